This design comes from an exercise in tuning for small area, a short achievable clock period and few clock cycles on the open sky130 flow, not from production work.
RTL that was checked went through simulation tests only; none was proved equivalent to the original.
Runs are listed by start time; runs that overlapped did not see each other's results, and the first one shown may already differ from the original design.
Some runs may be left out. An edit can pass the tests and still lose a function that they never use.
No functional check of the RTL was part of runs 2, 3, 7, 11 to 13, 20, 27, 28, 33 and 35.
Power is estimated from default activity; no workload was simulated.

===== design/flow/run.sh =====
#!/bin/bash
# synth_recipe.tcl (not shown) runs the flow's synth.tcl, then flattens the netlist and writes it again
# the make line also repeats each setting of config.mk as NAME=value (left out here)
make -C /OpenROAD-flow-scripts/flow DESIGN_CONFIG=/design/flow/config.mk WORK_HOME=/design/flow/orfs CLKGATE_MAP_FILE= SYNTH_SCRIPT=/design/flow/synth_recipe.tcl finish

===== design/flow/config.mk =====
export PLATFORM = sky130hd
export DESIGN_NAME = conv_engine
export DESIGN_NICKNAME = conv_engine
export VERILOG_FILES = /design/flow/design.v
export SDC_FILE = /design/flow/constraint.sdc
export NUM_CORES = 4
export LEC_CHECK = 0
export CAP_MARGIN = 20
export CORE_MARGIN = 2
export CORE_UTILIZATION = 40
export SLEW_MARGIN = 20

===== design/flow/constraint.sdc =====
create_clock -name core_clock -period 10.0 [get_ports {clk}]
set_input_delay 2.0000 -clock core_clock [delete_from_list [all_inputs] [get_ports {clk}]]
set_output_delay 2.0000 -clock core_clock [all_outputs]
set_load 0.01 [all_outputs]

===== design/flow/design.v =====
module iterator(
	clk,
	reset,
	en_ctrl, 
	i, 
	j, 
	k,
	l,
	m, 
	n,
	en_sum,
	en_save,
	fin_r,
	in_row,
	in_col
);
	parameter [8-1:0] CONV_DIM_IMG    = 32;  
	parameter [8-1:0] CONV_DIM_OUT    = 32;  
	parameter [8-1:0] CONV_DIM_KERNEL = 5;   
	parameter [8-1:0] CONV_OUT_CH     = 32;  
	parameter [8-1:0] CONV_DIM_CH     = 3;
	parameter [8-1:0] STRIDE          = 1;
	parameter [8-1:0] PADDING         = 2;
	input clk;
	input en_ctrl;
	input reset;
	output en_sum;
	output en_save;
	output reg fin_r;
	output reg [8-1:0] i;
	output reg [8-1:0] j; 
	output reg [8-1:0] k; 
	output reg [8-1:0] m; 
	output reg [8-1:0] n; 
	output reg [8-1:0] l; 
	output signed [8-1:0]  in_row, in_col;
	reg fin, finish;
	wire cond;
	assign in_row = (STRIDE * j) + m - PADDING;
	assign in_col = (STRIDE * k) + n - PADDING;
	assign cond   = en_ctrl & ~fin_r;
	assign en_sum = (en_ctrl && (l < CONV_DIM_CH) && (in_row >= 8'd0 && in_col >= 8'd0 && in_row < CONV_DIM_IMG && in_col < CONV_DIM_IMG)) ? 1'b1 : 1'b0;
	assign en_save = (m > 8'd0 || n > 8'd0) ? 1'b0 : (j < 8'd2) ? 1'd1 : (l == 8'd0) ? 1'd1 : 1'b0; 
	always @(posedge clk) begin
		if(reset) begin
			fin <= 0;
			fin_r <= 0;
		end else begin
			fin <= finish;
			fin_r <= fin;
		end
	end
	always @(posedge clk) begin
		if(reset) begin
			i <= 0;
			j <= 0;
			k <= 0;
			l <= 0;
			m <= 0;
			n <= 0;
			finish <= 0;
		end else if(cond) begin
		    if(en_sum) begin
				l <= l + 8'd1;
			end else begin
				l <= 0;
				n <= n + 8'd1;
				if(n == (CONV_DIM_KERNEL-1)) begin
			    	n <= 8'b0;
			    	m <= m + 8'b1;
			    	if(m == (CONV_DIM_KERNEL-1)) begin
			    		m <= 0;
			       		k <= k + 8'b1;
			       		if(k == (CONV_DIM_OUT-1)) begin
			           		k <= 0;
			           		j <= j + 8'b1;
			           		if(j == (CONV_DIM_OUT-1)) begin
				           		j <= 0;
				           		i <= i + 8'b1;
				           		if(i == (CONV_OUT_CH-1)) begin
				            		i <= 0;
					          		finish <= 1;
				           		end
				   	    	end
			           	end
		           	end
			    end
			end
		end
	end
endmodule
module addr_generator(
    clk,
    reset,
    enable,
    en_save,
    i,
    j,
    k,
    l,
    m,
    n,
    s_addr,
    w_addr,
    b_addr,
    save_addr
);
    parameter [8-1:0] CONV_DIM_IMG    = 32;
	parameter [8-1:0] CONV_DIM_KERNEL = 5;
	parameter [8-1:0] CONV_DIM_CH     = 3;
    parameter [8-1:0] CONV_OUT_CH     = 32;
    parameter [8-1:0] CONV_DIM_OUT    = 32;
    parameter [8-1:0] STRIDE          = 1;
    parameter [8-1:0] PADDING         = 2;
    parameter [8-1:0] KSIZE           = 4;
    input clk;
    input reset;
    input enable;
    input en_save;
    input [8-1:0] i;
    input [8-1:0] j;
    input [8-1:0] k;
    input [8-1:0] m;
    input [8-1:0] n;
    input [8-1:0] l;
    output reg [16-1:0] s_addr;
    output reg [16-1:0] w_addr;
    output reg [16-1:0] save_addr;
    output reg [16-1:0] b_addr;
    always @(posedge clk) begin
        if(reset) begin
            s_addr <= 0;
            w_addr <= 0;
            b_addr <= 0;
        end else if(enable) begin
            s_addr <= (((((STRIDE * j) + m - PADDING) * CONV_DIM_IMG) + ((STRIDE * k) + n - PADDING)) * CONV_DIM_CH) + l;
            w_addr <= (i * CONV_DIM_CH * CONV_DIM_KERNEL * CONV_DIM_KERNEL) + (((m * CONV_DIM_KERNEL) + (n)) * CONV_DIM_CH) + l;
            b_addr <= i;
        end
    end
    reg [7:0] i_r, j_r, k_r;
    reg [7:0] i_r1, j_r1, k_r1;
    always @(posedge clk) begin
        if (reset) begin
            i_r <= 0;
            j_r <= 0;
            k_r <= 0;
            i_r1 <= 0;
            j_r1 <= 0;
            k_r1 <= 0;
        end else begin
            i_r  <= i;
            i_r1 <= i_r;
            j_r <= j;
            j_r1 <= j_r;
            k_r <= k;
            k_r1 <= k_r;
        end
    end
    always @(posedge clk) begin
        if (reset) begin
            save_addr <= 0;
        end else if(en_save) begin
            if (j == 0 && k == 0) begin
                save_addr <= i_r1 + (((j_r1 * CONV_DIM_OUT) + (k_r1)) * CONV_OUT_CH);
            end else begin
                save_addr <= i + (((j * CONV_DIM_OUT) + (k[KSIZE:0]-1'b1)) * CONV_OUT_CH);
            end
        end
    end
endmodule  
module conv_ctrl(
    clk,
    reset,
    en_ctrl,
    s_addr,
    w_addr,
    b_addr,
    save_addr,
    en_sum,
    en_save,
    en_write,
    s_convout,
    en_sat,
    en_mac,
    en_mult_r,
    finish
);
    parameter [8-1:0] CONV_DIM_IMG    = 32;
    parameter [8-1:0] CONV_DIM_OUT    = 32;    
    parameter [8-1:0] CONV_DIM_KERNEL = 5;     
    parameter [8-1:0] CONV_DIM_CH     = 3;    
    parameter [8-1:0] CONV_OUT_CH     = 32;   
    parameter [8-1:0] STRIDE          = 1;    
    parameter [8-1:0] PADDING         = 2;    
    parameter [8-1:0] KSIZE           = 4;
    localparam [2:0] START     = 0;
    localparam [2:0] ITERATING = 1;
    localparam [2:0] SAVE      = 2;
    localparam [2:0] END       = 3;
    input clk;
    input reset;
    input en_ctrl;
    output [16-1:0] s_addr;
    output [16-1:0] w_addr;
    output [16-1:0] save_addr;
    output [16-1:0] b_addr;
    output finish;
    output en_sum, en_save;
    output en_mult_r;
    output reg en_write, en_mac, en_sat, s_convout;
    wire [8-1:0] i, j, k, l, m, n;
    wire signed [8-1:0] in_row, in_col;
    reg en_read;
    assign en_mult_r = (k >= 8'd2 || j == 8'd2) ? 1'b1 
                     : (k == 8'd1 || j == 8'd1) ? 1'b0 
                     : (m > 8'd0  || n > 8'd0) ? 1'b0 : 1'b1; 
    always @(posedge clk) begin
        if (reset) begin
            en_read   <= 1'b0;
            en_write  <= 1'b0;
            s_convout <= 1'b0;
            en_mac    <= 1'b0; 
            en_sat    <= 1'b0;
        end else if (en_ctrl) begin
            en_read   <= en_sum;
            en_mac    <= en_read;
            s_convout <= en_save;
            en_sat    <= en_save;
            en_write  <= en_sat;
        end
    end
    iterator #(
        .CONV_DIM_IMG(CONV_DIM_IMG),
        .CONV_DIM_OUT(CONV_DIM_OUT),
        .CONV_DIM_KERNEL(CONV_DIM_KERNEL),
        .CONV_OUT_CH(CONV_OUT_CH),
        .CONV_DIM_CH(CONV_DIM_CH),
        .STRIDE(STRIDE),
        .PADDING(PADDING)
    ) iter (
        .clk(clk),
        .reset(reset),
        .en_ctrl(en_ctrl),
        .i(i),
        .j(j),
        .k(k),
        .l(l),
        .m(m),
        .n(n),
        .en_sum(en_sum),
        .en_save(en_save),    
        .fin_r(finish),
        .in_row(in_row),
        .in_col(in_col)
    );
    addr_generator #(
        .CONV_DIM_IMG(CONV_DIM_IMG),
        .CONV_DIM_KERNEL(CONV_DIM_KERNEL),
        .CONV_DIM_CH(CONV_DIM_CH),
        .CONV_DIM_OUT(CONV_DIM_OUT),
        .CONV_OUT_CH(CONV_OUT_CH),
        .STRIDE(STRIDE),
        .PADDING(PADDING),
        .KSIZE(KSIZE)
    ) address_generator (
        .clk(clk),
        .reset(reset),
        .enable(en_sum),
        .en_save(s_convout),
        .i(i),
        .j(j),
        .k(k),
        .l(l),
        .m(m),
        .n(n),
        .s_addr(s_addr),
        .w_addr(w_addr),
        .b_addr(b_addr),
        .save_addr(save_addr)
    );
endmodule
module sig_altmult_accum
(
	input [7:0] dataa,
	input [7:0] datab,
	input clk, aclr, clken, sload,
	output signed [17:0] adder_out
);
	reg	signed [17:0] old_result;
	reg signed [17:0] accum_out;
	wire signed [17:0] multa;
	reg sload_reg;
	assign multa = $signed(dataa) * $signed(datab);
	always @ (accum_out, sload_reg)
	begin
		if (sload_reg)
			old_result <= 0;
		else
			old_result <= accum_out;
	end
	assign adder_out = accum_out;
	always @ (posedge clk)
	begin
		if (aclr)
		begin
			sload_reg <= 0;
			accum_out <= 0;
		end
		else if (clken)
		begin
			sload_reg <= sload;
			accum_out <= old_result + multa;
		end
	end
endmodule
module convolve(
    clk,
    reset,
    clken,
    s_convout,
    en_sat,
    en_mult_r,
    bias,
    signal,
    weight,
    convout
);
    parameter BIAS_SHIFT = 6;
    parameter OUT_SHIFT  = 9;
    input  clk, reset, clken, s_convout, en_sat, en_mult_r;
    input  [7:0] signal, weight;
    input  [7:0] bias;
    output wire signed [7:0] convout;
    wire signed [17:0] adder_out;
    reg signed  [17:0] conv_temp;
    sig_altmult_accum mac(
        .clk(clk),
        .aclr(reset | s_convout),
        .clken(clken),
        .sload(s_convout),
        .dataa(signal),
        .datab(weight),
        .adder_out(adder_out)
    );
    reg signed [17:0] multa_r;
    always @(posedge clk) begin
        if(reset) begin
            multa_r <= 18'b0;
        end else if(en_mult_r) begin
            if (clken && s_convout) begin
                multa_r <= $signed(signal) * $signed(weight);
            end
        end else begin
            multa_r <= 18'b0;
        end
    end
    always @(posedge clk) begin
        if(reset) begin
            conv_temp <= 18'b0;
        end else if(en_sat) begin
            conv_temp <= (adder_out + multa_r + ($signed(bias) <<< BIAS_SHIFT)) >>> OUT_SHIFT;
        end
    end
    assign convout = (conv_temp >  18'sd127) ?  8'd127  :
                     (conv_temp < -18'sd128) ? -8'd128  : conv_temp[7:0];
endmodule
module conv_engine(
    input         clk,
    input         reset,
    input         en_ctrl,
    output [15:0] s_addr,
    output [15:0] w_addr,
    output [15:0] b_addr,
    input  [7:0]  signal,
    input  [7:0]  weight,
    input  [7:0]  bias,
    output [15:0] save_addr,
    output [7:0]  convout,
    output        en_write,
    output        finish
);
    wire s_convout, en_save, en_sum;
    wire en_mac, en_sat, en_mult_r;
    conv_ctrl groundctrl (
        .clk(clk),
        .reset(reset),
        .en_ctrl(en_ctrl),
        .s_addr(s_addr),
        .w_addr(w_addr),
        .b_addr(b_addr),
        .save_addr(save_addr),
        .en_sum(en_sum),
        .en_save(en_save),
        .en_write(en_write),
        .s_convout(s_convout),
        .en_sat(en_sat),
        .en_mac(en_mac),
        .en_mult_r(en_mult_r),
        .finish(finish)
    );
    convolve conv (
        .clk(clk),
        .reset(reset),
        .clken(en_mac),
        .s_convout(en_write),
        .en_sat(en_sat),
        .en_mult_r(en_mult_r),
        .bias(bias),
        .signal(signal),
        .weight(weight),
        .convout(convout)
    );
endmodule

==> results.json, run 1 <==
{
  "status": "no timing/DRC/antenna violations",
  "clockRootBuffer": "clkbuf_16",
  "via_per_inst": 5.12,
  "overflow": 0,
  "critPathArrivalTime_ps": 8660,
  "detailed_place_hpwl_um": 32500,
  "cts_resized": 0,
  "yosys_warnings": 5,
  "grt_pass1_vias": 13487,
  "num_vias": 13845,
  "syn_area_per_cell_sq_um": 8.57,
  "cts_setup_buffers": 0,
  "finalMaxSlewViolations": 0,
  "ys_ff_latch": 199,
  "antenna_cells": 0,
  "worstSetupPathType": "input port to flip-flop",
  "dieHeight_um": 214,
  "first_iter_violations": 760,
  "nFillCells": 4305,
  "synth-edff-count": 0,
  "slew_headroom_pct": 35.8,
  "cts.sinks": 199,
  "hold_viol": 0,
  "rows": 76,
  "start_util_pct": 40.7,
  "path_clk_slew_ps": 90,
  "synthFlopType": "dfxtp_1",
  "cts_tree": "done",
  "syn2layout_area_growth_pct": 11.5,
  "worst_pin_slew_ps": 955,
  "period_minus_slack_ps": 8290,
  "cts_max_level": 4,
  "total_leakage_power_uw": 0.00870,
  "cts_buffers": 17,
  "fin_crit_sh_pct": 82.9,
  "required_ps": 10370,
  "syn_inst": 2049,
  "synth.distinct_cells": 77,
  "cts_hold_buffers": 0,
  "drive_gt1_share_pct": 2.88,
  "cts.path.max_buffers": 2,
  "wl_per_cell_um": 15.0,
  "die_width_um": 214,
  "skew_ps": 19.3,
  "final_nets": 2484,
  "power_density_nw_per_um2": 147,
  "worstHoldPathType": "flip-flop to flip-flop",
  "crit_path_end_kind": "flip-flop",
  "coreArea_sq_um": 43200,
  "gr-usage-all-layers_pct": 18.5,
  "netlist_area_sq_um": 17600,
  "async_reset_ff_share_pct": 0,
  "final_common_cell": "inv_1",
  "regToRegSetupSlack_ps": 3050,
  "maxCapViolations": 0,
  "ir_drop_mv": 0.104,
  "final_cell_mix": "inv_1, ha_1, dfxtp_1",
  "dieArea_sq_um": 45600,
  "fmax_mhz": 121,
  "setup_violations": 0,
  "gp_congestion": 0.844,
  "insertion_delay_ps": 470,
  "seq_area_frac_synth_pct": 22.7,
  "worst_slack_ps": 1710,
  "largest_reg_flops": 18,
  "drcViolationCount": 0,
  "grt_max_degree": 86,
  "grt_setup_unrepaired": "false",
  "grt_first_pass_wirelength_um": 67500,
  "io_buffers": 92,
  "drt_first_pass_iters": 5,
  "boundaryPins": 101,
  "startpoint_type": "input port",
  "antenna_found_initial": 1,
  "wirelength_um": 40700,
  "top_register": "conv.mac.accum_out",
  "setup_tns_ps": 0,
  "crit_fanout": 8,
  "dp_slack_ps": 1270,
  "antenna_left": 0
}
[metal layers]
metal,vias to the layer above,routed length [um],track usage (%)
met5,-,0,0
met4,0,538,4.65
met3,28,1310,2.34
met2,198,18600,29.7
met1,6653,20300,26.2
li1,6966,-,-
[cells in the mapped netlist (16+ instances only)]
| cell | n | area, sq um |
|---|---|---|
| or3_1 | 21 | 131 |
| clkbuf_1 | 46 | 173 |
| ha_1 | 231 | 2890 |
| nor2_1 | 161 | 604 |
| and2_1 | 38 | 238 |
| xnor2_1 | 105 | 920 |
| nand2b_1 | 22 | 138 |
| dfxtp_1 | 199 | 3980 |
| mux2i_1 | 27 | 270 |
| fa_1 | 119 | 2380 |
| nand3_1 | 41 | 205 |
| o21bai_1 | 16 | 120 |
| a21oi_1 | 149 | 746 |
| o21ai_0 | 57 | 285 |
| a21o_1 | 38 | 285 |
| nand2_1 | 180 | 676 |
| inv_1 | 261 | 980 |
| xor2_1 | 38 | 333 |
| a211oi_1 | 21 | 158 |
| nor2b_1 | 54 | 338 |
| nor3_1 | 36 | 180 |
[cell type report]
cell class / count / area (sq um) / share of cell area (%)
Inverter: 262 / 983 / 5.02
Sequential cell: 199 / 3980 / 20.3
Tap cell: 585 / 732 / 3.74
Timing Repair Buffer: 101 / 986 / 5.04
Multi-Input combinational cell: 1526 / 12300 / 62.7
Clock inverter: 14 / 179 / 0.914
Clock buffer: 18 / 429 / 2.19
[where the power goes]
part / internal (uW) / switching, uW / leakage (uW)
Combinational: 591 / 754 / 0.00680
Clock: 380 / 346 / 0.000292
Sequential: 799 / 10.5 / 0.00161
Total: 1770 / 1110 / 0.00870
[kinds of logic after synthesis]
kind of cell | share of synthesized area [%]
other | 0.0214
buffers and inverters | 7.52
adder cells (fa/ha/maj) | 30.1
flip-flops | 22.7
multiplexers | 1.67
XOR/XNOR | 7.39
AND/OR/NAND/NOR | 16.8
AO/OA/AOI/OAI | 13.8
[path summary, 6_finish.rpt]
kind                                                        from                                              endpoint  cells past startpoint
hold / removal    groundctrl.address_generator.i_r[1]$_SDFF_PP0_       groundctrl.address_generator.i_r1[1]$_SDFF_PP0_                      1
hold reg to reg   groundctrl.address_generator.i_r[1]$_SDFF_PP0_       groundctrl.address_generator.i_r1[1]$_SDFF_PP0_                      1
setup / recovery                                       weight[4]                   conv.mac.accum_out[17]$_SDFFE_PP0P_                     22
setup reg to reg               groundctrl.iter.i[0]$_SDFFE_PP0P_  groundctrl.address_generator.w_addr[15]$_SDFFE_PP0P_                     24
[through the flow]
stage | hold slack (ps) | utilization (%) | power (uW) | cells | instance area (sq um)
after CTS | 438 | 45.4 | 2910 | 2705 | 19600
after global routing | 453 | 45.4 | 3120 | 2705 | 19600
after global placement | 420 | 43.9 | 2160 | 2673 | 19000
after floorplan | 414 | - | 1900 | 2056 | 17600
after detailed placement | 421 | 43.9 | 2170 | 2673 | 19000
final | 439 | 45.4 | 2880 | 2705 | 19600
[critical path: stages]
cell and delay, ps:
clkdlybuf4s50_1 650, nand2_1 130, fa_1 470, fa_1 570, fa_1 440, fa_1 550
inv_1 40, ha_1 330, a21o_1 170, a21oi_1 220, o21bai_1 90, a21oi_1 230
o21ai_0 170, a21oi_1 290, xnor2_1 110, ha_1 360, nand2_1 90, a2111oi_0 620
o31ai_1 280, o311ai_0 450, a21oi_1 120, a31o_2 270
Testbench counts, summed over its fixed seeds: cycles 9,287,817.
==> run 2: changes to the inputs <==
==> design/flow/design.v (replaced) <==
module conv_engine(
    input         clk,
    input         reset,
    input         en_ctrl,
    output [15:0] s_addr,
    output [15:0] w_addr,
    output [15:0] b_addr,
    input  [7:0]  signal,
    input  [7:0]  weight,
    input  [7:0]  bias,
    output [15:0] save_addr,
    output [7:0]  convout,
    output        en_write,
    output        finish
);
    reg        go;           
    reg        done;         
    reg        stall;        
    reg [11:0] sa, wa;       
    reg [3:0]  k;            
    reg [2:0]  r;            
    reg        inb;          
    reg [4:0]  o, x, y;      
    wire x0 = (x == 5'd0), x1 = (x == 5'd1), x30 = (x == 5'd30), x31 = (x == 5'd31);
    wire y0 = (y == 5'd0), y1 = (y == 5'd1), y30 = (y == 5'd30), y31 = (y == 5'd31);
    wire [3:0] klast = (x0 | x31) ? 4'd8 : (x1 | x30) ? 4'd11 : 4'd14;
    wire [2:0] rlast = (y0 | y31) ? 3'd2 : (y1 | y30) ? 3'd3 : 3'd4;
    wire kend = (k == klast);
    wire rend = (r == rlast);
    wire [11:0] ds_row = (x0 | x31) ? 12'd88 : (x1 | x30) ? 12'd85 : 12'd82;
    wire [11:0] dw_row = (x0 | x31) ? 12'd7  : (x1 | x30) ? 12'd4  : 12'd1;
    wire [11:0] ds_rows = (y0 | y31) ? 12'd192 : (y1 | y30) ? 12'd288 : 12'd384;
    wire [11:0] dw_rows = (y0 | y31) ? 12'd30  : (y1 | y30) ? 12'd45  : 12'd60;
    wire [11:0] ds_back = -(ds_rows + {8'd0, klast});
    wire [11:0] dw_back = 12'd75 - (dw_rows + {8'd0, klast});
    wire [11:0] ds_pos = x31 ? ((y0 | y1) ? -12'd87 : 12'd9) : ((x0 | x1) ? 12'd0 : 12'd3);
    wire [11:0] dw_pos = x31 ? ((y0 | y1) ? -12'd9 : 12'd6) : ((x0 | x1) ? -12'd3 : 12'd0);
    wire adv = go & ~done & ~stall;
    wire last_out = (o == 5'd31);
    wire last_pos = x31 & y31;
    reg [11:0] ds, dw;
    always @* begin
        if (inb) begin
            ds = ds_back + (last_out ? ds_pos : 12'd0);
            dw = dw_back + (last_out ? (dw_pos - 12'd2400) : 12'd0);
        end else if (~kend) begin
            ds = 12'd1;
            dw = 12'd1;
        end else if (~rend) begin
            ds = ds_row;
            dw = dw_row;
        end else begin
            ds = 12'd0;
            dw = 12'd0;
        end
    end
    reg first1, b1, first2, b2, b3, wr_en, fin;
    always @(posedge clk) begin
        if (reset) begin
            go <= 1'b0;
            done <= 1'b0;
            stall <= 1'b0;
            sa <= 12'd0;
            wa <= 12'd36;
            k <= 4'd0;
            r <= 3'd0;
            inb <= 1'b0;
        end else begin
            go <= en_ctrl;
            if (adv) begin
                sa <= sa + ds;
                wa <= wa + dw;
                if (inb) begin
                    inb <= 1'b0;
                    k <= 4'd0;
                    r <= 3'd0;
                    if (last_out) begin
                        stall <= 1'b1;
                        if (last_pos) done <= 1'b1;
                    end
                end else if (~kend) begin
                    k <= k + 4'd1;
                end else if (~rend) begin
                    k <= 4'd0;
                    r <= r + 3'd1;
                end else begin
                    inb <= 1'b1;
                end
            end
            if (wr_en & last_out) stall <= 1'b0;
        end
    end
    always @(posedge clk) begin
        if (reset) begin
            o <= 5'd0;
            x <= 5'd0;
            y <= 5'd0;
        end else if (wr_en) begin
            o <= o + 5'd1;
            if (last_out) begin
                x <= x + 5'd1;
                if (x31) y <= y + 5'd1;
            end
        end
    end
    reg  [7:0]  sr, wr;
    reg  [17:0] acc;
    reg  [7:0]  cout_r;
    wire [15:0] prod = $signed(sr) * $signed(wr);
    wire [8:0]  t = acc[17:9];
    always @(posedge clk) begin
        sr <= b1 ? bias : signal;
        wr <= b1 ? 8'd64 : weight;
        acc <= (first2 ? 18'd0 : acc) + {{2{prod[15]}}, prod};
        cout_r <= (t[8] != t[7]) ? {t[8], {7{~t[8]}}} : t[7:0];
    end
    always @(posedge clk) begin
        if (reset) begin
            first1 <= 1'b0;
            b1 <= 1'b0;
            first2 <= 1'b0;
            b2 <= 1'b0;
            b3 <= 1'b0;
            wr_en <= 1'b0;
            fin <= 1'b0;
        end else begin
            first1 <= adv & ~inb & (k == 4'd0) & (r == 3'd0);
            b1 <= adv & inb;
            first2 <= first1;
            b2 <= b1;
            b3 <= b2;
            wr_en <= b3;
            if (b3 & last_out & last_pos) fin <= 1'b1;
        end
    end
    assign s_addr = {4'd0, sa};
    assign w_addr = {4'd0, wa};
    assign b_addr = {11'd0, o};
    assign save_addr = {1'b0, y, x, o};
    assign convout = cout_r;
    assign en_write = wr_en;
    assign finish = fin;
endmodule
==> run 2 against run 1 <==
Net effect: routed wire length fell by 51%; largest power group unchanged; sequential share of layout area fell by 1.5 points; flip-flop and latch count fell by 100; clock power fell by 49%; synthesized cell count fell by 47%; cell count fell by 47%; highest routed layer unchanged; still clean on timing, DRC and antenna.
==> results.json, run 2 <==
{
  "status": "no timing/DRC/antenna violations",
  "fin_area_sq_um": 10500,
  "coreArea_sq_um": 22600,
  "setup_tns_ps": 0,
  "required_ps": 10280,
  "cts_resized": 0,
  "fin_crit_sh_pct": 62.0,
  "netlist_area_sq_um": 9250,
  "setup_violations": 0,
  "syn_area_per_cell_sq_um": 8.58,
  "clockRootBuffer": "clkbuf_16",
  "dieArea_sq_um": 24400,
  "gr-usage-all-layers_pct": 17.3,
  "grt_pass1_vias": 7512,
  "slew_headroom_pct": 44.9,
  "async_reset_ff_share_pct": 0,
  "drt_first_pass_iters": 4,
  "synthFlopType": "dfxtp_1",
  "cts.sinks": 99,
  "worstSetupPathType": "flip-flop to flip-flop",
  "period_minus_slack_ps": 6200,
  "ir_drop_mv": 0.225,
  "dieHeight_um": 156,
  "first_iter_violations": 335,
  "rows": 55,
  "insertion_delay_ps": 360,
  "post-synth-top-count-cell": "inv_1",
  "final_nets": 1340,
  "via_per_inst": 5.11,
  "reg_top3": "acc (18), sa (12), wa (12)",
  "final_cell_mix": "inv_1, ha_1, dfxtp_1",
  "top_register": "acc",
  "synth.distinct_cells": 70,
  "gp_congestion": 0.825,
  "cts_hold_buffers": 0,
  "largest_reg_flops": 18,
  "syn2layout_area_growth_pct": 13.6,
  "io_buffers": 80,
  "crit_fanout": 7,
  "total_leakage_power_uw": 0.00472,
  "synthTopCellsByArea": "dfxtp_1, ha_1, fa_1, inv_1, xnor2_1",
  "multi_input_area_sq_um": 6560,
  "ys_top_cells_by_count": "inv_1, ha_1, dfxtp_1",
  "antenna_cells": 0,
  "worstHoldPathType": "flip-flop to flip-flop",
  "yosysTopAreaCellShare_pct": 21.4,
  "finalMaxSlewViolations": 0,
  "path_clk_slew_ps": 80,
  "placed_cell_area_sq_um": 10200,
  "worst_slack_ps": 3800,
  "grt_first_pass_wirelength_um": 34400,
  "final_util_pct": 46.4,
  "cts_max_level": 3,
  "crit_path_end_kind": "flip-flop",
  "fmax_mhz": 161,
  "wl_per_cell_um": 14.0,
  "regArea_sq_um": 1980,
  "grt_setup_unrepaired": "false",
  "seq_area_frac_synth_pct": 21.4,
  "critPathArrivalTime_ps": 6480,
  "power_uw": 2650,
  "antenna_found_initial": 0,
  "power_density_nw_per_um2": 252,
  "skew_ps": 10.7,
  "die_width_um": 156,
  "wirelength_um": 20000,
  "cts_buffers": 9,
  "synth-edff-count": 0,
  "hold_viol": 0,
  "boundaryPins": 101,
  "worst_pin_slew_ps": 815,
  "ys_ff_latch": 99,
  "syn_inst": 1078,
  "cts_setup_buffers": 0,
  "yosys_warnings": 1,
  "grt_max_degree": 58,
  "num_vias": 7317,
  "maxCapViolations": 0,
  "final_common_cell": "inv_1",
  "cts.path.max_buffers": 2,
  "detailed_place_hpwl_um": 15500,
  "dp_slack_ps": 3820,
  "nFillCells": 2275,
  "cts_tree": "done",
  "startpoint_type": "flip-flop",
  "drcViolationCount": 0,
  "antenna_left": 0,
  "yosys.area.top_type": "dfxtp_1",
  "start_util_pct": 40.9,
  "drive_gt1_share_pct": 4.10,
  "overflow": 0
}
run 2: where the power goes:
part	switching, uW	total (uW)	internal [uW]
registers	28.8	518	489
clock network	170	367	197
logic	928	1770	840
run 2: worst max-delay path, stage by stage, from the launching register on:
cell and delay, ps:
dfxtp_1 360, ha_1 220, and3_1 180, ha_1 250, a21oi_1 540, o21ai_0 430
inv_1 180, ha_1 160, inv_1 40, ha_1 200, fa_1 490, nor3b_4 350
o21bai_1 170, ha_1 190, o21ai_0 150, nor2_1 180, a211oi_1 70, ha_1 240
a2111oi_0 500, nor3_1 170, o31ai_1 340, a21oi_1 90, or4_1 470, a21oi_1 150
run 2: final timing paths:
path	startpoint	end	slack, ps	cells after the start
hold / removal	first1$_SDFF_PP0_	first2$_SDFF_PP0_	430	1
setup / recovery	y[0]$_SDFFE_PP0P_	wa[11]$_SDFFE_PP0P_	3800	23
hold reg to reg	first1$_SDFF_PP0_	first2$_SDFF_PP0_	430	1
setup reg to reg	y[0]$_SDFFE_PP0P_	wa[11]$_SDFFE_PP0P_	3800	23
run 2: cells by family (layout without fill, tap and decap cells):
kind of cell	Yosys count	in the layout	synth area share, %
AO/OA/AOI/OAI	199	199	14.3
XOR/XNOR	71	71	6.72
adder cells (fa/ha/maj)	173	173	28.3
buffers and inverters	180	229	8.41
flip-flops	99	99	21.4
multiplexers	14	14	1.62
other	1	20	0.0405
AND/OR/NAND/NOR	341	341	19.1
run 2: layout make-up:
class / count / share of cell area [%]
clock buffer: 10 / 2.18
clock inverter: 6 / 0.679
inverter: 129 / 4.61
multi-input combinational: 818 / 62.4
sequential: 99 / 18.9
tap: 285 / 3.39
timing repair buffer: 84 / 7.86
run 2: per-stage QoR:
step,instances,hold WS (ps)
floorplan,1097,414
global placement,1415,423
detailed placement,1415,424
CTS,1431,440
global route,1431,468
finish,1431,435
run 2: routing by layer:
layer	GRT usage, %	up-vias	share of wire (%)
met5	0	-	0
met3	3.44	18	2.7
met1	19.0	3525	42
li1	-	3696	-
met4	3.80	0	1.3
met2	34.1	78	54
==> run 3: changes to the inputs <==
--- a/design/flow/design.v
+++ b/design/flow/design.v
@@ -25,2 +25,4 @@
     wire y0 = (y == 5'd0), y1 = (y == 5'd1), y30 = (y == 5'd30), y31 = (y == 5'd31);
+    wire [2:0] xc = x0 ? 3'd1 : x1 ? 3'd2 : x30 ? 3'd3 : x31 ? 3'd4 : 3'd0;
+    wire [2:0] yc = y0 ? 3'd1 : y1 ? 3'd2 : y30 ? 3'd3 : y31 ? 3'd4 : 3'd0;
     wire [3:0] klast = (x0 | x31) ? 4'd8 : (x1 | x30) ? 4'd11 : 4'd14;
@@ -29,29 +31,10 @@
     wire rend = (r == rlast);
-    wire [11:0] ds_row = (x0 | x31) ? 12'd88 : (x1 | x30) ? 12'd85 : 12'd82;
-    wire [11:0] dw_row = (x0 | x31) ? 12'd7  : (x1 | x30) ? 12'd4  : 12'd1;
-    wire [11:0] ds_rows = (y0 | y31) ? 12'd192 : (y1 | y30) ? 12'd288 : 12'd384;
-    wire [11:0] dw_rows = (y0 | y31) ? 12'd30  : (y1 | y30) ? 12'd45  : 12'd60;
-    wire [11:0] ds_back = -(ds_rows + {8'd0, klast});
-    wire [11:0] dw_back = 12'd75 - (dw_rows + {8'd0, klast});
-    wire [11:0] ds_pos = x31 ? ((y0 | y1) ? -12'd87 : 12'd9) : ((x0 | x1) ? 12'd0 : 12'd3);
-    wire [11:0] dw_pos = x31 ? ((y0 | y1) ? -12'd9 : 12'd6) : ((x0 | x1) ? -12'd3 : 12'd0);
-    wire adv = go & ~done & ~stall;
     wire last_out = (o == 5'd31);
     wire last_pos = x31 & y31;
-    reg [11:0] ds, dw;
-    always @* begin
-        if (inb) begin
-            ds = ds_back + (last_out ? ds_pos : 12'd0);
-            dw = dw_back + (last_out ? (dw_pos - 12'd2400) : 12'd0);
-        end else if (~kend) begin
-            ds = 12'd1;
-            dw = 12'd1;
-        end else if (~rend) begin
-            ds = ds_row;
-            dw = dw_row;
-        end else begin
-            ds = 12'd0;
-            dw = 12'd0;
-        end
-    end
+    wire adv = go & ~done & ~stall;
+    wire [2:0] ev = inb ? (last_out ? 3'd4 : 3'd3) : ~kend ? 3'd0 : ~rend ? 3'd1 : 3'd2;
+    wire [8:0] dix = {ev, xc, yc};
+    wire [11:0] ds, dw;
+    assign ds = ((dix == 9'd292)) ? 12'd3905 : ((dix == 9'd192)) ? 12'd3698 : ((dix == 9'd289) | (dix == 9'd291)) ? 12'd3809 : ((dix == 9'd288) | (dix == 9'd290)) ? 12'd3713 : ((dix == 9'd194) | (dix == 9'd195)) ? 12'd3794 : ((dix == 9'd193) | (dix == 9'd196)) ? 12'd3890 : ((dix == 9'd208) | (dix == 9'd216) | (dix == 9'd256) | (dix == 9'd272)) ? 12'd3701 : ((dix == 9'd200) | (dix == 9'd224) | (dix == 9'd264) | (dix == 9'd280)) ? 12'd3704 : ((dix == 9'd64) | (dix == 9'd65) | (dix == 9'd66) | (dix == 9'd67) | (dix == 9'd68)) ? 12'd82 : ((dix == 9'd210) | (dix == 9'd211) | (dix == 9'd218) | (dix == 9'd219) | (dix == 9'd258) | (dix == 9'd259) | (dix == 9'd274) | (dix == 9'd275)) ? 12'd3797 : ((dix == 9'd209) | (dix == 9'd212) | (dix == 9'd217) | (dix == 9'd220) | (dix == 9'd257) | (dix == 9'd260) | (dix == 9'd273) | (dix == 9'd276)) ? 12'd3893 : ((dix == 9'd202) | (dix == 9'd203) | (dix == 9'd226) | (dix == 9'd227) | (dix == 9'd266) | (dix == 9'd267) | (dix == 9'd282) | (dix == 9'd283)) ? 12'd3800 : ((dix == 9'd201) | (dix == 9'd204) | (dix == 9'd225) | (dix == 9'd228) | (dix == 9'd265) | (dix == 9'd268) | (dix == 9'd281) | (dix == 9'd284)) ? 12'd3896 : ((dix == 9'd80) | (dix == 9'd81) | (dix == 9'd82) | (dix == 9'd83) | (dix == 9'd84) | (dix == 9'd88) | (dix == 9'd89) | (dix == 9'd90) | (dix == 9'd91) | (dix == 9'd92)) ? 12'd85 : ((dix == 9'd72) | (dix == 9'd73) | (dix == 9'd74) | (dix == 9'd75) | (dix == 9'd76) | (dix == 9'd96) | (dix == 9'd97) | (dix == 9'd98) | (dix == 9'd99) | (dix == 9'd100)) ? 12'd88 : ((dix == 9'd128) | (dix == 9'd129) | (dix == 9'd130) | (dix == 9'd131) | (dix == 9'd132) | (dix == 9'd136) | (dix == 9'd137) | (dix == 9'd138) | (dix == 9'd139) | (dix == 9'd140) | (dix == 9'd144) | (dix == 9'd145) | (dix == 9'd146) | (dix == 9'd147) | (dix == 9'd148) | (dix == 9'd152) | (dix == 9'd153) | (dix == 9'd154) | (dix == 9'd155) | (dix == 9'd156) | (dix == 9'd160) | (dix == 9'd161) | (dix == 9'd162) | (dix == 9'd163) | (dix == 9'd164)) ? 12'd0 : 12'd1;
+    assign dw = ((dix == 9'd292)) ? 12'd1739 : ((dix == 9'd289) | (dix == 9'd291)) ? 12'd1724 : ((dix == 9'd288) | (dix == 9'd290)) ? 12'd1709 : ((dix == 9'd264) | (dix == 9'd280)) ? 12'd1700 : ((dix == 9'd256) | (dix == 9'd272)) ? 12'd1697 : ((dix == 9'd194) | (dix == 9'd195)) ? 12'd16 : ((dix == 9'd193) | (dix == 9'd196)) ? 12'd31 : ((dix == 9'd266) | (dix == 9'd267) | (dix == 9'd282) | (dix == 9'd283)) ? 12'd1715 : ((dix == 9'd265) | (dix == 9'd268) | (dix == 9'd281) | (dix == 9'd284)) ? 12'd1730 : ((dix == 9'd258) | (dix == 9'd259) | (dix == 9'd274) | (dix == 9'd275)) ? 12'd1712 : ((dix == 9'd257) | (dix == 9'd260) | (dix == 9'd273) | (dix == 9'd276)) ? 12'd1727 : ((dix == 9'd210) | (dix == 9'd211) | (dix == 9'd218) | (dix == 9'd219)) ? 12'd19 : ((dix == 9'd209) | (dix == 9'd212) | (dix == 9'd217) | (dix == 9'd220)) ? 12'd34 : ((dix == 9'd202) | (dix == 9'd203) | (dix == 9'd226) | (dix == 9'd227)) ? 12'd22 : ((dix == 9'd201) | (dix == 9'd204) | (dix == 9'd225) | (dix == 9'd228)) ? 12'd37 : ((dix == 9'd80) | (dix == 9'd81) | (dix == 9'd82) | (dix == 9'd83) | (dix == 9'd84) | (dix == 9'd88) | (dix == 9'd89) | (dix == 9'd90) | (dix == 9'd91) | (dix == 9'd92) | (dix == 9'd208) | (dix == 9'd216)) ? 12'd4 : ((dix == 9'd72) | (dix == 9'd73) | (dix == 9'd74) | (dix == 9'd75) | (dix == 9'd76) | (dix == 9'd96) | (dix == 9'd97) | (dix == 9'd98) | (dix == 9'd99) | (dix == 9'd100) | (dix == 9'd200) | (dix == 9'd224)) ? 12'd7 : ((dix == 9'd128) | (dix == 9'd129) | (dix == 9'd130) | (dix == 9'd131) | (dix == 9'd132) | (dix == 9'd136) | (dix == 9'd137) | (dix == 9'd138) | (dix == 9'd139) | (dix == 9'd140) | (dix == 9'd144) | (dix == 9'd145) | (dix == 9'd146) | (dix == 9'd147) | (dix == 9'd148) | (dix == 9'd152) | (dix == 9'd153) | (dix == 9'd154) | (dix == 9'd155) | (dix == 9'd156) | (dix == 9'd160) | (dix == 9'd161) | (dix == 9'd162) | (dix == 9'd163) | (dix == 9'd164)) ? 12'd0 : 12'd1;
     reg first1, b1, first2, b2, b3, wr_en, fin;
@@ -105,13 +88,2 @@
     end
-    reg  [7:0]  sr, wr;
-    reg  [17:0] acc;
-    reg  [7:0]  cout_r;
-    wire [15:0] prod = $signed(sr) * $signed(wr);
-    wire [8:0]  t = acc[17:9];
-    always @(posedge clk) begin
-        sr <= b1 ? bias : signal;
-        wr <= b1 ? 8'd64 : weight;
-        acc <= (first2 ? 18'd0 : acc) + {{2{prod[15]}}, prod};
-        cout_r <= (t[8] != t[7]) ? {t[8], {7{~t[8]}}} : t[7:0];
-    end
     always @(posedge clk) begin
@@ -135,2 +107,221 @@
     end
+    reg  [7:0]  sr, wr;
+    always @(posedge clk) begin
+        sr <= b1 ? bias : signal;
+        wr <= b1 ? 8'd64 : weight;
+    end
+    wire one0 = wr[0] ^ 1'b0;
+    wire two0 = (wr[1] & ~wr[0] & ~1'b0) | (~wr[1] & wr[0] & 1'b0);
+    wire neg0 = wr[1];
+    wire one1 = wr[2] ^ wr[1];
+    wire two1 = (wr[3] & ~wr[2] & ~wr[1]) | (~wr[3] & wr[2] & wr[1]);
+    wire neg1 = wr[3];
+    wire one2 = wr[4] ^ wr[3];
+    wire two2 = (wr[5] & ~wr[4] & ~wr[3]) | (~wr[5] & wr[4] & wr[3]);
+    wire neg2 = wr[5];
+    wire one3 = wr[6] ^ wr[5];
+    wire two3 = (wr[7] & ~wr[6] & ~wr[5]) | (~wr[7] & wr[6] & wr[5]);
+    wire neg3 = wr[7];
+    wire [9:0] sx = {{2{sr[7]}}, sr};
+    wire [10:0] sx2 = {sx, 1'b0};
+    wire [9:0] e0;
+    assign e0[0] = ((one0 & sx[0]) | (two0 & sx2[0])) ^ neg0;
+    assign e0[1] = ((one0 & sx[1]) | (two0 & sx2[1])) ^ neg0;
+    assign e0[2] = ((one0 & sx[2]) | (two0 & sx2[2])) ^ neg0;
+    assign e0[3] = ((one0 & sx[3]) | (two0 & sx2[3])) ^ neg0;
+    assign e0[4] = ((one0 & sx[4]) | (two0 & sx2[4])) ^ neg0;
+    assign e0[5] = ((one0 & sx[5]) | (two0 & sx2[5])) ^ neg0;
+    assign e0[6] = ((one0 & sx[6]) | (two0 & sx2[6])) ^ neg0;
+    assign e0[7] = ((one0 & sx[7]) | (two0 & sx2[7])) ^ neg0;
+    assign e0[8] = ((one0 & sx[8]) | (two0 & sx2[8])) ^ neg0;
+    assign e0[9] = ((one0 & sx[9]) | (two0 & sx2[9])) ^ neg0;
+    wire [9:0] e1;
+    assign e1[0] = ((one1 & sx[0]) | (two1 & sx2[0])) ^ neg1;
+    assign e1[1] = ((one1 & sx[1]) | (two1 & sx2[1])) ^ neg1;
+    assign e1[2] = ((one1 & sx[2]) | (two1 & sx2[2])) ^ neg1;
+    assign e1[3] = ((one1 & sx[3]) | (two1 & sx2[3])) ^ neg1;
+    assign e1[4] = ((one1 & sx[4]) | (two1 & sx2[4])) ^ neg1;
+    assign e1[5] = ((one1 & sx[5]) | (two1 & sx2[5])) ^ neg1;
+    assign e1[6] = ((one1 & sx[6]) | (two1 & sx2[6])) ^ neg1;
+    assign e1[7] = ((one1 & sx[7]) | (two1 & sx2[7])) ^ neg1;
+    assign e1[8] = ((one1 & sx[8]) | (two1 & sx2[8])) ^ neg1;
+    assign e1[9] = ((one1 & sx[9]) | (two1 & sx2[9])) ^ neg1;
+    wire [9:0] e2;
+    assign e2[0] = ((one2 & sx[0]) | (two2 & sx2[0])) ^ neg2;
+    assign e2[1] = ((one2 & sx[1]) | (two2 & sx2[1])) ^ neg2;
+    assign e2[2] = ((one2 & sx[2]) | (two2 & sx2[2])) ^ neg2;
+    assign e2[3] = ((one2 & sx[3]) | (two2 & sx2[3])) ^ neg2;
+    assign e2[4] = ((one2 & sx[4]) | (two2 & sx2[4])) ^ neg2;
+    assign e2[5] = ((one2 & sx[5]) | (two2 & sx2[5])) ^ neg2;
+    assign e2[6] = ((one2 & sx[6]) | (two2 & sx2[6])) ^ neg2;
+    assign e2[7] = ((one2 & sx[7]) | (two2 & sx2[7])) ^ neg2;
+    assign e2[8] = ((one2 & sx[8]) | (two2 & sx2[8])) ^ neg2;
+    assign e2[9] = ((one2 & sx[9]) | (two2 & sx2[9])) ^ neg2;
+    wire [9:0] e3;
+    assign e3[0] = ((one3 & sx[0]) | (two3 & sx2[0])) ^ neg3;
+    assign e3[1] = ((one3 & sx[1]) | (two3 & sx2[1])) ^ neg3;
+    assign e3[2] = ((one3 & sx[2]) | (two3 & sx2[2])) ^ neg3;
+    assign e3[3] = ((one3 & sx[3]) | (two3 & sx2[3])) ^ neg3;
+    assign e3[4] = ((one3 & sx[4]) | (two3 & sx2[4])) ^ neg3;
+    assign e3[5] = ((one3 & sx[5]) | (two3 & sx2[5])) ^ neg3;
+    assign e3[6] = ((one3 & sx[6]) | (two3 & sx2[6])) ^ neg3;
+    assign e3[7] = ((one3 & sx[7]) | (two3 & sx2[7])) ^ neg3;
+    assign e3[8] = ((one3 & sx[8]) | (two3 & sx2[8])) ^ neg3;
+    assign e3[9] = ((one3 & sx[9]) | (two3 & sx2[9])) ^ neg3;
+    reg  [17:0] S, C;
+    wire [17:0] Sg = first2 ? 18'd0 : S;
+    wire [17:0] Cg = first2 ? 18'd0 : C;
+    wire fs0 = neg0 ^ Sg[0] ^ e0[0];
+    wire fc0 = (neg0 & Sg[0]) | (neg0 & e0[0]) | (Sg[0] & e0[0]);
+    wire fs1 = Sg[1] ^ Cg[1] ^ e0[1];
+    wire fc1 = (Sg[1] & Cg[1]) | (Sg[1] & e0[1]) | (Cg[1] & e0[1]);
+    wire fs2 = neg1 ^ Sg[2] ^ Cg[2];
+    wire fc2 = (neg1 & Sg[2]) | (neg1 & Cg[2]) | (Sg[2] & Cg[2]);
+    wire fs3 = e0[2] ^ e1[0] ^ fs2;
+    wire fc3 = (e0[2] & e1[0]) | (e0[2] & fs2) | (e1[0] & fs2);
+    wire fs4 = Sg[3] ^ Cg[3] ^ e0[3];
+    wire fc4 = (Sg[3] & Cg[3]) | (Sg[3] & e0[3]) | (Cg[3] & e0[3]);
+    wire fs5 = e1[1] ^ fc2 ^ fc3;
+    wire fc5 = (e1[1] & fc2) | (e1[1] & fc3) | (fc2 & fc3);
+    wire fs6 = neg2 ^ Sg[4] ^ Cg[4];
+    wire fc6 = (neg2 & Sg[4]) | (neg2 & Cg[4]) | (Sg[4] & Cg[4]);
+    wire fs7 = e0[4] ^ e1[2] ^ e2[0];
+    wire fc7 = (e0[4] & e1[2]) | (e0[4] & e2[0]) | (e1[2] & e2[0]);
+    wire fs8 = fs6 ^ fc4 ^ fs7;
+    wire fc8 = (fs6 & fc4) | (fs6 & fs7) | (fc4 & fs7);
+    wire fs9 = Sg[5] ^ Cg[5] ^ e0[5];
+    wire fc9 = (Sg[5] & Cg[5]) | (Sg[5] & e0[5]) | (Cg[5] & e0[5]);
+    wire fs10 = e1[3] ^ e2[1] ^ fc6;
+    wire fc10 = (e1[3] & e2[1]) | (e1[3] & fc6) | (e2[1] & fc6);
+    wire fs11 = fc7 ^ fs9 ^ fs10;
+    wire fc11 = (fc7 & fs9) | (fc7 & fs10) | (fs9 & fs10);
+    wire fs12 = neg3 ^ Sg[6] ^ Cg[6];
+    wire fc12 = (neg3 & Sg[6]) | (neg3 & Cg[6]) | (Sg[6] & Cg[6]);
+    wire fs13 = e0[6] ^ e1[4] ^ e2[2];
+    wire fc13 = (e0[6] & e1[4]) | (e0[6] & e2[2]) | (e1[4] & e2[2]);
+    wire fs14 = e3[0] ^ fs12 ^ fc9;
+    wire fc14 = (e3[0] & fs12) | (e3[0] & fc9) | (fs12 & fc9);
+    wire fs15 = fc10 ^ fs13 ^ fc11;
+    wire fc15 = (fc10 & fs13) | (fc10 & fc11) | (fs13 & fc11);
+    wire fs16 = Sg[7] ^ Cg[7] ^ e0[7];
+    wire fc16 = (Sg[7] & Cg[7]) | (Sg[7] & e0[7]) | (Cg[7] & e0[7]);
+    wire fs17 = e1[5] ^ e2[3] ^ e3[1];
+    wire fc17 = (e1[5] & e2[3]) | (e1[5] & e3[1]) | (e2[3] & e3[1]);
+    wire fs18 = fc12 ^ fc13 ^ fs16;
+    wire fc18 = (fc12 & fc13) | (fc12 & fs16) | (fc13 & fs16);
+    wire fs19 = fs17 ^ fc14 ^ fs18;
+    wire fc19 = (fs17 & fc14) | (fs17 & fs18) | (fc14 & fs18);
+    wire fs20 = Sg[8] ^ Cg[8] ^ e0[8];
+    wire fc20 = (Sg[8] & Cg[8]) | (Sg[8] & e0[8]) | (Cg[8] & e0[8]);
+    wire fs21 = e1[6] ^ e2[4] ^ e3[2];
+    wire fc21 = (e1[6] & e2[4]) | (e1[6] & e3[2]) | (e2[4] & e3[2]);
+    wire fs22 = fc16 ^ fc17 ^ fs20;
+    wire fc22 = (fc16 & fc17) | (fc16 & fs20) | (fc17 & fs20);
+    wire fs23 = fs21 ^ fc18 ^ fs22;
+    wire fc23 = (fs21 & fc18) | (fs21 & fs22) | (fc18 & fs22);
+    wire fs24 = ~(Sg[9] ^ Cg[9]);
+    wire fc24 = Sg[9] | Cg[9];
+    wire fs25 = ~e0[9] ^ e1[7] ^ e2[5];
+    wire fc25 = (~e0[9] & e1[7]) | (~e0[9] & e2[5]) | (e1[7] & e2[5]);
+    wire fs26 = e3[3] ^ fs24 ^ fc20;
+    wire fc26 = (e3[3] & fs24) | (e3[3] & fc20) | (fs24 & fc20);
+    wire fs27 = fc21 ^ fs25 ^ fc22;
+    wire fc27 = (fc21 & fs25) | (fc21 & fc22) | (fs25 & fc22);
+    wire fs28 = fs26 ^ fc23 ^ fs27;
+    wire fc28 = (fs26 & fc23) | (fs26 & fs27) | (fc23 & fs27);
+    wire fs29 = ~(Sg[10] ^ Cg[10]);
+    wire fc29 = Sg[10] | Cg[10];
+    wire fs30 = e1[8] ^ e2[6] ^ e3[4];
+    wire fc30 = (e1[8] & e2[6]) | (e1[8] & e3[4]) | (e2[6] & e3[4]);
+    wire fs31 = fc24 ^ fs29 ^ fc25;
+    wire fc31 = (fc24 & fs29) | (fc24 & fc25) | (fs29 & fc25);
+    wire fs32 = fs30 ^ fc26 ^ fs31;
+    wire fc32 = (fs30 & fc26) | (fs30 & fs31) | (fc26 & fs31);
+    wire fs33 = fc27 ^ fs32 ^ fc28;
+    wire fc33 = (fc27 & fs32) | (fc27 & fc28) | (fs32 & fc28);
+    wire fs34 = Sg[11] ^ Cg[11] ^ ~e1[9];
+    wire fc34 = (Sg[11] & Cg[11]) | (Sg[11] & ~e1[9]) | (Cg[11] & ~e1[9]);
+    wire fs35 = e2[7] ^ e3[5] ^ fc29;
+    wire fc35 = (e2[7] & e3[5]) | (e2[7] & fc29) | (e3[5] & fc29);
+    wire fs36 = fc30 ^ fs34 ^ fs35;
+    wire fc36 = (fc30 & fs34) | (fc30 & fs35) | (fs34 & fs35);
+    wire fs37 = fc31 ^ fs36 ^ fc32;
+    wire fc37 = (fc31 & fs36) | (fc31 & fc32) | (fs36 & fc32);
+    wire fs38 = ~(Sg[12] ^ Cg[12]);
+    wire fc38 = Sg[12] | Cg[12];
+    wire fs39 = e2[8] ^ e3[6] ^ fs38;
+    wire fc39 = (e2[8] & e3[6]) | (e2[8] & fs38) | (e3[6] & fs38);
+    wire fs40 = fc34 ^ fc35 ^ fs39;
+    wire fc40 = (fc34 & fc35) | (fc34 & fs39) | (fc35 & fs39);
+    wire fs41 = fc36 ^ fs40 ^ fc37;
+    wire fc41 = (fc36 & fs40) | (fc36 & fc37) | (fs40 & fc37);
+    wire fs42 = Sg[13] ^ Cg[13] ^ ~e2[9];
+    wire fc42 = (Sg[13] & Cg[13]) | (Sg[13] & ~e2[9]) | (Cg[13] & ~e2[9]);
+    wire fs43 = e3[7] ^ fc38 ^ fc39;
+    wire fc43 = (e3[7] & fc38) | (e3[7] & fc39) | (fc38 & fc39);
+    wire fs44 = fs42 ^ fc40 ^ fs43;
+    wire fc44 = (fs42 & fc40) | (fs42 & fs43) | (fc40 & fs43);
+    wire fs45 = ~(Sg[14] ^ Cg[14]);
+    wire fc45 = Sg[14] | Cg[14];
+    wire fs46 = e3[8] ^ fs45 ^ fc42;
+    wire fc46 = (e3[8] & fs45) | (e3[8] & fc42) | (fs45 & fc42);
+    wire fs47 = fc43 ^ fs46 ^ fc44;
+    wire fc47 = (fc43 & fs46) | (fc43 & fc44) | (fs46 & fc44);
+    wire fs48 = Sg[15] ^ Cg[15] ^ ~e3[9];
+    wire fc48 = (Sg[15] & Cg[15]) | (Sg[15] & ~e3[9]) | (Cg[15] & ~e3[9]);
+    wire fs49 = fc45 ^ fs48 ^ fc46;
+    wire fc49 = (fc45 & fs48) | (fc45 & fc46) | (fs48 & fc46);
+    wire fs50 = ~(Sg[16] ^ Cg[16]);
+    wire fc50 = Sg[16] | Cg[16];
+    wire fs51 = fs50 ^ fc48 ^ fc49;
+    wire fc51 = (fs50 & fc48) | (fs50 & fc49) | (fc48 & fc49);
+    wire fs52 = ~(Sg[17] ^ Cg[17]);
+    wire fc52 = Sg[17] | Cg[17];
+    wire fs53 = fc50 ^ fs52 ^ fc51;
+    wire fc53 = (fc50 & fs52) | (fc50 & fc51) | (fs52 & fc51);
+    wire sn0 = fs0;
+    wire cn0 = 1'b0;
+    wire sn1 = fc0;
+    wire cn1 = fs1;
+    wire sn2 = fc1;
+    wire cn2 = fs3;
+    wire sn3 = fs4;
+    wire cn3 = fs5;
+    wire sn4 = fc5;
+    wire cn4 = fs8;
+    wire sn5 = fc8;
+    wire cn5 = fs11;
+    wire sn6 = fs14;
+    wire cn6 = fs15;
+    wire sn7 = fc15;
+    wire cn7 = fs19;
+    wire sn8 = fc19;
+    wire cn8 = fs23;
+    wire sn9 = fs28;
+    wire cn9 = 1'b0;
+    wire sn10 = fs33;
+    wire cn10 = 1'b0;
+    wire sn11 = fc33;
+    wire cn11 = fs37;
+    wire sn12 = fs41;
+    wire cn12 = 1'b0;
+    wire sn13 = fc41;
+    wire cn13 = fs44;
+    wire sn14 = fs47;
+    wire cn14 = 1'b0;
+    wire sn15 = fc47;
+    wire cn15 = fs49;
+    wire sn16 = fs51;
+    wire cn16 = 1'b0;
+    wire sn17 = fs53;
+    wire cn17 = 1'b0;
+    always @(posedge clk) begin
+        S <= {sn17, sn16, sn15, sn14, sn13, sn12, sn11, sn10, sn9, sn8, sn7, sn6, sn5, sn4, sn3, sn2, sn1, sn0};
+        C <= {cn17, cn16, cn15, cn14, cn13, cn12, cn11, cn10, cn9, cn8, cn7, cn6, cn5, cn4, cn3, cn2, cn1, cn0};
+    end
+    wire [17:0] acc = S + C;
+    wire [8:0]  t = acc[17:9];
+    reg  [7:0]  cout_r;
+    always @(posedge clk)
+        cout_r <= (t[8] != t[7]) ? {t[8], {7{~t[8]}}} : t[7:0];
     assign s_addr = {4'd0, sa};
--- a/design/flow/config.mk
+++ b/design/flow/config.mk
@@ -10,2 +10,3 @@
 export CORE_UTILIZATION = 40
+export SETUP_SLACK_MARGIN = 5
 export SLEW_MARGIN = 20
==> run 3 against run 2 <==
Net effect: still clean; clock power rose by 11%; sequential power grew 19%; cell count is 7.1% lower; largest cell class unchanged.
==> results.json, run 3 <==
{
  "required_ps": 10310,
  "clockRootBuffer": "clkbuf_16",
  "syn_area_per_cell_sq_um": 8.24,
  "worst_pin_slew_ps": 911,
  "period_minus_slack_ps": 4370,
  "synth-edff-count": 0,
  "antenna_cells": 0,
  "worstHoldPathType": "flip-flop to flip-flop",
  "fin_crit_sh_pct": 43.7,
  "crit_path_cell_trace": "inv_1, ha_1, nand4_1, o31a_2, nor2_1, a211oi_2, nor2_2, o41ai_1, ha_1, inv_1, fa_1, nor2b_1, o21a_1, o21a_1, o31a_1, o2111ai_1, a2111o_1, nand3_1",
  "critical_path.max_stage_delay_ps": 700,
  "grt_first_pass_wirelength_um": 32900,
  "cts_max_level": 3,
  "rows": 53,
  "finalMaxSlewViolations": 0,
  "insertion_delay_ps": 360,
  "drt_first_pass_iters": 5,
  "ir_drop_mv": 0.0978,
  "boundaryPins": 101,
  "total_leakage_power_uw": 0.00386,
  "dieArea_sq_um": 22200,
  "dieHeight_um": 149,
  "antenna_found_initial": 0,
  "gr-usage-all-layers_pct": 18.1,
  "cts.path.max_buffers": 2,
  "slew_headroom_pct": 39.2,
  "cts.sinks": 110,
  "via_per_inst": 5.23,
  "final_common_cell": "dfxtp_1",
  "coreArea_sq_um": 20800,
  "yosysTopAreaCellShare_pct": 26.2,
  "die_width_um": 149,
  "async_reset_ff_share_pct": 0,
  "drcViolationCount": 0,
  "crit_path_end_kind": "flip-flop",
  "wl_per_cell_um": 14.5,
  "post-synth-top-count-cell": "dfxtp_1",
  "worstSetupPathType": "flip-flop to flip-flop",
  "status": "no timing/DRC/antenna violations",
  "multi_input_area_sq_um": 5590,
  "cts_tree": "done",
  "cts_setup_buffers": 0,
  "startpoint_type": "flip-flop",
  "syn2layout_area_growth_pct": 13.6,
  "yosys_warnings": 1,
  "fmax_mhz": 229,
  "ys_top_cells_by_count": "dfxtp_1, nand2_1, nor2_1",
  "final_util_pct": 45.9,
  "start_util_pct": 40.4,
  "grt_pass1_vias": 6778,
  "netlist_area_sq_um": 8420,
  "path_clk_slew_ps": 80,
  "overflow": 0,
  "final_nets": 1171,
  "crit_path_top_delay_cell": "a211oi_2",
  "nFillCells": 2080,
  "io_buffers": 80,
  "critPathTopFamily": "compound AO/OA/AOI/OAI gates",
  "regArea_sq_um": 2200,
  "grt_setup_unrepaired": "false",
  "syn_inst": 1022,
  "antenna_left": 0,
  "num_vias": 6953,
  "setup_tns_ps": 0,
  "maxCapViolations": 0,
  "gp_congestion": 0.922,
  "largest_reg_flops": 18,
  "cts_hold_buffers": 0,
  "grt_max_degree": 69,
  "hold_viol": 0,
  "drive_gt1_share_pct": 4.74,
  "cts_resized": 0,
  "synth.distinct_cells": 73,
  "critPathArrivalTime_ps": 4680,
  "skew_ps": 6.96,
  "synthFlopType": "dfxtp_1",
  "wirelength_um": 19300,
  "detailed_place_hpwl_um": 14300,
  "final_cell_mix": "dfxtp_1, nand2_1, clkdlybuf4s50_1",
  "crit_buf_inv": 2,
  "first_iter_violations": 491,
  "power_density_nw_per_um2": 192,
  "crit_fanout": 10,
  "reg_top3": "S (18), sa (12), wa (12)",
  "cts_buffers": 9,
  "yosys.area.top_type": "dfxtp_1",
  "ys_ff_latch": 110,
  "top_register": "S",
  "synthTopCellsByArea": "dfxtp_1, fa_1, ha_1, a21oi_1, nand2_1",
  "setup_violations": 0,
  "seq_area_frac_synth_pct": 26.2
}
==> run 3: cell type report <==
type / count / area share, %
repair buffers: 85 / 8.71
clock inverters: 4 / 0.811
inverters: 70 / 2.75
flip-flops and latches: 110 / 23.0
clock buffers: 12 / 2.68
multi-input cells: 773 / 58.4
well taps: 275 / 3.60
==> run 3: logic make-up (layout without fill, tap and decap cells) <==
kind of cell	Yosys count	in the layout	synth area share, %
DFF	110	110	26.2
other	1	20	0.0445
buffers and inverters	158	171	8.29
muxes	18	18	2.30
and+or+nand+nor	344	344	20.6
AOI/OAI and AO/OA	245	245	18.7
xor gates and xnor gates	36	36	3.74
adders and majority gates	110	110	20.2
==> run 3: report_power, final <==
part | internal, uW | leakage [uW] | switching [uW] | total [uW]
clock | 235 | 0.000163 | 173 | 409
combinational | 383 | 0.00279 | 434 | 817
sequential | 547 | 0.000908 | 68.3 | 615
total | 1170 | 0.00386 | 675 | 1840
==> run 3: per-stage QoR <==
step	setup WS (ps)	cells	cell area, sq um	power, uW	hold WS [ps]
finish	5630	1329	9570	1840	439
global route	5260	1329	9570	2050	470
CTS	5630	1329	9570	1870	444
detailed placement	5650	1313	9230	1450	424
global placement	5740	1313	9230	1410	422
floorplan	5900	1041	8490	1240	414
==> run 3: worst register-to-register path, cell delays in order, from the launching register on <==
cell and delay, ps:
dfxtp_1 410, inv_1 120, ha_1 200, nand4_1 150, o31a_2 280, nor2_1 80
a211oi_2 700, nor2_2 130, o41ai_1 390, ha_1 230, inv_1 50, fa_1 370
nor2b_1 150, o21a_1 150, o21a_1 150, o31a_1 170, o2111ai_1 140, a2111o_1 380
nand3_1 70
==> run 3: path summary, 6_finish.rpt <==
check	startpoint	endpoint	slack (ps)	depth (start not counted)
worst min-delay path	first1$_SDFF_PP0_	first2$_SDFF_PP0_	440	1
worst min register to register	first1$_SDFF_PP0_	first2$_SDFF_PP0_	440	1
worst max-delay path	y[0]$_SDFFE_PP0P_	wa[10]$_SDFFE_PP0P_	5630	18
worst max register to register	y[0]$_SDFFE_PP0P_	wa[10]$_SDFFE_PP0P_	5630	18
==> run 3: metal layers <==
metal	up-vias	part of all wire, %	track usage [%]
met5	-	0	0
met4	0	1.5	5.05
met3	18	3.7	2.87
met2	133	48	30.5
met1	3261	47	24.1
li1	3541	-	-
==> run 4: changes to the inputs <==
==> design/flow/design.v (replaced) <==
module conv_engine(
    input         clk,
    input         reset,
    input         en_ctrl,
    output [15:0] s_addr,
    output [15:0] w_addr,
    output [15:0] b_addr,
    input  [7:0]  signal,
    input  [7:0]  weight,
    input  [7:0]  bias,
    output [15:0] save_addr,
    output [7:0]  convout,
    output        en_write,
    output        finish
);
    reg        go;           
    reg        done;         
    reg        stall;        
    reg [11:0] sa, wa;       
    reg [3:0]  k;            
    reg [2:0]  r;            
    reg        inb;          
    reg [4:0]  o, x, y;      
    wire x0 = (x == 5'd0), x1 = (x == 5'd1), x30 = (x == 5'd30), x31 = (x == 5'd31);
    wire y0 = (y == 5'd0), y1 = (y == 5'd1), y30 = (y == 5'd30), y31 = (y == 5'd31);
    reg xa, xb, x31r, x01, ya, yb, y01;    
    always @(posedge clk) begin
        xa <= x0 | x31;
        xb <= x1 | x30;
        x31r <= x31;
        x01 <= x0 | x1;
        ya <= y0 | y31;
        yb <= y1 | y30;
        y01 <= y0 | y1;
    end
    wire [3:0] kpen = xa ? 4'd7 : xb ? 4'd10 : 4'd13;
    wire [2:0] rpen = ya ? 3'd1 : yb ? 3'd2 : 3'd3;
    reg kend, rend;          
    reg  last_out;           
    wire last_pos = x31r & ya & ~y01;
    wire adv = go & ~done & ~stall;
    wire ev_inc = ~inb & ~kend;
    wire ev_row = ~inb & kend & ~rend;
    wire ev_back = inb & ~last_out;
    wire ev_pos = inb & last_out;
    wire [11:0] ds, dw;
    assign ds = ({12{ev_inc}} & 12'd1)
        | ({12{ev_row & ~xa & ~xb}} & 12'd82)
        | ({12{ev_row & xa}} & 12'd88)
        | ({12{ev_row & xb}} & 12'd85)
        | ({12{ev_back & (~xa & ~xb) & (~ya & ~yb)}} & 12'd3698)
        | ({12{ev_back & (~xa & ~xb) & (ya)}} & 12'd3890)
        | ({12{ev_back & (~xa & ~xb) & (yb)}} & 12'd3794)
        | ({12{ev_back & (xa) & (~ya & ~yb)}} & 12'd3704)
        | ({12{ev_back & (xa) & (ya)}} & 12'd3896)
        | ({12{ev_back & (xa) & (yb)}} & 12'd3800)
        | ({12{ev_back & (xb) & (~ya & ~yb)}} & 12'd3701)
        | ({12{ev_back & (xb) & (ya)}} & 12'd3893)
        | ({12{ev_back & (xb) & (yb)}} & 12'd3797)
        | ({12{ev_pos & (~xa & ~xb) & (~ya & ~yb)}} & 12'd3701)
        | ({12{ev_pos & (~xa & ~xb) & (ya & y01)}} & 12'd3893)
        | ({12{ev_pos & (~xa & ~xb) & (yb & y01)}} & 12'd3797)
        | ({12{ev_pos & (~xa & ~xb) & (yb & ~y01)}} & 12'd3797)
        | ({12{ev_pos & (~xa & ~xb) & (ya & ~y01)}} & 12'd3893)
        | ({12{ev_pos & (xa & ~x31r) & (~ya & ~yb)}} & 12'd3704)
        | ({12{ev_pos & (xa & ~x31r) & (ya & y01)}} & 12'd3896)
        | ({12{ev_pos & (xa & ~x31r) & (yb & y01)}} & 12'd3800)
        | ({12{ev_pos & (xa & ~x31r) & (yb & ~y01)}} & 12'd3800)
        | ({12{ev_pos & (xa & ~x31r) & (ya & ~y01)}} & 12'd3896)
        | ({12{ev_pos & (xb & x01) & (~ya & ~yb)}} & 12'd3701)
        | ({12{ev_pos & (xb & x01) & (ya & y01)}} & 12'd3893)
        | ({12{ev_pos & (xb & x01) & (yb & y01)}} & 12'd3797)
        | ({12{ev_pos & (xb & x01) & (yb & ~y01)}} & 12'd3797)
        | ({12{ev_pos & (xb & x01) & (ya & ~y01)}} & 12'd3893)
        | ({12{ev_pos & (xb & ~x01) & (~ya & ~yb)}} & 12'd3704)
        | ({12{ev_pos & (xb & ~x01) & (ya & y01)}} & 12'd3896)
        | ({12{ev_pos & (xb & ~x01) & (yb & y01)}} & 12'd3800)
        | ({12{ev_pos & (xb & ~x01) & (yb & ~y01)}} & 12'd3800)
        | ({12{ev_pos & (xb & ~x01) & (ya & ~y01)}} & 12'd3896)
        | ({12{ev_pos & (xa & x31r) & (~ya & ~yb)}} & 12'd3713)
        | ({12{ev_pos & (xa & x31r) & (ya & y01)}} & 12'd3809)
        | ({12{ev_pos & (xa & x31r) & (yb & y01)}} & 12'd3713)
        | ({12{ev_pos & (xa & x31r) & (yb & ~y01)}} & 12'd3809)
        | ({12{ev_pos & (xa & x31r) & (ya & ~y01)}} & 12'd3905);
    assign dw = ({12{ev_inc}} & 12'd1)
        | ({12{ev_row & ~xa & ~xb}} & 12'd1)
        | ({12{ev_row & xa}} & 12'd7)
        | ({12{ev_row & xb}} & 12'd4)
        | ({12{ev_back & (~xa & ~xb) & (~ya & ~yb)}} & 12'd1)
        | ({12{ev_back & (~xa & ~xb) & (ya)}} & 12'd31)
        | ({12{ev_back & (~xa & ~xb) & (yb)}} & 12'd16)
        | ({12{ev_back & (xa) & (~ya & ~yb)}} & 12'd7)
        | ({12{ev_back & (xa) & (ya)}} & 12'd37)
        | ({12{ev_back & (xa) & (yb)}} & 12'd22)
        | ({12{ev_back & (xb) & (~ya & ~yb)}} & 12'd4)
        | ({12{ev_back & (xb) & (ya)}} & 12'd34)
        | ({12{ev_back & (xb) & (yb)}} & 12'd19)
        | ({12{ev_pos & (~xa & ~xb) & (~ya & ~yb)}} & 12'd1697)
        | ({12{ev_pos & (~xa & ~xb) & (ya & y01)}} & 12'd1727)
        | ({12{ev_pos & (~xa & ~xb) & (yb & y01)}} & 12'd1712)
        | ({12{ev_pos & (~xa & ~xb) & (yb & ~y01)}} & 12'd1712)
        | ({12{ev_pos & (~xa & ~xb) & (ya & ~y01)}} & 12'd1727)
        | ({12{ev_pos & (xa & ~x31r) & (~ya & ~yb)}} & 12'd1700)
        | ({12{ev_pos & (xa & ~x31r) & (ya & y01)}} & 12'd1730)
        | ({12{ev_pos & (xa & ~x31r) & (yb & y01)}} & 12'd1715)
        | ({12{ev_pos & (xa & ~x31r) & (yb & ~y01)}} & 12'd1715)
        | ({12{ev_pos & (xa & ~x31r) & (ya & ~y01)}} & 12'd1730)
        | ({12{ev_pos & (xb & x01) & (~ya & ~yb)}} & 12'd1697)
        | ({12{ev_pos & (xb & x01) & (ya & y01)}} & 12'd1727)
        | ({12{ev_pos & (xb & x01) & (yb & y01)}} & 12'd1712)
        | ({12{ev_pos & (xb & x01) & (yb & ~y01)}} & 12'd1712)
        | ({12{ev_pos & (xb & x01) & (ya & ~y01)}} & 12'd1727)
        | ({12{ev_pos & (xb & ~x01) & (~ya & ~yb)}} & 12'd1700)
        | ({12{ev_pos & (xb & ~x01) & (ya & y01)}} & 12'd1730)
        | ({12{ev_pos & (xb & ~x01) & (yb & y01)}} & 12'd1715)
        | ({12{ev_pos & (xb & ~x01) & (yb & ~y01)}} & 12'd1715)
        | ({12{ev_pos & (xb & ~x01) & (ya & ~y01)}} & 12'd1730)
        | ({12{ev_pos & (xa & x31r) & (~ya & ~yb)}} & 12'd1709)
        | ({12{ev_pos & (xa & x31r) & (ya & y01)}} & 12'd1724)
        | ({12{ev_pos & (xa & x31r) & (yb & y01)}} & 12'd1709)
        | ({12{ev_pos & (xa & x31r) & (yb & ~y01)}} & 12'd1724)
        | ({12{ev_pos & (xa & x31r) & (ya & ~y01)}} & 12'd1739);
    reg first1, b1, first2, b2, b3, wr_en, fin;
    always @(posedge clk) begin
        if (reset) begin
            go <= 1'b0;
            done <= 1'b0;
            stall <= 1'b0;
            sa <= 12'd0;
            wa <= 12'd36;
            k <= 4'd0;
            r <= 3'd0;
            inb <= 1'b0;
            kend <= 1'b0;
            rend <= 1'b0;
        end else begin
            go <= en_ctrl;
            sa <= sa + (ds & {12{adv}});
            wa <= wa + (dw & {12{adv}});
            if (adv) begin
                if (inb) begin
                    inb <= 1'b0;
                    k <= 4'd0;
                    r <= 3'd0;
                    kend <= 1'b0;
                    rend <= 1'b0;
                    if (last_out) begin
                        stall <= 1'b1;
                        if (last_pos) done <= 1'b1;
                    end
                end else if (~kend) begin
                    k <= k + 4'd1;
                    kend <= (k == kpen);
                end else if (~rend) begin
                    k <= 4'd0;
                    r <= r + 3'd1;
                    kend <= 1'b0;
                    rend <= (r == rpen);
                end else begin
                    inb <= 1'b1;
                end
            end
            if (wr_en & last_out) stall <= 1'b0;
        end
    end
    always @(posedge clk) begin
        if (reset) begin
            o <= 5'd0;
            x <= 5'd0;
            y <= 5'd0;
            last_out <= 1'b0;
        end else if (wr_en) begin
            o <= o + 5'd1;
            last_out <= (o == 5'd30);
            if (last_out) begin
                x <= x + 5'd1;
                if (x31) y <= y + 5'd1;
            end
        end
    end
    always @(posedge clk) begin
        if (reset) begin
            first1 <= 1'b0;
            b1 <= 1'b0;
            first2 <= 1'b0;
            b2 <= 1'b0;
            b3 <= 1'b0;
            wr_en <= 1'b0;
            fin <= 1'b0;
        end else begin
            first1 <= adv & ~inb & (k == 4'd0) & (r == 3'd0);
            b1 <= adv & inb;
            first2 <= first1;
            b2 <= b1;
            b3 <= b2;
            wr_en <= b3;
            if (b3 & last_out & last_pos) fin <= 1'b1;
        end
    end
    reg  [7:0]  sr;
    wire [7:0]  wd = b1 ? 8'd64 : weight;
    reg  [3:0]  one, two, neg;    
    always @(posedge clk) begin
        sr <= b1 ? bias : signal;
        one <= {wd[6] ^ wd[5], wd[4] ^ wd[3], wd[2] ^ wd[1], wd[0]};
        two <= {(wd[7] & ~wd[6] & ~wd[5]) | (~wd[7] & wd[6] & wd[5]),
                (wd[5] & ~wd[4] & ~wd[3]) | (~wd[5] & wd[4] & wd[3]),
                (wd[3] & ~wd[2] & ~wd[1]) | (~wd[3] & wd[2] & wd[1]),
                (wd[1] & ~wd[0])};
        neg <= {wd[7], wd[5], wd[3], wd[1]};
    end
    wire [9:0] sx = {{2{sr[7]}}, sr};
    wire [10:0] sx2 = {sx, 1'b0};
    wire [9:0] e0;
    assign e0[0] = ((one[0] & sx[0]) | (two[0] & sx2[0])) ^ neg[0];
    assign e0[1] = ((one[0] & sx[1]) | (two[0] & sx2[1])) ^ neg[0];
    assign e0[2] = ((one[0] & sx[2]) | (two[0] & sx2[2])) ^ neg[0];
    assign e0[3] = ((one[0] & sx[3]) | (two[0] & sx2[3])) ^ neg[0];
    assign e0[4] = ((one[0] & sx[4]) | (two[0] & sx2[4])) ^ neg[0];
    assign e0[5] = ((one[0] & sx[5]) | (two[0] & sx2[5])) ^ neg[0];
    assign e0[6] = ((one[0] & sx[6]) | (two[0] & sx2[6])) ^ neg[0];
    assign e0[7] = ((one[0] & sx[7]) | (two[0] & sx2[7])) ^ neg[0];
    assign e0[8] = ((one[0] & sx[8]) | (two[0] & sx2[8])) ^ neg[0];
    assign e0[9] = ((one[0] & sx[9]) | (two[0] & sx2[9])) ^ neg[0];
    wire [9:0] e1;
    assign e1[0] = ((one[1] & sx[0]) | (two[1] & sx2[0])) ^ neg[1];
    assign e1[1] = ((one[1] & sx[1]) | (two[1] & sx2[1])) ^ neg[1];
    assign e1[2] = ((one[1] & sx[2]) | (two[1] & sx2[2])) ^ neg[1];
    assign e1[3] = ((one[1] & sx[3]) | (two[1] & sx2[3])) ^ neg[1];
    assign e1[4] = ((one[1] & sx[4]) | (two[1] & sx2[4])) ^ neg[1];
    assign e1[5] = ((one[1] & sx[5]) | (two[1] & sx2[5])) ^ neg[1];
    assign e1[6] = ((one[1] & sx[6]) | (two[1] & sx2[6])) ^ neg[1];
    assign e1[7] = ((one[1] & sx[7]) | (two[1] & sx2[7])) ^ neg[1];
    assign e1[8] = ((one[1] & sx[8]) | (two[1] & sx2[8])) ^ neg[1];
    assign e1[9] = ((one[1] & sx[9]) | (two[1] & sx2[9])) ^ neg[1];
    wire [9:0] e2;
    assign e2[0] = ((one[2] & sx[0]) | (two[2] & sx2[0])) ^ neg[2];
    assign e2[1] = ((one[2] & sx[1]) | (two[2] & sx2[1])) ^ neg[2];
    assign e2[2] = ((one[2] & sx[2]) | (two[2] & sx2[2])) ^ neg[2];
    assign e2[3] = ((one[2] & sx[3]) | (two[2] & sx2[3])) ^ neg[2];
    assign e2[4] = ((one[2] & sx[4]) | (two[2] & sx2[4])) ^ neg[2];
    assign e2[5] = ((one[2] & sx[5]) | (two[2] & sx2[5])) ^ neg[2];
    assign e2[6] = ((one[2] & sx[6]) | (two[2] & sx2[6])) ^ neg[2];
    assign e2[7] = ((one[2] & sx[7]) | (two[2] & sx2[7])) ^ neg[2];
    assign e2[8] = ((one[2] & sx[8]) | (two[2] & sx2[8])) ^ neg[2];
    assign e2[9] = ((one[2] & sx[9]) | (two[2] & sx2[9])) ^ neg[2];
    wire [9:0] e3;
    assign e3[0] = ((one[3] & sx[0]) | (two[3] & sx2[0])) ^ neg[3];
    assign e3[1] = ((one[3] & sx[1]) | (two[3] & sx2[1])) ^ neg[3];
    assign e3[2] = ((one[3] & sx[2]) | (two[3] & sx2[2])) ^ neg[3];
    assign e3[3] = ((one[3] & sx[3]) | (two[3] & sx2[3])) ^ neg[3];
    assign e3[4] = ((one[3] & sx[4]) | (two[3] & sx2[4])) ^ neg[3];
    assign e3[5] = ((one[3] & sx[5]) | (two[3] & sx2[5])) ^ neg[3];
    assign e3[6] = ((one[3] & sx[6]) | (two[3] & sx2[6])) ^ neg[3];
    assign e3[7] = ((one[3] & sx[7]) | (two[3] & sx2[7])) ^ neg[3];
    assign e3[8] = ((one[3] & sx[8]) | (two[3] & sx2[8])) ^ neg[3];
    assign e3[9] = ((one[3] & sx[9]) | (two[3] & sx2[9])) ^ neg[3];
    reg  [17:0] S, C;
    wire [17:0] Sg = first2 ? 18'd0 : S;
    wire [17:0] Cg = first2 ? 18'd0 : C;
    wire fs0 = neg[0] ^ Sg[0] ^ e0[0];
    wire fc0 = (neg[0] & Sg[0]) | (neg[0] & e0[0]) | (Sg[0] & e0[0]);
    wire fs1 = Sg[1] ^ Cg[1] ^ e0[1];
    wire fc1 = (Sg[1] & Cg[1]) | (Sg[1] & e0[1]) | (Cg[1] & e0[1]);
    wire fs2 = neg[1] ^ Sg[2] ^ Cg[2];
    wire fc2 = (neg[1] & Sg[2]) | (neg[1] & Cg[2]) | (Sg[2] & Cg[2]);
    wire fs3 = e0[2] ^ e1[0] ^ fs2;
    wire fc3 = (e0[2] & e1[0]) | (e0[2] & fs2) | (e1[0] & fs2);
    wire fs4 = Sg[3] ^ Cg[3] ^ e0[3];
    wire fc4 = (Sg[3] & Cg[3]) | (Sg[3] & e0[3]) | (Cg[3] & e0[3]);
    wire fs5 = e1[1] ^ fc2 ^ fs4;
    wire fc5 = (e1[1] & fc2) | (e1[1] & fs4) | (fc2 & fs4);
    wire fs6 = neg[2] ^ Sg[4] ^ Cg[4];
    wire fc6 = (neg[2] & Sg[4]) | (neg[2] & Cg[4]) | (Sg[4] & Cg[4]);
    wire fs7 = e0[4] ^ e1[2] ^ e2[0];
    wire fc7 = (e0[4] & e1[2]) | (e0[4] & e2[0]) | (e1[2] & e2[0]);
    wire fs8 = fs6 ^ fc4 ^ fs7;
    wire fc8 = (fs6 & fc4) | (fs6 & fs7) | (fc4 & fs7);
    wire fs9 = Sg[5] ^ Cg[5] ^ e0[5];
    wire fc9 = (Sg[5] & Cg[5]) | (Sg[5] & e0[5]) | (Cg[5] & e0[5]);
    wire fs10 = e1[3] ^ e2[1] ^ fc6;
    wire fc10 = (e1[3] & e2[1]) | (e1[3] & fc6) | (e2[1] & fc6);
    wire fs11 = fc7 ^ fs9 ^ fs10;
    wire fc11 = (fc7 & fs9) | (fc7 & fs10) | (fs9 & fs10);
    wire fs12 = neg[3] ^ Sg[6] ^ Cg[6];
    wire fc12 = (neg[3] & Sg[6]) | (neg[3] & Cg[6]) | (Sg[6] & Cg[6]);
    wire fs13 = e0[6] ^ e1[4] ^ e2[2];
    wire fc13 = (e0[6] & e1[4]) | (e0[6] & e2[2]) | (e1[4] & e2[2]);
    wire fs14 = e3[0] ^ fs12 ^ fc9;
    wire fc14 = (e3[0] & fs12) | (e3[0] & fc9) | (fs12 & fc9);
    wire fs15 = fs13 ^ fc10 ^ fs14;
    wire fc15 = (fs13 & fc10) | (fs13 & fs14) | (fc10 & fs14);
    wire fs16 = Sg[7] ^ Cg[7] ^ e0[7];
    wire fc16 = (Sg[7] & Cg[7]) | (Sg[7] & e0[7]) | (Cg[7] & e0[7]);
    wire fs17 = e1[5] ^ e2[3] ^ e3[1];
    wire fc17 = (e1[5] & e2[3]) | (e1[5] & e3[1]) | (e2[3] & e3[1]);
    wire fs18 = fc12 ^ fc13 ^ fs16;
    wire fc18 = (fc12 & fc13) | (fc12 & fs16) | (fc13 & fs16);
    wire fs19 = fs17 ^ fc14 ^ fs18;
    wire fc19 = (fs17 & fc14) | (fs17 & fs18) | (fc14 & fs18);
    wire fs20 = Sg[8] ^ Cg[8] ^ e0[8];
    wire fc20 = (Sg[8] & Cg[8]) | (Sg[8] & e0[8]) | (Cg[8] & e0[8]);
    wire fs21 = e1[6] ^ e2[4] ^ e3[2];
    wire fc21 = (e1[6] & e2[4]) | (e1[6] & e3[2]) | (e2[4] & e3[2]);
    wire fs22 = fc16 ^ fc17 ^ fs20;
    wire fc22 = (fc16 & fc17) | (fc16 & fs20) | (fc17 & fs20);
    wire fs23 = fs21 ^ fc18 ^ fs22;
    wire fc23 = (fs21 & fc18) | (fs21 & fs22) | (fc18 & fs22);
    wire fs24 = ~(Sg[9] ^ Cg[9]);
    wire fc24 = Sg[9] | Cg[9];
    wire fs25 = ~e0[9] ^ e1[7] ^ e2[5];
    wire fc25 = (~e0[9] & e1[7]) | (~e0[9] & e2[5]) | (e1[7] & e2[5]);
    wire fs26 = e3[3] ^ fs24 ^ fc20;
    wire fc26 = (e3[3] & fs24) | (e3[3] & fc20) | (fs24 & fc20);
    wire fs27 = fc21 ^ fs25 ^ fc22;
    wire fc27 = (fc21 & fs25) | (fc21 & fc22) | (fs25 & fc22);
    wire fs28 = fs26 ^ fc23 ^ fs27;
    wire fc28 = (fs26 & fc23) | (fs26 & fs27) | (fc23 & fs27);
    wire fs29 = ~(Sg[10] ^ Cg[10]);
    wire fc29 = Sg[10] | Cg[10];
    wire fs30 = e1[8] ^ e2[6] ^ e3[4];
    wire fc30 = (e1[8] & e2[6]) | (e1[8] & e3[4]) | (e2[6] & e3[4]);
    wire fs31 = fc24 ^ fs29 ^ fc25;
    wire fc31 = (fc24 & fs29) | (fc24 & fc25) | (fs29 & fc25);
    wire fs32 = fs30 ^ fc26 ^ fs31;
    wire fc32 = (fs30 & fc26) | (fs30 & fs31) | (fc26 & fs31);
    wire fs33 = fc27 ^ fs32 ^ fc28;
    wire fc33 = (fc27 & fs32) | (fc27 & fc28) | (fs32 & fc28);
    wire fs34 = Sg[11] ^ Cg[11] ^ ~e1[9];
    wire fc34 = (Sg[11] & Cg[11]) | (Sg[11] & ~e1[9]) | (Cg[11] & ~e1[9]);
    wire fs35 = e2[7] ^ e3[5] ^ fc29;
    wire fc35 = (e2[7] & e3[5]) | (e2[7] & fc29) | (e3[5] & fc29);
    wire fs36 = fc30 ^ fs34 ^ fs35;
    wire fc36 = (fc30 & fs34) | (fc30 & fs35) | (fs34 & fs35);
    wire fs37 = fc31 ^ fs36 ^ fc32;
    wire fc37 = (fc31 & fs36) | (fc31 & fc32) | (fs36 & fc32);
    wire fs38 = ~(Sg[12] ^ Cg[12]);
    wire fc38 = Sg[12] | Cg[12];
    wire fs39 = e2[8] ^ e3[6] ^ fs38;
    wire fc39 = (e2[8] & e3[6]) | (e2[8] & fs38) | (e3[6] & fs38);
    wire fs40 = fc34 ^ fc35 ^ fs39;
    wire fc40 = (fc34 & fc35) | (fc34 & fs39) | (fc35 & fs39);
    wire fs41 = fc36 ^ fs40 ^ fc37;
    wire fc41 = (fc36 & fs40) | (fc36 & fc37) | (fs40 & fc37);
    wire fs42 = Sg[13] ^ Cg[13] ^ ~e2[9];
    wire fc42 = (Sg[13] & Cg[13]) | (Sg[13] & ~e2[9]) | (Cg[13] & ~e2[9]);
    wire fs43 = e3[7] ^ fc38 ^ fs42;
    wire fc43 = (e3[7] & fc38) | (e3[7] & fs42) | (fc38 & fs42);
    wire fs44 = fc39 ^ fs43 ^ fc40;
    wire fc44 = (fc39 & fs43) | (fc39 & fc40) | (fs43 & fc40);
    wire fs45 = ~(Sg[14] ^ Cg[14]);
    wire fc45 = Sg[14] | Cg[14];
    wire fs46 = e3[8] ^ fs45 ^ fc42;
    wire fc46 = (e3[8] & fs45) | (e3[8] & fc42) | (fs45 & fc42);
    wire fs47 = fc43 ^ fs46 ^ fc44;
    wire fc47 = (fc43 & fs46) | (fc43 & fc44) | (fs46 & fc44);
    wire fs48 = Sg[15] ^ Cg[15] ^ ~e3[9];
    wire fc48 = (Sg[15] & Cg[15]) | (Sg[15] & ~e3[9]) | (Cg[15] & ~e3[9]);
    wire fs49 = fc45 ^ fs48 ^ fc46;
    wire fc49 = (fc45 & fs48) | (fc45 & fc46) | (fs48 & fc46);
    wire fs50 = ~(Sg[16] ^ Cg[16]);
    wire fc50 = Sg[16] | Cg[16];
    wire fs51 = fs50 ^ fc48 ^ fc49;
    wire fc51 = (fs50 & fc48) | (fs50 & fc49) | (fc48 & fc49);
    wire fs52 = ~(Sg[17] ^ Cg[17]);
    wire fc52 = Sg[17] | Cg[17];
    wire fs53 = fc50 ^ fs52 ^ fc51;
    wire fc53 = (fc50 & fs52) | (fc50 & fc51) | (fs52 & fc51);
    wire sn0 = fs0;
    wire cn0 = 1'b0;
    wire sn1 = fc0;
    wire cn1 = fs1;
    wire sn2 = fc1;
    wire cn2 = fs3;
    wire sn3 = fc3;
    wire cn3 = fs5;
    wire sn4 = fc5;
    wire cn4 = fs8;
    wire sn5 = fc8;
    wire cn5 = fs11;
    wire sn6 = fc11;
    wire cn6 = fs15;
    wire sn7 = fc15;
    wire cn7 = fs19;
    wire sn8 = fc19;
    wire cn8 = fs23;
    wire sn9 = fs28;
    wire cn9 = 1'b0;
    wire sn10 = fs33;
    wire cn10 = 1'b0;
    wire sn11 = fc33;
    wire cn11 = fs37;
    wire sn12 = fs41;
    wire cn12 = 1'b0;
    wire sn13 = fc41;
    wire cn13 = fs44;
    wire sn14 = fs47;
    wire cn14 = 1'b0;
    wire sn15 = fc47;
    wire cn15 = fs49;
    wire sn16 = fs51;
    wire cn16 = 1'b0;
    wire sn17 = fs53;
    wire cn17 = 1'b0;
    always @(posedge clk) begin
        S <= {sn17, sn16, sn15, sn14, sn13, sn12, sn11, sn10, sn9, sn8, sn7, sn6, sn5, sn4, sn3, sn2, sn1, sn0};
        C <= {cn17, cn16, cn15, cn14, cn13, cn12, cn11, cn10, cn9, cn8, cn7, cn6, cn5, cn4, cn3, cn2, cn1, cn0};
    end
    wire [17:0] acc = S + C;
    wire [8:0]  t = acc[17:9];
    reg  [7:0]  cout_r;
    always @(posedge clk)
        cout_r <= (t[8] != t[7]) ? {t[8], {7{~t[8]}}} : t[7:0];
    assign s_addr = {4'd0, sa};
    assign w_addr = {4'd0, wa};
    assign b_addr = {11'd0, o};
    assign save_addr = {1'b0, y, x, o};
    assign convout = cout_r;
    assign en_write = wr_en;
    assign finish = fin;
endmodule
==> run 4 against run 3 <==
Net effect: flip-flop and latch count is 14 higher; largest cell class unchanged; global-route usage is 0.60 points lower; synthesized area is 4.8% lower; critical path depth is 5 lower; routed wire length is 7.7% lower; sequential share of layout area is 3.1 points higher; die area is 4.7% lower; first-iteration DRC count is 3.9% lower; still clean.
==> results.json, run 4 <==
{
  "status": "no timing/DRC/antenna violations",
  "required_ps": 10310,
  "wirelength_um": 17800,
  "dieArea_sq_um": 21200,
  "synth.distinct_cells": 64,
  "worst_hold_path.num_cells": 1,
  "power_uw": 2230,
  "cts_tree": "done",
  "seq_area_frac_synth_pct": 31.0,
  "reg2reg_to": "wa[10]$_SDFF_PP0_",
  "hold_end": "first2$_SDFF_PP0_",
  "setup_violations": 0,
  "insertion_delay_ps": 410,
  "gp_congestion": 0.882,
  "finalMaxSlewViolations": 0,
  "startpoint": "inb$_SDFFE_PP0P_",
  "final_cell_mix": "dfxtp_1, nor2_1, clkdlybuf4s50_1",
  "worst_pin_slew_ps": 880,
  "cts_hold_buffers": 0,
  "startpoint_type": "flip-flop",
  "gr-usage-all-layers_pct": 17.5,
  "grt_max_degree": 65,
  "cts_resized": 0,
  "hold_viol": 0,
  "cts.path.max_buffers": 2,
  "grt_first_pass_wirelength_um": 30300,
  "boundaryPins": 101,
  "synth-edff-count": 0,
  "syn_area_per_cell_sq_um": 8.83,
  "worstSetupPathType": "flip-flop to flip-flop",
  "period_minus_slack_ps": 3730,
  "synthTopCellsByArea": "dfxtp_1, fa_1, ha_1, xnor2_1, nor2_1",
  "maxCapViolations": 0,
  "grt_pass1_vias": 6198,
  "synthFlopType": "dfxtp_1",
  "largest_reg_flops": 18,
  "async_reset_ff_share_pct": 0,
  "ir_drop_mv": 0.119,
  "drcViolationCount": 0,
  "post-synth-top-count-cell": "dfxtp_1",
  "reg2reg_depth": 13,
  "first_iter_violations": 472,
  "yosys_warnings": 1,
  "rows": 51,
  "dp_cells": 1199,
  "critPathArrivalTime_ps": 4040,
  "syn2layout_area_growth_pct": 18.8,
  "fmax_mhz": 268,
  "slew_headroom_pct": 41.2,
  "wl_per_cell_um": 14.5,
  "dieHeight_um": 146,
  "yosys.area.top_type": "dfxtp_1",
  "p_comb_share_pct": 38.8,
  "stdcell_count": 1231,
  "total_leakage_power_uw": 0.00399,
  "rr_startpoint": "inb$_SDFFE_PP0P_",
  "antenna_cells": 0,
  "cts_buffers": 17,
  "overflow": 0,
  "drive_gt1_share_pct": 7.04,
  "final_nets": 1074,
  "netlist_area_sq_um": 8010,
  "power.net_switching_uw": 770,
  "skew_ps": 9.85,
  "placed_cell_area_sq_um": 8850,
  "power_density_nw_per_um2": 235,
  "dp_slack_ps": 6290,
  "grt_setup_unrepaired": "false",
  "via_per_inst": 4.99,
  "drt_first_pass_iters": 8,
  "cts_setup_buffers": 0,
  "fin_area_sq_um": 9520,
  "coreArea_sq_um": 19600,
  "final_common_cell": "dfxtp_1",
  "top_register": "S",
  "reg_top3": "S (18), sa (12), wa (12)",
  "yosysTopAreaCellShare_pct": 31.0,
  "cts.sinks": 124,
  "start_util_pct": 40.9,
  "antenna_left": 0,
  "cts_max_level": 4,
  "clockRootBuffer": "clkbuf_16",
  "fin_crit_sh_pct": 37.3,
  "pwr-share-clk_pct": 30.9,
  "regToRegSetupSlack_ps": 6270,
  "crit_fanout": 20,
  "path_clk_slew_ps": 60,
  "antenna_found_initial": 0,
  "worstHoldPathType": "flip-flop to flip-flop",
  "detailed_place_hpwl_um": 13100,
  "ys_top_cells_by_count": "dfxtp_1, nor2_1, inv_1",
  "seq_power_share_pct": 30.3,
  "syn_inst": 907,
  "internal_power_uw": 1460,
  "crit_path_end_kind": "flip-flop",
  "ys_ff_latch": 124,
  "io_buffers": 80,
  "setup_tns_ps": 0,
  "die_width_um": 146,
  "switching_share_pct": 34.4,
  "worst_slack_ps": 6270,
  "num_vias": 6141,
  "min-delay-start": "first1$_SDFF_PP0_"
}
==> run 4: power by group through the flow <==
stage	combinational [uW]	clock (uW)	sequential [uW]
4_1_cts	889	706	678
3_5_place_dp	876	0	687
3_3_place_gp	850	0	686
2_1_floorplan	679	0	669
5_1_grt	1050	731	692
6_report	867	690	678
==> run 4: how the worst max path moves through the flow <==
stage	end	slack, ps	cells after the start
CTS	wa[10]$_SDFF_PP0_	6270	13
finish	wa[10]$_SDFF_PP0_	6270	13
floorplan	S[12]$_DFF_P_	6890	9
global route	wa[10]$_SDFF_PP0_	5840	13
global placement	wa[10]$_SDFF_PP0_	6310	13
detailed placement	wa[10]$_SDFF_PP0_	6290	13
==> run 4: cell type report <==
type                    count  area [sq um]
repair buffers             81           803
clock inverters            13           211
well taps                 265           332
inverters                  78           293
fillers                  1892         10100
clock buffers              19           453
multi-input cells         651          4940
flip-flops and latches    124          2480
==> run 4: logic make-up after synthesis <==
group | count (synthesis) | synth area share (%)
xor+xnor | 64 | 7.00
mux | 22 | 3.01
fa+ha+maj | 94 | 19.2
buf+inv | 151 | 8.24
flops | 124 | 31.0
compound gates | 185 | 15.4
other cells | 1 | 0.0468
simple gates | 266 | 16.2
==> run 4: worst max-delay path, stage by stage, from the launching register on <==
cell and delay, ps:
dfxtp_1 710, nand2_1 230, nor2_1 260, nand2_1 130, o22a_1 220, a21boi_0 160, a21oi_1 240, ha_1 310
nor2b_1 160, o21a_1 170, o21ai_0 210, a21oi_1 150, o41ai_1 290, mux2_2 370
==> run 4: per-layer routing <==
metal | vias up | routed length (um) | global-route usage (%) | part of all wire [%]
li1 | 3101 | - | - | -
met1 | 2883 | 8110 | 21.7 | 45
met4 | 0 | 323 | 6.37 | 1.8
met2 | 137 | 8660 | 29.7 | 49
met5 | - | 0 | 0 | 0
met3 | 20 | 730 | 4.26 | 4.1
==> run 4: metrics by stage <==
step	hold slack [ps]	util, %
2_1_floorplan	397	-
3_3_place_gp	426	45.2
3_5_place_dp	426	45.2
4_1_cts	439	48.6
5_1_grt	445	48.6
6_report	434	48.6
Testbench counts for the RTL of run 4, summed over its fixed seeds: cycles 6,940,803.
==> run 5: changes to the inputs <==
==> design/flow/flow/run.sh (new file) <==
#!/bin/bash
set -uo pipefail
MARGIN=$(cat flow/margin 2>/dev/null || echo 7)
bash standard.sh "SETUP_SLACK_MARGIN=$MARGIN" \
    "BUFFER_PORTS_ARGS=-buffer_cell sky130_fd_sc_hd__buf_1" finish > run_make.log 2>&1
status=$?
tail -5 run_make.log
exit $status
==> design/flow/flow/margin (new file) <==
7
==> design/flow/standard.sh (new file) <==
#!/bin/bash
# synth_recipe.tcl (not shown) runs the flow's synth.tcl, then flattens the netlist and writes it again
# the make line also repeats each setting of config.mk as NAME=value (left out here)
make -C /OpenROAD-flow-scripts/flow DESIGN_CONFIG=/design/flow/config.mk WORK_HOME=/design/flow/orfs CLKGATE_MAP_FILE= SYNTH_SCRIPT=/design/flow/synth_recipe.tcl "${@:-finish}"
--- a/design/flow/config.mk
+++ b/design/flow/config.mk
@@ -10,3 +10,2 @@
 export CORE_UTILIZATION = 40
-export SETUP_SLACK_MARGIN = 5
 export SLEW_MARGIN = 20
removed: design/flow/run.sh
==> run 5 against run 4 <==
Net effect: still clean on timing, DRC and antenna; clock power is 9.0% lower; register-to-register slack better by 680 ps; sequential power barely moved; synthesized cell count is the same; critical endpoint is now wa[8]$_SDFF_PP0_.
==> results.json, run 5 <==
{
  "post-synth-top-count-cell": "dfxtp_1",
  "syn2layout_area_growth_pct": 20.8,
  "grt_pass1_vias": 6416,
  "coreArea_sq_um": 19600,
  "async_reset_ff_share_pct": 0,
  "reg_top3": "S (18), sa (12), wa (12)",
  "switching_share_pct": 36.1,
  "slew_headroom_pct": 44.0,
  "setup_violations": 0,
  "dieHeight_um": 146,
  "insertion_delay_ps": 420,
  "worst_pin_slew_ps": 839,
  "yosysTopAreaCellShare_pct": 31.0,
  "cts_buffers": 17,
  "ir_drop_mv": 0.130,
  "final_cell_mix": "dfxtp_1, inv_1, nor2_1",
  "gp_congestion": 0.854,
  "status": "no timing/DRC/antenna violations",
  "critPathArrivalTime_ps": 3350,
  "seq_power_share_pct": 31.2,
  "fin_crit_sh_pct": 30.5,
  "synthTopCellsByArea": "dfxtp_1, fa_1, ha_1, xnor2_1, nor2_1",
  "maxCapViolations": 0,
  "rows": 51,
  "worstSetupPathType": "flip-flop to flip-flop",
  "finalMaxSlewViolations": 0,
  "period_minus_slack_ps": 3050,
  "worst_hold_path.num_cells": 1,
  "power.net_switching_uw": 783,
  "cts_hold_buffers": 0,
  "skew_ps": 8.62,
  "wl_per_cell_um": 14.8,
  "fmax_mhz": 328,
  "seq_area_frac_synth_pct": 31.0,
  "synth-edff-count": 0,
  "reg2reg_depth": 15,
  "ys_ff_latch": 124,
  "cts_max_level": 4,
  "worst_slack_ps": 6950,
  "wirelength_um": 18900,
  "ys_top_cells_by_count": "dfxtp_1, nor2_1, inv_1",
  "internal_power_uw": 1390,
  "yosys.area.top_type": "dfxtp_1",
  "crit_fanout": 5,
  "total_leakage_power_uw": 0.00409,
  "pwr-share-clk_pct": 28.9,
  "stdcell_count": 1277,
  "cts_tree": "done",
  "gr-usage-all-layers_pct": 18.2,
  "crit_path_end_kind": "flip-flop",
  "via_per_inst": 5.05,
  "drcViolationCount": 0,
  "final_util_pct": 49.4,
  "placed_cell_area_sq_um": 8360,
  "largest_reg_flops": 18,
  "worstHoldPathType": "flip-flop to flip-flop",
  "clockRootBuffer": "clkbuf_16",
  "grt_first_pass_wirelength_um": 31300,
  "path_clk_slew_ps": 60,
  "dp_slack_ps": 6270,
  "io_buffers": 80,
  "final_nets": 1120,
  "hold_viol": 0,
  "overflow": 0,
  "detailed_place_hpwl_um": 13100,
  "drive_gt1_share_pct": 22.5,
  "cts.sinks": 124,
  "drt_first_pass_iters": 5,
  "dp_cells": 1199,
  "synth.distinct_cells": 64,
  "setup_tns_ps": 0,
  "num_vias": 6454,
  "start_util_pct": 40.9,
  "p_comb_share_pct": 39.9,
  "nFillCells": 1903,
  "synthFlopType": "dfxtp_1",
  "final_common_cell": "dfxtp_1",
  "syn_area_per_cell_sq_um": 8.83,
  "dieArea_sq_um": 21200,
  "grt_max_degree": 65,
  "required_ps": 10300,
  "first_iter_violations": 393,
  "startpoint_type": "flip-flop",
  "netlist_area_sq_um": 8010,
  "antenna_found_initial": 0,
  "syn_inst": 907,
  "grt_setup_unrepaired": "true",
  "antenna_cells": 0,
  "top_register": "S",
  "fin_area_sq_um": 9680,
  "power_density_nw_per_um2": 224,
  "boundaryPins": 101,
  "antenna_left": 0,
  "die_width_um": 146,
  "yosys_warnings": 1,
  "cts.path.max_buffers": 2
}
## run 5: power by group through the flow
stage | Clock, uW | Sequential [uW] | Combinational (uW)
after floorplan | 0 | 669 | 679
after global placement | 0 | 688 | 823
after detailed placement | 0 | 690 | 854
after CTS | 647 | 678 | 873
after global routing | 669 | 689 | 1050
final | 628 | 677 | 865
## run 5: stage by stage
stage / total power [uW] / hold WS (ps)
floorplan: 1350 / 397
global placement: 1510 / 418
detailed placement: 1540 / 422
CTS: 2200 / 434
global route: 2410 / 461
finish: 2170 / 432
## run 5: critical path, stage by stage (launching register included)
cell      delay [ps]
dfxtp_4          380
buf_6            100
nand4_1          210
nor2_2           200
nor2_1            70
o211ai_1         270
o21a_1           160
ha_2             180
inv_2             40
fa_2             360
nor2b_2          150
o21a_1           160
o21ai_2           80
a21oi_2          210
o31ai_2           80
mux2_2           270
## run 5: routing by layer
metal	track usage, %	share of wire [%]	routed length, um	vias to the layer above
met5	0	0	0	-
met4	7.79	1.9	365	0
met2	30.9	49	9200	138
li1	-	-	-	3198
met1	22.2	45	8570	3090
met3	4.20	4.1	784	28
## run 5: logic make-up (layout without fill, tap and decap cells)
family                   count (synthesis)  after routing  synth area share (%)
multiplexers                            22             22                  3.01
AND/OR/NAND/NOR                        266            266                  16.2
flip-flops                             124            124                  31.0
AO/OA/AOI/OAI                          185            185                  15.4
other                                    1             20                0.0468
buffers and inverters                  151            237                  8.24
XOR/XNOR                                64             64                  7.00
adder cells (fa/ha/maj)                 94             94                  19.2
## run 5: final cells by class
type	instances	area, sq um	share of cell area (%)
multi-input combinational	651	5170	53.4
sequential	124	2590	26.8
timing repair buffer	127	684	7.07
clock buffer	19	443	4.58
tap	265	332	3.43
inverter	78	293	3.02
clock inverter	13	165	1.71
## run 5: worst paths after layout
| path | start | end | slack, ps |
|---|---|---|---|
| setup reg to reg | last_out$_SDFFE_PP0P_ | wa[8]$_SDFF_PP0_ | 6950 |
| setup / recovery | last_out$_SDFFE_PP0P_ | wa[8]$_SDFF_PP0_ | 6950 |
| hold reg to reg | first1$_SDFF_PP0_ | first2$_SDFF_PP0_ | 430 |
| hold / removal | first1$_SDFF_PP0_ | first2$_SDFF_PP0_ | 430 |
## run 5: what timing repair did
action	in CTS	in global routing
buffers inserted	34	12
resized for setup	85	71
setup endpoints to repair	45	36
pin swaps	20	26
==> run 6: changes to the inputs <==
--- a/design/flow/config.mk
+++ b/design/flow/config.mk
@@ -10,2 +10,3 @@
 export CORE_UTILIZATION = 40
+export CTS_BUF_LIST = sky130_fd_sc_hd__clkbuf_4 sky130_fd_sc_hd__clkbuf_8
 export SLEW_MARGIN = 20
==> run 6 against run 5 <==
Net effect: count of clock-buffer cells in the layout did not move; via count rose by 1.8%; global-route usage barely moved; cell count rose by 1.6%; synthesized area did not move; clock power fell by 26%; combinational power barely moved; non-clock buffer count rose by 20; critical path depth fell by 1; worst hold slack improved by 3.9 ps; sequential power fell by 0.6%; largest power group unchanged.
==> results.json, run 6 <==
{
  "yosysTopAreaCellShare_pct": 31.0,
  "finalMaxSlewViolations": 0,
  "io_buffers": 80,
  "crit_path_top_delay_cell": "dfxtp_4",
  "yosys.area.top_type": "dfxtp_1",
  "overflow": 0,
  "gr-usage-all-layers_pct": 18.1,
  "total_leakage_power_uw": 0.00423,
  "gp_congestion": 0.854,
  "fmax_mhz": 331,
  "first_iter_violations": 377,
  "status": "no timing/DRC/antenna violations",
  "cts_buffers": 17,
  "netlist_area_sq_um": 8010,
  "dieArea_sq_um": 21200,
  "boundaryPins": 101,
  "antenna_left": 0,
  "setup_violations": 0,
  "post-synth-top-count-cell": "dfxtp_1",
  "period_minus_slack_ps": 3020,
  "slew_headroom_pct": 43.9,
  "final_cell_mix": "inv_1, nor2_1, dfxtp_1",
  "seq_area_frac_synth_pct": 31.0,
  "num_vias": 6567,
  "setup_tns_ps": 0,
  "syn2layout_area_growth_pct": 21.5,
  "power_density_nw_per_um2": 206,
  "crit_fanout": 8,
  "drive_gt1_share_pct": 26.9,
  "crit_path_end_kind": "flip-flop",
  "stdcell_count": 1297,
  "worstSetupPathType": "flip-flop to flip-flop",
  "startpoint_type": "flip-flop",
  "worstHoldPathType": "flip-flop to flip-flop",
  "crit_buf_inv": 2,
  "reg_top3": "S (18), sa (12), wa (12)",
  "required_ps": 10360,
  "clockRootBuffer": "clkbuf_8",
  "nFillCells": 1907,
  "synth.distinct_cells": 64,
  "startpoint": "last_out$_SDFFE_PP0P_",
  "insertion_delay_ps": 440,
  "crit_top_cell": "nand4_1",
  "top_register": "S",
  "grt_pass1_vias": 6424,
  "grt_max_degree": 65,
  "coreArea_sq_um": 19600,
  "rr_startpoint": "last_out$_SDFFE_PP0P_",
  "skew_ps": 11.7,
  "async_reset_ff_share_pct": 0,
  "synth-edff-count": 0,
  "cts.sinks": 124,
  "cts_tree": "done",
  "largest_reg_flops": 18,
  "ys_ff_latch": 124,
  "wirelength_um": 19100,
  "antenna_found_initial": 0,
  "syn_area_per_cell_sq_um": 8.83,
  "wl_per_cell_um": 14.7,
  "grt_setup_unrepaired": "true",
  "maxCapViolations": 0,
  "antenna_cells": 0,
  "die_width_um": 146,
  "rows": 51,
  "cts_max_level": 4,
  "yosys_warnings": 1,
  "drcViolationCount": 0,
  "drt_first_pass_iters": 5,
  "worst_pin_slew_ps": 840,
  "via_per_inst": 5.06,
  "path_clk_slew_ps": 70,
  "ir_drop_mv": 0.104,
  "fin_crit_sh_pct": 30.2,
  "cts.path.max_buffers": 2,
  "dp_cells": 1199,
  "critical_path.max_stage_delay_ps": 410,
  "final_nets": 1140,
  "min-delay-start": "first1$_SDFF_PP0_",
  "syn_inst": 907,
  "final_common_cell": "inv_1",
  "hold_viol": 0,
  "grt_first_pass_wirelength_um": 31400,
  "synthFlopType": "dfxtp_1",
  "crit_path_cell_trace": "nand4_1, buf_4, o22a_1, a21boi_2, a41oi_2, ha_2, inv_1, fa_2, nor2b_2, o2111ai_2, nand3_2, nand4_1, a21o_1, a21oi_1",
  "critPathArrivalTime_ps": 3380,
  "start_util_pct": 40.9,
  "dieHeight_um": 146,
  "ys_top_cells_by_count": "dfxtp_1, nor2_1, inv_1",
  "critPathTopFamily": "compound AO/OA/AOI/OAI gates",
  "synthTopCellsByArea": "dfxtp_1, fa_1, ha_1, xnor2_1, nor2_1",
  "detailed_place_hpwl_um": 13100
}
[run 6: cell counts after synthesis]
No cell type changed its count.
[run 6: power breakdown]
part	switching (uW)	internal, uW
clock network	209	257
logic	484	381
registers	69.2	604
[run 6: cell type report]
type,instances,area (sq um),share of cell area [%]
multi-input combinational,651,5190,53.3
sequential,124,2630,27.0
timing repair buffer,147,870,8.93
tap,265,332,3.41
inverter,78,297,3.05
clock buffer,19,255,2.62
clock inverter,13,165,1.70
[run 6: worst paths after layout]
kind                                     endpoint  slack (ps)  depth (start not counted)
worst max-delay path            sa[10]$_SDFF_PP0_        6980                         14
worst min-delay path            first2$_SDFF_PP0_         440                          1
worst max register to register  sa[10]$_SDFF_PP0_        6980                         14
worst min register to register  first2$_SDFF_PP0_         440                          1
[run 6: cells by family (layout without fill, tap and decap cells)]
kind of cell	count (synthesis)	count (layout)	share of synthesized area [%]
buffers and inverters	151	257	8.24
adders and majority gates	94	94	19.2
xor gates and xnor gates	64	64	7.00
muxes	22	22	3.01
other	1	20	0.0468
DFF	124	124	31.0
and+or+nand+nor	266	266	16.2
AOI/OAI and AO/OA	185	185	15.4
[run 6: layer usage]
metal	share of wire (%)	track usage, %	routed length (um)
met2	48	30.5	9250
met1	45	22.4	8540
met3	3.9	4.14	748
met4	3.0	7.75	575
met5	0	0	0
[run 6: timing repair]
item | CTS | global route
endpoints found under the setup margin | 54 | 49
setup buffers | 32 | 34
hold buffers | 0 | 0
resized for setup | 117 | 88
pin swaps | 19 | 25
[run 6: metrics by stage]
stage	area [sq um]	worst slack [ps]	hold WS [ps]	utilization (%)	power, uW
floorplan	8100	6990	397	-	1350
global placement	8360	6330	418	42.7	1510
detailed placement	8360	6270	422	42.7	1540
CTS	9260	6970	438	47.3	2030
global route	9730	6830	464	49.7	2240
finish	9730	6980	436	49.7	2000
## Run 7: large edit since run 6, in outline
design/flow/design.v: 421 -> 550 lines; modules unchanged: 0
  conv_engine: edited, 421 -> 550 lines, shown in part
==> module conv_engine, changes in run 7, first 21 of 825 lines <==
@@ -19,14 +19,16 @@
     reg [11:0] sa, wa;       
-    reg [3:0]  k;            
+    reg [2:0]  j;            
+    reg [1:0]  c;            
     reg [2:0]  r;            
     reg        inb;          
-    reg [4:0]  o, x, y;      
-    wire x0 = (x == 5'd0), x1 = (x == 5'd1), x30 = (x == 5'd30), x31 = (x == 5'd31);
+    reg        jend, rend;   
+    reg [4:0]  o, y;         
+    reg [3:0]  xp;
+    reg        last_out;     
+    wire p0n = (xp == 4'd0), p15n = (xp == 4'd15);
     wire y0 = (y == 5'd0), y1 = (y == 5'd1), y30 = (y == 5'd30), y31 = (y == 5'd31);
-    reg xa, xb, x31r, x01, ya, yb, y01;    
+    reg p0, p15, ya, yb, y01;    
     always @(posedge clk) begin
-        xa <= x0 | x31;
-        xb <= x1 | x30;
-        x31r <= x31;
--- a/design/flow/config.mk
+++ b/design/flow/config.mk
@@ -10,3 +10,2 @@
 export CORE_UTILIZATION = 40
-export CTS_BUF_LIST = sky130_fd_sc_hd__clkbuf_4 sky130_fd_sc_hd__clkbuf_8
 export SLEW_MARGIN = 20
==> run 7 against run 6 <==
Net effect: worst hold slack worse by 3.7 ps; synthesized area up 40%; highest routed layer unchanged; sequential share of layout area down 0.82 points; largest cell class unchanged; critical endpoint is now wa[3]$_SDFF_PP0_; combinational power up 51%; maximum frequency down 7.7%; clock power up about 40%; count of clock-buffer cells in the layout down 1; still clean on timing, DRC and antenna.
==> results.json, run 7 <==
{
  "seq_power_share_pct": 32.6,
  "cts.sinks": 169,
  "finalMaxSlewViolations": 0,
  "syn2layout_area_growth_pct": 20.4,
  "first_iter_violations": 508,
  "reg_top3": "Sa (18), Sb (18)",
  "async_reset_ff_share_pct": 0,
  "final_nets": 1500,
  "clockRootBuffer": "clkbuf_16",
  "slew_headroom_pct": 46.9,
  "yosys_warnings": 1,
  "final_cell_mix": "inv_1, dfxtp_1, nor2_1",
  "hold_viol": 0,
  "worst_hold_path.num_cells": 1,
  "pwr-share-clk_pct": 22.4,
  "crit_path_cell_trace": "and3b_2, nor3b_4, buf_6, buf_6, a221oi_4, a31oi_2, ha_1, a21oi_2, buf_4, buf_4, buf_4, buf_4, buf_4, buf_4, buf_4, buf_4, buf_4, xnor2_1, nor2_1",
  "whs_ps": 433,
  "antenna_cells": 0,
  "ir_drop_mv": 0.150,
  "seq_area_frac_synth_pct": 30.1,
  "worstSetupPathType": "flip-flop to flip-flop",
  "die_width_um": 172,
  "ys_top_cells_by_count": "dfxtp_1, inv_1, fa_1",
  "reg2reg_depth": 19,
  "drive_gt1_share_pct": 24.8,
  "crit_path_top_delay_cell": "ha_1",
  "cts_max_level": 4,
  "critPathTopFamily": "buffers and inverters",
  "final_common_cell": "inv_1",
  "period_minus_slack_ps": 3270,
  "coreArea_sq_um": 27700,
  "post-synth-top-count-cell": "dfxtp_1",
  "power_density_nw_per_um2": 215,
  "detailed_place_hpwl_um": 17000,
  "crit_fanout": 5,
  "p_comb_share_pct": 45.0,
  "synthFlopType": "dfxtp_1",
  "path_depth": 19,
  "start_util_pct": 40.5,
  "worst_pin_slew_ps": 795,
  "critical_path.max_stage_delay_ps": 370,
  "fmax_mhz": 306,
  "switching_share_pct": 39.2,
  "final_util_pct": 48.8,
  "antenna_left": 0,
  "overflow": 0,
  "power.net_switching_uw": 1140,
  "boundaryPins": 101,
  "setup_violations": 0,
  "maxCapViolations": 0,
  "crit_path_end_kind": "flip-flop",
  "syn_area_per_cell_sq_um": 9.24,
  "fin_area_sq_um": 13500,
  "required_ps": 10330,
  "drt_first_pass_iters": 7,
  "grt_setup_unrepaired": "true",
  "grt_max_degree": 53,
  "synth-edff-count": 0,
  "rows": 61,
  "synth.distinct_cells": 65,
  "insertion_delay_ps": 450,
  "startpoint_type": "flip-flop",
  "via_per_inst": 4.93,
  "status": "no timing/DRC/antenna violations",
  "cts_tree": "done",
  "crit_top_cell": "buf_4",
  "dieArea_sq_um": 29400,
  "drcViolationCount": 0,
  "antenna_found_initial": 0,
  "synthTopCellsByArea": "dfxtp_1, fa_1, ha_1, xnor2_1, inv_1",
  "cts_hold_buffers": 0,
  "skew_ps": 18.6,
  "critPathArrivalTime_ps": 3600,
  "internal_power_uw": 1770,
  "netlist_area_sq_um": 11200,
  "syn_inst": 1215,
  "yosys.area.top_type": "dfxtp_1",
  "cts.path.max_buffers": 2,
  "dieHeight_um": 172,
  "crit_buf_inv": 11,
  "cts_buffers": 17,
  "num_vias": 8467,
  "gr-usage-all-layers_pct": 17.8,
  "fin_crit_sh_pct": 32.7,
  "wirelength_um": 25300,
  "wl_per_cell_um": 14.7,
  "total_leakage_power_uw": 0.00580,
  "gp_congestion": 0.865,
  "yosysTopAreaCellShare_pct": 30.1,
  "grt_pass1_vias": 8620,
  "worstHoldPathType": "flip-flop to flip-flop",
  "path_clk_slew_ps": 90,
  "setup_tns_ps": 0,
  "placed_cell_area_sq_um": 11700,
  "grt_first_pass_wirelength_um": 41900,
  "io_buffers": 80,
  "ys_ff_latch": 169
}
==> run 7: power groups by stage <==
stage	Clock [uW]	Combinational, uW	Sequential (uW)
2_1_floorplan	0	969	932
5_1_grt	693	1560	967
3_3_place_gp	0	1200	963
3_5_place_dp	0	1230	968
6_report	650	1310	947
4_1_cts	668	1280	951
==> run 7: layout make-up <==
class / count / area (sq um)
fill: 2559 / 14200
multi-input combinational: 829 / 7320
timing repair buffer: 171 / 1100
sequential: 169 / 3540
clock inverter: 14 / 128
clock buffer: 18 / 439
tap: 378 / 473
inverter: 137 / 514
==> run 7: per-stage QoR <==
stage          total power, uW  instances  worst slack, ps
2_1_floorplan             1900       1234             6940
3_3_place_gp              2160       1594             6460
3_5_place_dp              2200       1594             6360
4_1_cts                   2900       1685             6790
5_1_grt                   3210       1716             6580
6_report                  2910       1716             6730
==> run 7: cell families after synthesis <==
logic type                 synth area share (%)
buffers and inverters                      8.83
other                                    0.0334
DFF                                        30.1
muxes                                     0.769
adders and majority gates                  23.4
xor gates and xnor gates                   9.05
and+or+nand+nor                            14.4
AOI/OAI and AO/OA                          13.3
==> run 7: what timing repair did <==
action | in CTS | in global routing
resized for setup | 126 | 115
pin swaps | 40 | 42
setup buffers | 59 | 31
hold endpoints to repair | 0 | 0
endpoints found under the setup margin | 55 | 66
==> run 7: worst paths after layout <==
path                     startpoint                end  slack [ps]
setup / recovery  jend$_SDFFE_PP0P_   wa[3]$_SDFF_PP0_        6730
hold / removal    first1$_SDFF_PP0_  first2$_SDFF_PP0_         430
setup reg to reg  jend$_SDFFE_PP0P_   wa[3]$_SDFF_PP0_        6730
hold reg to reg   first1$_SDFF_PP0_  first2$_SDFF_PP0_         430
==> run 7: per-layer routing <==
layer  up-vias  share of wire [%]  GRT usage, %
li1       4157                  -             -
met1      4068                 45          22.9
met2       198                 49          30.0
met3        44                4.2          3.27
met4         0                2.1          6.26
met5         -                  0             0
## Run 8: large edit since run 7, in outline
design/flow/design.v: 550 -> 554 lines; modules unchanged: 0
  conv_engine: edited, 550 -> 554 lines, shown in part
==> module conv_engine, changes in run 8, first 19 of 481 lines <==
@@ -42,64 +42,84 @@
     wire adv = go & ~done & ~stall;
-    wire ev_inc  = ~inb & ~jend;
-    wire ev_ch   = ~inb & jend & ~cend;
-    wire ev_row  = ~inb & jend & cend & ~rend;
-    wire ev_back = inb & ~last_out;
-    wire ev_pos  = inb & last_out;
+    wire hold = ~inb & jend & cend & rend;
+    wire inb_n  = adv ? hold : inb;
+    wire jend_n = adv ? (~inb & (~jend ? (j == jpen) : (cend & rend))) : jend;
+    wire cend_n = adv ? (~inb & (~jend ? cend : ~cend ? (c == 2'd1) : ~rend ? 1'b0 : 1'b1)) : cend;
+    wire rend_n = adv ? (~inb & ((jend & cend & ~rend) ? (r == rpen) : rend)) : rend;
+    wire last_out_n = lsb ? (o == 5'd30) : last_out;
+    wire stall_n = (lsb & last_out) ? 1'b0 : (adv & inb & last_out) ? 1'b1 : stall;
+    wire done_n = done | (adv & inb & last_out & last_pos);
+    wire adv_n = en_ctrl & ~done_n & ~stall_n;
+    reg a_inc, a_ch, a_row, a_back, a_pos;
+    always @(posedge clk) begin
+        if (reset) begin
==> run 8 against run 7 <==
Net effect: still clean on timing, DRC and antenna; die area down 0.62%; worst hold slack improved by 3.8 ps; non-clock buffer count down 48; synthesized area is 0.64% lower; routed wire length is 2.9% lower; clock power up 12%; critical path type is now flip-flop to primary output; largest power group unchanged.
==> results.json, run 8 <==
{
  "status": "no timing/DRC/antenna violations",
  "crit_path_cell_trace": "buf_1",
  "startpoint": "wa[2]$_SDFF_PP0_",
  "dieArea_sq_um": 29200,
  "seq_power_share_pct": 32.6,
  "cts_hold_buffers": 0,
  "yosys.area.top_type": "dfxtp_1",
  "cts_tree": "done",
  "crit_buf_inv": 1,
  "fmax_mhz": 332,
  "critPathTopFamily": "flip-flops",
  "via_per_inst": 4.91,
  "rows": 61,
  "skew_ps": 13.5,
  "async_reset_ff_share_pct": 0,
  "coreArea_sq_um": 27600,
  "final_common_cell": "inv_1",
  "rr_startpoint": "oneb[0]$_SDFF_PP0_",
  "switching_share_pct": 37.6,
  "total_leakage_power_uw": 0.00561,
  "wirelength_um": 24600,
  "die_width_um": 171,
  "ys_ff_latch": 172,
  "finalMaxSlewViolations": 0,
  "overflow": 0,
  "first_iter_violations": 410,
  "slew_headroom_pct": 54.4,
  "reg_top3": "Sa (18), Sb (18)",
  "critPathArrivalTime_ps": 1010,
  "internal_power_uw": 1870,
  "cts_max_level": 4,
  "setup_tns_ps": 0,
  "crit_path_end_kind": "primary output",
  "yosys_warnings": 1,
  "antenna_left": 0,
  "num_vias": 8190,
  "power_uw": 3000,
  "period_minus_slack_ps": 3010,
  "startpoint_type": "flip-flop",
  "synthTopCellsByArea": "dfxtp_1, fa_1, xnor2_1, ha_1, inv_1",
  "min-delay-start": "first1$_SDFF_PP0_",
  "grt_max_degree": 49,
  "syn2layout_area_growth_pct": 16.4,
  "start_util_pct": 40.4,
  "grtUsageMet3_pct": 2.85,
  "clockRootBuffer": "clkbuf_16",
  "final_cell_mix": "inv_1, dfxtp_1, fa_1",
  "final_nets": 1444,
  "boundaryPins": 101,
  "cts.sinks": 172,
  "grt_first_pass_wirelength_um": 40000,
  "wl_per_cell_um": 14.7,
  "setup_violations": 0,
  "crit_path_top_delay_cell": "dfxtp_1",
  "gp_congestion": 0.851,
  "synth-edff-count": 0,
  "synthFlopType": "dfxtp_1",
  "crit_fanout": 2,
  "grt_setup_unrepaired": "true",
  "fin_crit_sh_pct": 30.1,
  "antenna_found_initial": 0,
  "critical_path.max_stage_delay_ps": 410,
  "drive_gt1_share_pct": 18.5,
  "syn_inst": 1211,
  "antenna_cells": 0,
  "detailed_place_hpwl_um": 16900,
  "gr-usage-all-layers_pct": 17.1,
  "worstSetupPathType": "flip-flop to primary output",
  "grt_most_used_layer": "met2",
  "drcViolationCount": 0,
  "p_comb_share_pct": 43.2,
  "ir_drop_mv": 0.106,
  "syn_area_per_cell_sq_um": 9.21,
  "met2_usage_pct": 28.1,
  "drt_first_pass_iters": 5,
  "power_density_nw_per_um2": 231,
  "path_clk_slew_ps": 70,
  "dieHeight_um": 171,
  "worstHoldPathType": "flip-flop to flip-flop",
  "pwr-share-clk_pct": 24.2,
  "io_buffers": 80,
  "hold_viol": 0,
  "post-synth-top-count-cell": "dfxtp_1",
  "use_met1_pct": 23.0,
  "yosysTopAreaCellShare_pct": 30.9,
  "seq_area_frac_synth_pct": 30.9,
  "required_ps": 8000,
  "maxCapViolations": 0,
  "power.net_switching_uw": 1130,
  "synth.distinct_cells": 71,
  "grt_pass1_vias": 8062,
  "netlist_area_sq_um": 11200,
  "cts_buffers": 17,
  "cts.path.max_buffers": 2,
  "insertion_delay_ps": 440,
  "worst_pin_slew_ps": 683,
  "nFillCells": 2697,
  "ys_top_cells_by_count": "dfxtp_1, inv_1, fa_1"
}
==> run 8: changes by cell type after synthesis, moves of 4 or more <==
cell      delta
a21boi_0     -4
a31oi_1      -6
a41oi_1      -5
and2_1       -7
fa_1         -6
inv_1        -7
maj3_1       -6
mux2i_1      +4
nand2_1      +6
nand2b_1     +7
nand3_1      +7
nor2_1       -6
nor3b_1      -4
o21ai_0      +9
==> run 8: kinds of logic (layout without fill, tap and decap cells) <==
| group | Yosys count | count (layout) | synth area share, % |
|---|---|---|---|
| xor+xnor | 118 | 118 | 9.27 |
| mux | 11 | 11 | 1.07 |
| compound gates | 221 | 221 | 13.4 |
| simple gates | 315 | 315 | 14.8 |
| other cells | 1 | 20 | 0.0336 |
| buf+inv | 229 | 288 | 8.62 |
| fa+ha+maj | 144 | 144 | 22.0 |
| flops | 172 | 172 | 30.9 |
==> run 8: worst paths after layout <==
kind	to	slack [ps]	cells past startpoint
max	w_addr[2]	6990	1
max reg2reg	Sb[9]$_DFF_P_	7070	10
min	first2$_SDFF_PP0_	440	1
min reg2reg	first2$_SDFF_PP0_	440	1
==> run 8: cell type report <==
type	instances	area [sq um]	area share [%]
Clock buffer	19	453	3.49
Timing Repair inverter	1	7.51	0.0578
Tap cell	378	473	3.64
Timing Repair Buffer	123	666	5.13
Clock inverter	12	183	1.41
Multi-Input combinational cell	829	7120	54.8
Sequential cell	172	3570	27.5
Inverter	133	507	3.90
==> run 8: timing repair <==
item	CTS	global route
pin swaps	4	36
endpoints found under the setup margin	53	47
resized for setup	85	98
cloned	1	0
buffers inserted	13	29
==> run 8: per-stage QoR <==
step	utilization [%]	hold slack, ps	instances	area (sq um)	worst slack, ps
floorplan	-	414	1230	11300	6960
global placement	41.8	435	1593	11600	6570
detailed placement	41.8	427	1593	11600	6430
CTS	45.1	440	1638	12500	6940
global route	47.0	462	1667	13000	6920
finish	47.0	436	1667	13000	6990
==> run 8: power by group through the flow <==
stage / registers (uW) / clock network (uW) / logic [uW]
2_1_floorplan: 960 / 0 / 982
3_3_place_gp: 995 / 0 / 1230
3_5_place_dp: 997 / 0 / 1270
4_1_cts: 982 / 746 / 1290
5_1_grt: 1000 / 774 / 1540
6_report: 978 / 725 / 1290
==> run 8: metal layers <==
metal,wire (um),vias up
met5,0,-
met4,454,0
met3,946,28
met2,11700,172
met1,11500,3940
li1,-,4050
Testbench counts for the RTL of run 8, summed over its fixed seeds: cycles 4,181,571.
==> run 9: changes to the inputs <==
--- a/design/flow/design.v
+++ b/design/flow/design.v
@@ -27,13 +27,4 @@
     reg        last_out;     
-    wire p0n = (xp == 4'd0), p15n = (xp == 4'd15);
-    wire y0 = (y == 5'd0), y1 = (y == 5'd1), y30 = (y == 5'd30), y31 = (y == 5'd31);
     reg p0, p15, ya, yb, y01;    
-    always @(posedge clk) begin
-        p0 <= p0n;
-        p15 <= p15n;
-        ya <= y0 | y31;
-        yb <= y1 | y30;
-        y01 <= y0 | y1;
-    end
-    wire [2:0] jpen = p0 ? 3'd3 : p15 ? 3'd2 : 3'd4;
+    wire [2:0] jpen = (p0 | p15) ? 3'd2 : 3'd4;
     wire [2:0] rpen = ya ? 3'd1 : yb ? 3'd2 : 3'd3;
@@ -47,4 +38,4 @@
     wire rend_n = adv ? (~inb & ((jend & cend & ~rend) ? (r == rpen) : rend)) : rend;
-    wire last_out_n = lsb ? (o == 5'd30) : last_out;
-    wire stall_n = (lsb & last_out) ? 1'b0 : (adv & inb & last_out) ? 1'b1 : stall;
+    wire last_out_n = w2 ? (o == 5'd30) : last_out;
+    wire stall_n = (w2 & last_out) ? 1'b0 : (adv & inb & last_out) ? 1'b1 : stall;
     wire done_n = done | (adv & inb & last_out & last_pos);
@@ -69,9 +60,9 @@
     assign ds = ({12{a_inc & (~p0 & ~p15)}} & 12'd3)
-        | ({12{a_inc & (p0)}} & 12'd3)
+        | ({12{a_inc & (p0)}} & 12'd4093)
         | ({12{a_inc & (p15)}} & 12'd3)
         | ({12{a_ch & (~p0 & ~p15)}} & 12'd4082)
-        | ({12{a_ch & (p0)}} & 12'd4085)
+        | ({12{a_ch & (p0)}} & 12'd10)
         | ({12{a_ch & (p15)}} & 12'd4088)
         | ({12{a_row & (~p0 & ~p15)}} & 12'd79)
-        | ({12{a_row & (p0)}} & 12'd82)
+        | ({12{a_row & (p0)}} & 12'd103)
         | ({12{a_row & (p15)}} & 12'd85)
@@ -80,5 +71,5 @@
         | ({12{a_back & (~p0 & ~p15) & (~ya & ~yb)}} & 12'd3695)
-        | ({12{a_back & (p0) & (ya)}} & 12'd3890)
-        | ({12{a_back & (p0) & (yb)}} & 12'd3794)
-        | ({12{a_back & (p0) & (~ya & ~yb)}} & 12'd3698)
+        | ({12{a_back & (p0) & (ya)}} & 12'd3911)
+        | ({12{a_back & (p0) & (yb)}} & 12'd3815)
+        | ({12{a_back & (p0) & (~ya & ~yb)}} & 12'd3719)
         | ({12{a_back & (p15) & (ya)}} & 12'd3893)
@@ -89,17 +80,17 @@
         | ({12{a_pos & (~p0 & ~p15) & (~ya & ~yb)}} & 12'd3701)
-        | ({12{a_pos & (p0) & (ya)}} & 12'd3893)
-        | ({12{a_pos & (p0) & (yb)}} & 12'd3797)
-        | ({12{a_pos & (p0) & (~ya & ~yb)}} & 12'd3701)
-        | ({12{a_pos & (p15) & (~ya & ~yb)}} & 12'd3710)
-        | ({12{a_pos & (p15) & (ya & y01)}} & 12'd3806)
-        | ({12{a_pos & (p15) & (yb & y01)}} & 12'd3710)
-        | ({12{a_pos & (p15) & (yb & ~y01)}} & 12'd3806);
+        | ({12{a_pos & (p0) & (ya)}} & 12'd3902)
+        | ({12{a_pos & (p0) & (yb)}} & 12'd3806)
+        | ({12{a_pos & (p0) & (~ya & ~yb)}} & 12'd3710)
+        | ({12{a_pos & (p15) & (~ya & ~yb)}} & 12'd3722)
+        | ({12{a_pos & (p15) & (ya & y01)}} & 12'd3818)
+        | ({12{a_pos & (p15) & (yb & y01)}} & 12'd3722)
+        | ({12{a_pos & (p15) & (yb & ~y01)}} & 12'd3818);
     assign dw = ({12{a_inc & (~p0 & ~p15)}} & 12'd3)
-        | ({12{a_inc & (p0)}} & 12'd3)
+        | ({12{a_inc & (p0)}} & 12'd4093)
         | ({12{a_inc & (p15)}} & 12'd3)
         | ({12{a_ch & (~p0 & ~p15)}} & 12'd4082)
-        | ({12{a_ch & (p0)}} & 12'd4085)
+        | ({12{a_ch & (p0)}} & 12'd10)
         | ({12{a_ch & (p15)}} & 12'd4088)
         | ({12{a_row & (~p0 & ~p15)}} & 12'd4094)
-        | ({12{a_row & (p0)}} & 12'd1)
+        | ({12{a_row & (p0)}} & 12'd22)
         | ({12{a_row & (p15)}} & 12'd4)
@@ -108,5 +99,5 @@
         | ({12{a_back & (~p0 & ~p15) & (~ya & ~yb)}} & 12'd4094)
-        | ({12{a_back & (p0) & (ya)}} & 12'd31)
-        | ({12{a_back & (p0) & (yb)}} & 12'd16)
-        | ({12{a_back & (p0) & (~ya & ~yb)}} & 12'd1)
+        | ({12{a_back & (p0) & (ya)}} & 12'd52)
+        | ({12{a_back & (p0) & (yb)}} & 12'd37)
+        | ({12{a_back & (p0) & (~ya & ~yb)}} & 12'd22)
         | ({12{a_back & (p15) & (ya)}} & 12'd34)
@@ -117,11 +108,11 @@
         | ({12{a_pos & (~p0 & ~p15) & (~ya & ~yb)}} & 12'd1694)
-        | ({12{a_pos & (p0) & (ya)}} & 12'd1724)
-        | ({12{a_pos & (p0) & (yb)}} & 12'd1709)
-        | ({12{a_pos & (p0) & (~ya & ~yb)}} & 12'd1694)
-        | ({12{a_pos & (p15) & (~ya & ~yb)}} & 12'd1703)
-        | ({12{a_pos & (p15) & (ya & y01)}} & 12'd1718)
-        | ({12{a_pos & (p15) & (yb & y01)}} & 12'd1703)
-        | ({12{a_pos & (p15) & (yb & ~y01)}} & 12'd1718);
-    reg first1, b1, ga1, gb1, cinv1;
-    reg first2, b2, first3, b3, b4, wr_en, lsb, fin;
+        | ({12{a_pos & (p0) & (ya)}} & 12'd1736)
+        | ({12{a_pos & (p0) & (yb)}} & 12'd1721)
+        | ({12{a_pos & (p0) & (~ya & ~yb)}} & 12'd1706)
+        | ({12{a_pos & (p15) & (~ya & ~yb)}} & 12'd1712)
+        | ({12{a_pos & (p15) & (ya & y01)}} & 12'd1727)
+        | ({12{a_pos & (p15) & (yb & y01)}} & 12'd1712)
+        | ({12{a_pos & (p15) & (yb & ~y01)}} & 12'd1727);
+    reg first1, b1, ga1, gb1;
+    reg first2, b2, first3, b3, b4, wr_en, w2, lsb, fin;
     always @(posedge clk) begin
@@ -131,4 +122,4 @@
             stall <= 1'b0;
-            sa <= 12'd4093;
-            wa <= 12'd33;
+            sa <= 12'd9;
+            wa <= 12'd42;
             j <= 3'd0;
@@ -172,3 +163,3 @@
             end
-            if (lsb & last_out) stall <= 1'b0;
+            if (w2 & last_out) stall <= 1'b0;
         end
@@ -180,4 +171,9 @@
             y <= 5'd0;
+            p0 <= 1'b1;
+            p15 <= 1'b0;
+            ya <= 1'b1;
+            yb <= 1'b0;
+            y01 <= 1'b1;
             last_out <= 1'b0;
-        end else if (lsb) begin
+        end else if (w2) begin
             o <= o + 5'd1;
@@ -186,3 +182,10 @@
                 xp <= xp + 4'd1;
-                if (p15n) y <= y + 5'd1;
+                p0 <= p15;
+                p15 <= (xp == 4'd14);
+                if (p15) begin
+                    y <= y + 5'd1;
+                    ya <= (y == 5'd30);
+                    yb <= (y == 5'd0) | (y == 5'd29);
+                    y01 <= (y == 5'd0);
+                end
             end
@@ -196,3 +199,2 @@
             gb1 <= 1'b1;
-            cinv1 <= 1'b0;
             first2 <= 1'b0;
@@ -203,2 +205,3 @@
             wr_en <= 1'b0;
+            w2 <= 1'b0;
             lsb <= 1'b0;
@@ -208,5 +211,4 @@
             b1 <= adv & inb;
-            ga1 <= jend & ~p15;
+            ga1 <= jend & ~p15 & ~p0;
             gb1 <= ~adv | inb | (j == 3'd0);
-            cinv1 <= p0n & (j == 3'd0);
             first2 <= first1;
@@ -217,3 +219,4 @@
             wr_en <= b3 | b4;
-            lsb <= b4;
+            w2 <= b4;
+            lsb <= p0 ? b3 : b4;
             if (b4 & last_out & last_pos) fin <= 1'b1;
@@ -226,3 +229,3 @@
     always @(posedge clk) begin
-        sr <= b1 ? bias : cinv1 ? 8'd0 : signal;
+        sr <= b1 ? bias : signal;
         onea <= {wd[6] ^ wd[5], wd[4] ^ wd[3], wd[2] ^ wd[1], wd[0]};
--- a/design/flow/config.mk
+++ b/design/flow/config.mk
@@ -10,2 +10,4 @@
 export CORE_UTILIZATION = 40
+export CTS_CLUSTER_DIAMETER = 200
+export CTS_CLUSTER_SIZE = 50
 export SLEW_MARGIN = 20
==> run 9 against run 8 <==
Net effect: largest power group unchanged; cell area down 0.36%; core utilization down 0.17 points; global-route usage down 0.70 points; flip-flop and latch count unchanged; worst setup slack better by 21 ps; still clean; via count down 1.3%; combinational power about the same; critical path depth up 14; synthesized area about the same; first-iteration DRC count up 6.3%; sequential power about the same; critical path type is now flip-flop to flip-flop.
==> results.json, run 9 <==
{
  "cts.sinks": 172,
  "hold_viol": 0,
  "synth-simple-area-share_pct": 14.2,
  "post-synth-top-count-cell": "dfxtp_1",
  "ir_drop_mv": 0.144,
  "muxShareOfSynthArea_pct": 1.69,
  "ys_ff_latch": 172,
  "worst_pin_slew_ps": 801,
  "wirelength_um": 23400,
  "setup_violations": 0,
  "reg2reg_depth": 15,
  "synthXorXnorAreaFrac_pct": 10.2,
  "crit_path_end_kind": "flip-flop",
  "syn2layout_area_growth_pct": 16.0,
  "power_density_nw_per_um2": 228,
  "critPathArrivalTime_ps": 3290,
  "yosysTopAreaCellShare_pct": 30.9,
  "internal_power_uw": 1820,
  "dp_cells": 1582,
  "period_minus_slack_ps": 2990,
  "worstHoldPathType": "flip-flop to flip-flop",
  "seq_power_share_pct": 33.1,
  "fin_crit_sh_pct": 29.9,
  "synth.distinct_cells": 62,
  "first_iter_violations": 436,
  "die_width_um": 171,
  "stdcell_count": 1661,
  "overflow": 0,
  "final_cell_mix": "dfxtp_1, inv_1, xnor2_1",
  "final_nets": 1437,
  "startpoint": "p15$_SDFFE_PP0P_",
  "num_vias": 8084,
  "yosys_warnings": 1,
  "dieHeight_um": 171,
  "seq_area_frac_synth_pct": 30.9,
  "drcViolationCount": 0,
  "synthFlopType": "dfxtp_1",
  "regToRegSetupSlack_ps": 7010,
  "crit_fanout": 6,
  "drive_gt1_share_pct": 19.4,
  "antenna_found_initial": 0,
  "switching_share_pct": 38.5,
  "clockRootBuffer": "clkbuf_16",
  "antenna_left": 0,
  "cts_max_level": 4,
  "setup_tns_ps": 0,
  "final_common_cell": "dfxtp_1",
  "async_reset_ff_share_pct": 0,
  "grt_pass1_vias": 8041,
  "grt_max_degree": 69,
  "detailed_place_hpwl_um": 16400,
  "synthTopCellsByArea": "dfxtp_1, fa_1, xnor2_1, ha_1, inv_1",
  "cts.path.max_buffers": 2,
  "antenna_cells": 0,
  "reg2reg_to": "wa[11]$_SDFF_PP0_",
  "cts_hold_buffers": 0,
  "syn_area_per_cell_sq_um": 9.26,
  "startpoint_type": "flip-flop",
  "required_ps": 10300,
  "ys_top_cells_by_count": "dfxtp_1, inv_1, nor2_1",
  "skew_ps": 12.8,
  "syn_inst": 1204,
  "reg_top3": "Sa (18), Sb (18)",
  "cts_tree": "done",
  "dieArea_sq_um": 29200,
  "maxCapViolations": 0,
  "yosys.area.top_type": "dfxtp_1",
  "finalMaxSlewViolations": 0,
  "synth-edff-count": 0,
  "gp_congestion": 0.846,
  "pwr-share-clk_pct": 22.6,
  "netlist_area_sq_um": 11100,
  "start_util_pct": 40.4,
  "grt_setup_unrepaired": "true",
  "rr_startpoint": "p15$_SDFFE_PP0P_",
  "p_comb_share_pct": 44.3,
  "rows": 61,
  "via_per_inst": 4.87,
  "path_clk_slew_ps": 70,
  "endpoint": "wa[11]$_SDFF_PP0_",
  "status": "no timing/DRC/antenna violations",
  "worstSetupPathType": "flip-flop to flip-flop",
  "synth_top_family_by_area": "adder cells",
  "wl_per_cell_um": 14.1,
  "gr-usage-all-layers_pct": 16.4,
  "cts_buffers": 17,
  "slew_headroom_pct": 46.5,
  "synth_compound_area_share_pct": 12.3,
  "fmax_mhz": 335,
  "total_leakage_power_uw": 0.00547,
  "coreArea_sq_um": 27600,
  "grt_first_pass_wirelength_um": 38800,
  "io_buffers": 80,
  "drt_first_pass_iters": 5,
  "synthAdderAreaFrac_pct": 22.2,
  "boundaryPins": 101,
  "power.net_switching_uw": 1140,
  "insertion_delay_ps": 430
}
-- run 9: cell types whose count changed in the layout (fill, tap and decap cells not counted), sizes merged, moves of 7 or more --
cell   before  now
nand3      19    8
o22ai       0    7
nor2       76   90
a22o       11    1
xnor2      76   88
inv       134  124
a21oi      54   47
o21ai      42   35
-- run 9: layout make-up --
class | count | area [sq um]
tap | 378 | 473
timing repair buffer | 128 | 703
inverter | 124 | 470
clock buffer | 21 | 480
multi-input combinational | 827 | 7130
sequential | 172 | 3570
fill | 2664 | 14700
clock inverter | 11 | 109
-- run 9: worst max-delay path, stage by stage, from the launching register on --
cell and delay [ps]:
dfxtp_4 400, buf_6 130, nand2b_4 80, nand2_2 70
a21oi_1 80, or3_4 420, ha_4 220, a21o_1 180
a21oi_2 160, o21bai_2 120, a2111oi_4 390, o31ai_2 140
a21o_1 180, a21oi_2 130, xnor2_1 120, nor2_1 50
-- run 9: per-layer routing --
layer	GRT usage (%)	vias to the layer above	routed length (um)
met5	0	-	0
li1	-	4005	-
met4	4.27	0	362
met1	21.0	3880	10500
met3	2.57	29	787
met2	28.7	170	11800
-- run 9: per-stage QoR --
step,utilization (%),worst slack (ps),total power (uW),area [sq um],hold slack (ps)
floorplan,-,6970,1960,11300,414
global placement,41.8,6280,2240,11600,417
detailed placement,41.8,6220,2270,11600,427
CTS,44.8,6880,2970,12400,439
global route,46.8,6840,3290,12900,455
finish,46.8,7010,2950,12900,435
-- run 9: kinds of logic after synthesis --
family,count (synthesis)
AND/OR/NAND/NOR,312
AO/OA/AOI/OAI,204
multiplexers,16
XOR/XNOR,129
other,1
buffers and inverters,224
adder cells (fa/ha/maj),146
flip-flops,172
-- run 9: worst min-delay path by stage --
| stage | start | end | cells past startpoint |
|---|---|---|---|
| after floorplan | b2$_SDFF_PP0_ | b3$_SDFF_PP0_ | 1 |
| after global placement | first1$_SDFF_PP0_ | first2$_SDFF_PP0_ | 1 |
| after detailed placement | b2$_SDFF_PP0_ | b3$_SDFF_PP0_ | 1 |
| after CTS | first1$_SDFF_PP0_ | first2$_SDFF_PP0_ | 1 |
| after global routing | first1$_SDFF_PP0_ | first2$_SDFF_PP0_ | 1 |
| final | first1$_SDFF_PP0_ | first2$_SDFF_PP0_ | 1 |
-- run 9: power by group through the flow --
stage	logic (uW)	clock network (uW)	registers [uW]
floorplan	986	0	970
global placement	1250	0	997
detailed placement	1270	0	999
CTS	1300	684	983
global route	1580	712	1000
finish	1310	667	979
-- run 9: timing repair --
item                       CTS  global route
setup endpoints to repair   54            49
gates cloned                 0             0
pin swaps                    5            45
buffers inserted            10            37
gates resized for setup     73            93
Testbench counts for the RTL of run 9, summed over its fixed seeds: cycles 4,137,219.
==> run 10: changes to the inputs <==
--- a/design/flow/config.mk
+++ b/design/flow/config.mk
@@ -10,4 +10,4 @@
 export CORE_UTILIZATION = 40
-export CTS_CLUSTER_DIAMETER = 200
-export CTS_CLUSTER_SIZE = 50
+export CTS_BUF_LIST = sky130_fd_sc_hd__clkbuf_8
+export CTS_CLUSTER_SIZE = 30
 export SLEW_MARGIN = 20
==> run 10 against run 9 <==
Net effect: critical path depth fell by 2; largest cell class unchanged; synthesized cell count did not move; combinational power barely moved; critical path type unchanged; cell area barely moved; worst setup slack got worse by 30 ps; sequential power barely moved; sequential share of layout area rose by 0.27 points.
==> results.json, run 10 <==
{
  "status": "no timing/DRC/antenna violations",
  "wirelength_um": 23400,
  "fmax_mhz": 331,
  "syn_inst": 1204,
  "overflow": 0,
  "reg_top3": "Sa (18), Sb (18)",
  "required_ps": 10340,
  "drt_first_pass_iters": 5,
  "grt_max_degree": 69,
  "clockRootBuffer": "clkbuf_8",
  "synthTopCellsByArea": "dfxtp_1, fa_1, xnor2_1, ha_1, inv_1",
  "maxCapViolations": 0,
  "startpoint": "y01$_SDFFE_PP1P_",
  "critPathTopFamily": "compound AO/OA/AOI/OAI gates",
  "reg2reg_to": "wa[11]$_SDFF_PP0_",
  "ys_top_cells_by_count": "dfxtp_1, inv_1, nor2_1",
  "via_per_inst": 4.85,
  "fin_crit_sh_pct": 30.2,
  "grt_setup_unrepaired": "true",
  "drive_gt1_share_pct": 23.1,
  "min-delay-start": "first1$_SDFF_PP0_",
  "path_clk_slew_ps": 110,
  "hold_end": "first2$_SDFF_PP0_",
  "cts_buffers": 17,
  "crit_buf_inv": 0,
  "io_buffers": 80,
  "coreArea_sq_um": 27600,
  "cts_tree": "done",
  "drcViolationCount": 0,
  "gr-usage-all-layers_pct": 16.5,
  "wl_per_cell_um": 14.0,
  "first_iter_violations": 381,
  "finalMaxSlewViolations": 0,
  "total_leakage_power_uw": 0.00557,
  "die_width_um": 171,
  "ys_ff_latch": 172,
  "nFillCells": 2697,
  "crit_path_end_kind": "flip-flop",
  "setup_tns_ps": 0,
  "syn2layout_area_growth_pct": 16.0,
  "synthFlopType": "dfxtp_1",
  "worst_hold_path.num_cells": 1,
  "synth.distinct_cells": 62,
  "startpoint_type": "flip-flop",
  "antenna_left": 0,
  "gp_congestion": 0.846,
  "rows": 61,
  "cts_max_level": 4,
  "insertion_delay_ps": 470,
  "syn_area_per_cell_sq_um": 9.26,
  "regToRegSetupSlack_ps": 6980,
  "synth-edff-count": 0,
  "setup_violations": 0,
  "netlist_area_sq_um": 11100,
  "dieArea_sq_um": 29200,
  "rr_startpoint": "y01$_SDFFE_PP1P_",
  "worstSetupPathType": "flip-flop to flip-flop",
  "cts.sinks": 172,
  "yosys_warnings": 1,
  "post-synth-top-count-cell": "dfxtp_1",
  "power_density_nw_per_um2": 216,
  "async_reset_ff_share_pct": 0,
  "boundaryPins": 101,
  "antenna_found_initial": 0,
  "critical_path.max_stage_delay_ps": 410,
  "reg2reg_depth": 13,
  "final_cell_mix": "inv_1, dfxtp_1, nor2_1",
  "period_minus_slack_ps": 3020,
  "hold_viol": 0,
  "num_vias": 8114,
  "cts.path.max_buffers": 2,
  "antenna_cells": 0,
  "worstHoldPathType": "flip-flop to flip-flop",
  "slew_headroom_pct": 47.6,
  "critPathArrivalTime_ps": 3360,
  "grt_first_pass_wirelength_um": 38900,
  "worst_pin_slew_ps": 784,
  "crit_path_top_delay_cell": "or3_4",
  "crit_path_cell_trace": "mux2i_1, nor2_2, or3_4, ha_1, a21o_1, a21oi_2, o21bai_2, a2111oi_4, o31ai_2, a21o_1, a21oi_2, xnor2_1, nor2_1",
  "power_uw": 2790,
  "grt_pass1_vias": 8097,
  "seq_area_frac_synth_pct": 30.9,
  "start_util_pct": 40.4,
  "final_nets": 1448,
  "final_common_cell": "inv_1",
  "yosys.area.top_type": "dfxtp_1",
  "detailed_place_hpwl_um": 16400,
  "dieHeight_um": 171,
  "yosysTopAreaCellShare_pct": 30.9,
  "ir_drop_mv": 0.0832,
  "crit_fanout": 4,
  "skew_ps": 18.7
}
==> run 10: kinds of logic after synthesis <==
logic type,count (synthesis),share of synthesized area (%)
AO/OA/AOI/OAI,204,12.3
flip-flops,172,30.9
other,1,0.0336
buffers and inverters,224,8.42
XOR/XNOR,129,10.2
adder cells (fa/ha/maj),146,22.2
AND/OR/NAND/NOR,312,14.2
multiplexers,16,1.69
==> run 10: area by class of cell <==
type | instances | area, sq um | share of cell area, %
multi-input combinational | 827 | 7130 | 55.1
sequential | 172 | 3610 | 27.9
timing repair buffer | 139 | 860 | 6.64
tap | 378 | 473 | 3.66
inverter | 124 | 470 | 3.64
clock buffer | 21 | 289 | 2.23
clock inverter | 11 | 109 | 0.841
==> run 10: through the flow <==
stage	cells	setup slack [ps]	utilization, %	hold slack (ps)	cell area, sq um
6_report	1672	6980	46.8	438	12900
5_1_grt	1672	6790	46.8	458	12900
4_1_cts	1637	6880	44.8	442	12400
3_5_place_dp	1582	6220	41.8	427	11600
3_3_place_gp	1582	6280	41.8	417	11600
2_1_floorplan	1223	6970	-	414	11300
==> run 10: per-layer routing <==
metal	share of wire (%)	global-route usage, %	up-vias
met2	51	29.2	139
met3	3.1	2.64	25
li1	-	-	4031
met4	1.6	4.75	0
met1	44	20.9	3919
met5	0	0	-
==> run 10: what timing repair did <==
item,4_1_cts,5_1_grt
resized for setup,126,94
hold buffers,0,0
setup buffers,23,35
setup endpoints to repair,74,52
pin swaps,4,44
==> run 10: worst max-delay path by stage <==
stage	endpoint	slack, ps	cells past startpoint
2_1_floorplan	wa[10]$_SDFF_PP0_	6970	16
3_3_place_gp	wa[11]$_SDFF_PP0_	6280	14
3_5_place_dp	wa[11]$_SDFF_PP0_	6220	13
4_1_cts	wa[11]$_SDFF_PP0_	6880	14
5_1_grt	wa[10]$_SDFF_PP0_	6790	15
6_report	wa[11]$_SDFF_PP0_	6980	13
==> run 10: worst reg2reg max path: cells and delay by family, from the launching register on <==
kind | cells | cell delay (ps)
adders and majority gates | 1 | 280
xor gates and xnor gates | 1 | 130
muxes | 1 | 230
and+or+nand+nor | 3 | 560
AOI/OAI and AO/OA | 7 | 1320
DFF | 1 | 380
==> run 10: power breakdown <==
group          internal [uW]  leakage, uW  switching [uW]  total, uW
combinational            588      0.00392             724       1310
clock                    227     0.000197             275        502
sequential               862      0.00145             117        978
total                   1680      0.00557            1120       2790
==> run 11: changes to the inputs <==
--- a/design/flow/design.v
+++ b/design/flow/design.v
@@ -285,109 +285,109 @@
     wire [17:0] Cag = first2 ? 18'd0 : Ca;
-    wire fas0 = nega[0] ^ Sag[0] ^ ea0[0];
-    wire fac0 = (nega[0] & Sag[0]) | (nega[0] & ea0[0]) | (Sag[0] & ea0[0]);
-    wire fas1 = Sag[1] ^ Cag[1] ^ ea0[1];
-    wire fac1 = (Sag[1] & Cag[1]) | (Sag[1] & ea0[1]) | (Cag[1] & ea0[1]);
-    wire fas2 = nega[1] ^ Sag[2] ^ Cag[2];
-    wire fac2 = (nega[1] & Sag[2]) | (nega[1] & Cag[2]) | (Sag[2] & Cag[2]);
-    wire fas3 = ea0[2] ^ ea1[0] ^ fas2;
-    wire fac3 = (ea0[2] & ea1[0]) | (ea0[2] & fas2) | (ea1[0] & fas2);
-    wire fas4 = Sag[3] ^ Cag[3] ^ ea0[3];
-    wire fac4 = (Sag[3] & Cag[3]) | (Sag[3] & ea0[3]) | (Cag[3] & ea0[3]);
-    wire fas5 = ea1[1] ^ fac2 ^ fas4;
-    wire fac5 = (ea1[1] & fac2) | (ea1[1] & fas4) | (fac2 & fas4);
-    wire fas6 = nega[2] ^ Sag[4] ^ Cag[4];
-    wire fac6 = (nega[2] & Sag[4]) | (nega[2] & Cag[4]) | (Sag[4] & Cag[4]);
-    wire fas7 = ea0[4] ^ ea1[2] ^ ea2[0];
-    wire fac7 = (ea0[4] & ea1[2]) | (ea0[4] & ea2[0]) | (ea1[2] & ea2[0]);
-    wire fas8 = fas6 ^ fac4 ^ fas7;
-    wire fac8 = (fas6 & fac4) | (fas6 & fas7) | (fac4 & fas7);
-    wire fas9 = Sag[5] ^ Cag[5] ^ ea0[5];
-    wire fac9 = (Sag[5] & Cag[5]) | (Sag[5] & ea0[5]) | (Cag[5] & ea0[5]);
-    wire fas10 = ea1[3] ^ ea2[1] ^ fac6;
-    wire fac10 = (ea1[3] & ea2[1]) | (ea1[3] & fac6) | (ea2[1] & fac6);
-    wire fas11 = fac7 ^ fas9 ^ fas10;
-    wire fac11 = (fac7 & fas9) | (fac7 & fas10) | (fas9 & fas10);
-    wire fas12 = nega[3] ^ Sag[6] ^ Cag[6];
-    wire fac12 = (nega[3] & Sag[6]) | (nega[3] & Cag[6]) | (Sag[6] & Cag[6]);
-    wire fas13 = ea0[6] ^ ea1[4] ^ ea2[2];
-    wire fac13 = (ea0[6] & ea1[4]) | (ea0[6] & ea2[2]) | (ea1[4] & ea2[2]);
-    wire fas14 = ea3[0] ^ fas12 ^ fac9;
-    wire fac14 = (ea3[0] & fas12) | (ea3[0] & fac9) | (fas12 & fac9);
-    wire fas15 = fas13 ^ fac10 ^ fas14;
-    wire fac15 = (fas13 & fac10) | (fas13 & fas14) | (fac10 & fas14);
-    wire fas16 = Sag[7] ^ Cag[7] ^ ea0[7];
-    wire fac16 = (Sag[7] & Cag[7]) | (Sag[7] & ea0[7]) | (Cag[7] & ea0[7]);
-    wire fas17 = ea1[5] ^ ea2[3] ^ ea3[1];
-    wire fac17 = (ea1[5] & ea2[3]) | (ea1[5] & ea3[1]) | (ea2[3] & ea3[1]);
-    wire fas18 = fac12 ^ fac13 ^ fas16;
-    wire fac18 = (fac12 & fac13) | (fac12 & fas16) | (fac13 & fas16);
-    wire fas19 = fas17 ^ fac14 ^ fas18;
-    wire fac19 = (fas17 & fac14) | (fas17 & fas18) | (fac14 & fas18);
+    wire fas0, fac0;
+    conv_fa u_fas0 (.a(nega[0]), .b(Sag[0]), .c(Cag[0]), .s(fas0), .co(fac0));
+    wire fas1, fac1;
+    conv_fa u_fas1 (.a(Sag[1]), .b(Cag[1]), .c(ea0[1]), .s(fas1), .co(fac1));
+    wire fas2, fac2;
+    conv_fa u_fas2 (.a(nega[1]), .b(Sag[2]), .c(Cag[2]), .s(fas2), .co(fac2));
+    wire fas3, fac3;
+    conv_fa u_fas3 (.a(ea0[2]), .b(ea1[0]), .c(fas2), .s(fas3), .co(fac3));
+    wire fas4, fac4;
+    conv_fa u_fas4 (.a(Sag[3]), .b(Cag[3]), .c(ea0[3]), .s(fas4), .co(fac4));
+    wire fas5, fac5;
+    conv_fa u_fas5 (.a(ea1[1]), .b(fac2), .c(fas4), .s(fas5), .co(fac5));
+    wire fas6, fac6;
+    conv_fa u_fas6 (.a(nega[2]), .b(Sag[4]), .c(Cag[4]), .s(fas6), .co(fac6));
+    wire fas7, fac7;
+    conv_fa u_fas7 (.a(ea0[4]), .b(ea1[2]), .c(ea2[0]), .s(fas7), .co(fac7));
+    wire fas8, fac8;
+    conv_fa u_fas8 (.a(fas6), .b(fac4), .c(fas7), .s(fas8), .co(fac8));
+    wire fas9, fac9;
+    conv_fa u_fas9 (.a(Sag[5]), .b(Cag[5]), .c(ea0[5]), .s(fas9), .co(fac9));
+    wire fas10, fac10;
+    conv_fa u_fas10 (.a(ea1[3]), .b(ea2[1]), .c(fac6), .s(fas10), .co(fac10));
+    wire fas11, fac11;
+    conv_fa u_fas11 (.a(fac7), .b(fas9), .c(fas10), .s(fas11), .co(fac11));
+    wire fas12, fac12;
+    conv_fa u_fas12 (.a(nega[3]), .b(Sag[6]), .c(Cag[6]), .s(fas12), .co(fac12));
+    wire fas13, fac13;
+    conv_fa u_fas13 (.a(ea0[6]), .b(ea1[4]), .c(ea2[2]), .s(fas13), .co(fac13));
+    wire fas14, fac14;
+    conv_fa u_fas14 (.a(ea3[0]), .b(fas12), .c(fac9), .s(fas14), .co(fac14));
+    wire fas15, fac15;
+    conv_fa u_fas15 (.a(fas13), .b(fac10), .c(fas14), .s(fas15), .co(fac15));
+    wire fas16, fac16;
+    conv_fa u_fas16 (.a(Sag[7]), .b(Cag[7]), .c(ea0[7]), .s(fas16), .co(fac16));
+    wire fas17, fac17;
+    conv_fa u_fas17 (.a(ea1[5]), .b(ea2[3]), .c(ea3[1]), .s(fas17), .co(fac17));
+    wire fas18, fac18;
+    conv_fa u_fas18 (.a(fac12), .b(fac13), .c(fas16), .s(fas18), .co(fac18));
+    wire fas19, fac19;
+    conv_fa u_fas19 (.a(fas17), .b(fac14), .c(fas18), .s(fas19), .co(fac19));
     wire fas20 = ~(Sag[8] ^ Cag[8]);
     wire fac20 = Sag[8] | Cag[8];
-    wire fas21 = ~ea0[8] ^ ea1[6] ^ ea2[4];
-    wire fac21 = (~ea0[8] & ea1[6]) | (~ea0[8] & ea2[4]) | (ea1[6] & ea2[4]);
-    wire fas22 = ea3[2] ^ fas20 ^ fac16;
-    wire fac22 = (ea3[2] & fas20) | (ea3[2] & fac16) | (fas20 & fac16);
-    wire fas23 = fac17 ^ fas21 ^ fac18;
-    wire fac23 = (fac17 & fas21) | (fac17 & fac18) | (fas21 & fac18);
-    wire fas24 = fas22 ^ fac19 ^ fas23;
-    wire fac24 = (fas22 & fac19) | (fas22 & fas23) | (fac19 & fas23);
+    wire fas21, fac21;
+    conv_fa u_fas21 (.a(~ea0[8]), .b(ea1[6]), .c(ea2[4]), .s(fas21), .co(fac21));
+    wire fas22, fac22;
+    conv_fa u_fas22 (.a(ea3[2]), .b(fas20), .c(fac16), .s(fas22), .co(fac22));
+    wire fas23, fac23;
+    conv_fa u_fas23 (.a(fac17), .b(fas21), .c(fac18), .s(fas23), .co(fac23));
+    wire fas24, fac24;
+    conv_fa u_fas24 (.a(fas22), .b(fac19), .c(fas23), .s(fas24), .co(fac24));
     wire fas25 = ~(Sag[9] ^ Cag[9]);
     wire fac25 = Sag[9] | Cag[9];
-    wire fas26 = ea1[7] ^ ea2[5] ^ ea3[3];
-    wire fac26 = (ea1[7] & ea2[5]) | (ea1[7] & ea3[3]) | (ea2[5] & ea3[3]);
-    wire fas27 = fac20 ^ fas25 ^ fac21;
-    wire fac27 = (fac20 & fas25) | (fac20 & fac21) | (fas25 & fac21);
-    wire fas28 = fas26 ^ fac22 ^ fas27;
-    wire fac28 = (fas26 & fac22) | (fas26 & fas27) | (fac22 & fas27);
-    wire fas29 = fac23 ^ fas28 ^ fac24;
-    wire fac29 = (fac23 & fas28) | (fac23 & fac24) | (fas28 & fac24);
-    wire fas30 = Sag[10] ^ Cag[10] ^ ~ea1[8];
-    wire fac30 = (Sag[10] & Cag[10]) | (Sag[10] & ~ea1[8]) | (Cag[10] & ~ea1[8]);
-    wire fas31 = ea2[6] ^ ea3[4] ^ fac25;
-    wire fac31 = (ea2[6] & ea3[4]) | (ea2[6] & fac25) | (ea3[4] & fac25);
-    wire fas32 = fac26 ^ fas30 ^ fas31;
-    wire fac32 = (fac26 & fas30) | (fac26 & fas31) | (fas30 & fas31);
-    wire fas33 = fac27 ^ fas32 ^ fac28;
-    wire fac33 = (fac27 & fas32) | (fac27 & fac28) | (fas32 & fac28);
+    wire fas26, fac26;
+    conv_fa u_fas26 (.a(ea1[7]), .b(ea2[5]), .c(ea3[3]), .s(fas26), .co(fac26));
+    wire fas27, fac27;
+    conv_fa u_fas27 (.a(fac20), .b(fas25), .c(fac21), .s(fas27), .co(fac27));
+    wire fas28, fac28;
+    conv_fa u_fas28 (.a(fas26), .b(fac22), .c(fas27), .s(fas28), .co(fac28));
+    wire fas29 = fac23 ^ fas28;
+    wire fac29 = fac23 & fas28;
+    wire fas30, fac30;
+    conv_fa u_fas30 (.a(Sag[10]), .b(Cag[10]), .c(~ea1[8]), .s(fas30), .co(fac30));
+    wire fas31, fac31;
+    conv_fa u_fas31 (.a(ea2[6]), .b(ea3[4]), .c(fac25), .s(fas31), .co(fac31));
+    wire fas32, fac32;
+    conv_fa u_fas32 (.a(fac26), .b(fas30), .c(fas31), .s(fas32), .co(fac32));
+    wire fas33, fac33;
+    conv_fa u_fas33 (.a(fac27), .b(fas32), .c(fac28), .s(fas33), .co(fac33));
     wire fas34 = ~(Sag[11] ^ Cag[11]);
     wire fac34 = Sag[11] | Cag[11];
-    wire fas35 = ea2[7] ^ ea3[5] ^ fas34;
-    wire fac35 = (ea2[7] & ea3[5]) | (ea2[7] & fas34) | (ea3[5] & fas34);
-    wire fas36 = fac30 ^ fac31 ^ fas35;
-    wire fac36 = (fac30 & fac31) | (fac30 & fas35) | (fac31 & fas35);
-    wire fas37 = fac32 ^ fas36 ^ fac33;
-    wire fac37 = (fac32 & fas36) | (fac32 & fac33) | (fas36 & fac33);
-    wire fas38 = Sag[12] ^ Cag[12] ^ ~ea2[8];
-    wire fac38 = (Sag[12] & Cag[12]) | (Sag[12] & ~ea2[8]) | (Cag[12] & ~ea2[8]);
-    wire fas39 = ea3[6] ^ fac34 ^ fas38;
-    wire fac39 = (ea3[6] & fac34) | (ea3[6] & fas38) | (fac34 & fas38);
-    wire fas40 = fac35 ^ fas39 ^ fac36;
-    wire fac40 = (fac35 & fas39) | (fac35 & fac36) | (fas39 & fac36);
+    wire fas35, fac35;
+    conv_fa u_fas35 (.a(ea2[7]), .b(ea3[5]), .c(fas34), .s(fas35), .co(fac35));
+    wire fas36, fac36;
+    conv_fa u_fas36 (.a(fac30), .b(fac31), .c(fas35), .s(fas36), .co(fac36));
+    wire fas37 = fac32 ^ fas36;
+    wire fac37 = fac32 & fas36;
+    wire fas38, fac38;
+    conv_fa u_fas38 (.a(Sag[12]), .b(Cag[12]), .c(~ea2[8]), .s(fas38), .co(fac38));
+    wire fas39, fac39;
+    conv_fa u_fas39 (.a(ea3[6]), .b(fac34), .c(fas38), .s(fas39), .co(fac39));
+    wire fas40, fac40;
+    conv_fa u_fas40 (.a(fac35), .b(fas39), .c(fac36), .s(fas40), .co(fac40));
     wire fas41 = ~(Sag[13] ^ Cag[13]);
     wire fac41 = Sag[13] | Cag[13];
-    wire fas42 = ea3[7] ^ fas41 ^ fac38;
-    wire fac42 = (ea3[7] & fas41) | (ea3[7] & fac38) | (fas41 & fac38);
-    wire fas43 = fac39 ^ fas42 ^ fac40;
-    wire fac43 = (fac39 & fas42) | (fac39 & fac40) | (fas42 & fac40);
-    wire fas44 = Sag[14] ^ Cag[14] ^ ~ea3[8];
-    wire fac44 = (Sag[14] & Cag[14]) | (Sag[14] & ~ea3[8]) | (Cag[14] & ~ea3[8]);
-    wire fas45 = fac41 ^ fas44 ^ fac42;
-    wire fac45 = (fac41 & fas44) | (fac41 & fac42) | (fas44 & fac42);
+    wire fas42, fac42;
+    conv_fa u_fas42 (.a(ea3[7]), .b(fas41), .c(fac38), .s(fas42), .co(fac42));
+    wire fas43, fac43;
+    conv_fa u_fas43 (.a(fac39), .b(fas42), .c(fac40), .s(fas43), .co(fac43));
+    wire fas44, fac44;
+    conv_fa u_fas44 (.a(Sag[14]), .b(Cag[14]), .c(~ea3[8]), .s(fas44), .co(fac44));
+    wire fas45, fac45;
+    conv_fa u_fas45 (.a(fac41), .b(fas44), .c(fac42), .s(fas45), .co(fac45));
     wire fas46 = ~(Sag[15] ^ Cag[15]);
     wire fac46 = Sag[15] | Cag[15];
-    wire fas47 = fas46 ^ fac44 ^ fac45;
-    wire fac47 = (fas46 & fac44) | (fas46 & fac45) | (fac44 & fac45);
+    wire fas47, fac47;
+    conv_fa u_fas47 (.a(fas46), .b(fac44), .c(fac45), .s(fas47), .co(fac47));
     wire fas48 = ~(Sag[16] ^ Cag[16]);
     wire fac48 = Sag[16] | Cag[16];
-    wire fas49 = fac46 ^ fas48 ^ fac47;
-    wire fac49 = (fac46 & fas48) | (fac46 & fac47) | (fas48 & fac47);
+    wire fas49 = fac46 ^ fas48;
+    wire fac49 = fac46 & fas48;
     wire fas50 = ~(Sag[17] ^ Cag[17]);
     wire fac50 = Sag[17] | Cag[17];
-    wire fas51 = fac48 ^ fas50 ^ fac49;
-    wire fac51 = (fac48 & fas50) | (fac48 & fac49) | (fas50 & fac49);
+    wire fas51, fac51;
+    conv_fa u_fas51 (.a(fac48), .b(fas50), .c(fac49), .s(fas51), .co(fac51));
     always @(posedge clk) begin
-        Sa <= {fas51, fas49, fas47, fac43, fas43, fac37, fas37, fac29, fas29, fas24, fac15, fac11, fac8, fac5, fac3, fac1, fac0, fas0};
-        Ca <= {1'b0, 1'b0, 1'b0, fas45, 1'b0, fas40, 1'b0, fas33, 1'b0, 1'b0, fas19, fas15, fas11, fas8, fas5, fas3, fas1, 1'b0};
+        Sa <= {fas51, fac47, fas47, fac43, fas43, fac37, fac33, fac29, fac24, fas24, fac15, fac11, fac8, fac5, fac3, fac1, fac0, ea0[0]};
+        Ca <= {1'b0, fas49, 1'b0, fas45, 1'b0, fas40, fas37, fas33, fas29, 1'b0, fas19, fas15, fas11, fas8, fas5, fas3, fas1, fas0};
     end
@@ -436,109 +436,109 @@
     wire [17:0] Cbg = first3 ? 18'd0 : Cb;
-    wire fbs0 = negb[0] ^ Sbg[0] ^ eb0[0];
-    wire fbc0 = (negb[0] & Sbg[0]) | (negb[0] & eb0[0]) | (Sbg[0] & eb0[0]);
-    wire fbs1 = Sbg[1] ^ Cbg[1] ^ eb0[1];
-    wire fbc1 = (Sbg[1] & Cbg[1]) | (Sbg[1] & eb0[1]) | (Cbg[1] & eb0[1]);
-    wire fbs2 = negb[1] ^ Sbg[2] ^ Cbg[2];
-    wire fbc2 = (negb[1] & Sbg[2]) | (negb[1] & Cbg[2]) | (Sbg[2] & Cbg[2]);
-    wire fbs3 = eb0[2] ^ eb1[0] ^ fbs2;
-    wire fbc3 = (eb0[2] & eb1[0]) | (eb0[2] & fbs2) | (eb1[0] & fbs2);
-    wire fbs4 = Sbg[3] ^ Cbg[3] ^ eb0[3];
-    wire fbc4 = (Sbg[3] & Cbg[3]) | (Sbg[3] & eb0[3]) | (Cbg[3] & eb0[3]);
-    wire fbs5 = eb1[1] ^ fbc2 ^ fbs4;
-    wire fbc5 = (eb1[1] & fbc2) | (eb1[1] & fbs4) | (fbc2 & fbs4);
-    wire fbs6 = negb[2] ^ Sbg[4] ^ Cbg[4];
-    wire fbc6 = (negb[2] & Sbg[4]) | (negb[2] & Cbg[4]) | (Sbg[4] & Cbg[4]);
-    wire fbs7 = eb0[4] ^ eb1[2] ^ eb2[0];
-    wire fbc7 = (eb0[4] & eb1[2]) | (eb0[4] & eb2[0]) | (eb1[2] & eb2[0]);
-    wire fbs8 = fbs6 ^ fbc4 ^ fbs7;
-    wire fbc8 = (fbs6 & fbc4) | (fbs6 & fbs7) | (fbc4 & fbs7);
-    wire fbs9 = Sbg[5] ^ Cbg[5] ^ eb0[5];
-    wire fbc9 = (Sbg[5] & Cbg[5]) | (Sbg[5] & eb0[5]) | (Cbg[5] & eb0[5]);
-    wire fbs10 = eb1[3] ^ eb2[1] ^ fbc6;
-    wire fbc10 = (eb1[3] & eb2[1]) | (eb1[3] & fbc6) | (eb2[1] & fbc6);
-    wire fbs11 = fbc7 ^ fbs9 ^ fbs10;
-    wire fbc11 = (fbc7 & fbs9) | (fbc7 & fbs10) | (fbs9 & fbs10);
-    wire fbs12 = negb[3] ^ Sbg[6] ^ Cbg[6];
-    wire fbc12 = (negb[3] & Sbg[6]) | (negb[3] & Cbg[6]) | (Sbg[6] & Cbg[6]);
-    wire fbs13 = eb0[6] ^ eb1[4] ^ eb2[2];
-    wire fbc13 = (eb0[6] & eb1[4]) | (eb0[6] & eb2[2]) | (eb1[4] & eb2[2]);
-    wire fbs14 = eb3[0] ^ fbs12 ^ fbc9;
-    wire fbc14 = (eb3[0] & fbs12) | (eb3[0] & fbc9) | (fbs12 & fbc9);
-    wire fbs15 = fbs13 ^ fbc10 ^ fbs14;
-    wire fbc15 = (fbs13 & fbc10) | (fbs13 & fbs14) | (fbc10 & fbs14);
-    wire fbs16 = Sbg[7] ^ Cbg[7] ^ eb0[7];
-    wire fbc16 = (Sbg[7] & Cbg[7]) | (Sbg[7] & eb0[7]) | (Cbg[7] & eb0[7]);
-    wire fbs17 = eb1[5] ^ eb2[3] ^ eb3[1];
-    wire fbc17 = (eb1[5] & eb2[3]) | (eb1[5] & eb3[1]) | (eb2[3] & eb3[1]);
-    wire fbs18 = fbc12 ^ fbc13 ^ fbs16;
-    wire fbc18 = (fbc12 & fbc13) | (fbc12 & fbs16) | (fbc13 & fbs16);
-    wire fbs19 = fbs17 ^ fbc14 ^ fbs18;
-    wire fbc19 = (fbs17 & fbc14) | (fbs17 & fbs18) | (fbc14 & fbs18);
+    wire fbs0, fbc0;
+    conv_fa u_fbs0 (.a(negb[0]), .b(Sbg[0]), .c(Cbg[0]), .s(fbs0), .co(fbc0));
+    wire fbs1, fbc1;
+    conv_fa u_fbs1 (.a(Sbg[1]), .b(Cbg[1]), .c(eb0[1]), .s(fbs1), .co(fbc1));
+    wire fbs2, fbc2;
+    conv_fa u_fbs2 (.a(negb[1]), .b(Sbg[2]), .c(Cbg[2]), .s(fbs2), .co(fbc2));
+    wire fbs3, fbc3;
+    conv_fa u_fbs3 (.a(eb0[2]), .b(eb1[0]), .c(fbs2), .s(fbs3), .co(fbc3));
+    wire fbs4, fbc4;
+    conv_fa u_fbs4 (.a(Sbg[3]), .b(Cbg[3]), .c(eb0[3]), .s(fbs4), .co(fbc4));
+    wire fbs5, fbc5;
+    conv_fa u_fbs5 (.a(eb1[1]), .b(fbc2), .c(fbs4), .s(fbs5), .co(fbc5));
+    wire fbs6, fbc6;
+    conv_fa u_fbs6 (.a(negb[2]), .b(Sbg[4]), .c(Cbg[4]), .s(fbs6), .co(fbc6));
+    wire fbs7, fbc7;
+    conv_fa u_fbs7 (.a(eb0[4]), .b(eb1[2]), .c(eb2[0]), .s(fbs7), .co(fbc7));
+    wire fbs8, fbc8;
+    conv_fa u_fbs8 (.a(fbs6), .b(fbc4), .c(fbs7), .s(fbs8), .co(fbc8));
+    wire fbs9, fbc9;
+    conv_fa u_fbs9 (.a(Sbg[5]), .b(Cbg[5]), .c(eb0[5]), .s(fbs9), .co(fbc9));
+    wire fbs10, fbc10;
+    conv_fa u_fbs10 (.a(eb1[3]), .b(eb2[1]), .c(fbc6), .s(fbs10), .co(fbc10));
+    wire fbs11, fbc11;
+    conv_fa u_fbs11 (.a(fbc7), .b(fbs9), .c(fbs10), .s(fbs11), .co(fbc11));
+    wire fbs12, fbc12;
+    conv_fa u_fbs12 (.a(negb[3]), .b(Sbg[6]), .c(Cbg[6]), .s(fbs12), .co(fbc12));
+    wire fbs13, fbc13;
+    conv_fa u_fbs13 (.a(eb0[6]), .b(eb1[4]), .c(eb2[2]), .s(fbs13), .co(fbc13));
+    wire fbs14, fbc14;
+    conv_fa u_fbs14 (.a(eb3[0]), .b(fbs12), .c(fbc9), .s(fbs14), .co(fbc14));
+    wire fbs15, fbc15;
+    conv_fa u_fbs15 (.a(fbs13), .b(fbc10), .c(fbs14), .s(fbs15), .co(fbc15));
+    wire fbs16, fbc16;
+    conv_fa u_fbs16 (.a(Sbg[7]), .b(Cbg[7]), .c(eb0[7]), .s(fbs16), .co(fbc16));
+    wire fbs17, fbc17;
+    conv_fa u_fbs17 (.a(eb1[5]), .b(eb2[3]), .c(eb3[1]), .s(fbs17), .co(fbc17));
+    wire fbs18, fbc18;
+    conv_fa u_fbs18 (.a(fbc12), .b(fbc13), .c(fbs16), .s(fbs18), .co(fbc18));
+    wire fbs19, fbc19;
+    conv_fa u_fbs19 (.a(fbs17), .b(fbc14), .c(fbs18), .s(fbs19), .co(fbc19));
     wire fbs20 = ~(Sbg[8] ^ Cbg[8]);
     wire fbc20 = Sbg[8] | Cbg[8];
-    wire fbs21 = ~eb0[8] ^ eb1[6] ^ eb2[4];
-    wire fbc21 = (~eb0[8] & eb1[6]) | (~eb0[8] & eb2[4]) | (eb1[6] & eb2[4]);
-    wire fbs22 = eb3[2] ^ fbs20 ^ fbc16;
-    wire fbc22 = (eb3[2] & fbs20) | (eb3[2] & fbc16) | (fbs20 & fbc16);
-    wire fbs23 = fbc17 ^ fbs21 ^ fbc18;
-    wire fbc23 = (fbc17 & fbs21) | (fbc17 & fbc18) | (fbs21 & fbc18);
-    wire fbs24 = fbs22 ^ fbc19 ^ fbs23;
-    wire fbc24 = (fbs22 & fbc19) | (fbs22 & fbs23) | (fbc19 & fbs23);
+    wire fbs21, fbc21;
+    conv_fa u_fbs21 (.a(~eb0[8]), .b(eb1[6]), .c(eb2[4]), .s(fbs21), .co(fbc21));
+    wire fbs22, fbc22;
+    conv_fa u_fbs22 (.a(eb3[2]), .b(fbs20), .c(fbc16), .s(fbs22), .co(fbc22));
+    wire fbs23, fbc23;
+    conv_fa u_fbs23 (.a(fbc17), .b(fbs21), .c(fbc18), .s(fbs23), .co(fbc23));
+    wire fbs24, fbc24;
+    conv_fa u_fbs24 (.a(fbs22), .b(fbc19), .c(fbs23), .s(fbs24), .co(fbc24));
     wire fbs25 = ~(Sbg[9] ^ Cbg[9]);
     wire fbc25 = Sbg[9] | Cbg[9];
-    wire fbs26 = eb1[7] ^ eb2[5] ^ eb3[3];
-    wire fbc26 = (eb1[7] & eb2[5]) | (eb1[7] & eb3[3]) | (eb2[5] & eb3[3]);
-    wire fbs27 = fbc20 ^ fbs25 ^ fbc21;
-    wire fbc27 = (fbc20 & fbs25) | (fbc20 & fbc21) | (fbs25 & fbc21);
-    wire fbs28 = fbs26 ^ fbc22 ^ fbs27;
-    wire fbc28 = (fbs26 & fbc22) | (fbs26 & fbs27) | (fbc22 & fbs27);
-    wire fbs29 = fbc23 ^ fbs28 ^ fbc24;
-    wire fbc29 = (fbc23 & fbs28) | (fbc23 & fbc24) | (fbs28 & fbc24);
-    wire fbs30 = Sbg[10] ^ Cbg[10] ^ ~eb1[8];
-    wire fbc30 = (Sbg[10] & Cbg[10]) | (Sbg[10] & ~eb1[8]) | (Cbg[10] & ~eb1[8]);
-    wire fbs31 = eb2[6] ^ eb3[4] ^ fbc25;
-    wire fbc31 = (eb2[6] & eb3[4]) | (eb2[6] & fbc25) | (eb3[4] & fbc25);
-    wire fbs32 = fbc26 ^ fbs30 ^ fbs31;
-    wire fbc32 = (fbc26 & fbs30) | (fbc26 & fbs31) | (fbs30 & fbs31);
-    wire fbs33 = fbc27 ^ fbs32 ^ fbc28;
-    wire fbc33 = (fbc27 & fbs32) | (fbc27 & fbc28) | (fbs32 & fbc28);
+    wire fbs26, fbc26;
+    conv_fa u_fbs26 (.a(eb1[7]), .b(eb2[5]), .c(eb3[3]), .s(fbs26), .co(fbc26));
+    wire fbs27, fbc27;
+    conv_fa u_fbs27 (.a(fbc20), .b(fbs25), .c(fbc21), .s(fbs27), .co(fbc27));
+    wire fbs28, fbc28;
+    conv_fa u_fbs28 (.a(fbs26), .b(fbc22), .c(fbs27), .s(fbs28), .co(fbc28));
+    wire fbs29 = fbc23 ^ fbs28;
+    wire fbc29 = fbc23 & fbs28;
+    wire fbs30, fbc30;
+    conv_fa u_fbs30 (.a(Sbg[10]), .b(Cbg[10]), .c(~eb1[8]), .s(fbs30), .co(fbc30));
+    wire fbs31, fbc31;
+    conv_fa u_fbs31 (.a(eb2[6]), .b(eb3[4]), .c(fbc25), .s(fbs31), .co(fbc31));
+    wire fbs32, fbc32;
+    conv_fa u_fbs32 (.a(fbc26), .b(fbs30), .c(fbs31), .s(fbs32), .co(fbc32));
+    wire fbs33, fbc33;
+    conv_fa u_fbs33 (.a(fbc27), .b(fbs32), .c(fbc28), .s(fbs33), .co(fbc33));
     wire fbs34 = ~(Sbg[11] ^ Cbg[11]);
     wire fbc34 = Sbg[11] | Cbg[11];
-    wire fbs35 = eb2[7] ^ eb3[5] ^ fbs34;
-    wire fbc35 = (eb2[7] & eb3[5]) | (eb2[7] & fbs34) | (eb3[5] & fbs34);
-    wire fbs36 = fbc30 ^ fbc31 ^ fbs35;
-    wire fbc36 = (fbc30 & fbc31) | (fbc30 & fbs35) | (fbc31 & fbs35);
-    wire fbs37 = fbc32 ^ fbs36 ^ fbc33;
-    wire fbc37 = (fbc32 & fbs36) | (fbc32 & fbc33) | (fbs36 & fbc33);
-    wire fbs38 = Sbg[12] ^ Cbg[12] ^ ~eb2[8];
-    wire fbc38 = (Sbg[12] & Cbg[12]) | (Sbg[12] & ~eb2[8]) | (Cbg[12] & ~eb2[8]);
-    wire fbs39 = eb3[6] ^ fbc34 ^ fbs38;
-    wire fbc39 = (eb3[6] & fbc34) | (eb3[6] & fbs38) | (fbc34 & fbs38);
-    wire fbs40 = fbc35 ^ fbs39 ^ fbc36;
-    wire fbc40 = (fbc35 & fbs39) | (fbc35 & fbc36) | (fbs39 & fbc36);
+    wire fbs35, fbc35;
+    conv_fa u_fbs35 (.a(eb2[7]), .b(eb3[5]), .c(fbs34), .s(fbs35), .co(fbc35));
+    wire fbs36, fbc36;
+    conv_fa u_fbs36 (.a(fbc30), .b(fbc31), .c(fbs35), .s(fbs36), .co(fbc36));
+    wire fbs37 = fbc32 ^ fbs36;
+    wire fbc37 = fbc32 & fbs36;
+    wire fbs38, fbc38;
+    conv_fa u_fbs38 (.a(Sbg[12]), .b(Cbg[12]), .c(~eb2[8]), .s(fbs38), .co(fbc38));
+    wire fbs39, fbc39;
+    conv_fa u_fbs39 (.a(eb3[6]), .b(fbc34), .c(fbs38), .s(fbs39), .co(fbc39));
+    wire fbs40, fbc40;
+    conv_fa u_fbs40 (.a(fbc35), .b(fbs39), .c(fbc36), .s(fbs40), .co(fbc40));
     wire fbs41 = ~(Sbg[13] ^ Cbg[13]);
     wire fbc41 = Sbg[13] | Cbg[13];
-    wire fbs42 = eb3[7] ^ fbs41 ^ fbc38;
-    wire fbc42 = (eb3[7] & fbs41) | (eb3[7] & fbc38) | (fbs41 & fbc38);
-    wire fbs43 = fbc39 ^ fbs42 ^ fbc40;
-    wire fbc43 = (fbc39 & fbs42) | (fbc39 & fbc40) | (fbs42 & fbc40);
-    wire fbs44 = Sbg[14] ^ Cbg[14] ^ ~eb3[8];
-    wire fbc44 = (Sbg[14] & Cbg[14]) | (Sbg[14] & ~eb3[8]) | (Cbg[14] & ~eb3[8]);
-    wire fbs45 = fbc41 ^ fbs44 ^ fbc42;
-    wire fbc45 = (fbc41 & fbs44) | (fbc41 & fbc42) | (fbs44 & fbc42);
+    wire fbs42, fbc42;
+    conv_fa u_fbs42 (.a(eb3[7]), .b(fbs41), .c(fbc38), .s(fbs42), .co(fbc42));
+    wire fbs43, fbc43;
+    conv_fa u_fbs43 (.a(fbc39), .b(fbs42), .c(fbc40), .s(fbs43), .co(fbc43));
+    wire fbs44, fbc44;
+    conv_fa u_fbs44 (.a(Sbg[14]), .b(Cbg[14]), .c(~eb3[8]), .s(fbs44), .co(fbc44));
+    wire fbs45, fbc45;
+    conv_fa u_fbs45 (.a(fbc41), .b(fbs44), .c(fbc42), .s(fbs45), .co(fbc45));
     wire fbs46 = ~(Sbg[15] ^ Cbg[15]);
     wire fbc46 = Sbg[15] | Cbg[15];
-    wire fbs47 = fbs46 ^ fbc44 ^ fbc45;
-    wire fbc47 = (fbs46 & fbc44) | (fbs46 & fbc45) | (fbc44 & fbc45);
+    wire fbs47, fbc47;
+    conv_fa u_fbs47 (.a(fbs46), .b(fbc44), .c(fbc45), .s(fbs47), .co(fbc47));
     wire fbs48 = ~(Sbg[16] ^ Cbg[16]);
     wire fbc48 = Sbg[16] | Cbg[16];
-    wire fbs49 = fbc46 ^ fbs48 ^ fbc47;
-    wire fbc49 = (fbc46 & fbs48) | (fbc46 & fbc47) | (fbs48 & fbc47);
+    wire fbs49 = fbc46 ^ fbs48;
+    wire fbc49 = fbc46 & fbs48;
     wire fbs50 = ~(Sbg[17] ^ Cbg[17]);
     wire fbc50 = Sbg[17] | Cbg[17];
-    wire fbs51 = fbc48 ^ fbs50 ^ fbc49;
-    wire fbc51 = (fbc48 & fbs50) | (fbc48 & fbc49) | (fbs50 & fbc49);
+    wire fbs51, fbc51;
+    conv_fa u_fbs51 (.a(fbc48), .b(fbs50), .c(fbc49), .s(fbs51), .co(fbc51));
     always @(posedge clk) begin
-        Sb <= {fbs51, fbs49, fbs47, fbc43, fbs43, fbc37, fbs37, fbc29, fbs29, fbs24, fbc15, fbc11, fbc8, fbc5, fbc3, fbc1, fbc0, fbs0};
-        Cb <= {1'b0, 1'b0, 1'b0, fbs45, 1'b0, fbs40, 1'b0, fbs33, 1'b0, 1'b0, fbs19, fbs15, fbs11, fbs8, fbs5, fbs3, fbs1, 1'b0};
+        Sb <= {fbs51, fbc47, fbs47, fbc43, fbs43, fbc37, fbc33, fbc29, fbc24, fbs24, fbc15, fbc11, fbc8, fbc5, fbc3, fbc1, fbc0, eb0[0]};
+        Cb <= {1'b0, fbs49, 1'b0, fbs45, 1'b0, fbs40, fbs37, fbs33, fbs29, 1'b0, fbs19, fbs15, fbs11, fbs8, fbs5, fbs3, fbs1, fbs0};
     end
@@ -557 +557,5 @@
 endmodule
+module conv_fa(input a, input b, input c, output s, output co);
+    assign s = a ^ b ^ c;
+    assign co = (a & b) | (a & c) | (b & c);
+endmodule
--- a/design/flow/config.mk
+++ b/design/flow/config.mk
@@ -10,4 +10,3 @@
 export CORE_UTILIZATION = 40
-export CTS_BUF_LIST = sky130_fd_sc_hd__clkbuf_8
-export CTS_CLUSTER_SIZE = 30
 export SLEW_MARGIN = 20
+export SYNTH_HIERARCHICAL = 1
==> run 11 against run 10 <==
Net effect: combinational power up 5%; sequential share of layout area up 0.86 points; die area up 1.2%; synthesized area up 1.3%; total power up 9.9%; core utilization down 0.58 points; flip-flop and latch count up 8; still clean on timing, DRC and antenna.
==> results.json, run 11 <==
{
  "status": "no timing/DRC/antenna violations",
  "synth-edff-count": 0,
  "antenna_left": 0,
  "use_met1_pct": 21.8,
  "startpoint_type": "flip-flop",
  "boundaryPins": 101,
  "switching_share_pct": 37.9,
  "ys_top_cells_by_count": "dfxtp_1, xnor2_1, nor2_1",
  "final_cell_mix": "dfxtp_1, xnor2_1, nor2_1",
  "grt_max_degree": 72,
  "seq_power_share_pct": 33.6,
  "first_iter_violations": 493,
  "cts.sinks": 180,
  "cts.path.max_buffers": 2,
  "syn2layout_area_growth_pct": 13.8,
  "worst_hold_path.num_cells": 1,
  "netlist_area_sq_um": 11300,
  "reg2reg_depth": 16,
  "rr_startpoint": "p15$_SDFFE_PP0P_",
  "io_buffers": 80,
  "gp_congestion": 0.821,
  "post-synth-top-count-cell": "dfxtp_1",
  "antenna_found_initial": 0,
  "final_nets": 1408,
  "synthFlopType": "dfxtp_1",
  "worst_pin_slew_ps": 763,
  "regToRegSetupSlack_ps": 7000,
  "grt_first_pass_wirelength_um": 40100,
  "period_minus_slack_ps": 3000,
  "fin_crit_sh_pct": 30.0,
  "synth.distinct_cells": 64,
  "cts_hold_buffers": 0,
  "grt_setup_unrepaired": "true",
  "async_reset_ff_share_pct": 0,
  "total_leakage_power_uw": 0.00532,
  "drt_first_pass_iters": 5,
  "grt_pass1_vias": 8225,
  "rows": 61,
  "dieArea_sq_um": 29600,
  "yosys.area.top_type": "dfxtp_1",
  "cts_max_level": 4,
  "dieHeight_um": 172,
  "crit_fanout": 6,
  "overflow": 0,
  "clockRootBuffer": "clkbuf_16",
  "fmax_mhz": 333,
  "start_util_pct": 40.6,
  "p_comb_share_pct": 44.8,
  "drive_gt1_share_pct": 16.3,
  "grtUsageMet3_pct": 2.38,
  "met2_usage_pct": 30.1,
  "syn_inst": 1177,
  "via_per_inst": 5.01,
  "cts_tree": "done",
  "detailed_place_hpwl_um": 17600,
  "finalMaxSlewViolations": 0,
  "insertion_delay_ps": 430,
  "ir_drop_mv": 0.128,
  "worstSetupPathType": "flip-flop to flip-flop",
  "setup_tns_ps": 0,
  "antenna_cells": 0,
  "coreArea_sq_um": 27800,
  "hold_viol": 0,
  "crit_path_end_kind": "flip-flop",
  "seq_area_frac_synth_pct": 31.9,
  "syn_area_per_cell_sq_um": 9.59,
  "critPathArrivalTime_ps": 3300,
  "hold_end": "first2$_SDFF_PP0_",
  "power.net_switching_uw": 1160,
  "ys_ff_latch": 180,
  "cts_buffers": 17,
  "min-delay-start": "first1$_SDFF_PP0_",
  "die_width_um": 172,
  "whs_ps": 441,
  "reg_top3": "Sa (18), Sb (18)",
  "path_clk_slew_ps": 70,
  "synthTopCellsByArea": "dfxtp_1, fa_1, ha_1, xnor2_1, a22oi_1",
  "drcViolationCount": 0,
  "num_vias": 8090,
  "power_density_nw_per_um2": 239,
  "final_common_cell": "dfxtp_1",
  "wl_per_cell_um": 15.2,
  "maxCapViolations": 0,
  "required_ps": 10290,
  "slew_headroom_pct": 49.0,
  "skew_ps": 19.2,
  "wirelength_um": 24500,
  "internal_power_uw": 1910,
  "grt_most_used_layer": "met2",
  "setup_violations": 0,
  "worstHoldPathType": "flip-flop to flip-flop",
  "yosysTopAreaCellShare_pct": 31.9,
  "pwr-share-clk_pct": 21.7,
  "gr-usage-all-layers_pct": 17.0,
  "reg2reg_to": "wa[10]$_SDFF_PP0_",
  "yosys_warnings": 7
}
==> run 11: per-stage QoR <==
step                setup WS, ps  utilization [%]  instances  cell area [sq um]  total power (uW)
finish                      7000             46.3       1614              12800              3070
global route                6840             46.3       1614              12800              3370
CTS                         6930             45.0       1602              12500              3100
detailed placement          6410             42.1       1559              11700              2410
global placement            6450             42.1       1559              11700              2350
floorplan                   7000                -       1196              11400              2050
==> run 11: power by group through the flow <==
stage / Clock, uW / Sequential (uW) / Combinational, uW
after floorplan: 0 / 1010 / 1040
after global placement: 0 / 1050 / 1310
after detailed placement: 0 / 1050 / 1360
after CTS: 683 / 1030 / 1380
after global routing: 712 / 1050 / 1610
final: 665 / 1030 / 1370
==> run 11: what timing repair did <==
action                                  4_1_cts  5_1_grt
endpoints found under the setup margin       48       49
pin swaps                                    10       39
resized for setup                            71       82
buffers inserted                             11       12
hold endpoints to repair                      0        0
==> run 11: cells by family (layout without fill, tap and decap cells) <==
group,Yosys count,count (layout),synth area share [%]
simple gates,337,337,15.1
mux,13,13,1.26
fa+ha+maj,165,165,23.9
flops,180,180,31.9
buf+inv,144,184,5.65
xor+xnor,123,123,9.54
other cells,1,20,0.0332
compound gates,214,214,12.6
==> run 11: final cells by class <==
type / count / area (sq um)
Timing Repair Buffer: 104 / 523
Inverter: 48 / 180
Tap cell: 378 / 473
Sequential cell: 180 / 3690
Multi-Input combinational cell: 872 / 7410
Fill cell: 2736 / 14900
Clock buffer: 18 / 429
Clock inverter: 14 / 143
==> run 11: layer usage <==
layer | part of all wire, % | vias to the layer above
li1 | - | 3996
met1 | 46 | 3934
met2 | 50 | 134
met3 | 2.8 | 26
met4 | 1.4 | 0
met5 | 0 | -
==> run 11: Yosys stat by module (local to each module, per instance) <==
module / times used / flip-flops and latches
conv_engine: 1 / 180
conv_fa: 84 / 0
==> run 11: worst max path at each step <==
stage                startpoint                 to  cells after the start
2_1_floorplan   ya$_SDFFE_PP1P_  sa[10]$_SDFF_PP0_                     18
3_3_place_gp    p0$_SDFFE_PP1P_  wa[10]$_SDFF_PP0_                     16
3_5_place_dp    p0$_SDFFE_PP1P_  wa[10]$_SDFF_PP0_                     16
4_1_cts        p15$_SDFFE_PP0P_  wa[10]$_SDFF_PP0_                     16
5_1_grt         yb$_SDFFE_PP0P_  sa[10]$_SDFF_PP0_                     17
6_report       p15$_SDFFE_PP0P_  wa[10]$_SDFF_PP0_                     16
==> run 11: worst max-delay path: stages (launching register included) <==
cell	delay, ps
dfxtp_4	370
buf_6	130
a32o_2	250
nand2b_4	140
a21oi_2	110
nand2_1	70
ha_2	190
fa_2	370
a21o_1	210
a21oi_2	140
o21bai_1	110
a21oi_2	190
o21bai_1	110
a21oi_2	190
o21ai_1	90
xnor2_1	150
nor2_1	50
==> run 12: changes to the inputs <==
--- a/design/flow/design.v
+++ b/design/flow/design.v
@@ -343,4 +343,4 @@
     conv_fa u_fas28 (.a(fas26), .b(fac22), .c(fas27), .s(fas28), .co(fac28));
-    wire fas29 = fac23 ^ fas28;
-    wire fac29 = fac23 & fas28;
+    wire fas29, fac29;
+    conv_fa u_fas29 (.a(fac23), .b(fas28), .c(fac24), .s(fas29), .co(fac29));
     wire fas30, fac30;
@@ -359,4 +359,4 @@
     conv_fa u_fas36 (.a(fac30), .b(fac31), .c(fas35), .s(fas36), .co(fac36));
-    wire fas37 = fac32 ^ fas36;
-    wire fac37 = fac32 & fas36;
+    wire fas37, fac37;
+    conv_fa u_fas37 (.a(fac32), .b(fas36), .c(fac33), .s(fas37), .co(fac37));
     wire fas38, fac38;
@@ -383,4 +383,4 @@
     wire fac48 = Sag[16] | Cag[16];
-    wire fas49 = fac46 ^ fas48;
-    wire fac49 = fac46 & fas48;
+    wire fas49, fac49;
+    conv_fa u_fas49 (.a(fac46), .b(fas48), .c(fac47), .s(fas49), .co(fac49));
     wire fas50 = ~(Sag[17] ^ Cag[17]);
@@ -390,4 +390,4 @@
     always @(posedge clk) begin
-        Sa <= {fas51, fac47, fas47, fac43, fas43, fac37, fac33, fac29, fac24, fas24, fac15, fac11, fac8, fac5, fac3, fac1, fac0, ea0[0]};
-        Ca <= {1'b0, fas49, 1'b0, fas45, 1'b0, fas40, fas37, fas33, fas29, 1'b0, fas19, fas15, fas11, fas8, fas5, fas3, fas1, fas0};
+        Sa <= {fas51, fas49, fas47, fac43, fas43, fac37, fas37, fac29, fas29, fas24, fac15, fac11, fac8, fac5, fac3, fac1, fac0, ea0[0]};
+        Ca <= {1'b0, 1'b0, 1'b0, fas45, 1'b0, fas40, 1'b0, fas33, 1'b0, 1'b0, fas19, fas15, fas11, fas8, fas5, fas3, fas1, fas0};
     end
@@ -494,4 +494,4 @@
     conv_fa u_fbs28 (.a(fbs26), .b(fbc22), .c(fbs27), .s(fbs28), .co(fbc28));
-    wire fbs29 = fbc23 ^ fbs28;
-    wire fbc29 = fbc23 & fbs28;
+    wire fbs29, fbc29;
+    conv_fa u_fbs29 (.a(fbc23), .b(fbs28), .c(fbc24), .s(fbs29), .co(fbc29));
     wire fbs30, fbc30;
@@ -510,4 +510,4 @@
     conv_fa u_fbs36 (.a(fbc30), .b(fbc31), .c(fbs35), .s(fbs36), .co(fbc36));
-    wire fbs37 = fbc32 ^ fbs36;
-    wire fbc37 = fbc32 & fbs36;
+    wire fbs37, fbc37;
+    conv_fa u_fbs37 (.a(fbc32), .b(fbs36), .c(fbc33), .s(fbs37), .co(fbc37));
     wire fbs38, fbc38;
@@ -534,4 +534,4 @@
     wire fbc48 = Sbg[16] | Cbg[16];
-    wire fbs49 = fbc46 ^ fbs48;
-    wire fbc49 = fbc46 & fbs48;
+    wire fbs49, fbc49;
+    conv_fa u_fbs49 (.a(fbc46), .b(fbs48), .c(fbc47), .s(fbs49), .co(fbc49));
     wire fbs50 = ~(Sbg[17] ^ Cbg[17]);
@@ -541,4 +541,4 @@
     always @(posedge clk) begin
-        Sb <= {fbs51, fbc47, fbs47, fbc43, fbs43, fbc37, fbc33, fbc29, fbc24, fbs24, fbc15, fbc11, fbc8, fbc5, fbc3, fbc1, fbc0, eb0[0]};
-        Cb <= {1'b0, fbs49, 1'b0, fbs45, 1'b0, fbs40, fbs37, fbs33, fbs29, 1'b0, fbs19, fbs15, fbs11, fbs8, fbs5, fbs3, fbs1, fbs0};
+        Sb <= {fbs51, fbs49, fbs47, fbc43, fbs43, fbc37, fbs37, fbc29, fbs29, fbs24, fbc15, fbc11, fbc8, fbc5, fbc3, fbc1, fbc0, eb0[0]};
+        Cb <= {1'b0, 1'b0, 1'b0, fbs45, 1'b0, fbs40, 1'b0, fbs33, 1'b0, 1'b0, fbs19, fbs15, fbs11, fbs8, fbs5, fbs3, fbs1, fbs0};
     end
==> run 12 against run 11 <==
Net effect: sequential share of layout area down 0.75 points; maximum frequency decreased by 2.2%; largest power group unchanged; worst setup slack got worse by 66 ps; synthesized cell count decreased by 2.5%; die area fell by 1.8%; routed wire length grew 2.8%; critical path type unchanged; total power is 3.2% lower; cell area up 1.5%; flip-flop and latch count down 6; combinational power fell by 4%; global-route usage is 0.46 points higher; via count increased by 0.58%; critical endpoint is now sa[11]$_SDFF_PP0_.
==> results.json, run 12 <==
{
  "total_leakage_power_uw": 0.00541,
  "power_density_nw_per_um2": 228,
  "num_vias": 8137,
  "cts_tree": "done",
  "critPathTopFamily": "compound AO/OA/AOI/OAI gates",
  "drcViolationCount": 0,
  "syn2layout_area_growth_pct": 17.7,
  "dieArea_sq_um": 29100,
  "use_met1_pct": 24.0,
  "wirelength_um": 25200,
  "path_clk_slew_ps": 80,
  "fmax_mhz": 326,
  "boundaryPins": 101,
  "crit_path_top_delay_cell": "dfxtp_4",
  "drive_gt1_share_pct": 23.4,
  "fin_crit_sh_pct": 30.7,
  "critPathArrivalTime_ps": 3400,
  "crit_path_end_kind": "flip-flop",
  "overflow": 0,
  "met2_usage_pct": 28.5,
  "wl_per_cell_um": 15.6,
  "grt_first_pass_wirelength_um": 40300,
  "synth-edff-count": 0,
  "slew_headroom_pct": 43.1,
  "maxCapViolations": 0,
  "stdcell_count": 1613,
  "drt_first_pass_iters": 5,
  "syn_inst": 1148,
  "critical_path.max_stage_delay_ps": 410,
  "dieHeight_um": 170,
  "setup_tns_ps": 0,
  "reg_top3": "Sa (18), Sb (18)",
  "cts_buffers": 17,
  "multi_input_area_sq_um": 7340,
  "crit_path_cell_trace": "a32o_2, nand2_2, nand2_2, a211o_1, nand2b_4, ha_4, a21o_1, a21oi_2, o21ai_1, a21o_1, a21oi_2, o21ai_2, o41ai_2, xnor3_1, and2b_1",
  "yosysTopAreaCellShare_pct": 31.4,
  "yosys.area.top_type": "dfxtp_1",
  "cts_hold_buffers": 0,
  "ys_top_cells_by_count": "dfxtp_1, fa_1, nor2_1, xnor2_1, clkbuf_1",
  "synthTopCellsByArea": "dfxtp_1, fa_1, xnor2_1, ha_1, a22oi_1",
  "die_width_um": 170,
  "grt_pass1_vias": 7964,
  "period_minus_slack_ps": 3070,
  "start_util_pct": 40.9,
  "cts_max_level": 4,
  "final_common_cell": "dfxtp_1",
  "final_cell_mix": "dfxtp_1, nor2_1, xnor2_1",
  "worstHoldPathType": "flip-flop to flip-flop",
  "synth.distinct_cells": 73,
  "crit_buf_inv": 0,
  "ys_ff_latch": 174,
  "grt_setup_unrepaired": "true",
  "hold_viol": 0,
  "grt_most_used_layer": "met2",
  "seq_area_frac_synth_pct": 31.4,
  "required_ps": 10330,
  "synthFlopType": "dfxtp_1",
  "syn_area_per_cell_sq_um": 9.65,
  "coreArea_sq_um": 27100,
  "grtUsageMet3_pct": 3.07,
  "skew_ps": 17.9,
  "grt_max_degree": 73,
  "first_iter_violations": 548,
  "netlist_area_sq_um": 11100,
  "via_per_inst": 5.04,
  "dp_cells": 1522,
  "power_uw": 2970,
  "finalMaxSlewViolations": 0,
  "crit_fanout": 7,
  "rows": 60,
  "ir_drop_mv": 0.116,
  "detailed_place_hpwl_um": 17300,
  "worstSetupPathType": "flip-flop to flip-flop",
  "nFillCells": 2543,
  "worst_pin_slew_ps": 852,
  "gr-usage-all-layers_pct": 17.5,
  "gp_congestion": 0.883,
  "cts.sinks": 174,
  "async_reset_ff_share_pct": 0,
  "regArea_sq_um": 3650,
  "status": "no timing/DRC/antenna violations",
  "antenna_found_initial": 1,
  "post-synth-top-count-cell": "dfxtp_1",
  "antenna_left": 0,
  "cts.path.max_buffers": 2,
  "io_buffers": 80,
  "final_nets": 1400,
  "startpoint_type": "flip-flop",
  "clockRootBuffer": "clkbuf_16",
  "insertion_delay_ps": 440,
  "setup_violations": 0,
  "yosys_warnings": 7
}
[run 12: changes by cell type in the layout (fill, tap and decap cells not counted), moves of 8 or more]
cell	previous run	this run
o21ai_0	34	18
ha_1	66	51
dfxtp_4	16	37
fa_2	2	26
nor3_1	14	22
xor2_1	32	24
inv_1	46	38
a22oi_1	57	48
buf_4	22	53
a22oi_2	1	9
fa_1	84	66
o21ai_1	5	13
dfxtp_1	141	115
[run 12: area by class of cell]
type,count,area share [%]
multi-input cells,852,56.3
flip-flops and latches,174,28.0
well taps,372,3.57
diodes,1,0.0192
repair buffers,140,6.35
clock inverters,15,1.26
clock buffers,17,3.26
inverters,42,1.27
[run 12: repair_timing]
item                       4_1_cts  5_1_grt
setup endpoints to repair       53       44
gates cloned                     0        1
gates resized for setup        117       80
hold endpoints to repair         0        0
pin swaps                       20       44
setup buffers                   27       30
[run 12: report_power, final]
part           total, uW  internal, uW  leakage, uW  switching (uW)
logic               1310           633      0.00367             681
registers            988           870      0.00147             119
clock network        670           335     0.000280             335
[run 12: modules after synthesis (local to each module, per instance)]
module | cells inside | cell area, sq um | copies in the design | flip-flops and latches
conv_engine | 1058 | 9280 | 1 | 174
conv_fa | 1 | 20.0 | 90 | 0
[run 12: logic make-up after synthesis]
| kind of cell | Yosys count | share of synthesized area, % |
|---|---|---|
| buffers and inverters | 141 | 5.71 |
| adders and majority gates | 149 | 23.0 |
| other | 1 | 0.0338 |
| DFF | 174 | 31.4 |
| AOI/OAI and AO/OA | 208 | 12.9 |
| and+or+nand+nor | 344 | 15.9 |
| xor gates and xnor gates | 117 | 9.44 |
| muxes | 14 | 1.59 |
[run 12: routing by layer]
metal	wire (um)	vias to the layer above	share of wire, %
li1	-	3966	-
met2	11800	233	47
met5	0	-	0
met4	318	0	1.3
met1	11700	3911	47
met3	1370	27	5.5
[run 12: worst paths after layout]
kind / depth (start not counted) / startpoint / end / slack (ps)
setup / recovery: 15 / p15$_SDFFE_PP0P_ / sa[11]$_SDFF_PP0_ / 6930
hold / removal: 1 / b2$_SDFF_PP0_ / b3$_SDFF_PP0_ / 440
setup reg to reg: 15 / p15$_SDFFE_PP0P_ / sa[11]$_SDFF_PP0_ / 6930
hold reg to reg: 1 / b2$_SDFF_PP0_ / b3$_SDFF_PP0_ / 440
[run 12: per-stage QoR]
stage / instance area, sq um / setup WS [ps] / util (%) / hold WS, ps
after floorplan: 11300 / 6960 / - / 414
after global placement: 11500 / 6330 / 42.6 / 420
after detailed placement: 11500 / 6270 / 42.6 / 429
after CTS: 12600 / 6920 / 46.4 / 446
after global routing: 13000 / 6740 / 48.1 / 463
final: 13000 / 6930 / 48.1 / 440
==> run 13: changes to the inputs <==
--- a/design/flow/design.v
+++ b/design/flow/design.v
@@ -343,4 +343,4 @@
     conv_fa u_fas28 (.a(fas26), .b(fac22), .c(fas27), .s(fas28), .co(fac28));
-    wire fas29, fac29;
-    conv_fa u_fas29 (.a(fac23), .b(fas28), .c(fac24), .s(fas29), .co(fac29));
+    wire fas29 = fac23 ^ fas28;
+    wire fac29 = fac23 & fas28;
     wire fas30, fac30;
@@ -359,4 +359,4 @@
     conv_fa u_fas36 (.a(fac30), .b(fac31), .c(fas35), .s(fas36), .co(fac36));
-    wire fas37, fac37;
-    conv_fa u_fas37 (.a(fac32), .b(fas36), .c(fac33), .s(fas37), .co(fac37));
+    wire fas37 = fac32 ^ fas36;
+    wire fac37 = fac32 & fas36;
     wire fas38, fac38;
@@ -387,7 +387,7 @@
     wire fac50 = Sag[17] | Cag[17];
-    wire fas51, fac51;
-    conv_fa u_fas51 (.a(fac48), .b(fas50), .c(fac49), .s(fas51), .co(fac51));
+    wire fas51 = fac48 ^ fas50;
+    wire fac51 = fac48 & fas50;
     always @(posedge clk) begin
-        Sa <= {fas51, fas49, fas47, fac43, fas43, fac37, fas37, fac29, fas29, fas24, fac15, fac11, fac8, fac5, fac3, fac1, fac0, ea0[0]};
-        Ca <= {1'b0, 1'b0, 1'b0, fas45, 1'b0, fas40, 1'b0, fas33, 1'b0, 1'b0, fas19, fas15, fas11, fas8, fas5, fas3, fas1, fas0};
+        Sa <= {fac49, fas49, fas47, fac43, fas43, fac37, fac33, fac29, fac24, fas24, fac15, fac11, fac8, fac5, fac3, fac1, fac0, ea0[0]};
+        Ca <= {fas51, 1'b0, 1'b0, fas45, 1'b0, fas40, fas37, fas33, fas29, 1'b0, fas19, fas15, fas11, fas8, fas5, fas3, fas1, fas0};
     end
@@ -494,4 +494,4 @@
     conv_fa u_fbs28 (.a(fbs26), .b(fbc22), .c(fbs27), .s(fbs28), .co(fbc28));
-    wire fbs29, fbc29;
-    conv_fa u_fbs29 (.a(fbc23), .b(fbs28), .c(fbc24), .s(fbs29), .co(fbc29));
+    wire fbs29 = fbc23 ^ fbs28;
+    wire fbc29 = fbc23 & fbs28;
     wire fbs30, fbc30;
@@ -510,4 +510,4 @@
     conv_fa u_fbs36 (.a(fbc30), .b(fbc31), .c(fbs35), .s(fbs36), .co(fbc36));
-    wire fbs37, fbc37;
-    conv_fa u_fbs37 (.a(fbc32), .b(fbs36), .c(fbc33), .s(fbs37), .co(fbc37));
+    wire fbs37 = fbc32 ^ fbs36;
+    wire fbc37 = fbc32 & fbs36;
     wire fbs38, fbc38;
@@ -538,7 +538,7 @@
     wire fbc50 = Sbg[17] | Cbg[17];
-    wire fbs51, fbc51;
-    conv_fa u_fbs51 (.a(fbc48), .b(fbs50), .c(fbc49), .s(fbs51), .co(fbc51));
+    wire fbs51 = fbc48 ^ fbs50;
+    wire fbc51 = fbc48 & fbs50;
     always @(posedge clk) begin
-        Sb <= {fbs51, fbs49, fbs47, fbc43, fbs43, fbc37, fbs37, fbc29, fbs29, fbs24, fbc15, fbc11, fbc8, fbc5, fbc3, fbc1, fbc0, eb0[0]};
-        Cb <= {1'b0, 1'b0, 1'b0, fbs45, 1'b0, fbs40, 1'b0, fbs33, 1'b0, 1'b0, fbs19, fbs15, fbs11, fbs8, fbs5, fbs3, fbs1, fbs0};
+        Sb <= {fbc49, fbs49, fbs47, fbc43, fbs43, fbc37, fbc33, fbc29, fbc24, fbs24, fbc15, fbc11, fbc8, fbc5, fbc3, fbc1, fbc0, eb0[0]};
+        Cb <= {fbs51, 1'b0, 1'b0, fbs45, 1'b0, fbs40, fbs37, fbs33, fbs29, 1'b0, fbs19, fbs15, fbs11, fbs8, fbs5, fbs3, fbs1, fbs0};
     end
==> run 13 against run 12 <==
Net effect: clock skew shrank 2.7 ps; still clean on timing, DRC and antenna; clock power grew 3.7%; first-iteration DRC count grew 11%; worst hold slack gained 0.94 ps; core utilization shrank 1.9 points; flip-flop and latch count grew 6; count of clock-buffer cells in the layout grew 1; highest routed layer unchanged; non-clock buffer count shrank 15; largest power group unchanged.
==> results.json, run 13 <==
{
  "status": "no timing/DRC/antenna violations",
  "slew_headroom_pct": 52.1,
  "hold_viol": 0,
  "setup_violations": 0,
  "cts.sinks": 180,
  "async_reset_ff_share_pct": 0,
  "gr-usage-all-layers_pct": 17.8,
  "antenna_found_initial": 0,
  "muxShareOfSynthArea_pct": 1.28,
  "yosysTopAreaCellShare_pct": 31.4,
  "insertion_delay_ps": 440,
  "grt_first_pass_wirelength_um": 43300,
  "cts.path.max_buffers": 2,
  "post-synth-top-count-cell": "dfxtp_1",
  "syn_area_per_cell_sq_um": 9.55,
  "coreArea_sq_um": 28500,
  "startpoint_type": "flip-flop",
  "path_clk_slew_ps": 70,
  "power_uw": 3060,
  "crit_path_end_kind": "flip-flop",
  "period_minus_slack_ps": 3140,
  "dp_slack_ps": 6440,
  "overflow": 0,
  "final_cell_mix": "dfxtp_1, xnor2_1, nor2_1, fa_1, nand2_1",
  "gp_congestion": 0.845,
  "syn_inst": 1201,
  "detailed_place_hpwl_um": 18100,
  "synthTopCellsByArea": "dfxtp_1, fa_1, ha_1, xnor2_1, a22oi_1",
  "synthFlopType": "dfxtp_1",
  "start_util_pct": 40.3,
  "synth_compound_area_share_pct": 14.3,
  "seq_area_frac_synth_pct": 31.4,
  "drive_gt1_share_pct": 17.2,
  "grt_setup_unrepaired": "true",
  "antenna_left": 0,
  "final_util_pct": 46.2,
  "worstHoldPathType": "flip-flop to flip-flop",
  "setup_tns_ps": 0,
  "worstSetupPathType": "flip-flop to flip-flop",
  "total_leakage_power_uw": 0.00544,
  "synth.distinct_cells": 79,
  "grt_pass1_vias": 8460,
  "synth-simple-area-share_pct": 16.2,
  "grt_max_degree": 71,
  "fmax_mhz": 319,
  "antenna_cells": 0,
  "yosys.area.top_type": "dfxtp_1",
  "first_iter_violations": 606,
  "ys_ff_latch": 180,
  "dieArea_sq_um": 30100,
  "wirelength_um": 26400,
  "final_common_cell": "dfxtp_1",
  "final_nets": 1442,
  "skew_ps": 15.2,
  "required_ps": 10330,
  "synthXorXnorAreaFrac_pct": 9.23,
  "reg_top3": "Sa (18), Sb (18)",
  "yosys_warnings": 7,
  "worst_slack_ps": 6860,
  "dieHeight_um": 173,
  "worst_pin_slew_ps": 719,
  "rows": 62,
  "netlist_area_sq_um": 11500,
  "cts_max_level": 4,
  "ys_top_cells_by_count": "dfxtp_1, nor2_1, fa_1, xnor2_1, nand2_1",
  "critPathArrivalTime_ps": 3470,
  "synthAdderAreaFrac_pct": 22.2,
  "num_vias": 8583,
  "fin_crit_sh_pct": 31.4,
  "clockRootBuffer": "clkbuf_16",
  "power_density_nw_per_um2": 233,
  "maxCapViolations": 0,
  "crit_fanout": 6,
  "synth-edff-count": 0,
  "wl_per_cell_um": 15.9,
  "boundaryPins": 101,
  "die_width_um": 173,
  "drt_first_pass_iters": 5,
  "ir_drop_mv": 0.0995,
  "synth_top_family_by_area": "adder cells",
  "cts_tree": "done",
  "cts_buffers": 17,
  "drcViolationCount": 0,
  "finalMaxSlewViolations": 0,
  "syn2layout_area_growth_pct": 14.6,
  "via_per_inst": 5.17,
  "io_buffers": 80
}
==> run 13: changes by cell type after synthesis, sizes merged, moves of 5 or more <==
cell    change
nand2b      +8
nand2       +8
inv         -5
fa          -6
ha         +12
nor3        -7
xor2        +8
dfxtp       +6
a21oi       +9
a31oi       +5
==> run 13: metrics by stage <==
step                      instances  hold slack, ps  area [sq um]
after detailed placement       1586             429         11900
after global routing           1660             472         13100
after CTS                      1641             446         12800
after global placement         1586             420         11900
final                          1660             441         13100
after floorplan                1220             414         11600
==> run 13: repair_timing <==
| action | 4_1_cts | 5_1_grt |
|---|---|---|
| setup endpoints to repair | 50 | 42 |
| gates resized for setup | 69 | 71 |
| pin swaps | 8 | 29 |
| setup buffers | 23 | 19 |
| hold endpoints to repair | 0 | 0 |
| hold buffers | 0 | 0 |
==> run 13: path summary, 6_finish.rpt <==
path / start / end / slack (ps) / cells after the start
setup reg to reg: p15$_SDFFE_PP0P_ / wa[11]$_SDFF_PP0_ / 6860 / 14
hold reg to reg: b2$_SDFF_PP0_ / b3$_SDFF_PP0_ / 440 / 1
setup / recovery: p15$_SDFFE_PP0P_ / wa[11]$_SDFF_PP0_ / 6860 / 14
hold / removal: b2$_SDFF_PP0_ / b3$_SDFF_PP0_ / 440 / 1
==> run 13: worst max-delay path, cell delays in order (launching register included) <==
cell and delay [ps]:
dfxtp_4 380, nor2b_4 130, and3_4 200, a31oi_4 160, o21a_1 180, nand3_2 130, ha_4 260, a21o_1 160
a21oi_2 150, nor2b_1 70, o21a_1 220, o41ai_4 380, o21ai_2 90, a31oi_1 150, mux2_2 350
==> run 13: layout make-up <==
| class | instances | area, sq um |
|---|---|---|
| well taps | 384 | 480 |
| inverters | 38 | 146 |
| repair buffers | 125 | 693 |
| clock inverters | 14 | 158 |
| flip-flops and latches | 180 | 3710 |
| multi-input cells | 901 | 7520 |
| fillers | 2712 | 15300 |
| clock buffers | 18 | 439 |
==> run 13: kinds of logic (layout without fill, tap and decap cells) <==
logic type | count (synthesis) | in the layout
and+or+nand+nor | 360 | 360
xor gates and xnor gates | 120 | 120
buffers and inverters | 139 | 195
AOI/OAI and AO/OA | 236 | 236
muxes | 13 | 13
DFF | 180 | 180
other | 1 | 20
adders and majority gates | 152 | 152
==> run 13: modules after synthesis (local to each module, per instance) <==
module | cells inside | flip-flops and latches
conv_fa | 1 | 0
conv_engine | 1117 | 180
==> run 13: where the power goes <==
part           internal (uW)  switching, uW  total, uW  leakage, uW
clock                    364            331        695     0.000297
combinational            627            717       1340      0.00364
sequential               904            121       1020      0.00150
total                   1890           1170       3060      0.00544
==> run 13: layer usage <==
layer  track usage, %  part of all wire (%)
met1             23.2                    45
met2             29.9                    48
met3             3.38                   5.3
met4             5.93                   1.9
met5                0                     0
==> run 14: changes to the inputs <==
==> design/flow/design.v: back to that of run 9 <==
--- a/design/flow/config.mk
+++ b/design/flow/config.mk
@@ -11,2 +11 @@
 export SLEW_MARGIN = 20
-export SYNTH_HIERARCHICAL = 1
==> run 14 against run 13 <==
Net effect: still clean on timing, DRC and antenna; clock skew shrank 2.4 ps; total power shrank 3.5%; die area shrank 2.8%; non-clock buffer count grew 3; register-to-register slack gained 150 ps; cell count is essentially flat; flip-flop and latch count shrank 8; synthesized cell count grew 0.25%; cell area shrank 1.6%; first-iteration DRC count shrank 28%; maximum frequency grew 5.0%; global-route usage shrank 1.5 points.
==> results.json, run 14 <==
{
  "grt_max_degree": 69,
  "worstHoldPathType": "flip-flop to flip-flop",
  "netlist_area_sq_um": 11100,
  "crit_path_end_kind": "flip-flop",
  "internal_power_uw": 1820,
  "fmax_mhz": 335,
  "yosysTopAreaCellShare_pct": 30.9,
  "antenna_found_initial": 0,
  "ys_top_cells_by_count": "dfxtp_1, inv_1, nor2_1",
  "hold_viol": 0,
  "grt_first_pass_wirelength_um": 38800,
  "cts.sinks": 172,
  "overflow": 0,
  "yosys_warnings": 1,
  "wirelength_um": 23400,
  "gr-usage-all-layers_pct": 16.4,
  "grt_pass1_vias": 8041,
  "crit_fanout": 6,
  "worstSetupPathType": "flip-flop to flip-flop",
  "ys_ff_latch": 172,
  "drt_first_pass_iters": 5,
  "startpoint_type": "flip-flop",
  "dp_slack_ps": 6220,
  "dieArea_sq_um": 29200,
  "cts.path.max_buffers": 2,
  "p_comb_share_pct": 44.3,
  "skew_ps": 12.8,
  "async_reset_ff_share_pct": 0,
  "die_width_um": 171,
  "drive_gt1_share_pct": 19.4,
  "dr.max_layer_used": "met4",
  "setup_violations": 0,
  "cts_hold_buffers": 0,
  "total_leakage_power_uw": 0.00547,
  "critPathArrivalTime_ps": 3290,
  "maxCapViolations": 0,
  "gp_congestion": 0.846,
  "required_ps": 10300,
  "final_cell_mix": "dfxtp_1, inv_1, xnor2_1",
  "setup_tns_ps": 0,
  "syn2layout_area_growth_pct": 16.0,
  "status": "no timing/DRC/antenna violations",
  "worst_slack_ps": 7010,
  "final_common_cell": "dfxtp_1",
  "seq_power_share_pct": 33.1,
  "antenna_cells": 0,
  "boundaryPins": 101,
  "reg_top3": "Sa (18), Sb (18)",
  "syn_inst": 1204,
  "yosys.area.top_type": "dfxtp_1",
  "rows": 61,
  "power_density_nw_per_um2": 228,
  "cts_buffers": 17,
  "switching_share_pct": 38.5,
  "start_util_pct": 40.4,
  "slew_headroom_pct": 46.5,
  "power.net_switching_uw": 1140,
  "path_clk_slew_ps": 70,
  "seq_area_frac_synth_pct": 30.9,
  "drcViolationCount": 0,
  "fin_crit_sh_pct": 29.9,
  "met3WireLength_um": 787,
  "clockRootBuffer": "clkbuf_16",
  "dieHeight_um": 171,
  "synth-edff-count": 0,
  "coreArea_sq_um": 27600,
  "worst_pin_slew_ps": 801,
  "synthFlopType": "dfxtp_1",
  "antenna_left": 0,
  "post-synth-top-count-cell": "dfxtp_1",
  "final_nets": 1437,
  "syn_area_per_cell_sq_um": 9.26,
  "cts_tree": "done",
  "pwr-share-clk_pct": 22.6,
  "wl_per_cell_um": 14.1,
  "num_vias": 8084,
  "io_buffers": 80,
  "period_minus_slack_ps": 2990,
  "cts_max_level": 4,
  "first_iter_violations": 436,
  "grt_setup_unrepaired": "true",
  "power_uw": 2950,
  "finalMaxSlewViolations": 0,
  "wl_met2_um": 11800,
  "whs_ps": 435,
  "synth.distinct_cells": 62,
  "insertion_delay_ps": 430,
  "detailed_place_hpwl_um": 16400,
  "ir_drop_mv": 0.144,
  "wl_met1_um": 10500,
  "via_per_inst": 4.87,
  "synthTopCellsByArea": "dfxtp_1, fa_1, xnor2_1, ha_1, inv_1"
}
[run 14: changes by cell type after synthesis, moves of 7 or more]
| cell | before | now |
|---|---|---|
| dfxtp_1 | 180 | 172 |
| a21oi_1 | 55 | 47 |
| nand2b_1 | 32 | 44 |
| nand2_1 | 74 | 57 |
| inv_1 | 37 | 120 |
| ha_1 | 66 | 52 |
| nor2b_1 | 67 | 43 |
| xor2_1 | 33 | 40 |
[run 14: path summary, 6_finish.rpt]
kind,cells past startpoint,end,slack (ps),startpoint
setup / recovery,15,wa[11]$_SDFF_PP0_,7010,p15$_SDFFE_PP0P_
hold / removal,1,first2$_SDFF_PP0_,440,first1$_SDFF_PP0_
setup reg to reg,15,wa[11]$_SDFF_PP0_,7010,p15$_SDFFE_PP0P_
hold reg to reg,1,first2$_SDFF_PP0_,440,first1$_SDFF_PP0_
[run 14: routing by layer]
metal | GRT usage (%) | vias to the layer above
met5 | 0 | -
met4 | 4.27 | 0
met3 | 2.57 | 29
met2 | 28.7 | 170
met1 | 21.0 | 3880
li1 | - | 4005
[run 14: area by class of cell]
| cell class | instances | area [sq um] |
|---|---|---|
| fillers | 2664 | 14700 |
| multi-input cells | 827 | 7130 |
| flip-flops and latches | 172 | 3570 |
| repair buffers | 128 | 703 |
| clock buffers | 21 | 480 |
| well taps | 378 | 473 |
| inverters | 124 | 470 |
| clock inverters | 11 | 109 |
[run 14: power by group through the flow]
stage	sequential (uW)	clock, uW	combinational, uW
final	979	667	1310
after global placement	997	0	1250
after CTS	983	684	1300
after detailed placement	999	0	1270
after floorplan	970	0	986
after global routing	1000	712	1580
[run 14: logic make-up after synthesis]
| kind of cell | after synthesis | share of synthesized area, % |
|---|---|---|
| adders and majority gates | 146 | 22.2 |
| buffers and inverters | 224 | 8.42 |
| AOI/OAI and AO/OA | 204 | 12.3 |
| and+or+nand+nor | 312 | 14.2 |
| DFF | 172 | 30.9 |
| other | 1 | 0.0336 |
| xor gates and xnor gates | 129 | 10.2 |
| muxes | 16 | 1.69 |
[run 14: timing repair]
action | in CTS | in global routing
gates resized for setup | 73 | 93
setup endpoints to repair | 54 | 49
pin swaps | 5 | 45
gates cloned | 0 | 0
buffers inserted | 10 | 37
[run 14: worst max-delay path: stages, from the launching register on]
cell and delay [ps]:
dfxtp_4 400, buf_6 130, nand2b_4 80, nand2_2 70, a21oi_1 80, or3_4 420
ha_4 220, a21o_1 180, a21oi_2 160, o21bai_2 120, a2111oi_4 390, o31ai_2 140
a21o_1 180, a21oi_2 130, xnor2_1 120, nor2_1 50
[run 14: stage by stage]
step,cells,cell area [sq um],util [%]
after CTS,1624,12400,44.8
final,1661,12900,46.8
after global placement,1582,11600,41.8
after floorplan,1223,11300,-
after global routing,1661,12900,46.8
after detailed placement,1582,11600,41.8
Testbench counts for the RTL of run 14, summed over its fixed seeds: cycles 4,137,219.
==> run 15: changes to the inputs <==
==> design/flow/flow/margin (replaced) <==
6.8
==> run 15 against run 14 <==
Net effect: count of clock-buffer cells in the layout shrank 3; synthesized area is the same; first-iteration DRC count up 2.1%; still clean; register-to-register slack lost 110 ps; clock power down 4.3%; flip-flop and latch count unchanged; cell count decreased by 1.6%.
==> results.json, run 15 <==
{
  "synthFlopType": "dfxtp_1",
  "finalMaxSlewViolations": 0,
  "required_ps": 10310,
  "wl_per_cell_um": 13.8,
  "syn_area_per_cell_sq_um": 9.26,
  "start_util_pct": 40.4,
  "syn_inst": 1204,
  "antenna_found_initial": 0,
  "worst_pin_slew_ps": 818,
  "grt_first_pass_wirelength_um": 37700,
  "reg2reg_depth": 14,
  "stdcell_count": 1634,
  "ir_drop_mv": 0.143,
  "first_iter_violations": 445,
  "synth-simple-area-share_pct": 14.2,
  "ys_top_cells_by_count": "dfxtp_1, inv_1, nor2_1",
  "final_common_cell": "dfxtp_1",
  "worstSetupPathType": "flip-flop to flip-flop",
  "wirelength_um": 22600,
  "dieArea_sq_um": 29200,
  "dp_cells": 1582,
  "setup_violations": 0,
  "cts_max_level": 4,
  "grt_max_degree": 69,
  "gp_congestion": 0.823,
  "grt_setup_unrepaired": "true",
  "drt_first_pass_iters": 4,
  "insertion_delay_ps": 440,
  "critPathArrivalTime_ps": 3410,
  "io_buffers": 80,
  "synthTopCellsByArea": "dfxtp_1, fa_1, xnor2_1, ha_1, inv_1",
  "boundaryPins": 101,
  "cts_tree": "done",
  "cts_buffers": 17,
  "yosys.area.top_type": "dfxtp_1",
  "final_cell_mix": "dfxtp_1, inv_1, nor2_1",
  "worstHoldPathType": "flip-flop to flip-flop",
  "reg_top3": "Sa (18), Sb (18)",
  "rr_startpoint": "p15$_SDFFE_PP0P_",
  "yosys_warnings": 1,
  "rows": 61,
  "skew_ps": 8.58,
  "synth.distinct_cells": 62,
  "synth_top_family_by_area": "adder cells",
  "worst_hold_path.num_cells": 1,
  "crit_fanout": 11,
  "overflow": 0,
  "syn2layout_area_growth_pct": 11.3,
  "post-synth-top-count-cell": "dfxtp_1",
  "die_width_um": 171,
  "reg2reg_to": "wa[11]$_SDFF_PP0_",
  "fmax_mhz": 322,
  "clockRootBuffer": "clkbuf_16",
  "setup_tns_ps": 0,
  "synthAdderAreaFrac_pct": 22.2,
  "synthXorXnorAreaFrac_pct": 10.2,
  "seq_area_frac_synth_pct": 30.9,
  "hold_viol": 0,
  "async_reset_ff_share_pct": 0,
  "synth_compound_area_share_pct": 12.3,
  "coreArea_sq_um": 27600,
  "netlist_area_sq_um": 11100,
  "startpoint_type": "flip-flop",
  "muxShareOfSynthArea_pct": 1.69,
  "whs_ps": 439,
  "final_nets": 1411,
  "fin_crit_sh_pct": 31.0,
  "detailed_place_hpwl_um": 16700,
  "gr-usage-all-layers_pct": 16.2,
  "via_per_inst": 4.83,
  "regToRegSetupSlack_ps": 6900,
  "grt_pass1_vias": 7719,
  "total_leakage_power_uw": 0.00520,
  "cts.path.max_buffers": 2,
  "drcViolationCount": 0,
  "synth-edff-count": 0,
  "hold_end": "b3$_SDFF_PP0_",
  "period_minus_slack_ps": 3100,
  "path_clk_slew_ps": 70,
  "maxCapViolations": 0,
  "ys_ff_latch": 172,
  "num_vias": 7891,
  "crit_path_end_kind": "flip-flop",
  "yosysTopAreaCellShare_pct": 30.9,
  "cts.sinks": 172,
  "antenna_left": 0,
  "min-delay-start": "b2$_SDFF_PP0_",
  "antenna_cells": 0,
  "status": "no timing/DRC/antenna violations",
  "power_density_nw_per_um2": 232,
  "dieHeight_um": 171,
  "drive_gt1_share_pct": 10.8,
  "slew_headroom_pct": 45.4
}
## run 15: cell counts after synthesis
Identical to the previous run, type by type.
## run 15: metrics by stage
step | util (%) | power [uW] | cell area, sq um | setup slack (ps)
floorplan | - | 1950 | 11200 | 6810
global placement | 41.7 | 2230 | 11500 | 6150
detailed placement | 41.7 | 2270 | 11500 | 6090
CTS | 44.0 | 2930 | 12200 | 6760
global route | 44.9 | 3190 | 12400 | 6700
finish | 44.9 | 2880 | 12400 | 6900
## run 15: worst max-delay path by stage
stage,start,to,depth (start not counted)
2_1_floorplan,p0$_SDFFE_PP1P_,wa[10]$_SDFF_PP0_,16
3_3_place_gp,p0$_SDFFE_PP1P_,wa[11]$_SDFF_PP0_,14
3_5_place_dp,p0$_SDFFE_PP1P_,wa[11]$_SDFF_PP0_,14
4_1_cts,p15$_SDFFE_PP0P_,wa[11]$_SDFF_PP0_,13
5_1_grt,yb$_SDFFE_PP0P_,wa[11]$_SDFF_PP0_,14
6_report,p15$_SDFFE_PP0P_,wa[11]$_SDFF_PP0_,14
## run 15: kinds of logic (layout without fill, tap and decap cells)
logic type | after synthesis | count (layout)
mux | 16 | 16
xor+xnor | 129 | 129
simple gates | 312 | 312
other cells | 1 | 20
compound gates | 204 | 204
flops | 172 | 172
fa+ha+maj | 146 | 146
buf+inv | 224 | 257
## run 15: layer usage
metal / routed length (um) / track usage, %
met5: 0 / 0
met4: 420 / 5.08
met3: 716 / 2.89
met2: 11100 / 28.2
met1: 10300 / 20.4
## run 15: worst max-delay path: stages, from the launching register on
cell       delay, ps
dfxtp_4          390
nand2b_4         180
nand2_1           70
a21oi_1           60
or3_4            380
ha_1             290
a21o_1           190
a21oi_2          150
o21bai_1         110
a2111oi_2        500
o31ai_2          120
a21o_1           200
a21oi_2          150
xnor2_1          130
nor2_1            50
## run 15: area by class of cell
| type | instances | area [sq um] |
|---|---|---|
| Fill cell | 2732 | 15200 |
| Clock buffer | 18 | 439 |
| Clock inverter | 13 | 120 |
| Sequential cell | 172 | 3490 |
| Multi-Input combinational cell | 827 | 6950 |
| Tap cell | 378 | 473 |
| Timing Repair Buffer | 102 | 464 |
| Inverter | 124 | 467 |
## run 15: repair_timing
action / CTS / global route
hold endpoints to repair: 0 / 0
hold buffers: 0 / 0
gates cloned: 0 / 0
pin swaps: 1 / 11
setup buffers: 2 / 19
endpoints found under the setup margin: 24 / 13
resized for setup: 27 / 30
## run 15: power breakdown
part / total (uW) / switching [uW] / internal [uW]
Combinational: 1260 / 697 / 559
Sequential: 982 / 117 / 864
Clock: 638 / 289 / 349
Total: 2880 / 1100 / 1770
==> run 16: changes to the inputs <==
==> design/flow/flow/margin (replaced) <==
6.5
==> run 16 against run 15 <==
Net effect: die area unchanged; largest power group unchanged; critical path depth decreased by 5; highest routed layer unchanged; combinational power about the same; cell count decreased by 1.2%; count of clock-buffer cells in the layout decreased by 1; register-to-register slack got worse by 230 ps; global-route usage increased by 0.15 points; non-clock buffer count decreased by 20.
==> results.json, run 16 <==
{
  "cts_buffers": 17,
  "overflow": 0,
  "startpoint_type": "flip-flop",
  "skew_ps": 8.33,
  "final_nets": 1391,
  "insertion_delay_ps": 430,
  "post-synth-top-count-cell": "dfxtp_1",
  "synthFlopType": "dfxtp_1",
  "syn_area_per_cell_sq_um": 9.26,
  "finalMaxSlewViolations": 0,
  "final_cell_mix": "dfxtp_1, inv_1, nor2_1",
  "die_width_um": 171,
  "drive_gt1_share_pct": 7.44,
  "min-delay-start": "b2$_SDFF_PP0_",
  "antenna_left": 0,
  "fmax_mhz": 300,
  "io_buffers": 80,
  "worstHoldPathType": "flip-flop to flip-flop",
  "antenna_cells": 0,
  "netlist_area_sq_um": 11100,
  "seq_area_frac_synth_pct": 30.9,
  "rr_startpoint": "sr[3]$_DFF_P_",
  "yosysTopAreaCellShare_pct": 30.9,
  "detailed_place_hpwl_um": 16700,
  "async_reset_ff_share_pct": 0,
  "total_leakage_power_uw": 0.00514,
  "drcViolationCount": 0,
  "setup_tns_ps": 0,
  "final_common_cell": "dfxtp_1",
  "synth.distinct_cells": 62,
  "synth-edff-count": 0,
  "nFillCells": 2737,
  "power_density_nw_per_um2": 241,
  "gr-usage-all-layers_pct": 16.3,
  "syn2layout_area_growth_pct": 9.61,
  "maxCapViolations": 0,
  "cts_max_level": 4,
  "grt_max_degree": 69,
  "final_util_pct": 44.2,
  "grt_pass1_vias": 7899,
  "cts.path.max_buffers": 2,
  "syn_inst": 1204,
  "clockRootBuffer": "clkbuf_16",
  "dieArea_sq_um": 29200,
  "hold_end": "b3$_SDFF_PP0_",
  "worst_hold_path.num_cells": 1,
  "fin_crit_sh_pct": 33.3,
  "grt_setup_unrepaired": "false",
  "rows": 61,
  "ys_ff_latch": 172,
  "cts.sinks": 172,
  "reg2reg_to": "Sa[9]$_DFF_P_",
  "wl_per_cell_um": 13.8,
  "boundaryPins": 101,
  "slew_headroom_pct": 46.1,
  "antenna_found_initial": 0,
  "coreArea_sq_um": 27600,
  "synthTopCellsByArea": "dfxtp_1, fa_1, xnor2_1, ha_1, inv_1",
  "wirelength_um": 22300,
  "num_vias": 7851,
  "internal_power_uw": 1820,
  "via_per_inst": 4.86,
  "path_clk_slew_ps": 70,
  "setup_violations": 0,
  "status": "no timing/DRC/antenna violations",
  "stdcell_count": 1615,
  "power.net_switching_uw": 1120,
  "ys_top_cells_by_count": "dfxtp_1, inv_1, nor2_1",
  "hold_viol": 0,
  "critPathArrivalTime_ps": 3650,
  "yosys.area.top_type": "dfxtp_1",
  "worst_pin_slew_ps": 808,
  "grt_first_pass_wirelength_um": 38400,
  "reg2reg_depth": 9,
  "dp_cells": 1582,
  "first_iter_violations": 455,
  "switching_share_pct": 38.0,
  "dieHeight_um": 171,
  "seq_power_share_pct": 33.4,
  "drt_first_pass_iters": 6,
  "cts_tree": "done",
  "worstSetupPathType": "flip-flop to flip-flop",
  "gp_congestion": 0.815,
  "period_minus_slack_ps": 3330,
  "required_ps": 10320,
  "reg_top3": "Sa (18), Sb (18)",
  "regToRegSetupSlack_ps": 6670,
  "p_comb_share_pct": 42.7,
  "cts_hold_buffers": 0,
  "crit_fanout": 16,
  "pwr-share-clk_pct": 24.0,
  "start_util_pct": 40.4,
  "ir_drop_mv": 0.122,
  "crit_path_end_kind": "flip-flop",
  "yosys_warnings": 1
}
run 16: cell counts after synthesis:
No cell type changed its count.
run 16: timing repair:
| item | CTS | global route |
|---|---|---|
| setup endpoints to repair | 5 | 8 |
| buffers inserted | 0 | 1 |
| pin swaps | 0 | 1 |
| gates resized for setup | 6 | 17 |
run 16: logic make-up (layout without fill, tap and decap cells):
kind of cell             Yosys count  count (layout)  share of synthesized area, %
AO/OA/AOI/OAI                    204             204                          12.3
XOR/XNOR                         129             129                          10.2
adder cells (fa/ha/maj)          146             146                          22.2
buffers and inverters            224             238                          8.42
flip-flops                       172             172                          30.9
multiplexers                      16              16                          1.69
other                              1              20                        0.0336
AND/OR/NAND/NOR                  312             312                          14.2
run 16: worst max-delay path, cell delays in order, from the launching register on:
cell     delay (ps)
dfxtp_1         770
a22oi_1         210
xnor2_1         190
fa_1            460
fa_1            510
inv_1            50
fa_1            340
inv_1            80
fa_1            180
fa_1            400
run 16: through the flow:
stage	setup WS (ps)	hold slack, ps	power (uW)	area, sq um
5_1_grt	6500	451	3280	12200
3_5_place_dp	6080	426	2270	11500
6_report	6670	438	2940	12200
3_3_place_gp	6190	421	2230	11500
4_1_cts	6530	443	3000	12200
2_1_floorplan	6760	414	1950	11200
run 16: area by class of cell:
| class | count | area, sq um | area share [%] |
|---|---|---|---|
| Timing Repair Buffer | 82 | 317 | 2.59 |
| Tap cell | 378 | 473 | 3.87 |
| Sequential cell | 172 | 3470 | 28.4 |
| Clock buffer | 17 | 425 | 3.48 |
| Multi-Input combinational cell | 827 | 6880 | 56.3 |
| Clock inverter | 15 | 198 | 1.62 |
| Inverter | 124 | 465 | 3.81 |
run 16: power groups by stage:
stage	Combinational, uW	Sequential [uW]	Clock [uW]
3_5_place_dp	1270	997	0
5_1_grt	1520	1000	758
4_1_cts	1290	984	728
6_report	1260	982	706
3_3_place_gp	1230	997	0
2_1_floorplan	983	970	0
run 16: worst max path at each step:
stage	from	to	slack (ps)	cells past startpoint
final	sr[3]$_DFF_P_	Sa[9]$_DFF_P_	6670	9
after global routing	p0$_SDFFE_PP1P_	wa[10]$_SDFF_PP0_	6500	15
after CTS	p0$_SDFFE_PP1P_	wa[11]$_SDFF_PP0_	6530	14
after detailed placement	p0$_SDFFE_PP1P_	wa[11]$_SDFF_PP0_	6080	14
after global placement	p0$_SDFFE_PP1P_	wa[11]$_SDFF_PP0_	6190	14
after floorplan	p15$_SDFFE_PP0P_	wa[10]$_SDFF_PP0_	6760	16
run 16: per-layer routing:
| metal | part of all wire (%) | GRT usage [%] | wire length, um | vias to the layer above |
|---|---|---|---|---|
| met5 | 0 | 0 | 0 | - |
| met1 | 45 | 20.7 | 10000 | 3781 |
| met3 | 3.7 | 3.15 | 825 | 16 |
| met2 | 50 | 28.7 | 11200 | 141 |
| met4 | 1.1 | 3.87 | 234 | 0 |
| li1 | - | - | - | 3913 |
==> run 17: changes to the inputs <==
==> design/flow/flow/margin (replaced) <==
6.0
==> run 17 against run 16 <==
Net effect: still clean; clock power about the same; critical path depth up 5; non-clock buffer count down 1; die area unchanged; global-route usage about the same; cell count about the same; critical path type unchanged.
==> results.json, run 17 <==
{
  "reg_top3": "Sa (18), Sb (18)",
  "regArea_sq_um": 3450,
  "dieArea_sq_um": 29200,
  "dieHeight_um": 171,
  "nFillCells": 2742,
  "fmax_mhz": 277,
  "critPathTopFamily": "compound AO/OA/AOI/OAI gates",
  "critical_path.max_stage_delay_ps": 610,
  "drcViolationCount": 0,
  "final_util_pct": 44.0,
  "status": "no timing/DRC/antenna violations",
  "via_per_inst": 4.87,
  "start_util_pct": 40.4,
  "cts_resized": 0,
  "reg2reg_depth": 14,
  "ir_drop_mv": 0.122,
  "drt_first_pass_iters": 5,
  "ys_ff_latch": 172,
  "grt_max_degree": 69,
  "rows": 61,
  "cts.sinks": 172,
  "yosys.area.top_type": "dfxtp_1",
  "path_clk_slew_ps": 70,
  "worst_slack_ps": 6400,
  "worst_pin_slew_ps": 867,
  "cts_buffers": 17,
  "hold_viol": 0,
  "syn_inst": 1204,
  "post-synth-top-count-cell": "dfxtp_1",
  "worst_hold_path.num_cells": 1,
  "synth-edff-count": 0,
  "yosysTopAreaCellShare_pct": 30.9,
  "cts_setup_buffers": 0,
  "cts_hold_buffers": 0,
  "overflow": 0,
  "async_reset_ff_share_pct": 0,
  "cts.path.max_buffers": 2,
  "power_uw": 2940,
  "final_common_cell": "dfxtp_1",
  "boundaryPins": 101,
  "multi_input_area_sq_um": 6840,
  "slew_headroom_pct": 42.1,
  "synthTopCellsByArea": "dfxtp_1, fa_1, xnor2_1, ha_1, inv_1",
  "syn2layout_area_growth_pct": 9.04,
  "wirelength_um": 22200,
  "antenna_found_initial": 0,
  "cts_tree": "done",
  "maxCapViolations": 0,
  "period_minus_slack_ps": 3600,
  "final_cell_mix": "dfxtp_1, inv_1, nor2_1",
  "final_nets": 1390,
  "seq_area_frac_synth_pct": 30.9,
  "grt_setup_unrepaired": "false",
  "synth.distinct_cells": 62,
  "syn_area_per_cell_sq_um": 9.26,
  "detailed_place_hpwl_um": 16700,
  "grt_first_pass_wirelength_um": 38300,
  "worstSetupPathType": "flip-flop to flip-flop",
  "finalMaxSlewViolations": 0,
  "gp_congestion": 0.815,
  "crit_buf_inv": 0,
  "cts_max_level": 4,
  "skew_ps": 8.88,
  "required_ps": 10300,
  "crit_path_end_kind": "flip-flop",
  "setup_violations": 0,
  "grt_pass1_vias": 7894,
  "synthFlopType": "dfxtp_1",
  "netlist_area_sq_um": 11100,
  "antenna_cells": 0,
  "dp_cells": 1582,
  "worstHoldPathType": "flip-flop to flip-flop",
  "crit_fanout": 26,
  "antenna_left": 0,
  "num_vias": 7862,
  "drive_gt1_share_pct": 6.15,
  "first_iter_violations": 405,
  "critPathArrivalTime_ps": 3910,
  "fin_crit_sh_pct": 36.0,
  "clockRootBuffer": "clkbuf_16",
  "ys_top_cells_by_count": "dfxtp_1, inv_1, nor2_1",
  "crit_path_top_delay_cell": "dfxtp_2",
  "setup_tns_ps": 0,
  "stdcell_count": 1614,
  "gr-usage-all-layers_pct": 16.3,
  "coreArea_sq_um": 27600,
  "power_density_nw_per_um2": 242,
  "insertion_delay_ps": 430,
  "die_width_um": 171,
  "crit_path_cell_trace": "nand2b_1, nand2_1, a21oi_1, or3_1, ha_1, a21o_1, a21oi_1, o21bai_1, a2111oi_1, o31ai_1, a21o_1, a21oi_1, xnor2_1, nor2_1",
  "crit_top_cell": "a21oi_1",
  "path_depth": 14,
  "dp_slack_ps": 6080,
  "total_leakage_power_uw": 0.00513,
  "wl_per_cell_um": 13.7,
  "yosys_warnings": 1,
  "startpoint_type": "flip-flop",
  "io_buffers": 80
}
-- run 17: cell type report --
type	count	share of cell area, %
sequential	172	28.4
clock inverter	15	1.63
clock buffer	17	3.50
timing repair buffer	81	2.54
tap	378	3.89
multi-input combinational	827	56.3
inverter	124	3.83
-- run 17: per-stage QoR --
stage | area (sq um) | hold slack [ps]
after floorplan | 11200 | 414
after global placement | 11500 | 421
after detailed placement | 11500 | 426
after CTS | 12200 | 443
after global routing | 12200 | 458
final | 12200 | 438
-- run 17: report_power, final --
part / internal, uW / leakage [uW] / total (uW) / switching [uW]
Sequential: 865 / 0.00142 / 983 / 117
Clock: 403 / 0.000307 / 708 / 304
Combinational: 556 / 0.00340 / 1250 / 699
Total: 1820 / 0.00513 / 2940 / 1120
-- run 17: cells by family after synthesis --
group / share of synthesized area [%]
buffers and inverters: 8.42
adder cells (fa/ha/maj): 22.2
other: 0.0336
flip-flops: 30.9
multiplexers: 1.69
XOR/XNOR: 10.2
AO/OA/AOI/OAI: 12.3
AND/OR/NAND/NOR: 14.2
-- run 17: routing by layer --
metal	global-route usage, %	vias to the layer above	part of all wire, %
li1	-	3907	-
met1	20.7	3786	45
met2	28.6	153	50
met3	3.15	16	3.4
met4	3.87	0	1.1
met5	0	-	0
-- run 17: worst reg2reg max path, cell delays in order, from the launching register on --
cell and delay [ps]:
dfxtp_2 610, nand2b_1 240, nand2_1 120, a21oi_1 60, or3_1 390, ha_1 280, a21o_1 180, a21oi_1 220
o21bai_1 120, a2111oi_1 500, o31ai_1 200, a21o_1 200, a21oi_1 170, xnor2_1 130, nor2_1 50
-- run 17: final timing paths --
check	slack [ps]	start	to
hold reg to reg	440	b2$_SDFF_PP0_	b3$_SDFF_PP0_
setup reg to reg	6400	p0$_SDFFE_PP1P_	wa[11]$_SDFF_PP0_
hold / removal	440	b2$_SDFF_PP0_	b3$_SDFF_PP0_
setup / recovery	6400	p0$_SDFFE_PP1P_	wa[11]$_SDFF_PP0_
==> run 18: changes to the inputs <==
==> design/flow/flow/margin (replaced) <==
7.2
==> run 18 against run 17 <==
Net effect: maximum frequency up 20%; clock skew up 6.7 ps; count of clock-buffer cells in the layout up 1; flip-flop and latch count unchanged; cell count up 7.2%; still clean; global-route usage up 1.9 points; largest power group unchanged; cell area up 17%; register-to-register slack better by 590 ps; critical endpoint is now Sb[9]$_DFF_P_; sequential power up 0.6%; core utilization up 7.3 points; clock power down 3%; total power up 6.4%.
==> results.json, run 18 <==
{
  "status": "no timing/DRC/antenna violations",
  "ys_top_cells_by_count": "dfxtp_1, inv_1, nor2_1",
  "drive_gt1_share_pct": 32.4,
  "cts_max_level": 4,
  "reg_top3": "Sa (18), Sb (18)",
  "wl_met1_um": 10900,
  "pwr-share-clk_pct": 22.0,
  "insertion_delay_ps": 450,
  "grt_pass1_vias": 8744,
  "cts_tree": "done",
  "final_util_pct": 51.3,
  "ir_drop_mv": 0.118,
  "first_iter_violations": 559,
  "switching_share_pct": 38.1,
  "cts.path.max_buffers": 2,
  "dieArea_sq_um": 29200,
  "async_reset_ff_share_pct": 0,
  "required_ps": 10380,
  "maxCapViolations": 0,
  "syn2layout_area_growth_pct": 27.2,
  "synth.distinct_cells": 62,
  "total_leakage_power_uw": 0.00606,
  "drt_first_pass_iters": 5,
  "crit_path_top_delay_cell": "fa_2",
  "netlist_area_sq_um": 11100,
  "skew_ps": 15.5,
  "hold_viol": 0,
  "seq_area_frac_synth_pct": 30.9,
  "startpoint_type": "flip-flop",
  "drcViolationCount": 0,
  "cts_hold_buffers": 0,
  "crit_path_end_kind": "flip-flop",
  "multi_input_area_sq_um": 7350,
  "post-synth-top-count-cell": "dfxtp_1",
  "slew_headroom_pct": 44.2,
  "yosysTopAreaCellShare_pct": 30.9,
  "internal_power_uw": 1940,
  "seq_power_share_pct": 31.6,
  "finalMaxSlewViolations": 0,
  "power_density_nw_per_um2": 221,
  "via_per_inst": 4.97,
  "worstHoldPathType": "flip-flop to flip-flop",
  "worstSetupPathType": "flip-flop to flip-flop",
  "setup_tns_ps": 0,
  "num_vias": 8602,
  "critical_path.max_stage_delay_ps": 520,
  "wl_per_cell_um": 14.9,
  "gp_congestion": 0.845,
  "cts_buffers": 17,
  "final_common_cell": "inv_1",
  "nFillCells": 2526,
  "coreArea_sq_um": 27600,
  "p_comb_share_pct": 46.4,
  "overflow": 0,
  "gr-usage-all-layers_pct": 18.2,
  "crit_fanout": 5,
  "boundaryPins": 101,
  "antenna_left": 0,
  "dr.max_layer_used": "met4",
  "io_buffers": 80,
  "fin_crit_sh_pct": 30.1,
  "worst_slack_ps": 6990,
  "detailed_place_hpwl_um": 16900,
  "die_width_um": 171,
  "synthTopCellsByArea": "dfxtp_1, fa_1, xnor2_1, ha_1, inv_1",
  "worst_pin_slew_ps": 836,
  "ys_ff_latch": 172,
  "period_minus_slack_ps": 3010,
  "syn_inst": 1204,
  "crit_buf_inv": 3,
  "path_clk_slew_ps": 70,
  "rows": 61,
  "crit_path_cell_trace": "a22oi_2, xor2_2, fa_1, inv_1, fa_2, inv_2, fa_1, inv_2, fa_2, fa_2",
  "grt_first_pass_wirelength_um": 42700,
  "power_uw": 3130,
  "regArea_sq_um": 3640,
  "fmax_mhz": 332,
  "antenna_cells": 0,
  "cts.sinks": 172,
  "grt_max_degree": 69,
  "crit_top_cell": "fa_2",
  "antenna_found_initial": 0,
  "final_cell_mix": "inv_1, buf_4, dfxtp_1, nor2_1, xnor2_1",
  "synthFlopType": "dfxtp_1",
  "setup_violations": 0,
  "yosys_warnings": 1,
  "dieHeight_um": 171,
  "start_util_pct": 40.4,
  "dp_slack_ps": 6440,
  "yosys.area.top_type": "dfxtp_1",
  "wirelength_um": 25700,
  "synth-edff-count": 0,
  "final_nets": 1507,
  "critPathArrivalTime_ps": 3390,
  "met3WireLength_um": 1080,
  "wl_met2_um": 13200,
  "clockRootBuffer": "clkbuf_16",
  "grt_setup_unrepaired": "true",
  "syn_area_per_cell_sq_um": 9.26,
  "critPathTopFamily": "adder cells",
  "power.net_switching_uw": 1190
}
run 18: per-layer routing:
metal / up-vias / track usage [%]
met5: - / 0
met4: 0 / 6.19
met3: 48 / 3.17
met2: 227 / 32.2
met1: 4177 / 22.3
li1: 4150 / -
run 18: final cells by class:
class,instances,area share [%]
clock inverter,14,1.29
tap,378,3.33
timing repair buffer,198,11.6
inverter,124,3.32
multi-input combinational,827,51.8
clock buffer,18,3.02
sequential,172,25.6
run 18: cells by family (layout without fill, tap and decap cells):
logic type,Yosys count,in the layout,synth area share (%)
and+or+nand+nor,312,312,14.2
adders and majority gates,146,146,22.2
muxes,16,16,1.69
AOI/OAI and AO/OA,204,204,12.3
DFF,172,172,30.9
other,1,20,0.0336
buffers and inverters,224,354,8.42
xor gates and xnor gates,129,129,10.2
run 18: final timing paths:
kind | from | to | slack [ps] | cells past startpoint
worst max-delay path | sr[7]$_DFF_P_ | Sb[9]$_DFF_P_ | 6990 | 10
worst min-delay path | first1$_SDFF_PP0_ | first2$_SDFF_PP0_ | 440 | 1
worst max register to register | sr[7]$_DFF_P_ | Sb[9]$_DFF_P_ | 6990 | 10
worst min register to register | first1$_SDFF_PP0_ | first2$_SDFF_PP0_ | 440 | 1
run 18: power by group through the flow:
| stage | Combinational [uW] | Clock [uW] | Sequential [uW] |
|---|---|---|---|
| 2_1_floorplan | 993 | 0 | 971 |
| 5_1_grt | 1710 | 734 | 1010 |
| 4_1_cts | 1400 | 705 | 985 |
| 3_5_place_dp | 1270 | 0 | 1000 |
| 6_report | 1450 | 690 | 989 |
| 3_3_place_gp | 1240 | 0 | 1000 |
run 18: repair_timing:
action,4_1_cts,5_1_grt
cloned,0,0
setup buffers,88,29
endpoints found under the setup margin,96,95
resized for setup,257,105
pin swaps,39,45
run 18: per-stage QoR:
step / cells / area, sq um / hold slack (ps)
3_5_place_dp: 1582 / 11600 / 424
2_1_floorplan: 1223 / 11400 / 414
3_3_place_gp: 1582 / 11600 / 421
4_1_cts: 1702 / 13600 / 438
5_1_grt: 1731 / 14200 / 459
6_report: 1731 / 14200 / 436
==> run 19: changes to the inputs <==
==> design/flow/flow/run.sh (replaced) <==
#!/bin/bash
set -uo pipefail
MARGIN=$(cat flow/margin 2>/dev/null || echo 7)
EXTRA=()
if [[ -f flow/extra ]]; then
    while IFS= read -r line; do
        [[ -n "$line" ]] && EXTRA+=("$line")
    done < flow/extra
fi
bash standard.sh "SETUP_SLACK_MARGIN=$MARGIN" \
    "BUFFER_PORTS_ARGS=-buffer_cell sky130_fd_sc_hd__buf_1" "${EXTRA[@]}" finish > run_make.log 2>&1
status=$?
tail -5 run_make.log
exit $status
==> design/flow/flow/extra (new file) <==
SKIP_REPAIR_TIE_FANOUT=1
==> design/flow/flow/margin (replaced) <==
6.9
==> run 19 against run 18 <==
Net effect: total power shrank 5.1%; still clean on timing, DRC and antenna; clock power is 2% higher; worst hold slack better by 10 ps; global-route usage down 1.7 points; largest cell class unchanged; sequential power fell by 0.7%; critical path depth down 9; worst setup slack worse by 45 ps; via count is 6.2% lower; combinational power down 11%; count of clock-buffer cells in the layout shrank 1; highest routed layer unchanged; core utilization fell by 5.6 points; sequential share of layout area increased by 2.3 points.
==> results.json, run 19 <==
{
  "period_minus_slack_ps": 3060,
  "placed_cell_area_sq_um": 11500,
  "crit_path_top_delay_cell": "dfxtp_2",
  "boundaryPins": 101,
  "async_reset_ff_share_pct": 0,
  "ys_top_cells_by_count": "dfxtp_1, inv_1, nor2_1",
  "startpoint": "wa[1]$_SDFF_PP1_",
  "skew_ps": 8.10,
  "endpoint": "w_addr[1]",
  "ys_ff_latch": 172,
  "first_iter_violations": 531,
  "critical_path.max_stage_delay_ps": 440,
  "fin_crit_sh_pct": 30.6,
  "crit_path_end_kind": "primary output",
  "crit_path_cell_trace": "buf_1",
  "gp_congestion": 0.872,
  "syn_inst": 1204,
  "final_cell_mix": "dfxtp_1, inv_1, xnor2_1",
  "ir_drop_mv": 0.132,
  "io_buffers": 80,
  "multi_input_area_sq_um": 6990,
  "syn2layout_area_growth_pct": 13.4,
  "nFillCells": 2638,
  "drcViolationCount": 0,
  "synthTopCellsByArea": "dfxtp_1, fa_1, xnor2_1, ha_1, inv_1",
  "setup_violations": 0,
  "final_common_cell": "dfxtp_1",
  "regToRegSetupSlack_ps": 7000,
  "antenna_left": 0,
  "wirelength_um": 23400,
  "final_nets": 1405,
  "cts.sinks": 172,
  "setup_tns_ps": 0,
  "cts_hold_buffers": 0,
  "status": "no timing/DRC/antenna violations",
  "reg2reg_depth": 10,
  "worstHoldPathType": "flip-flop to flip-flop",
  "required_ps": 8000,
  "critPathArrivalTime_ps": 1060,
  "synth.distinct_cells": 62,
  "post-synth-top-count-cell": "dfxtp_1",
  "reg_top3": "Sa (18), Sb (18)",
  "finalMaxSlewViolations": 0,
  "fmax_mhz": 327,
  "drive_gt1_share_pct": 14.8,
  "num_vias": 8069,
  "worstSetupPathType": "flip-flop to primary output",
  "detailed_place_hpwl_um": 16700,
  "whs_ps": 447,
  "grt_first_pass_wirelength_um": 38800,
  "clockRootBuffer": "clkbuf_16",
  "overflow": 0,
  "dieArea_sq_um": 29200,
  "regArea_sq_um": 3530,
  "critPathTopFamily": "flip-flops",
  "maxCapViolations": 0,
  "path_clk_slew_ps": 70,
  "dieHeight_um": 171,
  "crit_buf_inv": 1,
  "synthFlopType": "dfxtp_1",
  "die_width_um": 171,
  "coreArea_sq_um": 27600,
  "yosys_warnings": 1,
  "yosys.area.top_type": "dfxtp_1",
  "path_depth": 1,
  "cts.path.max_buffers": 2,
  "reg2reg_to": "Sa[9]$_DFF_P_",
  "via_per_inst": 4.95,
  "cts_max_level": 4,
  "gr-usage-all-layers_pct": 16.5,
  "power_uw": 2970,
  "drt_first_pass_iters": 5,
  "cts_tree": "done",
  "total_leakage_power_uw": 0.00530,
  "worst_pin_slew_ps": 808,
  "grt_max_degree": 69,
  "cts_buffers": 17,
  "power_density_nw_per_um2": 235,
  "antenna_found_initial": 0,
  "startpoint_type": "flip-flop",
  "insertion_delay_ps": 440,
  "grt_setup_unrepaired": "true",
  "wl_per_cell_um": 14.4,
  "start_util_pct": 40.4,
  "rr_startpoint": "twoa[0]$_DFF_P_",
  "grt_pass1_vias": 7907,
  "rows": 61,
  "netlist_area_sq_um": 11100,
  "slew_headroom_pct": 46.1,
  "crit_fanout": 3,
  "syn_area_per_cell_sq_um": 9.26,
  "seq_area_frac_synth_pct": 30.9,
  "hold_viol": 0,
  "antenna_cells": 0,
  "fin_area_sq_um": 12600,
  "synth-edff-count": 0,
  "yosysTopAreaCellShare_pct": 30.9
}
[run 19: cell counts after synthesis]
No cell type changed its count.
[run 19: metrics by stage]
| stage | utilization, % | worst slack, ps | cells |
|---|---|---|---|
| after CTS | 44.0 | 6690 | 1597 |
| after global routing | 45.8 | 6810 | 1629 |
| after global placement | 41.5 | 6240 | 1563 |
| after detailed placement | 41.5 | 6150 | 1563 |
| after floorplan | - | 6850 | 1204 |
| final | 45.8 | 6940 | 1629 |
[run 19: worst min-delay path by stage]
stage                      startpoint           endpoint  slack (ps)  depth (start not counted)
floorplan               b2$_SDFF_PP0_      b3$_SDFF_PP0_         410                          1
global placement    first1$_SDFF_PP0_  first2$_SDFF_PP0_         420                          1
detailed placement      b2$_SDFF_PP0_      b3$_SDFF_PP0_         430                          1
CTS                 first1$_SDFF_PP0_  first2$_SDFF_PP0_         450                          1
global route        first1$_SDFF_PP0_  first2$_SDFF_PP0_         450                          1
finish              first1$_SDFF_PP0_  first2$_SDFF_PP0_         450                          1
[run 19: report_power, final]
group          total [uW]  switching, uW  internal, uW
logic                1290            716           569
clock network         705            321           384
registers             982            119           863
[run 19: area by class of cell]
type / instances / share of cell area [%]
clock buffer: 17 / 3.37
clock inverter: 15 / 1.51
inverter: 124 / 3.69
multi-input combinational: 808 / 55.3
sequential: 172 / 28.0
tap: 378 / 3.74
timing repair buffer: 115 / 4.45
[run 19: kinds of logic after synthesis]
kind of cell / share of synthesized area (%)
flops: 30.9
simple gates: 14.2
other cells: 0.0336
buf+inv: 8.42
compound gates: 12.3
fa+ha+maj: 22.2
xor+xnor: 10.2
mux: 1.69
[run 19: layer usage]
metal	vias up	share of wire, %	track usage (%)
met3	25	4.6	3.03
met2	189	50	29.0
met5	-	0	0
met1	3890	44	20.9
met4	0	1.4	4.24
li1	3965	-	-
[run 19: repair_timing]
action                     in CTS  in global routing
pin swaps                       1                 26
setup buffers                   2                 32
gates resized for setup        32                 74
setup endpoints to repair      32                 27
==> run 20: changes to the inputs <==
==> design/flow/design.v: back to that of run 11 <==
==> design/flow/flow/margin (replaced) <==
6.8
--- a/design/flow/config.mk
+++ b/design/flow/config.mk
@@ -11 +11,2 @@
 export SLEW_MARGIN = 20
+export SYNTH_HIERARCHICAL = 1
==> run 20 against run 19 <==
Net effect: routed wire length increased by 1.3%; still clean on timing, DRC and antenna; clock skew increased by 14 ps; via count decreased by 0.77%; register-to-register slack got worse by 90 ps; clock power about the same; maximum frequency decreased by 1.2%; worst hold slack got worse by 9.4 ps; flip-flop and latch count increased by 8.
==> results.json, run 20 <==
{
  "status": "no timing/DRC/antenna violations",
  "async_reset_ff_share_pct": 0,
  "final_nets": 1379,
  "critical_path.max_stage_delay_ps": 800,
  "ys_ff_latch": 180,
  "yosysTopAreaCellShare_pct": 31.9,
  "crit_top_cell": "fa_1",
  "period_minus_slack_ps": 3090,
  "setup_tns_ps": 0,
  "worstHoldPathType": "flip-flop to flip-flop",
  "start_util_pct": 40.6,
  "final_cell_mix": "dfxtp_1, xnor2_1, nor2_1",
  "stdcell_count": 1585,
  "fmax_mhz": 323,
  "setup_violations": 0,
  "grt_max_degree": 72,
  "worstSetupPathType": "flip-flop to flip-flop",
  "dieHeight_um": 172,
  "insertion_delay_ps": 430,
  "cts.path.max_buffers": 2,
  "startpoint_type": "flip-flop",
  "wirelength_um": 23700,
  "synth-edff-count": 0,
  "rows": 61,
  "finalMaxSlewViolations": 0,
  "crit_path_end_kind": "flip-flop",
  "clockRootBuffer": "clkbuf_16",
  "coreArea_sq_um": 27800,
  "critPathArrivalTime_ps": 3390,
  "antenna_cells": 0,
  "yosys.area.top_type": "dfxtp_1",
  "drcViolationCount": 0,
  "cts.sinks": 180,
  "cts_buffers": 17,
  "ir_drop_mv": 0.125,
  "total_leakage_power_uw": 0.00509,
  "path_clk_slew_ps": 60,
  "first_iter_violations": 535,
  "cts_tree": "done",
  "crit_buf_inv": 0,
  "netlist_area_sq_um": 11300,
  "yosys_warnings": 7,
  "grt_setup_unrepaired": "false",
  "antenna_left": 0,
  "wl_per_cell_um": 14.9,
  "internal_power_uw": 1940,
  "maxCapViolations": 0,
  "reg_top3": "Sa (18), Sb (18)",
  "required_ps": 10300,
  "switching_share_pct": 37.0,
  "seq_power_share_pct": 33.3,
  "overflow": 0,
  "die_width_um": 172,
  "dieArea_sq_um": 29600,
  "ys_top_cells_by_count": "dfxtp_1, xnor2_1, nor2_1",
  "crit_fanout": 16,
  "antenna_found_initial": 0,
  "syn_area_per_cell_sq_um": 9.59,
  "grt_first_pass_wirelength_um": 40300,
  "synthTopCellsByArea": "dfxtp_1, fa_1, ha_1, xnor2_1, a22oi_1",
  "hold_viol": 0,
  "slew_headroom_pct": 49.8,
  "gr-usage-all-layers_pct": 17.0,
  "io_buffers": 80,
  "dp_cells": 1540,
  "critPathTopFamily": "adder cells",
  "pwr-share-clk_pct": 22.9,
  "final_common_cell": "dfxtp_1",
  "fin_crit_sh_pct": 30.9,
  "grt_pass1_vias": 8054,
  "gp_congestion": 0.873,
  "num_vias": 8007,
  "syn_inst": 1177,
  "via_per_inst": 5.05,
  "power_density_nw_per_um2": 247,
  "drive_gt1_share_pct": 9.20,
  "synthFlopType": "dfxtp_1",
  "cts_max_level": 4,
  "syn2layout_area_growth_pct": 10.5,
  "p_comb_share_pct": 43.8,
  "skew_ps": 22.3,
  "worst_pin_slew_ps": 753,
  "synth.distinct_cells": 64,
  "crit_path_cell_trace": "a22oi_1, xnor2_1, fa_1, fa_1, fa_1, fa_1",
  "detailed_place_hpwl_um": 17300,
  "power.net_switching_uw": 1140,
  "seq_area_frac_synth_pct": 31.9,
  "post-synth-top-count-cell": "dfxtp_1",
  "drt_first_pass_iters": 5,
  "crit_path_top_delay_cell": "dfxtp_1",
  "boundaryPins": 101
}
## run 20: logic make-up (layout without fill, tap and decap cells)
| group | count (synthesis) | count (layout) | synth area share (%) |
|---|---|---|---|
| AO/OA/AOI/OAI | 214 | 214 | 12.6 |
| XOR/XNOR | 123 | 123 | 9.54 |
| adder cells (fa/ha/maj) | 165 | 165 | 23.9 |
| buffers and inverters | 144 | 174 | 5.65 |
| flip-flops | 180 | 180 | 31.9 |
| multiplexers | 13 | 13 | 1.26 |
| other | 1 | 1 | 0.0332 |
| AND/OR/NAND/NOR | 337 | 337 | 15.1 |
## run 20: cell type report
type	instances	area (sq um)
inverter	48	180
clock buffer	20	447
fill	2739	15300
sequential	180	3640
timing repair buffer	94	407
clock inverter	12	171
multi-input combinational	853	7160
tap	378	473
## run 20: per-module statistics from Yosys (local to each module, per instance)
| module | cells inside | copies in the design | flops+latches | area [sq um] |
|---|---|---|---|---|
| conv_engine | 1093 | 1 | 180 | 9610 |
| conv_fa | 1 | 84 | 0 | 20.0 |
## run 20: layer usage
layer	global-route usage, %	vias to the layer above	wire length, um
li1	-	3949	-
met3	2.40	27	865
met4	3.65	0	246
met2	28.3	150	11500
met5	0	-	0
met1	23.5	3881	11100
## run 20: per-stage QoR
stage               hold WS (ps)  util [%]  power, uW  instance area (sq um)  worst slack [ps]
finish                       437      44.9       3080                  12500              6910
floorplan                    414         -       2050                  11300              6800
global route                 463      44.9       3410                  12500              6790
detailed placement           426      41.8       2400                  11600              6350
global placement             422      41.8       2370                  11600              6430
CTS                          441      44.3       3140                  12300              6720
## run 20: worst paths after layout
kind | to | cells past startpoint | slack, ps | start
worst max-delay path | Sa[8]$_DFF_P_ | 6 | 6910 | sr[2]$_DFF_P_
worst min-delay path | b3$_SDFF_PP0_ | 1 | 440 | b2$_SDFF_PP0_
worst max register to register | Sa[8]$_DFF_P_ | 6 | 6910 | sr[2]$_DFF_P_
worst min register to register | b3$_SDFF_PP0_ | 1 | 440 | b2$_SDFF_PP0_
## run 20: repair_timing
item | CTS | global route
pin swaps | 4 | 5
endpoints found under the hold margin | 0 | 0
hold buffers | 0 | 0
gates resized for setup | 24 | 30
endpoints found under the setup margin | 18 | 15
setup buffers | 4 | 9
## run 20: power groups by stage
| stage | clock [uW] | combinational (uW) | sequential [uW] |
|---|---|---|---|
| finish | 706 | 1350 | 1030 |
| CTS | 726 | 1380 | 1030 |
| detailed placement | 0 | 1360 | 1040 |
| global route | 758 | 1600 | 1050 |
| floorplan | 0 | 1040 | 1010 |
| global placement | 0 | 1330 | 1040 |
==> run 21: changes to the inputs <==
==> design/flow/design.v: back to that of run 9 <==
--- a/design/flow/config.mk
+++ b/design/flow/config.mk
@@ -11,2 +11 @@
 export SLEW_MARGIN = 20
-export SYNTH_HIERARCHICAL = 1
==> run 21 against run 20 <==
Net effect: still clean on timing, DRC and antenna; maximum frequency about the same; clock power fell by 6.7%; clock skew fell by 11 ps; count of clock-buffer cells in the layout shrank 2; combinational power fell by 6%; core utilization fell by 0.44 points; highest routed layer unchanged.
==> results.json, run 21 <==
{
  "rr_startpoint": "sr[3]$_DFF_P_",
  "cts.sinks": 172,
  "drive_gt1_share_pct": 10.7,
  "gr-usage-all-layers_pct": 16.5,
  "cts.path.max_buffers": 2,
  "worst_hold_path.num_cells": 1,
  "dieHeight_um": 171,
  "antenna_cells": 0,
  "dieArea_sq_um": 29200,
  "drcViolationCount": 0,
  "cts_hold_buffers": 0,
  "synth.distinct_cells": 62,
  "pwr-share-clk_pct": 22.6,
  "p_comb_share_pct": 43.6,
  "num_vias": 7942,
  "worst_pin_slew_ps": 825,
  "finalMaxSlewViolations": 0,
  "worstSetupPathType": "flip-flop to primary output",
  "final_common_cell": "dfxtp_1",
  "worstHoldPathType": "flip-flop to flip-flop",
  "ys_ff_latch": 172,
  "total_leakage_power_uw": 0.00512,
  "gp_congestion": 0.780,
  "cts_buffers": 17,
  "required_ps": 8000,
  "netlist_area_sq_um": 11100,
  "internal_power_uw": 1780,
  "maxCapViolations": 0,
  "power_uw": 2910,
  "switching_share_pct": 38.8,
  "startpoint_type": "flip-flop",
  "wl_met2_um": 11500,
  "nFillCells": 2663,
  "insertion_delay_ps": 440,
  "reg2reg_depth": 9,
  "antenna_left": 0,
  "coreArea_sq_um": 27600,
  "dp_cells": 1563,
  "critPathArrivalTime_ps": 1100,
  "grt_max_degree": 69,
  "yosysTopAreaCellShare_pct": 30.9,
  "dr.max_layer_used": "met4",
  "yosys_warnings": 1,
  "seq_area_frac_synth_pct": 30.9,
  "crit_path_cell_trace": "buf_1",
  "critPathTopFamily": "flip-flops",
  "wl_met1_um": 10300,
  "seq_power_share_pct": 33.8,
  "final_nets": 1382,
  "syn2layout_area_growth_pct": 10.2,
  "setup_tns_ps": 0,
  "path_clk_slew_ps": 70,
  "boundaryPins": 101,
  "first_iter_violations": 443,
  "rows": 61,
  "fmax_mhz": 323,
  "start_util_pct": 40.4,
  "slew_headroom_pct": 44.9,
  "power.net_switching_uw": 1130,
  "wirelength_um": 23100,
  "multi_input_area_sq_um": 6890,
  "skew_ps": 11.7,
  "syn_inst": 1204,
  "crit_fanout": 7,
  "hold_end": "first2$_SDFF_PP0_",
  "clockRootBuffer": "clkbuf_16",
  "synthTopCellsByArea": "dfxtp_1, fa_1, xnor2_1, ha_1, inv_1",
  "antenna_found_initial": 0,
  "overflow": 0,
  "period_minus_slack_ps": 3100,
  "crit_path_end_kind": "primary output",
  "regArea_sq_um": 3500,
  "cts_tree": "done",
  "die_width_um": 171,
  "detailed_place_hpwl_um": 16500,
  "met3WireLength_um": 870,
  "setup_violations": 0,
  "power_density_nw_per_um2": 237,
  "regToRegSetupSlack_ps": 6920,
  "reg2reg_to": "Sa[9]$_DFF_P_",
  "yosys.area.top_type": "dfxtp_1",
  "crit_buf_inv": 1,
  "grt_setup_unrepaired": "true",
  "final_cell_mix": "dfxtp_1, inv_1, nor2_1, xnor2_1, fa_1",
  "stdcell_count": 1606,
  "hold_viol": 0,
  "ys_top_cells_by_count": "dfxtp_1, inv_1, nor2_1",
  "synthFlopType": "dfxtp_1",
  "ir_drop_mv": 0.146,
  "fin_crit_sh_pct": 31.0,
  "drt_first_pass_iters": 5,
  "synth-edff-count": 0,
  "min-delay-start": "first1$_SDFF_PP0_",
  "status": "no timing/DRC/antenna violations",
  "io_buffers": 80,
  "wl_per_cell_um": 14.4,
  "grt_pass1_vias": 7982,
  "critical_path.max_stage_delay_ps": 460,
  "cts_max_level": 4,
  "via_per_inst": 4.95,
  "grt_first_pass_wirelength_um": 39000,
  "post-synth-top-count-cell": "dfxtp_1",
  "crit_path_top_delay_cell": "dfxtp_1",
  "reg_top3": "Sa (18), Sb (18)",
  "async_reset_ff_share_pct": 0,
  "syn_area_per_cell_sq_um": 9.26
}
-- run 21: cell types whose count changed after synthesis, moves of 5 or more --
cell	delta
a21boi_0	-5
a31oi_1	-6
dfxtp_1	-8
ha_1	-20
inv_1	+72
nand2_1	-13
nand2b_1	+13
nor2b_1	-17
o21ai_0	-10
o22ai_1	+5
xor2_1	+8
-- run 21: routing by layer --
| metal | track usage [%] | vias to the layer above |
|---|---|---|
| met3 | 3.01 | 33 |
| li1 | - | 3923 |
| met5 | 0 | - |
| met4 | 4.79 | 0 |
| met1 | 20.9 | 3803 |
| met2 | 28.9 | 183 |
-- run 21: final cells by class --
cell class | count | share of cell area, %
clock buffer | 18 | 3.57
clock inverter | 14 | 1.09
inverter | 124 | 3.80
multi-input combinational | 808 | 56.0
sequential | 172 | 28.5
tap | 378 | 3.85
timing repair buffer | 92 | 3.19
-- run 21: power groups by stage --
stage	registers (uW)	clock network, uW	logic [uW]
final	984	659	1270
after global routing	1010	700	1520
after CTS	986	673	1290
after detailed placement	999	0	1270
after global placement	998	0	1230
after floorplan	970	0	983
-- run 21: cell families after synthesis --
logic type | after synthesis | share of synthesized area [%]
buffers and inverters | 224 | 8.42
adder cells (fa/ha/maj) | 146 | 22.2
flip-flops | 172 | 30.9
AND/OR/NAND/NOR | 312 | 14.2
other | 1 | 0.0336
multiplexers | 16 | 1.69
XOR/XNOR | 129 | 10.2
AO/OA/AOI/OAI | 204 | 12.3
-- run 21: how the worst max path moves through the flow --
stage	startpoint	to	slack [ps]	cells past startpoint
after detailed placement	p0$_SDFFE_PP1P_	wa[11]$_SDFF_PP0_	6140	14
after global placement	p0$_SDFFE_PP1P_	wa[11]$_SDFF_PP0_	6160	14
after CTS	p15$_SDFFE_PP0P_	wa[11]$_SDFF_PP0_	6680	14
after floorplan	p0$_SDFFE_PP1P_	wa[10]$_SDFF_PP0_	6810	16
final	y[2]$_SDFFE_PP0P_	save_addr[12]	6900	1
after global routing	p15$_SDFFE_PP0P_	wa[11]$_SDFF_PP0_	6740	13
-- run 21: metrics by stage --
stage / setup WS, ps / util [%] / cell area (sq um) / hold slack (ps)
2_1_floorplan: 6810 / - / 11200 / 414
3_3_place_gp: 6160 / 41.5 / 11500 / 417
3_5_place_dp: 6140 / 41.5 / 11500 / 427
4_1_cts: 6680 / 43.8 / 12100 / 441
5_1_grt: 6740 / 44.5 / 12300 / 455
6_report: 6900 / 44.5 / 12300 / 434
-- run 21: repair_timing --
action                                  4_1_cts  5_1_grt
resized for setup                            25       38
setup buffers                                 1       10
pin swaps                                     1        9
endpoints found under the setup margin       23       17
Testbench counts for the RTL of run 21, summed over its fixed seeds: cycles 4,137,219.
==> run 22: changes to the inputs <==
--- a/design/flow/config.mk
+++ b/design/flow/config.mk
@@ -9,3 +9,3 @@
 export CORE_MARGIN = 2
-export CORE_UTILIZATION = 40
+export CORE_UTILIZATION = 60
 export SLEW_MARGIN = 20
==> run 22 against run 21 <==
Net effect: global-route usage is 8.0 points higher; still clean on timing, DRC and antenna; sequential share of layout area is 0.60 points higher; cell count is 9.3% lower; synthesized cell count stayed put; flip-flop and latch count stayed put; non-clock buffer count is 1 lower; synthesized area stayed put; worst hold slack worse by 1.0 ps; sequential power hardly changed.
==> results.json, run 22 <==
{
  "dieHeight_um": 140,
  "wl_per_cell_um": 15.6,
  "required_ps": 10300,
  "ys_ff_latch": 172,
  "final_nets": 1381,
  "crit_path_top_delay_cell": "dfxtp_2",
  "reg_top3": "Sa (18), Sb (18)",
  "syn2layout_area_growth_pct": 8.12,
  "dieArea_sq_um": 19700,
  "io_buffers": 80,
  "synth-edff-count": 0,
  "gp_congestion": 0.855,
  "regToRegSetupSlack_ps": 6900,
  "drt_first_pass_iters": 5,
  "die_width_um": 140,
  "synth.distinct_cells": 62,
  "ys_top_cells_by_count": "dfxtp_1, inv_1, nor2_1",
  "slew_headroom_pct": 49.7,
  "power_uw": 2890,
  "setup_tns_ps": 0,
  "grt_max_degree": 69,
  "syn_inst": 1204,
  "detailed_place_hpwl_um": 16500,
  "critPathArrivalTime_ps": 3400,
  "cts.path.max_buffers": 2,
  "fin_crit_sh_pct": 31.0,
  "antenna_found_initial": 0,
  "ir_drop_mv": 0.118,
  "cts.sinks": 172,
  "cts_tree": "done",
  "final_cell_mix": "dfxtp_1, inv_1, nor2_1",
  "critical_path.max_stage_delay_ps": 560,
  "num_vias": 7993,
  "nFillCells": 1505,
  "insertion_delay_ps": 430,
  "period_minus_slack_ps": 3100,
  "status": "no timing/DRC/antenna violations",
  "async_reset_ff_share_pct": 0,
  "first_iter_violations": 423,
  "wirelength_um": 22800,
  "placed_cell_area_sq_um": 11300,
  "worstHoldPathType": "flip-flop to flip-flop",
  "post-synth-top-count-cell": "dfxtp_1",
  "crit_fanout": 16,
  "drive_gt1_share_pct": 10.3,
  "worst_pin_slew_ps": 753,
  "path_clk_slew_ps": 70,
  "grt_setup_unrepaired": "true",
  "yosys_warnings": 1,
  "antenna_left": 0,
  "via_per_inst": 5.49,
  "yosysTopAreaCellShare_pct": 30.9,
  "skew_ps": 11.8,
  "antenna_cells": 0,
  "total_leakage_power_uw": 0.00511,
  "setup_violations": 0,
  "synthFlopType": "dfxtp_1",
  "hold_viol": 0,
  "synthTopCellsByArea": "dfxtp_1, fa_1, xnor2_1, ha_1, inv_1",
  "syn_area_per_cell_sq_um": 9.26,
  "startpoint_type": "flip-flop",
  "boundaryPins": 101,
  "netlist_area_sq_um": 11100,
  "whs_ps": 433,
  "crit_top_cell": "fa_1",
  "power_density_nw_per_um2": 240,
  "seq_area_frac_synth_pct": 30.9,
  "clockRootBuffer": "clkbuf_16",
  "yosys.area.top_type": "dfxtp_1",
  "cts_buffers": 17,
  "critPathTopFamily": "adder cells",
  "drcViolationCount": 0,
  "grt_first_pass_wirelength_um": 39200,
  "rows": 49,
  "overflow": 0,
  "maxCapViolations": 0,
  "finalMaxSlewViolations": 0,
  "grt_pass1_vias": 8273,
  "cts_max_level": 4,
  "final_common_cell": "dfxtp_1",
  "crit_path_cell_trace": "a22oi_1, xnor2_1, fa_1, fa_1, inv_1, fa_1, inv_1, fa_1, fa_1",
  "worstSetupPathType": "flip-flop to flip-flop",
  "start_util_pct": 61.6,
  "fin_area_sq_um": 12100,
  "fmax_mhz": 322,
  "coreArea_sq_um": 18100,
  "crit_buf_inv": 2,
  "crit_path_end_kind": "flip-flop",
  "gr-usage-all-layers_pct": 24.5
}
-- run 22: cell counts after synthesis --
No cell type changed its count.
-- run 22: metrics by stage --
stage               setup WS (ps)  util, %  instances
floorplan                    6810        -       1204
finish                       6900     66.7       1456
global route                 6720     66.7       1456
global placement             6150     62.3       1414
CTS                          6750     65.7       1448
detailed placement           6070     62.3       1414
-- run 22: cell families after synthesis --
group,count (synthesis),synth area share (%)
simple gates,312,14.2
buf+inv,224,8.42
compound gates,204,12.3
flops,172,30.9
fa+ha+maj,146,22.2
xor+xnor,129,10.2
mux,16,1.69
other cells,1,0.0336
-- run 22: what timing repair did --
item | in CTS | in global routing
resized for setup | 25 | 36
hold buffers | 0 | 0
setup endpoints to repair | 22 | 17
pin swaps | 1 | 5
setup buffers | 2 | 8
-- run 22: report_power, final --
group          switching (uW)  internal [uW]  total [uW]
clock                     300            327         626
combinational             714            570        1280
sequential                119            864         983
-- run 22: area by class of cell --
class | count | area (sq um) | area share [%]
repair buffers | 91 | 379 | 3.14
multi-input cells | 808 | 6860 | 56.9
well taps | 229 | 287 | 2.38
inverters | 124 | 467 | 3.87
flip-flops and latches | 172 | 3510 | 29.1
clock buffers | 17 | 425 | 3.53
clock inverters | 15 | 128 | 1.06
-- run 22: worst paths after layout --
kind | from | endpoint | depth (start not counted)
setup / recovery | sr[4]$_DFF_P_ | Sb[9]$_DFF_P_ | 9
hold / removal | b2$_SDFF_PP0_ | b3$_SDFF_PP0_ | 1
setup reg to reg | sr[4]$_DFF_P_ | Sb[9]$_DFF_P_ | 9
hold reg to reg | b2$_SDFF_PP0_ | b3$_SDFF_PP0_ | 1
-- run 22: routing by layer --
layer / share of wire [%] / global-route usage (%) / vias up
li1: - / - / 3922
met1: 44 / 30.6 / 3894
met2: 51 / 43.6 / 148
met3: 3.6 / 4.58 / 29
met4: 1.5 / 6.80 / 0
met5: 0 / 0 / -
==> run 23: changes to the inputs <==
--- a/design/flow/config.mk
+++ b/design/flow/config.mk
@@ -9,3 +9,5 @@
 export CORE_MARGIN = 2
-export CORE_UTILIZATION = 60
+export CORE_UTILIZATION = 40
+export GPL_ROUTABILITY_DRIVEN = 1
+export GPL_TIMING_DRIVEN = 1
 export SLEW_MARGIN = 20
==> run 23 against run 22 <==
Net effect: still clean on timing, DRC and antenna; flip-flop and latch count did not move; maximum frequency is 0.20% higher; sequential share of layout area is 0.60 points lower; count of clock-buffer cells in the layout grew 1; synthesized cell count unchanged; via count is 0.64% lower; global-route usage is 8.0 points lower; worst hold slack improved by 1.0 ps; critical path depth down 8; combinational power about the same; synthesized area unchanged; total power up 0.70%; largest power group unchanged; highest routed layer unchanged.
==> results.json, run 23 <==
{
  "yosysTopAreaCellShare_pct": 30.9,
  "slew_headroom_pct": 44.9,
  "dp_slack_ps": 6140,
  "whs_ps": 434,
  "rows": 61,
  "final_nets": 1382,
  "crit_path_end_kind": "primary output",
  "synth-edff-count": 0,
  "die_width_um": 171,
  "drive_gt1_share_pct": 10.7,
  "cts.sinks": 172,
  "drt_first_pass_iters": 5,
  "placed_cell_area_sq_um": 11500,
  "overflow": 0,
  "setup_tns_ps": 0,
  "worstHoldPathType": "flip-flop to flip-flop",
  "antenna_left": 0,
  "startpoint": "y[2]$_SDFFE_PP0P_",
  "stdcell_count": 1606,
  "cts_tree": "done",
  "internal_power_uw": 1780,
  "required_ps": 8000,
  "skew_ps": 11.7,
  "synth_top_family_by_area": "adder cells",
  "cts.path.max_buffers": 2,
  "num_vias": 7942,
  "worst_pin_slew_ps": 825,
  "grt_max_degree": 69,
  "finalMaxSlewViolations": 0,
  "drcViolationCount": 0,
  "switching_share_pct": 38.8,
  "first_iter_violations": 443,
  "rr_startpoint": "sr[3]$_DFF_P_",
  "ys_ff_latch": 172,
  "cts_hold_buffers": 0,
  "detailed_place_hpwl_um": 16500,
  "syn_area_per_cell_sq_um": 9.26,
  "wl_per_cell_um": 14.4,
  "critPathTopFamily": "flip-flops",
  "clockRootBuffer": "clkbuf_16",
  "maxCapViolations": 0,
  "start_util_pct": 40.4,
  "gp_congestion": 0.780,
  "crit_path_cell_trace": "buf_1",
  "grt_setup_unrepaired": "true",
  "worst_slack_ps": 6900,
  "crit_fanout": 7,
  "p_comb_share_pct": 43.6,
  "status": "no timing/DRC/antenna violations",
  "crit_path_top_delay_cell": "dfxtp_1",
  "antenna_found_initial": 0,
  "seq_area_frac_synth_pct": 30.9,
  "wirelength_um": 23100,
  "post-synth-top-count-cell": "dfxtp_1",
  "grt_first_pass_wirelength_um": 39000,
  "boundaryPins": 101,
  "synthTopCellsByArea": "dfxtp_1, fa_1, xnor2_1, ha_1, inv_1",
  "nFillCells": 2663,
  "coreArea_sq_um": 27600,
  "muxShareOfSynthArea_pct": 1.69,
  "critical_path.max_stage_delay_ps": 460,
  "synth_compound_area_share_pct": 12.3,
  "cts_max_level": 4,
  "synthFlopType": "dfxtp_1",
  "gr-usage-all-layers_pct": 16.5,
  "cts_buffers": 17,
  "critPathArrivalTime_ps": 1100,
  "synthAdderAreaFrac_pct": 22.2,
  "total_leakage_power_uw": 0.00512,
  "fin_area_sq_um": 12300,
  "startpoint_type": "flip-flop",
  "synth-simple-area-share_pct": 14.2,
  "ys_top_cells_by_count": "dfxtp_1, inv_1, nor2_1",
  "syn_inst": 1204,
  "async_reset_ff_share_pct": 0,
  "fin_crit_sh_pct": 31.0,
  "via_per_inst": 4.95,
  "yosys_warnings": 1,
  "seq_power_share_pct": 33.8,
  "synthXorXnorAreaFrac_pct": 10.2,
  "synth.distinct_cells": 62,
  "fmax_mhz": 323,
  "syn2layout_area_growth_pct": 10.2,
  "worstSetupPathType": "flip-flop to primary output",
  "final_common_cell": "dfxtp_1",
  "insertion_delay_ps": 440,
  "ir_drop_mv": 0.146,
  "dieHeight_um": 171,
  "hold_viol": 0,
  "pwr-share-clk_pct": 22.6,
  "netlist_area_sq_um": 11100,
  "power_density_nw_per_um2": 237,
  "setup_violations": 0,
  "antenna_cells": 0,
  "period_minus_slack_ps": 3100,
  "dieArea_sq_um": 29200,
  "grt_pass1_vias": 7982,
  "min-delay-start": "first1$_SDFF_PP0_",
  "path_clk_slew_ps": 70,
  "final_cell_mix": "dfxtp_1, inv_1, nor2_1, xnor2_1, fa_1",
  "dp_cells": 1563,
  "reg_top3": "Sa (18), Sb (18)",
  "crit_buf_inv": 1,
  "yosys.area.top_type": "dfxtp_1",
  "power.net_switching_uw": 1130,
  "io_buffers": 80
}
[run 23: per-layer routing]
layer  vias up  global-route usage (%)  part of all wire [%]
met5         -                       0                     0
met4         0                    4.79                   1.7
met1      3803                    20.9                    45
met3        33                    3.01                   3.8
li1       3923                       -                     -
met2       183                    28.9                    50
[run 23: path summary, 6_finish.rpt]
kind	to	slack, ps	cells after the start
max	save_addr[12]	6900	1
min reg2reg	first2$_SDFF_PP0_	430	1
min	first2$_SDFF_PP0_	430	1
max reg2reg	Sa[9]$_DFF_P_	6920	9
[run 23: power by group through the flow]
stage                     sequential, uW  clock (uW)  combinational, uW
final                                984         659               1270
after global routing                1010         700               1520
after CTS                            986         673               1290
after detailed placement             999           0               1270
after global placement               998           0               1230
after floorplan                      970           0                983
[run 23: repair_timing]
action,in CTS,in global routing
pin swaps,1,9
endpoints found under the hold margin,0,0
setup endpoints to repair,23,17
gates cloned,0,0
setup buffers,1,10
gates resized for setup,25,38
[run 23: kinds of logic after synthesis]
kind of cell	count (synthesis)
simple gates	312
flops	172
mux	16
other cells	1
xor+xnor	129
buf+inv	224
compound gates	204
fa+ha+maj	146
[run 23: final cells by class]
type                       count  area [sq um]  share of cell area [%]
multi-input combinational    808          6890                    56.0
sequential                   172          3500                    28.5
tap                          378           473                    3.85
inverter                     124           467                    3.80
clock buffer                  18           439                    3.57
timing repair buffer          92           392                    3.19
clock inverter                14           134                    1.09
[run 23: through the flow]
stage	util (%)	power, uW
6_report	44.5	2910
5_1_grt	44.5	3230
4_1_cts	43.8	2950
3_5_place_dp	41.5	2270
3_3_place_gp	41.5	2230
2_1_floorplan	-	1950
==> run 24: changes to the inputs <==
--- a/design/flow/config.mk
+++ b/design/flow/config.mk
@@ -10,3 +10,2 @@
 export CORE_UTILIZATION = 40
-export GPL_ROUTABILITY_DRIVEN = 1
 export GPL_TIMING_DRIVEN = 1
==> run 24 against run 23 <==
Net effect: still clean; critical path depth did not move; die area did not move; synthesized area did not move; core utilization did not move; first-iteration DRC count did not move; critical path type unchanged; largest cell class unchanged.
==> results.json, run 24 <==
{
  "ir_drop_mv": 0.146,
  "nFillCells": 2663,
  "fin_crit_sh_pct": 31.0,
  "wl_met2_um": 11500,
  "drt_first_pass_iters": 5,
  "cts_tree": "done",
  "grt_max_degree": 69,
  "final_nets": 1382,
  "synth.distinct_cells": 62,
  "cts_max_level": 4,
  "overflow": 0,
  "final_cell_mix": "dfxtp_1, inv_1, nor2_1, xnor2_1, fa_1",
  "antenna_cells": 0,
  "start_util_pct": 40.4,
  "syn_area_per_cell_sq_um": 9.26,
  "drcViolationCount": 0,
  "crit_fanout": 7,
  "hold_viol": 0,
  "fmax_mhz": 323,
  "grt_first_pass_wirelength_um": 39000,
  "cts_buffers": 17,
  "coreArea_sq_um": 27600,
  "dieArea_sq_um": 29200,
  "syn2layout_area_growth_pct": 10.2,
  "boundaryPins": 101,
  "async_reset_ff_share_pct": 0,
  "slew_headroom_pct": 44.9,
  "worst_pin_slew_ps": 825,
  "final_common_cell": "dfxtp_1",
  "detailed_place_hpwl_um": 16500,
  "maxCapViolations": 0,
  "crit_path_top_delay_cell": "dfxtp_1",
  "num_vias": 7942,
  "post-synth-top-count-cell": "dfxtp_1",
  "power_density_nw_per_um2": 237,
  "skew_ps": 11.7,
  "gp_congestion": 0.780,
  "yosysTopAreaCellShare_pct": 30.9,
  "crit_path_end_kind": "primary output",
  "finalMaxSlewViolations": 0,
  "total_leakage_power_uw": 0.00512,
  "crit_path_cell_trace": "buf_1",
  "syn_inst": 1204,
  "crit_buf_inv": 1,
  "critical_path.max_stage_delay_ps": 460,
  "gr-usage-all-layers_pct": 16.5,
  "cts.path.max_buffers": 2,
  "netlist_area_sq_um": 11100,
  "stdcell_count": 1606,
  "die_width_um": 171,
  "dieHeight_um": 171,
  "period_minus_slack_ps": 3100,
  "dp_cells": 1563,
  "required_ps": 8000,
  "synth-edff-count": 0,
  "first_iter_violations": 443,
  "status": "no timing/DRC/antenna violations",
  "antenna_found_initial": 0,
  "path_clk_slew_ps": 70,
  "yosys_warnings": 1,
  "synthTopCellsByArea": "dfxtp_1, fa_1, xnor2_1, ha_1, inv_1",
  "startpoint_type": "flip-flop",
  "io_buffers": 80,
  "clockRootBuffer": "clkbuf_16",
  "wl_per_cell_um": 14.4,
  "grt_pass1_vias": 7982,
  "wirelength_um": 23100,
  "multi_input_area_sq_um": 6890,
  "cts_hold_buffers": 0,
  "ys_top_cells_by_count": "dfxtp_1, inv_1, nor2_1",
  "synthFlopType": "dfxtp_1",
  "seq_area_frac_synth_pct": 30.9,
  "yosys.area.top_type": "dfxtp_1",
  "rows": 61,
  "reg_top3": "Sa (18), Sb (18)",
  "antenna_left": 0,
  "via_per_inst": 4.95,
  "insertion_delay_ps": 440,
  "cts.sinks": 172,
  "met3WireLength_um": 870,
  "wl_met1_um": 10300,
  "regArea_sq_um": 3500,
  "drive_gt1_share_pct": 10.7,
  "setup_violations": 0,
  "ys_ff_latch": 172,
  "grt_setup_unrepaired": "true",
  "setup_tns_ps": 0,
  "critPathTopFamily": "flip-flops",
  "worstHoldPathType": "flip-flop to flip-flop",
  "dr.max_layer_used": "met4",
  "worstSetupPathType": "flip-flop to primary output",
  "critPathArrivalTime_ps": 1100
}
[run 24: cell counts in the layout (fill, tap and decap cells not counted)]
Identical to the previous run, type by type.
[run 24: path summary, 6_finish.rpt]
check                          from                end  slack (ps)  depth (start not counted)
setup / recovery  y[2]$_SDFFE_PP0P_      save_addr[12]        6900                          1
hold / removal    first1$_SDFF_PP0_  first2$_SDFF_PP0_         430                          1
setup reg to reg      sr[3]$_DFF_P_      Sa[9]$_DFF_P_        6920                          9
hold reg to reg   first1$_SDFF_PP0_  first2$_SDFF_PP0_         430                          1
[run 24: cell families after synthesis]
| group | after synthesis | synth area share (%) |
|---|---|---|
| AND/OR/NAND/NOR | 312 | 14.2 |
| buffers and inverters | 224 | 8.42 |
| AO/OA/AOI/OAI | 204 | 12.3 |
| flip-flops | 172 | 30.9 |
| adder cells (fa/ha/maj) | 146 | 22.2 |
| XOR/XNOR | 129 | 10.2 |
| multiplexers | 16 | 1.69 |
| other | 1 | 0.0336 |
[run 24: metrics by stage]
step                power, uW  setup slack (ps)  hold slack, ps  utilization, %  instance area [sq um]
floorplan                1950              6810             414               -                  11200
finish                   2910              6900             434            44.5                  12300
global route             3230              6740             455            44.5                  12300
CTS                      2950              6680             441            43.8                  12100
global placement         2230              6160             417            41.5                  11500
detailed placement       2270              6140             427            41.5                  11500
[run 24: where the power goes]
part           internal [uW]  total [uW]  switching (uW)
clock network            355         659             304
registers                864         984             120
logic                    564        1270             706
total                   1780        2910            1130
[run 24: cell type report]
cell class                      instances  area share, %
Multi-Input combinational cell        808           56.0
Sequential cell                       172           28.5
Tap cell                              378           3.85
Inverter                              124           3.80
Clock buffer                           18           3.57
Timing Repair Buffer                   92           3.19
Clock inverter                         14           1.09
[run 24: timing repair]
| action | 4_1_cts | 5_1_grt |
|---|---|---|
| gates cloned | 0 | 0 |
| endpoints found under the setup margin | 23 | 17 |
| pin swaps | 1 | 9 |
| setup buffers | 1 | 10 |
| gates resized for setup | 25 | 38 |
[run 24: metal layers]
layer | up-vias | track usage [%]
met3 | 33 | 3.01
li1 | 3923 | -
met5 | - | 0
met4 | 0 | 4.79
met1 | 3803 | 20.9
met2 | 183 | 28.9
==> run 25: changes to the inputs <==
==> design/flow/flow/extra (replaced) <==
SKIP_REPAIR_TIE_FANOUT=1
SETUP_MOVE_SEQUENCE=sizeup,swap
==> design/flow/flow/margin (replaced) <==
7
--- a/design/flow/config.mk
+++ b/design/flow/config.mk
@@ -10,3 +10,2 @@
 export CORE_UTILIZATION = 40
-export GPL_TIMING_DRIVEN = 1
 export SLEW_MARGIN = 20
==> run 25 against run 24 <==
Net effect: still clean; critical path depth grew 13; clock power grew 1%; via count shrank 1.3%; count of clock-buffer cells in the layout shrank 1; worst setup slack gained 40 ps; combinational power grew 3%; core utilization grew 0.90 points; cell count shrank 0.68%; maximum frequency grew 1.3%; non-clock buffer count shrank 11; synthesized cell count is the same; total power grew 1.5%; critical path type is now flip-flop to flip-flop; largest cell class unchanged; largest power group unchanged.
==> results.json, run 25 <==
{
  "yosysTopAreaCellShare_pct": 30.9,
  "cts_max_level": 4,
  "coreArea_sq_um": 27600,
  "required_ps": 10300,
  "cts.sinks": 172,
  "path_clk_slew_ps": 80,
  "placed_cell_area_sq_um": 11500,
  "seq_area_frac_synth_pct": 30.9,
  "dp_slack_ps": 6240,
  "via_per_inst": 4.91,
  "synthFlopType": "dfxtp_1",
  "rows": 61,
  "worst_pin_slew_ps": 817,
  "dr.max_layer_used": "met4",
  "finalMaxSlewViolations": 0,
  "detailed_place_hpwl_um": 16600,
  "fin_crit_sh_pct": 30.6,
  "syn_area_per_cell_sq_um": 9.26,
  "synth.distinct_cells": 62,
  "startpoint_type": "flip-flop",
  "antenna_left": 0,
  "async_reset_ff_share_pct": 0,
  "drcViolationCount": 0,
  "p_comb_share_pct": 44.2,
  "wl_per_cell_um": 14.5,
  "grt_setup_unrepaired": "true",
  "cts_buffers": 17,
  "antenna_found_initial": 0,
  "wl_met1_um": 10600,
  "syn2layout_area_growth_pct": 12.5,
  "drt_first_pass_iters": 4,
  "crit_fanout": 26,
  "power.net_switching_uw": 1180,
  "switching_share_pct": 39.8,
  "slew_headroom_pct": 45.5,
  "first_iter_violations": 504,
  "dieArea_sq_um": 29200,
  "final_common_cell": "dfxtp_1",
  "status": "no timing/DRC/antenna violations",
  "final_util_pct": 45.4,
  "final_nets": 1371,
  "grt_max_degree": 69,
  "internal_power_uw": 1780,
  "fin_area_sq_um": 12500,
  "stdcell_count": 1595,
  "worstSetupPathType": "flip-flop to flip-flop",
  "dieHeight_um": 171,
  "maxCapViolations": 0,
  "met3WireLength_um": 654,
  "start_util_pct": 40.4,
  "yosys_warnings": 1,
  "dp_cells": 1563,
  "cts.path.max_buffers": 2,
  "skew_ps": 9.34,
  "cts_setup_buffers": 0,
  "pwr-share-clk_pct": 22.6,
  "final_cell_mix": "dfxtp_1, inv_1, nor2_1",
  "io_buffers": 80,
  "overflow": 0,
  "grt_first_pass_wirelength_um": 38900,
  "synth-edff-count": 0,
  "worstHoldPathType": "flip-flop to flip-flop",
  "antenna_cells": 0,
  "num_vias": 7835,
  "worst_slack_ps": 6940,
  "wl_met2_um": 11600,
  "hold_viol": 0,
  "die_width_um": 171,
  "boundaryPins": 101,
  "insertion_delay_ps": 440,
  "reg_top3": "Sa (18), Sb (18)",
  "synthTopCellsByArea": "dfxtp_1, fa_1, xnor2_1, ha_1, inv_1",
  "critPathArrivalTime_ps": 3360,
  "crit_path_end_kind": "flip-flop",
  "syn_inst": 1204,
  "cts_tree": "done",
  "grt_pass1_vias": 7980,
  "seq_power_share_pct": 33.2,
  "period_minus_slack_ps": 3060,
  "clockRootBuffer": "clkbuf_16",
  "ys_ff_latch": 172,
  "fmax_mhz": 327,
  "setup_tns_ps": 0,
  "yosys.area.top_type": "dfxtp_1",
  "netlist_area_sq_um": 11100,
  "wirelength_um": 23200,
  "drive_gt1_share_pct": 17.8,
  "post-synth-top-count-cell": "dfxtp_1",
  "total_leakage_power_uw": 0.00527,
  "ir_drop_mv": 0.137,
  "setup_violations": 0,
  "gr-usage-all-layers_pct": 16.6,
  "ys_top_cells_by_count": "dfxtp_1, inv_1, nor2_1",
  "gp_congestion": 0.853,
  "power_density_nw_per_um2": 236
}
==> run 25: cell counts after synthesis <==
No cell type changed its count.
==> run 25: kinds of logic (layout without fill, tap and decap cells) <==
| kind of cell | after synthesis | after routing | synth area share, % |
|---|---|---|---|
| other | 1 | 1 | 0.0336 |
| DFF | 172 | 172 | 30.9 |
| adders and majority gates | 146 | 146 | 22.2 |
| buffers and inverters | 224 | 237 | 8.42 |
| and+or+nand+nor | 312 | 312 | 14.2 |
| muxes | 16 | 16 | 1.69 |
| xor gates and xnor gates | 129 | 129 | 10.2 |
| AOI/OAI and AO/OA | 204 | 204 | 12.3 |
==> run 25: metrics by stage <==
step	hold WS [ps]	total power, uW
global route	459	3290
CTS	441	2970
detailed placement	420	2280
global placement	417	2230
floorplan	414	1960
finish	439	2960
==> run 25: critical path: stages (launching register included) <==
cell and delay [ps]:
dfxtp_4 450, nand2b_4 210, nor2_1 140, a21oi_2 50, or3_4 370, ha_4 220, a21o_1 160, a21oi_2 190
o21bai_2 110, a2111oi_4 390, o31ai_2 110, a21o_1 200, a21oi_2 140, xnor2_1 130, nor2_1 50
==> run 25: power by group through the flow <==
| stage | logic (uW) | clock network, uW | registers [uW] |
|---|---|---|---|
| global route | 1580 | 708 | 1000 |
| detailed placement | 1280 | 0 | 998 |
| CTS | 1300 | 682 | 983 |
| floorplan | 986 | 0 | 970 |
| finish | 1310 | 667 | 982 |
| global placement | 1230 | 0 | 997 |
==> run 25: cell type report <==
cell class / instances / area (sq um)
inverters: 124 / 470
multi-input cells: 808 / 7070
clock inverters: 15 / 165
repair buffers: 81 / 367
well taps: 378 / 473
clock buffers: 17 / 425
flip-flops and latches: 172 / 3570
fillers: 2715 / 15100
==> run 25: timing repair <==
| item | 4_1_cts | 5_1_grt |
|---|---|---|
| hold buffers | 0 | 0 |
| gates resized for setup | 93 | 90 |
| pin swaps | 13 | 40 |
| setup endpoints to repair | 55 | 62 |
| endpoints found under the hold margin | 0 | 0 |
| gates cloned | 0 | 0 |
==> run 25: final timing paths <==
check	from	end	slack, ps	cells past startpoint
max	p0$_SDFFE_PP1P_	wa[11]$_SDFF_PP0_	6940	14
min	first1$_SDFF_PP0_	first2$_SDFF_PP0_	440	1
min reg2reg	first1$_SDFF_PP0_	first2$_SDFF_PP0_	440	1
max reg2reg	p0$_SDFFE_PP1P_	wa[11]$_SDFF_PP0_	6940	14
==> run 25: routing by layer <==
layer	global-route usage, %	vias up
met1	21.0	3791
met5	0	-
met4	4.90	0
met2	28.9	128
li1	-	3892
met3	3.12	24
==> run 26: changes to the inputs <==
==> design/flow/flow/extra (replaced) <==
SKIP_REPAIR_TIE_FANOUT=1
SKIP_GATE_CLONING=1
==> run 26 against run 25 <==
Net effect: via count is 4.1% higher; clock power barely moved; clock skew is essentially flat; die area unchanged; first-iteration DRC count fell by 0.60%; worst hold slack barely moved; core utilization increased by 1.6 points; largest power group unchanged; non-clock buffer count increased by 57; flip-flop and latch count is the same; combinational power barely moved; total power is 0.11% higher; maximum frequency up 1.5%.
==> results.json, run 26 <==
{
  "grt_max_degree": 69,
  "reg_top3": "Sa (18), Sb (18)",
  "cts_tree": "done",
  "worstHoldPathType": "flip-flop to flip-flop",
  "placed_cell_area_sq_um": 11500,
  "regToRegSetupSlack_ps": 6990,
  "hold_viol": 0,
  "worst_pin_slew_ps": 803,
  "rr_startpoint": "p0$_SDFFE_PP1P_",
  "stdcell_count": 1652,
  "reg2reg_to": "wa[11]$_SDFF_PP0_",
  "worstSetupPathType": "flip-flop to flip-flop",
  "yosysTopAreaCellShare_pct": 30.9,
  "dr.max_layer_used": "met4",
  "slew_headroom_pct": 46.4,
  "clockRootBuffer": "clkbuf_16",
  "critPathArrivalTime_ps": 3320,
  "synthTopCellsByArea": "dfxtp_1, fa_1, xnor2_1, ha_1, inv_1",
  "wl_met1_um": 10800,
  "syn_area_per_cell_sq_um": 9.26,
  "synth-edff-count": 0,
  "power_density_nw_per_um2": 228,
  "start_util_pct": 40.4,
  "final_common_cell": "dfxtp_1",
  "dp_cells": 1563,
  "wirelength_um": 24200,
  "detailed_place_hpwl_um": 16600,
  "syn2layout_area_growth_pct": 16.4,
  "startpoint_type": "flip-flop",
  "finalMaxSlewViolations": 0,
  "ys_top_cells_by_count": "dfxtp_1, inv_1, nor2_1",
  "crit_path_end_kind": "flip-flop",
  "hold_end": "first2$_SDFF_PP0_",
  "overflow": 0,
  "syn_inst": 1204,
  "grt_pass1_vias": 8075,
  "dieHeight_um": 171,
  "ir_drop_mv": 0.135,
  "antenna_cells": 0,
  "reg2reg_depth": 14,
  "final_util_pct": 47.0,
  "cts_buffers": 17,
  "dieArea_sq_um": 29200,
  "cts.path.max_buffers": 2,
  "met3WireLength_um": 968,
  "rows": 61,
  "cts.sinks": 172,
  "grt_setup_unrepaired": "true",
  "path_clk_slew_ps": 80,
  "boundaryPins": 101,
  "wl_per_cell_um": 14.7,
  "async_reset_ff_share_pct": 0,
  "post-synth-top-count-cell": "dfxtp_1",
  "fmax_mhz": 332,
  "skew_ps": 9.27,
  "ys_ff_latch": 172,
  "maxCapViolations": 0,
  "drive_gt1_share_pct": 21.8,
  "insertion_delay_ps": 440,
  "fin_area_sq_um": 13000,
  "multi_input_area_sq_um": 7060,
  "worst_hold_path.num_cells": 1,
  "min-delay-start": "first1$_SDFF_PP0_",
  "antenna_found_initial": 0,
  "grt_first_pass_wirelength_um": 39200,
  "first_iter_violations": 501,
  "final_nets": 1428,
  "netlist_area_sq_um": 11100,
  "antenna_left": 0,
  "nFillCells": 2676,
  "drt_first_pass_iters": 7,
  "drcViolationCount": 0,
  "wl_met2_um": 12000,
  "yosys.area.top_type": "dfxtp_1",
  "via_per_inst": 4.94,
  "total_leakage_power_uw": 0.00553,
  "seq_area_frac_synth_pct": 30.9,
  "required_ps": 10310,
  "cts_max_level": 4,
  "crit_fanout": 6,
  "gp_congestion": 0.853,
  "num_vias": 8156,
  "gr-usage-all-layers_pct": 16.8,
  "synthFlopType": "dfxtp_1",
  "status": "no timing/DRC/antenna violations",
  "io_buffers": 80,
  "final_cell_mix": "dfxtp_1, inv_1, xnor2_1",
  "regArea_sq_um": 3580,
  "period_minus_slack_ps": 3010,
  "setup_tns_ps": 0,
  "fin_crit_sh_pct": 30.1,
  "setup_violations": 0,
  "die_width_um": 171,
  "coreArea_sq_um": 27600,
  "yosys_warnings": 1,
  "synth.distinct_cells": 62
}
run 26: changes by cell type in the layout (fill, tap and decap cells not counted), sizes merged:
cell / before / now
clkbuf: 40 / 42
buf: 58 / 113
run 26: timing repair:
| item | in CTS | in global routing |
|---|---|---|
| setup endpoints to repair | 55 | 62 |
| pin swaps | 6 | 32 |
| hold buffers | 0 | 0 |
| gates resized for setup | 87 | 98 |
| setup buffers | 19 | 38 |
run 26: cells by family (layout without fill, tap and decap cells):
kind of cell             after synthesis  count (layout)  synth area share, %
buffers and inverters                224             294                 8.42
AND/OR/NAND/NOR                      312             312                 14.2
XOR/XNOR                             129             129                 10.2
flip-flops                           172             172                 30.9
other                                  1               1               0.0336
adder cells (fa/ha/maj)              146             146                 22.2
AO/OA/AOI/OAI                        204             204                 12.3
multiplexers                          16              16                 1.69
run 26: how the worst max path moves through the flow:
stage | startpoint | endpoint | slack [ps] | cells past startpoint
floorplan | p0$_SDFFE_PP1P_ | wa[10]$_SDFF_PP0_ | 6970 | 16
global placement | p0$_SDFFE_PP1P_ | wa[11]$_SDFF_PP0_ | 6290 | 14
detailed placement | p0$_SDFFE_PP1P_ | wa[11]$_SDFF_PP0_ | 6240 | 14
CTS | p15$_SDFFE_PP0P_ | wa[11]$_SDFF_PP0_ | 6950 | 14
global route | p0$_SDFFE_PP1P_ | wa[11]$_SDFF_PP0_ | 6820 | 14
finish | p0$_SDFFE_PP1P_ | wa[11]$_SDFF_PP0_ | 6990 | 14
run 26: final cells by class:
class | count | area share, %
multi-input cells | 808 | 54.5
clock buffers | 17 | 3.28
flip-flops and latches | 172 | 27.6
repair buffers | 138 | 6.11
clock inverters | 15 | 1.27
inverters | 124 | 3.63
well taps | 378 | 3.65
run 26: through the flow:
stage / hold slack [ps] / power [uW] / worst slack, ps
after floorplan: 414 / 1960 / 6970
after global placement: 417 / 2230 / 6290
after detailed placement: 420 / 2280 / 6240
after CTS: 441 / 2960 / 6950
after global routing: 459 / 3300 / 6820
final: 439 / 2960 / 6990
run 26: per-layer routing:
layer	global-route usage, %	vias to the layer above
met5	0	-
met4	4.83	0
met3	3.12	36
met2	29.3	190
met1	21.2	3928
li1	-	4002
run 26: power breakdown:
group / internal, uW / switching (uW) / total (uW)
clock network: 336 / 329 / 665
registers: 861 / 119 / 979
logic: 588 / 728 / 1320
run 26: worst max-delay path, cell delays in order (launching register included):
cell       delay, ps
dfxtp_4          380
nand2b_4         180
nor2_2           130
a21oi_2           40
or3_4            400
ha_4             220
a21o_1           160
a21oi_2          160
o21bai_1         130
a2111oi_2        450
o31ai_2          140
a21o_1           190
a21oi_2          130
xnor2_1          120
nor2_1            50
==> run 27: changes to the inputs <==
==> design/flow/design.v (replaced) <==
module conv_engine(
    input         clk,
    input         reset,
    input         en_ctrl,
    output [15:0] s_addr,
    output [15:0] w_addr,
    output [15:0] b_addr,
    input  [7:0]  signal,
    input  [7:0]  weight,
    input  [7:0]  bias,
    output [15:0] save_addr,
    output [7:0]  convout,
    output        en_write,
    output        finish
);
    reg        go;           
    reg        done;         
    reg        stall;        
    reg [11:0] sa, wa;       
    reg [2:0]  j;            
    reg [1:0]  c;            
    reg [2:0]  r;            
    reg        inb;          
    reg        jend, rend;   
    reg [4:0]  o, y;         
    reg [3:0]  xp;
    reg        last_out;     
    reg p0, p15, ya, yb, y01;    
    wire [2:0] jpen = (p0 | p15) ? 3'd2 : 3'd4;
    wire [2:0] rpen = ya ? 3'd1 : yb ? 3'd2 : 3'd3;
    wire cend = (c == 2'd2);
    wire last_pos = p15 & ya & ~y01;
    wire adv = go & ~done & ~stall;
    wire hold = ~inb & jend & cend & rend;
    wire inb_n  = adv ? hold : inb;
    wire jend_n = adv ? (~inb & (~jend ? (j == jpen) : (cend & rend))) : jend;
    wire cend_n = adv ? (~inb & (~jend ? cend : ~cend ? (c == 2'd1) : ~rend ? 1'b0 : 1'b1)) : cend;
    wire rend_n = adv ? (~inb & ((jend & cend & ~rend) ? (r == rpen) : rend)) : rend;
    wire last_out_n = w2 ? (o == 5'd30) : last_out;
    wire stall_n = (w2 & last_out) ? 1'b0 : (adv & inb & last_out) ? 1'b1 : stall;
    wire done_n = done | (adv & inb & last_out & last_pos);
    wire adv_n = en_ctrl & ~done_n & ~stall_n;
    reg a_inc, a_ch, a_row, a_back, a_pos;
    always @(posedge clk) begin
        if (reset) begin
            a_inc <= 1'b0;
            a_ch <= 1'b0;
            a_row <= 1'b0;
            a_back <= 1'b0;
            a_pos <= 1'b0;
        end else begin
            a_inc <= adv_n & ~inb_n & ~jend_n;
            a_ch <= adv_n & ~inb_n & jend_n & ~cend_n;
            a_row <= adv_n & ~inb_n & jend_n & cend_n & ~rend_n;
            a_back <= adv_n & inb_n & ~last_out_n;
            a_pos <= adv_n & inb_n & last_out_n;
        end
    end
    wire [11:0] ds, dw;
    assign ds = ({12{a_inc & (~p0 & ~p15)}} & 12'd3)
        | ({12{a_inc & (p0)}} & 12'd4093)
        | ({12{a_inc & (p15)}} & 12'd3)
        | ({12{a_ch & (~p0 & ~p15)}} & 12'd4082)
        | ({12{a_ch & (p0)}} & 12'd10)
        | ({12{a_ch & (p15)}} & 12'd4088)
        | ({12{a_row & (~p0 & ~p15)}} & 12'd79)
        | ({12{a_row & (p0)}} & 12'd103)
        | ({12{a_row & (p15)}} & 12'd85)
        | ({12{a_back & (~p0 & ~p15) & (ya)}} & 12'd3887)
        | ({12{a_back & (~p0 & ~p15) & (yb)}} & 12'd3791)
        | ({12{a_back & (~p0 & ~p15) & (~ya & ~yb)}} & 12'd3695)
        | ({12{a_back & (p0) & (ya)}} & 12'd3911)
        | ({12{a_back & (p0) & (yb)}} & 12'd3815)
        | ({12{a_back & (p0) & (~ya & ~yb)}} & 12'd3719)
        | ({12{a_back & (p15) & (ya)}} & 12'd3893)
        | ({12{a_back & (p15) & (yb)}} & 12'd3797)
        | ({12{a_back & (p15) & (~ya & ~yb)}} & 12'd3701)
        | ({12{a_pos & (~p0 & ~p15) & (ya)}} & 12'd3893)
        | ({12{a_pos & (~p0 & ~p15) & (yb)}} & 12'd3797)
        | ({12{a_pos & (~p0 & ~p15) & (~ya & ~yb)}} & 12'd3701)
        | ({12{a_pos & (p0) & (ya)}} & 12'd3902)
        | ({12{a_pos & (p0) & (yb)}} & 12'd3806)
        | ({12{a_pos & (p0) & (~ya & ~yb)}} & 12'd3710)
        | ({12{a_pos & (p15) & (~ya & ~yb)}} & 12'd3722)
        | ({12{a_pos & (p15) & (ya & y01)}} & 12'd3818)
        | ({12{a_pos & (p15) & (yb & y01)}} & 12'd3722)
        | ({12{a_pos & (p15) & (yb & ~y01)}} & 12'd3818);
    assign dw = ({12{a_inc & (~p0 & ~p15)}} & 12'd3)
        | ({12{a_inc & (p0)}} & 12'd4093)
        | ({12{a_inc & (p15)}} & 12'd3)
        | ({12{a_ch & (~p0 & ~p15)}} & 12'd4082)
        | ({12{a_ch & (p0)}} & 12'd10)
        | ({12{a_ch & (p15)}} & 12'd4088)
        | ({12{a_row & (~p0 & ~p15)}} & 12'd4094)
        | ({12{a_row & (p0)}} & 12'd22)
        | ({12{a_row & (p15)}} & 12'd4)
        | ({12{a_back & (~p0 & ~p15) & (ya)}} & 12'd28)
        | ({12{a_back & (~p0 & ~p15) & (yb)}} & 12'd13)
        | ({12{a_back & (~p0 & ~p15) & (~ya & ~yb)}} & 12'd4094)
        | ({12{a_back & (p0) & (ya)}} & 12'd52)
        | ({12{a_back & (p0) & (yb)}} & 12'd37)
        | ({12{a_back & (p0) & (~ya & ~yb)}} & 12'd22)
        | ({12{a_back & (p15) & (ya)}} & 12'd34)
        | ({12{a_back & (p15) & (yb)}} & 12'd19)
        | ({12{a_back & (p15) & (~ya & ~yb)}} & 12'd4)
        | ({12{a_pos & (~p0 & ~p15) & (ya)}} & 12'd1724)
        | ({12{a_pos & (~p0 & ~p15) & (yb)}} & 12'd1709)
        | ({12{a_pos & (~p0 & ~p15) & (~ya & ~yb)}} & 12'd1694)
        | ({12{a_pos & (p0) & (ya)}} & 12'd1736)
        | ({12{a_pos & (p0) & (yb)}} & 12'd1721)
        | ({12{a_pos & (p0) & (~ya & ~yb)}} & 12'd1706)
        | ({12{a_pos & (p15) & (~ya & ~yb)}} & 12'd1712)
        | ({12{a_pos & (p15) & (ya & y01)}} & 12'd1727)
        | ({12{a_pos & (p15) & (yb & y01)}} & 12'd1712)
        | ({12{a_pos & (p15) & (yb & ~y01)}} & 12'd1727);
    reg first1, b1, ga1, gb1;
    reg first2, b2, first3, b3, b4, wr_en, w2, lsb, fin;
    always @(posedge clk) begin
        if (reset) begin
            go <= 1'b0;
            done <= 1'b0;
            stall <= 1'b0;
            sa <= 12'd9;
            wa <= 12'd42;
            j <= 3'd0;
            c <= 2'd0;
            r <= 3'd0;
            inb <= 1'b0;
            jend <= 1'b0;
            rend <= 1'b0;
        end else begin
            go <= en_ctrl;
            sa <= sa + ds;
            wa <= wa + dw;
            if (adv) begin
                if (inb) begin
                    inb <= 1'b0;
                    j <= 3'd0;
                    c <= 2'd0;
                    r <= 3'd0;
                    jend <= 1'b0;
                    rend <= 1'b0;
                    if (last_out) begin
                        stall <= 1'b1;
                        if (last_pos) done <= 1'b1;
                    end
                end else if (~jend) begin
                    j <= j + 3'd1;
                    jend <= (j == jpen);
                end else if (~cend) begin
                    j <= 3'd0;
                    c <= c + 2'd1;
                    jend <= 1'b0;
                end else if (~rend) begin
                    j <= 3'd0;
                    c <= 2'd0;
                    r <= r + 3'd1;
                    jend <= 1'b0;
                    rend <= (r == rpen);
                end else begin
                    inb <= 1'b1;
                end
            end
            if (w2 & last_out) stall <= 1'b0;
        end
    end
    always @(posedge clk) begin
        if (reset) begin
            o <= 5'd0;
            xp <= 4'd0;
            y <= 5'd0;
            p0 <= 1'b1;
            p15 <= 1'b0;
            ya <= 1'b1;
            yb <= 1'b0;
            y01 <= 1'b1;
            last_out <= 1'b0;
        end else if (w2) begin
            o <= o + 5'd1;
            last_out <= (o == 5'd30);
            if (last_out) begin
                xp <= xp + 4'd1;
                p0 <= p15;
                p15 <= (xp == 4'd14);
                if (p15) begin
                    y <= y + 5'd1;
                    ya <= (y == 5'd30);
                    yb <= (y == 5'd0) | (y == 5'd29);
                    y01 <= (y == 5'd0);
                end
            end
        end
    end
    always @(posedge clk) begin
        if (reset) begin
            first1 <= 1'b0;
            b1 <= 1'b0;
            ga1 <= 1'b0;
            gb1 <= 1'b1;
            first2 <= 1'b0;
            b2 <= 1'b0;
            first3 <= 1'b0;
            b3 <= 1'b0;
            b4 <= 1'b0;
            wr_en <= 1'b0;
            w2 <= 1'b0;
            lsb <= 1'b0;
            fin <= 1'b0;
        end else begin
            first1 <= adv & ~inb & (j == 3'd0) & (c == 2'd0) & (r == 3'd0);
            b1 <= adv & inb;
            ga1 <= jend & ~p15 & ~p0;
            gb1 <= ~adv | inb | (j == 3'd0);
            first2 <= first1;
            b2 <= b1;
            first3 <= first2;
            b3 <= b2;
            b4 <= b3;
            wr_en <= b3 | b4;
            w2 <= b4;
            lsb <= p0 ? b3 : b4;
            if (b4 & last_out & last_pos) fin <= 1'b1;
        end
    end
    reg  [7:0]  sra, srb;         
    reg  [3:0]  onea, twoa, nega;    
    reg  [3:0]  oneb, twob, negb;    
    wire [7:0]  wd = b1 ? 8'd64 : ga1 ? 8'd0 : weight;
    always @(posedge clk) begin
        sra <= b1 ? bias : signal;
        srb <= b1 ? bias : signal;
        onea <= {wd[6] ^ wd[5], wd[4] ^ wd[3], wd[2] ^ wd[1], wd[0]};
        twoa <= {(wd[7] & ~wd[6] & ~wd[5]) | (~wd[7] & wd[6] & wd[5]),
                 (wd[5] & ~wd[4] & ~wd[3]) | (~wd[5] & wd[4] & wd[3]),
                 (wd[3] & ~wd[2] & ~wd[1]) | (~wd[3] & wd[2] & wd[1]),
                 (wd[1] & ~wd[0])};
        nega <= {wd[7], wd[5], wd[3], wd[1]};
        oneb <= b1 ? 4'b1000 : gb1 ? 4'b0000 : onea;
        twob <= (b1 | gb1) ? 4'b0000 : twoa;
        negb <= (b1 | gb1) ? 4'b0000 : nega;
    end
    wire [9:0]  sxa = {{2{sra[7]}}, sra};
    wire [10:0] sx2a = {sxa, 1'b0};
    wire [9:0]  sxb = {{2{srb[7]}}, srb};
    wire [10:0] sx2b = {sxb, 1'b0};
    wire [8:0] ea0;
    assign ea0[0] = ((onea[0] & sxa[0]) | (twoa[0] & sx2a[0])) ^ nega[0];
    assign ea0[1] = ((onea[0] & sxa[1]) | (twoa[0] & sx2a[1])) ^ nega[0];
    assign ea0[2] = ((onea[0] & sxa[2]) | (twoa[0] & sx2a[2])) ^ nega[0];
    assign ea0[3] = ((onea[0] & sxa[3]) | (twoa[0] & sx2a[3])) ^ nega[0];
    assign ea0[4] = ((onea[0] & sxa[4]) | (twoa[0] & sx2a[4])) ^ nega[0];
    assign ea0[5] = ((onea[0] & sxa[5]) | (twoa[0] & sx2a[5])) ^ nega[0];
    assign ea0[6] = ((onea[0] & sxa[6]) | (twoa[0] & sx2a[6])) ^ nega[0];
    assign ea0[7] = ((onea[0] & sxa[7]) | (twoa[0] & sx2a[7])) ^ nega[0];
    assign ea0[8] = ((onea[0] & sxa[8]) | (twoa[0] & sx2a[8])) ^ nega[0];
    wire [8:0] ea1;
    assign ea1[0] = ((onea[1] & sxa[0]) | (twoa[1] & sx2a[0])) ^ nega[1];
    assign ea1[1] = ((onea[1] & sxa[1]) | (twoa[1] & sx2a[1])) ^ nega[1];
    assign ea1[2] = ((onea[1] & sxa[2]) | (twoa[1] & sx2a[2])) ^ nega[1];
    assign ea1[3] = ((onea[1] & sxa[3]) | (twoa[1] & sx2a[3])) ^ nega[1];
    assign ea1[4] = ((onea[1] & sxa[4]) | (twoa[1] & sx2a[4])) ^ nega[1];
    assign ea1[5] = ((onea[1] & sxa[5]) | (twoa[1] & sx2a[5])) ^ nega[1];
    assign ea1[6] = ((onea[1] & sxa[6]) | (twoa[1] & sx2a[6])) ^ nega[1];
    assign ea1[7] = ((onea[1] & sxa[7]) | (twoa[1] & sx2a[7])) ^ nega[1];
    assign ea1[8] = ((onea[1] & sxa[8]) | (twoa[1] & sx2a[8])) ^ nega[1];
    wire [8:0] ea2;
    assign ea2[0] = ((onea[2] & sxa[0]) | (twoa[2] & sx2a[0])) ^ nega[2];
    assign ea2[1] = ((onea[2] & sxa[1]) | (twoa[2] & sx2a[1])) ^ nega[2];
    assign ea2[2] = ((onea[2] & sxa[2]) | (twoa[2] & sx2a[2])) ^ nega[2];
    assign ea2[3] = ((onea[2] & sxa[3]) | (twoa[2] & sx2a[3])) ^ nega[2];
    assign ea2[4] = ((onea[2] & sxa[4]) | (twoa[2] & sx2a[4])) ^ nega[2];
    assign ea2[5] = ((onea[2] & sxa[5]) | (twoa[2] & sx2a[5])) ^ nega[2];
    assign ea2[6] = ((onea[2] & sxa[6]) | (twoa[2] & sx2a[6])) ^ nega[2];
    assign ea2[7] = ((onea[2] & sxa[7]) | (twoa[2] & sx2a[7])) ^ nega[2];
    assign ea2[8] = ((onea[2] & sxa[8]) | (twoa[2] & sx2a[8])) ^ nega[2];
    wire [8:0] ea3;
    assign ea3[0] = ((onea[3] & sxa[0]) | (twoa[3] & sx2a[0])) ^ nega[3];
    assign ea3[1] = ((onea[3] & sxa[1]) | (twoa[3] & sx2a[1])) ^ nega[3];
    assign ea3[2] = ((onea[3] & sxa[2]) | (twoa[3] & sx2a[2])) ^ nega[3];
    assign ea3[3] = ((onea[3] & sxa[3]) | (twoa[3] & sx2a[3])) ^ nega[3];
    assign ea3[4] = ((onea[3] & sxa[4]) | (twoa[3] & sx2a[4])) ^ nega[3];
    assign ea3[5] = ((onea[3] & sxa[5]) | (twoa[3] & sx2a[5])) ^ nega[3];
    assign ea3[6] = ((onea[3] & sxa[6]) | (twoa[3] & sx2a[6])) ^ nega[3];
    assign ea3[7] = ((onea[3] & sxa[7]) | (twoa[3] & sx2a[7])) ^ nega[3];
    assign ea3[8] = ((onea[3] & sxa[8]) | (twoa[3] & sx2a[8])) ^ nega[3];
    reg  [17:0] Sa, Ca;
    wire [17:0] Sag = first2 ? 18'd0 : Sa;
    wire [17:0] Cag = first2 ? 18'd0 : Ca;
    wire fas0, fac0;
    conv_fa u_fas0 (.a(nega[0]), .b(Sag[0]), .c(Cag[0]), .s(fas0), .co(fac0));
    wire fas1, fac1;
    conv_fa u_fas1 (.a(Sag[1]), .b(Cag[1]), .c(ea0[1]), .s(fas1), .co(fac1));
    wire fas2, fac2;
    conv_fa u_fas2 (.a(nega[1]), .b(Sag[2]), .c(Cag[2]), .s(fas2), .co(fac2));
    wire fas3, fac3;
    conv_fa u_fas3 (.a(ea0[2]), .b(ea1[0]), .c(fas2), .s(fas3), .co(fac3));
    wire fas4, fac4;
    conv_fa u_fas4 (.a(Sag[3]), .b(Cag[3]), .c(ea0[3]), .s(fas4), .co(fac4));
    wire fas5, fac5;
    conv_fa u_fas5 (.a(ea1[1]), .b(fac2), .c(fas4), .s(fas5), .co(fac5));
    wire fas6, fac6;
    conv_fa u_fas6 (.a(nega[2]), .b(Sag[4]), .c(Cag[4]), .s(fas6), .co(fac6));
    wire fas7, fac7;
    conv_fa u_fas7 (.a(ea0[4]), .b(ea1[2]), .c(ea2[0]), .s(fas7), .co(fac7));
    wire fas8, fac8;
    conv_fa u_fas8 (.a(fas6), .b(fac4), .c(fas7), .s(fas8), .co(fac8));
    wire fas9, fac9;
    conv_fa u_fas9 (.a(Sag[5]), .b(Cag[5]), .c(ea0[5]), .s(fas9), .co(fac9));
    wire fas10, fac10;
    conv_fa u_fas10 (.a(ea1[3]), .b(ea2[1]), .c(fac6), .s(fas10), .co(fac10));
    wire fas11, fac11;
    conv_fa u_fas11 (.a(fac7), .b(fas9), .c(fas10), .s(fas11), .co(fac11));
    wire fas12, fac12;
    conv_fa u_fas12 (.a(nega[3]), .b(Sag[6]), .c(Cag[6]), .s(fas12), .co(fac12));
    wire fas13, fac13;
    conv_fa u_fas13 (.a(ea0[6]), .b(ea1[4]), .c(ea2[2]), .s(fas13), .co(fac13));
    wire fas14, fac14;
    conv_fa u_fas14 (.a(ea3[0]), .b(fas12), .c(fac9), .s(fas14), .co(fac14));
    wire fas15, fac15;
    conv_fa u_fas15 (.a(fas13), .b(fac10), .c(fas14), .s(fas15), .co(fac15));
    wire fas16, fac16;
    conv_fa u_fas16 (.a(Sag[7]), .b(Cag[7]), .c(ea0[7]), .s(fas16), .co(fac16));
    wire fas17, fac17;
    conv_fa u_fas17 (.a(ea1[5]), .b(ea2[3]), .c(ea3[1]), .s(fas17), .co(fac17));
    wire fas18, fac18;
    conv_fa u_fas18 (.a(fac12), .b(fac13), .c(fas16), .s(fas18), .co(fac18));
    wire fas19, fac19;
    conv_fa u_fas19 (.a(fas17), .b(fac14), .c(fas18), .s(fas19), .co(fac19));
    wire fas20 = ~(Sag[8] ^ Cag[8]);
    wire fac20 = Sag[8] | Cag[8];
    wire fas21, fac21;
    conv_fa u_fas21 (.a(~ea0[8]), .b(ea1[6]), .c(ea2[4]), .s(fas21), .co(fac21));
    wire fas22, fac22;
    conv_fa u_fas22 (.a(ea3[2]), .b(fas20), .c(fac16), .s(fas22), .co(fac22));
    wire fas23, fac23;
    conv_fa u_fas23 (.a(fac17), .b(fas21), .c(fac18), .s(fas23), .co(fac23));
    wire fas24, fac24;
    conv_fa u_fas24 (.a(fas22), .b(fac19), .c(fas23), .s(fas24), .co(fac24));
    wire fas25 = ~(Sag[9] ^ Cag[9]);
    wire fac25 = Sag[9] | Cag[9];
    wire fas26, fac26;
    conv_fa u_fas26 (.a(ea1[7]), .b(ea2[5]), .c(ea3[3]), .s(fas26), .co(fac26));
    wire fas27, fac27;
    conv_fa u_fas27 (.a(fac20), .b(fas25), .c(fac21), .s(fas27), .co(fac27));
    wire fas28, fac28;
    conv_fa u_fas28 (.a(fas26), .b(fac22), .c(fas27), .s(fas28), .co(fac28));
    wire fas29, fac29;
    conv_fa u_fas29 (.a(fac23), .b(fas28), .c(fac24), .s(fas29), .co(fac29));
    wire fas30, fac30;
    conv_fa u_fas30 (.a(Sag[10]), .b(Cag[10]), .c(~ea1[8]), .s(fas30), .co(fac30));
    wire fas31, fac31;
    conv_fa u_fas31 (.a(ea2[6]), .b(ea3[4]), .c(fac25), .s(fas31), .co(fac31));
    wire fas32, fac32;
    conv_fa u_fas32 (.a(fac26), .b(fas30), .c(fas31), .s(fas32), .co(fac32));
    wire fas33, fac33;
    conv_fa u_fas33 (.a(fac27), .b(fas32), .c(fac28), .s(fas33), .co(fac33));
    wire fas34 = ~(Sag[11] ^ Cag[11]);
    wire fac34 = Sag[11] | Cag[11];
    wire fas35, fac35;
    conv_fa u_fas35 (.a(ea2[7]), .b(ea3[5]), .c(fas34), .s(fas35), .co(fac35));
    wire fas36, fac36;
    conv_fa u_fas36 (.a(fac30), .b(fac31), .c(fas35), .s(fas36), .co(fac36));
    wire fas37, fac37;
    conv_fa u_fas37 (.a(fac32), .b(fas36), .c(fac33), .s(fas37), .co(fac37));
    wire fas38, fac38;
    conv_fa u_fas38 (.a(Sag[12]), .b(Cag[12]), .c(~ea2[8]), .s(fas38), .co(fac38));
    wire fas39, fac39;
    conv_fa u_fas39 (.a(ea3[6]), .b(fac34), .c(fas38), .s(fas39), .co(fac39));
    wire fas40, fac40;
    conv_fa u_fas40 (.a(fac35), .b(fas39), .c(fac36), .s(fas40), .co(fac40));
    wire fas41 = ~(Sag[13] ^ Cag[13]);
    wire fac41 = Sag[13] | Cag[13];
    wire fas42, fac42;
    conv_fa u_fas42 (.a(ea3[7]), .b(fas41), .c(fac38), .s(fas42), .co(fac42));
    wire fas43, fac43;
    conv_fa u_fas43 (.a(fac39), .b(fas42), .c(fac40), .s(fas43), .co(fac43));
    wire fas44, fac44;
    conv_fa u_fas44 (.a(Sag[14]), .b(Cag[14]), .c(~ea3[8]), .s(fas44), .co(fac44));
    wire fas45, fac45;
    conv_fa u_fas45 (.a(fac41), .b(fas44), .c(fac42), .s(fas45), .co(fac45));
    wire fas46 = ~(Sag[15] ^ Cag[15]);
    wire fac46 = Sag[15] | Cag[15];
    wire fas47, fac47;
    conv_fa u_fas47 (.a(fas46), .b(fac44), .c(fac45), .s(fas47), .co(fac47));
    wire fas48 = ~(Sag[16] ^ Cag[16]);
    wire fac48 = Sag[16] | Cag[16];
    wire fas49, fac49;
    conv_fa u_fas49 (.a(fac46), .b(fas48), .c(fac47), .s(fas49), .co(fac49));
    wire fas50 = ~(Sag[17] ^ Cag[17]);
    wire fac50 = Sag[17] | Cag[17];
    wire fas51, fac51;
    conv_fa u_fas51 (.a(fac48), .b(fas50), .c(fac49), .s(fas51), .co(fac51));
    always @(posedge clk) begin
        Sa <= {fas51, fas49, fas47, fac43, fas43, fac37, fas37, fac29, fas29, fas24, fac15, fac11, fac8, fac5, fac3, fac1, fac0, ea0[0]};
        Ca <= {1'b0, 1'b0, 1'b0, fas45, 1'b0, fas40, 1'b0, fas33, 1'b0, 1'b0, fas19, fas15, fas11, fas8, fas5, fas3, fas1, fas0};
    end
    wire [8:0] eb0;
    assign eb0[0] = ((oneb[0] & sxb[0]) | (twob[0] & sx2b[0])) ^ negb[0];
    assign eb0[1] = ((oneb[0] & sxb[1]) | (twob[0] & sx2b[1])) ^ negb[0];
    assign eb0[2] = ((oneb[0] & sxb[2]) | (twob[0] & sx2b[2])) ^ negb[0];
    assign eb0[3] = ((oneb[0] & sxb[3]) | (twob[0] & sx2b[3])) ^ negb[0];
    assign eb0[4] = ((oneb[0] & sxb[4]) | (twob[0] & sx2b[4])) ^ negb[0];
    assign eb0[5] = ((oneb[0] & sxb[5]) | (twob[0] & sx2b[5])) ^ negb[0];
    assign eb0[6] = ((oneb[0] & sxb[6]) | (twob[0] & sx2b[6])) ^ negb[0];
    assign eb0[7] = ((oneb[0] & sxb[7]) | (twob[0] & sx2b[7])) ^ negb[0];
    assign eb0[8] = ((oneb[0] & sxb[8]) | (twob[0] & sx2b[8])) ^ negb[0];
    wire [8:0] eb1;
    assign eb1[0] = ((oneb[1] & sxb[0]) | (twob[1] & sx2b[0])) ^ negb[1];
    assign eb1[1] = ((oneb[1] & sxb[1]) | (twob[1] & sx2b[1])) ^ negb[1];
    assign eb1[2] = ((oneb[1] & sxb[2]) | (twob[1] & sx2b[2])) ^ negb[1];
    assign eb1[3] = ((oneb[1] & sxb[3]) | (twob[1] & sx2b[3])) ^ negb[1];
    assign eb1[4] = ((oneb[1] & sxb[4]) | (twob[1] & sx2b[4])) ^ negb[1];
    assign eb1[5] = ((oneb[1] & sxb[5]) | (twob[1] & sx2b[5])) ^ negb[1];
    assign eb1[6] = ((oneb[1] & sxb[6]) | (twob[1] & sx2b[6])) ^ negb[1];
    assign eb1[7] = ((oneb[1] & sxb[7]) | (twob[1] & sx2b[7])) ^ negb[1];
    assign eb1[8] = ((oneb[1] & sxb[8]) | (twob[1] & sx2b[8])) ^ negb[1];
    wire [8:0] eb2;
    assign eb2[0] = ((oneb[2] & sxb[0]) | (twob[2] & sx2b[0])) ^ negb[2];
    assign eb2[1] = ((oneb[2] & sxb[1]) | (twob[2] & sx2b[1])) ^ negb[2];
    assign eb2[2] = ((oneb[2] & sxb[2]) | (twob[2] & sx2b[2])) ^ negb[2];
    assign eb2[3] = ((oneb[2] & sxb[3]) | (twob[2] & sx2b[3])) ^ negb[2];
    assign eb2[4] = ((oneb[2] & sxb[4]) | (twob[2] & sx2b[4])) ^ negb[2];
    assign eb2[5] = ((oneb[2] & sxb[5]) | (twob[2] & sx2b[5])) ^ negb[2];
    assign eb2[6] = ((oneb[2] & sxb[6]) | (twob[2] & sx2b[6])) ^ negb[2];
    assign eb2[7] = ((oneb[2] & sxb[7]) | (twob[2] & sx2b[7])) ^ negb[2];
    assign eb2[8] = ((oneb[2] & sxb[8]) | (twob[2] & sx2b[8])) ^ negb[2];
    wire [8:0] eb3;
    assign eb3[0] = ((oneb[3] & sxb[0]) | (twob[3] & sx2b[0])) ^ negb[3];
    assign eb3[1] = ((oneb[3] & sxb[1]) | (twob[3] & sx2b[1])) ^ negb[3];
    assign eb3[2] = ((oneb[3] & sxb[2]) | (twob[3] & sx2b[2])) ^ negb[3];
    assign eb3[3] = ((oneb[3] & sxb[3]) | (twob[3] & sx2b[3])) ^ negb[3];
    assign eb3[4] = ((oneb[3] & sxb[4]) | (twob[3] & sx2b[4])) ^ negb[3];
    assign eb3[5] = ((oneb[3] & sxb[5]) | (twob[3] & sx2b[5])) ^ negb[3];
    assign eb3[6] = ((oneb[3] & sxb[6]) | (twob[3] & sx2b[6])) ^ negb[3];
    assign eb3[7] = ((oneb[3] & sxb[7]) | (twob[3] & sx2b[7])) ^ negb[3];
    assign eb3[8] = ((oneb[3] & sxb[8]) | (twob[3] & sx2b[8])) ^ negb[3];
    reg  [17:0] Sb, Cb;
    wire [17:0] Sbg = first3 ? 18'd0 : Sb;
    wire [17:0] Cbg = first3 ? 18'd0 : Cb;
    wire fbs0, fbc0;
    conv_fa u_fbs0 (.a(negb[0]), .b(Sbg[0]), .c(Cbg[0]), .s(fbs0), .co(fbc0));
    wire fbs1, fbc1;
    conv_fa u_fbs1 (.a(Sbg[1]), .b(Cbg[1]), .c(eb0[1]), .s(fbs1), .co(fbc1));
    wire fbs2, fbc2;
    conv_fa u_fbs2 (.a(negb[1]), .b(Sbg[2]), .c(Cbg[2]), .s(fbs2), .co(fbc2));
    wire fbs3, fbc3;
    conv_fa u_fbs3 (.a(eb0[2]), .b(eb1[0]), .c(fbs2), .s(fbs3), .co(fbc3));
    wire fbs4, fbc4;
    conv_fa u_fbs4 (.a(Sbg[3]), .b(Cbg[3]), .c(eb0[3]), .s(fbs4), .co(fbc4));
    wire fbs5, fbc5;
    conv_fa u_fbs5 (.a(eb1[1]), .b(fbc2), .c(fbs4), .s(fbs5), .co(fbc5));
    wire fbs6, fbc6;
    conv_fa u_fbs6 (.a(negb[2]), .b(Sbg[4]), .c(Cbg[4]), .s(fbs6), .co(fbc6));
    wire fbs7, fbc7;
    conv_fa u_fbs7 (.a(eb0[4]), .b(eb1[2]), .c(eb2[0]), .s(fbs7), .co(fbc7));
    wire fbs8, fbc8;
    conv_fa u_fbs8 (.a(fbs6), .b(fbc4), .c(fbs7), .s(fbs8), .co(fbc8));
    wire fbs9, fbc9;
    conv_fa u_fbs9 (.a(Sbg[5]), .b(Cbg[5]), .c(eb0[5]), .s(fbs9), .co(fbc9));
    wire fbs10, fbc10;
    conv_fa u_fbs10 (.a(eb1[3]), .b(eb2[1]), .c(fbc6), .s(fbs10), .co(fbc10));
    wire fbs11, fbc11;
    conv_fa u_fbs11 (.a(fbc7), .b(fbs9), .c(fbs10), .s(fbs11), .co(fbc11));
    wire fbs12, fbc12;
    conv_fa u_fbs12 (.a(negb[3]), .b(Sbg[6]), .c(Cbg[6]), .s(fbs12), .co(fbc12));
    wire fbs13, fbc13;
    conv_fa u_fbs13 (.a(eb0[6]), .b(eb1[4]), .c(eb2[2]), .s(fbs13), .co(fbc13));
    wire fbs14, fbc14;
    conv_fa u_fbs14 (.a(eb3[0]), .b(fbs12), .c(fbc9), .s(fbs14), .co(fbc14));
    wire fbs15, fbc15;
    conv_fa u_fbs15 (.a(fbs13), .b(fbc10), .c(fbs14), .s(fbs15), .co(fbc15));
    wire fbs16, fbc16;
    conv_fa u_fbs16 (.a(Sbg[7]), .b(Cbg[7]), .c(eb0[7]), .s(fbs16), .co(fbc16));
    wire fbs17, fbc17;
    conv_fa u_fbs17 (.a(eb1[5]), .b(eb2[3]), .c(eb3[1]), .s(fbs17), .co(fbc17));
    wire fbs18, fbc18;
    conv_fa u_fbs18 (.a(fbc12), .b(fbc13), .c(fbs16), .s(fbs18), .co(fbc18));
    wire fbs19, fbc19;
    conv_fa u_fbs19 (.a(fbs17), .b(fbc14), .c(fbs18), .s(fbs19), .co(fbc19));
    wire fbs20 = ~(Sbg[8] ^ Cbg[8]);
    wire fbc20 = Sbg[8] | Cbg[8];
    wire fbs21, fbc21;
    conv_fa u_fbs21 (.a(~eb0[8]), .b(eb1[6]), .c(eb2[4]), .s(fbs21), .co(fbc21));
    wire fbs22, fbc22;
    conv_fa u_fbs22 (.a(eb3[2]), .b(fbs20), .c(fbc16), .s(fbs22), .co(fbc22));
    wire fbs23, fbc23;
    conv_fa u_fbs23 (.a(fbc17), .b(fbs21), .c(fbc18), .s(fbs23), .co(fbc23));
    wire fbs24, fbc24;
    conv_fa u_fbs24 (.a(fbs22), .b(fbc19), .c(fbs23), .s(fbs24), .co(fbc24));
    wire fbs25 = ~(Sbg[9] ^ Cbg[9]);
    wire fbc25 = Sbg[9] | Cbg[9];
    wire fbs26, fbc26;
    conv_fa u_fbs26 (.a(eb1[7]), .b(eb2[5]), .c(eb3[3]), .s(fbs26), .co(fbc26));
    wire fbs27, fbc27;
    conv_fa u_fbs27 (.a(fbc20), .b(fbs25), .c(fbc21), .s(fbs27), .co(fbc27));
    wire fbs28, fbc28;
    conv_fa u_fbs28 (.a(fbs26), .b(fbc22), .c(fbs27), .s(fbs28), .co(fbc28));
    wire fbs29, fbc29;
    conv_fa u_fbs29 (.a(fbc23), .b(fbs28), .c(fbc24), .s(fbs29), .co(fbc29));
    wire fbs30, fbc30;
    conv_fa u_fbs30 (.a(Sbg[10]), .b(Cbg[10]), .c(~eb1[8]), .s(fbs30), .co(fbc30));
    wire fbs31, fbc31;
    conv_fa u_fbs31 (.a(eb2[6]), .b(eb3[4]), .c(fbc25), .s(fbs31), .co(fbc31));
    wire fbs32, fbc32;
    conv_fa u_fbs32 (.a(fbc26), .b(fbs30), .c(fbs31), .s(fbs32), .co(fbc32));
    wire fbs33, fbc33;
    conv_fa u_fbs33 (.a(fbc27), .b(fbs32), .c(fbc28), .s(fbs33), .co(fbc33));
    wire fbs34 = ~(Sbg[11] ^ Cbg[11]);
    wire fbc34 = Sbg[11] | Cbg[11];
    wire fbs35, fbc35;
    conv_fa u_fbs35 (.a(eb2[7]), .b(eb3[5]), .c(fbs34), .s(fbs35), .co(fbc35));
    wire fbs36, fbc36;
    conv_fa u_fbs36 (.a(fbc30), .b(fbc31), .c(fbs35), .s(fbs36), .co(fbc36));
    wire fbs37, fbc37;
    conv_fa u_fbs37 (.a(fbc32), .b(fbs36), .c(fbc33), .s(fbs37), .co(fbc37));
    wire fbs38, fbc38;
    conv_fa u_fbs38 (.a(Sbg[12]), .b(Cbg[12]), .c(~eb2[8]), .s(fbs38), .co(fbc38));
    wire fbs39, fbc39;
    conv_fa u_fbs39 (.a(eb3[6]), .b(fbc34), .c(fbs38), .s(fbs39), .co(fbc39));
    wire fbs40, fbc40;
    conv_fa u_fbs40 (.a(fbc35), .b(fbs39), .c(fbc36), .s(fbs40), .co(fbc40));
    wire fbs41 = ~(Sbg[13] ^ Cbg[13]);
    wire fbc41 = Sbg[13] | Cbg[13];
    wire fbs42, fbc42;
    conv_fa u_fbs42 (.a(eb3[7]), .b(fbs41), .c(fbc38), .s(fbs42), .co(fbc42));
    wire fbs43, fbc43;
    conv_fa u_fbs43 (.a(fbc39), .b(fbs42), .c(fbc40), .s(fbs43), .co(fbc43));
    wire fbs44, fbc44;
    conv_fa u_fbs44 (.a(Sbg[14]), .b(Cbg[14]), .c(~eb3[8]), .s(fbs44), .co(fbc44));
    wire fbs45, fbc45;
    conv_fa u_fbs45 (.a(fbc41), .b(fbs44), .c(fbc42), .s(fbs45), .co(fbc45));
    wire fbs46 = ~(Sbg[15] ^ Cbg[15]);
    wire fbc46 = Sbg[15] | Cbg[15];
    wire fbs47, fbc47;
    conv_fa u_fbs47 (.a(fbs46), .b(fbc44), .c(fbc45), .s(fbs47), .co(fbc47));
    wire fbs48 = ~(Sbg[16] ^ Cbg[16]);
    wire fbc48 = Sbg[16] | Cbg[16];
    wire fbs49, fbc49;
    conv_fa u_fbs49 (.a(fbc46), .b(fbs48), .c(fbc47), .s(fbs49), .co(fbc49));
    wire fbs50 = ~(Sbg[17] ^ Cbg[17]);
    wire fbc50 = Sbg[17] | Cbg[17];
    wire fbs51, fbc51;
    conv_fa u_fbs51 (.a(fbc48), .b(fbs50), .c(fbc49), .s(fbs51), .co(fbc51));
    always @(posedge clk) begin
        Sb <= {fbs51, fbs49, fbs47, fbc43, fbs43, fbc37, fbs37, fbc29, fbs29, fbs24, fbc15, fbc11, fbc8, fbc5, fbc3, fbc1, fbc0, eb0[0]};
        Cb <= {1'b0, 1'b0, 1'b0, fbs45, 1'b0, fbs40, 1'b0, fbs33, 1'b0, 1'b0, fbs19, fbs15, fbs11, fbs8, fbs5, fbs3, fbs1, fbs0};
    end
    wire [17:0] acc = b3 ? (Sa + Ca) : (Sb + Cb);
    wire [8:0]  t = acc[17:9];
    reg  [7:0]  cout_r;
    always @(posedge clk)
        cout_r <= (t[8] != t[7]) ? {t[8], {7{~t[8]}}} : t[7:0];
    assign s_addr = {4'd0, sa};
    assign w_addr = {4'd0, wa};
    assign b_addr = {11'd0, o};
    assign save_addr = {1'b0, y, xp, lsb, o};
    assign convout = cout_r;
    assign en_write = wr_en;
    assign finish = fin;
endmodule
module conv_fa(input a, input b, input c, output s, output co);
    assign s = a ^ b ^ c;
    assign co = (a & b) | (a & c) | (b & c);
endmodule
==> design/flow/flow/extra (replaced) <==
SKIP_REPAIR_TIE_FANOUT=1
==> design/flow/flow/margin (replaced) <==
6.8
--- a/design/flow/config.mk
+++ b/design/flow/config.mk
@@ -11 +11,2 @@
 export SLEW_MARGIN = 20
+export SYNTH_HIERARCHICAL = 1
==> run 27 against run 26 <==
Net effect: still clean on timing, DRC and antenna; count of clock-buffer cells in the layout grew 1; total power is 0.63% lower; first-iteration DRC count down 13%.
==> results.json, run 27 <==
{
  "yosys_warnings": 7,
  "cts_hold_buffers": 0,
  "gr-usage-all-layers_pct": 17.1,
  "via_per_inst": 5.05,
  "reg2reg_to": "sa[11]$_SDFF_PP0_",
  "ys_ff_latch": 174,
  "async_reset_ff_share_pct": 0,
  "setup_violations": 0,
  "dieArea_sq_um": 29100,
  "regToRegSetupSlack_ps": 6820,
  "grt_first_pass_wirelength_um": 39700,
  "drcViolationCount": 0,
  "antenna_left": 0,
  "dieHeight_um": 170,
  "first_iter_violations": 435,
  "critPathArrivalTime_ps": 3510,
  "gp_congestion": 0.865,
  "syn_area_per_cell_sq_um": 9.65,
  "total_leakage_power_uw": 0.00513,
  "drt_first_pass_iters": 5,
  "ir_drop_mv": 0.0980,
  "fin_crit_sh_pct": 31.8,
  "grt_setup_unrepaired": "true",
  "antenna_found_initial": 0,
  "grt_pass1_vias": 7902,
  "antenna_cells": 0,
  "yosysTopAreaCellShare_pct": 31.4,
  "final_cell_mix": "dfxtp_1, xnor2_1, nor2_1",
  "rr_startpoint": "p15$_SDFFE_PP0P_",
  "synthFlopType": "dfxtp_1",
  "reg2reg_depth": 16,
  "syn_inst": 1148,
  "synth.distinct_cells": 73,
  "num_vias": 7941,
  "io_buffers": 80,
  "cts.sinks": 174,
  "final_nets": 1361,
  "wl_per_cell_um": 15.1,
  "clockRootBuffer": "clkbuf_16",
  "dr.max_layer_used": "met4",
  "yosys.area.top_type": "dfxtp_1",
  "final_util_pct": 46.4,
  "final_common_cell": "dfxtp_1",
  "skew_ps": 13.9,
  "seq_area_frac_synth_pct": 31.4,
  "startpoint": "p15$_SDFFE_PP0P_",
  "insertion_delay_ps": 430,
  "coreArea_sq_um": 27100,
  "endpoint": "sa[11]$_SDFF_PP0_",
  "required_ps": 10330,
  "cts.path.max_buffers": 2,
  "setup_tns_ps": 0,
  "start_util_pct": 40.9,
  "overflow": 0,
  "ys_top_cells_by_count": "dfxtp_1, fa_1, nor2_1, xnor2_1, clkbuf_1",
  "syn2layout_area_growth_pct": 13.5,
  "path_clk_slew_ps": 70,
  "worst_pin_slew_ps": 858,
  "worstHoldPathType": "flip-flop to flip-flop",
  "fmax_mhz": 315,
  "cts_max_level": 4,
  "wirelength_um": 23800,
  "boundaryPins": 101,
  "drive_gt1_share_pct": 16.2,
  "detailed_place_hpwl_um": 16500,
  "synth-edff-count": 0,
  "cts_buffers": 17,
  "met3WireLength_um": 1110,
  "die_width_um": 170,
  "finalMaxSlewViolations": 0,
  "startpoint_type": "flip-flop",
  "wl_met2_um": 11000,
  "hold_viol": 0,
  "crit_path_end_kind": "flip-flop",
  "post-synth-top-count-cell": "dfxtp_1",
  "worstSetupPathType": "flip-flop to flip-flop",
  "power_density_nw_per_um2": 234,
  "wl_met1_um": 11400,
  "period_minus_slack_ps": 3180,
  "grt_max_degree": 73,
  "reg_top3": "Sa (18), Sb (18)",
  "slew_headroom_pct": 42.7,
  "rows": 60,
  "crit_fanout": 5,
  "netlist_area_sq_um": 11100,
  "maxCapViolations": 0,
  "status": "no timing/DRC/antenna violations",
  "cts_tree": "done",
  "synthTopCellsByArea": "dfxtp_1, fa_1, xnor2_1, ha_1, a22oi_1"
}
run 27: changes by cell type in the layout (fill, tap and decap cells not counted), moves of 12 or more:
cell      delta
buf_4       -18
inv_1       -78
buf_1       +36
dfxtp_1     +19
clkbuf_2    -24
nor2b_1     +20
buf_2       -14
xor2_1      -12
nand2b_1    -19
run 27: stage by stage:
step | cells | total power, uW | hold WS, ps | cell area (sq um) | worst slack (ps)
3_3_place_gp | 1502 | 2240 | 425 | 11400 | 6160
4_1_cts | 1551 | 2970 | 442 | 12300 | 6810
5_1_grt | 1573 | 3250 | 461 | 12600 | 6690
2_1_floorplan | 1148 | 1950 | 414 | 11100 | 6790
3_5_place_dp | 1502 | 2250 | 426 | 11400 | 6050
6_report | 1573 | 2940 | 440 | 12600 | 6820
run 27: cell type report:
type / count / area, sq um
Tap cell: 372 / 465
Timing Repair Buffer: 120 / 617
Clock inverter: 14 / 171
Sequential cell: 174 / 3570
Multi-Input combinational cell: 833 / 7160
Clock buffer: 18 / 429
Inverter: 42 / 161
Fill cell: 2612 / 14500
run 27: worst max-delay path, cell delays in order, from the launching register on:
cell	delay, ps
dfxtp_4	370
buf_6	130
a32o_2	280
nand2_2	80
nand2_2	50
a211o_1	280
nand2b_4	160
ha_4	210
a21o_1	160
a21oi_2	140
o21ai_1	70
a21o_1	180
a21oi_2	170
o21ai_2	90
o41ai_2	290
xnor3_1	250
and2b_1	160
run 27: where the power goes:
group	leakage [uW]	internal [uW]	switching, uW
logic	0.00339	604	662
registers	0.00145	874	118
clock network	0.000295	360	323
total	0.00513	1840	1100
run 27: repair_timing:
item                       CTS  global route
pin swaps                    6            33
gates resized for setup     63            58
setup endpoints to repair   23            16
buffers inserted            17            22
run 27: worst min path at each step:
stage	from	end	slack [ps]	cells after the start
final	b2$_SDFF_PP0_	b3$_SDFF_PP0_	440	1
after global routing	b2$_SDFF_PP0_	b3$_SDFF_PP0_	460	1
after CTS	b2$_SDFF_PP0_	b3$_SDFF_PP0_	440	1
after detailed placement	b2$_SDFF_PP0_	b3$_SDFF_PP0_	430	1
after global placement	b2$_SDFF_PP0_	b3$_SDFF_PP0_	430	1
after floorplan	b2$_SDFF_PP0_	b3$_SDFF_PP0_	410	1
run 27: Yosys stat by module (local to each module, per instance):
module | flip-flops and latches | cell area [sq um] | times used
conv_fa | 0 | 20.0 | 90
conv_engine | 174 | 9280 | 1
run 27: logic make-up after synthesis:
family / count (synthesis) / share of synthesized area (%)
adder cells (fa/ha/maj): 149 / 23.0
flip-flops: 174 / 31.4
multiplexers: 14 / 1.59
AO/OA/AOI/OAI: 208 / 12.9
XOR/XNOR: 117 / 9.44
other: 1 / 0.0338
AND/OR/NAND/NOR: 344 / 15.9
buffers and inverters: 141 / 5.71
run 27: routing by layer:
metal  vias to the layer above  global-route usage [%]
met2                       195                    27.4
met3                        26                    3.00
met4                         0                    3.98
li1                       3912                       -
met5                         -                       0
met1                      3808                    24.1
==> run 28: changes to the inputs <==
--- a/design/flow/design.v
+++ b/design/flow/design.v
@@ -390,7 +390,7 @@
     wire fac50 = Sag[17] | Cag[17];
-    wire fas51, fac51;
-    conv_fa u_fas51 (.a(fac48), .b(fas50), .c(fac49), .s(fas51), .co(fac51));
+    wire fas51 = fac48 ^ fas50;
+    wire fac51 = fac48 & fas50;
     always @(posedge clk) begin
-        Sa <= {fas51, fas49, fas47, fac43, fas43, fac37, fas37, fac29, fas29, fas24, fac15, fac11, fac8, fac5, fac3, fac1, fac0, ea0[0]};
-        Ca <= {1'b0, 1'b0, 1'b0, fas45, 1'b0, fas40, 1'b0, fas33, 1'b0, 1'b0, fas19, fas15, fas11, fas8, fas5, fas3, fas1, fas0};
+        Sa <= {fac49, fas49, fas47, fac43, fas43, fac37, fas37, fac29, fas29, fas24, fac15, fac11, fac8, fac5, fac3, fac1, fac0, ea0[0]};
+        Ca <= {fas51, 1'b0, 1'b0, fas45, 1'b0, fas40, 1'b0, fas33, 1'b0, 1'b0, fas19, fas15, fas11, fas8, fas5, fas3, fas1, fas0};
     end
@@ -541,7 +541,7 @@
     wire fbc50 = Sbg[17] | Cbg[17];
-    wire fbs51, fbc51;
-    conv_fa u_fbs51 (.a(fbc48), .b(fbs50), .c(fbc49), .s(fbs51), .co(fbc51));
+    wire fbs51 = fbc48 ^ fbs50;
+    wire fbc51 = fbc48 & fbs50;
     always @(posedge clk) begin
-        Sb <= {fbs51, fbs49, fbs47, fbc43, fbs43, fbc37, fbs37, fbc29, fbs29, fbs24, fbc15, fbc11, fbc8, fbc5, fbc3, fbc1, fbc0, eb0[0]};
-        Cb <= {1'b0, 1'b0, 1'b0, fbs45, 1'b0, fbs40, 1'b0, fbs33, 1'b0, 1'b0, fbs19, fbs15, fbs11, fbs8, fbs5, fbs3, fbs1, fbs0};
+        Sb <= {fbc49, fbs49, fbs47, fbc43, fbs43, fbc37, fbs37, fbc29, fbs29, fbs24, fbc15, fbc11, fbc8, fbc5, fbc3, fbc1, fbc0, eb0[0]};
+        Cb <= {fbs51, 1'b0, 1'b0, fbs45, 1'b0, fbs40, 1'b0, fbs33, 1'b0, 1'b0, fbs19, fbs15, fbs11, fbs8, fbs5, fbs3, fbs1, fbs0};
     end
==> run 28 against run 27 <==
Net effect: still clean on timing, DRC and antenna; worst hold slack worse by 1.4 ps; clock skew grew 12 ps; maximum frequency increased by 2.5%; total power is 3.9% higher; clock power decreased by 0.7%; worst setup slack improved by 78 ps; combinational power grew 8%; sequential share of layout area rose by 0.57 points; routed wire length is 2.1% lower; cell area is 0.94% lower; via count up 2.4%; largest cell class unchanged; largest power group unchanged.
==> results.json, run 28 <==
{
  "synth-simple-area-share_pct": 15.8,
  "worstSetupPathType": "flip-flop to flip-flop",
  "placed_cell_area_sq_um": 11500,
  "power_uw": 3060,
  "detailed_place_hpwl_um": 16900,
  "antenna_left": 0,
  "reg_top3": "Sa (18), Sb (18)",
  "cts.path.max_buffers": 2,
  "fin_area_sq_um": 12500,
  "first_iter_violations": 486,
  "syn2layout_area_growth_pct": 11.1,
  "cts.sinks": 176,
  "crit_path_cell_trace": "a22oi_2, xnor2_2, fa_1, fa_1, fa_1, fa_1, fa_1",
  "wirelength_um": 23300,
  "fin_crit_sh_pct": 31.0,
  "maxCapViolations": 0,
  "startpoint_type": "flip-flop",
  "drt_first_pass_iters": 5,
  "grt_setup_unrepaired": "true",
  "worstHoldPathType": "flip-flop to flip-flop",
  "final_common_cell": "dfxtp_1",
  "dp_slack_ps": 6190,
  "synthXorXnorAreaFrac_pct": 9.77,
  "wl_per_cell_um": 14.7,
  "power_density_nw_per_um2": 245,
  "muxShareOfSynthArea_pct": 1.19,
  "fmax_mhz": 323,
  "ys_top_cells_by_count": "dfxtp_1, xnor2_1, fa_1",
  "synthTopCellsByArea": "dfxtp_1, fa_1, xnor2_1, ha_1, a22oi_1",
  "period_minus_slack_ps": 3100,
  "drcViolationCount": 0,
  "grt_max_degree": 71,
  "dieHeight_um": 171,
  "ys_ff_latch": 176,
  "synthAdderAreaFrac_pct": 22.6,
  "synth_top_family_by_area": "adder cells",
  "crit_path_end_kind": "flip-flop",
  "yosysTopAreaCellShare_pct": 31.4,
  "crit_path_top_delay_cell": "fa_1",
  "cts_hold_buffers": 0,
  "critical_path.max_stage_delay_ps": 480,
  "hold_viol": 0,
  "synth.distinct_cells": 73,
  "insertion_delay_ps": 450,
  "path_clk_slew_ps": 70,
  "worst_slack_ps": 6900,
  "critPathArrivalTime_ps": 3410,
  "rows": 61,
  "crit_fanout": 6,
  "worst_pin_slew_ps": 739,
  "netlist_area_sq_um": 11200,
  "crit_top_cell": "fa_1",
  "yosys.area.top_type": "dfxtp_1",
  "nFillCells": 2666,
  "die_width_um": 171,
  "antenna_found_initial": 0,
  "grt_pass1_vias": 7880,
  "drive_gt1_share_pct": 11.5,
  "antenna_cells": 0,
  "io_buffers": 80,
  "slew_headroom_pct": 50.7,
  "setup_tns_ps": 0,
  "coreArea_sq_um": 27700,
  "boundaryPins": 101,
  "gp_congestion": 0.918,
  "ir_drop_mv": 0.120,
  "cts_buffers": 17,
  "post-synth-top-count-cell": "dfxtp_1",
  "finalMaxSlewViolations": 0,
  "via_per_inst": 5.14,
  "synthFlopType": "dfxtp_1",
  "overflow": 0,
  "dieArea_sq_um": 29400,
  "synth-edff-count": 0,
  "synth_compound_area_share_pct": 13.5,
  "start_util_pct": 40.5,
  "syn_inst": 1174,
  "final_cell_mix": "dfxtp_1, xnor2_1, fa_1",
  "cts_tree": "done",
  "clockRootBuffer": "clkbuf_16",
  "yosys_warnings": 7,
  "status": "no timing/DRC/antenna violations",
  "final_nets": 1363,
  "grt_first_pass_wirelength_um": 39300,
  "syn_area_per_cell_sq_um": 9.55,
  "gr-usage-all-layers_pct": 16.8,
  "num_vias": 8130,
  "setup_violations": 0,
  "seq_area_frac_synth_pct": 31.4,
  "skew_ps": 25.6,
  "required_ps": 10310,
  "total_leakage_power_uw": 0.00494,
  "async_reset_ff_share_pct": 0,
  "cts_max_level": 4
}
run 28: cell count changes in the layout (fill, tap and decap cells not counted), moves of 6 or more:
cell	before	now
a21o_1	16	10
a21oi_1	37	54
a21oi_2	11	4
buf_4	36	17
fa_2	10	3
o21ai_0	20	44
o21ai_1	12	3
o21ai_2	7	1
or3_1	1	7
xor2_1	25	33
run 28: what timing repair did:
item                                    4_1_cts  5_1_grt
pin swaps                                     1        7
endpoints found under the setup margin       22       20
setup buffers                                 3       15
resized for setup                            35       46
run 28: cell families after synthesis:
family                   Yosys count
AND/OR/NAND/NOR                  342
AO/OA/AOI/OAI                    229
flip-flops                       176
adder cells (fa/ha/maj)          150
buffers and inverters            139
XOR/XNOR                         125
multiplexers                      12
other                              1
run 28: Yosys stat by module (local to each module, per instance):
module       times used  area [sq um]  flip-flops and latches
conv_fa              88          20.0                       0
conv_engine           1          9450                     176
run 28: where the power goes:
part	internal, uW	switching [uW]
logic	641	729
clock network	341	337
registers	887	122
run 28: stage by stage:
stage          hold slack, ps  util, %  cells
2_1_floorplan             414        -   1174
3_5_place_dp              426     41.6   1533
5_1_grt                   450     45.0   1583
6_report                  439     45.0   1583
3_3_place_gp              417     41.6   1533
4_1_cts                   440     44.1   1568
run 28: area by class of cell:
class	count	area, sq um	area share, %
timing repair buffer	99	439	3.53
multi-input combinational	859	7170	57.6
clock buffer	17	425	3.42
clock inverter	15	190	1.53
sequential	176	3610	29.0
inverter	39	146	1.18
tap	378	473	3.80
run 28: critical path: cells and delay by family (launching register included):
family,cells,cell delay [ps]
AO/OA/AOI/OAI,1,230
adder cells (fa/ha/maj),5,2200
flip-flops,1,380
XOR/XNOR,1,160
run 28: worst paths after layout:
kind,startpoint,to,slack (ps),depth (start not counted)
min reg2reg,b2$_SDFF_PP0_,b3$_SDFF_PP0_,440,1
max reg2reg,onea[0]$_DFF_P_,Sa[9]$_DFF_P_,6900,7
max,onea[0]$_DFF_P_,Sa[9]$_DFF_P_,6900,7
min,b2$_SDFF_PP0_,b3$_SDFF_PP0_,440,1
run 28: routing by layer:
| layer | track usage, % | up-vias | share of wire (%) |
|---|---|---|---|
| li1 | - | 3982 | - |
| met1 | 23.8 | 3946 | 49 |
| met2 | 26.3 | 185 | 46 |
| met3 | 2.35 | 17 | 3.5 |
| met4 | 5.38 | 0 | 1.5 |
| met5 | 0 | - | 0 |
==> run 29: changes to the inputs <==
==> design/flow/design.v: back to that of run 9 <==
==> design/flow/flow/margin (replaced) <==
7
--- a/design/flow/config.mk
+++ b/design/flow/config.mk
@@ -11,2 +11,2 @@
 export SLEW_MARGIN = 20
-export SYNTH_HIERARCHICAL = 1
+export TNS_END_PERCENT = 30
==> run 29 against run 28 <==
Net effect: still clean; via count decreased by 0.85%; first-iteration DRC count up 9.1%; sequential share of layout area fell by 1.0 points; worst hold slack got worse by 2.7 ps; critical path depth down 6; cell count rose by 3.0%; combinational power down 4%; largest power group unchanged; highest routed layer unchanged.
==> results.json, run 29 <==
{
  "dieArea_sq_um": 29200,
  "netlist_area_sq_um": 11100,
  "critPathArrivalTime_ps": 1070,
  "drcViolationCount": 0,
  "endpoint": "save_addr[13]",
  "crit_path_end_kind": "primary output",
  "dieHeight_um": 171,
  "antenna_found_initial": 0,
  "path_clk_slew_ps": 70,
  "boundaryPins": 101,
  "worstHoldPathType": "flip-flop to flip-flop",
  "period_minus_slack_ps": 3070,
  "cts.path.max_buffers": 2,
  "cts.sinks": 172,
  "synthTopCellsByArea": "dfxtp_1, fa_1, xnor2_1, ha_1, inv_1",
  "io_buffers": 80,
  "reg2reg_depth": 10,
  "detailed_place_hpwl_um": 16500,
  "grt_pass1_vias": 7977,
  "yosys.area.top_type": "dfxtp_1",
  "syn_area_per_cell_sq_um": 9.26,
  "gp_congestion": 0.827,
  "synth.distinct_cells": 62,
  "yosys_warnings": 1,
  "synthFlopType": "dfxtp_1",
  "rr_startpoint": "sr[7]$_DFF_P_",
  "overflow": 0,
  "insertion_delay_ps": 440,
  "reg2reg_to": "Sb[9]$_DFF_P_",
  "critPathTopFamily": "flip-flops",
  "via_per_inst": 4.94,
  "syn2layout_area_growth_pct": 13.7,
  "ys_top_cells_by_count": "dfxtp_1, inv_1, nor2_1",
  "seq_area_frac_synth_pct": 30.9,
  "power_density_nw_per_um2": 232,
  "cts_hold_buffers": 0,
  "ir_drop_mv": 0.139,
  "regToRegSetupSlack_ps": 7020,
  "post-synth-top-count-cell": "dfxtp_1",
  "syn_inst": 1204,
  "finalMaxSlewViolations": 0,
  "setup_tns_ps": 0,
  "coreArea_sq_um": 27600,
  "critical_path.max_stage_delay_ps": 450,
  "yosysTopAreaCellShare_pct": 30.9,
  "hold_viol": 0,
  "final_nets": 1407,
  "cts_buffers": 17,
  "crit_path_cell_trace": "buf_1",
  "skew_ps": 10.8,
  "total_leakage_power_uw": 0.00531,
  "grt_first_pass_wirelength_um": 38700,
  "antenna_cells": 0,
  "drt_first_pass_iters": 6,
  "antenna_left": 0,
  "async_reset_ff_share_pct": 0,
  "start_util_pct": 40.4,
  "grt_setup_unrepaired": "true",
  "worst_slack_ps": 6930,
  "drive_gt1_share_pct": 15.9,
  "reg_top3": "Sa (18), Sb (18)",
  "wl_per_cell_um": 14.5,
  "final_common_cell": "dfxtp_1",
  "crit_fanout": 6,
  "cts_max_level": 4,
  "slew_headroom_pct": 44.3,
  "setup_violations": 0,
  "dp_slack_ps": 6190,
  "startpoint_type": "flip-flop",
  "crit_path_top_delay_cell": "dfxtp_1",
  "maxCapViolations": 0,
  "fin_crit_sh_pct": 30.7,
  "die_width_um": 171,
  "cts_tree": "done",
  "grt_max_degree": 69,
  "synth-edff-count": 0,
  "worst_pin_slew_ps": 835,
  "final_cell_mix": "dfxtp_1, inv_1, nor2_1, xnor2_1, fa_1",
  "gr-usage-all-layers_pct": 16.7,
  "crit_buf_inv": 1,
  "required_ps": 8000,
  "first_iter_violations": 530,
  "worstSetupPathType": "flip-flop to primary output",
  "ys_ff_latch": 172,
  "num_vias": 8061,
  "path_depth": 1,
  "wirelength_um": 23700,
  "fmax_mhz": 326,
  "clockRootBuffer": "clkbuf_16",
  "rows": 61,
  "status": "no timing/DRC/antenna violations",
  "startpoint": "y[3]$_SDFFE_PP0P_"
}
==> run 29: worst min path at each step <==
stage                            startpoint                 to  slack (ps)  depth (start not counted)
final                         b2$_SDFF_PP0_      b3$_SDFF_PP0_         440                          1
after global routing      first1$_SDFF_PP0_  first2$_SDFF_PP0_         450                          1
after CTS                     b2$_SDFF_PP0_      b3$_SDFF_PP0_         440                          1
after detailed placement      b2$_SDFF_PP0_      b3$_SDFF_PP0_         420                          1
after global placement    first1$_SDFF_PP0_  first2$_SDFF_PP0_         420                          1
after floorplan               b2$_SDFF_PP0_      b3$_SDFF_PP0_         410                          1
==> run 29: per-layer routing <==
layer  wire length (um)  vias up  GRT usage (%)
met3                856       31           2.85
met4                432        0           5.90
met5                  0        -              0
li1                   -     3954              -
met1              10600     3905           20.6
met2              11800      171           29.2
==> run 29: logic make-up after synthesis <==
kind of cell	count (synthesis)	share of synthesized area (%)
AOI/OAI and AO/OA	204	12.3
xor gates and xnor gates	129	10.2
adders and majority gates	146	22.2
buffers and inverters	224	8.42
DFF	172	30.9
muxes	16	1.69
other	1	0.0336
and+or+nand+nor	312	14.2
==> run 29: through the flow <==
stage               hold slack (ps)  cells  power [uW]  utilization, %  area (sq um)
floorplan                       414   1204        1960               -         11200
CTS                             438   1606        2950            44.4         12300
detailed placement              422   1563        2270            41.5         11500
finish                          436   1631        2940            45.9         12700
global route                    448   1631        3280            45.9         12700
global placement                417   1563        2240            41.5         11500
==> run 29: timing repair <==
action                     CTS  global route
setup endpoints to repair   57            61
hold endpoints to repair     0             0
buffers inserted            11            25
gates resized for setup     56            68
pin swaps                    4            25
==> run 29: worst reg2reg max path, stage by stage (launching register included) <==
cell and delay [ps]:
dfxtp_4 390, a22oi_2 240, xor2_2 190, fa_1 430, inv_1 80, fa_1 420
inv_1 80, fa_1 160, inv_1 50, fa_1 400, fa_1 430
==> run 29: area by class of cell <==
| class | count | area, sq um |
|---|---|---|
| Timing Repair Buffer | 117 | 609 |
| Clock inverter | 14 | 121 |
| Fill cell | 2668 | 15000 |
| Tap cell | 378 | 473 |
| Inverter | 124 | 470 |
| Clock buffer | 18 | 439 |
| Sequential cell | 172 | 3550 |
| Multi-Input combinational cell | 808 | 7010 |
==> run 29: power breakdown <==
part           switching, uW  internal [uW]
Combinational            733            582
Clock                    315            335
Sequential               117            862
Testbench counts for the RTL of run 29, summed over its fixed seeds: cycles 4,137,219.
==> run 30: changes to the inputs <==
--- a/design/flow/config.mk
+++ b/design/flow/config.mk
@@ -11,2 +11,2 @@
 export SLEW_MARGIN = 20
-export TNS_END_PERCENT = 30
+export TNS_END_PERCENT = 60
==> run 30 against run 29 <==
Net effect: synthesized area stayed put; maximum frequency is 2.3% higher; critical path depth stayed put; via count is 1.3% higher; sequential share of layout area is 0.32 points lower; flip-flop and latch count stayed put; register-to-register slack hardly changed; non-clock buffer count is 12 higher; clock power is 13% higher; critical path type unchanged; highest routed layer unchanged.
==> results.json, run 30 <==
{
  "stdcell_count": 1642,
  "regArea_sq_um": 3570,
  "grt_first_pass_wirelength_um": 39300,
  "reg_top3": "Sa (18), Sb (18)",
  "power_density_nw_per_um2": 235,
  "coreArea_sq_um": 27600,
  "io_buffers": 80,
  "antenna_left": 0,
  "crit_path_top_delay_cell": "dfxtp_1",
  "antenna_cells": 0,
  "dp_cells": 1563,
  "crit_path_cell_trace": "buf_1",
  "drive_gt1_share_pct": 18.5,
  "antenna_found_initial": 0,
  "hold_viol": 0,
  "post-synth-top-count-cell": "dfxtp_1",
  "syn_area_per_cell_sq_um": 9.26,
  "multi_input_area_sq_um": 7050,
  "maxCapViolations": 0,
  "nFillCells": 2688,
  "synthFlopType": "dfxtp_1",
  "gp_congestion": 0.823,
  "via_per_inst": 4.97,
  "ir_drop_mv": 0.149,
  "worstSetupPathType": "flip-flop to primary output",
  "synth.distinct_cells": 62,
  "yosys.area.top_type": "dfxtp_1",
  "critPathTopFamily": "flip-flops",
  "clockRootBuffer": "clkbuf_16",
  "insertion_delay_ps": 440,
  "boundaryPins": 101,
  "async_reset_ff_share_pct": 0,
  "overflow": 0,
  "cts_tree": "done",
  "path_clk_slew_ps": 70,
  "ys_top_cells_by_count": "dfxtp_1, inv_1, nor2_1",
  "rows": 61,
  "fmax_mhz": 333,
  "seq_area_frac_synth_pct": 30.9,
  "wl_met2_um": 12500,
  "fin_crit_sh_pct": 30.0,
  "dieArea_sq_um": 29200,
  "placed_cell_area_sq_um": 11500,
  "worst_pin_slew_ps": 829,
  "drcViolationCount": 0,
  "startpoint_type": "flip-flop",
  "yosysTopAreaCellShare_pct": 30.9,
  "setup_tns_ps": 0,
  "setup_violations": 0,
  "syn_inst": 1204,
  "total_leakage_power_uw": 0.00543,
  "die_width_um": 171,
  "fin_area_sq_um": 12900,
  "critical_path.max_stage_delay_ps": 400,
  "met3WireLength_um": 930,
  "wl_per_cell_um": 14.8,
  "worstHoldPathType": "flip-flop to flip-flop",
  "start_util_pct": 40.4,
  "final_common_cell": "dfxtp_1",
  "dr.max_layer_used": "met4",
  "wirelength_um": 24300,
  "grt_pass1_vias": 8171,
  "final_nets": 1419,
  "gr-usage-all-layers_pct": 16.8,
  "cts.path.max_buffers": 2,
  "synthTopCellsByArea": "dfxtp_1, fa_1, xnor2_1, ha_1, inv_1",
  "grt_max_degree": 69,
  "skew_ps": 12.5,
  "syn2layout_area_growth_pct": 15.7,
  "slew_headroom_pct": 44.7,
  "drt_first_pass_iters": 5,
  "cts.sinks": 172,
  "finalMaxSlewViolations": 0,
  "grt_setup_unrepaired": "true",
  "netlist_area_sq_um": 11100,
  "final_cell_mix": "dfxtp_1, inv_1, xnor2_1",
  "wl_met1_um": 10700,
  "critPathArrivalTime_ps": 1000,
  "crit_fanout": 4,
  "synth-edff-count": 0,
  "detailed_place_hpwl_um": 16700,
  "ys_ff_latch": 172,
  "crit_buf_inv": 1,
  "cts_max_level": 4,
  "crit_path_end_kind": "primary output",
  "period_minus_slack_ps": 3000,
  "yosys_warnings": 1,
  "cts_buffers": 17,
  "power_uw": 3040,
  "num_vias": 8168,
  "cts_hold_buffers": 0,
  "required_ps": 8000,
  "status": "no timing/DRC/antenna violations",
  "dieHeight_um": 171,
  "first_iter_violations": 517
}
-- run 30: cell counts after synthesis --
No cell type changed its count.
-- run 30: final timing paths --
path         cells past startpoint                end               start  slack, ps
max                              1       save_addr[8]  xp[2]$_SDFFE_PP0P_       7000
min                              1  first2$_SDFF_PP0_   first1$_SDFF_PP0_        440
min reg2reg                      1  first2$_SDFF_PP0_   first1$_SDFF_PP0_        440
max reg2reg                     14  wa[11]$_SDFF_PP0_     p0$_SDFFE_PP1P_       7010
-- run 30: area by class of cell --
class,instances,share of cell area (%)
inverter,124,3.62
multi-input combinational,808,54.6
clock buffer,18,3.40
sequential,172,27.7
timing repair buffer,129,5.44
tap,378,3.66
clock inverter,13,1.60
-- run 30: per-layer routing --
metal / vias to the layer above / GRT usage [%]
li1: 3982 / -
met1: 3989 / 20.9
met2: 177 / 29.7
met3: 20 / 2.78
met4: 0 / 5.01
met5: - / 0
-- run 30: metrics by stage --
step           setup WS (ps)  hold slack (ps)  util [%]
2_1_floorplan           6970              414         -
3_3_place_gp            6270              418      41.5
3_5_place_dp            6190              424      41.5
4_1_cts                 6870              438      44.7
5_1_grt                 6900              454      46.7
6_report                7000              436      46.7
-- run 30: kinds of logic after synthesis --
family	count (synthesis)	synth area share, %
simple gates	312	14.2
buf+inv	224	8.42
compound gates	204	12.3
flops	172	30.9
fa+ha+maj	146	22.2
xor+xnor	129	10.2
mux	16	1.69
other cells	1	0.0336
-- run 30: power by group --
group          total, uW  leakage (uW)  internal, uW  switching [uW]
logic               1320       0.00367           587             737
clock network        733      0.000314           432             301
registers            981       0.00144           861             120
total               3040       0.00543          1880            1160
-- run 30: timing repair --
| item | in CTS | in global routing |
|---|---|---|
| buffers inserted | 11 | 37 |
| pin swaps | 5 | 36 |
| gates resized for setup | 57 | 98 |
| setup endpoints to repair | 52 | 62 |
==> run 31: changes to the inputs <==
==> design/flow/flow/run.sh (replaced) <==
#!/bin/bash
set -uo pipefail
MARGIN=$(cat flow/margin 2>/dev/null || echo 7)
PORTBUF=$(cat flow/portbuf 2>/dev/null || echo sky130_fd_sc_hd__buf_1)
EXTRA=()
if [[ -f flow/extra ]]; then
    while IFS= read -r line; do
        [[ -n "$line" ]] && EXTRA+=("$line")
    done < flow/extra
fi
bash standard.sh "SETUP_SLACK_MARGIN=$MARGIN" \
    "BUFFER_PORTS_ARGS=-buffer_cell $PORTBUF" "${EXTRA[@]}" finish > run_make.log 2>&1
status=$?
tail -5 run_make.log
exit $status
==> design/flow/flow/margin (replaced) <==
6.8
==> design/flow/flow/portbuf (new file) <==
sky130_fd_sc_hd__buf_2
--- a/design/flow/config.mk
+++ b/design/flow/config.mk
@@ -11,2 +11 @@
 export SLEW_MARGIN = 20
-export TNS_END_PERCENT = 60
==> run 31 against run 30 <==
Net effect: critical endpoint is now save_addr[12]; critical path depth unchanged; largest cell class unchanged; total power decreased by 3.9%; sequential share of layout area rose by 0.57 points; still clean; count of clock-buffer cells in the layout is 1 lower; die area is the same; synthesized area did not move; clock skew shrank 3.9 ps.
==> results.json, run 31 <==
{
  "gp_congestion": 0.803,
  "cts_hold_buffers": 0,
  "crit_buf_inv": 1,
  "dp_slack_ps": 6070,
  "async_reset_ff_share_pct": 0,
  "startpoint_type": "flip-flop",
  "crit_path_cell_trace": "buf_2",
  "skew_ps": 8.67,
  "final_nets": 1381,
  "worstSetupPathType": "flip-flop to primary output",
  "crit_path_end_kind": "primary output",
  "status": "no timing/DRC/antenna violations",
  "crit_fanout": 7,
  "power_density_nw_per_um2": 236,
  "grt_max_degree": 69,
  "detailed_place_hpwl_um": 16600,
  "required_ps": 8000,
  "coreArea_sq_um": 27600,
  "seq_area_frac_synth_pct": 30.9,
  "drive_gt1_share_pct": 16.7,
  "dieArea_sq_um": 29200,
  "worst_hold_path.num_cells": 1,
  "worstHoldPathType": "flip-flop to flip-flop",
  "worst_pin_slew_ps": 798,
  "seq_power_share_pct": 33.7,
  "syn_area_per_cell_sq_um": 9.26,
  "synthFlopType": "dfxtp_1",
  "yosys_warnings": 1,
  "crit_path_top_delay_cell": "dfxtp_1",
  "reg_top3": "Sa (18), Sb (18)",
  "first_iter_violations": 437,
  "ys_ff_latch": 172,
  "antenna_cells": 0,
  "dp_cells": 1563,
  "nFillCells": 2764,
  "post-synth-top-count-cell": "dfxtp_1",
  "drt_first_pass_iters": 5,
  "synth-edff-count": 0,
  "worst_slack_ps": 6910,
  "yosys.area.top_type": "dfxtp_1",
  "pwr-share-clk_pct": 22.5,
  "power.net_switching_uw": 1110,
  "cts_tree": "done",
  "io_buffers": 80,
  "num_vias": 7910,
  "insertion_delay_ps": 430,
  "total_leakage_power_uw": 0.00538,
  "cts.sinks": 172,
  "rows": 61,
  "path_depth": 1,
  "stdcell_count": 1603,
  "fmax_mhz": 323,
  "hold_end": "b3$_SDFF_PP0_",
  "reg2reg_to": "wa[11]$_SDFF_PP0_",
  "dr.max_layer_used": "met4",
  "critPathArrivalTime_ps": 1090,
  "switching_share_pct": 38.2,
  "finalMaxSlewViolations": 0,
  "wl_per_cell_um": 14.4,
  "setup_tns_ps": 0,
  "wirelength_um": 23000,
  "grt_pass1_vias": 8021,
  "setup_violations": 0,
  "synthTopCellsByArea": "dfxtp_1, fa_1, xnor2_1, ha_1, inv_1",
  "clockRootBuffer": "clkbuf_16",
  "critPathTopFamily": "flip-flops",
  "period_minus_slack_ps": 3090,
  "via_per_inst": 4.93,
  "synth.distinct_cells": 62,
  "critical_path.max_stage_delay_ps": 470,
  "cts_buffers": 17,
  "cts_max_level": 4,
  "placed_cell_area_sq_um": 11600,
  "slew_headroom_pct": 46.7,
  "drcViolationCount": 0,
  "gr-usage-all-layers_pct": 16.6,
  "grt_setup_unrepaired": "true",
  "fin_crit_sh_pct": 30.9,
  "die_width_um": 171,
  "overflow": 0,
  "dieHeight_um": 171,
  "boundaryPins": 101,
  "path_clk_slew_ps": 70,
  "yosysTopAreaCellShare_pct": 30.9,
  "rr_startpoint": "p15$_SDFFE_PP0P_",
  "internal_power_uw": 1800,
  "final_cell_mix": "dfxtp_1, inv_1, nor2_1",
  "wl_met1_um": 10100,
  "grt_first_pass_wirelength_um": 38800,
  "final_common_cell": "dfxtp_1",
  "ys_top_cells_by_count": "dfxtp_1, inv_1, nor2_1",
  "reg2reg_depth": 14,
  "antenna_left": 0,
  "met3WireLength_um": 896,
  "regToRegSetupSlack_ps": 6910,
  "min-delay-start": "b2$_SDFF_PP0_",
  "fin_area_sq_um": 12400,
  "wl_met2_um": 11700,
  "start_util_pct": 40.4,
  "p_comb_share_pct": 43.8,
  "ir_drop_mv": 0.107,
  "hold_viol": 0,
  "netlist_area_sq_um": 11100,
  "syn2layout_area_growth_pct": 11.0,
  "antenna_found_initial": 0,
  "syn_inst": 1204,
  "maxCapViolations": 0,
  "whs_ps": 436,
  "cts.path.max_buffers": 2
}
run 31: kinds of logic after synthesis:
group / synth area share, %
AOI/OAI and AO/OA: 12.3
xor gates and xnor gates: 10.2
adders and majority gates: 22.2
buffers and inverters: 8.42
DFF: 30.9
muxes: 1.69
other: 0.0336
and+or+nand+nor: 14.2
run 31: final cells by class:
type / instances / area (sq um) / share of cell area (%)
Multi-Input combinational cell: 808 / 6890 / 55.7
Sequential cell: 172 / 3500 / 28.2
Timing Repair Buffer: 91 / 483 / 3.90
Tap cell: 378 / 473 / 3.82
Inverter: 124 / 467 / 3.77
Clock buffer: 17 / 425 / 3.44
Clock inverter: 13 / 144 / 1.16
run 31: worst max path at each step:
stage / from / endpoint
after floorplan: p0$_SDFFE_PP1P_ / wa[10]$_SDFF_PP0_
after global placement: p0$_SDFFE_PP1P_ / wa[11]$_SDFF_PP0_
after CTS: p15$_SDFFE_PP0P_ / wa[11]$_SDFF_PP0_
final: y[2]$_SDFFE_PP0P_ / save_addr[12]
after global routing: p15$_SDFFE_PP0P_ / wa[11]$_SDFF_PP0_
after detailed placement: p0$_SDFFE_PP1P_ / wa[11]$_SDFF_PP0_
run 31: through the flow:
step / util [%] / total power (uW)
after global routing: 44.8 / 3230
final: 44.8 / 2920
after global placement: 41.8 / 2230
after CTS: 44.1 / 2970
after detailed placement: 41.8 / 2270
after floorplan: - / 1950
run 31: routing by layer:
layer  vias to the layer above  GRT usage (%)
met5                         -              0
met4                         0           4.50
met3                        25           3.22
met2                       153           29.3
met1                      3814           20.7
li1                       3918              -
run 31: power by group through the flow:
stage / registers [uW] / logic [uW] / clock network [uW]
floorplan: 970 / 983 / 0
global placement: 997 / 1240 / 0
detailed placement: 999 / 1270 / 0
CTS: 986 / 1310 / 674
global route: 1000 / 1530 / 703
finish: 983 / 1280 / 658
run 31: what timing repair did:
action                                  CTS  global route
setup buffers                             1             9
gates resized for setup                  27            34
cloned                                    0             0
endpoints found under the setup margin   27            17
pin swaps                                 1             5
==> run 32: changes to the inputs <==
==> design/flow/flow/run.sh (replaced) <==
#!/bin/bash
set -uo pipefail
MARGIN=$(cat flow/margin 2>/dev/null || echo 7)
EXTRA=()
if [[ -f flow/extra ]]; then
    while IFS= read -r line; do
        [[ -n "$line" ]] && EXTRA+=("$line")
    done < flow/extra
fi
bash standard.sh "SETUP_SLACK_MARGIN=$MARGIN" \
    "BUFFER_PORTS_ARGS=-buffer_cell sky130_fd_sc_hd__buf_1" "${EXTRA[@]}" finish > run_make.log 2>&1
status=$?
tail -5 run_make.log
exit $status
--- a/design/flow/config.mk
+++ b/design/flow/config.mk
@@ -11 +11,2 @@
 export SLEW_MARGIN = 20
+export TNS_END_PERCENT = 30
removed: design/flow/flow/portbuf
==> run 32 against run 31 <==
Net effect: count of clock-buffer cells in the layout is 1 higher; maximum frequency is 2.8% lower; clock skew is 1.0 ps lower; sequential power hardly changed; routed wire length is 1.4% lower; register-to-register slack worse by 90 ps; still clean; worst setup slack worse by 90 ps; worst hold slack better by 1.4 ps.
==> results.json, run 32 <==
{
  "status": "no timing/DRC/antenna violations",
  "final_common_cell": "dfxtp_1",
  "startpoint_type": "flip-flop",
  "fin_area_sq_um": 12200,
  "final_cell_mix": "dfxtp_1, inv_1, nor2_1",
  "critPathTopFamily": "compound AO/OA/AOI/OAI gates",
  "total_leakage_power_uw": 0.00510,
  "grt_setup_unrepaired": "true",
  "path_depth": 14,
  "muxShareOfSynthArea_pct": 1.69,
  "reg2reg_to": "wa[11]$_SDFF_PP0_",
  "async_reset_ff_share_pct": 0,
  "crit_buf_inv": 0,
  "hold_end": "b3$_SDFF_PP0_",
  "worst_pin_slew_ps": 820,
  "worst_slack_ps": 6820,
  "drcViolationCount": 0,
  "dieHeight_um": 171,
  "seq_area_frac_synth_pct": 30.9,
  "wl_per_cell_um": 14.2,
  "synth_top_family_by_area": "adder cells",
  "insertion_delay_ps": 430,
  "switching_share_pct": 38.7,
  "num_vias": 7865,
  "crit_path_end_kind": "flip-flop",
  "skew_ps": 7.67,
  "fin_crit_sh_pct": 31.8,
  "antenna_found_initial": 0,
  "coreArea_sq_um": 27600,
  "power_density_nw_per_um2": 237,
  "cts.sinks": 172,
  "drive_gt1_share_pct": 9.17,
  "clockRootBuffer": "clkbuf_16",
  "yosysTopAreaCellShare_pct": 30.9,
  "setup_tns_ps": 0,
  "synth-simple-area-share_pct": 14.2,
  "cts_hold_buffers": 0,
  "ys_ff_latch": 172,
  "io_buffers": 80,
  "cts_tree": "done",
  "min-delay-start": "b2$_SDFF_PP0_",
  "boundaryPins": 101,
  "final_nets": 1376,
  "reg_top3": "Sa (18), Sb (18)",
  "grt_pass1_vias": 8103,
  "dieArea_sq_um": 29200,
  "slew_headroom_pct": 45.3,
  "internal_power_uw": 1770,
  "setup_violations": 0,
  "synth-edff-count": 0,
  "placed_cell_area_sq_um": 11500,
  "gr-usage-all-layers_pct": 16.6,
  "syn_inst": 1204,
  "netlist_area_sq_um": 11100,
  "cts_max_level": 4,
  "worstHoldPathType": "flip-flop to flip-flop",
  "reg2reg_depth": 14,
  "rows": 61,
  "dp_slack_ps": 6100,
  "wirelength_um": 22700,
  "finalMaxSlewViolations": 0,
  "gp_congestion": 0.795,
  "hold_viol": 0,
  "antenna_cells": 0,
  "worst_hold_path.num_cells": 1,
  "synthFlopType": "dfxtp_1",
  "synth_compound_area_share_pct": 12.3,
  "rr_startpoint": "p15$_SDFFE_PP0P_",
  "fmax_mhz": 314,
  "crit_path_top_delay_cell": "dfxtp_4",
  "overflow": 0,
  "syn_area_per_cell_sq_um": 9.26,
  "worstSetupPathType": "flip-flop to flip-flop",
  "crit_fanout": 11,
  "maxCapViolations": 0,
  "synthXorXnorAreaFrac_pct": 10.2,
  "path_clk_slew_ps": 70,
  "p_comb_share_pct": 43.5,
  "antenna_left": 0,
  "start_util_pct": 40.4,
  "critical_path.max_stage_delay_ps": 400,
  "seq_power_share_pct": 34.1,
  "power.net_switching_uw": 1120,
  "first_iter_violations": 342,
  "yosys.area.top_type": "dfxtp_1",
  "grt_max_degree": 69,
  "ir_drop_mv": 0.135,
  "required_ps": 10300,
  "crit_path_cell_trace": "nand2b_2, nand2_1, a21oi_1, or3_1, ha_1, a21o_1, a21oi_2, o21bai_1, a2111oi_4, o31ai_2, a21o_1, a21oi_1, xnor2_1, nor2_1",
  "whs_ps": 438,
  "die_width_um": 171,
  "via_per_inst": 4.92,
  "ys_top_cells_by_count": "dfxtp_1, inv_1, nor2_1",
  "synthAdderAreaFrac_pct": 22.2,
  "pwr-share-clk_pct": 22.4,
  "critPathArrivalTime_ps": 3490,
  "cts_buffers": 17,
  "grt_first_pass_wirelength_um": 39100,
  "period_minus_slack_ps": 3180,
  "detailed_place_hpwl_um": 16600,
  "drt_first_pass_iters": 6,
  "synthTopCellsByArea": "dfxtp_1, fa_1, xnor2_1, ha_1, inv_1",
  "regToRegSetupSlack_ps": 6820,
  "syn2layout_area_growth_pct": 9.44,
  "cts.path.max_buffers": 2,
  "synth.distinct_cells": 62,
  "yosys_warnings": 1,
  "post-synth-top-count-cell": "dfxtp_1"
}
## run 32: cell counts after synthesis
No cell type changed its count.
## run 32: what timing repair did
action / CTS / global route
setup buffers: 1 / 4
gates resized for setup: 25 / 21
cloned: 0 / 0
pin swaps: 1 / 5
endpoints found under the setup margin: 25 / 19
## run 32: cells by family (layout without fill, tap and decap cells)
family | count (synthesis) | in the layout
XOR/XNOR | 129 | 129
adder cells (fa/ha/maj) | 146 | 146
multiplexers | 16 | 16
other | 1 | 1
flip-flops | 172 | 172
AND/OR/NAND/NOR | 312 | 312
AO/OA/AOI/OAI | 204 | 204
buffers and inverters | 224 | 242
## run 32: final cells by class
type / instances / area, sq um
Timing Repair Buffer: 86 / 347
Clock buffer: 18 / 429
Tap cell: 378 / 473
Inverter: 124 / 469
Fill cell: 2798 / 15400
Clock inverter: 14 / 138
Multi-Input combinational cell: 808 / 6870
Sequential cell: 172 / 3480
## run 32: how the worst max path moves through the flow
stage,startpoint,to,slack [ps]
after floorplan,sr[6]$_DFF_P_,Sb[9]$_DFF_P_,6800
after global placement,p0$_SDFFE_PP1P_,wa[11]$_SDFF_PP0_,6170
after detailed placement,p0$_SDFFE_PP1P_,wa[11]$_SDFF_PP0_,6100
after CTS,p15$_SDFFE_PP0P_,wa[11]$_SDFF_PP0_,6700
after global routing,p15$_SDFFE_PP0P_,wa[11]$_SDFF_PP0_,6650
final,p15$_SDFFE_PP0P_,wa[11]$_SDFF_PP0_,6820
## run 32: worst reg2reg max path, stage by stage, from the launching register on
cell	delay, ps
dfxtp_4	400
nand2b_2	270
nand2_1	100
a21oi_1	60
or3_1	400
ha_1	290
a21o_1	180
a21oi_2	190
o21bai_1	140
a2111oi_4	350
o31ai_2	150
a21o_1	190
a21oi_1	160
xnor2_1	140
nor2_1	50
## run 32: layer usage
metal	track usage (%)	up-vias	routed length (um)
met5	0	-	0
met4	5.38	0	465
met3	2.98	33	696
met2	28.6	135	11100
met1	21.0	3794	10400
li1	-	3903	-
## run 32: per-stage QoR
stage	power, uW	utilization, %	instances
CTS	2940	43.7	1596
global route	3210	44.2	1600
detailed placement	2270	41.5	1563
global placement	2230	41.5	1563
floorplan	1950	-	1204
finish	2890	44.2	1600
## run 32: power by group through the flow
stage	clock, uW	combinational, uW	sequential, uW
after detailed placement	0	1270	999
after floorplan	0	983	970
after CTS	665	1290	985
final	647	1260	984
after global placement	0	1230	998
after global routing	694	1510	1010
--- run 33: outline of the changes from run 32 ---
design/flow/design.v: 557 -> 564 lines; modules unchanged: 0
  conv_engine: edited, 557 -> 560 lines, shown in part
  conv_fa: new, 4 lines
==> module conv_engine, changes in run 33, first 8 of 568 lines <==
@@ -224,3 +224,3 @@
     end
-    reg  [7:0]  sr;               
+    reg  [7:0]  sra, srb;         
     reg  [3:0]  onea, twoa, nega;    
@@ -229,3 +229,4 @@
     always @(posedge clk) begin
-        sr <= b1 ? bias : signal;
==> module conv_fa as of run 33 <==
module conv_fa(input a, input b, input c, output s, output co);
    assign s = a ^ b ^ c;
    assign co = (a & b) | (a & c) | (b & c);
endmodule
==> design/flow/flow/run.sh (replaced) <==
#!/bin/bash
set -uo pipefail
MARGIN=$(cat flow/margin 2>/dev/null || echo 7)
PORTBUF=$(cat flow/portbuf 2>/dev/null || echo sky130_fd_sc_hd__buf_1)
EXTRA=()
if [[ -f flow/extra ]]; then
    while IFS= read -r line; do
        [[ -n "$line" ]] && EXTRA+=("$line")
    done < flow/extra
fi
bash standard.sh "SETUP_SLACK_MARGIN=$MARGIN" \
    "BUFFER_PORTS_ARGS=-buffer_cell $PORTBUF" "${EXTRA[@]}" finish > run_make.log 2>&1
status=$?
tail -5 run_make.log
exit $status
--- a/design/flow/config.mk
+++ b/design/flow/config.mk
@@ -11,2 +11 @@
 export SLEW_MARGIN = 20
-export TNS_END_PERCENT = 30
==> run 33 against run 32 <==
Net effect: still clean on timing, DRC and antenna; worst setup slack better by 74 ps; sequential power increased by 0.7%; worst hold slack got worse by 1.5 ps; count of clock-buffer cells in the layout down 1; highest routed layer unchanged.
==> results.json, run 33 <==
{
  "worstSetupPathType": "flip-flop to flip-flop",
  "final_nets": 1411,
  "gr-usage-all-layers_pct": 17.5,
  "wirelength_um": 24700,
  "ir_drop_mv": 0.122,
  "die_width_um": 172,
  "worst_hold_path.num_cells": 1,
  "synth.distinct_cells": 66,
  "min-delay-start": "b2$_SDFF_PP0_",
  "clockRootBuffer": "clkbuf_16",
  "cts.sinks": 172,
  "cts_tree": "done",
  "grt_setup_unrepaired": "true",
  "boundaryPins": 101,
  "io_buffers": 80,
  "grt_pass1_vias": 8371,
  "antenna_left": 0,
  "regArea_sq_um": 3510,
  "final_cell_mix": "dfxtp_1, inv_1, nor2_1",
  "crit_path_end_kind": "flip-flop",
  "yosysTopAreaCellShare_pct": 30.4,
  "synthTopCellsByArea": "dfxtp_1, fa_1, ha_1, xor2_1, xnor2_1",
  "coreArea_sq_um": 27900,
  "post-synth-top-count-cell": "dfxtp_1",
  "seq_area_frac_synth_pct": 30.4,
  "netlist_area_sq_um": 11300,
  "cts.path.max_buffers": 2,
  "multi_input_area_sq_um": 7090,
  "setup_tns_ps": 0,
  "power_density_nw_per_um2": 244,
  "worstHoldPathType": "flip-flop to flip-flop",
  "hold_viol": 0,
  "regToRegSetupSlack_ps": 6890,
  "cts_buffers": 17,
  "ys_top_cells_by_count": "dfxtp_1, inv_1, nor2_1",
  "gp_congestion": 0.870,
  "period_minus_slack_ps": 3110,
  "rows": 61,
  "hold_end": "b3$_SDFF_PP0_",
  "reg_top3": "Sa (18), Sb (18)",
  "critPathArrivalTime_ps": 3430,
  "fin_crit_sh_pct": 31.1,
  "num_vias": 8202,
  "finalMaxSlewViolations": 0,
  "grt_max_degree": 69,
  "grt_first_pass_wirelength_um": 41000,
  "synth-edff-count": 0,
  "antenna_found_initial": 0,
  "drt_first_pass_iters": 5,
  "antenna_cells": 0,
  "final_util_pct": 44.9,
  "slew_headroom_pct": 46.3,
  "maxCapViolations": 0,
  "drcViolationCount": 0,
  "power_uw": 3060,
  "insertion_delay_ps": 440,
  "rr_startpoint": "sra[6]$_DFF_P_",
  "start_util_pct": 40.7,
  "syn_area_per_cell_sq_um": 9.20,
  "path_clk_slew_ps": 70,
  "cts_max_level": 4,
  "async_reset_ff_share_pct": 0,
  "detailed_place_hpwl_um": 18300,
  "yosys_warnings": 1,
  "syn2layout_area_growth_pct": 10.4,
  "status": "no timing/DRC/antenna violations",
  "drive_gt1_share_pct": 10.3,
  "skew_ps": 13.2,
  "overflow": 0,
  "reg2reg_depth": 8,
  "first_iter_violations": 524,
  "cts_hold_buffers": 0,
  "synthFlopType": "dfxtp_1",
  "nFillCells": 2690,
  "ys_ff_latch": 172,
  "reg2reg_to": "Sa[9]$_DFF_P_",
  "total_leakage_power_uw": 0.00520,
  "wl_per_cell_um": 15.1,
  "startpoint_type": "flip-flop",
  "fmax_mhz": 322,
  "worst_pin_slew_ps": 804,
  "syn_inst": 1233,
  "dieArea_sq_um": 29700,
  "crit_fanout": 16,
  "via_per_inst": 5.02,
  "dieHeight_um": 172,
  "yosys.area.top_type": "dfxtp_1",
  "required_ps": 10320,
  "setup_violations": 0,
  "final_common_cell": "dfxtp_1"
}
## run 33: cell count changes after synthesis, moves of 5 or more
cell,before,now
a21boi_0,0,5
a21o_1,12,7
maj3_1,0,10
maj3_2,6,0
mux2_2,10,15
nand2_1,57,72
nand2b_1,44,32
nand3_1,8,14
nor3b_1,1,7
o22ai_1,7,2
xnor2_1,88,59
xor2_1,40,62
## run 33: repair_timing
item                       4_1_cts  5_1_grt
setup buffers                    4        6
pin swaps                        0       11
resized for setup               25       47
setup endpoints to repair       21       17
gates cloned                     0        0
## run 33: kinds of logic after synthesis
kind of cell | count (synthesis) | share of synthesized area (%)
AND/OR/NAND/NOR | 329 | 14.4
buffers and inverters | 221 | 8.19
AO/OA/AOI/OAI | 217 | 13.1
flip-flops | 172 | 30.4
adder cells (fa/ha/maj) | 150 | 22.2
XOR/XNOR | 123 | 9.63
multiplexers | 20 | 2.04
other | 1 | 0.0331
## run 33: how the worst max path moves through the flow
stage                           from                 to  slack, ps
finish                sra[6]$_DFF_P_      Sa[9]$_DFF_P_       6890
global route        p15$_SDFFE_PP0P_  sa[11]$_SDFF_PP0_       6750
CTS                 p15$_SDFFE_PP0P_  wa[11]$_SDFF_PP0_       6780
detailed placement   p0$_SDFFE_PP1P_  wa[11]$_SDFF_PP0_       6230
global placement     p0$_SDFFE_PP1P_  wa[11]$_SDFF_PP0_       6280
floorplan           p15$_SDFFE_PP0P_  wa[11]$_SDFF_PP0_       6820
## run 33: through the flow
| step | hold WS, ps | setup slack (ps) | area, sq um | std cells |
|---|---|---|---|---|
| floorplan | 414 | 6820 | 11300 | 1233 |
| global placement | 418 | 6280 | 11700 | 1593 |
| detailed placement | 425 | 6230 | 11700 | 1593 |
| CTS | 441 | 6780 | 12300 | 1629 |
| global route | 452 | 6750 | 12500 | 1635 |
| finish | 436 | 6890 | 12500 | 1635 |
## run 33: cell type report
class,instances,area share (%)
inverter,122,3.68
tap,378,3.78
clock inverter,15,1.44
clock buffer,17,3.40
multi-input combinational,840,56.6
sequential,172,28.0
timing repair buffer,91,3.05
## run 33: where the power goes
group / leakage, uW / switching [uW] / internal, uW
combinational: 0.00348 / 763 / 614
sequential: 0.00143 / 126 / 865
clock: 0.000287 / 310 / 378
## run 33: critical path, stage by stage, from the launching register on
cell and delay [ps]:
dfxtp_4 420, a22oi_2 210, xor2_1 210, fa_1 460
fa_1 370, inv_1 70, fa_1 420, fa_1 400
fa_1 430
## run 33: metal layers
metal	track usage [%]	vias to the layer above	share of wire (%)
li1	-	4027	-
met1	21.5	3929	44
met2	30.7	202	50
met3	3.04	44	4.2
met4	6.47	0	1.9
met5	0	-	0
==> run 34: changes to the inputs <==
==> design/flow/design.v: back to that of run 9 <==
==> design/flow/flow/run.sh (replaced) <==
#!/bin/bash
set -uo pipefail
MARGIN=$(cat flow/margin 2>/dev/null || echo 7)
EXTRA=()
if [[ -f flow/extra ]]; then
    while IFS= read -r line; do
        [[ -n "$line" ]] && EXTRA+=("$line")
    done < flow/extra
fi
bash standard.sh "SETUP_SLACK_MARGIN=$MARGIN" \
    "BUFFER_PORTS_ARGS=-buffer_cell sky130_fd_sc_hd__buf_1" "${EXTRA[@]}" finish > run_make.log 2>&1
status=$?
tail -5 run_make.log
exit $status
--- a/design/flow/config.mk
+++ b/design/flow/config.mk
@@ -10,2 +10,3 @@
 export CORE_UTILIZATION = 40
+export CTS_BUF_LIST = sky130_fd_sc_hd__clkbuf_8
 export SLEW_MARGIN = 20
==> run 34 against run 33 <==
Net effect: still clean on timing, DRC and antenna; sequential power shrank 0.9%; first-iteration DRC count shrank 31%; total power shrank 10%; register-to-register slack gained 30 ps; critical path depth shrank 7; worst hold slack gained 0.64 ps; maximum frequency shrank 0.34%; clock skew grew 1.5 ps; worst setup slack lost 11 ps; non-clock buffer count grew 7; combinational power shrank 8%; largest cell class unchanged; highest routed layer unchanged.
==> results.json, run 34 <==
{
  "status": "no timing/DRC/antenna violations",
  "critPathArrivalTime_ps": 1120,
  "maxCapViolations": 0,
  "fin_area_sq_um": 12100,
  "fmax_mhz": 320,
  "detailed_place_hpwl_um": 16500,
  "grt_most_used_layer": "met2",
  "ir_drop_mv": 0.0937,
  "num_vias": 7988,
  "nFillCells": 2676,
  "antenna_left": 0,
  "yosys_warnings": 1,
  "start_util_pct": 40.4,
  "io_buffers": 80,
  "dieHeight_um": 171,
  "regArea_sq_um": 3500,
  "insertion_delay_ps": 470,
  "yosysTopAreaCellShare_pct": 30.9,
  "clockRootBuffer": "clkbuf_8",
  "grt_setup_unrepaired": "true",
  "worst_pin_slew_ps": 853,
  "crit_fanout": 6,
  "yosys.area.top_type": "dfxtp_1",
  "drcViolationCount": 0,
  "synth.distinct_cells": 62,
  "worstHoldPathType": "flip-flop to flip-flop",
  "async_reset_ff_share_pct": 0,
  "path_clk_slew_ps": 100,
  "min-delay-start": "first1$_SDFF_PP0_",
  "cts.path.max_buffers": 2,
  "total_leakage_power_uw": 0.00506,
  "ys_ff_latch": 172,
  "setup_tns_ps": 0,
  "crit_path_cell_trace": "buf_1",
  "regToRegSetupSlack_ps": 6920,
  "cts_buffers": 17,
  "grtUsageMet3_pct": 2.82,
  "gr-usage-all-layers_pct": 16.5,
  "ys_top_cells_by_count": "dfxtp_1, inv_1, nor2_1",
  "synthFlopType": "dfxtp_1",
  "final_common_cell": "dfxtp_1",
  "first_iter_violations": 361,
  "critical_path.max_stage_delay_ps": 460,
  "post-synth-top-count-cell": "dfxtp_1",
  "slew_headroom_pct": 43.0,
  "seq_area_frac_synth_pct": 30.9,
  "via_per_inst": 4.96,
  "grt_pass1_vias": 8002,
  "synthTopCellsByArea": "dfxtp_1, fa_1, xnor2_1, ha_1, inv_1",
  "grt_first_pass_wirelength_um": 38900,
  "fin_crit_sh_pct": 31.2,
  "syn2layout_area_growth_pct": 8.88,
  "rows": 61,
  "synth-edff-count": 0,
  "antenna_cells": 0,
  "cts.sinks": 172,
  "rr_startpoint": "sr[3]$_DFF_P_",
  "use_met1_pct": 20.8,
  "cts_tree": "done",
  "overflow": 0,
  "required_ps": 8000,
  "placed_cell_area_sq_um": 11500,
  "reg_top3": "Sa (18), Sb (18)",
  "skew_ps": 14.8,
  "met2_usage_pct": 28.8,
  "setup_violations": 0,
  "multi_input_area_sq_um": 6880,
  "cts_max_level": 4,
  "netlist_area_sq_um": 11100,
  "power_density_nw_per_um2": 226,
  "gp_congestion": 0.780,
  "wl_per_cell_um": 14.2,
  "crit_path_top_delay_cell": "dfxtp_1",
  "crit_path_end_kind": "primary output",
  "startpoint": "y[0]$_SDFFE_PP0P_",
  "final_cell_mix": "dfxtp_1, inv_1, nor2_1, xnor2_1, fa_1",
  "wirelength_um": 22900,
  "period_minus_slack_ps": 3120,
  "finalMaxSlewViolations": 0,
  "hold_viol": 0,
  "drive_gt1_share_pct": 11.2,
  "grt_max_degree": 69,
  "startpoint_type": "flip-flop",
  "boundaryPins": 101,
  "dieArea_sq_um": 29200,
  "drt_first_pass_iters": 5,
  "critPathTopFamily": "flip-flops",
  "syn_area_per_cell_sq_um": 9.26,
  "die_width_um": 171,
  "worstSetupPathType": "flip-flop to primary output",
  "final_nets": 1388,
  "syn_inst": 1204,
  "coreArea_sq_um": 27600,
  "crit_buf_inv": 1,
  "antenna_found_initial": 0
}
==> run 34: cell types whose count changed in the layout (fill, tap and decap cells not counted), moves of 6 or more <==
cell and delta:
xor2_1 -22, clkbuf_8 +18, clkbuf_16 -17, maj3_1 -10, o22ai_1 +6, xnor2_1 +29
nor3b_1 -6, nand3_1 -6, maj3_2 +6, buf_4 +8, nand2b_1 +10, nand2_1 -13
==> run 34: cell families after synthesis <==
| group | count (synthesis) | synth area share (%) |
|---|---|---|
| buffers and inverters | 224 | 8.42 |
| multiplexers | 16 | 1.69 |
| flip-flops | 172 | 30.9 |
| AND/OR/NAND/NOR | 312 | 14.2 |
| other | 1 | 0.0336 |
| AO/OA/AOI/OAI | 204 | 12.3 |
| adder cells (fa/ha/maj) | 146 | 22.2 |
| XOR/XNOR | 129 | 10.2 |
==> run 34: where the power goes <==
| group | internal, uW | switching, uW | total [uW] |
|---|---|---|---|
| clock | 208 | 278 | 486 |
| sequential | 863 | 119 | 982 |
| combinational | 565 | 705 | 1270 |
==> run 34: area by class of cell <==
type	instances	area share, %
Multi-Input combinational cell	808	56.7
Sequential cell	172	28.8
Tap cell	378	3.90
Inverter	124	3.84
Timing Repair Buffer	98	3.60
Clock buffer	18	2.04
Clock inverter	14	1.10
==> run 34: what timing repair did <==
action | 4_1_cts | 5_1_grt
buffers inserted | 1 | 16
resized for setup | 26 | 37
hold buffers | 0 | 0
setup endpoints to repair | 23 | 18
pin swaps | 1 | 9
==> run 34: worst paths after layout <==
kind | to | cells after the start
setup / recovery | save_addr[10] | 1
hold / removal | first2$_SDFF_PP0_ | 1
setup reg to reg | Sa[9]$_DFF_P_ | 9
hold reg to reg | first2$_SDFF_PP0_ | 1
==> run 34: routing by layer <==
layer	vias up	part of all wire (%)
met2	181	50
met5	-	0
met3	30	3.6
met4	0	1.7
li1	3926	-
met1	3851	45
==> run 34: through the flow <==
stage                     cells  total power (uW)  hold slack (ps)  worst slack [ps]  util [%]
after floorplan            1204              1950              414              6810         -
after CTS                  1596              2780              443              6680      43.1
final                      1612              2740              437              6880      43.9
after detailed placement   1563              2270              427              6140      41.5
after global routing       1612              3060              460              6720      43.9
after global placement     1563              2230              417              6160      41.5
Testbench counts for the RTL of run 34, summed over its fixed seeds: cycles 4,137,219.
==> run 35: changes to the inputs <==
--- a/design/flow/design.v
+++ b/design/flow/design.v
@@ -242,2 +242,4 @@
     wire [10:0] sx2 = {sx, 1'b0};
+    wire px = p0 | p15;    
+    wire [17:0] init = ya ? (px ? 18'd243456 : 18'd113920) : yb ? (px ? 18'd244480 : 18'd246528) : (px ? 18'd245504 : 18'd116992);
     wire [8:0] ea0;
@@ -283,3 +285,3 @@
     reg  [17:0] Sa, Ca;
-    wire [17:0] Sag = first2 ? 18'd0 : Sa;
+    wire [17:0] Sag = first2 ? init : Sa;
     wire [17:0] Cag = first2 ? 18'd0 : Ca;
@@ -325,69 +327,55 @@
     wire fac19 = (fas17 & fac14) | (fas17 & fas18) | (fac14 & fas18);
-    wire fas20 = ~(Sag[8] ^ Cag[8]);
-    wire fac20 = Sag[8] | Cag[8];
-    wire fas21 = ~ea0[8] ^ ea1[6] ^ ea2[4];
-    wire fac21 = (~ea0[8] & ea1[6]) | (~ea0[8] & ea2[4]) | (ea1[6] & ea2[4]);
-    wire fas22 = ea3[2] ^ fas20 ^ fac16;
-    wire fac22 = (ea3[2] & fas20) | (ea3[2] & fac16) | (fas20 & fac16);
-    wire fas23 = fac17 ^ fas21 ^ fac18;
-    wire fac23 = (fac17 & fas21) | (fac17 & fac18) | (fas21 & fac18);
-    wire fas24 = fas22 ^ fac19 ^ fas23;
-    wire fac24 = (fas22 & fac19) | (fas22 & fas23) | (fac19 & fas23);
-    wire fas25 = ~(Sag[9] ^ Cag[9]);
-    wire fac25 = Sag[9] | Cag[9];
-    wire fas26 = ea1[7] ^ ea2[5] ^ ea3[3];
-    wire fac26 = (ea1[7] & ea2[5]) | (ea1[7] & ea3[3]) | (ea2[5] & ea3[3]);
-    wire fas27 = fac20 ^ fas25 ^ fac21;
-    wire fac27 = (fac20 & fas25) | (fac20 & fac21) | (fas25 & fac21);
-    wire fas28 = fas26 ^ fac22 ^ fas27;
-    wire fac28 = (fas26 & fac22) | (fas26 & fas27) | (fac22 & fas27);
-    wire fas29 = fac23 ^ fas28 ^ fac24;
-    wire fac29 = (fac23 & fas28) | (fac23 & fac24) | (fas28 & fac24);
-    wire fas30 = Sag[10] ^ Cag[10] ^ ~ea1[8];
-    wire fac30 = (Sag[10] & Cag[10]) | (Sag[10] & ~ea1[8]) | (Cag[10] & ~ea1[8]);
-    wire fas31 = ea2[6] ^ ea3[4] ^ fac25;
-    wire fac31 = (ea2[6] & ea3[4]) | (ea2[6] & fac25) | (ea3[4] & fac25);
-    wire fas32 = fac26 ^ fas30 ^ fas31;
-    wire fac32 = (fac26 & fas30) | (fac26 & fas31) | (fas30 & fas31);
-    wire fas33 = fac27 ^ fas32 ^ fac28;
-    wire fac33 = (fac27 & fas32) | (fac27 & fac28) | (fas32 & fac28);
-    wire fas34 = ~(Sag[11] ^ Cag[11]);
-    wire fac34 = Sag[11] | Cag[11];
-    wire fas35 = ea2[7] ^ ea3[5] ^ fas34;
-    wire fac35 = (ea2[7] & ea3[5]) | (ea2[7] & fas34) | (ea3[5] & fas34);
-    wire fas36 = fac30 ^ fac31 ^ fas35;
-    wire fac36 = (fac30 & fac31) | (fac30 & fas35) | (fac31 & fas35);
-    wire fas37 = fac32 ^ fas36 ^ fac33;
-    wire fac37 = (fac32 & fas36) | (fac32 & fac33) | (fas36 & fac33);
-    wire fas38 = Sag[12] ^ Cag[12] ^ ~ea2[8];
-    wire fac38 = (Sag[12] & Cag[12]) | (Sag[12] & ~ea2[8]) | (Cag[12] & ~ea2[8]);
-    wire fas39 = ea3[6] ^ fac34 ^ fas38;
-    wire fac39 = (ea3[6] & fac34) | (ea3[6] & fas38) | (fac34 & fas38);
-    wire fas40 = fac35 ^ fas39 ^ fac36;
-    wire fac40 = (fac35 & fas39) | (fac35 & fac36) | (fas39 & fac36);
-    wire fas41 = ~(Sag[13] ^ Cag[13]);
-    wire fac41 = Sag[13] | Cag[13];
-    wire fas42 = ea3[7] ^ fas41 ^ fac38;
-    wire fac42 = (ea3[7] & fas41) | (ea3[7] & fac38) | (fas41 & fac38);
-    wire fas43 = fac39 ^ fas42 ^ fac40;
-    wire fac43 = (fac39 & fas42) | (fac39 & fac40) | (fas42 & fac40);
-    wire fas44 = Sag[14] ^ Cag[14] ^ ~ea3[8];
-    wire fac44 = (Sag[14] & Cag[14]) | (Sag[14] & ~ea3[8]) | (Cag[14] & ~ea3[8]);
-    wire fas45 = fac41 ^ fas44 ^ fac42;
-    wire fac45 = (fac41 & fas44) | (fac41 & fac42) | (fas44 & fac42);
-    wire fas46 = ~(Sag[15] ^ Cag[15]);
-    wire fac46 = Sag[15] | Cag[15];
-    wire fas47 = fas46 ^ fac44 ^ fac45;
-    wire fac47 = (fas46 & fac44) | (fas46 & fac45) | (fac44 & fac45);
-    wire fas48 = ~(Sag[16] ^ Cag[16]);
-    wire fac48 = Sag[16] | Cag[16];
-    wire fas49 = fac46 ^ fas48 ^ fac47;
-    wire fac49 = (fac46 & fas48) | (fac46 & fac47) | (fas48 & fac47);
-    wire fas50 = ~(Sag[17] ^ Cag[17]);
-    wire fac50 = Sag[17] | Cag[17];
-    wire fas51 = fac48 ^ fas50 ^ fac49;
-    wire fac51 = (fac48 & fas50) | (fac48 & fac49) | (fas50 & fac49);
+    wire fas20 = Sag[8] ^ Cag[8] ^ ~ea0[8];
+    wire fac20 = (Sag[8] & Cag[8]) | (Sag[8] & ~ea0[8]) | (Cag[8] & ~ea0[8]);
+    wire fas21 = ea1[6] ^ ea2[4] ^ ea3[2];
+    wire fac21 = (ea1[6] & ea2[4]) | (ea1[6] & ea3[2]) | (ea2[4] & ea3[2]);
+    wire fas22 = fac16 ^ fac17 ^ fas20;
+    wire fac22 = (fac16 & fac17) | (fac16 & fas20) | (fac17 & fas20);
+    wire fas23 = fas21 ^ fac18 ^ fas22;
+    wire fac23 = (fas21 & fac18) | (fas21 & fas22) | (fac18 & fas22);
+    wire fas24 = Sag[9] ^ Cag[9] ^ ea1[7];
+    wire fac24 = (Sag[9] & Cag[9]) | (Sag[9] & ea1[7]) | (Cag[9] & ea1[7]);
+    wire fas25 = ea2[5] ^ ea3[3] ^ fac20;
+    wire fac25 = (ea2[5] & ea3[3]) | (ea2[5] & fac20) | (ea3[3] & fac20);
+    wire fas26 = fac21 ^ fas24 ^ fac22;
+    wire fac26 = (fac21 & fas24) | (fac21 & fac22) | (fas24 & fac22);
+    wire fas27 = fas25 ^ fac23 ^ fas26;
+    wire fac27 = (fas25 & fac23) | (fas25 & fas26) | (fac23 & fas26);
+    wire fas28 = Sag[10] ^ Cag[10] ^ ~ea1[8];
+    wire fac28 = (Sag[10] & Cag[10]) | (Sag[10] & ~ea1[8]) | (Cag[10] & ~ea1[8]);
+    wire fas29 = ea2[6] ^ ea3[4] ^ fac24;
+    wire fac29 = (ea2[6] & ea3[4]) | (ea2[6] & fac24) | (ea3[4] & fac24);
+    wire fas30 = fas28 ^ fac25 ^ fas29;
+    wire fac30 = (fas28 & fac25) | (fas28 & fas29) | (fac25 & fas29);
+    wire fas31 = fac26 ^ fas30 ^ fac27;
+    wire fac31 = (fac26 & fas30) | (fac26 & fac27) | (fas30 & fac27);
+    wire fas32 = Sag[11] ^ Cag[11] ^ ea2[7];
+    wire fac32 = (Sag[11] & Cag[11]) | (Sag[11] & ea2[7]) | (Cag[11] & ea2[7]);
+    wire fas33 = ea3[5] ^ fac28 ^ fas32;
+    wire fac33 = (ea3[5] & fac28) | (ea3[5] & fas32) | (fac28 & fas32);
+    wire fas34 = fac29 ^ fas33 ^ fac30;
+    wire fac34 = (fac29 & fas33) | (fac29 & fac30) | (fas33 & fac30);
+    wire fas35 = Sag[12] ^ Cag[12] ^ ~ea2[8];
+    wire fac35 = (Sag[12] & Cag[12]) | (Sag[12] & ~ea2[8]) | (Cag[12] & ~ea2[8]);
+    wire fas36 = ea3[6] ^ fac32 ^ fas35;
+    wire fac36 = (ea3[6] & fac32) | (ea3[6] & fas35) | (fac32 & fas35);
+    wire fas37 = fac33 ^ fas36 ^ fac34;
+    wire fac37 = (fac33 & fas36) | (fac33 & fac34) | (fas36 & fac34);
+    wire fas38 = Sag[13] ^ Cag[13] ^ ea3[7];
+    wire fac38 = (Sag[13] & Cag[13]) | (Sag[13] & ea3[7]) | (Cag[13] & ea3[7]);
+    wire fas39 = fac35 ^ fas38 ^ fac36;
+    wire fac39 = (fac35 & fas38) | (fac35 & fac36) | (fas38 & fac36);
+    wire fas40 = Sag[14] ^ Cag[14] ^ ~ea3[8];
+    wire fac40 = (Sag[14] & Cag[14]) | (Sag[14] & ~ea3[8]) | (Cag[14] & ~ea3[8]);
+    wire fas41 = fac38 ^ fas40 ^ fac39;
+    wire fac41 = (fac38 & fas40) | (fac38 & fac39) | (fas40 & fac39);
+    wire fas42 = Sag[15] ^ Cag[15] ^ fac40;
+    wire fac42 = (Sag[15] & Cag[15]) | (Sag[15] & fac40) | (Cag[15] & fac40);
+    wire fas43 = Sag[16] ^ Cag[16] ^ fac42;
+    wire fac43 = (Sag[16] & Cag[16]) | (Sag[16] & fac42) | (Cag[16] & fac42);
+    wire fas44 = Sag[17] ^ Cag[17] ^ fac43;
+    wire fac44 = (Sag[17] & Cag[17]) | (Sag[17] & fac43) | (Cag[17] & fac43);
     always @(posedge clk) begin
-        Sa <= {fas51, fas49, fas47, fac43, fas43, fac37, fas37, fac29, fas29, fas24, fac15, fac11, fac8, fac5, fac3, fac1, fac0, fas0};
-        Ca <= {1'b0, 1'b0, 1'b0, fas45, 1'b0, fas40, 1'b0, fas33, 1'b0, 1'b0, fas19, fas15, fas11, fas8, fas5, fas3, fas1, 1'b0};
+        Sa <= {fas44, fas43, fac41, fas41, fac37, fas37, fac31, fas31, fas27, fac19, fac15, fac11, fac8, fac5, fac3, fac1, fac0, fas0};
+        Ca <= {1'b0, 1'b0, fas42, 1'b0, fas39, 1'b0, fas34, 1'b0, 1'b0, fas23, fas19, fas15, fas11, fas8, fas5, fas3, fas1, 1'b0};
     end
@@ -434,3 +422,3 @@
     reg  [17:0] Sb, Cb;
-    wire [17:0] Sbg = first3 ? 18'd0 : Sb;
+    wire [17:0] Sbg = first3 ? init : Sb;
     wire [17:0] Cbg = first3 ? 18'd0 : Cb;
@@ -476,69 +464,55 @@
     wire fbc19 = (fbs17 & fbc14) | (fbs17 & fbs18) | (fbc14 & fbs18);
-    wire fbs20 = ~(Sbg[8] ^ Cbg[8]);
-    wire fbc20 = Sbg[8] | Cbg[8];
-    wire fbs21 = ~eb0[8] ^ eb1[6] ^ eb2[4];
-    wire fbc21 = (~eb0[8] & eb1[6]) | (~eb0[8] & eb2[4]) | (eb1[6] & eb2[4]);
-    wire fbs22 = eb3[2] ^ fbs20 ^ fbc16;
-    wire fbc22 = (eb3[2] & fbs20) | (eb3[2] & fbc16) | (fbs20 & fbc16);
-    wire fbs23 = fbc17 ^ fbs21 ^ fbc18;
-    wire fbc23 = (fbc17 & fbs21) | (fbc17 & fbc18) | (fbs21 & fbc18);
-    wire fbs24 = fbs22 ^ fbc19 ^ fbs23;
-    wire fbc24 = (fbs22 & fbc19) | (fbs22 & fbs23) | (fbc19 & fbs23);
-    wire fbs25 = ~(Sbg[9] ^ Cbg[9]);
-    wire fbc25 = Sbg[9] | Cbg[9];
-    wire fbs26 = eb1[7] ^ eb2[5] ^ eb3[3];
-    wire fbc26 = (eb1[7] & eb2[5]) | (eb1[7] & eb3[3]) | (eb2[5] & eb3[3]);
-    wire fbs27 = fbc20 ^ fbs25 ^ fbc21;
-    wire fbc27 = (fbc20 & fbs25) | (fbc20 & fbc21) | (fbs25 & fbc21);
-    wire fbs28 = fbs26 ^ fbc22 ^ fbs27;
-    wire fbc28 = (fbs26 & fbc22) | (fbs26 & fbs27) | (fbc22 & fbs27);
-    wire fbs29 = fbc23 ^ fbs28 ^ fbc24;
-    wire fbc29 = (fbc23 & fbs28) | (fbc23 & fbc24) | (fbs28 & fbc24);
-    wire fbs30 = Sbg[10] ^ Cbg[10] ^ ~eb1[8];
-    wire fbc30 = (Sbg[10] & Cbg[10]) | (Sbg[10] & ~eb1[8]) | (Cbg[10] & ~eb1[8]);
-    wire fbs31 = eb2[6] ^ eb3[4] ^ fbc25;
-    wire fbc31 = (eb2[6] & eb3[4]) | (eb2[6] & fbc25) | (eb3[4] & fbc25);
-    wire fbs32 = fbc26 ^ fbs30 ^ fbs31;
-    wire fbc32 = (fbc26 & fbs30) | (fbc26 & fbs31) | (fbs30 & fbs31);
-    wire fbs33 = fbc27 ^ fbs32 ^ fbc28;
-    wire fbc33 = (fbc27 & fbs32) | (fbc27 & fbc28) | (fbs32 & fbc28);
-    wire fbs34 = ~(Sbg[11] ^ Cbg[11]);
-    wire fbc34 = Sbg[11] | Cbg[11];
-    wire fbs35 = eb2[7] ^ eb3[5] ^ fbs34;
-    wire fbc35 = (eb2[7] & eb3[5]) | (eb2[7] & fbs34) | (eb3[5] & fbs34);
-    wire fbs36 = fbc30 ^ fbc31 ^ fbs35;
-    wire fbc36 = (fbc30 & fbc31) | (fbc30 & fbs35) | (fbc31 & fbs35);
-    wire fbs37 = fbc32 ^ fbs36 ^ fbc33;
-    wire fbc37 = (fbc32 & fbs36) | (fbc32 & fbc33) | (fbs36 & fbc33);
-    wire fbs38 = Sbg[12] ^ Cbg[12] ^ ~eb2[8];
-    wire fbc38 = (Sbg[12] & Cbg[12]) | (Sbg[12] & ~eb2[8]) | (Cbg[12] & ~eb2[8]);
-    wire fbs39 = eb3[6] ^ fbc34 ^ fbs38;
-    wire fbc39 = (eb3[6] & fbc34) | (eb3[6] & fbs38) | (fbc34 & fbs38);
-    wire fbs40 = fbc35 ^ fbs39 ^ fbc36;
-    wire fbc40 = (fbc35 & fbs39) | (fbc35 & fbc36) | (fbs39 & fbc36);
-    wire fbs41 = ~(Sbg[13] ^ Cbg[13]);
-    wire fbc41 = Sbg[13] | Cbg[13];
-    wire fbs42 = eb3[7] ^ fbs41 ^ fbc38;
-    wire fbc42 = (eb3[7] & fbs41) | (eb3[7] & fbc38) | (fbs41 & fbc38);
-    wire fbs43 = fbc39 ^ fbs42 ^ fbc40;
-    wire fbc43 = (fbc39 & fbs42) | (fbc39 & fbc40) | (fbs42 & fbc40);
-    wire fbs44 = Sbg[14] ^ Cbg[14] ^ ~eb3[8];
-    wire fbc44 = (Sbg[14] & Cbg[14]) | (Sbg[14] & ~eb3[8]) | (Cbg[14] & ~eb3[8]);
-    wire fbs45 = fbc41 ^ fbs44 ^ fbc42;
-    wire fbc45 = (fbc41 & fbs44) | (fbc41 & fbc42) | (fbs44 & fbc42);
-    wire fbs46 = ~(Sbg[15] ^ Cbg[15]);
-    wire fbc46 = Sbg[15] | Cbg[15];
-    wire fbs47 = fbs46 ^ fbc44 ^ fbc45;
-    wire fbc47 = (fbs46 & fbc44) | (fbs46 & fbc45) | (fbc44 & fbc45);
-    wire fbs48 = ~(Sbg[16] ^ Cbg[16]);
-    wire fbc48 = Sbg[16] | Cbg[16];
-    wire fbs49 = fbc46 ^ fbs48 ^ fbc47;
-    wire fbc49 = (fbc46 & fbs48) | (fbc46 & fbc47) | (fbs48 & fbc47);
-    wire fbs50 = ~(Sbg[17] ^ Cbg[17]);
-    wire fbc50 = Sbg[17] | Cbg[17];
-    wire fbs51 = fbc48 ^ fbs50 ^ fbc49;
-    wire fbc51 = (fbc48 & fbs50) | (fbc48 & fbc49) | (fbs50 & fbc49);
+    wire fbs20 = Sbg[8] ^ Cbg[8] ^ ~eb0[8];
+    wire fbc20 = (Sbg[8] & Cbg[8]) | (Sbg[8] & ~eb0[8]) | (Cbg[8] & ~eb0[8]);
+    wire fbs21 = eb1[6] ^ eb2[4] ^ eb3[2];
+    wire fbc21 = (eb1[6] & eb2[4]) | (eb1[6] & eb3[2]) | (eb2[4] & eb3[2]);
+    wire fbs22 = fbc16 ^ fbc17 ^ fbs20;
+    wire fbc22 = (fbc16 & fbc17) | (fbc16 & fbs20) | (fbc17 & fbs20);
+    wire fbs23 = fbs21 ^ fbc18 ^ fbs22;
+    wire fbc23 = (fbs21 & fbc18) | (fbs21 & fbs22) | (fbc18 & fbs22);
+    wire fbs24 = Sbg[9] ^ Cbg[9] ^ eb1[7];
+    wire fbc24 = (Sbg[9] & Cbg[9]) | (Sbg[9] & eb1[7]) | (Cbg[9] & eb1[7]);
+    wire fbs25 = eb2[5] ^ eb3[3] ^ fbc20;
+    wire fbc25 = (eb2[5] & eb3[3]) | (eb2[5] & fbc20) | (eb3[3] & fbc20);
+    wire fbs26 = fbc21 ^ fbs24 ^ fbc22;
+    wire fbc26 = (fbc21 & fbs24) | (fbc21 & fbc22) | (fbs24 & fbc22);
+    wire fbs27 = fbs25 ^ fbc23 ^ fbs26;
+    wire fbc27 = (fbs25 & fbc23) | (fbs25 & fbs26) | (fbc23 & fbs26);
+    wire fbs28 = Sbg[10] ^ Cbg[10] ^ ~eb1[8];
+    wire fbc28 = (Sbg[10] & Cbg[10]) | (Sbg[10] & ~eb1[8]) | (Cbg[10] & ~eb1[8]);
+    wire fbs29 = eb2[6] ^ eb3[4] ^ fbc24;
+    wire fbc29 = (eb2[6] & eb3[4]) | (eb2[6] & fbc24) | (eb3[4] & fbc24);
+    wire fbs30 = fbs28 ^ fbc25 ^ fbs29;
+    wire fbc30 = (fbs28 & fbc25) | (fbs28 & fbs29) | (fbc25 & fbs29);
+    wire fbs31 = fbc26 ^ fbs30 ^ fbc27;
+    wire fbc31 = (fbc26 & fbs30) | (fbc26 & fbc27) | (fbs30 & fbc27);
+    wire fbs32 = Sbg[11] ^ Cbg[11] ^ eb2[7];
+    wire fbc32 = (Sbg[11] & Cbg[11]) | (Sbg[11] & eb2[7]) | (Cbg[11] & eb2[7]);
+    wire fbs33 = eb3[5] ^ fbc28 ^ fbs32;
+    wire fbc33 = (eb3[5] & fbc28) | (eb3[5] & fbs32) | (fbc28 & fbs32);
+    wire fbs34 = fbc29 ^ fbs33 ^ fbc30;
+    wire fbc34 = (fbc29 & fbs33) | (fbc29 & fbc30) | (fbs33 & fbc30);
+    wire fbs35 = Sbg[12] ^ Cbg[12] ^ ~eb2[8];
+    wire fbc35 = (Sbg[12] & Cbg[12]) | (Sbg[12] & ~eb2[8]) | (Cbg[12] & ~eb2[8]);
+    wire fbs36 = eb3[6] ^ fbc32 ^ fbs35;
+    wire fbc36 = (eb3[6] & fbc32) | (eb3[6] & fbs35) | (fbc32 & fbs35);
+    wire fbs37 = fbc33 ^ fbs36 ^ fbc34;
+    wire fbc37 = (fbc33 & fbs36) | (fbc33 & fbc34) | (fbs36 & fbc34);
+    wire fbs38 = Sbg[13] ^ Cbg[13] ^ eb3[7];
+    wire fbc38 = (Sbg[13] & Cbg[13]) | (Sbg[13] & eb3[7]) | (Cbg[13] & eb3[7]);
+    wire fbs39 = fbc35 ^ fbs38 ^ fbc36;
+    wire fbc39 = (fbc35 & fbs38) | (fbc35 & fbc36) | (fbs38 & fbc36);
+    wire fbs40 = Sbg[14] ^ Cbg[14] ^ ~eb3[8];
+    wire fbc40 = (Sbg[14] & Cbg[14]) | (Sbg[14] & ~eb3[8]) | (Cbg[14] & ~eb3[8]);
+    wire fbs41 = fbc38 ^ fbs40 ^ fbc39;
+    wire fbc41 = (fbc38 & fbs40) | (fbc38 & fbc39) | (fbs40 & fbc39);
+    wire fbs42 = Sbg[15] ^ Cbg[15] ^ fbc40;
+    wire fbc42 = (Sbg[15] & Cbg[15]) | (Sbg[15] & fbc40) | (Cbg[15] & fbc40);
+    wire fbs43 = Sbg[16] ^ Cbg[16] ^ fbc42;
+    wire fbc43 = (Sbg[16] & Cbg[16]) | (Sbg[16] & fbc42) | (Cbg[16] & fbc42);
+    wire fbs44 = Sbg[17] ^ Cbg[17] ^ fbc43;
+    wire fbc44 = (Sbg[17] & Cbg[17]) | (Sbg[17] & fbc43) | (Cbg[17] & fbc43);
     always @(posedge clk) begin
-        Sb <= {fbs51, fbs49, fbs47, fbc43, fbs43, fbc37, fbs37, fbc29, fbs29, fbs24, fbc15, fbc11, fbc8, fbc5, fbc3, fbc1, fbc0, fbs0};
-        Cb <= {1'b0, 1'b0, 1'b0, fbs45, 1'b0, fbs40, 1'b0, fbs33, 1'b0, 1'b0, fbs19, fbs15, fbs11, fbs8, fbs5, fbs3, fbs1, 1'b0};
+        Sb <= {fbs44, fbs43, fbc41, fbs41, fbc37, fbs37, fbc31, fbs31, fbs27, fbc19, fbc15, fbc11, fbc8, fbc5, fbc3, fbc1, fbc0, fbs0};
+        Cb <= {1'b0, 1'b0, fbs42, 1'b0, fbs39, 1'b0, fbs34, 1'b0, 1'b0, fbs23, fbs19, fbs15, fbs11, fbs8, fbs5, fbs3, fbs1, 1'b0};
     end
==> design/flow/flow/run.sh (replaced) <==
#!/bin/bash
set -uo pipefail
MARGIN=$(cat flow/margin 2>/dev/null || echo 7)
PORTBUF=$(cat flow/portbuf 2>/dev/null || echo sky130_fd_sc_hd__buf_1)
EXTRA=()
if [[ -f flow/extra ]]; then
    while IFS= read -r line; do
        [[ -n "$line" ]] && EXTRA+=("$line")
    done < flow/extra
fi
bash standard.sh "SETUP_SLACK_MARGIN=$MARGIN" \
    "BUFFER_PORTS_ARGS=-buffer_cell $PORTBUF" "${EXTRA[@]}" finish > run_make.log 2>&1
status=$?
tail -5 run_make.log
exit $status
==> run 35 against run 34 <==
Net effect: still clean; synthesized area increased by 2.2%; non-clock buffer count decreased by 4; via count up 5.5%; clock power grew 7.4%; worst setup slack better by 21 ps; global-route usage up 0.36 points; synthesized cell count increased by 3.7%; core utilization rose by 0.28 points; flip-flop and latch count grew 2; largest cell class unchanged; highest routed layer unchanged.
==> results.json, run 35 <==
{
  "crit_fanout": 6,
  "syn_inst": 1249,
  "insertion_delay_ps": 470,
  "die_width_um": 173,
  "yosys.area.top_type": "dfxtp_1",
  "rows": 61,
  "crit_path_cell_trace": "buf_1",
  "start_util_pct": 40.8,
  "overflow": 0,
  "ys_top_cells_by_count": "dfxtp_1, inv_1, nor2_1",
  "dieArea_sq_um": 29800,
  "ys_ff_latch": 174,
  "gp_congestion": 0.847,
  "final_common_cell": "dfxtp_1",
  "antenna_found_initial": 0,
  "boundaryPins": 101,
  "final_util_pct": 44.2,
  "cts.sinks": 174,
  "drive_gt1_share_pct": 9.80,
  "crit_path_top_delay_cell": "dfxtp_1",
  "antenna_left": 0,
  "gr-usage-all-layers_pct": 16.8,
  "syn2layout_area_growth_pct": 8.42,
  "ir_drop_mv": 0.0857,
  "grt_max_degree": 61,
  "grt_setup_unrepaired": "true",
  "antenna_cells": 0,
  "cts.path.max_buffers": 2,
  "grt_pass1_vias": 7983,
  "path_clk_slew_ps": 100,
  "fin_crit_sh_pct": 31.0,
  "synth.distinct_cells": 69,
  "grt_first_pass_wirelength_um": 41100,
  "io_buffers": 80,
  "final_cell_mix": "dfxtp_1, inv_1, nor2_1",
  "power_density_nw_per_um2": 221,
  "finalMaxSlewViolations": 0,
  "setup_violations": 0,
  "post-synth-top-count-cell": "dfxtp_1",
  "syn_area_per_cell_sq_um": 9.12,
  "final_nets": 1431,
  "via_per_inst": 5.10,
  "dieHeight_um": 173,
  "netlist_area_sq_um": 11400,
  "first_iter_violations": 563,
  "critPathTopFamily": "flip-flops",
  "worst_slack_ps": 6900,
  "worstSetupPathType": "flip-flop to primary output",
  "skew_ps": 15.5,
  "synthTopCellsByArea": "dfxtp_1, fa_1, ha_1, xnor2_1, a22oi_1",
  "critPathArrivalTime_ps": 1100,
  "yosys_warnings": 1,
  "reg_top3": "Sa (18), Sb (18)",
  "required_ps": 8000,
  "cts_tree": "done",
  "crit_buf_inv": 1,
  "critical_path.max_stage_delay_ps": 450,
  "synthFlopType": "dfxtp_1",
  "clockRootBuffer": "clkbuf_8",
  "synth-edff-count": 0,
  "setup_tns_ps": 0,
  "slew_headroom_pct": 52.2,
  "detailed_place_hpwl_um": 18500,
  "dp_slack_ps": 6290,
  "cts_max_level": 4,
  "crit_path_end_kind": "primary output",
  "cts_hold_buffers": 0,
  "total_leakage_power_uw": 0.00512,
  "drt_first_pass_iters": 6,
  "coreArea_sq_um": 27900,
  "hold_viol": 0,
  "status": "no timing/DRC/antenna violations",
  "maxCapViolations": 0,
  "worst_pin_slew_ps": 716,
  "worstHoldPathType": "flip-flop to flip-flop",
  "wl_per_cell_um": 15.1,
  "cts_buffers": 17,
  "wirelength_um": 24900,
  "seq_area_frac_synth_pct": 30.6,
  "startpoint_type": "flip-flop",
  "num_vias": 8430,
  "fmax_mhz": 323,
  "yosysTopAreaCellShare_pct": 30.6,
  "drcViolationCount": 0,
  "period_minus_slack_ps": 3100,
  "async_reset_ff_share_pct": 0
}
[run 35: changes by cell type after synthesis, sizes merged, moves of 6 or more]
cell,delta
fa,-10
nor2b,-10
o21a,+9
or3,+11
and3,+8
xnor2,-11
nand2b,-13
inv,-9
o21ai,+6
nand2,+13
a211oi,+7
ha,+12
nor3,+6
[run 35: per-layer routing]
| layer | routed length (um) | vias to the layer above | global-route usage [%] |
|---|---|---|---|
| met2 | 11200 | 220 | 25.9 |
| met1 | 12200 | 4007 | 24.5 |
| met4 | 312 | 0 | 4.38 |
| met5 | 0 | - | 0 |
| li1 | - | 4176 | - |
| met3 | 1270 | 27 | 2.90 |
[run 35: final timing paths]
path / from / to / slack (ps) / cells after the start
worst min-delay path: first1$_SDFF_PP0_ / first2$_SDFF_PP0_ / 440 / 1
worst max-delay path: o[2]$_SDFFE_PP0P_ / save_addr[2] / 6900 / 1
worst max register to register: sr[2]$_DFF_P_ / Sa[10]$_DFF_P_ / 6920 / 9
worst min register to register: first1$_SDFF_PP0_ / first2$_SDFF_PP0_ / 440 / 1
[run 35: layout make-up]
| type | count | area (sq um) |
|---|---|---|
| well taps | 378 | 473 |
| flip-flops and latches | 174 | 3540 |
| multi-input cells | 859 | 7060 |
| repair buffers | 94 | 412 |
| fillers | 2771 | 15600 |
| clock buffers | 19 | 262 |
| clock inverters | 13 | 156 |
| inverters | 116 | 440 |
[run 35: logic make-up (layout without fill, tap and decap cells)]
family / after synthesis / count (layout) / share of synthesized area (%)
AOI/OAI and AO/OA: 243 / 243 / 14.7
xor gates and xnor gates: 119 / 119 / 9.15
and+or+nand+nor: 331 / 331 / 14.7
adders and majority gates: 145 / 145 / 21.0
other: 1 / 1 / 0.0329
muxes: 20 / 20 / 1.88
DFF: 174 / 174 / 30.6
buffers and inverters: 216 / 242 / 7.97
[run 35: worst register-to-register path: stages, from the launching register on]
cell,delay [ps]
dfxtp_2,610
a22oi_1,150
xnor2_1,170
fa_1,450
fa_1,510
inv_1,50
fa_1,350
inv_1,80
fa_1,180
fa_1,410
[run 35: power breakdown]
| part | leakage (uW) | total (uW) | switching (uW) | internal (uW) |
|---|---|---|---|---|
| clock network | 0.000204 | 522 | 280 | 242 |
| registers | 0.00144 | 989 | 124 | 866 |
| logic | 0.00347 | 1220 | 684 | 533 |
| total | 0.00512 | 2730 | 1090 | 1640 |
[run 35: what timing repair did]
item                                    4_1_cts  5_1_grt
pin swaps                                     0        3
buffers inserted                              5        5
resized for setup                            25       33
endpoints found under the setup margin       25       15
[run 35: metrics by stage]
stage                     std cells  area [sq um]  power [uW]  hold WS (ps)
final                          1653         12400        2730           440
after global routing           1653         12400        2990           456
after CTS                      1648         12200        2760           441
after detailed placement       1611         11700        2240           420
after global placement         1611         11700        2180           419
after floorplan                1249         11400        1910           414
==> run 36: changes to the inputs <==
==> design/flow/design.v: back to that of run 9 <==
==> design/flow/flow/run.sh (replaced) <==
#!/bin/bash
set -uo pipefail
MARGIN=$(cat flow/margin 2>/dev/null || echo 7)
EXTRA=()
if [[ -f flow/extra ]]; then
    while IFS= read -r line; do
        [[ -n "$line" ]] && EXTRA+=("$line")
    done < flow/extra
fi
bash standard.sh "SETUP_SLACK_MARGIN=$MARGIN" \
    "BUFFER_PORTS_ARGS=-buffer_cell sky130_fd_sc_hd__buf_1" "${EXTRA[@]}" finish > run_make.log 2>&1
status=$?
tail -5 run_make.log
exit $status
==> design/flow/flow/margin (replaced) <==
7.0
==> run 36 against run 35 <==
Net effect: routed wire length is 2.5% lower; core utilization is 3.4 points higher; flip-flop and latch count is 2 lower; largest power group unchanged.
==> results.json, run 36 <==
{
  "synthFlopType": "dfxtp_1",
  "required_ps": 10350,
  "worstHoldPathType": "flip-flop to flip-flop",
  "drcViolationCount": 0,
  "antenna_found_initial": 0,
  "grt_first_pass_wirelength_um": 39700,
  "post-synth-top-count-cell": "dfxtp_1",
  "reg_top3": "Sa (18), Sb (18)",
  "hold_viol": 0,
  "setup_violations": 0,
  "total_leakage_power_uw": 0.00566,
  "fin_crit_sh_pct": 30.5,
  "final_common_cell": "inv_1",
  "crit_path_cell_trace": "buf_6, nand2b_4, nand2_2, a21oi_1, or3_4, ha_4, a21o_1, a21oi_2, o21bai_1, a2111oi_2, o31ai_2, a21o_1, a21oi_2, xnor2_1, nor2_1",
  "synthTopCellsByArea": "dfxtp_1, fa_1, xnor2_1, ha_1, inv_1",
  "cts.sinks": 172,
  "ys_top_cells_by_count": "dfxtp_1, inv_1, nor2_1",
  "antenna_left": 0,
  "finalMaxSlewViolations": 0,
  "dieHeight_um": 171,
  "insertion_delay_ps": 480,
  "synth-edff-count": 0,
  "first_iter_violations": 575,
  "wl_per_cell_um": 14.5,
  "drt_first_pass_iters": 5,
  "crit_path_end_kind": "flip-flop",
  "async_reset_ff_share_pct": 0,
  "crit_path_top_delay_cell": "a2111oi_2",
  "final_cell_mix": "inv_1, dfxtp_1, nor2_1",
  "syn_inst": 1204,
  "die_width_um": 171,
  "boundaryPins": 101,
  "wirelength_um": 24300,
  "dieArea_sq_um": 29200,
  "cts_buffers": 17,
  "grt_pass1_vias": 8188,
  "grt_max_degree": 69,
  "grt_setup_unrepaired": "true",
  "overflow": 0,
  "yosys_warnings": 1,
  "yosys.area.top_type": "dfxtp_1",
  "rows": 61,
  "power_density_nw_per_um2": 214,
  "drive_gt1_share_pct": 26.2,
  "cts_tree": "done",
  "startpoint": "p15$_SDFFE_PP0P_",
  "startpoint_type": "flip-flop",
  "skew_ps": 13.2,
  "gr-usage-all-layers_pct": 17.0,
  "maxCapViolations": 0,
  "critical_path.max_stage_delay_ps": 450,
  "via_per_inst": 4.91,
  "syn2layout_area_growth_pct": 17.9,
  "syn_area_per_cell_sq_um": 9.26,
  "dp_slack_ps": 6240,
  "yosysTopAreaCellShare_pct": 30.9,
  "gp_congestion": 0.853,
  "fmax_mhz": 328,
  "crit_fanout": 6,
  "path_clk_slew_ps": 110,
  "coreArea_sq_um": 27600,
  "cts_max_level": 4,
  "worst_slack_ps": 6950,
  "io_buffers": 80,
  "cts_hold_buffers": 0,
  "rr_startpoint": "p15$_SDFFE_PP0P_",
  "netlist_area_sq_um": 11100,
  "num_vias": 8211,
  "critPathArrivalTime_ps": 3400,
  "status": "no timing/DRC/antenna violations",
  "clockRootBuffer": "clkbuf_8",
  "worstSetupPathType": "flip-flop to flip-flop",
  "cts.path.max_buffers": 2,
  "slew_headroom_pct": 46.8,
  "detailed_place_hpwl_um": 16600,
  "ys_ff_latch": 172,
  "setup_tns_ps": 0,
  "seq_area_frac_synth_pct": 30.9,
  "synth.distinct_cells": 62,
  "final_nets": 1450,
  "ir_drop_mv": 0.0996,
  "start_util_pct": 40.4,
  "min-delay-start": "b2$_SDFF_PP0_",
  "worst_pin_slew_ps": 797,
  "antenna_cells": 0,
  "period_minus_slack_ps": 3050
}
==> run 36: routing by layer <==
layer | share of wire [%] | track usage, %
met5 | 0 | 0
met4 | 1.7 | 4.79
met3 | 3.8 | 3.15
met2 | 50 | 29.7
met1 | 45 | 21.3
==> run 36: area by class of cell <==
class	count	area [sq um]
Multi-Input combinational cell	808	7060
Fill cell	2641	14500
Clock inverter	15	165
Clock buffer	17	234
Sequential cell	172	3610
Inverter	124	470
Tap cell	378	473
Timing Repair Buffer	160	1130
==> run 36: cells by family after synthesis <==
group	count (synthesis)	synth area share [%]
compound gates	204	12.3
xor+xnor	129	10.2
fa+ha+maj	146	22.2
buf+inv	224	8.42
flops	172	30.9
mux	16	1.69
other cells	1	0.0336
simple gates	312	14.2
==> run 36: worst max-delay path: cells and delay by family, from the launching register on <==
| kind | cells | cell delay (ps) |
|---|---|---|
| XOR/XNOR | 1 | 120 |
| flip-flops | 1 | 420 |
| AND/OR/NAND/NOR | 4 | 600 |
| adder cells (fa/ha/maj) | 1 | 220 |
| buffers and inverters | 1 | 140 |
| AO/OA/AOI/OAI | 8 | 1430 |
==> run 36: path summary, 6_finish.rpt <==
check | endpoint | slack, ps | cells past startpoint
setup / recovery | wa[11]$_SDFF_PP0_ | 6950 | 15
hold / removal | b3$_SDFF_PP0_ | 440 | 1
setup reg to reg | wa[11]$_SDFF_PP0_ | 6950 | 15
hold reg to reg | b3$_SDFF_PP0_ | 440 | 1
==> run 36: metrics by stage <==
step / cells / util, % / total power, uW / cell area, sq um / hold slack, ps
global route: 1674 / 47.6 / 3150 / 13100 / 463
detailed placement: 1563 / 41.5 / 2280 / 11500 / 420
finish: 1674 / 47.6 / 2810 / 13100 / 441
CTS: 1624 / 45.1 / 2800 / 12500 / 444
global placement: 1563 / 41.5 / 2230 / 11500 / 417
floorplan: 1204 / - / 1960 / 11200 / 414
==> run 36: what timing repair did <==
action | in CTS | in global routing
pin swaps | 4 | 36
setup endpoints to repair | 76 | 72
setup buffers | 29 | 49
resized for setup | 158 | 93
endpoints found under the hold margin | 0 | 0
cloned | 0 | 1
==> run 36: report_power, final <==
part	internal (uW)	total [uW]	switching (uW)
logic	608	1340	733
clock network	190	493	304
registers	863	981	117
Testbench counts for the RTL of run 36, summed over its fixed seeds: cycles 4,137,219.
==> run 37: changes to the inputs <==
==> design/flow/flow/margin (replaced) <==
6.9
==> run 37 against run 36 <==
Net effect: worst hold slack better by 2.2 ps; combinational power decreased by 4%; routed wire length fell by 5.0%; core utilization decreased by 2.6 points; synthesized area stayed put; critical path depth is 14 lower; via count shrank 1.4%; critical path type is now flip-flop to primary output; largest cell class unchanged.
==> results.json, run 37 <==
{
  "detailed_place_hpwl_um": 16700,
  "wl_per_cell_um": 14.2,
  "yosys_warnings": 1,
  "reg2reg_depth": 10,
  "die_width_um": 171,
  "path_clk_slew_ps": 100,
  "netlist_area_sq_um": 11100,
  "ir_drop_mv": 0.0908,
  "grt_setup_unrepaired": "true",
  "via_per_inst": 4.98,
  "seq_area_frac_synth_pct": 30.9,
  "final_cell_mix": "dfxtp_1, inv_1, xnor2_1",
  "first_iter_violations": 577,
  "syn_inst": 1204,
  "yosys.area.top_type": "dfxtp_1",
  "total_leakage_power_uw": 0.00521,
  "antenna_cells": 0,
  "coreArea_sq_um": 27600,
  "syn2layout_area_growth_pct": 11.6,
  "gr-usage-all-layers_pct": 16.5,
  "grt_max_degree": 69,
  "synth.distinct_cells": 62,
  "grt_pass1_vias": 7934,
  "synthFlopType": "dfxtp_1",
  "ys_top_cells_by_count": "dfxtp_1, inv_1, nor2_1",
  "syn_area_per_cell_sq_um": 9.26,
  "antenna_left": 0,
  "drt_first_pass_iters": 5,
  "critPathTopFamily": "flip-flops",
  "slew_headroom_pct": 45.2,
  "reg2reg_to": "Sa[9]$_DFF_P_",
  "dieHeight_um": 171,
  "power_uw": 2790,
  "drcViolationCount": 0,
  "skew_ps": 9.93,
  "clockRootBuffer": "clkbuf_8",
  "power_density_nw_per_um2": 224,
  "ys_ff_latch": 172,
  "path_depth": 1,
  "io_buffers": 80,
  "fmax_mhz": 325,
  "crit_buf_inv": 1,
  "worstSetupPathType": "flip-flop to primary output",
  "overflow": 0,
  "worst_hold_path.num_cells": 1,
  "maxCapViolations": 0,
  "reg_top3": "Sa (18), Sb (18)",
  "num_vias": 8092,
  "cts.sinks": 172,
  "grt_first_pass_wirelength_um": 38800,
  "crit_path_end_kind": "primary output",
  "setup_violations": 0,
  "startpoint_type": "flip-flop",
  "worstHoldPathType": "flip-flop to flip-flop",
  "dieArea_sq_um": 29200,
  "required_ps": 8000,
  "finalMaxSlewViolations": 0,
  "final_nets": 1402,
  "cts_hold_buffers": 0,
  "setup_tns_ps": 0,
  "status": "no timing/DRC/antenna violations",
  "nFillCells": 2677,
  "regArea_sq_um": 3550,
  "synthTopCellsByArea": "dfxtp_1, fa_1, xnor2_1, ha_1, inv_1",
  "worst_pin_slew_ps": 821,
  "drive_gt1_share_pct": 15.4,
  "period_minus_slack_ps": 3070,
  "rows": 61,
  "cts_buffers": 17,
  "cts_max_level": 4,
  "yosysTopAreaCellShare_pct": 30.9,
  "regToRegSetupSlack_ps": 7010,
  "rr_startpoint": "sr[6]$_DFF_P_",
  "critPathArrivalTime_ps": 1070,
  "fin_crit_sh_pct": 30.7,
  "antenna_found_initial": 0,
  "synth-edff-count": 0,
  "cts_tree": "done",
  "critical_path.max_stage_delay_ps": 430,
  "final_common_cell": "dfxtp_1",
  "gp_congestion": 0.872,
  "crit_path_cell_trace": "buf_1",
  "endpoint": "w_addr[1]",
  "start_util_pct": 40.4,
  "hold_viol": 0,
  "async_reset_ff_share_pct": 0,
  "insertion_delay_ps": 470,
  "crit_path_top_delay_cell": "dfxtp_2",
  "cts.path.max_buffers": 2,
  "multi_input_area_sq_um": 6980,
  "startpoint": "wa[1]$_SDFF_PP1_",
  "post-synth-top-count-cell": "dfxtp_1",
  "crit_fanout": 3,
  "boundaryPins": 101,
  "wirelength_um": 23100
}
## run 37: cell counts after synthesis
Identical to the previous run, type by type.
## run 37: where the power goes
part	total (uW)	switching [uW]	internal [uW]
logic	1280	709	567
clock network	534	297	238
registers	980	118	861
## run 37: final cells by class
| type | count | share of cell area (%) |
|---|---|---|
| multi-input combinational | 808 | 56.1 |
| inverter | 124 | 3.75 |
| sequential | 172 | 28.5 |
| tap | 378 | 3.80 |
| clock buffer | 17 | 1.88 |
| timing repair buffer | 112 | 4.38 |
| clock inverter | 15 | 1.54 |
## run 37: worst min-delay path by stage
stage	startpoint	endpoint
2_1_floorplan	b2$_SDFF_PP0_	b3$_SDFF_PP0_
3_3_place_gp	first1$_SDFF_PP0_	first2$_SDFF_PP0_
3_5_place_dp	b2$_SDFF_PP0_	b3$_SDFF_PP0_
4_1_cts	first1$_SDFF_PP0_	first2$_SDFF_PP0_
5_1_grt	first1$_SDFF_PP0_	first2$_SDFF_PP0_
6_report	first1$_SDFF_PP0_	first2$_SDFF_PP0_
## run 37: logic make-up (layout without fill, tap and decap cells)
family                   Yosys count  after routing  share of synthesized area, %
AO/OA/AOI/OAI                    204            204                          12.3
XOR/XNOR                         129            129                          10.2
adder cells (fa/ha/maj)          146            146                          22.2
buffers and inverters            224            268                          8.42
flip-flops                       172            172                          30.9
multiplexers                      16             16                          1.69
other                              1              1                        0.0336
AND/OR/NAND/NOR                  312            312                          14.2
## run 37: what timing repair did
item	4_1_cts	5_1_grt
setup buffers	9	22
resized for setup	46	72
endpoints found under the setup margin	47	33
pin swaps	2	22
## run 37: through the flow
stage | util [%] | worst slack [ps] | hold slack (ps) | cells | area [sq um]
2_1_floorplan | - | 6850 | 414 | 1204 | 11200
3_3_place_gp | 41.5 | 6240 | 424 | 1563 | 11500
3_5_place_dp | 41.5 | 6150 | 430 | 1563 | 11500
4_1_cts | 43.6 | 6700 | 446 | 1604 | 12000
5_1_grt | 45.0 | 6830 | 451 | 1626 | 12400
6_report | 45.0 | 6930 | 443 | 1626 | 12400
## run 37: layer usage
layer | part of all wire (%) | track usage (%) | routed length (um) | up-vias
met1 | 45 | 21.0 | 10300 | 3880
met3 | 4.2 | 2.96 | 963 | 45
met2 | 49 | 28.6 | 11300 | 206
met5 | 0 | 0 | 0 | -
li1 | - | - | - | 3961
met4 | 2.2 | 5.08 | 503 | 0
==> run 38: changes to the inputs <==
--- a/design/flow/design.v
+++ b/design/flow/design.v
@@ -27,2 +27,4 @@
     reg        last_out;     
+    reg first1, b1, ga1, gb1;
+    reg first2, b2, first3, b3, b4, wr_en, w2, lsb, fin;
     reg p0, p15, ya, yb, y01;    
@@ -115,4 +117,2 @@
         | ({12{a_pos & (p15) & (yb & ~y01)}} & 12'd1727);
-    reg first1, b1, ga1, gb1;
-    reg first2, b2, first3, b3, b4, wr_en, w2, lsb, fin;
     always @(posedge clk) begin
==> design/flow/flow/margin (replaced) <==
6.8
==> run 38 against run 37 <==
Net effect: maximum frequency fell by 0.28%; core utilization fell by 0.95 points; die area rose by 0.90%; synthesized cell count rose by 2.2%; count of clock-buffer cells in the layout rose by 1; flip-flop and latch count did not move; worst setup slack got worse by 8.7 ps; routed wire length rose by 2.4%; sequential power fell by 0.6%; sequential share of layout area rose by 0.13 points; critical endpoint is now save_addr[0].
==> results.json, run 38 <==
{
  "status": "no timing/DRC/antenna violations",
  "start_util_pct": 40.6,
  "hold_viol": 0,
  "crit_path_cell_trace": "buf_1",
  "syn_area_per_cell_sq_um": 9.14,
  "syn2layout_area_growth_pct": 8.52,
  "power_uw": 2740,
  "regToRegSetupSlack_ps": 6930,
  "antenna_cells": 0,
  "synthFlopType": "dfxtp_1",
  "clockRootBuffer": "clkbuf_8",
  "worstHoldPathType": "flip-flop to flip-flop",
  "finalMaxSlewViolations": 0,
  "cts.sinks": 172,
  "netlist_area_sq_um": 11300,
  "grt_setup_unrepaired": "true",
  "yosysTopAreaCellShare_pct": 30.6,
  "worstSetupPathType": "flip-flop to primary output",
  "fmax_mhz": 324,
  "crit_fanout": 6,
  "cts_hold_buffers": 0,
  "setup_violations": 0,
  "via_per_inst": 5.00,
  "drcViolationCount": 0,
  "dieHeight_um": 172,
  "gp_congestion": 0.871,
  "wirelength_um": 23600,
  "first_iter_violations": 614,
  "cts.path.max_buffers": 2,
  "fin_crit_sh_pct": 30.8,
  "final_nets": 1416,
  "antenna_left": 0,
  "gr-usage-all-layers_pct": 17.0,
  "syn_inst": 1231,
  "post-synth-top-count-cell": "dfxtp_1",
  "coreArea_sq_um": 27700,
  "required_ps": 8000,
  "startpoint_type": "flip-flop",
  "yosys_warnings": 1,
  "wl_per_cell_um": 14.4,
  "grt_first_pass_wirelength_um": 40100,
  "antenna_found_initial": 0,
  "setup_tns_ps": 0,
  "drt_first_pass_iters": 5,
  "critPathArrivalTime_ps": 1080,
  "critPathTopFamily": "flip-flops",
  "critical_path.max_stage_delay_ps": 450,
  "detailed_place_hpwl_um": 17200,
  "num_vias": 8194,
  "synth.distinct_cells": 65,
  "crit_path_top_delay_cell": "dfxtp_1",
  "power_density_nw_per_um2": 224,
  "cts_max_level": 4,
  "rows": 61,
  "final_common_cell": "dfxtp_1",
  "synth-edff-count": 0,
  "reg_top3": "Sa (18), Sb (18)",
  "grt_max_degree": 69,
  "io_buffers": 80,
  "cts_tree": "done",
  "async_reset_ff_share_pct": 0,
  "worst_pin_slew_ps": 869,
  "cts_buffers": 17,
  "die_width_um": 172,
  "nFillCells": 2680,
  "period_minus_slack_ps": 3080,
  "slew_headroom_pct": 42.0,
  "insertion_delay_ps": 470,
  "synthTopCellsByArea": "dfxtp_1, fa_1, xnor2_1, ha_1, inv_1",
  "maxCapViolations": 0,
  "path_clk_slew_ps": 90,
  "grt_pass1_vias": 8216,
  "ys_top_cells_by_count": "dfxtp_1, inv_1, nor2_1",
  "final_cell_mix": "dfxtp_1, inv_1, nor2_1",
  "seq_area_frac_synth_pct": 30.6,
  "dieArea_sq_um": 29500,
  "drive_gt1_share_pct": 11.9,
  "crit_buf_inv": 1,
  "boundaryPins": 101,
  "ys_ff_latch": 172,
  "total_leakage_power_uw": 0.00519,
  "crit_path_end_kind": "primary output",
  "skew_ps": 22.8,
  "yosys.area.top_type": "dfxtp_1",
  "ir_drop_mv": 0.0977,
  "overflow": 0
}
==> run 38: cell count changes in the layout (fill, tap and decap cells not counted), moves of 5 or more <==
| cell | delta |
|---|---|
| dfxtp_1 | +19 |
| nand3_1 | +13 |
| nor2_1 | +8 |
| and3_1 | +5 |
| o21ai_1 | +5 |
| buf_4 | -11 |
| dfxtp_4 | -10 |
| inv_8 | -7 |
| inv_1 | +8 |
| nor2b_1 | -8 |
| dfxtp_2 | -9 |
| nor3_1 | +7 |
==> run 38: path summary, 6_finish.rpt <==
kind,depth (start not counted),to,start
setup / recovery,1,save_addr[0],o[0]$_SDFFE_PP0P_
hold reg to reg,1,b3$_SDFF_PP0_,b2$_SDFF_PP0_
hold / removal,1,b3$_SDFF_PP0_,b2$_SDFF_PP0_
setup reg to reg,14,sa[11]$_SDFF_PP0_,yb$_SDFFE_PP0P_
==> run 38: what timing repair did <==
item                       4_1_cts  5_1_grt
setup endpoints to repair       28       15
pin swaps                        4       15
resized for setup               29       42
setup buffers                   10        8
==> run 38: layer usage <==
metal,track usage [%],vias up,routed length (um)
li1,-,4020,-
met3,2.67,33,827
met2,29.0,189,11400
met4,5.31,0,505
met1,22.0,3952,10900
met5,0,-,0
==> run 38: where the power goes <==
part	internal, uW	switching (uW)	total [uW]
logic	577	726	1300
clock network	183	276	459
registers	863	111	974
==> run 38: layout make-up <==
cell class                      count  area, sq um  area share, %
Multi-Input combinational cell    824         6930           56.7
Sequential cell                   172         3500           28.7
Inverter                          135          508           4.16
Tap cell                          378          473           3.87
Timing Repair Buffer               99          442           3.62
Clock buffer                       18          248           2.03
Clock inverter                     13          109          0.891
==> run 38: per-stage QoR <==
stage / utilization [%] / hold WS (ps) / instance area (sq um) / instances / setup WS, ps
after CTS: 43.5 / 445 / 12000 / 1631 / 6750
after detailed placement: 41.8 / 428 / 11600 / 1590 / 6100
after global routing: 44.1 / 451 / 12200 / 1639 / 6740
after floorplan: - / 414 / 11300 / 1231 / 6810
after global placement: 41.8 / 421 / 11600 / 1590 / 6160
final: 44.1 / 442 / 12200 / 1639 / 6920
==> run 38: kinds of logic (layout without fill, tap and decap cells) <==
family                     Yosys count  in the layout  synth area share, %
AOI/OAI and AO/OA                  211            211                 12.7
DFF                                172            172                 30.6
muxes                               17             17                 1.69
buffers and inverters              235            265                 8.71
other                                1              1               0.0333
and+or+nand+nor                    327            327                 14.8
xor gates and xnor gates           123            123                 9.57
adders and majority gates          145            145                 21.9
Testbench counts for the RTL of run 38, summed over its fixed seeds: cycles 4,137,219.

[afterwards: timing with drivers on the ports]
The flow's constraints put no driver on any port. The routed layouts listed below were extracted and timed again, unchanged, in two steps.
Step 1 assumes that a clkbuf_16 drives the clock port and a buf_2 every other input.
Step 2, shift: input delay + t, output delay - t, t = (earliest + latest rising clock arrival at the registers) / 2. This alone moves slack from input paths to output paths.
Three values: no drivers, after step 1, after step 2; two values: the first two.
run | shift t [ns] | slack for setup (ns) | worst register clock-pin slew, ns | pins driven straight from the clock port
run 1 | 0.511 | 1.709 / 1.738 / 1.227 | 0.09 / 0.09 | 1
run 2 | 0.395 | 3.799 / 3.799 / 3.799 | 0.08 / 0.08 | 1
run 3 | 0.401 | 5.628 / 5.628 / 5.628 | 0.08 / 0.08 | 1
run 4 | 0.456 | 6.268 / 6.268 / 6.268 | 0.06 / 0.06 | 1
run 5 | 0.460 | 6.952 / 6.952 / 6.830 | 0.06 / 0.06 | 1
run 6 | 0.479 | 6.983 / 6.983 / 6.839 | 0.08 / 0.08 | 1
run 7 | 0.488 | 6.731 / 6.731 / 6.713 | 0.09 / 0.09 | 1
run 8 | 0.476 | 6.992 / 6.946 / 6.793 | 0.07 / 0.07 | 1
run 9 | 0.474 | 7.013 / 6.979 / 6.711 | 0.07 / 0.07 | 1
run 10 | 0.506 | 6.983 / 6.949 / 6.700 | 0.11 / 0.11 | 1
run 11 | 0.471 | 6.995 / 6.959 / 6.768 | 0.08 / 0.08 | 1
run 12 | 0.479 | 6.929 / 6.929 / 6.688 | 0.08 / 0.08 | 1
run 13 | 0.486 | 6.864 / 6.864 / 6.773 | 0.08 / 0.08 | 1
run 14 | 0.474 | 7.013 / 6.979 / 6.711 | 0.07 / 0.07 | 1
run 15 | 0.478 | 6.899 / 6.867 / 6.729 | 0.07 / 0.07 | 1
run 16 | 0.476 | 6.670 / 6.670 / 6.670 | 0.07 / 0.07 | 1
run 17 | 0.477 | 6.395 / 6.395 / 6.395 | 0.07 / 0.07 | 1
run 18 | 0.486 | 6.988 / 6.988 / 6.940 | 0.08 / 0.08 | 1
run 19 | 0.484 | 6.943 / 6.895 / 6.727 | 0.08 / 0.08 | 1
run 20 | 0.471 | 6.906 / 6.892 / 6.745 | 0.08 / 0.08 | 1
run 21 | 0.486 | 6.904 / 6.853 / 6.690 | 0.07 / 0.07 | 1
run 22 | 0.463 | 6.897 / 6.879 / 6.732 | 0.07 / 0.07 | 1
run 23 | 0.486 | 6.904 / 6.853 / 6.690 | 0.07 / 0.07 | 1
run 24 | 0.486 | 6.904 / 6.853 / 6.690 | 0.07 / 0.07 | 1
run 25 | 0.481 | 6.944 / 6.944 / 6.685 | 0.08 / 0.08 | 1
run 26 | 0.489 | 6.988 / 6.949 / 6.682 | 0.08 / 0.08 | 1
run 27 | 0.475 | 6.825 / 6.825 / 6.730 | 0.08 / 0.08 | 1
run 28 | 0.480 | 6.903 / 6.862 / 6.705 | 0.09 / 0.09 | 1
run 29 | 0.490 | 6.931 / 6.879 / 6.685 | 0.07 / 0.07 | 1
run 30 | 0.478 | 6.999 / 6.950 / 6.680 | 0.07 / 0.07 | 1
run 31 | 0.480 | 6.905 / 6.853 / 6.673 | 0.07 / 0.07 | 1
run 32 | 0.476 | 6.816 / 6.816 / 6.686 | 0.07 / 0.07 | 1
run 33 | 0.483 | 6.890 / 6.881 / 6.769 | 0.08 / 0.08 | 1
run 34 | 0.506 | 6.880 / 6.837 / 6.700 | 0.10 / 0.10 | 1
run 35 | 0.506 | 6.901 / 6.856 / 6.419 | 0.10 / 0.10 | 1
run 36 | 0.516 | 6.953 / 6.953 / 6.632 | 0.11 / 0.11 | 1
run 37 | 0.513 | 6.925 / 6.880 / 6.743 | 0.11 / 0.11 | 1
run 38 | 0.504 | 6.916 / 6.869 / 6.570 | 0.11 / 0.11 | 1
After both steps every run listed still meets setup and hold.
